This design comes from an exercise in tuning for small area and a short achievable clock period on the open sky130 flow, not from production work.
At most, simulation tests tie the RTL to the original design; equivalence was not proved.
Order is by start time. A run may have started before the one above it ended, and the first run may already hold edits.
Not every run is shown, and edits may drop behaviour that the tests do not exercise.
Only the layout flow was run in runs 3, 14, 17 and 18; the RTL was not checked for function there.

<file path="flow/design.v">
module assignment6_part1 (
	output reg [15:0] result,
	input wire [7:0] character,
	input wire enable_character,
	input wire clk,
	input wire rst
);
	wire parsed_turn;
	wire signed [15:0] amount;
	parser m_parser (parsed_turn, amount, character, enable_character, clk, rst);
	reg signed [15:0] dial;
	reg signed [15:0] s_dial_signed;
	reg [15:0] s_dial;
	reg [15:0] s_result;
	always @* begin
		s_dial_signed = (dial + amount) % 100;
		s_dial = s_dial_signed < 0 ? s_dial_signed + 100 : s_dial_signed;
		s_result = s_dial == 0 ? result + 1 : result;
	end
	always @(posedge clk) begin
		if (rst) begin
			dial <= 50;
			result <= 0;
		end else if (parsed_turn) begin
			dial <= s_dial;
			result <= s_result;
		end
	end
endmodule
module assignment6_part2 (
	output reg [15:0] result,
	input wire [7:0] character,
	input wire enable_character,
	input wire clk,
	input wire rst
);
	wire parsed_turn;
	wire signed [15:0] amount;
	parser m_parser (parsed_turn, amount, character, enable_character, clk, rst);
	reg signed [15:0] dial;
	reg signed [15:0] s_dial_signed;
	reg [15:0] s_dial;
	reg [15:0] s_result;
	reg [15:0] s_amount_unsigned;
	reg s_zero_hit_after_mod_100;
	always @* begin
		s_dial_signed = (dial + amount) % 100;
		s_dial = s_dial_signed < 0 ? s_dial_signed + 100 : s_dial_signed;
		s_amount_unsigned = amount < 0 ? -amount : amount;
		s_zero_hit_after_mod_100 =
			(amount < 0 && s_amount_unsigned % 100 >= dial && dial != 0) ||
			(amount >= 0 && s_amount_unsigned % 100 + dial >= 100);
		s_result = result + s_amount_unsigned / 100 + s_zero_hit_after_mod_100;
	end
	always @(posedge clk) begin
		if (rst) begin
			dial <= 50;
			result <= 0;
		end else if (parsed_turn) begin
			dial <= s_dial;
			result <= s_result;
		end
	end
endmodule
module parser (
	output wire parsed_turn,
	output wire signed [15:0] amount,
	input wire [7:0] character,
	input wire enable_character,
	input wire clk,
	input wire rst
);
	localparam L = 0;
	localparam R = 1;
	assign parsed_turn = character == "\n" && enable_character;
	assign amount = s_amount;
	reg direction;
	reg [15:0] abs_amount;
	reg s_direction;
	reg [15:0] s_abs_amount;
	reg signed [15:0] s_amount;
	always @* begin
		case (character)
			"L": s_direction = L;
			"R": s_direction = R;
			default: s_direction = direction;
		endcase
		case (character)
			"L",
			"R": s_abs_amount = abs_amount;
			default:
				if (character >= "0" && character <= "9")
					s_abs_amount = abs_amount * 10 + character - "0";
				else
					s_abs_amount = 0;
		endcase
		case (direction)
			L: s_amount = -abs_amount;
			R: s_amount = abs_amount;
		endcase
	end
	always @(posedge clk) begin
		if (rst)
			abs_amount <= 0;
		else if (enable_character) begin
			direction <= s_direction;
			abs_amount <= s_abs_amount;
		end
	end
endmodule
module aoc_dial_top (
	output wire [15:0] result_part1,
	output wire [15:0] result_part2,
	input wire [7:0] character,
	input wire enable_character,
	input wire clk,
	input wire rst
);
	assignment6_part1 m_part1 (result_part1, character, enable_character, clk, rst);
	assignment6_part2 m_part2 (result_part2, character, enable_character, clk, rst);
endmodule
</file>
<file path="flow/constraint.sdc">
create_clock -name core_clock -period 19.0 [get_ports {clk}]
set_input_delay 3.8000 -clock core_clock [delete_from_list [all_inputs] [get_ports {clk}]]
set_output_delay 3.8000 -clock core_clock [all_outputs]
set_load 0.01 [all_outputs]
</file>
<file path="flow/run.sh">
#!/bin/bash
# synth_recipe.tcl (not shown) runs the flow's synth.tcl, then flattens the netlist and writes it again
# the make line also repeats each setting of config.mk as NAME=value (left out here)
make -C /OpenROAD-flow-scripts/flow DESIGN_CONFIG=/design/flow/config.mk WORK_HOME=/design/flow/orfs CLKGATE_MAP_FILE= SYNTH_SCRIPT=/design/flow/synth_recipe.tcl finish
</file>
<file path="flow/config.mk">
export PLATFORM = sky130hd
export DESIGN_NAME = aoc_dial_top
export DESIGN_NICKNAME = aoc_dial_top
export VERILOG_FILES = /design/flow/design.v
export SDC_FILE = /design/flow/constraint.sdc
export NUM_CORES = 4
export LEC_CHECK = 0
export CAP_MARGIN = 20
export CORE_MARGIN = 2
export CORE_UTILIZATION = 40
export SLEW_MARGIN = 20
</file>
==> results of run 1 <==
==> critical path: cells and delay by family, from the launching register on <==
kind	cells	cell delay, ps
and+or+nand+nor	25	4490
xor gates and xnor gates	6	1670
DFF	1	440
AOI/OAI and AO/OA	32	7650
adders and majority gates	7	2300
buffers and inverters	3	400
==> layout make-up <==
class	count	area (sq um)	area share [%]
Inverter	113	424	2.34
Sequential cell	81	1630	9.01
Timing Repair Buffer	57	528	2.92
Multi-Input combinational cell	2059	14500	80.3
Clock inverter	5	36.3	0.200
Clock buffer	11	264	1.46
Tap cell	539	674	3.72
==> cell usage after synthesis (15+ instances only) <==
cell / instances / share of area (%)
nand2_1: 162 / 3.6
clkbuf_1: 64 / 1.4
or3_1: 29 / 1.1
o21ai_0: 109 / 3.2
xor2_1: 70 / 3.6
nand2b_1: 30 / 1.1
and4_1: 16 / 0.83
a21oi_1: 173 / 5.1
nor2_1: 204 / 4.5
nand3_1: 86 / 2.6
a31oi_1: 34 / 1.3
a22oi_1: 24 / 1.1
o22ai_1: 17 / 0.63
o211ai_1: 40 / 1.8
ha_1: 130 / 9.6
o31ai_1: 23 / 1.0
dfxtp_1: 80 / 9.5
nor3_1: 88 / 2.6
o21a_1: 35 / 1.6
and3_1: 23 / 0.85
nor4_1: 26 / 0.96
inv_1: 111 / 2.5
or2_2: 19 / 0.70
a211oi_1: 49 / 2.2
or4_1: 15 / 0.67
a211o_1: 25 / 1.3
nor2b_1: 19 / 0.70
nand4_1: 35 / 1.3
o21bai_1: 23 / 1.0
o211a_1: 15 / 0.89
a21o_1: 49 / 2.2
xnor2_1: 138 / 7.2
mux2i_1: 26 / 1.5
and2_1: 24 / 0.89
==> worst max path at each step <==
stage          slack [ps]  cells past startpoint                           start                  to
2_1_floorplan        4160                     75  m_part1.m_parser.abs_amount[1]  m_part2.result[11]
3_3_place_gp         2700                     73  m_part1.m_parser.abs_amount[0]  m_part2.result[12]
3_5_place_dp         2050                     73  m_part1.m_parser.abs_amount[0]  m_part2.result[14]
4_1_cts              2020                     73  m_part1.m_parser.abs_amount[0]  m_part2.result[14]
5_1_grt               180                     73  m_part1.m_parser.abs_amount[0]  m_part2.result[14]
6_report             1870                     73  m_part1.m_parser.abs_amount[0]  m_part2.result[14]
==> registers in the layout (all words and copies together), names as in the netlist <==
register / cells
m_part1.dial: 16
m_part1.m_parser.abs_amount: 16
m_part1.result: 16
m_part2.dial: 16
m_part2.m_parser.direction: 1
m_part2.result: 16
==> metrics by stage <==
| step | std cells | setup slack (ps) | instance area, sq um |
|---|---|---|---|
| 6_report | 2865 | 1870 | 18100 |
| 5_1_grt | 2865 | 175 | 18100 |
| 4_1_cts | 2865 | 2020 | 18100 |
| 3_5_place_dp | 2849 | 2050 | 17800 |
| 3_3_place_gp | 2849 | 2700 | 17800 |
| 2_1_floorplan | 2328 | 4160 | 16900 |
==> kinds of logic (layout without fill, tap and decap cells) <==
kind of cell	Yosys count	in the layout	synth area share, %
AO/OA/AOI/OAI	843	843	36.4
multiplexers	39	39	2.51
XOR/XNOR	213	213	11.4
buffers and inverters	188	186	4.28
adder cells (fa/ha/maj)	138	138	10.5
AND/OR/NAND/NOR	826	826	25.1
flip-flops	81	81	9.67
==> per-layer routing <==
metal	share of wire [%]	GRT usage, %	wire length, um	vias up
met4	2.2	6.58	1130	0
met1	48	31.2	24000	8499
met3	4.5	1.87	2270	72
met5	0	0	0	-
met2	45	36.4	22800	534
li1	-	-	-	8921
==> results.sh, run 1 <==
export IMPL_cts_repair_timing_setup_buffer_count=0
export IMPL_cpPeakStageDelay_ps=680
export IMPL_worst_setup_path_type="flop to flop"
export IMPL_crit_slowest_cell="a2111oi_1"
export IMPL_fin_util_pct=43.4
export IMPL_final_setup_viol_count=0
export IMPL_grt_overflow=0
export IMPL_fmax_mhz=58.4
export IMPL_floorplan_die_width_um=209
export IMPL_antenna_violating_nets_post_route=0
export IMPL_syn2layout_area_growth_pct=7.34
export IMPL_hold_class="flop to flop"
export IMPL_min_period_ps=17130
export IMPL_synth_nets=2476
export IMPL_antenna_cells=0
export IMPL_cts_made_buffers=9
export IMPL_critical_path_reg2reg_endpoint="m_part2.result[14]"
export IMPL_initial_utilization_pct=40.4
export IMPL_post_cts_resized_instances=0
export IMPL_core_area_sq_um=41800
export IMPL_number_of_global_route_vias_before_repair=16630
export IMPL_synth_seq_cells=81
export IMPL_rsz0062_at_grt="no"
export IMPL_vias=18026
export IMPL_syn_area_per_cell_sq_um=7.25
export IMPL_die_h_um=209
export IMPL_dieArea_sq_um=43800
export IMPL_finalSetupTns_ps=0
export IMPL_final_wtd_congestion=0.972
export IMPL_worst_r2r_cell_count=73
export IMPL_most_common_layout_cells="nor2_1, a21oi_1, nand2_1"
export IMPL_async_flop_share_pct=0
export IMPL_grt_max_degree=78
export IMPL_critPathCaptureType="flop"
export IMPL_worstHoldPathCells=2
export IMPL_r2r_start="m_part1.m_parser.abs_amount[0]"
export IMPL_share_of_cells_above_drive_strength_1_pct=6.10
export IMPL_residual_drc=0
export IMPL_layout_nets=2469
export IMPL_hold_worst_slack_ps=460
export IMPL_io_buffer_count=42
export IMPL_slew_limit_headroom_pct=31.1
export IMPL_timing_final_max_slew_violations=0
export IMPL_cell_type_with_the_highest_occurrence_count_on_the_critical_path="o21ai_0"
export IMPL_clock_tree_htree_level_count=3
export IMPL_totalWireLength_um=50100
export IMPL_cts_tree="built"
export IMPL_cp_startpoint_kind="flop"
export IMPL_critical_path_required_ps=19210
export IMPL_wl_per_cell_um=17.5
export IMPL_clkLatencyLatePin_ps=370
export IMPL_antenna_found_initial=0
export IMPL_postSynth_topFlopCell="dfxtp_1"
export IMPL_post_synth_instance_area_sq_um=16900
export IMPL_hpwlAfterDp_um=39400
export IMPL_cts_sinks=81
export IMPL_clkTransAtPathRegs_ps=70
export IMPL_regToRegSetupSlack_ps=1870
export IMPL_arrival_worst_endpoint_ps=17340
export IMPL_cp_max_fo=11
export IMPL_clock_root_buffer="clkbuf_16"
export IMPL_max_slew_worst_pin_slew_ps=1030
export IMPL_cts_root_to_sink_buffers=2
export IMPL_synth_sequential_area_ratio_pct=9.67
export IMPL_cap_viol_max_count=0
export IMPL_standard_cell_row_count=75
export IMPL_mean_number_of_vias_per_cell=6.29
export IMPL_synth_lib_cells_used_distinct=126
export IMPL_filler_cell_count=4245
export IMPL_initialDrtViolationCount=1278
export IMPL_final_period_utilization_pct=90.2
export IMPL_run_status="finished clean"
export IMPL_timing_hold_violations_final=0
export IMPL_synth_warning_count=3
export IMPL_timing_hold_worst_endpoint="m_part1.dial[7]"
export IMPL_grt_pass1_wl_um=83300
export IMPL_pin_count=43
export IMPL_layout_commonest_cell="nor2_1"
export IMPL_timing_clock_skew_ps=10.6
export IMPL_track_usage_pct=22.3
export IMPL_count_of_hold_fix_buffers_inserted_at_cts=0
export IMPL_min_delay_start="m_part1.dial[7]"
export IMPL_synth_edff_count=1
export IMPL_detailedRoute_firstPassIterationCount=7
export IMPL_syn_inst=2328
Power of run 1 is not shown: the default activity estimate is doubtful for this run.
==> run 2: changes to the inputs <==
==> flow/design.v (replaced) <==
module assignment6 (
	output reg [15:0] result1,
	output reg [15:0] result2,
	input wire [7:0] character,
	input wire enable_character,
	input wire clk,
	input wire rst
);
	reg direction;           
	reg [9:0] q;
	reg [3:0] r1, r0;
	reg [3:0] d1, d0;
	wire is_digit = character[7:4] == 4'h3 && (!character[3] || character[2:1] == 2'b00);
	wire is_lr = character == "L" || character == "R";
	wire is_nl = character == 8'h0a;
	wire [3:0] dg = character[3:0];
	function ge3(input [3:0] a, input [3:0] b, input [3:0] c, input integer k);
		ge3 = a > k / 100 || (a == k / 100 && (b > (k / 10) % 10 || (b == (k / 10) % 10 && c >= k % 10)));
	endfunction
	wire [10:0] gt;
	assign gt[0] = 1'b1;
	assign gt[1] = q > 10'd65;
	assign gt[2] = q > 10'd131;
	assign gt[3] = q > 10'd196;
	assign gt[4] = q > 10'd262;
	assign gt[5] = q > 10'd327;
	assign gt[6] = q > 10'd393;
	assign gt[7] = q > 10'd458;
	assign gt[8] = q > 10'd524;
	assign gt[9] = q > 10'd589;
	assign gt[10] = 1'b0;
	wire e =
		(q == 10'd65  && ge3(r1, r0, dg, 536)) ||
		(q == 10'd131 && ge3(r1, r0, dg, 72)) ||
		(q == 10'd196 && ge3(r1, r0, dg, 608)) ||
		(q == 10'd262 && ge3(r1, r0, dg, 144)) ||
		(q == 10'd327 && ge3(r1, r0, dg, 680)) ||
		(q == 10'd393 && ge3(r1, r0, dg, 216)) ||
		(q == 10'd458 && ge3(r1, r0, dg, 752)) ||
		(q == 10'd524 && ge3(r1, r0, dg, 288)) ||
		(q == 10'd589 && ge3(r1, r0, dg, 824));
	wire [9:0] sel, kk;
	genvar gi;
	generate
		for (gi = 0; gi <= 9; gi = gi + 1) begin : g_sel
			assign sel[gi] = gt[gi] && !gt[gi + 1];
		end
		assign kk[0] = sel[0] && !e;
		for (gi = 1; gi <= 9; gi = gi + 1) begin : g_k
			assign kk[gi] = e ? sel[gi - 1] : sel[gi];
		end
	endgenerate
	wire [9:0] ak =
		({10{kk[1]}} & 10'd655) | ({10{kk[2]}} & 10'd286) | ({10{kk[3]}} & 10'd942) |
		({10{kk[4]}} & 10'd573) | ({10{kk[5]}} & 10'd204) | ({10{kk[6]}} & 10'd860) |
		({10{kk[7]}} & 10'd491) | ({10{kk[8]}} & 10'd122) | ({10{kk[9]}} & 10'd778);
	wire [3:0] bk1 =
		({4{kk[1]}} & 4'd3) | ({4{kk[2]}} & 4'd7) | ({4{kk[4]}} & 4'd4) |
		({4{kk[5]}} & 4'd8) | ({4{kk[6]}} & 4'd1) | ({4{kk[7]}} & 4'd5) |
		({4{kk[8]}} & 4'd8) | ({4{kk[9]}} & 4'd2);
	wire [3:0] bk0 =
		({4{kk[1]}} & 4'd6) | ({4{kk[2]}} & 4'd2) | ({4{kk[3]}} & 4'd8) |
		({4{kk[4]}} & 4'd4) | ({4{kk[6]}} & 4'd6) | ({4{kk[7]}} & 4'd2) |
		({4{kk[8]}} & 4'd8) | ({4{kk[9]}} & 4'd4);
	wire b0 = dg < bk0;
	wire [3:0] t0 = dg - bk0;
	wire [3:0] n_r0 = b0 ? t0 + 4'd10 : t0;
	wire [4:0] t1 = {1'b0, r0} - {1'b0, bk1} - b0;
	wire borrow = t1[4];
	wire [3:0] n_r1 = borrow ? t1[3:0] + 4'd10 : t1[3:0];
	wire [9:0] n_q = {q[6:0], 3'b000} + {q[8:0], 1'b0} + {6'd0, r1} + ~ak + {9'd0, !borrow};
	wire r_ge68 = r1 > 4'd6 || (r1 == 4'd6 && r0 >= 4'd8);
	wire r_gt68 = r1 > 4'd6 || (r1 == 4'd6 && r0 > 4'd8);
	wire r_gt36 = r1 > 4'd3 || (r1 == 4'd3 && r0 > 4'd6);
	wire q327 = q == 10'd327;
	wire ge = gt[5] || (q327 && r_ge68);      
	wire flip = gt[5] || (q327 && r_gt68);    
	wire nz = q != 10'd0 || r1 != 4'd0 || r0 != 4'd0;
	wire neg = direction ? ge : (nz && !flip);
	wire f0b = r0 > 4'd6;
	wire [3:0] f0 = 4'd6 - r0 + (f0b ? 4'd10 : 4'd0);
	wire [3:0] f1t = 4'd3 - r1 - f0b;
	wire [3:0] f1 = r_gt36 ? f1t + 4'd10 : f1t;
	wire [3:0] rm1 = flip ? f1 : r1;
	wire [3:0] rm0 = flip ? f0 : r0;
	wire [9:0] qm = flip ? 10'd655 - q - r_gt36 : q;
	wire [3:0] o1 = neg ? 4'd9 - rm1 : rm1;
	wire [3:0] o0 = neg ? 4'd9 - rm0 : rm0;
	wire [4:0] s0 = d0 + o0 + neg;
	wire c0 = s0 > 5'd9;
	wire [3:0] nd0 = c0 ? s0 - 5'd10 : s0;
	wire [4:0] s1 = d1 + o1 + c0;
	wire c1 = s1 > 5'd9;
	wire [3:0] nd1 = c1 ? s1 - 5'd10 : s1;
	wire nd_zero = nd0 == 4'd0 && nd1 == 4'd0;
	wire d_nz = d0 != 4'd0 || d1 != 4'd0;
	wire hit = neg ? d_nz && (!c1 || nd_zero) : c1;
	wire turn = enable_character && is_nl;
	always @(posedge clk) begin
		if (enable_character && is_lr)
			direction <= character[4];    
	end
	always @(posedge clk) begin
		if (rst) begin
			q <= 0;
			r1 <= 0;
			r0 <= 0;
		end else if (enable_character && !is_lr) begin
			if (is_digit) begin
				q <= n_q;
				r1 <= n_r1;
				r0 <= n_r0;
			end else begin
				q <= 0;
				r1 <= 0;
				r0 <= 0;
			end
		end
	end
	always @(posedge clk) begin
		if (rst) begin
			d1 <= 4'd5;
			d0 <= 4'd0;
			result1 <= 0;
			result2 <= 0;
		end else if (turn) begin
			d1 <= nd1;
			d0 <= nd0;
			result1 <= result1 + nd_zero;
			result2 <= result2 + qm + hit;
		end
	end
endmodule
module aoc_dial_top (
	output wire [15:0] result_part1,
	output wire [15:0] result_part2,
	input wire [7:0] character,
	input wire enable_character,
	input wire clk,
	input wire rst
);
	assignment6 m_dial (result_part1, result_part2, character, enable_character, clk, rst);
endmodule
==> results.sh, run 2 <==
export IMPL_antenna_cells=0
export IMPL_cts_made_buffers=9
export IMPL_cpPeakStageDelay_ps=590
export IMPL_yosys_area_top_type="dfxtp_1"
export IMPL_grt_pass1_wl_um=26300
export IMPL_die_h_um=131
export IMPL_dieArea_sq_um=17200
export IMPL_residual_drc=0
export IMPL_synth_sequential_area_ratio_pct=18.4
export IMPL_timing_clock_skew_ps=7.22
export IMPL_vias=5807
export IMPL_synth_seq_cells=59
export IMPL_synth_top_cells_by_count="ha_1, nand2_1, nor2_1"
export IMPL_fin_util_pct=46.1
export IMPL_clock_root_buffer="clkbuf_16"
export IMPL_hpwlAfterDp_um=11900
export IMPL_rsz0062_at_grt="no"
export IMPL_final_setup_viol_count=0
export IMPL_layout_nets=958
export IMPL_run_status="finished clean"
export IMPL_synth_nets=936
export IMPL_syn_inst=822
export IMPL_critPathTopFamily="compound AO/OA/AOI/OAI gates"
export IMPL_synth_lib_cells_used_distinct=78
export IMPL_slew_limit_headroom_pct=45.5
export IMPL_synth_edff_count=1
export IMPL_antenna_found_initial=0
export IMPL_layoutNonFillerInstCount=1065
export IMPL_crit_slowest_cell="clkdlybuf4s50_1"
export IMPL_number_of_global_route_vias_before_repair=5324
export IMPL_post_cts_resized_instances=0
export IMPL_worst_setup_path_type="primary input to flop"
export IMPL_timing_hold_violations_final=0
export IMPL_cap_viol_max_count=0
export IMPL_timing_final_max_slew_violations=0
export IMPL_arrival_worst_endpoint_ps=10850
export IMPL_min_period_ps=10570
export IMPL_standard_cell_row_count=46
export IMPL_critPathCaptureType="flop"
export IMPL_clkTransAtPathRegs_ps=50
export IMPL_postLayoutCellArea_sq_um=7300
export IMPL_syn_area_per_cell_sq_um=7.86
export IMPL_final_wtd_congestion=0.890
export IMPL_fmax_mhz=94.6
export IMPL_post_synth_instance_area_sq_um=6460
export IMPL_share_of_cells_above_drive_strength_1_pct=5.42
export IMPL_worstPathBufferInverterCount=3
export IMPL_cts_root_to_sink_buffers=2
export IMPL_layout_commonest_cell="ha_1"
export IMPL_synth_warning_count=1
export IMPL_cts_repair_timing_setup_buffer_count=0
export IMPL_core_area_sq_um=15800
export IMPL_initial_utilization_pct=40.8
export IMPL_totalWireLength_um=15900
export IMPL_dp_cells=1049
export IMPL_detailedRoute_firstPassIterationCount=4
export IMPL_cts_tree="built"
export IMPL_io_buffer_count=42
export IMPL_filler_cell_count=1598
export IMPL_most_common_layout_cells="ha_1, nand2_1, nor2_1"
export IMPL_async_flop_share_pct=0
export IMPL_antenna_violating_nets_post_route=0
export IMPL_mean_number_of_vias_per_cell=5.45
export IMPL_cp_startpoint_kind="primary input"
export IMPL_floorplan_die_width_um=131
export IMPL_cts_sinks=59
export IMPL_most_frequent_cell_after_synthesis="ha_1"
export IMPL_count_of_hold_fix_buffers_inserted_at_cts=0
export IMPL_biggestRegsByFlops="m_dial.result1 x16, m_dial.result2 x16, m_dial.q x10"
export IMPL_clkLatencyLatePin_ps=340
export IMPL_syn2layout_area_growth_pct=13.0
export IMPL_grt_max_degree=60
export IMPL_track_usage_pct=19.4
export IMPL_grt_overflow=0
export IMPL_synth_top_area_share_pct=18.0
export IMPL_clock_tree_htree_level_count=3
export IMPL_cp_max_fo=23
export IMPL_initialDrtViolationCount=371
export IMPL_hold_class="flop to flop"
export IMPL_finalSetupTns_ps=0
export IMPL_placed_cell_area_sq_um=7030
export IMPL_postSynth_topFlopCell="dfxtp_1"
export IMPL_wl_per_cell_um=14.9
export IMPL_max_slew_worst_pin_slew_ps=817
export IMPL_final_period_utilization_pct=55.6
export IMPL_synth_area_leaders="dfxtp_1, ha_1, fa_1"
export IMPL_critical_path_required_ps=19280
export IMPL_pin_count=43
## run 2: cell count changes after synthesis, sizes merged, moves of 36 or more
cell / change
nor2: -128
xnor2: -105
nand2: -84
xor2: -50
o21ai: -86
a21oi: -121
a211oi: -50
nor3: -80
nand3: -56
inv: -50
a21o: -38
ha: -49
clkbuf: -37
o211ai: -36
## run 2: worst register-to-register path: cells and delay by family, from the launching register on
kind                     cells  cell delay (ps)
AO/OA/AOI/OAI               16             4730
flip-flops                   1              550
adder cells (fa/ha/maj)      7             2180
AND/OR/NAND/NOR              5              590
XOR/XNOR                     2              660
multiplexers                 1              410
buffers and inverters        3              350
## run 2: logic make-up (layout without fill, tap and decap cells)
| group | count (synthesis) | in the layout | synth area share (%) |
|---|---|---|---|
| AOI/OAI and AO/OA | 187 | 187 | 18.9 |
| adders and majority gates | 103 | 103 | 22.5 |
| buffers and inverters | 100 | 127 | 6.22 |
| and+or+nand+nor | 301 | 301 | 23.6 |
| DFF | 59 | 59 | 18.4 |
| xor gates and xnor gates | 56 | 56 | 7.59 |
| muxes | 16 | 16 | 2.67 |
## run 2: metrics by stage
step                      hold slack [ps]  worst slack [ps]
after floorplan                       462              9150
after detailed placement              470              8090
final                                 477              8430
after global routing                  501              7860
after global placement                463              8150
after CTS                             479              8430
## run 2: final timing paths
path	from	to	slack, ps	depth (start not counted)
max	character[2]	m_dial.q[9]	8430	31
min	m_dial.result1[0]	m_dial.result1[0]	480	2
max reg2reg	m_dial.q[3]	m_dial.result2[9]	9440	34
min reg2reg	m_dial.result1[0]	m_dial.result1[0]	480	2
## run 2: per-layer routing
metal	up-vias	share of wire, %	global-route usage (%)
li1	2951	-	-
met1	2699	49	26.6
met2	135	45	30.9
met3	22	3.9	2.92
met4	0	1.9	7.01
met5	-	0	0
## run 2: final cells by class
type | count | area [sq um] | share of cell area, %
clock inverter | 5 | 38.8 | 0.531
clock buffer | 11 | 233 | 3.19
inverter | 62 | 233 | 3.19
tap | 216 | 270 | 3.70
sequential | 59 | 1190 | 16.3
timing repair buffer | 49 | 468 | 6.41
multi-input combinational | 663 | 4870 | 66.7
Power of run 2 is not shown: the default activity estimate is doubtful for this run.
==> run 3: changes to the inputs <==
==> flow/design.v (replaced) <==
module assignment6 (
	output reg [15:0] result1,
	output reg [15:0] result2,
	input wire [7:0] character,
	input wire enable_character,
	input wire clk,
	input wire rst
);
	reg direction;           
	reg [9:0] q;
	reg [3:0] r1, r0;
	reg [3:0] d1, d0;
	function [3:0] nines(input [3:0] x);
		nines = {~(x[3] | x[2] | x[1]), x[2] ^ x[1], x[1], ~x[0]};
	endfunction
	function [3:0] tab10(input [3:0] x, input [39:0] t);
		integer i;
		begin
			tab10 = 4'd0;
			for (i = 0; i < 10; i = i + 1)
				tab10 = tab10 | ({4{x == i}} & t[4 * i +: 4]);
		end
	endfunction
	function [3:0] bcdsub(input [3:0] x, input [3:0] y);
		reg [4:0] t;
		begin
			t = {1'b0, x} - {1'b0, y};
			bcdsub = t[4] ? t[3:0] + 4'd10 : t[3:0];
		end
	endfunction
	function [4:0] bcdadd(input [3:0] x, input [3:0] y, input ci);
		reg [4:0] t;
		begin
			t = {1'b0, x} + {1'b0, y} + {4'd0, ci};
			bcdadd = t > 5'd9 ? {1'b1, t[3:0] + 4'd6} : t;
		end
	endfunction
	wire is_digit = character[7:4] == 4'h3 && (!character[3] || character[2:1] == 2'b00);
	wire is_lr = character == "L" || character == "R";
	wire is_nl = character == 8'h0a;
	wire [3:0] dg = character[3:0];
	wire [10:0] gt;
	assign gt[0] = 1'b1;
	assign gt[1] = q > 10'd65;
	assign gt[2] = q > 10'd131;
	assign gt[3] = q > 10'd196;
	assign gt[4] = q > 10'd262;
	assign gt[5] = q > 10'd327;
	assign gt[6] = q > 10'd393;
	assign gt[7] = q > 10'd458;
	assign gt[8] = q > 10'd524;
	assign gt[9] = q > 10'd589;
	assign gt[10] = 1'b0;
	wire [9:1] eq;
	assign eq[1] = q == 10'd65;
	assign eq[2] = q == 10'd131;
	assign eq[3] = q == 10'd196;
	assign eq[4] = q == 10'd262;
	assign eq[5] = q == 10'd327;
	assign eq[6] = q == 10'd393;
	assign eq[7] = q == 10'd458;
	assign eq[8] = q == 10'd524;
	assign eq[9] = q == 10'd589;
	wire [9:0] sel;
	genvar gi;
	generate
		for (gi = 0; gi <= 9; gi = gi + 1) begin : g_sel
			assign sel[gi] = gt[gi] && !gt[gi + 1];
		end
	endgenerate
	wire e_hi =
		(eq[1] && {r1, r0} > 8'h53) || (eq[2] && {r1, r0} > 8'h07) ||
		(eq[3] && {r1, r0} > 8'h60) || (eq[4] && {r1, r0} > 8'h14) ||
		(eq[5] && {r1, r0} > 8'h68) || (eq[6] && {r1, r0} > 8'h21) ||
		(eq[7] && {r1, r0} > 8'h75) || (eq[8] && {r1, r0} > 8'h28) ||
		(eq[9] && {r1, r0} > 8'h82);
	wire e_mid =
		(eq[1] && {r1, r0} == 8'h53) || (eq[2] && {r1, r0} == 8'h07) ||
		(eq[3] && {r1, r0} == 8'h60) || (eq[4] && {r1, r0} == 8'h14) ||
		(eq[5] && {r1, r0} == 8'h68) || (eq[6] && {r1, r0} == 8'h21) ||
		(eq[7] && {r1, r0} == 8'h75) || (eq[8] && {r1, r0} == 8'h28) ||
		(eq[9] && {r1, r0} == 8'h82);
	wire [3:0] t0 =
		({4{eq[1]}} & 4'd6) | ({4{eq[2]}} & 4'd2) | ({4{eq[3]}} & 4'd8) |
		({4{eq[4]}} & 4'd4) | ({4{eq[5]}} & 4'd0) | ({4{eq[6]}} & 4'd6) |
		({4{eq[7]}} & 4'd2) | ({4{eq[8]}} & 4'd8) | ({4{eq[9]}} & 4'd4);
	wire e = e_hi || (e_mid && dg >= t0);
	wire [9:0] nak =
		({10{sel[0]}} & ~10'd0)   | ({10{sel[1]}} & ~10'd655) | ({10{sel[2]}} & ~10'd286) |
		({10{sel[3]}} & ~10'd942) | ({10{sel[4]}} & ~10'd573) | ({10{sel[5]}} & ~10'd204) |
		({10{sel[6]}} & ~10'd860) | ({10{sel[7]}} & ~10'd491) | ({10{sel[8]}} & ~10'd122) |
		({10{sel[9]}} & ~10'd778);
	wire [3:0] bk1 =
		({4{sel[1]}} & 4'd3) | ({4{sel[2]}} & 4'd7) | ({4{sel[4]}} & 4'd4) |
		({4{sel[5]}} & 4'd8) | ({4{sel[6]}} & 4'd1) | ({4{sel[7]}} & 4'd5) |
		({4{sel[8]}} & 4'd8) | ({4{sel[9]}} & 4'd2);
	wire [3:0] bk0 =
		({4{sel[1]}} & 4'd6) | ({4{sel[2]}} & 4'd2) | ({4{sel[3]}} & 4'd8) |
		({4{sel[4]}} & 4'd4) | ({4{sel[6]}} & 4'd6) | ({4{sel[7]}} & 4'd2) |
		({4{sel[8]}} & 4'd8) | ({4{sel[9]}} & 4'd4);
	wire [3:0] bj1 =
		({4{eq[1]}} & 4'd3) | ({4{eq[2]}} & 4'd7) | ({4{eq[4]}} & 4'd4) |
		({4{eq[5]}} & 4'd8) | ({4{eq[6]}} & 4'd1) | ({4{eq[7]}} & 4'd5) |
		({4{eq[8]}} & 4'd8) | ({4{eq[9]}} & 4'd2);
	wire [3:0] bj0 =
		({4{eq[1]}} & 4'd6) | ({4{eq[2]}} & 4'd2) | ({4{eq[3]}} & 4'd8) |
		({4{eq[4]}} & 4'd4) | ({4{eq[6]}} & 4'd6) | ({4{eq[7]}} & 4'd2) |
		({4{eq[8]}} & 4'd8) | ({4{eq[9]}} & 4'd4);
	wire [3:0] dj =
		({4{eq[1]}} & 4'd5) | ({4{eq[3]}} & 4'd6) | ({4{eq[4]}} & 4'd1) |
		({4{eq[5]}} & 4'd6) | ({4{eq[6]}} & 4'd2) | ({4{eq[7]}} & 4'd7) |
		({4{eq[8]}} & 4'd2) | ({4{eq[9]}} & 4'd8);
	wire [9:0] y0m1 = {q[6:0], 3'b000} + {q[8:0], 1'b0} + {6'd0, r1} + nak;
	wire [9:0] y0 = y0m1 + 10'd1;
	wire dlt_k = dg < bk0;
	wire borrow_k = r0 < bk1 || (r0 == bk1 && dlt_k);
	wire [9:0] nq_k = borrow_k ? y0m1 : y0;
	wire [3:0] nr0_k = bcdsub(dg, bk0);
	wire [3:0] nr1_k = dlt_k ? bcdsub(r0, bk1 + 4'd1) : bcdsub(r0, bk1);
	wire [3:0] sj = r1 - dj;
	wire dlt_j = dg < bj0;
	wire borrow_j = r0 < bj1 || (r0 == bj1 && dlt_j);
	wire [3:0] nq_j = borrow_j ? sj - 4'd1 : sj;
	wire [3:0] nr0_j = bcdsub(dg, bj0);
	wire [3:0] nr1_j = dlt_j ? bcdsub(r0, bj1 + 4'd1) : bcdsub(r0, bj1);
	wire [9:0] n_q = e ? {6'd0, nq_j} : nq_k;
	wire [3:0] n_r1 = e ? nr1_j : nr1_k;
	wire [3:0] n_r0 = e ? nr0_j : nr0_k;
	wire r_ge68 = {r1, r0} >= 8'h68;
	wire r_gt68 = {r1, r0} > 8'h68;
	wire r_gt36 = {r1, r0} > 8'h36;
	wire ge = gt[5] || (eq[5] && r_ge68);      
	wire flip = gt[5] || (eq[5] && r_gt68);    
	wire nz = q != 10'd0 || r1 != 4'd0 || r0 != 4'd0;
	wire neg = direction ? ge : (nz && !flip);
	wire [3:0] f0 = tab10(r0, {4'd7, 4'd8, 4'd9, 4'd0, 4'd1, 4'd2, 4'd3, 4'd4, 4'd5, 4'd6});
	wire r0_gt6 = r0 > 4'd6;
	wire [3:0] f1 = r0_gt6 ? tab10(r1, {4'd3, 4'd4, 4'd5, 4'd6, 4'd7, 4'd8, 4'd9, 4'd0, 4'd1, 4'd2})
	                       : tab10(r1, {4'd4, 4'd5, 4'd6, 4'd7, 4'd8, 4'd9, 4'd0, 4'd1, 4'd2, 4'd3});
	wire [3:0] rm1 = flip ? f1 : r1;
	wire [3:0] rm0 = flip ? f0 : r0;
	wire [3:0] o1 = neg ? nines(rm1) : rm1;
	wire [3:0] o0 = neg ? nines(rm0) : rm0;
	wire [4:0] u0 = bcdadd(d0, o0, neg);
	wire [4:0] u1 = bcdadd(d1, o1, u0[4]);
	wire [3:0] nd0 = u0[3:0], nd1 = u1[3:0];
	wire nd_zero = nd0 == 4'd0 && nd1 == 4'd0;
	wire d_nz = d0 != 4'd0 || d1 != 4'd0;
	wire hit = neg ? d_nz && (!u1[4] || nd_zero) : u1[4];
	wire turn = enable_character && is_nl;
	wire [15:0] res2_next = result2 + {{6{flip}}, q ^ {10{flip}}} + {6'd0, flip ? 10'd655 : 10'd0}
		+ {15'd0, flip && !r_gt36} + {15'd0, hit};
	always @(posedge clk) begin
		if (enable_character && is_lr)
			direction <= character[4];    
	end
	always @(posedge clk) begin
		if (rst) begin
			q <= 0;
			r1 <= 0;
			r0 <= 0;
		end else if (enable_character && !is_lr) begin
			if (is_digit) begin
				q <= n_q;
				r1 <= n_r1;
				r0 <= n_r0;
			end else begin
				q <= 0;
				r1 <= 0;
				r0 <= 0;
			end
		end
	end
	always @(posedge clk) begin
		if (rst) begin
			d1 <= 4'd5;
			d0 <= 4'd0;
			result1 <= 0;
			result2 <= 0;
		end else begin
			if (turn) begin
				d1 <= nd1;
				d0 <= nd0;
				result2 <= res2_next;
			end
			result1 <= result1 + (turn && nd_zero);
		end
	end
endmodule
module aoc_dial_top (
	output wire [15:0] result_part1,
	output wire [15:0] result_part2,
	input wire [7:0] character,
	input wire enable_character,
	input wire clk,
	input wire rst
);
	assignment6 m_dial (result_part1, result_part2, character, enable_character, clk, rst);
endmodule
==> results.sh, run 3 <==
export IMPL_rsz0062_at_grt="no"
export IMPL_filler_cell_count=1858
export IMPL_synth_lib_cells_used_distinct=74
export IMPL_synth_nets=1119
export IMPL_dieArea_sq_um=20000
export IMPL_clkTransAtPathRegs_ps=60
export IMPL_syn_inst=999
export IMPL_antenna_cells=0
export IMPL_synth_warning_count=1
export IMPL_initialDrtViolationCount=575
export IMPL_finalSetupTns_ps=0
export IMPL_number_of_global_route_vias_before_repair=6650
export IMPL_worst_setup_path_type="flop to flop"
export IMPL_sequential_standard_cell_area_sq_um=1190
export IMPL_layout_nets=1134
export IMPL_track_usage_pct=20.9
export IMPL_synth_edff_count=1
export IMPL_hpwlAfterDp_um=15400
export IMPL_min_delay_start="m_dial.result2[5]"
export IMPL_cpPeakStageDelay_ps=800
export IMPL_min_period_ps=10840
export IMPL_antenna_violating_nets_post_route=0
export IMPL_totalWireLength_um=20300
export IMPL_timing_critical_path_from="m_dial.r1[1]"
export IMPL_async_flop_share_pct=0
export IMPL_critPathTopFamily="compound AO/OA/AOI/OAI gates"
export IMPL_residual_drc=0
export IMPL_timing_final_max_slew_violations=0
export IMPL_critical_path_required_ps=19230
export IMPL_multi_input_logic_area_sq_um=5830
export IMPL_post_cts_resized_instances=0
export IMPL_antenna_found_initial=0
export IMPL_die_h_um=141
export IMPL_final_period_utilization_pct=57.0
export IMPL_arrival_worst_endpoint_ps=11070
export IMPL_detailedRoute_firstPassIterationCount=5
export IMPL_final_setup_viol_count=0
export IMPL_grt_overflow=0
export IMPL_timing_hold_violations_final=0
export IMPL_final_wtd_congestion=0.934
export IMPL_fmax_mhz=92.3
export IMPL_wl_per_cell_um=16.2
export IMPL_dp_cells=1237
export IMPL_count_of_hold_fix_buffers_inserted_at_cts=0
export IMPL_biggestRegsByFlops="m_dial.result1 x16, m_dial.result2 x16, m_dial.q x10"
export IMPL_standard_cell_row_count=50
export IMPL_synth_top_cells_by_count="nor2_1, inv_1, ha_1"
export IMPL_r2r_start="m_dial.r1[1]"
export IMPL_cp_startpoint_kind="flop"
export IMPL_layout_commonest_cell="nor2_1"
export IMPL_postSynth_topFlopCell="dfxtp_1"
export IMPL_syn2layout_area_growth_pct=12.6
export IMPL_max_slew_worst_pin_slew_ps=924
export IMPL_mean_number_of_vias_per_cell=5.65
export IMPL_core_area_sq_um=18600
export IMPL_share_of_cells_above_drive_strength_1_pct=4.71
export IMPL_initial_utilization_pct=40.6
export IMPL_cap_viol_max_count=0
export IMPL_timing_clock_skew_ps=7.06
export IMPL_worstPathBufferInverterCount=4
export IMPL_syn_area_per_cell_sq_um=7.55
export IMPL_cts_tree="built"
export IMPL_cts_root_to_sink_buffers=2
export IMPL_synth_top_area_share_pct=15.4
export IMPL_hold_class="flop to flop"
export IMPL_hold_worst_slack_ps=481
export IMPL_post_synth_instance_area_sq_um=7540
export IMPL_postLayoutCellArea_sq_um=8490
export IMPL_cp_max_fo=25
export IMPL_pin_count=43
export IMPL_most_frequent_cell_after_synthesis="nor2_1"
export IMPL_vias=7074
export IMPL_crit_slowest_cell="o31ai_4"
export IMPL_clock_tree_htree_level_count=3
export IMPL_synth_sequential_area_ratio_pct=15.8
export IMPL_run_status="finished clean"
export IMPL_most_common_layout_cells="nor2_1, inv_1, ha_1"
export IMPL_slew_limit_headroom_pct=38.0
export IMPL_cts_repair_timing_setup_buffer_count=0
export IMPL_grt_pass1_wl_um=34100
export IMPL_critPathCaptureType="flop"
export IMPL_yosys_area_top_type="dfxtp_1"
export IMPL_cts_made_buffers=9
export IMPL_clkLatencyLatePin_ps=350
export IMPL_grt_max_degree=57
export IMPL_cell_type_with_the_highest_occurrence_count_on_the_critical_path="a21oi_1"
export IMPL_layoutNonFillerInstCount=1253
export IMPL_synth_seq_cells=59
export IMPL_clock_root_buffer="clkbuf_16"
export IMPL_cts_sinks=59
export IMPL_io_buffer_count=42
export IMPL_floorplan_die_width_um=141
export IMPL_synth_area_leaders="dfxtp_1, ha_1, fa_1"
export IMPL_placed_cell_area_sq_um=8140
==> run 3: cell count changes in the layout (fill, tap and decap cells not counted), sizes merged, moves of 11 or more <==
cell / before / now
nor2b: 12 / 23
a21oi: 56 / 67
xor2: 20 / 40
o21ai: 41 / 53
nor3: 12 / 27
nor2: 77 / 99
inv: 62 / 90
mux2i: 6 / 18
==> run 3: worst register-to-register path: cells and delay by family, from the launching register on <==
family,cells,cell delay (ps)
AOI/OAI and AO/OA,17,3720
xor gates and xnor gates,3,790
adders and majority gates,7,2530
buffers and inverters,4,680
DFF,1,750
and+or+nand+nor,11,2270
==> run 3: layout make-up <==
class	count	share of cell area (%)
flip-flops and latches	59	14.0
clock inverters	6	1.31
clock buffers	10	2.81
well taps	234	3.45
repair buffers	51	5.69
inverters	92	4.07
multi-input cells	801	68.7
==> run 3: cells by family (layout without fill, tap and decap cells) <==
| kind of cell | count (synthesis) | count (layout) | share of synthesized area [%] |
|---|---|---|---|
| simple gates | 363 | 363 | 24.8 |
| compound gates | 220 | 220 | 18.6 |
| buf+inv | 139 | 159 | 6.93 |
| fa+ha+maj | 109 | 109 | 20.5 |
| xor+xnor | 82 | 82 | 9.70 |
| flops | 59 | 59 | 15.8 |
| mux | 27 | 27 | 3.78 |
==> run 3: final timing paths <==
| kind | endpoint | slack, ps | cells after the start |
|---|---|---|---|
| worst max-delay path | m_dial.result2[10] | 8160 | 42 |
| worst min-delay path | m_dial.result2[5] | 480 | 2 |
| worst max register to register | m_dial.result2[10] | 8160 | 42 |
| worst min register to register | m_dial.result2[5] | 480 | 2 |
==> run 3: per-stage QoR <==
step,worst slack (ps),util (%)
6_report,8160,45.7
5_1_grt,7150,45.7
4_1_cts,8240,45.7
3_3_place_gp,8570,43.8
2_1_floorplan,9870,-
3_5_place_dp,8200,43.8
==> run 3: metal layers <==
layer  share of wire [%]  vias up  track usage (%)
met5                   0        -                0
met4                 1.1        0             4.11
met3                 4.9       21             3.78
met2                  45      177             33.6
met1                  49     3327             29.5
li1                    -     3549                -
Power of run 3 is not shown: the default activity estimate is doubtful for this run.
==> run 4: changes to the inputs <==
==> flow/design.v (replaced) <==
module assignment6 (
	output reg [15:0] result1,
	output reg [15:0] result2,
	input wire [7:0] character,
	input wire enable_character,
	input wire clk,
	input wire rst
);
	reg direction;           
	reg [9:0] q;
	reg [3:0] r1, r0;
	reg [3:0] d1, d0;
	function [3:0] nines(input [3:0] x);
		nines = {~(x[3] | x[2] | x[1]), x[2] ^ x[1], x[1], ~x[0]};
	endfunction
	function [3:0] tab10(input [3:0] x, input [39:0] t);
		integer i;
		begin
			tab10 = 4'd0;
			for (i = 0; i < 10; i = i + 1)
				tab10 = tab10 | ({4{x == i}} & t[4 * i +: 4]);
		end
	endfunction
	function [3:0] bcdsub(input [3:0] x, input [3:0] y);
		reg [4:0] t;
		begin
			t = {1'b0, x} - {1'b0, y};
			bcdsub = t[4] ? t[3:0] + 4'd10 : t[3:0];
		end
	endfunction
	function [4:0] bcdadd(input [3:0] x, input [3:0] y, input ci);
		reg [4:0] t;
		begin
			t = {1'b0, x} + {1'b0, y} + {4'd0, ci};
			bcdadd = t > 5'd9 ? {1'b1, t[3:0] + 4'd6} : t;
		end
	endfunction
	wire is_digit = character[7:4] == 4'h3 && (!character[3] || character[2:1] == 2'b00);
	wire is_lr = character == "L" || character == "R";
	wire is_nl = character == 8'h0a;
	wire [3:0] dg = character[3:0];
	wire [3:0] rlo = r0;
	wire [7:0] r = {r1, r0};
	wire [10:0] gt;     
	wire [9:1] tie;     
	assign gt[0] = 1'b1;
	assign gt[1] = q > 10'd65  || (q == 10'd65  && r > 8'h53);
	assign gt[2] = q > 10'd131 || (q == 10'd131 && r > 8'h07);
	assign gt[3] = q > 10'd196 || (q == 10'd196 && r > 8'h60);
	assign gt[4] = q > 10'd262 || (q == 10'd262 && r > 8'h14);
	assign gt[5] = q > 10'd327 || (q == 10'd327 && r >= 8'h68);    
	assign gt[6] = q > 10'd393 || (q == 10'd393 && r > 8'h21);
	assign gt[7] = q > 10'd458 || (q == 10'd458 && r > 8'h75);
	assign gt[8] = q > 10'd524 || (q == 10'd524 && r > 8'h28);
	assign gt[9] = q > 10'd589 || (q == 10'd589 && r > 8'h82);
	assign gt[10] = 1'b0;
	assign tie[1] = q == 10'd65  && r == 8'h53;
	assign tie[2] = q == 10'd131 && r == 8'h07;
	assign tie[3] = q == 10'd196 && r == 8'h60;
	assign tie[4] = q == 10'd262 && r == 8'h14;
	assign tie[5] = 1'b0;
	assign tie[6] = q == 10'd393 && r == 8'h21;
	assign tie[7] = q == 10'd458 && r == 8'h75;
	assign tie[8] = q == 10'd524 && r == 8'h28;
	assign tie[9] = q == 10'd589 && r == 8'h82;
	wire [3:0] dj =
		({4{tie[1]}} & 4'd6) | ({4{tie[2]}} & 4'd2) | ({4{tie[3]}} & 4'd8) |
		({4{tie[4]}} & 4'd4) | ({4{tie[6]}} & 4'd6) | ({4{tie[7]}} & 4'd2) |
		({4{tie[8]}} & 4'd8) | ({4{tie[9]}} & 4'd4);
	wire e = (|tie) && dg >= dj;
	wire [3:0] nr0_j = dg - dj;
	wire [9:0] sel;
	genvar gi;
	generate
		for (gi = 0; gi <= 9; gi = gi + 1) begin : g_sel
			assign sel[gi] = gt[gi] && !gt[gi + 1];
		end
	endgenerate
	wire [9:0] nak =
		({10{sel[0]}} & ~10'd0)   | ({10{sel[1]}} & ~10'd655) | ({10{sel[2]}} & ~10'd286) |
		({10{sel[3]}} & ~10'd942) | ({10{sel[4]}} & ~10'd573) | ({10{sel[5]}} & ~10'd204) |
		({10{sel[6]}} & ~10'd860) | ({10{sel[7]}} & ~10'd491) | ({10{sel[8]}} & ~10'd122) |
		({10{sel[9]}} & ~10'd778);
	wire [3:0] bk1 =
		({4{sel[1]}} & 4'd3) | ({4{sel[2]}} & 4'd7) | ({4{sel[4]}} & 4'd4) |
		({4{sel[5]}} & 4'd8) | ({4{sel[6]}} & 4'd1) | ({4{sel[7]}} & 4'd5) |
		({4{sel[8]}} & 4'd8) | ({4{sel[9]}} & 4'd2);
	wire [3:0] bk0 =
		({4{sel[1]}} & 4'd6) | ({4{sel[2]}} & 4'd2) | ({4{sel[3]}} & 4'd8) |
		({4{sel[4]}} & 4'd4) | ({4{sel[6]}} & 4'd6) | ({4{sel[7]}} & 4'd2) |
		({4{sel[8]}} & 4'd8) | ({4{sel[9]}} & 4'd4);
	wire [9:0] y0m1 = {q[6:0], 3'b000} + {q[8:0], 1'b0} + {6'd0, r1} + nak;
	wire [9:0] y0 = y0m1 + 10'd1;
	wire b0k = dg < bk0;
	wire borrow_k = rlo < bk1 || (rlo == bk1 && b0k);
	wire [9:0] nq_k = borrow_k ? y0m1 : y0;
	wire [3:0] nr0_k = bcdsub(dg, bk0);
	wire [3:0] nr1_k = b0k ? bcdsub(rlo, bk1 + 4'd1) : bcdsub(rlo, bk1);
	wire [9:0] n_q = e ? 10'd0 : nq_k;
	wire [3:0] n_r1 = e ? 4'd0 : nr1_k;
	wire [3:0] n_r0 = e ? nr0_j : nr0_k;
	wire r_gt68 = r > 8'h68;
	wire r_gt36 = r > 8'h36;
	wire ge = gt[5];                                   
	wire flip = q > 10'd327 || (q == 10'd327 && r_gt68);    
	wire nz = q != 10'd0 || r != 8'h00;
	wire neg = direction ? ge : (nz && !flip);
	wire [3:0] f0 = tab10(r0, {4'd7, 4'd8, 4'd9, 4'd0, 4'd1, 4'd2, 4'd3, 4'd4, 4'd5, 4'd6});
	wire r0_gt6 = r0 > 4'd6;
	wire [3:0] f1 = r0_gt6 ? tab10(r1, {4'd3, 4'd4, 4'd5, 4'd6, 4'd7, 4'd8, 4'd9, 4'd0, 4'd1, 4'd2})
	                       : tab10(r1, {4'd4, 4'd5, 4'd6, 4'd7, 4'd8, 4'd9, 4'd0, 4'd1, 4'd2, 4'd3});
	wire [3:0] rm1 = flip ? f1 : r1;
	wire [3:0] rm0 = flip ? f0 : r0;
	wire d_nz = d0 != 4'd0 || d1 != 4'd0;
	wire d0_nz = d0 != 4'd0;
	wire [3:0] md0 = d0_nz ? 4'd10 - d0 : 4'd0;
	wire [3:0] md1 = d0_nz ? nines(d1) : (d1 != 4'd0 ? 4'd10 - d1 : 4'd0);
	wire [3:0] v1 = neg ? d1 : md1;
	wire [3:0] v0 = neg ? d0 : md0;
	wire rm_ge_v = rm1 > v1 || (rm1 == v1 && rm0 >= v0);
	wire nd_zero = rm1 == v1 && rm0 == v0;
	wire hit = d_nz && rm_ge_v;
	wire [3:0] o1 = neg ? nines(rm1) : rm1;
	wire [3:0] o0 = neg ? nines(rm0) : rm0;
	wire [4:0] u0 = bcdadd(d0, o0, neg);
	wire [4:0] u1 = bcdadd(d1, o1, u0[4]);
	wire turn = enable_character && is_nl;
	wire [15:0] res2_next = result2 + {{6{flip}}, q ^ {10{flip}}} + {6'd0, flip ? 10'd655 : 10'd0}
		+ {15'd0, flip && !r_gt36} + {15'd0, hit};
	wire [15:0] res1_next = result1 + 16'd1;
	wire ld_a = rst || (enable_character && !is_lr);
	wire clr_a = rst || !is_digit;
	wire ld_t = rst || turn;
	wire ld_1 = rst || (turn && nd_zero);
	always @(posedge clk) begin
		if (enable_character && is_lr)
			direction <= character[4];    
		if (ld_a) begin
			q <= clr_a ? 10'd0 : n_q;
			r1 <= clr_a ? 4'd0 : n_r1;
			r0 <= clr_a ? 4'd0 : n_r0;
		end
		if (ld_t) begin
			d1 <= rst ? 4'd5 : u1[3:0];
			d0 <= rst ? 4'd0 : u0[3:0];
			result2 <= rst ? 16'd0 : res2_next;
		end
		if (ld_1)
			result1 <= rst ? 16'd0 : res1_next;
	end
endmodule
module aoc_dial_top (
	output wire [15:0] result_part1,
	output wire [15:0] result_part2,
	input wire [7:0] character,
	input wire enable_character,
	input wire clk,
	input wire rst
);
	assignment6 m_dial (result_part1, result_part2, character, enable_character, clk, rst);
endmodule
--- a/flow/config.mk
+++ b/flow/config.mk
@@ -6,6 +6,8 @@
 export NUM_CORES = 4
 export LEC_CHECK = 0
+export ABC_AREA = 1
 export CAP_MARGIN = 20
 export CORE_MARGIN = 2
-export CORE_UTILIZATION = 40
+export CORE_UTILIZATION = 65
+export PLACE_DENSITY = 0.75
 export SLEW_MARGIN = 20
==> results.sh, run 4 <==
export IMPL_count_of_hold_fix_buffers_inserted_at_cts=0
export IMPL_synth_lib_cells_used_distinct=60
export IMPL_post_synth_instance_area_sq_um=7660
export IMPL_biggestRegsByFlops="m_dial.result1 x16, m_dial.result2 x16, m_dial.q x10"
export IMPL_totalWireLength_um=18800
export IMPL_antenna_cells=0
export IMPL_cts_tree="built"
export IMPL_critPathCaptureType="flop"
export IMPL_arrival_worst_endpoint_ps=6770
export IMPL_cts_repair_timing_setup_buffer_count=0
export IMPL_clkTransAtPathRegs_ps=60
export IMPL_core_area_sq_um=11500
export IMPL_mean_number_of_vias_per_cell=5.77
export IMPL_antenna_found_initial=0
export IMPL_rsz0062_at_grt="no"
export IMPL_worstHoldPathCells=2
export IMPL_share_of_cells_above_drive_strength_1_pct=10.8
export IMPL_pre_cts_setup_slack_ps=11990
export IMPL_worstPathBufferInverterCount=2
export IMPL_timing_final_max_slew_violations=0
export IMPL_track_usage_pct=30.9
export IMPL_vias=7059
export IMPL_clkLatencyLatePin_ps=350
export IMPL_detailedRoute_firstPassIterationCount=7
export IMPL_timing_critical_path_from="character[2]"
export IMPL_clock_tree_htree_level_count=3
export IMPL_pin_count=43
export IMPL_number_of_global_route_vias_before_repair=6798
export IMPL_syn2layout_area_growth_pct=9.93
export IMPL_residual_drc=0
export IMPL_worst_setup_path_type="primary input to flop"
export IMPL_regToRegSetupSlack_ps=12840
export IMPL_most_frequent_cell_after_synthesis="nand2_1"
export IMPL_final_wtd_congestion=1.03
export IMPL_cp_max_fo=7
export IMPL_synth_warning_count=1
export IMPL_synth_top_cells_by_count="nand2_1, inv_1, nor2_1"
export IMPL_most_common_layout_cells="nand2_1, inv_1, nor2_1"
export IMPL_grt_max_degree=33
export IMPL_sequential_standard_cell_area_sq_um=1770
export IMPL_layout_setup_ws_ps=12340
export IMPL_antenna_violating_nets_post_route=0
export IMPL_cpPeakStageDelay_ps=630
export IMPL_worst_r2r_cell_count=32
export IMPL_path_depth=16
export IMPL_dp_cells=1207
export IMPL_post_cts_resized_instances=0
export IMPL_cells_along_the_critical_path="clkdlybuf4s50_1 -> inv_1 -> fa_1 -> fa_1 -> nand4_1 -> nand2_2 -> nor2_2 -> nand2_1 -> nor3_2 -> nand2_1 -> nor2_1 -> nand2_1 -> nand2_1 -> nand2_1 -> nor2_1 -> nor2_2"
export IMPL_yosys_area_top_type="edfxtp_1"
export IMPL_final_setup_viol_count=0
export IMPL_filler_cell_count=974
export IMPL_cts_made_buffers=9
export IMPL_timing_hold_violations_final=0
export IMPL_synth_sequential_area_ratio_pct=23.1
export IMPL_multi_input_logic_area_sq_um=5030
export IMPL_layout_nets=1185
export IMPL_finalSetupTns_ps=0
export IMPL_wl_per_cell_um=15.4
export IMPL_slew_limit_headroom_pct=34.1
export IMPL_cp_startpoint_kind="primary input"
export IMPL_fmax_mhz=150
export IMPL_min_period_ps=6660
export IMPL_cap_viol_max_count=0
export IMPL_timing_clock_skew_ps=8.59
export IMPL_initial_utilization_pct=66.8
export IMPL_syn_inst=1039
export IMPL_grt_overflow=0
export IMPL_r2r_start="m_dial.r0[1]"
export IMPL_cts_root_to_sink_buffers=2
export IMPL_crit_slowest_cell="clkdlybuf4s50_1"
export IMPL_run_status="finished clean"
export IMPL_io_buffer_count=42
export IMPL_dieArea_sq_um=12700
export IMPL_hpwlAfterDp_um=14700
export IMPL_initialDrtViolationCount=629
export IMPL_critical_path_required_ps=19110
export IMPL_async_flop_share_pct=0
export IMPL_final_period_utilization_pct=35.0
export IMPL_floorplan_die_width_um=113
export IMPL_synth_top_area_share_pct=23.1
export IMPL_clock_root_buffer="clkbuf_16"
export IMPL_synth_seq_cells=59
export IMPL_critPathTopFamily="simple AND/OR/NAND/NOR gates"
export IMPL_layout_commonest_cell="nand2_1"
export IMPL_synth_edff_count=59
export IMPL_cts_sinks=59
export IMPL_synth_nets=1149
export IMPL_synth_area_leaders="edfxtp_1, ha_1, nand2_1"
export IMPL_standard_cell_row_count=39
export IMPL_grt_pass1_wl_um=31900
export IMPL_syn_area_per_cell_sq_um=7.37
export IMPL_critical_path_reg2reg_endpoint="m_dial.d1[2]"
export IMPL_die_h_um=113
export IMPL_layoutNonFillerInstCount=1223
export IMPL_postSynth_topFlopCell="edfxtp_1"
export IMPL_max_slew_worst_pin_slew_ps=987
export IMPL_fin_util_pct=73.4
export IMPL_crit_end="m_dial.q[9]"
export IMPL_hold_class="flop to flop"
export IMPL_cell_type_with_the_highest_occurrence_count_on_the_critical_path="nand2_1"
==> run 4: cell count changes after synthesis, sizes merged, moves of 18 or more <==
cell,before,now
a22oi,18,0
a21oi,67,86
nor2b,23,1
xnor2,41,9
nand2,69,199
clkbuf,41,4
inv,89,184
edfxtp,1,59
nor2,99,119
dfxtp,58,0
mux2i,18,0
==> run 4: how the worst min path moves through the flow <==
stage / startpoint / end / slack [ps]
after detailed placement: m_dial.result1[15] / m_dial.result1[15] / 610
after CTS: m_dial.result1[11] / m_dial.result1[11] / 640
after floorplan: m_dial.result1[0] / m_dial.result1[0] / 650
after global routing: m_dial.result1[0] / m_dial.result1[0] / 670
after global placement: m_dial.result1[0] / m_dial.result1[0] / 620
final: m_dial.result1[15] / m_dial.result1[15] / 630
==> run 4: layout make-up <==
cell class                 instances  area share, %
sequential                        59           21.0
inverter                         184           8.35
clock buffer                      11           2.76
multi-input combinational        777           59.8
clock inverter                     5          0.758
tap                              143           2.13
timing repair buffer              44           5.17
==> run 4: logic make-up after synthesis <==
logic type      count (synthesis)  synth area share [%]
compound gates                194                  14.6
xor+xnor                       33                  3.77
fa+ha+maj                      99                  18.1
buf+inv                       203                  11.1
flops                          59                  23.1
mux                             1                 0.147
simple gates                  450                  29.0
==> run 4: worst register-to-register path, delay by kind of cell (launching register included) <==
family,cells,cell delay (ps)
adders and majority gates,5,1590
and+or+nand+nor,13,1470
buffers and inverters,7,810
AOI/OAI and AO/OA,5,780
xor gates and xnor gates,2,630
DFF,1,590
==> run 4: per-stage QoR <==
step,hold slack (ps),area [sq um]
after floorplan,648,7660
after global placement,620,8120
after detailed placement,611,8120
after CTS,642,8420
after global routing,674,8420
final,629,8420
==> run 4: metal layers <==
metal | GRT usage [%] | wire length [um] | up-vias
li1 | - | - | 3556
met2 | 49.3 | 8440 | 244
met4 | 10.2 | 434 | 0
met5 | 0 | 0 | -
met1 | 43.2 | 8760 | 3208
met3 | 4.97 | 1200 | 51
Power of run 4 is not shown: the default activity estimate is doubtful for this run.
==> run 5: changes to the inputs <==
==> flow/flow/run.sh (new file) <==
#!/bin/bash
# Standard layout, with plain buffers on the ports instead of the delay
# buffers buffer_ports picks by default.
set -e
export BUFFER_PORTS_ARGS="-buffer_cell sky130_fd_sc_hd__buf_2"
cat standard.sh > standard_sh_copy.log
bash standard.sh > standard.log 2>&1
==> flow/standard.sh (new file) <==
#!/bin/bash
# synth_recipe.tcl (not shown) runs the flow's synth.tcl, then flattens the netlist and writes it again
# the make line also repeats each setting of config.mk as NAME=value (left out here)
make -C /OpenROAD-flow-scripts/flow DESIGN_CONFIG=/design/flow/config.mk WORK_HOME=/design/flow/orfs CLKGATE_MAP_FILE= SYNTH_SCRIPT=/design/flow/synth_recipe.tcl "${@:-finish}"
--- a/flow/config.mk
+++ b/flow/config.mk
@@ -9,5 +9,4 @@
 export CAP_MARGIN = 20
 export CORE_MARGIN = 2
-export CORE_UTILIZATION = 65
-export PLACE_DENSITY = 0.75
+export CORE_UTILIZATION = 40
 export SLEW_MARGIN = 20
removed: flow/run.sh
==> results.sh, run 5 <==
export IMPL_cts_repair_timing_setup_buffer_count=0
export IMPL_crit_slowest_cell="fa_1"
export IMPL_cpPeakStageDelay_ps=490
export IMPL_filler_cell_count=1934
export IMPL_wl_per_cell_um=14.9
export IMPL_synth_top_area_share_pct=23.1
export IMPL_syn2layout_area_growth_pct=8.91
export IMPL_most_frequent_cell_after_synthesis="nand2_1"
export IMPL_biggestRegsByFlops="m_dial.result1 x16, m_dial.result2 x16, m_dial.q x10"
export IMPL_antenna_violating_nets_post_route=0
export IMPL_timing_final_max_slew_violations=0
export IMPL_finalSetupTns_ps=0
export IMPL_totalWireLength_um=19600
export IMPL_clkLatencyLatePin_ps=350
export IMPL_slew_limit_headroom_pct=42.7
export IMPL_synth_warning_count=1
export IMPL_most_common_layout_cells="nand2_1, inv_1, nor2_1"
export IMPL_run_status="finished clean"
export IMPL_pin_count=43
export IMPL_syn_inst=1039
export IMPL_cts_tree="built"
export IMPL_synth_seq_cells=59
export IMPL_grt_pass1_wl_um=32200
export IMPL_synth_edff_count=59
export IMPL_clock_root_buffer="clkbuf_16"
export IMPL_syn_area_per_cell_sq_um=7.37
export IMPL_arrival_worst_endpoint_ps=6270
export IMPL_async_flop_share_pct=0
export IMPL_clkTransAtPathRegs_ps=60
export IMPL_clock_tree_htree_level_count=3
export IMPL_timing_critical_path_from="character[1]"
export IMPL_final_period_utilization_pct=32.5
export IMPL_critical_path_required_ps=19100
export IMPL_cts_made_buffers=9
export IMPL_hold_class="flop to flop"
export IMPL_cell_type_with_the_highest_occurrence_count_on_the_critical_path="nand2_1"
export IMPL_cells_along_the_critical_path="buf_2 -> inv_1 -> ha_1 -> fa_1 -> fa_1 -> nand4_1 -> nand2_2 -> nor2_2 -> nand2_1 -> nor3_2 -> nand2_1 -> nor2_1 -> nand2_1 -> nand2_1 -> nand2_1 -> nor2_1 -> nor2_2"
export IMPL_antenna_cells=0
export IMPL_count_of_hold_fix_buffers_inserted_at_cts=0
export IMPL_cp_startpoint_kind="primary input"
export IMPL_post_synth_instance_area_sq_um=7660
export IMPL_initial_utilization_pct=40.8
export IMPL_standard_cell_row_count=50
export IMPL_number_of_global_route_vias_before_repair=6504
export IMPL_postSynth_topFlopCell="edfxtp_1"
export IMPL_io_buffer_count=42
export IMPL_cp_max_fo=7
export IMPL_rsz0062_at_grt="no"
export IMPL_synth_area_leaders="edfxtp_1, ha_1, nand2_1"
export IMPL_dieArea_sq_um=20300
export IMPL_cap_viol_max_count=0
export IMPL_pre_cts_setup_slack_ps=12460
export IMPL_residual_drc=0
export IMPL_track_usage_pct=20.0
export IMPL_antenna_found_initial=0
export IMPL_min_delay_start="m_dial.result1[14]"
export IMPL_floorplan_die_width_um=142
export IMPL_fmax_mhz=162
export IMPL_die_h_um=142
export IMPL_core_area_sq_um=18800
export IMPL_min_period_ps=6180
export IMPL_cts_root_to_sink_buffers=2
export IMPL_synth_top_cells_by_count="nand2_1, inv_1, nor2_1"
export IMPL_hpwlAfterDp_um=15600
export IMPL_timing_clock_skew_ps=13.0
export IMPL_initialDrtViolationCount=497
export IMPL_vias=6872
export IMPL_post_cts_resized_instances=0
export IMPL_layout_nets=1186
export IMPL_max_slew_worst_pin_slew_ps=848
export IMPL_layout_commonest_cell="nand2_1"
export IMPL_r2r_start="m_dial.q[2]"
export IMPL_timing_hold_violations_final=0
export IMPL_layout_setup_ws_ps=12820
export IMPL_final_setup_viol_count=0
export IMPL_synth_nets=1149
export IMPL_synth_sequential_area_ratio_pct=23.1
export IMPL_final_wtd_congestion=0.986
export IMPL_mean_number_of_vias_per_cell=5.23
export IMPL_worst_setup_path_type="primary input to flop"
export IMPL_critPathCaptureType="flop"
export IMPL_cts_sinks=59
export IMPL_share_of_cells_above_drive_strength_1_pct=14.8
export IMPL_grt_max_degree=27
export IMPL_yosys_area_top_type="edfxtp_1"
export IMPL_grt_overflow=0
export IMPL_synth_lib_cells_used_distinct=60
export IMPL_detailedRoute_firstPassIterationCount=5
## run 5: cell type report
type                       instances  area [sq um]  share of cell area (%)
multi-input combinational        777          5030                    60.3
clock buffer                       9           225                    2.70
timing repair buffer              45           233                    2.79
inverter                         184           703                    8.43
sequential                        59          1770                    21.2
tap                              234           293                    3.51
clock inverter                     6          81.3                   0.975
## run 5: metal layers
layer	global-route usage [%]	wire (um)	vias to the layer above
li1	-	-	3569
met1	28.7	9860	3138
met2	31.2	8620	139
met3	2.49	734	26
met4	6.51	405	0
met5	0	0	-
## run 5: through the flow
| stage | instance area [sq um] | hold slack [ps] | util [%] | instances |
|---|---|---|---|---|
| 6_report | 8340 | 621 | 44.4 | 1314 |
| 5_1_grt | 8340 | 645 | 44.4 | 1314 |
| 4_1_cts | 8340 | 621 | 44.4 | 1314 |
| 3_5_place_dp | 8030 | 615 | 42.8 | 1299 |
| 3_3_place_gp | 8030 | 608 | 42.8 | 1299 |
| 2_1_floorplan | 7660 | 648 | - | 1039 |
## run 5: worst paths after layout
path,cells after the start,endpoint,slack (ps)
worst max-delay path,17,m_dial.q[9],12820
worst min register to register,1,m_dial.result1[14],620
worst max register to register,31,m_dial.d1[2],12980
worst min-delay path,1,m_dial.result1[14],620
## run 5: critical path, delay by kind of cell
family,cells,cell delay [ps]
fa+ha+maj,3,1100
buf+inv,2,160
simple gates,12,1210
## run 5: cell families (layout without fill, tap and decap cells)
family | after synthesis | count (layout) | share of synthesized area (%)
and+or+nand+nor | 450 | 450 | 29.0
DFF | 59 | 59 | 23.1
xor gates and xnor gates | 33 | 33 | 3.77
buffers and inverters | 203 | 244 | 11.1
muxes | 1 | 1 | 0.147
AOI/OAI and AO/OA | 194 | 194 | 14.6
adders and majority gates | 99 | 99 | 18.1
Power of run 5 is not shown: the default activity estimate is doubtful for this run.
==> run 6: changes to the inputs <==
==> flow/run.sh (new file) <==
#!/bin/bash
# synth_recipe.tcl (not shown) runs the flow's synth.tcl, then flattens the netlist and writes it again
# the make line also repeats each setting of config.mk as NAME=value (left out here)
make -C /OpenROAD-flow-scripts/flow DESIGN_CONFIG=/design/flow/config.mk WORK_HOME=/design/flow/orfs CLKGATE_MAP_FILE= SYNTH_SCRIPT=/design/flow/synth_recipe.tcl finish
removed: flow/flow/run.sh
removed: flow/standard.sh
==> results.sh, run 6 <==
export IMPL_run_status="finished clean"
export IMPL_grt_max_degree=25
export IMPL_initial_utilization_pct=40.8
export IMPL_layout_setup_ws_ps=12370
export IMPL_hold_class="flop to flop"
export IMPL_hpwlAfterDp_um=15400
export IMPL_r2r_start="m_dial.r0[1]"
export IMPL_mean_number_of_vias_per_cell=5.21
export IMPL_final_setup_viol_count=0
export IMPL_cts_root_to_sink_buffers=2
export IMPL_syn_inst=1039
export IMPL_post_cts_resized_instances=0
export IMPL_cts_tree="built"
export IMPL_finalSetupTns_ps=0
export IMPL_antenna_found_initial=0
export IMPL_rsz0062_at_grt="no"
export IMPL_synth_sequential_area_ratio_pct=23.1
export IMPL_timing_clock_skew_ps=7.56
export IMPL_die_h_um=142
export IMPL_dieArea_sq_um=20300
export IMPL_regToRegSetupSlack_ps=13000
export IMPL_timing_final_max_slew_violations=0
export IMPL_grt_pass1_wl_um=32500
export IMPL_cap_viol_max_count=0
export IMPL_critPathCaptureType="flop"
export IMPL_cp_startpoint_kind="primary input"
export IMPL_antenna_violating_nets_post_route=0
export IMPL_synth_top_area_share_pct=23.1
export IMPL_synth_lib_cells_used_distinct=60
export IMPL_synth_warning_count=1
export IMPL_clock_root_buffer="clkbuf_16"
export IMPL_synth_edff_count=59
export IMPL_timing_hold_worst_endpoint="m_dial.result1[14]"
export IMPL_vias=6851
export IMPL_pin_count=43
export IMPL_totalWireLength_um=19400
export IMPL_synth_top_cells_by_count="nand2_1, inv_1, nor2_1"
export IMPL_wl_per_cell_um=14.8
export IMPL_min_delay_start="m_dial.result1[14]"
export IMPL_worst_r2r_cell_count=32
export IMPL_layout_commonest_cell="nand2_1"
export IMPL_cts_sinks=59
export IMPL_clkLatencyLatePin_ps=340
export IMPL_slew_limit_headroom_pct=47.8
export IMPL_fmax_mhz=151
export IMPL_track_usage_pct=19.9
export IMPL_syn_area_per_cell_sq_um=7.37
export IMPL_share_of_cells_above_drive_strength_1_pct=10.8
export IMPL_core_area_sq_um=18800
export IMPL_timing_hold_violations_final=0
export IMPL_syn2layout_area_growth_pct=11.5
export IMPL_floorplan_die_width_um=142
export IMPL_detailedRoute_firstPassIterationCount=6
export IMPL_postSynth_topFlopCell="edfxtp_1"
export IMPL_synth_seq_cells=59
export IMPL_final_wtd_congestion=0.935
export IMPL_critical_path_reg2reg_endpoint="m_dial.d1[2]"
export IMPL_cts_made_buffers=9
export IMPL_layout_nets=1187
export IMPL_standard_cell_row_count=50
export IMPL_residual_drc=0
export IMPL_worstHoldPathCells=1
export IMPL_initialDrtViolationCount=442
export IMPL_pre_cts_setup_slack_ps=12030
export IMPL_synth_area_leaders="edfxtp_1, ha_1, nand2_1"
export IMPL_worst_setup_path_type="primary input to flop"
export IMPL_filler_cell_count=1916
export IMPL_most_common_layout_cells="nand2_1, inv_1, nor2_1"
export IMPL_max_slew_worst_pin_slew_ps=773
export IMPL_clock_tree_htree_level_count=3
export IMPL_arrival_worst_endpoint_ps=6720
export IMPL_io_buffer_count=42
export IMPL_cp_max_fo=7
export IMPL_post_synth_instance_area_sq_um=7660
export IMPL_grt_overflow=0
export IMPL_biggestRegsByFlops="m_dial.result1 x16, m_dial.result2 x16, m_dial.q x10"
export IMPL_critical_path_required_ps=19090
export IMPL_synth_nets=1149
export IMPL_final_period_utilization_pct=34.9
export IMPL_antenna_cells=0
export IMPL_min_period_ps=6630
export IMPL_cts_repair_timing_setup_buffer_count=0
export IMPL_count_of_hold_fix_buffers_inserted_at_cts=0
export IMPL_clkTransAtPathRegs_ps=60
export IMPL_async_flop_share_pct=0
export IMPL_number_of_global_route_vias_before_repair=6532
export IMPL_yosys_area_top_type="edfxtp_1"
export IMPL_most_frequent_cell_after_synthesis="nand2_1"
==> run 6: through the flow <==
stage	area, sq um	std cells	hold slack (ps)	util [%]
after floorplan	7660	1039	648	-
after global placement	8250	1300	622	44.0
after detailed placement	8250	1300	623	44.0
after CTS	8540	1316	632	45.5
after global routing	8540	1316	653	45.5
final	8540	1316	630	45.5
==> run 6: cells by family after synthesis <==
group	share of synthesized area, %
adders and majority gates	18.1
buffers and inverters	11.1
xor gates and xnor gates	3.77
and+or+nand+nor	29.0
muxes	0.147
DFF	23.1
AOI/OAI and AO/OA	14.6
==> run 6: critical path, stage by stage <==
cell and delay, ps:
clkdlybuf4s50_1 650, inv_1 130, fa_1 440, fa_1 500, nand4_1 160, nand2_2 120
nor3_2 180, nand2_1 100, nor2_1 130, inv_1 80, nor3_2 130, nand2_1 80
o21ai_0 150, a21oi_1 50
==> run 6: worst max path at each step <==
stage	end	slack (ps)	start
3_5_place_dp	m_dial.q[9]	12030	character[2]
2_1_floorplan	m_dial.q[9]	12820	character[1]
6_report	m_dial.q[8]	12370	character[2]
5_1_grt	m_dial.q[8]	12100	character[2]
3_3_place_gp	m_dial.q[9]	12050	character[2]
4_1_cts	m_dial.q[9]	12380	character[2]
==> run 6: metal layers <==
layer / share of wire [%] / track usage (%) / vias up
li1: - / - / 3555
met1: 49 / 27.7 / 3108
met2: 45 / 32.4 / 160
met3: 4.5 / 3.26 / 28
met4: 1.5 / 4.59 / 0
met5: 0 / 0 / -
==> run 6: area by class of cell <==
class | count | area (sq um) | share of cell area, %
inverters | 184 | 703 | 8.24
clock inverters | 6 | 56.3 | 0.660
well taps | 234 | 293 | 3.43
repair buffers | 46 | 450 | 5.28
flip-flops and latches | 59 | 1770 | 20.8
multi-input cells | 777 | 5030 | 59.0
clock buffers | 10 | 229 | 2.68
Power of run 6 is not shown: the default activity estimate is doubtful for this run.
==> run 7: changes to the inputs <==
==> flow/flow/run.sh (new file) <==
#!/bin/bash
# Standard layout, with plain buffers on the ports instead of the delay
# buffers buffer_ports picks by default, and timing repair that aims past
# the clock period (the constraints themselves are unchanged).
set -e
export BUFFER_PORTS_ARGS="-buffer_cell sky130_fd_sc_hd__buf_2"
export SETUP_SLACK_MARGIN=13
bash standard.sh > standard.log 2>&1
==> flow/standard.sh (new file) <==
#!/bin/bash
# synth_recipe.tcl (not shown) runs the flow's synth.tcl, then flattens the netlist and writes it again
# the make line also repeats each setting of config.mk as NAME=value (left out here)
make -C /OpenROAD-flow-scripts/flow DESIGN_CONFIG=/design/flow/config.mk WORK_HOME=/design/flow/orfs CLKGATE_MAP_FILE= SYNTH_SCRIPT=/design/flow/synth_recipe.tcl "${@:-finish}"
removed: flow/run.sh
==> results.sh, run 7 <==
export IMPL_run_status="finished clean"
export IMPL_core_area_sq_um=18800
export IMPL_cap_viol_max_count=0
export IMPL_filler_cell_count=1911
export IMPL_biggestRegsByFlops="m_dial.result1 x16, m_dial.result2 x16, m_dial.q x10"
export IMPL_sequential_standard_cell_area_sq_um=1770
export IMPL_antenna_found_initial=0
export IMPL_syn_area_per_cell_sq_um=7.37
export IMPL_clock_root_buffer="clkbuf_16"
export IMPL_timing_clock_skew_ps=11.6
export IMPL_clkTransAtPathRegs_ps=60
export IMPL_syn2layout_area_growth_pct=14.9
export IMPL_wl_per_cell_um=15.0
export IMPL_antenna_cells=0
export IMPL_track_usage_pct=20.2
export IMPL_cts_sinks=59
export IMPL_layoutNonFillerInstCount=1357
export IMPL_final_wtd_congestion=0.963
export IMPL_most_frequent_cell_after_synthesis="nand2_1"
export IMPL_layout_nets=1228
export IMPL_synth_top_area_share_pct=23.1
export IMPL_r2r_start="m_dial.r1[3]"
export IMPL_hpwlAfterDp_um=15600
export IMPL_clkLatencyLatePin_ps=350
export IMPL_cts_root_to_sink_buffers=2
export IMPL_placed_cell_area_sq_um=8060
export IMPL_antenna_violating_nets_post_route=0
export IMPL_async_flop_share_pct=0
export IMPL_number_of_global_route_vias_before_repair=6567
export IMPL_totalWireLength_um=20300
export IMPL_io_buffer_count=42
export IMPL_mean_number_of_vias_per_cell=5.23
export IMPL_synth_top_cells_by_count="nand2_1, inv_1, nor2_1"
export IMPL_critPathCaptureType="flop"
export IMPL_max_slew_worst_pin_slew_ps=710
export IMPL_synth_area_leaders="edfxtp_1, ha_1, nand2_1"
export IMPL_synth_sequential_area_ratio_pct=23.1
export IMPL_clock_tree_htree_level_count=3
export IMPL_yosys_area_top_type="edfxtp_1"
export IMPL_timing_final_max_slew_violations=0
export IMPL_worstHoldPathCells=1
export IMPL_hold_class="flop to flop"
export IMPL_pin_count=43
export IMPL_layout_setup_ws_ps=13100
export IMPL_timing_hold_violations_final=0
export IMPL_synth_lib_cells_used_distinct=60
export IMPL_cts_made_buffers=9
export IMPL_fmax_mhz=170
export IMPL_cp_max_fo=6
export IMPL_min_period_ps=5900
export IMPL_min_delay_start="m_dial.result1[14]"
export IMPL_syn_inst=1039
export IMPL_dp_cells=1299
export IMPL_residual_drc=0
export IMPL_cp_startpoint_kind="primary input"
export IMPL_grt_overflow=0
export IMPL_grt_pass1_wl_um=32800
export IMPL_finalSetupTns_ps=0
export IMPL_post_synth_instance_area_sq_um=7660
export IMPL_synth_seq_cells=59
export IMPL_critical_path_reg2reg_endpoint="m_dial.d1[2]"
export IMPL_floorplan_die_width_um=142
export IMPL_multi_input_logic_area_sq_um=5130
export IMPL_grt_max_degree=33
export IMPL_synth_nets=1149
export IMPL_share_of_cells_above_drive_strength_1_pct=19.1
export IMPL_worst_setup_path_type="primary input to flop"
export IMPL_vias=7099
export IMPL_detailedRoute_firstPassIterationCount=5
export IMPL_worst_r2r_cell_count=33
export IMPL_postSynth_topFlopCell="edfxtp_1"
export IMPL_arrival_worst_endpoint_ps=6000
export IMPL_initial_utilization_pct=40.8
export IMPL_synth_edff_count=59
export IMPL_dieArea_sq_um=20300
export IMPL_count_of_hold_fix_buffers_inserted_at_cts=0
export IMPL_die_h_um=142
export IMPL_critical_path_required_ps=19110
export IMPL_timing_hold_worst_endpoint="m_dial.result1[14]"
export IMPL_most_common_layout_cells="nand2_1, inv_1, nor2_1"
export IMPL_standard_cell_row_count=50
export IMPL_final_setup_viol_count=0
export IMPL_rsz0062_at_grt="no"
export IMPL_final_period_utilization_pct=31.0
export IMPL_regToRegSetupSlack_ps=13470
export IMPL_timing_critical_path_from="character[1]"
export IMPL_layout_commonest_cell="nand2_1"
export IMPL_synth_warning_count=1
export IMPL_cts_tree="built"
export IMPL_pre_cts_setup_slack_ps=12530
export IMPL_slew_limit_headroom_pct=52.0
export IMPL_initialDrtViolationCount=577
export IMPL_postLayoutCellArea_sq_um=8790
[run 7: cell counts after synthesis]
No cell type changed its count.
[run 7: worst max-delay path: stages]
cell	delay, ps
buf_4	130
inv_12	40
ha_4	150
fa_2	360
fa_2	390
nand4_1	130
nand2_4	100
nor2_4	110
nand2_2	90
nor3_4	140
nand2_2	90
nor2_2	100
nand2_1	60
nand2_1	70
nand2_2	60
nor2_2	130
nor2_2	40
[run 7: metal layers]
layer  wire [um]  track usage, %  part of all wire, %
met3         873            2.49                  4.3
met2        9370            33.2                   46
met1        9690            28.1                   48
met5           0               0                    0
met4         376            5.58                  1.9
[run 7: how the worst max path moves through the flow]
stage | to | cells past startpoint | slack (ps)
after CTS | m_dial.d1[2] | 31 | 13010
after floorplan | m_dial.q[9] | 16 | 12920
after global placement | m_dial.q[9] | 17 | 12550
final | m_dial.q[9] | 17 | 13100
after global routing | m_dial.q[9] | 17 | 12970
after detailed placement | m_dial.q[9] | 17 | 12530
[run 7: cells by family (layout without fill, tap and decap cells)]
group / after synthesis / in the layout / share of synthesized area (%)
AO/OA/AOI/OAI: 194 / 194 / 14.6
adder cells (fa/ha/maj): 99 / 99 / 18.1
buffers and inverters: 203 / 286 / 11.1
multiplexers: 1 / 1 / 0.147
AND/OR/NAND/NOR: 450 / 451 / 29.0
flip-flops: 59 / 59 / 23.1
XOR/XNOR: 33 / 33 / 3.77
[run 7: what timing repair did]
item,CTS,global route
cloned,0,1
endpoints found under the setup margin,4,5
resized for setup,1,20
pin swaps,1,11
buffers inserted,4,37
[run 7: stage by stage]
step | hold slack, ps | utilization (%)
floorplan | 648 | -
global placement | 607 | 43.0
detailed placement | 619 | 43.0
CTS | 627 | 44.9
global route | 651 | 46.9
finish | 621 | 46.9
[run 7: cell type report]
type                            count  share of cell area (%)
Sequential cell                    59                    20.1
Multi-Input combinational cell    778                    58.3
Inverter                          184                    8.25
Clock buffer                       10                    2.60
Timing Repair Buffer               86                    6.20
Tap cell                          234                    3.33
Clock inverter                      6                    1.18
Power of run 7 is not shown: the default activity estimate is doubtful for this run.
==> run 8: changes to the inputs <==
--- a/flow/design.v
+++ b/flow/design.v
@@ -34,4 +34,26 @@
 			t = {1'b0, x} + {1'b0, y} + {4'd0, ci};
 			bcdadd = t > 5'd9 ? {1'b1, t[3:0] + 4'd6} : t;
+		end
+	endfunction
+	function [10:0] skadd10(input [9:0] a, input [9:0] b, input ci);
+		reg [9:0] g, p, gg, pp;
+		reg [10:0] c;
+		integer i, l, j;
+		begin
+			g = a & b;
+			p = a ^ b;
+			gg = g;
+			pp = p;
+			for (l = 0; l < 4; l = l + 1)
+				for (i = 0; i < 10; i = i + 1)
+					if ((i >> l) & 1) begin
+						j = ((i >> (l + 1)) << (l + 1)) + (1 << l) - 1;
+						gg[i] = gg[i] | (pp[i] & gg[j]);
+						pp[i] = pp[i] & pp[j];
+					end
+			c[0] = ci;
+			for (i = 1; i <= 10; i = i + 1)
+				c[i] = gg[i - 1] | (pp[i - 1] & ci);
+			skadd10 = {c[10], p ^ c[9:0]};
 		end
 	endfunction
@@ -126,6 +148,13 @@
 	wire [4:0] u1 = bcdadd(d1, o1, u0[4]);
 	wire turn = enable_character && is_nl;
-	wire [15:0] res2_next = result2 + {{6{flip}}, q ^ {10{flip}}} + {6'd0, flip ? 10'd655 : 10'd0}
-		+ {15'd0, flip && !r_gt36} + {15'd0, hit};
+	wire [9:0] xa = result2[9:0];
+	wire [9:0] xb = q ^ {10{flip}};
+	wire [9:0] xc = {10{flip}} & 10'd655;
+	wire [9:0] cs_s = xa ^ xb ^ xc;
+	wire [10:0] cs_c = {(xa & xb) | (xa & xc) | (xb & xc), flip && !r_gt36};
+	wire [10:0] lo = skadd10(cs_s, cs_c[9:0], hit);
+	wire up = lo[10] ^ cs_c[10] ^ flip;
+	wire [5:0] hi_inc = result2[15:10] + 6'd1;
+	wire [15:0] res2_next = {up ? hi_inc : result2[15:10], lo[9:0]};
 	wire [15:0] res1_next = result1 + 16'd1;
 	wire ld_a = rst || (enable_character && !is_lr);
==> flow/flow/run.sh (replaced) <==
#!/bin/bash
# Standard layout, with plain buffers on the ports instead of the delay
# buffers buffer_ports picks by default.
set -e
export BUFFER_PORTS_ARGS="-buffer_cell sky130_fd_sc_hd__buf_2"
bash standard.sh > standard.log 2>&1
==> results.sh, run 8 <==
export IMPL_critical_path_required_ps=19090
export IMPL_pin_count=43
export IMPL_antenna_cells=0
export IMPL_hpwlAfterDp_um=14800
export IMPL_layout_commonest_cell="inv_1"
export IMPL_initialDrtViolationCount=543
export IMPL_multi_input_logic_area_sq_um=4440
export IMPL_globalRouteMet1Util_pct=30.7
export IMPL_cp_startpoint_kind="primary input"
export IMPL_yosys_area_top_type="edfxtp_1"
export IMPL_grt_pass1_wl_um=31100
export IMPL_layout_nets=1115
export IMPL_synth_nets=1074
export IMPL_min_delay_start="m_dial.result2[15]"
export IMPL_mean_number_of_vias_per_cell=5.23
export IMPL_number_of_global_route_vias_before_repair=6218
export IMPL_clkLatencyLatePin_ps=330
export IMPL_synth_seq_cells=59
export IMPL_dieArea_sq_um=18500
export IMPL_timing_hold_worst_endpoint="m_dial.result2[15]"
export IMPL_critical_path_reg2reg_endpoint="m_dial.d1[2]"
export IMPL_synth_top_area_share_pct=25.4
export IMPL_async_flop_share_pct=0
export IMPL_final_period_utilization_pct=32.8
export IMPL_worst_setup_path_type="primary input to flop"
export IMPL_synth_warning_count=1
export IMPL_cts_root_to_sink_buffers=2
export IMPL_most_common_layout_cells="inv_1, nand2_1, nor2_1"
export IMPL_arrival_worst_endpoint_ps=6320
export IMPL_detailedRoute_firstPassIterationCount=7
export IMPL_syn2layout_area_growth_pct=10.4
export IMPL_io_buffer_count=42
export IMPL_initial_utilization_pct=40.6
export IMPL_standard_cell_row_count=48
export IMPL_max_slew_worst_pin_slew_ps=900
export IMPL_hold_class="flop to flop"
export IMPL_critPathCaptureType="flop"
export IMPL_cells_along_the_critical_path="buf_2 -> inv_1 -> ha_1 -> fa_1 -> fa_1 -> nand4_1 -> nand2_1 -> inv_1 -> nand2_1 -> nor2_1 -> nand2_1 -> nor2_1 -> nand2_1 -> xor2_1 -> nand3_1 -> nand2_1 -> nor2_1"
export IMPL_cts_made_buffers=9
export IMPL_post_synth_instance_area_sq_um=6970
export IMPL_crit_slowest_cell="fa_1"
export IMPL_cts_repair_timing_setup_buffer_count=0
export IMPL_share_of_cells_above_drive_strength_1_pct=8.45
export IMPL_timing_final_max_slew_violations=0
export IMPL_grt_max_degree=29
export IMPL_count_of_hold_fix_buffers_inserted_at_cts=0
export IMPL_antenna_found_initial=0
export IMPL_worst_r2r_cell_count=30
export IMPL_grt_overflow=0
export IMPL_wl_per_cell_um=14.8
export IMPL_finalSetupTns_ps=0
export IMPL_gr_usage_met3_pct=2.54
export IMPL_run_status="finished clean"
export IMPL_timing_hold_violations_final=0
export IMPL_critPathTopFamily="adder cells"
export IMPL_worstPathBufferInverterCount=3
export IMPL_fmax_mhz=160
export IMPL_postSynth_topFlopCell="edfxtp_1"
export IMPL_sequential_standard_cell_area_sq_um=1770
export IMPL_antenna_violating_nets_post_route=0
export IMPL_cts_sinks=59
export IMPL_cell_type_with_the_highest_occurrence_count_on_the_critical_path="nand2_1"
export IMPL_regToRegSetupSlack_ps=12870
export IMPL_final_setup_viol_count=0
export IMPL_slew_limit_headroom_pct=39.9
export IMPL_vias=6499
export IMPL_clkTransAtPathRegs_ps=60
export IMPL_track_usage_pct=21.2
export IMPL_synth_lib_cells_used_distinct=55
export IMPL_syn_inst=972
export IMPL_residual_drc=0
export IMPL_cts_tree="built"
export IMPL_die_h_um=136
export IMPL_synth_top_cells_by_count="inv_1, nand2_1, nor2_1"
export IMPL_cpPeakStageDelay_ps=500
export IMPL_min_period_ps=6230
export IMPL_r2r_start="m_dial.q[3]"
export IMPL_clock_root_buffer="clkbuf_16"
export IMPL_cap_viol_max_count=0
export IMPL_synth_sequential_area_ratio_pct=25.4
export IMPL_worstHoldPathCells=2
export IMPL_most_frequent_cell_after_synthesis="inv_1"
export IMPL_synth_edff_count=59
export IMPL_timing_critical_path_from="character[1]"
export IMPL_gr_max_usage_layer="met2"
export IMPL_syn_area_per_cell_sq_um=7.17
export IMPL_floorplan_die_width_um=136
export IMPL_synth_area_leaders="edfxtp_1, ha_1, inv_1"
export IMPL_biggestRegsByFlops="m_dial.result1 x16, m_dial.result2 x16, m_dial.q x10"
export IMPL_final_wtd_congestion=0.991
export IMPL_post_cts_resized_instances=0
export IMPL_cp_max_fo=7
export IMPL_clock_tree_htree_level_count=3
export IMPL_core_area_sq_um=17200
export IMPL_global_route_track_usage_on_met2_pct=33.0
export IMPL_rsz0062_at_grt="no"
export IMPL_totalWireLength_um=18400
export IMPL_timing_clock_skew_ps=9.41
export IMPL_filler_cell_count=1837
==> run 8: worst register-to-register path, delay by kind of cell, from the launching register on <==
family / cells / cell delay, ps
XOR/XNOR: 2 / 460
adder cells (fa/ha/maj): 5 / 1660
buffers and inverters: 8 / 1070
AND/OR/NAND/NOR: 8 / 920
AO/OA/AOI/OAI: 7 / 1200
flip-flops: 1 / 530
==> run 8: through the flow <==
step | cell area [sq um] | utilization (%) | std cells | setup slack (ps) | hold slack (ps)
3_5_place_dp | 7410 | 43.1 | 1227 | 12450 | 609
4_1_cts | 7700 | 44.8 | 1243 | 12770 | 626
3_3_place_gp | 7410 | 43.1 | 1227 | 12500 | 597
2_1_floorplan | 6970 | - | 972 | 12660 | 648
6_report | 7700 | 44.8 | 1243 | 12770 | 622
5_1_grt | 7700 | 44.8 | 1243 | 12150 | 669
==> run 8: logic make-up (layout without fill, tap and decap cells) <==
logic type	Yosys count	in the layout	share of synthesized area, %
XOR/XNOR	37	37	4.76
AO/OA/AOI/OAI	182	182	15.1
multiplexers	1	1	0.162
adder cells (fa/ha/maj)	91	91	18.4
flip-flops	59	59	25.4
AND/OR/NAND/NOR	403	403	25.1
buffers and inverters	199	245	11.0
==> run 8: layer usage <==
metal	vias to the layer above	part of all wire [%]
met5	-	0
met4	0	2.0
met3	27	4.9
met2	166	45
met1	2976	49
li1	3330	-
==> run 8: how the worst max path moves through the flow <==
stage,endpoint,slack [ps],cells after the start
6_report,m_dial.q[9],12770,17
5_1_grt,m_dial.d1[2],12150,32
4_1_cts,m_dial.q[9],12770,17
3_5_place_dp,m_dial.q[9],12450,17
3_3_place_gp,m_dial.q[9],12500,17
2_1_floorplan,m_dial.result1[0],12660,4
==> run 8: final cells by class <==
type,instances,area share (%)
inverters,185,9.02
repair buffers,44,2.93
clock buffers,11,3.02
multi-input cells,714,57.6
flip-flops and latches,59,23.0
well taps,225,3.66
clock inverters,5,0.699
Power of run 8 is not shown: the default activity estimate is doubtful for this run.
==> run 9: changes to the inputs <==
--- a/flow/config.mk
+++ b/flow/config.mk
@@ -10,3 +10,4 @@
 export CORE_MARGIN = 2
 export CORE_UTILIZATION = 40
+export CTS_BUF_LIST = sky130_fd_sc_hd__clkbuf_4
 export SLEW_MARGIN = 20
==> results.sh, run 9 <==
export IMPL_cap_viol_max_count=0
export IMPL_critical_path_required_ps=19160
export IMPL_clkLatencyLatePin_ps=430
export IMPL_detailedRoute_firstPassIterationCount=6
export IMPL_synth_nets=1074
export IMPL_multi_input_logic_area_sq_um=4440
export IMPL_final_period_utilization_pct=32.2
export IMPL_arrival_worst_endpoint_ps=6290
export IMPL_antenna_found_initial=1
export IMPL_cp_max_fo=16
export IMPL_timing_clock_skew_ps=13.2
export IMPL_cpPeakStageDelay_ps=560
export IMPL_synth_warning_count=1
export IMPL_vias=6479
export IMPL_syn_area_per_cell_sq_um=7.17
export IMPL_hold_class="flop to flop"
export IMPL_grt_pass1_wl_um=31100
export IMPL_yosys_area_top_type="edfxtp_1"
export IMPL_synth_edff_count=59
export IMPL_track_usage_pct=21.3
export IMPL_critPathCaptureType="flop"
export IMPL_dieArea_sq_um=18500
export IMPL_sequential_standard_cell_area_sq_um=1770
export IMPL_cell_type_with_the_highest_occurrence_count_on_the_critical_path="inv_1"
export IMPL_clkTransAtPathRegs_ps=110
export IMPL_filler_cell_count=1860
export IMPL_run_status="finished clean"
export IMPL_async_flop_share_pct=0
export IMPL_syn2layout_area_growth_pct=8.33
export IMPL_timing_final_max_slew_violations=0
export IMPL_initialDrtViolationCount=565
export IMPL_crit_slowest_cell="edfxtp_1"
export IMPL_biggestRegsByFlops="m_dial.result1 x16, m_dial.result2 x16, m_dial.q x10"
export IMPL_fin_util_pct=44.0
export IMPL_antenna_violating_nets_post_route=0
export IMPL_number_of_global_route_vias_before_repair=6225
export IMPL_cts_sinks=59
export IMPL_worst_setup_path_type="flop to flop"
export IMPL_final_wtd_congestion=0.991
export IMPL_grt_overflow=0
export IMPL_synth_lib_cells_used_distinct=55
export IMPL_clock_root_buffer="clkbuf_4"
export IMPL_final_setup_viol_count=0
export IMPL_cts_repair_timing_setup_buffer_count=0
export IMPL_core_area_sq_um=17200
export IMPL_post_synth_instance_area_sq_um=6970
export IMPL_synth_seq_cells=59
export IMPL_synth_top_cells_by_count="inv_1, nand2_1, nor2_1"
export IMPL_residual_drc=0
export IMPL_postSynth_topFlopCell="edfxtp_1"
export IMPL_synth_area_leaders="edfxtp_1, ha_1, inv_1"
export IMPL_synth_top_area_share_pct=25.4
export IMPL_totalWireLength_um=18400
export IMPL_cts_tree="built"
export IMPL_most_common_layout_cells="inv_1, nand2_1, nor2_1"
export IMPL_finalSetupTns_ps=0
export IMPL_pin_count=43
export IMPL_min_period_ps=6130
export IMPL_rsz0062_at_grt="no"
export IMPL_io_buffer_count=42
export IMPL_layout_commonest_cell="inv_1"
export IMPL_synth_sequential_area_ratio_pct=25.4
export IMPL_clock_tree_htree_level_count=3
export IMPL_fmax_mhz=163
export IMPL_most_frequent_cell_after_synthesis="inv_1"
export IMPL_post_cts_resized_instances=0
export IMPL_grt_max_degree=29
export IMPL_layout_nets=1115
export IMPL_standard_cell_row_count=48
export IMPL_cts_made_buffers=9
export IMPL_share_of_cells_above_drive_strength_1_pct=8.64
export IMPL_mean_number_of_vias_per_cell=5.20
export IMPL_cts_root_to_sink_buffers=2
export IMPL_count_of_hold_fix_buffers_inserted_at_cts=0
export IMPL_timing_hold_violations_final=0
export IMPL_cp_startpoint_kind="flop"
export IMPL_wl_per_cell_um=14.8
export IMPL_slew_limit_headroom_pct=40.1
export IMPL_floorplan_die_width_um=136
export IMPL_initial_utilization_pct=40.6
export IMPL_syn_inst=972
export IMPL_hpwlAfterDp_um=14800
export IMPL_die_h_um=136
export IMPL_max_slew_worst_pin_slew_ps=889
run 9: cell counts after synthesis:
No cell type changed its count.
run 9: final cells by class:
cell class	count	area share [%]
clock buffers	11	1.09
multi-input cells	714	58.8
well taps	225	3.73
clock inverters	5	0.713
flip-flops and latches	59	23.5
repair buffers	44	2.98
diodes	2	0.0663
inverters	185	9.20
run 9: layer usage:
metal	vias up	global-route usage (%)	part of all wire, %
met4	0	6.31	2.2
met3	31	3.58	5.2
met5	-	0	0
li1	3325	-	-
met1	2935	30.5	48
met2	188	32.8	44
run 9: worst max-delay path: cells and delay by family, from the launching register on:
kind	cells	cell delay (ps)
fa+ha+maj	5	1660
simple gates	11	1240
buf+inv	8	1040
compound gates	5	870
flops	1	560
xor+xnor	2	470
run 9: kinds of logic after synthesis:
logic type / share of synthesized area [%]
AND/OR/NAND/NOR: 25.1
buffers and inverters: 11.0
XOR/XNOR: 4.76
adder cells (fa/ha/maj): 18.4
AO/OA/AOI/OAI: 15.1
flip-flops: 25.4
multiplexers: 0.162
run 9: stage by stage:
stage	setup slack [ps]	hold WS (ps)	instances	area, sq um
detailed placement	12450	609	1227	7410
global placement	12500	597	1227	7410
floorplan	12660	648	972	6970
CTS	12850	640	1243	7550
global route	12150	679	1245	7550
finish	12870	638	1245	7550
run 9: final timing paths:
kind,from,endpoint,slack (ps),depth (start not counted)
setup / recovery,m_dial.r0[1],m_dial.d1[2],12870,31
hold reg to reg,m_dial.result2[15],m_dial.result2[15],640,2
setup reg to reg,m_dial.r0[1],m_dial.d1[2],12870,31
hold / removal,m_dial.result2[15],m_dial.result2[15],640,2
Power of run 9 is not shown: the default activity estimate is doubtful for this run.
==> run 10: changes to the inputs <==
==> flow/flow/run.sh (replaced) <==
#!/bin/bash
# Standard layout, with plain buffers on the ports instead of the delay
# buffers buffer_ports picks by default, and a clock tree of small buffers
# without dummy loads.
set -e
export BUFFER_PORTS_ARGS="-buffer_cell sky130_fd_sc_hd__buf_2"
export CTS_ARGS="-sink_clustering_enable -repair_clock_nets -buf_list sky130_fd_sc_hd__clkbuf_8 -dont_use_dummy_load"
bash standard.sh > standard.log 2>&1
--- a/flow/config.mk
+++ b/flow/config.mk
@@ -10,4 +10,3 @@
 export CORE_MARGIN = 2
 export CORE_UTILIZATION = 40
-export CTS_BUF_LIST = sky130_fd_sc_hd__clkbuf_4
 export SLEW_MARGIN = 20
==> results.sh, run 10 <==
export IMPL_run_status="finished clean"
export IMPL_critical_path_required_ps=19100
export IMPL_rsz0062_at_grt="no"
export IMPL_synth_top_area_share_pct=25.4
export IMPL_cpPeakStageDelay_ps=500
export IMPL_mean_number_of_vias_per_cell=5.26
export IMPL_postSynth_topFlopCell="edfxtp_1"
export IMPL_worst_setup_path_type="primary input to flop"
export IMPL_number_of_global_route_vias_before_repair=6222
export IMPL_vias=6501
export IMPL_cap_viol_max_count=0
export IMPL_synth_lib_cells_used_distinct=55
export IMPL_share_of_cells_above_drive_strength_1_pct=8.01
export IMPL_critPathCaptureType="flop"
export IMPL_track_usage_pct=21.2
export IMPL_final_period_utilization_pct=32.7
export IMPL_synth_edff_count=59
export IMPL_finalSetupTns_ps=0
export IMPL_die_h_um=136
export IMPL_layout_nets=1115
export IMPL_clock_tree_htree_level_count=3
export IMPL_cp_max_fo=7
export IMPL_synth_warning_count=1
export IMPL_cts_root_to_sink_buffers=2
export IMPL_biggestRegsByFlops="m_dial.result1 x16, m_dial.result2 x16, m_dial.q x10"
export IMPL_worstHoldPathCells=2
export IMPL_wl_per_cell_um=14.9
export IMPL_hold_class="flop to flop"
export IMPL_syn_area_per_cell_sq_um=7.17
export IMPL_totalWireLength_um=18400
export IMPL_most_frequent_cell_after_synthesis="inv_1"
export IMPL_antenna_cells=0
export IMPL_synth_nets=1074
export IMPL_io_buffer_count=42
export IMPL_final_wtd_congestion=0.991
export IMPL_dieArea_sq_um=18500
export IMPL_cell_type_with_the_highest_occurrence_count_on_the_critical_path="nand2_1"
export IMPL_layout_commonest_cell="inv_1"
export IMPL_core_area_sq_um=17200
export IMPL_cts_tree="built"
export IMPL_initialDrtViolationCount=526
export IMPL_post_synth_instance_area_sq_um=6970
export IMPL_worst_r2r_cell_count=30
export IMPL_timing_final_max_slew_violations=0
export IMPL_final_setup_viol_count=0
export IMPL_cells_along_the_critical_path="buf_2 -> inv_1 -> ha_1 -> fa_1 -> fa_1 -> nand4_1 -> nand2_1 -> inv_1 -> nand2_1 -> nor2_1 -> nand2_1 -> nor2_1 -> nand2_1 -> xor2_1 -> nand3_1 -> nand2_1 -> nor2_1"
export IMPL_post_cts_resized_instances=0
export IMPL_cts_sinks=59
export IMPL_max_slew_worst_pin_slew_ps=903
export IMPL_timing_hold_violations_final=0
export IMPL_arrival_worst_endpoint_ps=6310
export IMPL_syn2layout_area_growth_pct=8.08
export IMPL_layout_setup_ws_ps=12780
export IMPL_syn_inst=972
export IMPL_fin_util_pct=43.9
export IMPL_antenna_violating_nets_post_route=0
export IMPL_yosys_area_top_type="edfxtp_1"
export IMPL_fmax_mhz=161
export IMPL_cp_startpoint_kind="primary input"
export IMPL_synth_top_cells_by_count="inv_1, nand2_1, nor2_1"
export IMPL_grt_overflow=0
export IMPL_synth_sequential_area_ratio_pct=25.4
export IMPL_cts_made_buffers=9
export IMPL_standard_cell_row_count=48
export IMPL_filler_cell_count=1856
export IMPL_async_flop_share_pct=0
export IMPL_synth_seq_cells=59
export IMPL_most_common_layout_cells="inv_1, nand2_1, nor2_1"
export IMPL_min_period_ps=6220
export IMPL_hpwlAfterDp_um=14800
export IMPL_grt_pass1_wl_um=31100
export IMPL_pin_count=43
export IMPL_synth_area_leaders="edfxtp_1, ha_1, inv_1"
export IMPL_clkTransAtPathRegs_ps=70
export IMPL_detailedRoute_firstPassIterationCount=5
export IMPL_crit_slowest_cell="fa_1"
export IMPL_count_of_hold_fix_buffers_inserted_at_cts=0
export IMPL_cts_repair_timing_setup_buffer_count=0
export IMPL_timing_clock_skew_ps=15.4
export IMPL_initial_utilization_pct=40.6
export IMPL_clock_root_buffer="clkbuf_8"
export IMPL_pre_cts_setup_slack_ps=12450
export IMPL_clkLatencyLatePin_ps=340
export IMPL_antenna_found_initial=0
export IMPL_residual_drc=0
export IMPL_grt_max_degree=29
export IMPL_floorplan_die_width_um=136
export IMPL_slew_limit_headroom_pct=39.7
[run 10: cell counts after synthesis]
Identical to the previous run, type by type.
[run 10: cell type report]
type	count	area (sq um)	share of cell area, %
multi-input combinational	714	4440	58.9
sequential	59	1770	23.5
inverter	185	694	9.22
tap	225	282	3.74
timing repair buffer	44	225	2.99
clock buffer	9	124	1.64
[run 10: final timing paths]
kind                           start                  to  slack (ps)
hold reg to reg   m_dial.result2[15]  m_dial.result2[15]         630
hold / removal    m_dial.result2[15]  m_dial.result2[15]         630
setup / recovery        character[1]         m_dial.q[9]       12780
setup reg to reg         m_dial.q[3]        m_dial.d1[2]       12880
[run 10: kinds of logic (layout without fill, tap and decap cells)]
| group | after synthesis | in the layout | synth area share (%) |
|---|---|---|---|
| multiplexers | 1 | 1 | 0.162 |
| buffers and inverters | 199 | 238 | 11.0 |
| flip-flops | 59 | 59 | 25.4 |
| AO/OA/AOI/OAI | 182 | 182 | 15.1 |
| XOR/XNOR | 37 | 37 | 4.76 |
| adder cells (fa/ha/maj) | 91 | 91 | 18.4 |
| AND/OR/NAND/NOR | 403 | 403 | 25.1 |
[run 10: worst max-delay path, delay by kind of cell]
kind	cells	cell delay (ps)
xor gates and xnor gates	1	180
adders and majority gates	3	1110
and+or+nand+nor	10	970
buffers and inverters	3	260
[run 10: per-layer routing]
metal | vias to the layer above | share of wire, % | global-route usage (%)
met5 | - | 0 | 0
met4 | 0 | 2.3 | 6.25
met3 | 30 | 4.2 | 2.76
met2 | 170 | 44 | 33.1
met1 | 2979 | 49 | 30.6
li1 | 3322 | - | -
[run 10: per-stage QoR]
stage               area (sq um)  cells  hold WS, ps
finish                      7530   1236          629
global route                7530   1236          672
CTS                         7530   1236          631
detailed placement          7410   1227          609
global placement            7410   1227          597
floorplan                   6970    972          648
Power of run 10 is not shown: the default activity estimate is doubtful for this run.
==> run 11: changes to the inputs <==
==> flow/flow/run.sh (replaced) <==
#!/bin/bash
# Standard layout, with plain buffers on the ports instead of the delay
# buffers buffer_ports picks by default, and a clock tree of small buffers
# without dummy loads.
set -e
export BUFFER_PORTS_ARGS="-buffer_cell sky130_fd_sc_hd__buf_2"
export CTS_ARGS="-sink_clustering_enable -repair_clock_nets -buf_list sky130_fd_sc_hd__clkbuf_8 -dont_use_dummy_load -sink_clustering_size 30 -sink_clustering_max_diameter 200"
bash standard.sh > standard.log 2>&1
==> results.sh, run 11 <==
export IMPL_run_status="finished clean"
export IMPL_hold_worst_slack_ps=629
export IMPL_antenna_found_initial=0
export IMPL_count_of_hold_fix_buffers_inserted_at_cts=0
export IMPL_io_buffer_count=42
export IMPL_standard_cell_row_count=48
export IMPL_synth_area_leaders="edfxtp_1, ha_1, inv_1"
export IMPL_clock_tree_htree_level_count=3
export IMPL_worst_setup_path_type="primary input to flop"
export IMPL_syn_area_per_cell_sq_um=7.17
export IMPL_mean_number_of_vias_per_cell=5.26
export IMPL_synthesized_area_fraction_occupied_by_xor_and_xnor_cells_pct=4.76
export IMPL_timing_final_max_slew_violations=0
export IMPL_initial_utilization_pct=40.6
export IMPL_detailedRoute_firstPassIterationCount=5
export IMPL_max_slew_worst_pin_slew_ps=903
export IMPL_track_usage_pct=21.2
export IMPL_cts_tree="built"
export IMPL_synth_nets=1074
export IMPL_wl_per_cell_um=14.9
export IMPL_clkLatencyLatePin_ps=340
export IMPL_cts_repair_timing_setup_buffer_count=0
export IMPL_post_synth_instance_area_sq_um=6970
export IMPL_antenna_cells=0
export IMPL_cp_startpoint_kind="primary input"
export IMPL_cap_viol_max_count=0
export IMPL_most_common_layout_cells="inv_1, nand2_1, nor2_1"
export IMPL_grt_overflow=0
export IMPL_yosys_mux_area_fraction_pct=0.162
export IMPL_min_period_ps=6220
export IMPL_die_h_um=136
export IMPL_most_frequent_cell_after_synthesis="inv_1"
export IMPL_synth_sequential_area_ratio_pct=25.4
export IMPL_finalSetupTns_ps=0
export IMPL_timing_clock_skew_ps=15.4
export IMPL_antenna_violating_nets_post_route=0
export IMPL_number_of_global_route_vias_before_repair=6222
export IMPL_critical_path_required_ps=19100
export IMPL_syn2layout_area_growth_pct=8.08
export IMPL_layout_commonest_cell="inv_1"
export IMPL_arrival_worst_endpoint_ps=6310
export IMPL_fmax_mhz=161
export IMPL_hpwlAfterDp_um=14800
export IMPL_synth_simple_gate_area_share_pct=25.1
export IMPL_grt_max_degree=29
export IMPL_synth_top_area_share_pct=25.4
export IMPL_cts_made_buffers=9
export IMPL_pin_count=43
export IMPL_core_area_sq_um=17200
export IMPL_share_of_cells_above_drive_strength_1_pct=8.01
export IMPL_synth_edff_count=59
export IMPL_grt_pass1_wl_um=31100
export IMPL_post_cts_resized_instances=0
export IMPL_yosys_area_top_type="edfxtp_1"
export IMPL_synth_seq_cells=59
export IMPL_postSynth_topFlopCell="edfxtp_1"
export IMPL_initialDrtViolationCount=526
export IMPL_syn_inst=972
export IMPL_hold_class="flop to flop"
export IMPL_dieArea_sq_um=18500
export IMPL_synth_top_cells_by_count="inv_1, nand2_1, nor2_1"
export IMPL_synth_compound_area_share_pct=15.1
export IMPL_synth_warning_count=1
export IMPL_cp_max_fo=7
export IMPL_biggestRegsByFlops="m_dial.result1 x16, m_dial.result2 x16, m_dial.q x10"
export IMPL_residual_drc=0
export IMPL_final_wtd_congestion=0.991
export IMPL_clock_root_buffer="clkbuf_8"
export IMPL_cts_sinks=59
export IMPL_rsz0062_at_grt="no"
export IMPL_layout_nets=1115
export IMPL_clkTransAtPathRegs_ps=70
export IMPL_async_flop_share_pct=0
export IMPL_floorplan_die_width_um=136
export IMPL_synth_top_family_by_area="simple AND/OR/NAND/NOR gates"
export IMPL_critPathCaptureType="flop"
export IMPL_vias=6501
export IMPL_synth_fa_ha_area_share_pct=18.4
export IMPL_synth_lib_cells_used_distinct=55
export IMPL_timing_hold_violations_final=0
export IMPL_final_setup_viol_count=0
export IMPL_slew_limit_headroom_pct=39.7
export IMPL_final_period_utilization_pct=32.7
export IMPL_cts_root_to_sink_buffers=2
export IMPL_totalWireLength_um=18400
==> run 11: cell counts after synthesis <==
No cell type changed its count.
==> run 11: logic make-up after synthesis <==
| family | after synthesis |
|---|---|
| buffers and inverters | 199 |
| adder cells (fa/ha/maj) | 91 |
| XOR/XNOR | 37 |
| multiplexers | 1 |
| AND/OR/NAND/NOR | 403 |
| flip-flops | 59 |
| AO/OA/AOI/OAI | 182 |
==> run 11: metrics by stage <==
step	setup WS [ps]	util, %	std cells	cell area [sq um]
floorplan	12660	-	972	6970
global placement	12500	43.1	1227	7410
detailed placement	12450	43.1	1227	7410
CTS	12800	43.9	1236	7530
global route	12160	43.9	1236	7530
finish	12780	43.9	1236	7530
==> run 11: final timing paths <==
| kind | startpoint | end | slack (ps) | depth (start not counted) |
|---|---|---|---|---|
| setup reg to reg | m_dial.q[3] | m_dial.d1[2] | 12880 | 30 |
| hold / removal | m_dial.result2[15] | m_dial.result2[15] | 630 | 2 |
| setup / recovery | character[1] | m_dial.q[9] | 12780 | 17 |
| hold reg to reg | m_dial.result2[15] | m_dial.result2[15] | 630 | 2 |
==> run 11: layout make-up <==
class / count / area [sq um]
timing repair buffer: 44 / 225
inverter: 185 / 694
clock buffer: 9 / 124
fill: 1856 / 9640
tap: 225 / 282
sequential: 59 / 1770
multi-input combinational: 714 / 4440
==> run 11: critical path: stages <==
cell     delay [ps]
buf_2            90
inv_1            70
ha_1            230
fa_1            380
fa_1            500
nand4_1         140
nand2_1         140
inv_1           100
nand2_1          80
nor2_1          130
nand2_1          60
nor2_1          120
nand2_1          80
xor2_1          180
nand3_1         100
nand2_1          80
nor2_1           40
==> run 11: metal layers <==
| layer | global-route usage (%) | up-vias | routed length (um) |
|---|---|---|---|
| li1 | - | 3322 | - |
| met1 | 30.6 | 2979 | 9070 |
| met2 | 33.1 | 170 | 8180 |
| met3 | 2.76 | 30 | 770 |
| met4 | 6.25 | 0 | 426 |
| met5 | 0 | - | 0 |
Power of run 11 is not shown: the default activity estimate is doubtful for this run.
==> run 12: changes to the inputs <==
==> flow/flow/run.sh (replaced) <==
#!/bin/bash
# Standard layout, with plain buffers on the ports instead of the delay
# buffers buffer_ports picks by default, and a clock tree of small buffers
# without dummy loads.
set -e
export BUFFER_PORTS_ARGS="-buffer_cell sky130_fd_sc_hd__buf_2"
export CTS_ARGS="-sink_clustering_enable -repair_clock_nets -buf_list sky130_fd_sc_hd__clkbuf_8 -dont_use_dummy_load"
export SETUP_SLACK_MARGIN=13.1
bash standard.sh > standard.log 2>&1
==> results.sh, run 12 <==
export IMPL_run_status="finished clean"
export IMPL_residual_drc=0
export IMPL_critPathCaptureType="flop"
export IMPL_rsz0062_at_grt="no"
export IMPL_gr_max_usage_layer="met2"
export IMPL_antenna_found_initial=0
export IMPL_biggestRegsByFlops="m_dial.result1 x16, m_dial.result2 x16, m_dial.q x10"
export IMPL_postSynth_topFlopCell="edfxtp_1"
export IMPL_synth_warning_count=1
export IMPL_synth_compound_area_share_pct=15.1
export IMPL_most_frequent_cell_after_synthesis="inv_1"
export IMPL_io_buffer_count=42
export IMPL_cp_startpoint_kind="primary input"
export IMPL_arrival_worst_endpoint_ps=5860
export IMPL_global_route_track_usage_on_met2_pct=31.4
export IMPL_synthesized_area_fraction_occupied_by_xor_and_xnor_cells_pct=4.76
export IMPL_clkTransAtPathRegs_ps=80
export IMPL_synth_top_area_share_pct=25.4
export IMPL_totalWireLength_um=18700
export IMPL_vias=6550
export IMPL_pin_count=43
export IMPL_initial_utilization_pct=40.6
export IMPL_synth_seq_cells=59
export IMPL_finalSetupTns_ps=0
export IMPL_hpwlAfterDp_um=14900
export IMPL_antenna_violating_nets_post_route=0
export IMPL_cap_viol_max_count=0
export IMPL_layout_commonest_cell="inv_1"
export IMPL_wl_per_cell_um=14.9
export IMPL_post_synth_instance_area_sq_um=6970
export IMPL_worst_setup_path_type="primary input to flop"
export IMPL_core_area_sq_um=17200
export IMPL_critical_path_required_ps=19110
export IMPL_min_period_ps=5750
export IMPL_cts_sinks=59
export IMPL_synth_area_leaders="edfxtp_1, ha_1, inv_1"
export IMPL_timing_clock_skew_ps=24.2
export IMPL_cts_root_to_sink_buffers=2
export IMPL_syn_inst=972
export IMPL_clock_tree_htree_level_count=3
export IMPL_dieArea_sq_um=18500
export IMPL_hold_class="flop to flop"
export IMPL_cts_tree="built"
export IMPL_grt_pass1_wl_um=30500
export IMPL_synth_nets=1074
export IMPL_final_wtd_congestion=0.978
export IMPL_mean_number_of_vias_per_cell=5.21
export IMPL_max_slew_worst_pin_slew_ps=932
export IMPL_synth_top_family_by_area="simple AND/OR/NAND/NOR gates"
export IMPL_cts_made_buffers=9
export IMPL_yosys_mux_area_fraction_pct=0.162
export IMPL_cp_max_fo=5
export IMPL_number_of_global_route_vias_before_repair=6037
export IMPL_synth_sequential_area_ratio_pct=25.4
export IMPL_track_usage_pct=20.9
export IMPL_fmax_mhz=174
export IMPL_syn2layout_area_growth_pct=12.9
export IMPL_syn_area_per_cell_sq_um=7.17
export IMPL_antenna_cells=0
export IMPL_timing_hold_violations_final=0
export IMPL_globalRouteMet1Util_pct=30.1
export IMPL_synth_edff_count=59
export IMPL_final_setup_viol_count=0
export IMPL_standard_cell_row_count=48
export IMPL_grt_max_degree=29
export IMPL_synth_lib_cells_used_distinct=55
export IMPL_share_of_cells_above_drive_strength_1_pct=12.8
export IMPL_grt_overflow=0
export IMPL_initialDrtViolationCount=567
export IMPL_timing_final_max_slew_violations=0
export IMPL_async_flop_share_pct=0
export IMPL_most_common_layout_cells="inv_1, nand2_1, nor2_1"
export IMPL_synth_fa_ha_area_share_pct=18.4
export IMPL_final_period_utilization_pct=30.3
export IMPL_die_h_um=136
export IMPL_synth_top_cells_by_count="inv_1, nand2_1, nor2_1"
export IMPL_yosys_area_top_type="edfxtp_1"
export IMPL_detailedRoute_firstPassIterationCount=5
export IMPL_clkLatencyLatePin_ps=360
export IMPL_synth_simple_gate_area_share_pct=25.1
export IMPL_floorplan_die_width_um=136
export IMPL_layout_nets=1136
export IMPL_gr_usage_met3_pct=3.24
export IMPL_clock_root_buffer="clkbuf_8"
export IMPL_slew_limit_headroom_pct=37.2
run 12: cell count changes in the layout (fill, tap and decap cells not counted), moves of 4 or more:
cell,delta
inv_1,-9
buf_4,+21
inv_2,+5
nand2_1,-4
nor2_1,-5
run 12: logic make-up (layout without fill, tap and decap cells):
logic type,count (synthesis),after routing
and+or+nand+nor,403,403
buffers and inverters,199,259
AOI/OAI and AO/OA,182,182
adders and majority gates,91,91
DFF,59,59
xor gates and xnor gates,37,37
muxes,1,1
run 12: worst max-delay path, cell delays in order:
cell	delay (ps)
buf_6	100
inv_12	30
ha_4	150
fa_2	340
fa_2	390
nand4_1	100
nand2_2	110
inv_2	90
nand2_4	60
nor2_4	90
nand2_1	70
nor2_2	120
nand2_2	80
xor2_2	150
a21oi_1	130
nor2_1	50
run 12: path summary, 6_finish.rpt:
check | slack [ps] | depth (start not counted) | from | end
worst max-delay path | 13250 | 16 | character[1] | m_dial.q[9]
worst min-delay path | 640 | 1 | m_dial.result2[10] | m_dial.result2[10]
worst max register to register | 13470 | 31 | m_dial.q[9] | m_dial.d1[2]
worst min register to register | 640 | 1 | m_dial.result2[10] | m_dial.result2[10]
run 12: cell type report:
class                      count  area (sq um)
timing repair buffer          65           398
fill                        1792          9310
sequential                    59          1770
inverter                     185           719
multi-input combinational    714          4580
clock buffer                   9           124
tap                          225           282
run 12: stage by stage:
step | area [sq um] | std cells | hold slack (ps) | utilization, % | setup slack (ps)
after global placement | 7460 | 1226 | 610 | 43.4 | 12650
final | 7870 | 1257 | 637 | 45.8 | 13250
after global routing | 7870 | 1257 | 682 | 45.8 | 13090
after floorplan | 7020 | 972 | 648 | - | 13020
after detailed placement | 7460 | 1226 | 622 | 43.4 | 12600
after CTS | 7600 | 1237 | 634 | 44.3 | 13090
run 12: repair_timing:
action                     in CTS  in global routing
setup endpoints to repair      22                 21
pin swaps                       1                 11
resized for setup               2                 35
buffers inserted                2                 19
hold buffers                    0                  0
run 12: per-layer routing:
layer / vias to the layer above / part of all wire (%)
met5: - / 0
met4: 0 / 3.4
met3: 36 / 4.1
met2: 172 / 43
met1: 2997 / 49
li1: 3345 / -
Power of run 12 is not shown: the default activity estimate is doubtful for this run.
==> run 13: changes to the inputs <==
==> flow/flow/run.sh (replaced) <==
#!/bin/bash
# The standard flow's layout (standard.sh) with three changes to how it is made:
# - synthesis is the standard flow's script, with ABC mapping by flow/abc_area.script
#   (registers are untouched: they are mapped before ABC runs);
# - plain buffers on the ports instead of the delay buffers buffer_ports
#   picks by default;
# - a clock tree of clkbuf_8 without dummy loads.
set -e
W=$PWD
export BUFFER_PORTS_ARGS="-buffer_cell sky130_fd_sc_hd__buf_2"
export CTS_ARGS="-sink_clustering_enable -repair_clock_nets -buf_list sky130_fd_sc_hd__clkbuf_8 -dont_use_dummy_load"
{
	echo "proc abc {args} { set i [lsearch \$args -script]; if {\$i >= 0} { lset args [expr {\$i + 1}] $W/flow/abc_area.script }; yosys abc {*}\$args }"
	cat synth_recipe.tcl
} > flow_synth.tcl
sed "s#SYNTH_SCRIPT=[^ ]*#SYNTH_SCRIPT=$W/flow_synth.tcl#" standard.sh > standard_flow_synth.sh
bash standard_flow_synth.sh synth > synth.log 2>&1
bash standard.sh > standard.log 2>&1
==> flow/flow/abc_area.script (new file) <==
strash
ifraig
scorr
dc2
strash
&get -n
&st
&dch -f
&nf -R 1000
&put
topo
stime -c
upsize -c
dnsize -c
==> results.sh, run 13 <==
export IMPL_most_common_layout_cells="nor2_1, ha_1, clkinv_1"
export IMPL_share_of_cells_above_drive_strength_1_pct=7.43
export IMPL_timing_critical_path_from="m_dial.q[5]"
export IMPL_post_cts_resized_instances=0
export IMPL_totalWireLength_um=15800
export IMPL_post_synth_instance_area_sq_um=6340
export IMPL_dieArea_sq_um=16900
export IMPL_cp_max_fo=27
export IMPL_layout_nets=898
export IMPL_initial_utilization_pct=40.5
export IMPL_cap_viol_max_count=0
export IMPL_finalSetupTns_ps=0
export IMPL_cts_sinks=59
export IMPL_antenna_violating_nets_post_route=0
export IMPL_pin_count=43
export IMPL_clock_tree_htree_level_count=3
export IMPL_clkTransAtPathRegs_ps=80
export IMPL_min_delay_start="m_dial.result1[0]"
export IMPL_cts_made_buffers=9
export IMPL_synth_nets=843
export IMPL_number_of_global_route_vias_before_repair=5525
export IMPL_final_period_utilization_pct=35.4
export IMPL_wl_per_cell_um=15.6
export IMPL_initialDrtViolationCount=379
export IMPL_cp_startpoint_kind="flop"
export IMPL_floorplan_die_width_um=130
export IMPL_final_setup_viol_count=0
export IMPL_syn2layout_area_growth_pct=9.77
export IMPL_synth_area_leaders="edfxtp_1, ha_1, fa_1"
export IMPL_grt_overflow=0
export IMPL_hpwlAfterDp_um=12200
export IMPL_vias=5609
export IMPL_crit_slowest_cell="edfxtp_1"
export IMPL_clock_root_buffer="clkbuf_8"
export IMPL_postSynth_topFlopCell="edfxtp_1"
export IMPL_timing_hold_violations_final=0
export IMPL_io_buffer_count=42
export IMPL_run_status="finished clean"
export IMPL_synth_edff_count=59
export IMPL_count_of_hold_fix_buffers_inserted_at_cts=0
export IMPL_synth_lib_cells_used_distinct=53
export IMPL_timing_final_max_slew_violations=0
export IMPL_cpPeakStageDelay_ps=480
export IMPL_cts_tree="built"
export IMPL_clkLatencyLatePin_ps=360
export IMPL_syn_area_per_cell_sq_um=8.55
export IMPL_cts_root_to_sink_buffers=2
export IMPL_arrival_worst_endpoint_ps=6720
export IMPL_final_wtd_congestion=0.898
export IMPL_synth_warning_count=1
export IMPL_standard_cell_row_count=46
export IMPL_yosys_area_top_type="edfxtp_1"
export IMPL_hold_class="flop to flop"
export IMPL_worst_setup_path_type="flop to flop"
export IMPL_synth_sequential_area_ratio_pct=28.0
export IMPL_grt_max_degree=46
export IMPL_fmax_mhz=149
export IMPL_antenna_found_initial=0
export IMPL_async_flop_share_pct=0
export IMPL_mean_number_of_vias_per_cell=5.55
export IMPL_critPathCaptureType="flop"
export IMPL_biggestRegsByFlops="m_dial.result1 x16, m_dial.result2 x16, m_dial.q x10"
export IMPL_layout_commonest_cell="nor2_1"
export IMPL_cts_repair_timing_setup_buffer_count=0
export IMPL_residual_drc=0
export IMPL_max_slew_worst_pin_slew_ps=898
export IMPL_die_h_um=130
export IMPL_min_period_ps=6730
export IMPL_track_usage_pct=19.9
export IMPL_r2r_start="m_dial.q[5]"
export IMPL_synth_seq_cells=59
export IMPL_rsz0062_at_grt="no"
export IMPL_detailedRoute_firstPassIterationCount=6
export IMPL_core_area_sq_um=15700
export IMPL_most_frequent_cell_after_synthesis="nor2_1"
export IMPL_slew_limit_headroom_pct=40.1
export IMPL_timing_clock_skew_ps=24.1
export IMPL_cell_type_with_the_highest_occurrence_count_on_the_critical_path="o21a_1"
export IMPL_grt_pass1_wl_um=26600
export IMPL_syn_inst=741
export IMPL_filler_cell_count=1604
export IMPL_antenna_cells=0
export IMPL_critical_path_required_ps=18990
export IMPL_synth_top_area_share_pct=28.0
export IMPL_synth_top_cells_by_count="nor2_1, ha_1, clkinv_1"
[run 13: changes by cell type in the layout (fill, tap and decap cells not counted), sizes merged, moves of 9 or more]
| cell | before | now |
|---|---|---|
| and3 | 4 | 17 |
| nand3 | 41 | 20 |
| a21o | 2 | 12 |
| a21oi | 74 | 65 |
| nand2 | 169 | 58 |
| buf | 64 | 44 |
| xnor2 | 15 | 29 |
| inv | 183 | 1 |
| clkinv | 0 | 69 |
| nor2 | 122 | 77 |
| o21ai | 64 | 30 |
| o21a | 2 | 12 |
| nor2b | 0 | 17 |
| nor3 | 28 | 58 |
[run 13: final timing paths]
path | end | slack, ps | depth (start not counted)
min reg2reg | m_dial.result1[0] | 650 | 1
max reg2reg | m_dial.result2[14] | 12270 | 29
min | m_dial.result1[0] | 650 | 1
max | m_dial.result2[14] | 12270 | 29
[run 13: area by class of cell]
| cell class | instances | area [sq um] | area share [%] |
|---|---|---|---|
| multi-input cells | 612 | 4300 | 61.8 |
| repair buffers | 44 | 225 | 3.24 |
| flip-flops and latches | 59 | 1770 | 25.5 |
| well taps | 216 | 270 | 3.89 |
| clock buffers | 9 | 124 | 1.78 |
| inverters | 70 | 263 | 3.78 |
[run 13: kinds of logic (layout without fill, tap and decap cells)]
logic type	count (synthesis)	after routing	synth area share (%)
buf+inv	70	123	4.15
mux	6	6	0.968
xor+xnor	48	48	6.64
simple gates	307	307	24.2
fa+ha+maj	91	91	20.2
flops	59	59	28.0
compound gates	160	160	15.9
[run 13: critical path: cells and delay by family, from the launching register on]
kind	cells	cell delay (ps)
fa+ha+maj	1	300
compound gates	17	3330
mux	1	90
flops	1	480
simple gates	10	2150
[run 13: metrics by stage]
stage	std cells	hold slack, ps	instance area (sq um)	setup WS (ps)	utilization, %
6_report	1010	645	6960	12270	44.4
5_1_grt	1010	694	6960	11650	44.4
4_1_cts	1010	652	6960	12280	44.4
3_5_place_dp	1001	639	6830	12080	43.6
3_3_place_gp	1001	636	6830	12120	43.6
2_1_floorplan	741	648	6340	12540	-
[run 13: routing by layer]
metal  global-route usage [%]  share of wire [%]  wire [um]
met5                        0                  0          0
met1                     27.8                 49       7670
met3                     3.69                5.0        787
met4                     5.76                1.6        258
met2                     31.6                 45       7050
Power of run 13 is not shown: the default activity estimate is doubtful for this run.
==> run 14: changes to the inputs <==
--- a/flow/design.v
+++ b/flow/design.v
@@ -86,10 +86,12 @@
 	assign tie[8] = q == 10'd524 && r == 8'h28;
 	assign tie[9] = q == 10'd589 && r == 8'h82;
-	wire [3:0] dj =
-		({4{tie[1]}} & 4'd6) | ({4{tie[2]}} & 4'd2) | ({4{tie[3]}} & 4'd8) |
-		({4{tie[4]}} & 4'd4) | ({4{tie[6]}} & 4'd6) | ({4{tie[7]}} & 4'd2) |
-		({4{tie[8]}} & 4'd8) | ({4{tie[9]}} & 4'd4);
-	wire e = (|tie) && dg >= dj;
-	wire [3:0] nr0_j = dg - dj;
+	wire td2 = tie[2] || tie[7];
+	wire td4 = tie[4] || tie[9];
+	wire td6 = tie[1] || tie[6];
+	wire td8 = tie[3] || tie[8];
+	wire e = (td2 && dg >= 4'd2) || (td4 && dg >= 4'd4) || (td6 && dg >= 4'd6) || (td8 && dg >= 4'd8);
+	wire [3:0] nr0_j =
+		({4{td2}} & tab10(dg, {4'd7, 4'd6, 4'd5, 4'd4, 4'd3, 4'd2, 4'd1, 4'd0, 4'd9, 4'd8})) | ({4{td4}} & tab10(dg, {4'd5, 4'd4, 4'd3, 4'd2, 4'd1, 4'd0, 4'd9, 4'd8, 4'd7, 4'd6})) |
+		({4{td6}} & tab10(dg, {4'd3, 4'd2, 4'd1, 4'd0, 4'd9, 4'd8, 4'd7, 4'd6, 4'd5, 4'd4})) | ({4{td8}} & tab10(dg, {4'd1, 4'd0, 4'd9, 4'd8, 4'd7, 4'd6, 4'd5, 4'd4, 4'd3, 4'd2}));
 	wire [9:0] sel;
 	genvar gi;
@@ -112,10 +114,21 @@
 		({4{sel[4]}} & 4'd4) | ({4{sel[6]}} & 4'd6) | ({4{sel[7]}} & 4'd2) |
 		({4{sel[8]}} & 4'd8) | ({4{sel[9]}} & 4'd4);
-	wire [9:0] y0m1 = {q[6:0], 3'b000} + {q[8:0], 1'b0} + {6'd0, r1} + nak;
-	wire [9:0] y0 = y0m1 + 10'd1;
-	wire b0k = dg < bk0;
+	wire [9:0] ya = {q[6:0], 3'b000}, yb = {q[8:0], 1'b0}, yc = {6'd0, r1};
+	wire [9:0] ys1 = ya ^ yb ^ yc;
+	wire [9:0] yc1 = {(ya[8:0] & yb[8:0]) | (ya[8:0] & yc[8:0]) | (yb[8:0] & yc[8:0]), 1'b0};
+	wire [9:0] ys2 = ys1 ^ yc1 ^ nak;
+	wire [9:0] yc2 = {(ys1[8:0] & yc1[8:0]) | (ys1[8:0] & nak[8:0]) | (yc1[8:0] & nak[8:0]), 1'b0};
+	wire bz0 = sel[0] || sel[5];
+	wire bz2 = sel[2] || sel[7];
+	wire bz4 = sel[4] || sel[9];
+	wire bz6 = sel[1] || sel[6];
+	wire bz8 = sel[3] || sel[8];
+	wire b0k = (bz2 && dg < 4'd2) || (bz4 && dg < 4'd4) || (bz6 && dg < 4'd6) || (bz8 && dg < 4'd8);
+	wire [3:0] nr0_k =
+		({4{bz0}} & dg) | ({4{bz2}} & tab10(dg, {4'd7, 4'd6, 4'd5, 4'd4, 4'd3, 4'd2, 4'd1, 4'd0, 4'd9, 4'd8})) | ({4{bz4}} & tab10(dg, {4'd5, 4'd4, 4'd3, 4'd2, 4'd1, 4'd0, 4'd9, 4'd8, 4'd7, 4'd6})) |
+		({4{bz6}} & tab10(dg, {4'd3, 4'd2, 4'd1, 4'd0, 4'd9, 4'd8, 4'd7, 4'd6, 4'd5, 4'd4})) | ({4{bz8}} & tab10(dg, {4'd1, 4'd0, 4'd9, 4'd8, 4'd7, 4'd6, 4'd5, 4'd4, 4'd3, 4'd2}));
 	wire borrow_k = rlo < bk1 || (rlo == bk1 && b0k);
-	wire [9:0] nq_k = borrow_k ? y0m1 : y0;
-	wire [3:0] nr0_k = bcdsub(dg, bk0);
+	wire [10:0] yk = skadd10(ys2, yc2, !borrow_k);
+	wire [9:0] nq_k = yk[9:0];
 	wire [3:0] nr1_k = b0k ? bcdsub(rlo, bk1 + 4'd1) : bcdsub(rlo, bk1);
 	wire [9:0] n_q = e ? 10'd0 : nq_k;
--- a/flow/flow/run.sh
+++ b/flow/flow/run.sh
@@ -16,3 +16,4 @@
 sed "s#SYNTH_SCRIPT=[^ ]*#SYNTH_SCRIPT=$W/flow_synth.tcl#" standard.sh > standard_flow_synth.sh
 bash standard_flow_synth.sh synth > synth.log 2>&1
+export SETUP_SLACK_MARGIN=13.3
 bash standard.sh > standard.log 2>&1
==> results.sh, run 14 <==
export IMPL_run_status="finished clean"
export IMPL_dieArea_sq_um=16400
export IMPL_antenna_cells=0
export IMPL_pre_cts_setup_slack_ps=11870
export IMPL_worstHoldPathCells=1
export IMPL_totalWireLength_um=18700
export IMPL_count_of_hold_fix_buffers_inserted_at_cts=0
export IMPL_final_setup_viol_count=0
export IMPL_synth_edff_count=59
export IMPL_initialDrtViolationCount=526
export IMPL_synth_area_leaders="edfxtp_1, ha_1, a21oi_1"
export IMPL_clock_root_buffer="clkbuf_8"
export IMPL_path_depth=18
export IMPL_final_period_utilization_pct=33.2
export IMPL_cap_viol_max_count=0
export IMPL_filler_cell_count=1451
export IMPL_cts_made_buffers=9
export IMPL_post_synth_instance_area_sq_um=6140
export IMPL_arrival_worst_endpoint_ps=6400
export IMPL_placed_cell_area_sq_um=6740
export IMPL_cts_sinks=59
export IMPL_async_flop_share_pct=0
export IMPL_biggestRegsByFlops="m_dial.result1 x16, m_dial.result2 x16, m_dial.q x10"
export IMPL_die_h_um=128
export IMPL_hold_class="flop to flop"
export IMPL_synth_warning_count=1
export IMPL_synth_top_cells_by_count="a21oi_1, nor2_1, ha_1"
export IMPL_io_buffer_count=42
export IMPL_standard_cell_row_count=45
export IMPL_clkTransAtPathRegs_ps=80
export IMPL_cp_max_fo=7
export IMPL_clkLatencyLatePin_ps=360
export IMPL_critPathCaptureType="flop"
export IMPL_finalSetupTns_ps=0
export IMPL_worstPathBufferInverterCount=2
export IMPL_antenna_found_initial=0
export IMPL_detailedRoute_firstPassIterationCount=5
export IMPL_syn_area_per_cell_sq_um=8.59
export IMPL_vias=6084
export IMPL_most_common_layout_cells="buf_4, a21oi_1, nor2_1"
export IMPL_antenna_violating_nets_post_route=0
export IMPL_core_area_sq_um=15100
export IMPL_cts_tree="built"
export IMPL_yosys_area_top_type="edfxtp_1"
export IMPL_grt_max_degree=31
export IMPL_mean_number_of_vias_per_cell=5.84
export IMPL_syn_inst=715
export IMPL_cp_startpoint_kind="primary input"
export IMPL_worst_r2r_cell_count=33
export IMPL_layout_nets=947
export IMPL_regToRegSetupSlack_ps=13020
export IMPL_fmax_mhz=159
export IMPL_synth_sequential_area_ratio_pct=28.9
export IMPL_pin_count=43
export IMPL_worst_setup_path_type="primary input to flop"
export IMPL_synth_lib_cells_used_distinct=62
export IMPL_layout_commonest_cell="buf_4"
export IMPL_min_period_ps=6300
export IMPL_cpPeakStageDelay_ps=190
export IMPL_wl_per_cell_um=17.9
export IMPL_synth_seq_cells=59
export IMPL_residual_drc=0
export IMPL_clock_tree_htree_level_count=3
export IMPL_slew_limit_headroom_pct=42.0
export IMPL_postLayoutCellArea_sq_um=7930
export IMPL_crit_slowest_cell="a21o_1"
export IMPL_most_frequent_cell_after_synthesis="a21oi_1"
export IMPL_hpwlAfterDp_um=12800
export IMPL_cells_along_the_critical_path="buf_12 -> buf_12 -> nor3_4 -> and2_4 -> nor3_4 -> nor3b_2 -> a21oi_2 -> and3_4 -> o21ai_4 -> nand2b_1 -> a21o_1 -> a21o_1 -> a21o_1 -> a21o_1 -> a21o_1 -> and2_4 -> nor3_4 -> nor2_1"
export IMPL_rsz0062_at_grt="yes"
export IMPL_share_of_cells_above_drive_strength_1_pct=24.9
export IMPL_layout_setup_ws_ps=12700
export IMPL_syn2layout_area_growth_pct=29.1
export IMPL_critPathTopFamily="simple AND/OR/NAND/NOR gates"
export IMPL_fin_util_pct=52.6
export IMPL_synth_top_area_share_pct=28.9
export IMPL_timing_final_max_slew_violations=0
export IMPL_floorplan_die_width_um=128
export IMPL_grt_pass1_wl_um=30300
export IMPL_cts_root_to_sink_buffers=2
export IMPL_track_usage_pct=23.2
export IMPL_number_of_global_route_vias_before_repair=5901
export IMPL_max_slew_worst_pin_slew_ps=868
export IMPL_timing_clock_skew_ps=33.3
export IMPL_initial_utilization_pct=40.7
export IMPL_final_wtd_congestion=0.892
export IMPL_critical_path_required_ps=19100
export IMPL_grt_overflow=0
export IMPL_cell_type_with_the_highest_occurrence_count_on_the_critical_path="a21o_1"
export IMPL_postSynth_topFlopCell="edfxtp_1"
export IMPL_synth_nets=806
export IMPL_timing_hold_violations_final=0
[run 14: what timing repair did]
item,in CTS,in global routing
resized for setup,48,35
cloned,2,0
setup endpoints to repair,38,22
pin swaps,53,45
buffers inserted,63,21
endpoints found under the hold margin,0,0
[run 14: cell families (layout without fill, tap and decap cells)]
kind of cell	Yosys count	after routing	share of synthesized area (%)
AOI/OAI and AO/OA	200	200	20.3
xor gates and xnor gates	35	35	4.99
adders and majority gates	80	80	18.0
buffers and inverters	38	177	2.32
DFF	59	59	28.9
muxes	5	5	0.835
and+or+nand+nor	298	298	24.7
[run 14: worst register-to-register path, delay by kind of cell, from the launching register on]
family	cells	cell delay (ps)
AO/OA/AOI/OAI	14	2270
AND/OR/NAND/NOR	13	2060
buffers and inverters	4	590
flip-flops	1	460
adder cells (fa/ha/maj)	1	270
XOR/XNOR	1	80
[run 14: path summary, 6_finish.rpt]
kind                      from                 end
max reg2reg        m_dial.q[3]  m_dial.result2[12]
max               character[1]         m_dial.q[9]
min          m_dial.result1[0]   m_dial.result1[0]
min reg2reg  m_dial.result1[0]   m_dial.result1[0]
[run 14: per-layer routing]
metal	vias to the layer above	routed length (um)	GRT usage [%]	share of wire, %
li1	2952	-	-	-
met4	0	331	6.53	1.8
met5	-	0	0	0
met2	177	8920	38.4	48
met3	26	879	3.67	4.7
met1	2929	8530	31.6	46
[run 14: final cells by class]
cell class                 instances  area (sq um)  area share [%]
inverter                          38           146            1.85
multi-input combinational        618          4650            58.7
sequential                        59          1770            22.3
timing repair buffer             130          1000            12.6
tap                              188           235            2.97
clock buffer                       9           124            1.56
[run 14: metrics by stage]
stage / hold WS, ps / cells
floorplan: 648 / 715
global placement: 619 / 947
detailed placement: 640 / 947
CTS: 652 / 1021
global route: 699 / 1042
finish: 648 / 1042
Power of run 14 is not shown: the default activity estimate is doubtful for this run.
==> run 15: changes to the inputs <==
==> flow/design.v: back to that of run 8 <==
==> flow/flow/run.sh (replaced) <==
#!/bin/bash
# Standard layout, with plain buffers on the ports instead of the delay
# buffers buffer_ports picks by default, and a clock tree of small buffers
# without dummy loads.
set -e
export BUFFER_PORTS_ARGS="-buffer_cell sky130_fd_sc_hd__buf_2"
export CTS_ARGS="-sink_clustering_enable -repair_clock_nets -buf_list sky130_fd_sc_hd__clkbuf_8 -dont_use_dummy_load"
export SETUP_SLACK_MARGIN=13.5
bash standard.sh > standard.log 2>&1
removed: flow/flow/abc_area.script
==> results.sh, run 15 <==
export IMPL_synth_area_leaders="edfxtp_1, ha_1, inv_1"
export IMPL_synth_lib_cells_used_distinct=55
export IMPL_grt_pass1_wl_um=32100
export IMPL_most_common_layout_cells="inv_1, nand2_1, nor2_1"
export IMPL_initialDrtViolationCount=464
export IMPL_track_usage_pct=22.0
export IMPL_cells_along_the_critical_path="buf_12 -> inv_12 -> ha_4 -> fa_2 -> fa_2 -> nand4_1 -> nand2_2 -> inv_2 -> nand2_4 -> nor2_4 -> nand2_2 -> nor2_4 -> nand2_2 -> xor2_1 -> nand3_1 -> nand2_1 -> nor2_1"
export IMPL_critical_path_required_ps=19110
export IMPL_cts_made_buffers=9
export IMPL_slew_limit_headroom_pct=52.1
export IMPL_mean_number_of_vias_per_cell=5.30
export IMPL_syn_area_per_cell_sq_um=7.17
export IMPL_count_of_hold_fix_buffers_inserted_at_cts=0
export IMPL_timing_final_max_slew_violations=0
export IMPL_crit_slowest_cell="fa_2"
export IMPL_synth_sequential_area_ratio_pct=25.4
export IMPL_clock_tree_htree_level_count=3
export IMPL_fin_util_pct=47.5
export IMPL_max_slew_worst_pin_slew_ps=713
export IMPL_cp_startpoint_kind="primary input"
export IMPL_final_setup_viol_count=0
export IMPL_clkTransAtPathRegs_ps=70
export IMPL_die_h_um=136
export IMPL_layout_nets=1164
export IMPL_worst_setup_path_type="primary input to flop"
export IMPL_dieArea_sq_um=18500
export IMPL_most_frequent_cell_after_synthesis="inv_1"
export IMPL_cpPeakStageDelay_ps=360
export IMPL_grt_overflow=0
export IMPL_share_of_cells_above_drive_strength_1_pct=16.0
export IMPL_cts_root_to_sink_buffers=2
export IMPL_synth_edff_count=59
export IMPL_cell_type_with_the_highest_occurrence_count_on_the_critical_path="nand2_2"
export IMPL_synth_warning_count=1
export IMPL_totalWireLength_um=19700
export IMPL_timing_clock_skew_ps=17.8
export IMPL_clkLatencyLatePin_ps=360
export IMPL_postSynth_topFlopCell="edfxtp_1"
export IMPL_async_flop_share_pct=0
export IMPL_arrival_worst_endpoint_ps=5810
export IMPL_timing_hold_violations_final=0
export IMPL_synth_nets=1074
export IMPL_wl_per_cell_um=15.3
export IMPL_final_period_utilization_pct=30.0
export IMPL_rsz0062_at_grt="yes"
export IMPL_antenna_violating_nets_post_route=0
export IMPL_critPathCaptureType="flop"
export IMPL_syn_inst=972
export IMPL_run_status="finished clean"
export IMPL_initial_utilization_pct=40.6
export IMPL_biggestRegsByFlops="m_dial.result1 x16, m_dial.result2 x16, m_dial.q x10"
export IMPL_detailedRoute_firstPassIterationCount=6
export IMPL_filler_cell_count=1808
export IMPL_yosys_area_top_type="edfxtp_1"
export IMPL_pin_count=43
export IMPL_clock_root_buffer="clkbuf_8"
export IMPL_cp_max_fo=4
export IMPL_layoutNonFillerInstCount=1285
export IMPL_dp_cells=1225
export IMPL_floorplan_die_width_um=136
export IMPL_synth_top_area_share_pct=25.4
export IMPL_antenna_cells=0
export IMPL_hold_worst_slack_ps=631
export IMPL_post_synth_instance_area_sq_um=6970
export IMPL_grt_max_degree=29
export IMPL_io_buffer_count=42
export IMPL_residual_drc=0
export IMPL_synth_top_cells_by_count="inv_1, nand2_1, nor2_1"
export IMPL_final_wtd_congestion=0.974
export IMPL_fmax_mhz=175
export IMPL_min_period_ps=5700
export IMPL_cts_sinks=59
export IMPL_vias=6806
export IMPL_synth_seq_cells=59
export IMPL_number_of_global_route_vias_before_repair=6472
export IMPL_cts_tree="built"
export IMPL_antenna_found_initial=0
export IMPL_hpwlAfterDp_um=14900
export IMPL_layout_commonest_cell="inv_1"
export IMPL_standard_cell_row_count=48
export IMPL_syn2layout_area_growth_pct=17.1
export IMPL_cap_viol_max_count=0
export IMPL_core_area_sq_um=17200
export IMPL_hold_class="flop to flop"
export IMPL_finalSetupTns_ps=0
## run 15: repair_timing
item,CTS,global route
pin swaps,10,10
hold endpoints to repair,0,0
buffers inserted,31,20
setup endpoints to repair,66,24
resized for setup,23,34
## run 15: cells by family (layout without fill, tap and decap cells)
group | count (synthesis) | count (layout) | synth area share (%)
AND/OR/NAND/NOR | 403 | 403 | 25.1
buffers and inverters | 199 | 287 | 11.0
XOR/XNOR | 37 | 37 | 4.76
multiplexers | 1 | 1 | 0.162
flip-flops | 59 | 59 | 25.4
AO/OA/AOI/OAI | 182 | 182 | 15.1
adder cells (fa/ha/maj) | 91 | 91 | 18.4
## run 15: worst max-delay path, delay by kind of cell
family / cells / cell delay, ps
XOR/XNOR: 1 / 180
adder cells (fa/ha/maj): 3 / 840
buffers and inverters: 3 / 210
AND/OR/NAND/NOR: 10 / 780
## run 15: final cells by class
type	count	area [sq um]	area share (%)
Multi-Input combinational cell	714	4650	56.9
Tap cell	225	282	3.45
Inverter	185	714	8.75
Sequential cell	59	1770	21.7
Clock buffer	9	124	1.52
Timing Repair Buffer	93	623	7.63
## run 15: routing by layer
| metal | GRT usage, % | up-vias | part of all wire [%] |
|---|---|---|---|
| met5 | 0 | - | 0 |
| met2 | 34.5 | 201 | 45 |
| li1 | - | 3414 | - |
| met3 | 3.32 | 35 | 5.0 |
| met4 | 7.70 | 0 | 2.4 |
| met1 | 30.8 | 3156 | 47 |
## run 15: worst paths after layout
check	start	endpoint	slack, ps	cells past startpoint
max	character[1]	m_dial.q[9]	13300	17
min	m_dial.result2[15]	m_dial.result2[15]	630	2
max reg2reg	m_dial.r1[1]	m_dial.q[9]	13630	27
min reg2reg	m_dial.result2[15]	m_dial.result2[15]	630	2
## run 15: stage by stage
| step | instance area, sq um | setup slack, ps |
|---|---|---|
| after global routing | 8160 | 13170 |
| after global placement | 7450 | 12660 |
| final | 8160 | 13300 |
| after detailed placement | 7450 | 12590 |
| after CTS | 7880 | 13320 |
| after floorplan | 7030 | 13020 |
Power of run 15 is not shown: the default activity estimate is doubtful for this run.
==> run 16: changes to the inputs <==
==> flow/flow/run.sh (replaced) <==
#!/bin/bash
# The standard flow's layout (standard.sh) with three changes to how it is made:
# - synthesis is the standard flow's script, with ABC mapping by flow/abc_area.script
#   (registers are untouched: they are mapped before ABC runs);
# - plain buffers on the ports instead of the delay buffers buffer_ports
#   picks by default;
# - a clock tree of clkbuf_8 without dummy loads.
set -e
W=$PWD
export BUFFER_PORTS_ARGS="-buffer_cell sky130_fd_sc_hd__buf_2"
export CTS_ARGS="-sink_clustering_enable -repair_clock_nets -buf_list sky130_fd_sc_hd__clkbuf_8 -dont_use_dummy_load"
{
	echo "proc abc {args} { set i [lsearch \$args -script]; if {\$i >= 0} { lset args [expr {\$i + 1}] $W/flow/abc_area.script }; yosys abc {*}\$args }"
	cat synth_recipe.tcl
} > flow_synth.tcl
sed "s#SYNTH_SCRIPT=[^ ]*#SYNTH_SCRIPT=$W/flow_synth.tcl#" standard.sh > standard_flow_synth.sh
bash standard_flow_synth.sh synth > synth.log 2>&1
export SETUP_SLACK_MARGIN=13.3
bash standard.sh > standard.log 2>&1
==> flow/flow/abc_area.script (new file) <==
strash
ifraig
scorr
dc2
strash
&get -n
&st
&dch -f
&nf -R 1000
&put
topo
stime -c
upsize -c
dnsize -c
==> results.sh, run 16 <==
export IMPL_run_status="finished clean"
export IMPL_detailedRoute_firstPassIterationCount=5
export IMPL_critical_path_required_ps=19060
export IMPL_synth_top_family_by_area="simple AND/OR/NAND/NOR gates"
export IMPL_cts_sinks=59
export IMPL_synth_seq_cells=59
export IMPL_synth_sequential_area_ratio_pct=28.0
export IMPL_synth_fa_ha_area_share_pct=20.2
export IMPL_final_period_utilization_pct=30.1
export IMPL_syn2layout_area_growth_pct=22.2
export IMPL_antenna_cells=0
export IMPL_io_buffer_count=42
export IMPL_timing_hold_worst_endpoint="m_dial.result2[10]"
export IMPL_slew_limit_headroom_pct=35.2
export IMPL_hpwlAfterDp_um=13500
export IMPL_most_common_layout_cells="ha_1, nor2_1, clkinv_1"
export IMPL_pin_count=43
export IMPL_filler_cell_count=1485
export IMPL_rsz0062_at_grt="yes"
export IMPL_async_flop_share_pct=0
export IMPL_mean_number_of_vias_per_cell=5.62
export IMPL_standard_cell_row_count=46
export IMPL_syn_inst=741
export IMPL_worstHoldPathCells=1
export IMPL_timing_hold_violations_final=0
export IMPL_biggestRegsByFlops="m_dial.result1 x16, m_dial.result2 x16, m_dial.q x10"
export IMPL_layout_nets=953
export IMPL_cap_viol_max_count=0
export IMPL_regToRegSetupSlack_ps=13280
export IMPL_max_slew_worst_pin_slew_ps=960
export IMPL_antenna_found_initial=0
export IMPL_synthesized_area_fraction_occupied_by_xor_and_xnor_cells_pct=6.64
export IMPL_grt_pass1_wl_um=29600
export IMPL_arrival_worst_endpoint_ps=5780
export IMPL_finalSetupTns_ps=0
export IMPL_critPathCaptureType="flop"
export IMPL_final_setup_viol_count=0
export IMPL_cp_startpoint_kind="flop"
export IMPL_die_h_um=130
export IMPL_synth_simple_gate_area_share_pct=24.2
export IMPL_synth_top_area_share_pct=28.0
export IMPL_clock_tree_htree_level_count=3
export IMPL_synth_compound_area_share_pct=15.9
export IMPL_core_area_sq_um=15700
export IMPL_r2r_start="m_dial.q[9]"
export IMPL_synth_top_cells_by_count="nor2_1, ha_1, clkinv_1"
export IMPL_post_synth_instance_area_sq_um=6340
export IMPL_count_of_hold_fix_buffers_inserted_at_cts=0
export IMPL_min_delay_start="m_dial.result2[10]"
export IMPL_vias=5982
export IMPL_syn_area_per_cell_sq_um=8.55
export IMPL_postSynth_topFlopCell="edfxtp_1"
export IMPL_hold_class="flop to flop"
export IMPL_clkLatencyLatePin_ps=360
export IMPL_pre_cts_setup_slack_ps=12420
export IMPL_initial_utilization_pct=40.5
export IMPL_min_period_ps=5720
export IMPL_fin_util_pct=49.4
export IMPL_wl_per_cell_um=17.4
export IMPL_cts_tree="built"
export IMPL_cts_root_to_sink_buffers=2
export IMPL_synth_area_leaders="edfxtp_1, ha_1, fa_1"
export IMPL_grt_overflow=0
export IMPL_initialDrtViolationCount=346
export IMPL_layout_setup_ws_ps=13280
export IMPL_fmax_mhz=175
export IMPL_grt_max_degree=46
export IMPL_clkTransAtPathRegs_ps=80
export IMPL_share_of_cells_above_drive_strength_1_pct=20.3
export IMPL_cp_max_fo=6
export IMPL_floorplan_die_width_um=130
export IMPL_yosys_mux_area_fraction_pct=0.968
export IMPL_critical_path_reg2reg_endpoint="m_dial.result2[12]"
export IMPL_timing_final_max_slew_violations=0
export IMPL_residual_drc=0
export IMPL_most_frequent_cell_after_synthesis="nor2_1"
export IMPL_yosys_area_top_type="edfxtp_1"
export IMPL_dieArea_sq_um=16900
export IMPL_clock_root_buffer="clkbuf_8"
export IMPL_synth_warning_count=1
export IMPL_cts_made_buffers=9
export IMPL_totalWireLength_um=18500
export IMPL_number_of_global_route_vias_before_repair=5820
export IMPL_timing_clock_skew_ps=24.4
export IMPL_final_wtd_congestion=0.939
export IMPL_synth_lib_cells_used_distinct=53
export IMPL_synth_nets=843
export IMPL_antenna_violating_nets_post_route=0
export IMPL_layout_commonest_cell="ha_1"
export IMPL_track_usage_pct=22.5
export IMPL_worst_r2r_cell_count=27
export IMPL_synth_edff_count=59
export IMPL_worst_setup_path_type="flop to flop"
==> run 16: routing by layer <==
layer / share of wire, % / GRT usage [%] / vias to the layer above
met2: 46 / 36.3 / 205
met1: 46 / 30.6 / 2813
li1: - / - / 2918
met5: 0 / 0 / -
met3: 5.3 / 3.85 / 46
met4: 2.9 / 7.72 / 0
==> run 16: critical path, cell delays in order (launching register included) <==
cell,delay (ps)
edfxtp_1,470
nand2b_4,210
nor4_4,280
nand3_2,140
o21a_4,270
a21oi_4,210
a21oi_4,70
a211oi_1,300
xor2_1,200
nand2_1,90
ha_1,300
a211oi_2,200
o21ai_1,90
nand2_1,90
a31oi_2,70
a21o_1,200
a21oi_2,150
nor2b_2,70
o21a_1,210
o21a_1,200
o21a_1,210
o21a_1,190
o21a_1,200
o21a_1,210
o21a_1,200
or3_1,330
a21oi_2,180
nor2_4,80
==> run 16: layout make-up <==
type	count	area (sq um)	area share (%)
tap	216	270	3.49
timing repair buffer	98	659	8.52
multi-input combinational	613	4640	59.9
inverter	70	279	3.60
sequential	59	1770	22.9
clock buffer	9	124	1.60
==> run 16: worst max path at each step <==
stage	startpoint	end	slack, ps	depth (start not counted)
after floorplan	character[1]	m_dial.q[9]	12970	13
after global placement	character[1]	m_dial.q[9]	12600	14
after detailed placement	m_dial.q[4]	m_dial.result2[15]	12420	29
after CTS	m_dial.q[3]	m_dial.result2[12]	13300	27
after global routing	m_dial.q[7]	m_dial.result2[12]	13010	29
final	m_dial.q[9]	m_dial.result2[12]	13280	27
==> run 16: logic make-up after synthesis <==
group,after synthesis
xor+xnor,48
simple gates,307
flops,59
compound gates,160
buf+inv,70
mux,6
fa+ha+maj,91
==> run 16: stage by stage <==
stage	cells	hold WS (ps)	instance area, sq um
2_1_floorplan	741	648	6400
3_3_place_gp	1001	621	6900
3_5_place_dp	1001	637	6900
4_1_cts	1045	648	7420
5_1_grt	1065	664	7740
6_report	1065	647	7740
==> run 16: repair_timing <==
item / 4_1_cts / 5_1_grt
setup endpoints to repair: 43 / 13
pin swaps: 15 / 28
gates resized for setup: 29 / 43
gates cloned: 1 / 0
buffers inserted: 34 / 20
Power of run 16 is not shown: the default activity estimate is doubtful for this run.
==> run 17: changes to the inputs <==
--- a/flow/design.v
+++ b/flow/design.v
@@ -112,9 +112,13 @@
 		({4{sel[4]}} & 4'd4) | ({4{sel[6]}} & 4'd6) | ({4{sel[7]}} & 4'd2) |
 		({4{sel[8]}} & 4'd8) | ({4{sel[9]}} & 4'd4);
-	wire [9:0] y0m1 = {q[6:0], 3'b000} + {q[8:0], 1'b0} + {6'd0, r1} + nak;
-	wire [9:0] y0 = y0m1 + 10'd1;
+	wire [9:0] ya = {q[6:0], 3'b000}, yb = {q[8:0], 1'b0}, yc = {6'd0, r1};
+	wire [9:0] ys1 = ya ^ yb ^ yc;
+	wire [9:0] yc1 = {(ya[8:0] & yb[8:0]) | (ya[8:0] & yc[8:0]) | (yb[8:0] & yc[8:0]), 1'b0};
+	wire [9:0] ys2 = ys1 ^ yc1 ^ nak;
+	wire [9:0] yc2 = {(ys1[8:0] & yc1[8:0]) | (ys1[8:0] & nak[8:0]) | (yc1[8:0] & nak[8:0]), 1'b0};
 	wire b0k = dg < bk0;
 	wire borrow_k = rlo < bk1 || (rlo == bk1 && b0k);
-	wire [9:0] nq_k = borrow_k ? y0m1 : y0;
+	wire [10:0] yk = skadd10(ys2, yc2, !borrow_k);
+	wire [9:0] nq_k = yk[9:0];
 	wire [3:0] nr0_k = bcdsub(dg, bk0);
 	wire [3:0] nr1_k = b0k ? bcdsub(rlo, bk1 + 4'd1) : bcdsub(rlo, bk1);
--- a/flow/flow/run.sh
+++ b/flow/flow/run.sh
@@ -16,4 +16,4 @@
 sed "s#SYNTH_SCRIPT=[^ ]*#SYNTH_SCRIPT=$W/flow_synth.tcl#" standard.sh > standard_flow_synth.sh
 bash standard_flow_synth.sh synth > synth.log 2>&1
-export SETUP_SLACK_MARGIN=13.3
+export SETUP_SLACK_MARGIN=13.2
 bash standard.sh > standard.log 2>&1
==> results.sh, run 17 <==
export IMPL_cells_along_the_critical_path="buf_12 -> clkinv_8 -> ha_4 -> fa_2 -> fa_2 -> a31oi_4 -> a31oi_4 -> nor2b_2 -> o21ai_2 -> nand2b_1 -> a21o_1 -> a21o_1 -> a21o_1 -> a21o_1 -> and2_4 -> o21a_1 -> nor3_1"
export IMPL_vias=5988
export IMPL_synth_top_cells_by_count="nor2_1, ha_1, a21oi_1"
export IMPL_count_of_hold_fix_buffers_inserted_at_cts=0
export IMPL_number_of_global_route_vias_before_repair=5845
export IMPL_synth_area_leaders="edfxtp_1, ha_1, fa_1"
export IMPL_finalSetupTns_ps=0
export IMPL_slew_limit_headroom_pct=48.1
export IMPL_r2r_start="m_dial.q[4]"
export IMPL_timing_critical_path_from="character[1]"
export IMPL_synth_warning_count=1
export IMPL_crit_slowest_cell="fa_2"
export IMPL_wl_per_cell_um=17.7
export IMPL_post_synth_instance_area_sq_um=6170
export IMPL_arrival_worst_endpoint_ps=6300
export IMPL_cts_root_to_sink_buffers=2
export IMPL_core_area_sq_um=15100
export IMPL_initialDrtViolationCount=307
export IMPL_layout_commonest_cell="buf_4"
export IMPL_fin_util_pct=52.3
export IMPL_antenna_found_initial=0
export IMPL_initial_utilization_pct=40.8
export IMPL_io_buffer_count=42
export IMPL_synth_lib_cells_used_distinct=61
export IMPL_cp_startpoint_kind="primary input"
export IMPL_final_period_utilization_pct=32.6
export IMPL_cts_sinks=59
export IMPL_rsz0062_at_grt="yes"
export IMPL_hpwlAfterDp_um=12400
export IMPL_layout_nets=960
export IMPL_hold_class="flop to flop"
export IMPL_standard_cell_row_count=45
export IMPL_synth_nets=806
export IMPL_cpPeakStageDelay_ps=380
export IMPL_critPathCaptureType="flop"
export IMPL_detailedRoute_firstPassIterationCount=4
export IMPL_clock_tree_htree_level_count=3
export IMPL_synth_seq_cells=59
export IMPL_fmax_mhz=161
export IMPL_dieArea_sq_um=16400
export IMPL_timing_final_max_slew_violations=0
export IMPL_synth_top_area_share_pct=28.7
export IMPL_pin_count=43
export IMPL_min_period_ps=6190
export IMPL_die_h_um=128
export IMPL_syn_area_per_cell_sq_um=8.75
export IMPL_run_status="finished clean"
export IMPL_totalWireLength_um=18500
export IMPL_most_frequent_cell_after_synthesis="nor2_1"
export IMPL_min_delay_start="m_dial.result1[0]"
export IMPL_cell_type_with_the_highest_occurrence_count_on_the_critical_path="a21o_1"
export IMPL_synth_sequential_area_ratio_pct=28.7
export IMPL_timing_clock_skew_ps=27.7
export IMPL_final_setup_viol_count=0
export IMPL_yosys_area_top_type="edfxtp_1"
export IMPL_postSynth_topFlopCell="edfxtp_1"
export IMPL_placed_cell_area_sq_um=6710
export IMPL_synth_edff_count=59
export IMPL_filler_cell_count=1383
export IMPL_syn_inst=706
export IMPL_cp_max_fo=3
export IMPL_postLayoutCellArea_sq_um=7910
export IMPL_biggestRegsByFlops="m_dial.result1 x16, m_dial.result2 x16, m_dial.q x10"
export IMPL_worst_setup_path_type="primary input to flop"
export IMPL_max_slew_worst_pin_slew_ps=771
export IMPL_floorplan_die_width_um=128
export IMPL_critical_path_required_ps=19110
export IMPL_timing_hold_violations_final=0
export IMPL_grt_overflow=0
export IMPL_antenna_cells=0
export IMPL_most_common_layout_cells="buf_4, ha_1, nor2_1"
export IMPL_async_flop_share_pct=0
export IMPL_residual_drc=0
export IMPL_antenna_violating_nets_post_route=0
export IMPL_cts_tree="built"
export IMPL_syn2layout_area_growth_pct=28.2
export IMPL_cts_made_buffers=9
export IMPL_grt_max_degree=46
export IMPL_track_usage_pct=22.8
export IMPL_clkTransAtPathRegs_ps=80
export IMPL_cap_viol_max_count=0
export IMPL_clock_root_buffer="clkbuf_8"
export IMPL_mean_number_of_vias_per_cell=5.72
export IMPL_share_of_cells_above_drive_strength_1_pct=25.1
export IMPL_grt_pass1_wl_um=29500
export IMPL_clkLatencyLatePin_ps=370
export IMPL_final_wtd_congestion=0.950
==> run 17: cell types whose count changed in the layout (fill, tap and decap cells not counted), sizes merged, moves of 7 or more <==
cell    change
buf        +44
nor3       -17
a211oi      -7
a31oi       +9
clkinv     -21
==> run 17: kinds of logic after synthesis <==
| kind of cell | Yosys count | synth area share (%) |
|---|---|---|
| xor gates and xnor gates | 39 | 5.53 |
| and+or+nand+nor | 294 | 24.4 |
| muxes | 3 | 0.507 |
| DFF | 59 | 28.7 |
| AOI/OAI and AO/OA | 174 | 17.8 |
| adders and majority gates | 89 | 20.1 |
| buffers and inverters | 48 | 2.96 |
==> run 17: repair_timing <==
| item | CTS | global route |
|---|---|---|
| cloned | 1 | 1 |
| hold endpoints to repair | 0 | 0 |
| setup endpoints to repair | 22 | 18 |
| buffers inserted | 80 | 16 |
| pin swaps | 21 | 21 |
| resized for setup | 43 | 36 |
==> run 17: path summary, 6_finish.rpt <==
kind	depth (start not counted)	endpoint	slack (ps)
worst max register to register	31	m_dial.result2[15]	12960
worst max-delay path	17	m_dial.q[9]	12810
worst min-delay path	1	m_dial.result1[0]	650
worst min register to register	1	m_dial.result1[0]	650
==> run 17: through the flow <==
| stage | worst slack [ps] | std cells | hold WS (ps) |
|---|---|---|---|
| 2_1_floorplan | 12470 | 706 | 647 |
| 3_3_place_gp | 12070 | 939 | 634 |
| 3_5_place_dp | 11980 | 939 | 642 |
| 4_1_cts | 12830 | 1029 | 654 |
| 5_1_grt | 12670 | 1046 | 681 |
| 6_report | 12810 | 1046 | 654 |
==> run 17: per-layer routing <==
layer  GRT usage, %  part of all wire [%]
met4           7.56                   2.7
met5              0                     0
met1           30.0                    46
met3           4.34                   4.3
met2           37.6                    47
==> run 17: layout make-up <==
type                            instances  area [sq um]  area share [%]
Sequential cell                        59          1770            22.4
Timing Repair Buffer                  142          1070            13.5
Inverter                               48           203            2.56
Multi-Input combinational cell        600          4510            57.0
Clock buffer                            9           124            1.57
Tap cell                              188           235            2.97
==> run 17: critical path: cells and delay by family <==
family                     cells  cell delay [ps]
AOI/OAI and AO/OA              8             1050
and+or+nand+nor                4              430
adders and majority gates      3              880
buffers and inverters          2              130
Power of run 17 is not shown: the default activity estimate is doubtful for this run.
==> run 18: changes to the inputs <==
--- a/flow/design.v
+++ b/flow/design.v
@@ -117,5 +117,6 @@
 	wire [9:0] ys2 = ys1 ^ yc1 ^ nak;
 	wire [9:0] yc2 = {(ys1[8:0] & yc1[8:0]) | (ys1[8:0] & nak[8:0]) | (yc1[8:0] & nak[8:0]), 1'b0};
-	wire b0k = dg < bk0;
+	wire b0k = ((sel[2] || sel[7]) && dg < 4'd2) || ((sel[4] || sel[9]) && dg < 4'd4) ||
+		((sel[1] || sel[6]) && dg < 4'd6) || ((sel[3] || sel[8]) && dg < 4'd8);
 	wire borrow_k = rlo < bk1 || (rlo == bk1 && b0k);
 	wire [10:0] yk = skadd10(ys2, yc2, !borrow_k);
@@ -159,6 +160,6 @@
 	wire [10:0] lo = skadd10(cs_s, cs_c[9:0], hit);
 	wire up = lo[10] ^ cs_c[10] ^ flip;
-	wire [5:0] hi_inc = result2[15:10] + 6'd1;
-	wire [15:0] res2_next = {up ? hi_inc : result2[15:10], lo[9:0]};
+	wire [5:0] hi_ones = {&result2[14:10], &result2[13:10], &result2[12:10], &result2[11:10], result2[10], 1'b1};
+	wire [15:0] res2_next = {result2[15:10] ^ ({6{up}} & hi_ones), lo[9:0]};
 	wire [15:0] res1_next = result1 + 16'd1;
 	wire ld_a = rst || (enable_character && !is_lr);
==> results.sh, run 18 <==
export IMPL_layout_commonest_cell="buf_4"
export IMPL_postSynth_topFlopCell="edfxtp_1"
export IMPL_most_common_layout_cells="buf_4, ha_1, nor2_1"
export IMPL_async_flop_share_pct=0
export IMPL_arrival_worst_endpoint_ps=6260
export IMPL_clkTransAtPathRegs_ps=70
export IMPL_layout_nets=990
export IMPL_critical_path_required_ps=19100
export IMPL_initial_utilization_pct=40.5
export IMPL_worstPathBufferInverterCount=3
export IMPL_vias=6281
export IMPL_filler_cell_count=1417
export IMPL_pin_count=43
export IMPL_timing_clock_skew_ps=18.2
export IMPL_biggestRegsByFlops="m_dial.result1 x16, m_dial.result2 x16, m_dial.q x10"
export IMPL_synth_sequential_area_ratio_pct=27.9
export IMPL_final_wtd_congestion=0.911
export IMPL_grt_max_degree=45
export IMPL_synth_nets=827
export IMPL_cts_sinks=59
export IMPL_residual_drc=0
export IMPL_hpwlAfterDp_um=12900
export IMPL_synth_seq_cells=59
export IMPL_clock_tree_htree_level_count=3
export IMPL_grt_pass1_wl_um=30100
export IMPL_post_synth_instance_area_sq_um=6360
export IMPL_rsz0062_at_grt="yes"
export IMPL_fin_util_pct=53.6
export IMPL_cpPeakStageDelay_ps=460
export IMPL_initialDrtViolationCount=457
export IMPL_min_period_ps=6150
export IMPL_syn2layout_area_growth_pct=32.4
export IMPL_clock_root_buffer="clkbuf_8"
export IMPL_syn_inst=726
export IMPL_multi_input_logic_area_sq_um=4970
export IMPL_die_h_um=130
export IMPL_io_buffer_count=42
export IMPL_cell_type_with_the_highest_occurrence_count_on_the_critical_path="a21o_1"
export IMPL_max_slew_worst_pin_slew_ps=951
export IMPL_worst_setup_path_type="flop to flop"
export IMPL_final_period_utilization_pct=32.4
export IMPL_clkLatencyLatePin_ps=370
export IMPL_synth_warning_count=1
export IMPL_dieArea_sq_um=16900
export IMPL_number_of_global_route_vias_before_repair=5971
export IMPL_cp_max_fo=6
export IMPL_fmax_mhz=163
export IMPL_detailedRoute_firstPassIterationCount=7
export IMPL_core_area_sq_um=15700
export IMPL_final_setup_viol_count=0
export IMPL_grt_overflow=0
export IMPL_cts_made_buffers=9
export IMPL_antenna_cells=0
export IMPL_wl_per_cell_um=17.9
export IMPL_sequential_standard_cell_area_sq_um=1770
export IMPL_most_frequent_cell_after_synthesis="ha_1"
export IMPL_mean_number_of_vias_per_cell=5.69
export IMPL_critPathCaptureType="flop"
export IMPL_cts_root_to_sink_buffers=2
export IMPL_run_status="finished clean"
export IMPL_synth_edff_count=59
export IMPL_totalWireLength_um=19700
export IMPL_crit_slowest_cell="edfxtp_1"
export IMPL_track_usage_pct=22.9
export IMPL_synth_top_cells_by_count="ha_1, nor2_1, a21oi_1"
export IMPL_timing_final_max_slew_violations=0
export IMPL_hold_class="flop to flop"
export IMPL_floorplan_die_width_um=130
export IMPL_antenna_violating_nets_post_route=0
export IMPL_cts_tree="built"
export IMPL_syn_area_per_cell_sq_um=8.76
export IMPL_slew_limit_headroom_pct=35.8
export IMPL_synth_lib_cells_used_distinct=68
export IMPL_synth_area_leaders="edfxtp_1, ha_1, fa_1"
export IMPL_antenna_found_initial=0
export IMPL_cap_viol_max_count=0
export IMPL_standard_cell_row_count=46
export IMPL_finalSetupTns_ps=0
export IMPL_synth_top_area_share_pct=27.9
export IMPL_timing_hold_violations_final=0
export IMPL_yosys_area_top_type="edfxtp_1"
export IMPL_cp_startpoint_kind="flop"
export IMPL_critPathTopFamily="simple AND/OR/NAND/NOR gates"
export IMPL_share_of_cells_above_drive_strength_1_pct=30.3
-- run 18: changes by cell type after synthesis, moves of 4 or more --
cell      previous run  this run
a211oi_1             2         9
nand3_1             15        24
and3_1              19        15
xnor2_1             24        28
o21a_1              16        12
a31oi_1             14        10
or2_1                5         1
nand4_1             12         6
nor3_1              41        48
-- run 18: routing by layer --
layer	vias to the layer above	part of all wire, %	track usage, %
li1	3023	-	-
met5	-	0	0
met4	0	3.7	9.74
met3	55	4.9	4.31
met1	3001	43	28.7
met2	202	48	38.5
-- run 18: logic make-up (layout without fill, tap and decap cells) --
| logic type | count (synthesis) | after routing | synth area share (%) |
|---|---|---|---|
| and+or+nand+nor | 308 | 309 | 25.7 |
| AOI/OAI and AO/OA | 171 | 171 | 17.2 |
| adders and majority gates | 90 | 90 | 19.6 |
| DFF | 59 | 59 | 27.9 |
| buffers and inverters | 50 | 210 | 2.95 |
| xor gates and xnor gates | 43 | 43 | 5.92 |
| muxes | 5 | 5 | 0.826 |
-- run 18: worst paths after layout --
path                           from                 end  slack (ps)  cells after the start
setup / recovery        m_dial.q[4]  m_dial.result2[15]       12850                     32
hold / removal    m_dial.result1[0]   m_dial.result1[0]         650                      1
setup reg to reg        m_dial.q[4]  m_dial.result2[15]       12850                     32
hold reg to reg   m_dial.result1[0]   m_dial.result1[0]         650                      1
-- run 18: cell type report --
class,instances,area share [%]
Sequential cell,59,21.0
Clock buffer,9,1.47
Tap cell,216,3.21
Timing Repair Buffer,151,13.0
Multi-Input combinational cell,618,59.0
Inverter,50,2.27
-- run 18: timing repair --
item | 4_1_cts | 5_1_grt
gates resized for setup | 68 | 56
endpoints found under the setup margin | 64 | 61
pin swaps | 25 | 33
endpoints found under the hold margin | 0 | 0
buffers inserted | 71 | 37
gates cloned | 1 | 0
hold buffers | 0 | 0
-- run 18: worst register-to-register path, delay by kind of cell, from the launching register on --
kind / cells / cell delay (ps)
simple gates: 16 / 2730
compound gates: 12 / 2140
xor+xnor: 1 / 140
buf+inv: 3 / 420
flops: 1 / 460
-- run 18: stage by stage --
stage          hold WS [ps]  area, sq um  worst slack, ps  cells
2_1_floorplan           647         6440            12710    726
3_3_place_gp            626         6930            12260    985
3_5_place_dp            630         6930            12220    985
4_1_cts                 652         7900            12920   1066
5_1_grt                 714         8420            12540   1103
6_report                650         8420            12850   1103
Power of run 18 is not shown: the default activity estimate is doubtful for this run.
==> run 19: changes to the inputs <==
--- a/flow/design.v
+++ b/flow/design.v
@@ -112,14 +112,10 @@
 		({4{sel[4]}} & 4'd4) | ({4{sel[6]}} & 4'd6) | ({4{sel[7]}} & 4'd2) |
 		({4{sel[8]}} & 4'd8) | ({4{sel[9]}} & 4'd4);
-	wire [9:0] ya = {q[6:0], 3'b000}, yb = {q[8:0], 1'b0}, yc = {6'd0, r1};
-	wire [9:0] ys1 = ya ^ yb ^ yc;
-	wire [9:0] yc1 = {(ya[8:0] & yb[8:0]) | (ya[8:0] & yc[8:0]) | (yb[8:0] & yc[8:0]), 1'b0};
-	wire [9:0] ys2 = ys1 ^ yc1 ^ nak;
-	wire [9:0] yc2 = {(ys1[8:0] & yc1[8:0]) | (ys1[8:0] & nak[8:0]) | (yc1[8:0] & nak[8:0]), 1'b0};
+	wire [9:0] y0m1 = {q[6:0], 3'b000} + {q[8:0], 1'b0} + {6'd0, r1} + nak;
+	wire [9:0] y0 = y0m1 + 10'd1;
 	wire b0k = ((sel[2] || sel[7]) && dg < 4'd2) || ((sel[4] || sel[9]) && dg < 4'd4) ||
 		((sel[1] || sel[6]) && dg < 4'd6) || ((sel[3] || sel[8]) && dg < 4'd8);
 	wire borrow_k = rlo < bk1 || (rlo == bk1 && b0k);
-	wire [10:0] yk = skadd10(ys2, yc2, !borrow_k);
-	wire [9:0] nq_k = yk[9:0];
+	wire [9:0] nq_k = borrow_k ? y0m1 : y0;
 	wire [3:0] nr0_k = bcdsub(dg, bk0);
 	wire [3:0] nr1_k = b0k ? bcdsub(rlo, bk1 + 4'd1) : bcdsub(rlo, bk1);
--- a/flow/flow/run.sh
+++ b/flow/flow/run.sh
@@ -16,4 +16,4 @@
 sed "s#SYNTH_SCRIPT=[^ ]*#SYNTH_SCRIPT=$W/flow_synth.tcl#" standard.sh > standard_flow_synth.sh
 bash standard_flow_synth.sh synth > synth.log 2>&1
-export SETUP_SLACK_MARGIN=13.2
+export SETUP_SLACK_MARGIN=13.3
 bash standard.sh > standard.log 2>&1
==> results.sh, run 19 <==
export IMPL_grt_overflow=0
export IMPL_fmax_mhz=165
export IMPL_grt_pass1_wl_um=28600
export IMPL_cts_tree="built"
export IMPL_track_usage_pct=21.2
export IMPL_synth_warning_count=1
export IMPL_rsz0062_at_grt="yes"
export IMPL_cp_max_fo=6
export IMPL_cts_sinks=59
export IMPL_initial_utilization_pct=40.6
export IMPL_slew_limit_headroom_pct=56.3
export IMPL_worst_setup_path_type="flop to flop"
export IMPL_syn_area_per_cell_sq_um=8.76
export IMPL_count_of_hold_fix_buffers_inserted_at_cts=0
export IMPL_async_flop_share_pct=0
export IMPL_antenna_found_initial=0
export IMPL_cp_startpoint_kind="flop"
export IMPL_timing_clock_skew_ps=23.2
export IMPL_cts_root_to_sink_buffers=2
export IMPL_clkTransAtPathRegs_ps=70
export IMPL_finalSetupTns_ps=0
export IMPL_synth_lib_cells_used_distinct=72
export IMPL_synth_area_leaders="edfxtp_1, ha_1, fa_1"
export IMPL_min_period_ps=6050
export IMPL_hpwlAfterDp_um=12700
export IMPL_layout_commonest_cell="buf_4"
export IMPL_hold_class="flop to flop"
export IMPL_totalWireLength_um=17800
export IMPL_number_of_global_route_vias_before_repair=5954
export IMPL_synth_top_cells_by_count="nor2_1, ha_1, a21oi_1"
export IMPL_timing_hold_violations_final=0
export IMPL_residual_drc=0
export IMPL_clkLatencyLatePin_ps=370
export IMPL_floorplan_die_width_um=131
export IMPL_syn_inst=734
export IMPL_sequential_standard_cell_area_sq_um=1770
export IMPL_synth_edff_count=59
export IMPL_final_wtd_congestion=1.02
export IMPL_mean_number_of_vias_per_cell=5.67
export IMPL_standard_cell_row_count=46
export IMPL_filler_cell_count=1486
export IMPL_initialDrtViolationCount=333
export IMPL_antenna_violating_nets_post_route=0
export IMPL_critPathTopFamily="compound AO/OA/AOI/OAI gates"
export IMPL_postSynth_topFlopCell="edfxtp_1"
export IMPL_wl_per_cell_um=16.5
export IMPL_synth_nets=836
export IMPL_clock_tree_htree_level_count=3
export IMPL_layout_setup_ws_ps=12950
export IMPL_io_buffer_count=42
export IMPL_post_synth_instance_area_sq_um=6430
export IMPL_cts_made_buffers=9
export IMPL_pre_cts_setup_slack_ps=12390
export IMPL_synth_top_area_share_pct=27.5
export IMPL_most_frequent_cell_after_synthesis="nor2_1"
export IMPL_antenna_cells=0
export IMPL_critPathCaptureType="flop"
export IMPL_cap_viol_max_count=0
export IMPL_clock_root_buffer="clkbuf_8"
export IMPL_crit_slowest_cell="edfxtp_1"
export IMPL_syn2layout_area_growth_pct=24.0
export IMPL_arrival_worst_endpoint_ps=6160
export IMPL_core_area_sq_um=15800
export IMPL_biggestRegsByFlops="m_dial.result1 x16, m_dial.result2 x16, m_dial.q x10"
export IMPL_synth_seq_cells=59
export IMPL_most_common_layout_cells="buf_4, nor2_1, ha_1"
export IMPL_run_status="finished clean"
export IMPL_cpPeakStageDelay_ps=480
export IMPL_timing_final_max_slew_violations=0
export IMPL_max_slew_worst_pin_slew_ps=655
export IMPL_detailedRoute_firstPassIterationCount=5
export IMPL_grt_max_degree=45
export IMPL_worstPathBufferInverterCount=1
export IMPL_die_h_um=131
export IMPL_multi_input_logic_area_sq_um=4760
export IMPL_pin_count=43
export IMPL_final_period_utilization_pct=31.9
export IMPL_yosys_area_top_type="edfxtp_1"
export IMPL_critical_path_required_ps=19110
export IMPL_share_of_cells_above_drive_strength_1_pct=25.3
export IMPL_dieArea_sq_um=17100
export IMPL_cell_type_with_the_highest_occurrence_count_on_the_critical_path="o21a_1"
export IMPL_vias=6090
export IMPL_synth_sequential_area_ratio_pct=27.5
export IMPL_final_setup_viol_count=0
export IMPL_layout_nets=963
-- run 19: cell count changes in the layout (fill, tap and decap cells not counted), sizes merged, moves of 8 or more --
cell    before  now
nand2       57   48
xnor2       28   36
buf        151  114
clkinv      46   56
nand3       26   18
nor2        73   87
-- run 19: area by class of cell --
cell class / count / share of cell area, %
multi-input cells: 611 / 59.7
flip-flops and latches: 59 / 22.2
repair buffers: 115 / 9.62
inverters: 65 / 3.56
well taps: 216 / 3.39
clock buffers: 9 / 1.55
-- run 19: final timing paths --
check	from	to	slack, ps	cells past startpoint
max reg2reg	m_dial.r1[3]	m_dial.result2[15]	12950	32
max	m_dial.r1[3]	m_dial.result2[15]	12950	32
min	m_dial.result1[0]	m_dial.result1[0]	660	1
min reg2reg	m_dial.result1[0]	m_dial.result1[0]	660	1
-- run 19: kinds of logic after synthesis --
family	synth area share (%)
muxes	0.953
adders and majority gates	19.8
xor gates and xnor gates	6.81
AOI/OAI and AO/OA	16.1
DFF	27.5
and+or+nand+nor	24.9
buffers and inverters	3.83
-- run 19: stage by stage --
stage / utilization, % / hold slack, ps / std cells / cell area [sq um]
detailed placement: 44.3 / 644 / 993 / 7020
global placement: 44.3 / 628 / 993 / 7020
floorplan: - / 648 / 734 / 6530
CTS: 48.8 / 658 / 1060 / 7720
finish: 50.4 / 658 / 1075 / 7970
global route: 50.4 / 698 / 1075 / 7970
-- run 19: repair_timing --
item                                    4_1_cts  5_1_grt
cloned                                        1        0
endpoints found under the setup margin       40       33
endpoints found under the hold margin         0        0
setup buffers                                57       15
pin swaps                                    14       13
resized for setup                            36       29
-- run 19: metal layers --
layer | track usage (%) | vias to the layer above | wire length (um)
met3 | 3.22 | 44 | 833
li1 | - | 2927 | -
met2 | 35.3 | 203 | 8650
met5 | 0 | - | 0
met1 | 26.9 | 2916 | 7700
met4 | 10.7 | 0 | 584
Power of run 19 is not shown: the default activity estimate is doubtful for this run.
==> run 20: changes to the inputs <==
--- a/flow/design.v
+++ b/flow/design.v
@@ -114,6 +114,5 @@
 	wire [9:0] y0m1 = {q[6:0], 3'b000} + {q[8:0], 1'b0} + {6'd0, r1} + nak;
 	wire [9:0] y0 = y0m1 + 10'd1;
-	wire b0k = ((sel[2] || sel[7]) && dg < 4'd2) || ((sel[4] || sel[9]) && dg < 4'd4) ||
-		((sel[1] || sel[6]) && dg < 4'd6) || ((sel[3] || sel[8]) && dg < 4'd8);
+	wire b0k = dg < bk0;
 	wire borrow_k = rlo < bk1 || (rlo == bk1 && b0k);
 	wire [9:0] nq_k = borrow_k ? y0m1 : y0;
@@ -156,6 +155,6 @@
 	wire [10:0] lo = skadd10(cs_s, cs_c[9:0], hit);
 	wire up = lo[10] ^ cs_c[10] ^ flip;
-	wire [5:0] hi_ones = {&result2[14:10], &result2[13:10], &result2[12:10], &result2[11:10], result2[10], 1'b1};
-	wire [15:0] res2_next = {result2[15:10] ^ ({6{up}} & hi_ones), lo[9:0]};
+	wire [5:0] hi_inc = result2[15:10] + 6'd1;
+	wire [15:0] res2_next = {up ? hi_inc : result2[15:10], lo[9:0]};
 	wire [15:0] res1_next = result1 + 16'd1;
 	wire ld_a = rst || (enable_character && !is_lr);
--- a/flow/flow/run.sh
+++ b/flow/flow/run.sh
@@ -17,3 +17,4 @@
 bash standard_flow_synth.sh synth > synth.log 2>&1
 export SETUP_SLACK_MARGIN=13.3
+export SETUP_MOVE_SEQUENCE="unbuffer,sizeup,swap"
 bash standard.sh > standard.log 2>&1
==> results.sh, run 20 <==
export IMPL_run_status="finished clean"
export IMPL_critical_path_reg2reg_endpoint="m_dial.result2[12]"
export IMPL_wl_per_cell_um=17.1
export IMPL_placed_cell_area_sq_um=6900
export IMPL_timing_hold_violations_final=0
export IMPL_postLayoutCellArea_sq_um=7310
export IMPL_timing_critical_path_from="m_dial.q[9]"
export IMPL_slew_limit_headroom_pct=43.0
export IMPL_cp_startpoint_kind="flop"
export IMPL_crit_slowest_cell="edfxtp_1"
export IMPL_initial_utilization_pct=40.5
export IMPL_synth_top_cells_by_count="nor2_1, ha_1, clkinv_1"
export IMPL_most_common_layout_cells="nor2_1, ha_1, clkinv_1"
export IMPL_die_h_um=130
export IMPL_layoutNonFillerInstCount=1010
export IMPL_synth_sequential_area_ratio_pct=28.0
export IMPL_clock_root_buffer="clkbuf_8"
export IMPL_syn_area_per_cell_sq_um=8.55
export IMPL_final_period_utilization_pct=32.0
export IMPL_floorplan_die_width_um=130
export IMPL_worstHoldPathCells=1
export IMPL_yosys_area_top_type="edfxtp_1"
export IMPL_number_of_global_route_vias_before_repair=5664
export IMPL_synth_top_area_share_pct=28.0
export IMPL_dieArea_sq_um=16900
export IMPL_cap_viol_max_count=0
export IMPL_max_slew_worst_pin_slew_ps=855
export IMPL_hpwlAfterDp_um=13500
export IMPL_count_of_hold_fix_buffers_inserted_at_cts=0
export IMPL_detailedRoute_firstPassIterationCount=5
export IMPL_most_frequent_cell_after_synthesis="nor2_1"
export IMPL_grt_pass1_wl_um=28300
export IMPL_cpPeakStageDelay_ps=640
export IMPL_dp_cells=1001
export IMPL_antenna_found_initial=0
export IMPL_syn2layout_area_growth_pct=15.4
export IMPL_synth_top_family_by_area="simple AND/OR/NAND/NOR gates"
export IMPL_finalSetupTns_ps=0
export IMPL_antenna_cells=0
export IMPL_synth_nets=843
export IMPL_cts_made_buffers=9
export IMPL_synth_seq_cells=59
export IMPL_fmax_mhz=164
export IMPL_synth_simple_gate_area_share_pct=24.2
export IMPL_final_wtd_congestion=0.939
export IMPL_cts_tree="built"
export IMPL_crit_end="m_dial.result2[12]"
export IMPL_synth_area_leaders="edfxtp_1, ha_1, fa_1"
export IMPL_biggestRegsByFlops="m_dial.result1 x16, m_dial.result2 x16, m_dial.q x10"
export IMPL_post_synth_instance_area_sq_um=6340
export IMPL_standard_cell_row_count=46
export IMPL_critical_path_required_ps=19080
export IMPL_postSynth_topFlopCell="edfxtp_1"
export IMPL_antenna_violating_nets_post_route=0
export IMPL_regToRegSetupSlack_ps=12910
export IMPL_min_period_ps=6090
export IMPL_grt_max_degree=46
export IMPL_worst_setup_path_type="flop to flop"
export IMPL_arrival_worst_endpoint_ps=6170
export IMPL_totalWireLength_um=17300
export IMPL_synth_fa_ha_area_share_pct=20.2
export IMPL_async_flop_share_pct=0
export IMPL_layout_nets=898
export IMPL_cts_sinks=59
export IMPL_cp_max_fo=27
export IMPL_core_area_sq_um=15700
export IMPL_initialDrtViolationCount=267
export IMPL_critPathCaptureType="flop"
export IMPL_synth_warning_count=1
export IMPL_yosys_mux_area_fraction_pct=0.968
export IMPL_vias=5663
export IMPL_grt_overflow=0
export IMPL_synth_lib_cells_used_distinct=53
export IMPL_io_buffer_count=42
export IMPL_timing_clock_skew_ps=24.4
export IMPL_timing_final_max_slew_violations=0
export IMPL_clock_tree_htree_level_count=3
export IMPL_syn_inst=741
export IMPL_r2r_start="m_dial.q[9]"
export IMPL_track_usage_pct=21.4
export IMPL_cts_root_to_sink_buffers=2
export IMPL_synth_edff_count=59
export IMPL_worst_r2r_cell_count=28
export IMPL_clkLatencyLatePin_ps=360
export IMPL_hold_class="flop to flop"
export IMPL_residual_drc=0
export IMPL_synthesized_area_fraction_occupied_by_xor_and_xnor_cells_pct=6.64
export IMPL_synth_compound_area_share_pct=15.9
export IMPL_pin_count=43
export IMPL_final_setup_viol_count=0
export IMPL_rsz0062_at_grt="yes"
export IMPL_clkTransAtPathRegs_ps=80
export IMPL_cell_type_with_the_highest_occurrence_count_on_the_critical_path="o21a_1"
export IMPL_share_of_cells_above_drive_strength_1_pct=14.1
export IMPL_mean_number_of_vias_per_cell=5.61
==> run 20: metrics by stage <==
stage | hold slack (ps) | util, % | worst slack (ps)
after floorplan | 648 | - | 12970
after detailed placement | 637 | 44.1 | 12420
after global placement | 621 | 44.1 | 12600
after CTS | 648 | 45.9 | 13000
final | 648 | 46.7 | 12910
after global routing | 664 | 46.7 | 12510
==> run 20: worst min path at each step <==
stage	startpoint	to	slack [ps]
floorplan	m_dial.result2[10]	m_dial.result2[10]	650
global placement	m_dial.result2[10]	m_dial.result2[10]	620
detailed placement	m_dial.result2[10]	m_dial.result2[10]	640
CTS	m_dial.result2[10]	m_dial.result2[10]	650
global route	m_dial.result2[10]	m_dial.result2[10]	660
finish	m_dial.result2[10]	m_dial.result2[10]	650
==> run 20: critical path: cells and delay by family, from the launching register on <==
kind / cells / cell delay (ps)
AOI/OAI and AO/OA: 16 / 3010
and+or+nand+nor: 10 / 1690
DFF: 1 / 640
adders and majority gates: 1 / 300
muxes: 1 / 100
==> run 20: cell type report <==
type                            instances  area, sq um
Clock buffer                            9          124
Fill cell                            1531         8340
Inverter                               70          285
Multi-Input combinational cell        612         4620
Sequential cell                        59         1770
Tap cell                              216          270
Timing Repair Buffer                   44          243
==> run 20: timing repair <==
item	CTS	global route
pin swaps	28	8
resized for setup	39	26
cloned	0	0
setup buffers	0	0
endpoints found under the setup margin	43	33
==> run 20: cell families (layout without fill, tap and decap cells) <==
kind of cell             count (synthesis)  count (layout)
buffers and inverters                   70             123
XOR/XNOR                                48              48
adder cells (fa/ha/maj)                 91              91
AND/OR/NAND/NOR                        307             307
flip-flops                              59              59
multiplexers                             6               6
AO/OA/AOI/OAI                          160             160
==> run 20: routing by layer <==
layer	GRT usage, %	part of all wire (%)	up-vias
li1	-	-	2805
met1	29.5	47	2671
met2	34.7	46	156
met3	3.20	4.1	31
met4	7.08	2.3	0
met5	0	0	-
Power of run 20 is not shown: the default activity estimate is doubtful for this run.
==> run 21: changes to the inputs <==
--- a/flow/flow/run.sh
+++ b/flow/flow/run.sh
@@ -16,5 +16,4 @@
 sed "s#SYNTH_SCRIPT=[^ ]*#SYNTH_SCRIPT=$W/flow_synth.tcl#" standard.sh > standard_flow_synth.sh
 bash standard_flow_synth.sh synth > synth.log 2>&1
-export SETUP_SLACK_MARGIN=13.3
-export SETUP_MOVE_SEQUENCE="unbuffer,sizeup,swap"
+export SETUP_SLACK_MARGIN=13.6
 bash standard.sh > standard.log 2>&1
==> results.sh, run 21 <==
export IMPL_run_status="finished clean"
export IMPL_fmax_mhz=174
export IMPL_biggestRegsByFlops="m_dial.result1 x16, m_dial.result2 x16, m_dial.q x10"
export IMPL_final_period_utilization_pct=30.3
export IMPL_layout_setup_ws_ps=13240
export IMPL_totalWireLength_um=18600
export IMPL_mean_number_of_vias_per_cell=5.59
export IMPL_most_frequent_cell_after_synthesis="nor2_1"
export IMPL_cts_tree="built"
export IMPL_rsz0062_at_grt="yes"
export IMPL_die_h_um=130
export IMPL_detailedRoute_firstPassIterationCount=5
export IMPL_cts_root_to_sink_buffers=2
export IMPL_io_buffer_count=42
export IMPL_wl_per_cell_um=16.7
export IMPL_most_common_layout_cells="buf_4, ha_1, clkinv_1"
export IMPL_timing_clock_skew_ps=18.6
export IMPL_hold_worst_slack_ps=642
export IMPL_postSynth_topFlopCell="edfxtp_1"
export IMPL_antenna_cells=0
export IMPL_initial_utilization_pct=40.5
export IMPL_post_synth_instance_area_sq_um=6340
export IMPL_cap_viol_max_count=0
export IMPL_antenna_violating_nets_post_route=0
export IMPL_cp_startpoint_kind="primary input"
export IMPL_grt_max_degree=46
export IMPL_critical_path_required_ps=19090
export IMPL_hpwlAfterDp_um=12700
export IMPL_cells_along_the_critical_path="buf_12 -> clkinv_8 -> ha_4 -> fa_2 -> fa_2 -> nand3_2 -> o21ai_4 -> nor3_4 -> nand3_2 -> nor2_2 -> nand2_2 -> xor2_2 -> nor2_1 -> a211oi_2"
export IMPL_cts_sinks=59
export IMPL_synth_seq_cells=59
export IMPL_layout_commonest_cell="buf_4"
export IMPL_syn_area_per_cell_sq_um=8.55
export IMPL_clock_tree_htree_level_count=3
export IMPL_grt_overflow=0
export IMPL_timing_hold_violations_final=0
export IMPL_arrival_worst_endpoint_ps=5850
export IMPL_synth_top_cells_by_count="nor2_1, ha_1, clkinv_1"
export IMPL_clkLatencyLatePin_ps=360
export IMPL_synth_nets=843
export IMPL_max_slew_worst_pin_slew_ps=850
export IMPL_core_area_sq_um=15700
export IMPL_critPathTopFamily="adder cells"
export IMPL_floorplan_die_width_um=130
export IMPL_cpPeakStageDelay_ps=390
export IMPL_final_setup_viol_count=0
export IMPL_synth_lib_cells_used_distinct=53
export IMPL_share_of_cells_above_drive_strength_1_pct=28.0
export IMPL_cts_made_buffers=9
export IMPL_syn2layout_area_growth_pct=32.0
export IMPL_synth_area_leaders="edfxtp_1, ha_1, fa_1"
export IMPL_worst_setup_path_type="primary input to flop"
export IMPL_worstPathBufferInverterCount=2
export IMPL_layout_nets=1003
export IMPL_clkTransAtPathRegs_ps=70
export IMPL_synth_sequential_area_ratio_pct=28.0
export IMPL_initialDrtViolationCount=470
export IMPL_clock_root_buffer="clkbuf_8"
export IMPL_standard_cell_row_count=46
export IMPL_finalSetupTns_ps=0
export IMPL_track_usage_pct=21.5
export IMPL_postLayoutCellArea_sq_um=8370
export IMPL_pre_cts_setup_slack_ps=12590
export IMPL_timing_final_max_slew_violations=0
export IMPL_slew_limit_headroom_pct=43.4
export IMPL_final_wtd_congestion=0.965
export IMPL_vias=6232
export IMPL_crit_slowest_cell="fa_2"
export IMPL_yosys_area_top_type="edfxtp_1"
export IMPL_number_of_global_route_vias_before_repair=5795
export IMPL_grt_pass1_wl_um=28800
export IMPL_hold_class="flop to flop"
export IMPL_sequential_standard_cell_area_sq_um=1770
export IMPL_residual_drc=0
export IMPL_synth_top_area_share_pct=28.0
export IMPL_cp_max_fo=2
export IMPL_min_period_ps=5760
export IMPL_syn_inst=741
export IMPL_antenna_found_initial=0
export IMPL_dieArea_sq_um=16900
export IMPL_async_flop_share_pct=0
export IMPL_pin_count=43
export IMPL_placed_cell_area_sq_um=6960
export IMPL_synth_edff_count=59
export IMPL_filler_cell_count=1441
export IMPL_synth_warning_count=1
export IMPL_multi_input_logic_area_sq_um=4830
export IMPL_critPathCaptureType="flop"
==> run 21: cell counts after synthesis <==
No cell type changed its count.
==> run 21: through the flow <==
step / utilization [%] / instances
detailed placement: 44.5 / 1001
global placement: 44.5 / 1001
finish: 53.4 / 1115
CTS: 49.3 / 1075
floorplan: - / 741
global route: 53.4 / 1115
==> run 21: cell type report <==
cell class	instances	share of cell area, %
well taps	216	3.23
repair buffers	147	13.0
flip-flops and latches	59	21.2
inverters	70	3.42
clock buffers	9	1.48
multi-input cells	614	57.7
==> run 21: per-layer routing <==
metal	wire [um]	track usage, %	up-vias
met3	810	2.75	32
li1	-	-	3025
met4	412	7.15	0
met5	0	0	-
met1	8160	28.3	2968
met2	9200	36.7	207
==> run 21: what timing repair did <==
item,in CTS,in global routing
buffers inserted,64,39
endpoints found under the hold margin,0,0
setup endpoints to repair,27,41
gates resized for setup,39,73
gates cloned,1,1
pin swaps,24,48
hold buffers,0,0
==> run 21: kinds of logic after synthesis <==
kind of cell	share of synthesized area [%]
adder cells (fa/ha/maj)	20.2
multiplexers	0.968
AO/OA/AOI/OAI	15.9
AND/OR/NAND/NOR	24.2
XOR/XNOR	6.64
flip-flops	28.0
buffers and inverters	4.15
==> run 21: path summary, 6_finish.rpt <==
check	startpoint	to	slack [ps]	cells after the start
max	character[1]	m_dial.q[9]	13240	14
min reg2reg	m_dial.result1[0]	m_dial.result1[0]	640	1
min	m_dial.result1[0]	m_dial.result1[0]	640	1
max reg2reg	m_dial.q[4]	m_dial.d1[2]	13390	24
Power of run 21 is not shown: the default activity estimate is doubtful for this run.
==> run 22: changes to the inputs <==
--- a/flow/flow/run.sh
+++ b/flow/flow/run.sh
@@ -16,4 +16,4 @@
 sed "s#SYNTH_SCRIPT=[^ ]*#SYNTH_SCRIPT=$W/flow_synth.tcl#" standard.sh > standard_flow_synth.sh
 bash standard_flow_synth.sh synth > synth.log 2>&1
-export SETUP_SLACK_MARGIN=13.6
+export SETUP_SLACK_MARGIN=13.3
 bash standard.sh > standard.log 2>&1
--- a/flow/config.mk
+++ b/flow/config.mk
@@ -9,4 +9,5 @@
 export CAP_MARGIN = 20
 export CORE_MARGIN = 2
-export CORE_UTILIZATION = 40
+export CORE_UTILIZATION = 60
+export PLACE_DENSITY = 0.7
 export SLEW_MARGIN = 20
==> results.sh, run 22 <==
export IMPL_synth_top_cells_by_count="nor2_1, ha_1, clkinv_1"
export IMPL_floorplan_die_width_um=107
export IMPL_grt_max_degree=46
export IMPL_cts_root_to_sink_buffers=2
export IMPL_postSynth_topFlopCell="edfxtp_1"
export IMPL_layout_setup_ws_ps=13090
export IMPL_synth_edff_count=59
export IMPL_final_setup_viol_count=0
export IMPL_grt_overflow=0
export IMPL_layout_commonest_cell="buf_4"
export IMPL_vias=6541
export IMPL_antenna_violating_nets_post_route=0
export IMPL_cts_sinks=59
export IMPL_pre_cts_setup_slack_ps=12420
export IMPL_detailedRoute_firstPassIterationCount=6
export IMPL_timing_clock_skew_ps=23.1
export IMPL_cpPeakStageDelay_ps=580
export IMPL_final_period_utilization_pct=31.1
export IMPL_syn2layout_area_growth_pct=24.9
export IMPL_hpwlAfterDp_um=13500
export IMPL_clkTransAtPathRegs_ps=70
export IMPL_syn_inst=741
export IMPL_synth_lib_cells_used_distinct=53
export IMPL_residual_drc=0
export IMPL_yosys_area_top_type="edfxtp_1"
export IMPL_synth_top_area_share_pct=28.0
export IMPL_core_area_sq_um=10300
export IMPL_track_usage_pct=34.6
export IMPL_cap_viol_max_count=0
export IMPL_dp_cells=920
export IMPL_timing_final_max_slew_violations=0
export IMPL_wl_per_cell_um=20.5
export IMPL_hold_class="flop to flop"
export IMPL_biggestRegsByFlops="m_dial.result1 x16, m_dial.result2 x16, m_dial.q x10"
export IMPL_most_common_layout_cells="buf_4, ha_1, clkinv_1"
export IMPL_min_period_ps=5910
export IMPL_cp_startpoint_kind="flop"
export IMPL_timing_hold_violations_final=0
export IMPL_worst_setup_path_type="flop to flop"
export IMPL_dieArea_sq_um=11400
export IMPL_multi_input_logic_area_sq_um=4720
export IMPL_syn_area_per_cell_sq_um=8.55
export IMPL_max_slew_worst_pin_slew_ps=794
export IMPL_slew_limit_headroom_pct=47.1
export IMPL_critical_path_required_ps=19130
export IMPL_run_status="finished clean"
export IMPL_number_of_global_route_vias_before_repair=6182
export IMPL_mean_number_of_vias_per_cell=6.48
export IMPL_most_frequent_cell_after_synthesis="nor2_1"
export IMPL_initial_utilization_pct=61.7
export IMPL_totalWireLength_um=20700
export IMPL_synth_area_leaders="edfxtp_1, ha_1, fa_1"
export IMPL_layout_nets=977
export IMPL_critPathCaptureType="flop"
export IMPL_cell_type_with_the_highest_occurrence_count_on_the_critical_path="o21a_1"
export IMPL_finalSetupTns_ps=0
export IMPL_standard_cell_row_count=37
export IMPL_initialDrtViolationCount=749
export IMPL_async_flop_share_pct=0
export IMPL_placed_cell_area_sq_um=6790
export IMPL_cts_made_buffers=9
export IMPL_grt_pass1_wl_um=30600
export IMPL_final_wtd_congestion=0.979
export IMPL_synth_sequential_area_ratio_pct=28.0
export IMPL_postLayoutCellArea_sq_um=7920
export IMPL_crit_slowest_cell="edfxtp_1"
export IMPL_die_h_um=107
export IMPL_antenna_found_initial=0
export IMPL_cts_tree="built"
export IMPL_sequential_standard_cell_area_sq_um=1770
export IMPL_io_buffer_count=42
export IMPL_count_of_hold_fix_buffers_inserted_at_cts=0
export IMPL_fmax_mhz=169
export IMPL_share_of_cells_above_drive_strength_1_pct=24.2
export IMPL_synth_nets=843
export IMPL_clock_tree_htree_level_count=3
export IMPL_cp_max_fo=9
export IMPL_layoutNonFillerInstCount=1010
export IMPL_synth_warning_count=1
export IMPL_clock_root_buffer="clkbuf_8"
export IMPL_rsz0062_at_grt="yes"
export IMPL_pin_count=43
export IMPL_synth_seq_cells=59
export IMPL_clkLatencyLatePin_ps=350
export IMPL_post_synth_instance_area_sq_um=6340
export IMPL_arrival_worst_endpoint_ps=6040
export IMPL_filler_cell_count=718
==> run 22: cell count changes in the layout (fill, tap and decap cells not counted), sizes merged <==
cell      change
buf          -25
clkinvlp      +2
diode         +1
inv           -2
or2           -1
==> run 22: final cells by class <==
class	instances	share of cell area, %
sequential	59	22.4
tap	136	2.15
multi-input combinational	613	59.6
timing repair buffer	122	10.7
clock buffer	9	1.56
antenna	1	0.0316
inverter	70	3.59
==> run 22: worst paths after layout <==
check | cells past startpoint | startpoint | slack [ps] | end
max | 27 | m_dial.q[1] | 13090 | m_dial.result2[12]
min | 1 | m_dial.result1[0] | 640 | m_dial.result1[0]
max reg2reg | 27 | m_dial.q[1] | 13090 | m_dial.result2[12]
min reg2reg | 1 | m_dial.result1[0] | 640 | m_dial.result1[0]
==> run 22: through the flow <==
stage	utilization, %	hold slack (ps)
2_1_floorplan	-	648
3_3_place_gp	66.1	620
3_5_place_dp	66.1	627
4_1_cts	72.4	638
5_1_grt	77.0	656
6_report	77.0	639
==> run 22: logic make-up after synthesis <==
| kind of cell | count (synthesis) | share of synthesized area [%] |
|---|---|---|
| buffers and inverters | 70 | 4.15 |
| muxes | 6 | 0.968 |
| DFF | 59 | 28.0 |
| xor gates and xnor gates | 48 | 6.64 |
| and+or+nand+nor | 307 | 24.2 |
| AOI/OAI and AO/OA | 160 | 15.9 |
| adders and majority gates | 91 | 20.2 |
==> run 22: worst max-delay path: cells and delay by family (launching register included) <==
kind	cells	cell delay [ps]
AO/OA/AOI/OAI	15	2960
multiplexers	1	190
AND/OR/NAND/NOR	9	1550
adder cells (fa/ha/maj)	1	270
buffers and inverters	1	150
flip-flops	1	580
==> run 22: timing repair <==
item / CTS / global route
buffers inserted: 48 / 31
pin swaps: 30 / 20
gates cloned: 1 / 0
resized for setup: 38 / 51
endpoints found under the setup margin: 25 / 14
==> run 22: metal layers <==
| layer | vias up | GRT usage [%] | wire, um |
|---|---|---|---|
| li1 | 2959 | - | - |
| met5 | - | 0 | 0 |
| met1 | 3088 | 43.1 | 7940 |
| met3 | 98 | 8.02 | 1880 |
| met2 | 396 | 57.4 | 9940 |
| met4 | 0 | 15.0 | 993 |
Power of run 22 is not shown: the default activity estimate is doubtful for this run.
==> run 23: changes to the inputs <==
--- a/flow/flow/run.sh
+++ b/flow/flow/run.sh
@@ -16,4 +16,4 @@
 sed "s#SYNTH_SCRIPT=[^ ]*#SYNTH_SCRIPT=$W/flow_synth.tcl#" standard.sh > standard_flow_synth.sh
 bash standard_flow_synth.sh synth > synth.log 2>&1
-export SETUP_SLACK_MARGIN=13.3
+export SETUP_SLACK_MARGIN=13.2
 bash standard.sh > standard.log 2>&1
--- a/flow/config.mk
+++ b/flow/config.mk
@@ -9,5 +9,4 @@
 export CAP_MARGIN = 20
 export CORE_MARGIN = 2
-export CORE_UTILIZATION = 60
-export PLACE_DENSITY = 0.7
+export CORE_UTILIZATION = 40
 export SLEW_MARGIN = 20
==> results.sh, run 23 <==
export IMPL_count_of_hold_fix_buffers_inserted_at_cts=0
export IMPL_hpwlAfterDp_um=13500
export IMPL_timing_clock_skew_ps=20.5
export IMPL_worst_setup_path_type="primary input to flop"
export IMPL_placed_cell_area_sq_um=6900
export IMPL_critPathCaptureType="flop"
export IMPL_timing_hold_violations_final=0
export IMPL_postSynth_topFlopCell="edfxtp_1"
export IMPL_slew_limit_headroom_pct=33.4
export IMPL_mean_number_of_vias_per_cell=5.61
export IMPL_finalSetupTns_ps=0
export IMPL_timing_critical_path_from="character[1]"
export IMPL_pre_cts_setup_slack_ps=12360
export IMPL_initialDrtViolationCount=419
export IMPL_standard_cell_row_count=46
export IMPL_most_frequent_cell_after_synthesis="nor2_1"
export IMPL_max_slew_worst_pin_slew_ps=986
export IMPL_share_of_cells_above_drive_strength_1_pct=20.8
export IMPL_grt_overflow=0
export IMPL_residual_drc=0
export IMPL_cts_root_to_sink_buffers=2
export IMPL_routed_top_layer="met4"
export IMPL_antenna_found_initial=0
export IMPL_detailedRoute_firstPassIterationCount=4
export IMPL_synth_area_leaders="edfxtp_1, ha_1, fa_1"
export IMPL_rsz0062_at_grt="yes"
export IMPL_synth_seq_cells=59
export IMPL_cp_max_fo=5
export IMPL_antenna_violating_nets_post_route=0
export IMPL_track_usage_pct=21.8
export IMPL_floorplan_die_width_um=130
export IMPL_filler_cell_count=1503
export IMPL_cts_sinks=59
export IMPL_hold_worst_slack_ps=641
export IMPL_layout_setup_ws_ps=13220
export IMPL_clkTransAtPathRegs_ps=60
export IMPL_biggestRegsByFlops="m_dial.result1 x16, m_dial.result2 x16, m_dial.q x10"
export IMPL_arrival_worst_endpoint_ps=5860
export IMPL_synth_edff_count=59
export IMPL_synth_top_cells_by_count="nor2_1, ha_1, clkinv_1"
export IMPL_syn2layout_area_growth_pct=22.6
export IMPL_wire_length_on_met3_um=846
export IMPL_final_period_utilization_pct=30.4
export IMPL_critical_path_reg2reg_endpoint="m_dial.result2[12]"
export IMPL_grt_max_degree=46
export IMPL_yosys_area_top_type="edfxtp_1"
export IMPL_final_setup_viol_count=0
export IMPL_cts_made_buffers=9
export IMPL_die_h_um=130
export IMPL_number_of_global_route_vias_before_repair=5756
export IMPL_postLayoutCellArea_sq_um=7770
export IMPL_met1Wirelength_um=8510
export IMPL_most_common_layout_cells="ha_1, buf_4, nor2_1"
export IMPL_crit_slowest_cell="fa_2"
export IMPL_syn_area_per_cell_sq_um=8.55
export IMPL_fmax_mhz=173
export IMPL_syn_inst=741
export IMPL_clock_root_buffer="clkbuf_8"
export IMPL_r2r_start="m_dial.q[5]"
export IMPL_clock_tree_htree_level_count=3
export IMPL_crit_end="m_dial.q[9]"
export IMPL_totalWireLength_um=18500
export IMPL_cp_startpoint_kind="primary input"
export IMPL_critical_path_required_ps=19080
export IMPL_wl_per_cell_um=17.2
export IMPL_regToRegSetupSlack_ps=13300
export IMPL_min_period_ps=5780
export IMPL_clkLatencyLatePin_ps=350
export IMPL_synth_top_area_share_pct=28.0
export IMPL_run_status="finished clean"
export IMPL_grt_pass1_wl_um=28800
export IMPL_synth_warning_count=1
export IMPL_timing_final_max_slew_violations=0
export IMPL_dieArea_sq_um=16900
export IMPL_cpPeakStageDelay_ps=360
export IMPL_layout_commonest_cell="ha_1"
export IMPL_antenna_cells=0
export IMPL_post_synth_instance_area_sq_um=6340
export IMPL_core_area_sq_um=15700
export IMPL_cells_along_the_critical_path="buf_6 -> clkinv_8 -> ha_4 -> fa_2 -> fa_2 -> nand3_2 -> o21ai_4 -> nor3_4 -> nand3_2 -> nor2_4 -> nand2_1 -> xor2_2 -> nor2_1 -> a211oi_2"
export IMPL_cts_tree="built"
export IMPL_worst_r2r_cell_count=29
export IMPL_layout_nets=964
export IMPL_cap_viol_max_count=0
export IMPL_vias=6032
export IMPL_hold_class="flop to flop"
export IMPL_pin_count=43
export IMPL_async_flop_share_pct=0
export IMPL_final_wtd_congestion=0.946
export IMPL_io_buffer_count=42
export IMPL_wl_met2_um=8700
export IMPL_synth_nets=843
export IMPL_synth_sequential_area_ratio_pct=28.0
export IMPL_initial_utilization_pct=40.5
export IMPL_synth_lib_cells_used_distinct=53
-- run 23: per-stage QoR --
stage / cells / utilization, %
after floorplan: 741 / -
after global placement: 1001 / 44.1
after detailed placement: 1001 / 44.1
after CTS: 1038 / 46.7
after global routing: 1076 / 49.6
final: 1076 / 49.6
-- run 23: cell families (layout without fill, tap and decap cells) --
group	count (synthesis)	in the layout	share of synthesized area [%]
fa+ha+maj	91	91	20.2
xor+xnor	48	48	6.64
mux	6	6	0.968
simple gates	307	307	24.2
buf+inv	70	188	4.15
flops	59	59	28.0
compound gates	160	161	15.9
-- run 23: what timing repair did --
action                                  in CTS  in global routing
gates cloned                                 1                  0
pin swaps                                   12                 26
endpoints found under the setup margin      20                 29
gates resized for setup                     21                 41
hold endpoints to repair                     0                  0
setup buffers                               27                 38
-- run 23: how the worst min path moves through the flow --
stage,from,to,slack (ps),depth (start not counted)
after floorplan,m_dial.result2[10],m_dial.result2[10],650,1
after global placement,m_dial.result1[0],m_dial.result1[0],620,1
after detailed placement,m_dial.result2[10],m_dial.result2[10],630,1
after CTS,m_dial.result2[10],m_dial.result2[10],640,1
after global routing,m_dial.result1[0],m_dial.result1[0],670,1
final,m_dial.result2[10],m_dial.result2[10],640,1
-- run 23: area by class of cell --
| cell class | instances | area, sq um | area share (%) |
|---|---|---|---|
| clock buffer | 9 | 124 | 1.59 |
| inverter | 70 | 279 | 3.59 |
| multi-input combinational | 613 | 4600 | 59.2 |
| sequential | 59 | 1770 | 22.8 |
| tap | 216 | 270 | 3.48 |
| timing repair buffer | 109 | 722 | 9.29 |
-- run 23: worst max-delay path, delay by kind of cell --
kind            cells  cell delay (ps)
fa+ha+maj           3              850
simple gates        6              740
xor+xnor            1              170
buf+inv             2              160
compound gates      2              130
-- run 23: routing by layer --
layer	up-vias	global-route usage, %
met5	-	0
met4	0	6.58
met3	40	4.02
met2	161	35.4
met1	2902	29.6
li1	2929	-
Power of run 23 is not shown: the default activity estimate is doubtful for this run.
==> run 24: changes to the inputs <==
--- a/flow/flow/run.sh
+++ b/flow/flow/run.sh
@@ -16,4 +16,4 @@
 sed "s#SYNTH_SCRIPT=[^ ]*#SYNTH_SCRIPT=$W/flow_synth.tcl#" standard.sh > standard_flow_synth.sh
 bash standard_flow_synth.sh synth > synth.log 2>&1
-export SETUP_SLACK_MARGIN=13.2
+export SETUP_SLACK_MARGIN=13.3
 bash standard.sh > standard.log 2>&1
==> flow/flow/abc_area.script (replaced) <==
strash
ifraig
scorr
dc2
strash
dch -f
map -B 0.9
topo
stime -c
upsize -c
dnsize -c
==> results.sh, run 24 <==
export IMPL_run_status="finished clean"
export IMPL_cts_made_buffers=9
export IMPL_core_area_sq_um=16500
export IMPL_cpPeakStageDelay_ps=440
export IMPL_count_of_hold_fix_buffers_inserted_at_cts=0
export IMPL_mean_number_of_vias_per_cell=5.11
export IMPL_io_buffer_count=42
export IMPL_hold_class="flop to flop"
export IMPL_synth_lib_cells_used_distinct=50
export IMPL_final_wtd_congestion=0.931
export IMPL_crit_slowest_cell="fa_2"
export IMPL_synth_warning_count=1
export IMPL_clkLatencyLatePin_ps=380
export IMPL_timing_hold_violations_final=0
export IMPL_arrival_worst_endpoint_ps=6040
export IMPL_initial_utilization_pct=40.7
export IMPL_sequential_standard_cell_area_sq_um=1770
export IMPL_detailedRoute_firstPassIterationCount=7
export IMPL_synth_top_cells_by_count="clkinv_1, nand2_1, nor2_1"
export IMPL_worstPathBufferInverterCount=3
export IMPL_synthesized_area_fraction_occupied_by_xor_and_xnor_cells_pct=4.30
export IMPL_grt_max_degree=31
export IMPL_floorplan_die_width_um=134
export IMPL_clkTransAtPathRegs_ps=90
export IMPL_track_usage_pct=20.5
export IMPL_clock_root_buffer="clkbuf_8"
export IMPL_slew_limit_headroom_pct=39.4
export IMPL_syn2layout_area_growth_pct=18.6
export IMPL_hpwlAfterDp_um=13800
export IMPL_synth_seq_cells=59
export IMPL_synth_top_family_by_area="simple AND/OR/NAND/NOR gates"
export IMPL_layout_commonest_cell="clkinv_1"
export IMPL_yosys_mux_area_fraction_pct=0
export IMPL_final_setup_viol_count=0
export IMPL_cts_tree="built"
export IMPL_finalSetupTns_ps=0
export IMPL_antenna_found_initial=0
export IMPL_grt_pass1_wl_um=29100
export IMPL_most_common_layout_cells="clkinv_1, nand2_1, nor2_1"
export IMPL_worst_setup_path_type="primary input to flop"
export IMPL_final_period_utilization_pct=31.1
export IMPL_vias=6316
export IMPL_totalWireLength_um=17800
export IMPL_min_period_ps=5900
export IMPL_antenna_violating_nets_post_route=0
export IMPL_standard_cell_row_count=47
export IMPL_cts_root_to_sink_buffers=2
export IMPL_syn_area_per_cell_sq_um=7.31
export IMPL_async_flop_share_pct=0
export IMPL_grt_overflow=0
export IMPL_cts_sinks=59
export IMPL_fmax_mhz=169
export IMPL_cap_viol_max_count=0
export IMPL_antenna_cells=0
export IMPL_layout_nets=1121
export IMPL_pre_cts_setup_slack_ps=12290
export IMPL_synth_area_leaders="edfxtp_1, ha_1, clkinv_1"
export IMPL_synth_nets=1022
export IMPL_critPathTopFamily="adder cells"
export IMPL_filler_cell_count=1674
export IMPL_timing_clock_skew_ps=35.4
export IMPL_syn_inst=920
export IMPL_synth_top_area_share_pct=26.3
export IMPL_multi_input_logic_area_sq_um=4440
export IMPL_rsz0062_at_grt="yes"
export IMPL_dieArea_sq_um=17900
export IMPL_cp_max_fo=2
export IMPL_layout_setup_ws_ps=13100
export IMPL_synth_sequential_area_ratio_pct=26.3
export IMPL_die_h_um=134
export IMPL_synth_fa_ha_area_share_pct=19.0
export IMPL_cells_along_the_critical_path="buf_12 -> clkinv_16 -> ha_4 -> fa_2 -> fa_2 -> nand4_1 -> nand2_2 -> nor2_4 -> inv_4 -> nor2_4 -> nand3_2 -> nor2_2 -> nand2_2 -> xnor2_2 -> a21oi_1 -> o21a_1"
export IMPL_critPathCaptureType="flop"
export IMPL_share_of_cells_above_drive_strength_1_pct=18.0
export IMPL_wl_per_cell_um=14.4
export IMPL_clock_tree_htree_level_count=3
export IMPL_synth_simple_gate_area_share_pct=24.7
export IMPL_number_of_global_route_vias_before_repair=6034
export IMPL_yosys_area_top_type="edfxtp_1"
export IMPL_cp_startpoint_kind="primary input"
export IMPL_synth_edff_count=59
export IMPL_postSynth_topFlopCell="edfxtp_1"
export IMPL_critical_path_required_ps=19140
export IMPL_initialDrtViolationCount=488
export IMPL_residual_drc=0
export IMPL_max_slew_worst_pin_slew_ps=907
export IMPL_biggestRegsByFlops="m_dial.result1 x16, m_dial.result2 x16, m_dial.q x10"
export IMPL_timing_final_max_slew_violations=0
export IMPL_most_frequent_cell_after_synthesis="clkinv_1"
export IMPL_post_synth_instance_area_sq_um=6730
export IMPL_synth_compound_area_share_pct=14.6
export IMPL_pin_count=43
## run 24: routing by layer
| metal | up-vias | track usage, % | wire length [um] |
|---|---|---|---|
| met2 | 147 | 32.8 | 8040 |
| met3 | 35 | 4.19 | 842 |
| met4 | 0 | 8.16 | 582 |
| met1 | 2877 | 27.1 | 8360 |
| li1 | 3257 | - | - |
| met5 | - | 0 | 0 |
## run 24: kinds of logic (layout without fill, tap and decap cells)
group,after synthesis,after routing
fa+ha+maj,91,91
buf+inv,194,291
compound gates,167,167
xor+xnor,33,33
flops,59,59
simple gates,376,376
## run 24: path summary, 6_finish.rpt
kind	start	end	slack, ps	cells after the start
worst max-delay path	character[1]	m_dial.q[9]	13100	16
worst min-delay path	m_dial.result2[10]	m_dial.result2[10]	640	1
worst max register to register	m_dial.q[5]	m_dial.d1[2]	13630	32
worst min register to register	m_dial.result2[10]	m_dial.result2[10]	640	1
## run 24: timing repair
action                     4_1_cts  5_1_grt
pin swaps                       15       13
hold endpoints to repair         0        0
resized for setup               30       32
setup endpoints to repair       44       38
setup buffers                   25       19
## run 24: cell type report
| cell class | instances | area share, % |
|---|---|---|
| multi-input cells | 667 | 55.6 |
| repair buffers | 88 | 7.39 |
| flip-flops and latches | 59 | 22.2 |
| inverters | 194 | 9.80 |
| well taps | 220 | 3.45 |
| clock buffers | 9 | 1.55 |
## run 24: metrics by stage
stage                     hold WS [ps]  util (%)  cells  cell area (sq um)
after floorplan                    636         -    920               6790
after global placement             603      44.1   1184               7290
after detailed placement           630      44.1   1184               7290
after CTS                          641      46.8   1218               7740
after global routing               664      48.3   1237               7980
final                              636      48.3   1237               7980
Power of run 24 is not shown: the default activity estimate is doubtful for this run.
==> run 25: changes to the inputs <==
--- a/flow/design.v
+++ b/flow/design.v
@@ -114,5 +114,6 @@
 	wire [9:0] y0m1 = {q[6:0], 3'b000} + {q[8:0], 1'b0} + {6'd0, r1} + nak;
 	wire [9:0] y0 = y0m1 + 10'd1;
-	wire b0k = dg < bk0;
+	wire b0k = ((sel[2] || sel[7]) && dg < 4'd2) || ((sel[4] || sel[9]) && dg < 4'd4) ||
+		((sel[1] || sel[6]) && dg < 4'd6) || ((sel[3] || sel[8]) && dg < 4'd8);
 	wire borrow_k = rlo < bk1 || (rlo == bk1 && b0k);
 	wire [9:0] nq_k = borrow_k ? y0m1 : y0;
@@ -155,6 +156,6 @@
 	wire [10:0] lo = skadd10(cs_s, cs_c[9:0], hit);
 	wire up = lo[10] ^ cs_c[10] ^ flip;
-	wire [5:0] hi_inc = result2[15:10] + 6'd1;
-	wire [15:0] res2_next = {up ? hi_inc : result2[15:10], lo[9:0]};
+	wire [5:0] hi_ones = {&result2[14:10], &result2[13:10], &result2[12:10], &result2[11:10], result2[10], 1'b1};
+	wire [15:0] res2_next = {result2[15:10] ^ ({6{up}} & hi_ones), lo[9:0]};
 	wire [15:0] res1_next = result1 + 16'd1;
 	wire ld_a = rst || (enable_character && !is_lr);
==> flow/flow/run.sh (replaced) <==
#!/bin/bash
# Standard layout, with plain buffers on the ports instead of the delay
# buffers buffer_ports picks by default, and a clock tree of small buffers
# without dummy loads.
set -e
export BUFFER_PORTS_ARGS="-buffer_cell sky130_fd_sc_hd__buf_2"
export CTS_ARGS="-sink_clustering_enable -repair_clock_nets -buf_list sky130_fd_sc_hd__clkbuf_8 -dont_use_dummy_load"
export SETUP_SLACK_MARGIN=13.3
bash standard.sh > standard.log 2>&1
removed: flow/flow/abc_area.script
==> results.sh, run 25 <==
export IMPL_cts_root_to_sink_buffers=2
export IMPL_grt_pass1_wl_um=32600
export IMPL_critical_path_required_ps=19160
export IMPL_worstPathBufferInverterCount=3
export IMPL_mean_number_of_vias_per_cell=5.20
export IMPL_core_area_sq_um=18000
export IMPL_synth_top_cells_by_count="nand2_1, inv_1, nor2_1"
export IMPL_die_h_um=140
export IMPL_slew_limit_headroom_pct=55.9
export IMPL_syn2layout_area_growth_pct=11.7
export IMPL_regToRegSetupSlack_ps=13610
export IMPL_post_synth_instance_area_sq_um=7370
export IMPL_syn_inst=1065
export IMPL_pre_cts_setup_slack_ps=12640
export IMPL_residual_drc=0
export IMPL_final_setup_viol_count=0
export IMPL_synth_warning_count=1
export IMPL_async_flop_share_pct=0
export IMPL_totalWireLength_um=19800
export IMPL_most_frequent_cell_after_synthesis="nand2_1"
export IMPL_final_wtd_congestion=0.996
export IMPL_number_of_global_route_vias_before_repair=6696
export IMPL_synth_seq_cells=59
export IMPL_antenna_cells=0
export IMPL_synth_top_area_share_pct=24.0
export IMPL_initial_utilization_pct=40.9
export IMPL_synth_lib_cells_used_distinct=52
export IMPL_finalSetupTns_ps=0
export IMPL_min_period_ps=5440
export IMPL_biggestRegsByFlops="m_dial.result1 x16, m_dial.result2 x16, m_dial.q x10"
export IMPL_floorplan_die_width_um=140
export IMPL_filler_cell_count=1934
export IMPL_syn_area_per_cell_sq_um=6.92
export IMPL_initialDrtViolationCount=476
export IMPL_share_of_cells_above_drive_strength_1_pct=13.7
export IMPL_dieArea_sq_um=19500
export IMPL_cap_viol_max_count=0
export IMPL_postSynth_topFlopCell="edfxtp_1"
export IMPL_antenna_violating_nets_post_route=0
export IMPL_cpPeakStageDelay_ps=360
export IMPL_cts_made_buffers=9
export IMPL_max_slew_worst_pin_slew_ps=657
export IMPL_clock_tree_htree_level_count=3
export IMPL_clock_root_buffer="clkbuf_8"
export IMPL_hold_worst_slack_ps=633
export IMPL_most_common_layout_cells="nand2_1, inv_1, nor2_1"
export IMPL_wl_per_cell_um=14.6
export IMPL_critPathCaptureType="flop"
export IMPL_run_status="finished clean"
export IMPL_detailedRoute_firstPassIterationCount=5
export IMPL_synth_edff_count=59
export IMPL_layout_setup_ws_ps=13560
export IMPL_timing_clock_skew_ps=18.2
export IMPL_crit_slowest_cell="nor2_2"
export IMPL_clkLatencyLatePin_ps=340
export IMPL_track_usage_pct=20.5
export IMPL_io_buffer_count=42
export IMPL_cp_max_fo=8
export IMPL_cp_startpoint_kind="primary input"
export IMPL_cts_tree="built"
export IMPL_hold_class="flop to flop"
export IMPL_rsz0062_at_grt="yes"
export IMPL_synth_area_leaders="edfxtp_1, ha_1, nand2_1"
export IMPL_timing_final_max_slew_violations=0
export IMPL_fmax_mhz=184
export IMPL_critPathTopFamily="simple AND/OR/NAND/NOR gates"
export IMPL_layout_commonest_cell="nand2_1"
export IMPL_cts_sinks=59
export IMPL_timing_hold_violations_final=0
export IMPL_grt_overflow=0
export IMPL_standard_cell_row_count=49
export IMPL_cells_along_the_critical_path="buf_2 -> ha_1 -> a21oi_1 -> nand3_1 -> nand2_1 -> inv_1 -> nor2_2 -> inv_1 -> a21oi_1"
export IMPL_arrival_worst_endpoint_ps=5610
export IMPL_layout_nets=1235
export IMPL_clkTransAtPathRegs_ps=70
export IMPL_grt_max_degree=29
export IMPL_hpwlAfterDp_um=16000
export IMPL_yosys_area_top_type="edfxtp_1"
export IMPL_final_period_utilization_pct=28.7
export IMPL_vias=7071
export IMPL_pin_count=43
export IMPL_count_of_hold_fix_buffers_inserted_at_cts=0
export IMPL_antenna_found_initial=0
export IMPL_synth_sequential_area_ratio_pct=24.0
export IMPL_synth_nets=1167
export IMPL_worst_setup_path_type="primary input to flop"
run 25: area by class of cell:
cell class | instances | area [sq um] | share of cell area [%]
Clock buffer | 9 | 124 | 1.50
Inverter | 188 | 718 | 8.72
Multi-Input combinational cell | 803 | 4900 | 59.5
Sequential cell | 59 | 1770 | 21.5
Tap cell | 229 | 287 | 3.48
Timing Repair Buffer | 72 | 435 | 5.29
run 25: final timing paths:
path | from | endpoint | cells past startpoint
setup reg to reg | m_dial.r0[3] | m_dial.d1[2] | 29
setup / recovery | character[3] | m_dial.q[7] | 9
hold reg to reg | m_dial.result2[15] | m_dial.result2[15] | 2
hold / removal | m_dial.result2[15] | m_dial.result2[15] | 2
run 25: worst min-delay path: stages (launching register included):
cell and delay (ps):
edfxtp_1 370, xor2_1 70, nor2_1 80
run 25: stage by stage:
| step | std cells | utilization (%) | cell area, sq um |
|---|---|---|---|
| 2_1_floorplan | 1065 | - | 7380 |
| 3_3_place_gp | 1321 | 43.3 | 7810 |
| 3_5_place_dp | 1321 | 43.3 | 7810 |
| 4_1_cts | 1339 | 44.5 | 8020 |
| 5_1_grt | 1360 | 45.7 | 8240 |
| 6_report | 1360 | 45.7 | 8240 |
run 25: cell families after synthesis:
kind of cell             count (synthesis)  share of synthesized area [%]
AND/OR/NAND/NOR                        515                           30.7
buffers and inverters                  203                           10.7
AO/OA/AOI/OAI                          147                           11.4
adder cells (fa/ha/maj)                 91                           17.3
flip-flops                              59                           24.0
XOR/XNOR                                48                           5.70
multiplexers                             2                          0.289
run 25: layer usage:
metal	share of wire, %	up-vias	global-route usage (%)
li1	-	3630	-
met1	49	3208	29.4
met2	45	204	32.8
met3	4.9	29	1.89
met4	1.8	0	6.47
met5	0	-	0
run 25: repair_timing:
action,4_1_cts,5_1_grt
setup buffers,9,20
resized for setup,8,19
endpoints found under the setup margin,45,52
pin swaps,0,6
Power of run 25 is not shown: the default activity estimate is doubtful for this run.
==> run 26: changes to the inputs <==
--- a/flow/flow/run.sh
+++ b/flow/flow/run.sh
@@ -6,4 +6,4 @@
 export BUFFER_PORTS_ARGS="-buffer_cell sky130_fd_sc_hd__buf_2"
 export CTS_ARGS="-sink_clustering_enable -repair_clock_nets -buf_list sky130_fd_sc_hd__clkbuf_8 -dont_use_dummy_load"
-export SETUP_SLACK_MARGIN=13.3
+export SETUP_SLACK_MARGIN=13.1
 bash standard.sh > standard.log 2>&1
==> results.sh, run 26 <==
export IMPL_cts_root_to_sink_buffers=2
export IMPL_vias=7018
export IMPL_timing_clock_skew_ps=16.4
export IMPL_pin_count=43
export IMPL_initial_utilization_pct=40.9
export IMPL_postLayoutCellArea_sq_um=8110
export IMPL_postSynth_topFlopCell="edfxtp_1"
export IMPL_cts_tree="built"
export IMPL_cp_startpoint_kind="primary input"
export IMPL_synth_top_cells_by_count="nand2_1, inv_1, nor2_1"
export IMPL_run_status="finished clean"
export IMPL_initialDrtViolationCount=458
export IMPL_async_flop_share_pct=0
export IMPL_clkLatencyLatePin_ps=340
export IMPL_residual_drc=0
export IMPL_number_of_global_route_vias_before_repair=6657
export IMPL_slew_limit_headroom_pct=45.4
export IMPL_clock_tree_htree_level_count=3
export IMPL_yosys_area_top_type="edfxtp_1"
export IMPL_synth_warning_count=1
export IMPL_worst_setup_path_type="primary input to flop"
export IMPL_grt_max_degree=29
export IMPL_synth_lib_cells_used_distinct=52
export IMPL_timing_final_max_slew_violations=0
export IMPL_final_period_utilization_pct=30.0
export IMPL_synth_area_leaders="edfxtp_1, ha_1, nand2_1"
export IMPL_detailedRoute_firstPassIterationCount=5
export IMPL_wl_per_cell_um=14.6
export IMPL_io_buffer_count=42
export IMPL_core_area_sq_um=18000
export IMPL_min_period_ps=5700
export IMPL_standard_cell_row_count=49
export IMPL_dieArea_sq_um=19500
export IMPL_synth_nets=1167
export IMPL_synth_sequential_area_ratio_pct=24.0
export IMPL_max_slew_worst_pin_slew_ps=814
export IMPL_wire_length_on_met3_um=1100
export IMPL_share_of_cells_above_drive_strength_1_pct=11.8
export IMPL_worstHoldPathCells=2
export IMPL_met1Wirelength_um=9470
export IMPL_grt_overflow=0
export IMPL_final_setup_viol_count=0
export IMPL_synth_seq_cells=59
export IMPL_fmax_mhz=175
export IMPL_layout_commonest_cell="nand2_1"
export IMPL_timing_hold_violations_final=0
export IMPL_grt_pass1_wl_um=32400
export IMPL_layout_nets=1223
export IMPL_cts_sinks=59
export IMPL_worst_r2r_cell_count=26
export IMPL_rsz0062_at_grt="yes"
export IMPL_routed_top_layer="met4"
export IMPL_antenna_cells=0
export IMPL_totalWireLength_um=19600
export IMPL_most_frequent_cell_after_synthesis="nand2_1"
export IMPL_regToRegSetupSlack_ps=13470
export IMPL_biggestRegsByFlops="m_dial.result1 x16, m_dial.result2 x16, m_dial.q x10"
export IMPL_antenna_found_initial=0
export IMPL_cp_max_fo=28
export IMPL_syn2layout_area_growth_pct=10.1
export IMPL_syn_inst=1065
export IMPL_finalSetupTns_ps=0
export IMPL_critPathCaptureType="flop"
export IMPL_die_h_um=140
export IMPL_mean_number_of_vias_per_cell=5.21
export IMPL_arrival_worst_endpoint_ps=5670
export IMPL_antenna_violating_nets_post_route=0
export IMPL_cap_viol_max_count=0
export IMPL_most_common_layout_cells="nand2_1, inv_1, nor2_1"
export IMPL_clkTransAtPathRegs_ps=70
export IMPL_cts_made_buffers=9
export IMPL_synth_top_area_share_pct=24.0
export IMPL_clock_root_buffer="clkbuf_8"
export IMPL_floorplan_die_width_um=140
export IMPL_syn_area_per_cell_sq_um=6.92
export IMPL_hold_class="flop to flop"
export IMPL_synth_edff_count=59
export IMPL_placed_cell_area_sq_um=7810
export IMPL_hpwlAfterDp_um=16000
export IMPL_critical_path_required_ps=18970
export IMPL_wl_met2_um=8700
export IMPL_final_wtd_congestion=0.996
export IMPL_track_usage_pct=20.4
export IMPL_post_synth_instance_area_sq_um=7370
[run 26: through the flow]
| stage | instances | setup WS, ps | hold slack, ps | utilization (%) |
|---|---|---|---|---|
| after floorplan | 1065 | 13480 | 645 | - |
| after global placement | 1321 | 12650 | 622 | 43.3 |
| after detailed placement | 1321 | 12640 | 622 | 43.3 |
| after CTS | 1332 | 13020 | 644 | 44.1 |
| after global routing | 1348 | 13020 | 663 | 45.0 |
| final | 1348 | 13300 | 633 | 45.0 |
[run 26: layout make-up]
class / instances / area, sq um
Clock buffer: 9 / 124
Fill cell: 1940 / 9910
Timing Repair Buffer: 60 / 345
Sequential cell: 59 / 1770
Inverter: 188 / 718
Tap cell: 229 / 287
Multi-Input combinational cell: 803 / 4870
[run 26: worst max-delay path, stage by stage]
cell,delay [ps]
buf_2,320
clkinv_1,750
nand2_2,780
[run 26: repair_timing]
action / in CTS / in global routing
gates resized for setup: 2 / 11
pin swaps: 0 / 1
setup endpoints to repair: 27 / 21
endpoints found under the hold margin: 0 / 0
hold buffers: 0 / 0
gates cloned: 0 / 0
buffers inserted: 2 / 15
[run 26: path summary, 6_finish.rpt]
check                            end          startpoint
hold / removal    m_dial.result2[15]  m_dial.result2[15]
hold reg to reg   m_dial.result2[15]  m_dial.result2[15]
setup / recovery        m_dial.d1[2]                 rst
setup reg to reg        m_dial.d1[2]         m_dial.q[4]
[run 26: per-layer routing]
layer | vias to the layer above | global-route usage (%)
li1 | 3609 | -
met1 | 3174 | 29.1
met2 | 209 | 32.5
met3 | 26 | 2.10
met4 | 0 | 6.37
met5 | - | 0
[run 26: kinds of logic (layout without fill, tap and decap cells)]
| family | count (synthesis) | after routing | share of synthesized area (%) |
|---|---|---|---|
| buffers and inverters | 203 | 257 | 10.7 |
| multiplexers | 2 | 2 | 0.289 |
| AND/OR/NAND/NOR | 515 | 515 | 30.7 |
| XOR/XNOR | 48 | 48 | 5.70 |
| flip-flops | 59 | 59 | 24.0 |
| adder cells (fa/ha/maj) | 91 | 91 | 17.3 |
| AO/OA/AOI/OAI | 147 | 147 | 11.4 |
Power of run 26 is not shown: the default activity estimate is doubtful for this run.
==> run 27: changes to the inputs <==
--- a/flow/flow/run.sh
+++ b/flow/flow/run.sh
@@ -6,4 +6,4 @@
 export BUFFER_PORTS_ARGS="-buffer_cell sky130_fd_sc_hd__buf_2"
 export CTS_ARGS="-sink_clustering_enable -repair_clock_nets -buf_list sky130_fd_sc_hd__clkbuf_8 -dont_use_dummy_load"
-export SETUP_SLACK_MARGIN=13.1
+export SETUP_SLACK_MARGIN=12.9
 bash standard.sh > standard.log 2>&1
==> results.sh, run 27 <==
export IMPL_postLayoutCellArea_sq_um=8050
export IMPL_track_usage_pct=20.3
export IMPL_detailedRoute_firstPassIterationCount=5
export IMPL_synth_edff_count=59
export IMPL_arrival_worst_endpoint_ps=5830
export IMPL_run_status="finished clean"
export IMPL_io_buffer_count=42
export IMPL_grt_max_degree=29
export IMPL_synth_nets=1167
export IMPL_final_setup_viol_count=0
export IMPL_vias=7001
export IMPL_cts_tree="built"
export IMPL_count_of_hold_fix_buffers_inserted_at_cts=0
export IMPL_share_of_cells_above_drive_strength_1_pct=11.0
export IMPL_rsz0062_at_grt="yes"
export IMPL_clock_tree_htree_level_count=3
export IMPL_timing_final_max_slew_violations=0
export IMPL_cts_root_to_sink_buffers=2
export IMPL_sequential_standard_cell_area_sq_um=1770
export IMPL_cp_max_fo=28
export IMPL_wl_per_cell_um=14.5
export IMPL_synth_warning_count=1
export IMPL_syn2layout_area_growth_pct=9.17
export IMPL_critPathCaptureType="flop"
export IMPL_grt_overflow=0
export IMPL_synth_lib_cells_used_distinct=52
export IMPL_syn_inst=1065
export IMPL_hpwlAfterDp_um=16000
export IMPL_postSynth_topFlopCell="edfxtp_1"
export IMPL_synth_seq_cells=59
export IMPL_initial_utilization_pct=40.9
export IMPL_slew_limit_headroom_pct=42.7
export IMPL_pin_count=43
export IMPL_grt_pass1_wl_um=32300
export IMPL_synth_area_leaders="edfxtp_1, ha_1, nand2_1"
export IMPL_number_of_global_route_vias_before_repair=6664
export IMPL_cts_made_buffers=9
export IMPL_standard_cell_row_count=49
export IMPL_antenna_cells=0
export IMPL_timing_hold_violations_final=0
export IMPL_pre_cts_setup_slack_ps=12640
export IMPL_clkTransAtPathRegs_ps=70
export IMPL_filler_cell_count=1944
export IMPL_worst_setup_path_type="primary input to flop"
export IMPL_mean_number_of_vias_per_cell=5.22
export IMPL_max_slew_worst_pin_slew_ps=857
export IMPL_clkLatencyLatePin_ps=340
export IMPL_hold_class="flop to flop"
export IMPL_final_wtd_congestion=0.996
export IMPL_residual_drc=0
export IMPL_totalWireLength_um=19500
export IMPL_cap_viol_max_count=0
export IMPL_timing_clock_skew_ps=17.1
export IMPL_yosys_area_top_type="edfxtp_1"
export IMPL_most_common_layout_cells="nand2_1, inv_1, nor2_1"
export IMPL_final_period_utilization_pct=30.9
export IMPL_synth_top_area_share_pct=24.0
export IMPL_antenna_violating_nets_post_route=0
export IMPL_die_h_um=140
export IMPL_critical_path_required_ps=18950
export IMPL_post_synth_instance_area_sq_um=7370
export IMPL_cp_startpoint_kind="primary input"
export IMPL_core_area_sq_um=18000
export IMPL_placed_cell_area_sq_um=7810
export IMPL_cts_sinks=59
export IMPL_synth_top_cells_by_count="nand2_1, inv_1, nor2_1"
export IMPL_initialDrtViolationCount=470
export IMPL_dieArea_sq_um=19500
export IMPL_multi_input_logic_area_sq_um=4850
export IMPL_async_flop_share_pct=0
export IMPL_most_frequent_cell_after_synthesis="nand2_1"
export IMPL_finalSetupTns_ps=0
export IMPL_clock_root_buffer="clkbuf_8"
export IMPL_antenna_found_initial=0
export IMPL_layout_nets=1216
export IMPL_layout_setup_ws_ps=13120
export IMPL_floorplan_die_width_um=140
export IMPL_synth_sequential_area_ratio_pct=24.0
export IMPL_fmax_mhz=170
export IMPL_biggestRegsByFlops="m_dial.result1 x16, m_dial.result2 x16, m_dial.q x10"
export IMPL_min_period_ps=5880
export IMPL_layout_commonest_cell="nand2_1"
export IMPL_syn_area_per_cell_sq_um=6.92
## run 27: final timing paths
check | slack, ps | depth (start not counted) | start | endpoint
setup reg to reg | 13240 | 28 | m_dial.r0[3] | m_dial.d1[2]
hold / removal | 630 | 2 | m_dial.result2[15] | m_dial.result2[15]
hold reg to reg | 630 | 2 | m_dial.result2[15] | m_dial.result2[15]
setup / recovery | 13120 | 3 | rst | m_dial.r1[1]
## run 27: cell type report
type	count	area share, %
Multi-Input combinational cell	803	60.3
Sequential cell	59	22.0
Inverter	188	8.93
Timing Repair Buffer	53	3.64
Tap cell	229	3.56
Clock buffer	9	1.54
## run 27: layer usage
metal / routed length, um / part of all wire [%] / vias up / global-route usage [%]
met1: 9580 / 49 / 3186 / 29.0
met4: 308 / 1.6 / 0 / 6.37
met2: 8650 / 44 / 188 / 32.3
met5: 0 / 0 / - / 0
li1: - / - / 3603 / -
met3: 934 / 4.8 / 24 / 2.10
## run 27: logic make-up after synthesis
kind of cell,Yosys count,synth area share (%)
fa+ha+maj,91,17.3
buf+inv,203,10.7
xor+xnor,48,5.70
compound gates,147,11.4
mux,2,0.289
flops,59,24.0
simple gates,515,30.7
## run 27: repair_timing
item | CTS | global route
endpoints found under the setup margin | 1 | 27
resized for setup | 0 | 9
pin swaps | 0 | 0
setup buffers | 1 | 9
## run 27: worst max-delay path: stages
cell and delay [ps]:
buf_2 320, clkinv_1 740, nand2_1 950
## run 27: stage by stage
stage	hold slack, ps	instances	util (%)
floorplan	645	1065	-
global placement	622	1321	43.3
detailed placement	622	1321	43.3
CTS	644	1331	44.1
global route	663	1341	44.6
finish	633	1341	44.6
Power of run 27 is not shown: the default activity estimate is doubtful for this run.
==> run 28: changes to the inputs <==
--- a/flow/flow/run.sh
+++ b/flow/flow/run.sh
@@ -6,4 +6,4 @@
 export BUFFER_PORTS_ARGS="-buffer_cell sky130_fd_sc_hd__buf_2"
 export CTS_ARGS="-sink_clustering_enable -repair_clock_nets -buf_list sky130_fd_sc_hd__clkbuf_8 -dont_use_dummy_load"
-export SETUP_SLACK_MARGIN=12.9
+export SETUP_SLACK_MARGIN=13.7
 bash standard.sh > standard.log 2>&1
==> results.sh, run 28 <==
export IMPL_clkTransAtPathRegs_ps=60
export IMPL_io_buffer_count=42
export IMPL_layout_commonest_cell="nand2_1"
export IMPL_grt_pass1_wl_um=34200
export IMPL_layout_nets=1276
export IMPL_arrival_worst_endpoint_ps=5320
export IMPL_most_frequent_cell_after_synthesis="nand2_1"
export IMPL_hpwlAfterDp_um=16400
export IMPL_postLayoutCellArea_sq_um=8750
export IMPL_pin_count=43
export IMPL_grt_max_degree=29
export IMPL_core_area_sq_um=18000
export IMPL_synth_seq_cells=59
export IMPL_synth_edff_count=59
export IMPL_synth_sequential_area_ratio_pct=24.0
export IMPL_yosys_mux_area_fraction_pct=0.289
export IMPL_worst_setup_path_type="primary input to flop"
export IMPL_fmax_mhz=192
export IMPL_synth_lib_cells_used_distinct=52
export IMPL_critPathCaptureType="flop"
export IMPL_cts_sinks=59
export IMPL_initial_utilization_pct=40.9
export IMPL_totalWireLength_um=21500
export IMPL_async_flop_share_pct=0
export IMPL_synth_area_leaders="edfxtp_1, ha_1, nand2_1"
export IMPL_hold_class="flop to flop"
export IMPL_track_usage_pct=21.6
export IMPL_fin_util_pct=48.5
export IMPL_number_of_global_route_vias_before_repair=6675
export IMPL_syn_area_per_cell_sq_um=6.92
export IMPL_post_synth_instance_area_sq_um=7370
export IMPL_placed_cell_area_sq_um=7830
export IMPL_antenna_violating_nets_post_route=0
export IMPL_final_period_utilization_pct=27.4
export IMPL_rsz0062_at_grt="no"
export IMPL_standard_cell_row_count=49
export IMPL_initialDrtViolationCount=517
export IMPL_synth_nets=1167
export IMPL_slew_limit_headroom_pct=62.0
export IMPL_timing_hold_violations_final=0
export IMPL_biggestRegsByFlops="m_dial.result1 x16, m_dial.result2 x16, m_dial.q x10"
export IMPL_timing_final_max_slew_violations=0
export IMPL_detailedRoute_firstPassIterationCount=5
export IMPL_residual_drc=0
export IMPL_syn_inst=1065
export IMPL_antenna_cells=0
export IMPL_timing_clock_skew_ps=21.3
export IMPL_synth_warning_count=1
export IMPL_synth_top_area_share_pct=24.0
export IMPL_cp_startpoint_kind="primary input"
export IMPL_final_setup_viol_count=0
export IMPL_cts_root_to_sink_buffers=2
export IMPL_floorplan_die_width_um=140
export IMPL_vias=7287
export IMPL_synth_compound_area_share_pct=11.4
export IMPL_cts_made_buffers=9
export IMPL_synth_top_cells_by_count="nand2_1, inv_1, nor2_1"
export IMPL_syn2layout_area_growth_pct=18.7
export IMPL_count_of_hold_fix_buffers_inserted_at_cts=0
export IMPL_critical_path_required_ps=19110
export IMPL_most_common_layout_cells="nand2_1, inv_1, nor2_1"
export IMPL_share_of_cells_above_drive_strength_1_pct=20.1
export IMPL_max_slew_worst_pin_slew_ps=566
export IMPL_clock_tree_htree_level_count=3
export IMPL_layoutNonFillerInstCount=1401
export IMPL_synth_top_family_by_area="simple AND/OR/NAND/NOR gates"
export IMPL_multi_input_logic_area_sq_um=5070
export IMPL_clkLatencyLatePin_ps=350
export IMPL_min_period_ps=5210
export IMPL_dp_cells=1321
export IMPL_wl_per_cell_um=15.4
export IMPL_cp_max_fo=9
export IMPL_dieArea_sq_um=19500
export IMPL_yosys_area_top_type="edfxtp_1"
export IMPL_sequential_standard_cell_area_sq_um=1770
export IMPL_filler_cell_count=1822
export IMPL_clock_root_buffer="clkbuf_8"
export IMPL_run_status="finished clean"
export IMPL_synthesized_area_fraction_occupied_by_xor_and_xnor_cells_pct=5.70
export IMPL_synth_fa_ha_area_share_pct=17.3
export IMPL_finalSetupTns_ps=0
export IMPL_final_wtd_congestion=0.980
export IMPL_grt_overflow=0
export IMPL_postSynth_topFlopCell="edfxtp_1"
export IMPL_antenna_found_initial=0
export IMPL_die_h_um=140
export IMPL_cap_viol_max_count=0
export IMPL_cts_tree="built"
export IMPL_synth_simple_gate_area_share_pct=30.7
export IMPL_mean_number_of_vias_per_cell=5.20
## run 28: cell count changes in the layout (fill, tap and decap cells not counted), sizes merged
cell,previous run,this run
nand2,226,227
buf,53,112
## run 28: per-stage QoR
step | hold slack [ps] | worst slack (ps)
global route | 662 | 13640
finish | 624 | 13790
CTS | 628 | 13700
global placement | 595 | 12810
detailed placement | 610 | 12780
floorplan | 645 | 13680
## run 28: layer usage
metal / track usage [%] / wire, um / part of all wire (%) / vias to the layer above
met5: 0 / 0 / 0 / -
met4: 7.47 / 630 / 2.9 / 0
met1: 30.6 / 10100 / 47 / 3328
met3: 3.54 / 1070 / 5.0 / 45
met2: 33.5 / 9740 / 45 / 210
li1: - / - / - / 3704
## run 28: logic make-up (layout without fill, tap and decap cells)
logic type | after synthesis | after routing
flops | 59 | 59
fa+ha+maj | 91 | 91
buf+inv | 203 | 309
compound gates | 147 | 147
xor+xnor | 48 | 48
simple gates | 515 | 516
mux | 2 | 2
## run 28: worst max-delay path: stages
cell	delay, ps
buf_2	200
inv_1	90
fa_1	550
inv_1	40
ha_1	260
nand2_1	50
o21ai_1	80
o21ai_1	170
nor2_1	60
## run 28: path summary, 6_finish.rpt
path                                          from            endpoint  slack, ps  cells past startpoint
worst max register to register         m_dial.q[9]        m_dial.d1[2]      13960                     29
worst max-delay path                  character[2]        m_dial.r0[2]      13790                      9
worst min register to register  m_dial.result2[15]  m_dial.result2[15]        620                      2
worst min-delay path            m_dial.result2[15]  m_dial.result2[15]        620                      2
## run 28: timing repair
action / 4_1_cts / 5_1_grt
resized for setup: 18 / 69
cloned: 0 / 1
buffers inserted: 23 / 47
pin swaps: 1 / 22
setup endpoints to repair: 67 / 12
## run 28: area by class of cell
cell class / count / area share (%)
multi-input cells: 804 / 57.9
flip-flops and latches: 59 / 20.2
repair buffers: 112 / 8.66
inverters: 188 / 8.45
well taps: 229 / 3.27
clock buffers: 9 / 1.42
Power of run 28 is not shown: the default activity estimate is doubtful for this run.
==> run 29: changes to the inputs <==
--- a/flow/flow/run.sh
+++ b/flow/flow/run.sh
@@ -6,4 +6,4 @@
 export BUFFER_PORTS_ARGS="-buffer_cell sky130_fd_sc_hd__buf_2"
 export CTS_ARGS="-sink_clustering_enable -repair_clock_nets -buf_list sky130_fd_sc_hd__clkbuf_8 -dont_use_dummy_load"
-export SETUP_SLACK_MARGIN=13.7
+export SETUP_SLACK_MARGIN=13.4
 bash standard.sh > standard.log 2>&1
==> results.sh, run 29 <==
export IMPL_run_status="finished clean"
export IMPL_detailedRoute_firstPassIterationCount=5
export IMPL_synth_edff_count=59
export IMPL_die_h_um=140
export IMPL_worst_r2r_cell_count=29
export IMPL_synth_seq_cells=59
export IMPL_critical_path_required_ps=19080
export IMPL_grt_overflow=0
export IMPL_cap_viol_max_count=0
export IMPL_synth_warning_count=1
export IMPL_layout_nets=1238
export IMPL_final_period_utilization_pct=28.3
export IMPL_synth_area_leaders="edfxtp_1, ha_1, nand2_1"
export IMPL_timing_clock_skew_ps=16.5
export IMPL_grt_max_degree=29
export IMPL_synthesized_area_fraction_occupied_by_xor_and_xnor_cells_pct=5.70
export IMPL_core_area_sq_um=18000
export IMPL_async_flop_share_pct=0
export IMPL_placed_cell_area_sq_um=7810
export IMPL_antenna_violating_nets_post_route=0
export IMPL_critPathCaptureType="flop"
export IMPL_most_frequent_cell_after_synthesis="nand2_1"
export IMPL_cp_startpoint_kind="primary input"
export IMPL_multi_input_logic_area_sq_um=4910
export IMPL_cts_root_to_sink_buffers=2
export IMPL_antenna_found_initial=0
export IMPL_slew_limit_headroom_pct=55.8
export IMPL_dieArea_sq_um=19500
export IMPL_yosys_area_top_type="edfxtp_1"
export IMPL_floorplan_die_width_um=140
export IMPL_track_usage_pct=20.5
export IMPL_synth_simple_gate_area_share_pct=30.7
export IMPL_postSynth_topFlopCell="edfxtp_1"
export IMPL_min_delay_start="m_dial.result2[15]"
export IMPL_count_of_hold_fix_buffers_inserted_at_cts=0
export IMPL_synth_sequential_area_ratio_pct=24.0
export IMPL_arrival_worst_endpoint_ps=5460
export IMPL_cts_tree="built"
export IMPL_layout_commonest_cell="nand2_1"
export IMPL_synth_fa_ha_area_share_pct=17.3
export IMPL_synth_top_family_by_area="simple AND/OR/NAND/NOR gates"
export IMPL_clkLatencyLatePin_ps=340
export IMPL_antenna_cells=0
export IMPL_final_setup_viol_count=0
export IMPL_rsz0062_at_grt="no"
export IMPL_timing_final_max_slew_violations=0
export IMPL_postLayoutCellArea_sq_um=8270
export IMPL_sequential_standard_cell_area_sq_um=1770
export IMPL_share_of_cells_above_drive_strength_1_pct=14.2
export IMPL_fmax_mhz=186
export IMPL_clock_tree_htree_level_count=3
export IMPL_vias=7055
export IMPL_syn_inst=1065
export IMPL_clock_root_buffer="clkbuf_8"
export IMPL_cts_made_buffers=9
export IMPL_residual_drc=0
export IMPL_most_common_layout_cells="nand2_1, inv_1, nor2_1"
export IMPL_initialDrtViolationCount=432
export IMPL_critical_path_reg2reg_endpoint="m_dial.d1[2]"
export IMPL_pin_count=43
export IMPL_io_buffer_count=42
export IMPL_synth_top_cells_by_count="nand2_1, inv_1, nor2_1"
export IMPL_timing_hold_worst_endpoint="m_dial.result2[15]"
export IMPL_r2r_start="m_dial.r0[3]"
export IMPL_syn2layout_area_growth_pct=12.2
export IMPL_standard_cell_row_count=49
export IMPL_yosys_mux_area_fraction_pct=0.289
export IMPL_finalSetupTns_ps=0
export IMPL_worstHoldPathCells=2
export IMPL_initial_utilization_pct=40.9
export IMPL_min_period_ps=5370
export IMPL_synth_lib_cells_used_distinct=52
export IMPL_final_wtd_congestion=0.996
export IMPL_worst_setup_path_type="primary input to flop"
export IMPL_hpwlAfterDp_um=16000
export IMPL_biggestRegsByFlops="m_dial.result1 x16, m_dial.result2 x16, m_dial.q x10"
export IMPL_filler_cell_count=1926
export IMPL_synth_compound_area_share_pct=11.4
export IMPL_grt_pass1_wl_um=32600
export IMPL_wl_per_cell_um=14.5
export IMPL_totalWireLength_um=19800
export IMPL_synth_nets=1167
export IMPL_mean_number_of_vias_per_cell=5.18
export IMPL_cp_max_fo=5
export IMPL_hold_class="flop to flop"
export IMPL_cts_sinks=59
export IMPL_max_slew_worst_pin_slew_ps=658
export IMPL_clkTransAtPathRegs_ps=70
export IMPL_post_synth_instance_area_sq_um=7370
export IMPL_timing_hold_violations_final=0
export IMPL_syn_area_per_cell_sq_um=6.92
export IMPL_regToRegSetupSlack_ps=13750
export IMPL_number_of_global_route_vias_before_repair=6700
export IMPL_synth_top_area_share_pct=24.0
==> run 29: how the worst max path moves through the flow <==
stage	start	end	cells after the start
floorplan	character[1]	m_dial.result1[0]	4
global placement	rst	m_dial.d1[1]	3
detailed placement	rst	m_dial.d1[0]	3
CTS	m_dial.r0[0]	m_dial.d1[2]	29
global route	m_dial.q[0]	m_dial.d1[2]	28
finish	character[1]	m_dial.r0[2]	10
==> run 29: metal layers <==
layer / wire length, um / share of wire [%] / global-route usage (%) / vias up
met5: 0 / 0 / 0 / -
met4: 360 / 1.8 / 6.58 / 0
met3: 1060 / 5.3 / 1.89 / 25
met2: 8860 / 45 / 32.8 / 197
met1: 9540 / 48 / 29.3 / 3190
li1: - / - / - / 3643
==> run 29: layout make-up <==
cell class	instances	share of cell area, %
Clock buffer	9	1.50
Timing Repair Buffer	75	5.58
Tap cell	229	3.46
Sequential cell	59	21.4
Multi-Input combinational cell	803	59.4
Inverter	188	8.65
==> run 29: stage by stage <==
step / hold WS (ps) / utilization (%) / worst slack (ps) / cells
floorplan: 645 / - / 13480 / 1065
global placement: 622 / 43.3 / 12650 / 1321
detailed placement: 622 / 43.3 / 12640 / 1321
CTS: 644 / 44.7 / 13390 / 1341
global route: 663 / 45.9 / 13410 / 1363
finish: 633 / 45.9 / 13630 / 1363
==> run 29: cell families (layout without fill, tap and decap cells) <==
logic type | Yosys count | after routing
buffers and inverters | 203 | 272
AND/OR/NAND/NOR | 515 | 515
XOR/XNOR | 48 | 48
multiplexers | 2 | 2
flip-flops | 59 | 59
adder cells (fa/ha/maj) | 91 | 91
AO/OA/AOI/OAI | 147 | 147
==> run 29: critical path, stage by stage <==
cell     delay (ps)
buf_2           120
inv_1           100
ha_1            250
fa_1            500
inv_1            50
ha_1            270
nand2_1          60
o21ai_0          70
o21ai_0         180
nor2_1           60
==> run 29: timing repair <==
| action | in CTS | in global routing |
|---|---|---|
| setup buffers | 11 | 21 |
| endpoints found under the setup margin | 45 | 14 |
| resized for setup | 12 | 20 |
| pin swaps | 0 | 6 |
Power of run 29 is not shown: the default activity estimate is doubtful for this run.
==> run 30: changes to the inputs <==
==> flow/flow/run.sh (replaced) <==
#!/bin/bash
# The standard flow's layout (standard.sh) with three changes to how it is made:
# - synthesis is the standard flow's script, with ABC mapping by flow/abc_area.script
#   (registers are untouched: they are mapped before ABC runs);
# - plain buffers on the ports instead of the delay buffers buffer_ports
#   picks by default;
# - a clock tree of clkbuf_8 without dummy loads.
set -e
W=$PWD
export BUFFER_PORTS_ARGS="-buffer_cell sky130_fd_sc_hd__buf_2"
export CTS_ARGS="-sink_clustering_enable -repair_clock_nets -buf_list sky130_fd_sc_hd__clkbuf_8 -dont_use_dummy_load"
{
	echo "proc abc {args} { set i [lsearch \$args -script]; if {\$i >= 0} { lset args [expr {\$i + 1}] $W/flow/abc_area.script }; yosys abc {*}\$args }"
	cat synth_recipe.tcl
} > flow_synth.tcl
sed "s#SYNTH_SCRIPT=[^ ]*#SYNTH_SCRIPT=$W/flow_synth.tcl#" standard.sh > standard_flow_synth.sh
bash standard_flow_synth.sh synth > synth.log 2>&1
export SETUP_SLACK_MARGIN=13.3
bash standard.sh > standard.log 2>&1
==> flow/flow/abc_area.script (new file) <==
strash
ifraig
scorr
dc2
strash
&get -n
&st
&dch -f
&nf -R 1000
&put
&get -n
&st
&dch -f
&nf -R 1000
&put
topo
stime -c
upsize -c
dnsize -c
==> results.sh, run 30 <==
export IMPL_cts_root_to_sink_buffers=2
export IMPL_count_of_hold_fix_buffers_inserted_at_cts=0
export IMPL_cts_sinks=59
export IMPL_cell_type_with_the_highest_occurrence_count_on_the_critical_path="o21a_1"
export IMPL_sequential_standard_cell_area_sq_um=1770
export IMPL_grt_max_degree=45
export IMPL_cp_max_fo=8
export IMPL_initial_utilization_pct=40.5
export IMPL_antenna_found_initial=0
export IMPL_min_period_ps=6040
export IMPL_dp_cells=995
export IMPL_synth_warning_count=1
export IMPL_biggestRegsByFlops="m_dial.result1 x16, m_dial.result2 x16, m_dial.q x10"
export IMPL_synth_nets=838
export IMPL_hold_class="flop to flop"
export IMPL_clkTransAtPathRegs_ps=80
export IMPL_syn_area_per_cell_sq_um=8.64
export IMPL_die_h_um=130
export IMPL_share_of_cells_above_drive_strength_1_pct=25.1
export IMPL_layout_nets=973
export IMPL_clock_root_buffer="clkbuf_8"
export IMPL_floorplan_die_width_um=130
export IMPL_clkLatencyLatePin_ps=370
export IMPL_yosys_area_top_type="edfxtp_1"
export IMPL_grt_overflow=0
export IMPL_postSynth_topFlopCell="edfxtp_1"
export IMPL_worst_setup_path_type="flop to flop"
export IMPL_wl_per_cell_um=16.5
export IMPL_run_status="finished clean"
export IMPL_final_period_utilization_pct=31.8
export IMPL_grt_pass1_wl_um=28700
export IMPL_synth_seq_cells=59
export IMPL_cpPeakStageDelay_ps=510
export IMPL_antenna_cells=0
export IMPL_standard_cell_row_count=46
export IMPL_rsz0062_at_grt="yes"
export IMPL_wl_met2_um=8690
export IMPL_met1Wirelength_um=7900
export IMPL_pin_count=43
export IMPL_max_slew_worst_pin_slew_ps=897
export IMPL_core_area_sq_um=15700
export IMPL_vias=6010
export IMPL_synth_sequential_area_ratio_pct=27.8
export IMPL_final_setup_viol_count=0
export IMPL_fmax_mhz=166
export IMPL_hpwlAfterDp_um=13100
export IMPL_cap_viol_max_count=0
export IMPL_syn2layout_area_growth_pct=25.3
export IMPL_number_of_global_route_vias_before_repair=5812
export IMPL_synth_area_leaders="edfxtp_1, ha_1, fa_1"
export IMPL_antenna_violating_nets_post_route=0
export IMPL_slew_limit_headroom_pct=40.2
export IMPL_async_flop_share_pct=0
export IMPL_layoutNonFillerInstCount=1085
export IMPL_cts_tree="built"
export IMPL_multi_input_logic_area_sq_um=4690
export IMPL_totalWireLength_um=17900
export IMPL_cts_made_buffers=9
export IMPL_detailedRoute_firstPassIterationCount=5
export IMPL_mean_number_of_vias_per_cell=5.54
export IMPL_synth_lib_cells_used_distinct=58
export IMPL_track_usage_pct=21.7
export IMPL_timing_clock_skew_ps=31.3
export IMPL_wire_length_on_met3_um=653
export IMPL_timing_hold_violations_final=0
export IMPL_crit_slowest_cell="edfxtp_1"
export IMPL_most_common_layout_cells="buf_4, ha_1, nor2_1"
export IMPL_final_wtd_congestion=0.933
export IMPL_synth_edff_count=59
export IMPL_post_synth_instance_area_sq_um=6360
export IMPL_most_frequent_cell_after_synthesis="ha_1"
export IMPL_initialDrtViolationCount=323
export IMPL_finalSetupTns_ps=0
export IMPL_timing_final_max_slew_violations=0
export IMPL_clock_tree_htree_level_count=3
export IMPL_routed_top_layer="met4"
export IMPL_synth_top_area_share_pct=27.8
export IMPL_dieArea_sq_um=16900
export IMPL_io_buffer_count=42
export IMPL_synth_top_cells_by_count="ha_1, nor2_1, clkinv_1"
export IMPL_cp_startpoint_kind="flop"
export IMPL_filler_cell_count=1501
export IMPL_critical_path_required_ps=19100
export IMPL_critPathCaptureType="flop"
export IMPL_syn_inst=736
export IMPL_arrival_worst_endpoint_ps=6140
export IMPL_residual_drc=0
export IMPL_layout_commonest_cell="buf_4"
==> run 30: routing by layer <==
layer | track usage [%] | vias up
li1 | - | 2963
met1 | 27.5 | 2841
met2 | 35.8 | 160
met3 | 3.12 | 46
met4 | 11.5 | 0
met5 | 0 | -
==> run 30: stage by stage <==
step                      hold WS (ps)  util [%]  area, sq um  worst slack, ps
after floorplan                    648         -         6480            12940
after global placement             614      44.4         6970            12230
after detailed placement           620      44.4         6970            12050
after CTS                          635      49.3         7750            12860
after global routing               656      50.7         7970            12640
final                              637      50.7         7970            12960
==> run 30: kinds of logic (layout without fill, tap and decap cells) <==
family / after synthesis / after routing / share of synthesized area, %
compound gates: 172 / 173 / 17.5
xor+xnor: 50 / 50 / 6.88
fa+ha+maj: 91 / 91 / 20.0
buf+inv: 68 / 200 / 4.01
flops: 59 / 59 / 27.8
mux: 5 / 5 / 0.806
simple gates: 291 / 291 / 23.0
==> run 30: cell type report <==
class / instances / share of cell area (%)
clock buffer: 9 / 1.55
inverter: 68 / 3.55
multi-input combinational: 610 / 58.9
sequential: 59 / 22.2
tap: 216 / 3.39
timing repair buffer: 123 / 10.4
==> run 30: worst max-delay path, delay by kind of cell (launching register included) <==
kind            cells  cell delay, ps
buf+inv             1             200
simple gates       14            2070
fa+ha+maj           1             310
flops               1             510
xor+xnor            1             160
compound gates     15            2540
==> run 30: worst paths after layout <==
path	slack [ps]	endpoint	cells after the start	startpoint
max reg2reg	12960	m_dial.result2[15]	32	m_dial.r1[3]
max	12960	m_dial.result2[15]	32	m_dial.r1[3]
min reg2reg	640	m_dial.result1[15]	1	m_dial.result1[15]
min	640	m_dial.result1[15]	1	m_dial.result1[15]
==> run 30: repair_timing <==
action / 4_1_cts / 5_1_grt
endpoints found under the setup margin: 41 / 40
gates resized for setup: 36 / 23
pin swaps: 33 / 29
setup buffers: 64 / 16
cloned: 1 / 0
Power of run 30 is not shown: the default activity estimate is doubtful for this run.
==> run 31: changes to the inputs <==
==> flow/flow/run.sh (replaced) <==
#!/bin/bash
# Standard layout, with plain buffers on the ports instead of the delay
# buffers buffer_ports picks by default, and a clock tree of small buffers
# without dummy loads.
set -e
export BUFFER_PORTS_ARGS="-buffer_cell sky130_fd_sc_hd__buf_2"
export CTS_ARGS="-sink_clustering_enable -repair_clock_nets -buf_list sky130_fd_sc_hd__clkbuf_4 -dont_use_dummy_load"
export SETUP_SLACK_MARGIN=13.4
bash standard.sh > standard.log 2>&1
removed: flow/flow/abc_area.script
==> results.sh, run 31 <==
export IMPL_run_status="finished clean"
export IMPL_syn_inst=1065
export IMPL_grt_max_degree=29
export IMPL_worst_setup_path_type="primary input to flop"
export IMPL_layout_commonest_cell="nand2_1"
export IMPL_grt_overflow=0
export IMPL_track_usage_pct=20.5
export IMPL_max_slew_worst_pin_slew_ps=654
export IMPL_post_synth_instance_area_sq_um=7370
export IMPL_die_h_um=140
export IMPL_totalWireLength_um=19800
export IMPL_cts_made_buffers=9
export IMPL_timing_hold_violations_final=0
export IMPL_cap_viol_max_count=0
export IMPL_timing_final_max_slew_violations=0
export IMPL_synth_edff_count=59
export IMPL_io_buffer_count=42
export IMPL_cp_startpoint_kind="primary input"
export IMPL_synth_seq_cells=59
export IMPL_core_area_sq_um=18000
export IMPL_wl_per_cell_um=14.6
export IMPL_grt_pass1_wl_um=32600
export IMPL_mean_number_of_vias_per_cell=5.20
export IMPL_most_common_layout_cells="nand2_1, inv_1, nor2_1"
export IMPL_clock_root_buffer="clkbuf_4"
export IMPL_synth_top_area_share_pct=24.0
export IMPL_syn2layout_area_growth_pct=11.1
export IMPL_standard_cell_row_count=49
export IMPL_count_of_hold_fix_buffers_inserted_at_cts=0
export IMPL_antenna_violating_nets_post_route=0
export IMPL_final_setup_viol_count=0
export IMPL_cts_sinks=59
export IMPL_postSynth_topFlopCell="edfxtp_1"
export IMPL_filler_cell_count=1941
export IMPL_fmax_mhz=186
export IMPL_critical_path_required_ps=19250
export IMPL_synth_area_leaders="edfxtp_1, ha_1, nand2_1"
export IMPL_hpwlAfterDp_um=16000
export IMPL_dieArea_sq_um=19500
export IMPL_syn_area_per_cell_sq_um=6.92
export IMPL_most_frequent_cell_after_synthesis="nand2_1"
export IMPL_rsz0062_at_grt="yes"
export IMPL_pin_count=43
export IMPL_critPathCaptureType="flop"
export IMPL_cp_max_fo=8
export IMPL_floorplan_die_width_um=140
export IMPL_synth_top_cells_by_count="nand2_1, inv_1, nor2_1"
export IMPL_vias=7087
export IMPL_cts_tree="built"
export IMPL_detailedRoute_firstPassIterationCount=5
export IMPL_synth_warning_count=1
export IMPL_number_of_global_route_vias_before_repair=6714
export IMPL_slew_limit_headroom_pct=56.1
export IMPL_residual_drc=0
export IMPL_antenna_found_initial=1
export IMPL_cts_root_to_sink_buffers=2
export IMPL_share_of_cells_above_drive_strength_1_pct=13.9
export IMPL_synth_sequential_area_ratio_pct=24.0
export IMPL_layout_nets=1236
export IMPL_biggestRegsByFlops="m_dial.result1 x16, m_dial.result2 x16, m_dial.q x10"
export IMPL_synth_nets=1167
export IMPL_yosys_area_top_type="edfxtp_1"
export IMPL_hold_class="flop to flop"
export IMPL_initialDrtViolationCount=461
export IMPL_arrival_worst_endpoint_ps=5610
export IMPL_final_wtd_congestion=0.996
export IMPL_clock_tree_htree_level_count=3
export IMPL_initial_utilization_pct=40.9
export IMPL_clkLatencyLatePin_ps=420
export IMPL_async_flop_share_pct=0
export IMPL_clkTransAtPathRegs_ps=110
export IMPL_finalSetupTns_ps=0
export IMPL_final_period_utilization_pct=28.2
export IMPL_min_period_ps=5360
export IMPL_synth_lib_cells_used_distinct=52
export IMPL_timing_clock_skew_ps=30.3
[run 31: changes by cell type in the layout (fill, tap and decap cells not counted), sizes merged, moves of 14 or more]
cell / delta
a31oi: -14
and3: -16
buf: -49
clkinv: -62
inv: +181
nand2: +174
nand3: +46
nand4: +20
nor2: +77
nor3: -32
o21ai: +31
xnor2: -20
xor2: +18
[run 31: final timing paths]
kind / from / to / slack (ps) / cells after the start
worst min register to register: m_dial.result2[15] / m_dial.result2[15] / 640 / 2
worst max register to register: m_dial.r0[3] / m_dial.d1[2] / 13670 / 29
worst max-delay path: character[3] / m_dial.q[7] / 13640 / 9
worst min-delay path: m_dial.result2[15] / m_dial.result2[15] / 640 / 2
[run 31: cells by family (layout without fill, tap and decap cells)]
| family | count (synthesis) | in the layout | synth area share, % |
|---|---|---|---|
| and+or+nand+nor | 515 | 515 | 30.7 |
| buffers and inverters | 203 | 270 | 10.7 |
| AOI/OAI and AO/OA | 147 | 147 | 11.4 |
| xor gates and xnor gates | 48 | 48 | 5.70 |
| adders and majority gates | 91 | 91 | 17.3 |
| DFF | 59 | 59 | 24.0 |
| other | 0 | 1 | 0 |
| muxes | 2 | 2 | 0.289 |
[run 31: through the flow]
step / instance area (sq um) / utilization [%] / instances / hold slack [ps] / setup WS (ps)
2_1_floorplan: 7380 / - / 1065 / 645 / 13480
3_3_place_gp: 7810 / 43.3 / 1321 / 622 / 12650
3_5_place_dp: 7810 / 43.3 / 1321 / 622 / 12640
4_1_cts: 8000 / 44.4 / 1341 / 653 / 13390
5_1_grt: 8190 / 45.4 / 1362 / 673 / 13320
6_report: 8190 / 45.4 / 1362 / 642 / 13640
[run 31: worst max-delay path, stage by stage]
cell and delay, ps:
buf_2 140, ha_1 350, a21oi_1 160, nand3_1 90, nand2_1 130, inv_1 100, nor2_2 360, inv_1 250
a21oi_1 230
[run 31: layout make-up]
class	instances	area, sq um	area share (%)
diodes	1	2.50	0.0306
clock buffers	9	67.6	0.825
inverters	188	716	8.74
multi-input cells	803	4900	59.9
flip-flops and latches	59	1770	21.6
well taps	229	287	3.50
repair buffers	73	443	5.41
[run 31: timing repair]
item                                    in CTS  in global routing
resized for setup                           12                 16
pin swaps                                    0                  6
buffers inserted                            11                 19
endpoints found under the setup margin      45                 11
[run 31: routing by layer]
metal	track usage (%)	routed length, um	up-vias	share of wire (%)
met1	29.3	9790	3234	49
met3	2.17	860	24	4.3
met5	0	0	-	0
li1	-	-	3641	-
met2	32.8	8850	188	45
met4	6.32	344	0	1.7
Power of run 31 is not shown: the default activity estimate is doubtful for this run.
==> run 32: changes to the inputs <==
--- a/flow/flow/run.sh
+++ b/flow/flow/run.sh
@@ -4,5 +4,5 @@
 # without dummy loads.
 set -e
-export BUFFER_PORTS_ARGS="-buffer_cell sky130_fd_sc_hd__buf_2"
+export BUFFER_PORTS_ARGS="-buffer_cell sky130_fd_sc_hd__buf_1"
 export CTS_ARGS="-sink_clustering_enable -repair_clock_nets -buf_list sky130_fd_sc_hd__clkbuf_4 -dont_use_dummy_load"
 export SETUP_SLACK_MARGIN=13.4
==> results.sh, run 32 <==
export IMPL_run_status="finished clean"
export IMPL_io_buffer_count=42
export IMPL_syn2layout_area_growth_pct=10.3
export IMPL_cts_made_buffers=9
export IMPL_final_wtd_congestion=0.989
export IMPL_timing_final_max_slew_violations=0
export IMPL_cts_sinks=59
export IMPL_initial_utilization_pct=40.9
export IMPL_antenna_found_initial=1
export IMPL_postSynth_topFlopCell="edfxtp_1"
export IMPL_worst_r2r_cell_count=26
export IMPL_syn_area_per_cell_sq_um=6.92
export IMPL_core_area_sq_um=18000
export IMPL_wl_per_cell_um=14.4
export IMPL_share_of_cells_above_drive_strength_1_pct=9.99
export IMPL_max_slew_worst_pin_slew_ps=910
export IMPL_timing_critical_path_from="rst"
export IMPL_clkLatencyLatePin_ps=400
export IMPL_fmax_mhz=183
export IMPL_cts_tree="built"
export IMPL_grt_max_degree=29
export IMPL_layout_setup_ws_ps=13530
export IMPL_synth_top_area_share_pct=24.0
export IMPL_initialDrtViolationCount=545
export IMPL_synth_top_cells_by_count="nand2_1, inv_1, nor2_1"
export IMPL_critPathCaptureType="flop"
export IMPL_layout_nets=1235
export IMPL_synth_warning_count=1
export IMPL_mean_number_of_vias_per_cell=5.16
export IMPL_grt_pass1_wl_um=31600
export IMPL_crit_slowest_cell="clkinv_1"
export IMPL_most_frequent_cell_after_synthesis="nand2_1"
export IMPL_timing_clock_skew_ps=35.4
export IMPL_floorplan_die_width_um=140
export IMPL_die_h_um=140
export IMPL_yosys_area_top_type="edfxtp_1"
export IMPL_cp_startpoint_kind="primary input"
export IMPL_number_of_global_route_vias_before_repair=6494
export IMPL_final_period_utilization_pct=28.8
export IMPL_antenna_violating_nets_post_route=0
export IMPL_most_common_layout_cells="nand2_1, inv_1, nor2_1"
export IMPL_synth_nets=1167
export IMPL_crit_end="m_dial.d0[1]"
export IMPL_clock_tree_htree_level_count=3
export IMPL_track_usage_pct=19.9
export IMPL_dieArea_sq_um=19500
export IMPL_rsz0062_at_grt="no"
export IMPL_detailedRoute_firstPassIterationCount=5
export IMPL_synth_edff_count=59
export IMPL_pin_count=43
export IMPL_cts_root_to_sink_buffers=2
export IMPL_regToRegSetupSlack_ps=13780
export IMPL_worst_setup_path_type="primary input to flop"
export IMPL_hpwlAfterDp_um=15700
export IMPL_post_synth_instance_area_sq_um=7370
export IMPL_cpPeakStageDelay_ps=760
export IMPL_async_flop_share_pct=0
export IMPL_totalWireLength_um=19600
export IMPL_path_depth=4
export IMPL_min_period_ps=5470
export IMPL_synth_seq_cells=59
export IMPL_layout_commonest_cell="nand2_1"
export IMPL_hold_class="flop to flop"
export IMPL_synth_lib_cells_used_distinct=52
export IMPL_grt_overflow=0
export IMPL_cells_along_the_critical_path="buf_1 -> buf_4 -> clkinv_1 -> nand2_4"
export IMPL_residual_drc=0
export IMPL_cp_max_fo=28
export IMPL_slew_limit_headroom_pct=38.9
export IMPL_syn_inst=1065
export IMPL_critPathTopFamily="buffers and inverters"
export IMPL_vias=7022
export IMPL_standard_cell_row_count=49
export IMPL_biggestRegsByFlops="m_dial.result1 x16, m_dial.result2 x16, m_dial.q x10"
export IMPL_arrival_worst_endpoint_ps=5510
export IMPL_pre_cts_setup_slack_ps=12710
export IMPL_critical_path_reg2reg_endpoint="m_dial.d1[1]"
export IMPL_r2r_start="m_dial.q[3]"
export IMPL_cap_viol_max_count=0
export IMPL_critical_path_required_ps=19040
export IMPL_final_setup_viol_count=0
export IMPL_clkTransAtPathRegs_ps=80
export IMPL_filler_cell_count=1911
export IMPL_timing_hold_violations_final=0
export IMPL_clock_root_buffer="clkbuf_4"
export IMPL_hold_worst_slack_ps=631
export IMPL_synth_sequential_area_ratio_pct=24.0
export IMPL_finalSetupTns_ps=0
export IMPL_synth_area_leaders="edfxtp_1, ha_1, nand2_1"
export IMPL_worstPathBufferInverterCount=3
run 32: changes by cell type in the layout (fill, tap and decap cells not counted), moves of 2 or more:
cell | before | now
nor2_1 | 138 | 136
nor2_2 | 9 | 13
buf_4 | 31 | 29
inv_2 | 20 | 18
buf_1 | 0 | 42
nand2_2 | 17 | 15
buf_2 | 42 | 0
inv_4 | 2 | 4
nor2_4 | 4 | 2
run 32: through the flow:
stage | cells | util (%) | instance area [sq um]
finish | 1361 | 45.1 | 8130
global route | 1361 | 45.1 | 8130
CTS | 1336 | 43.7 | 7880
detailed placement | 1322 | 43.1 | 7760
global placement | 1322 | 43.1 | 7760
floorplan | 1065 | - | 7380
run 32: worst min-delay path by stage:
stage / depth (start not counted) / end / from
floorplan: 2 / m_dial.result2[15] / m_dial.result2[15]
global placement: 2 / m_dial.result1[2] / m_dial.result1[2]
detailed placement: 2 / m_dial.result2[15] / m_dial.result2[15]
CTS: 1 / m_dial.result1[0] / m_dial.result1[0]
global route: 1 / m_dial.result1[0] / m_dial.result1[0]
finish: 1 / m_dial.result1[0] / m_dial.result1[0]
run 32: final cells by class:
type	count	area, sq um	share of cell area (%)
Antenna cell	1	2.50	0.0308
Clock buffer	9	67.6	0.832
Inverter	188	719	8.85
Multi-Input combinational cell	803	4900	60.3
Sequential cell	59	1770	21.8
Tap cell	229	287	3.53
Timing Repair Buffer	72	380	4.68
run 32: metal layers:
metal | track usage (%) | wire, um | vias to the layer above
met5 | 0 | 0 | -
met4 | 5.42 | 322 | 0
met3 | 2.65 | 1090 | 23
met2 | 31.6 | 8680 | 207
met1 | 28.6 | 9500 | 3166
li1 | - | - | 3626
run 32: cells by family after synthesis:
| logic type | synth area share (%) |
|---|---|
| AO/OA/AOI/OAI | 11.4 |
| flip-flops | 24.0 |
| AND/OR/NAND/NOR | 30.7 |
| multiplexers | 0.289 |
| adder cells (fa/ha/maj) | 17.3 |
| buffers and inverters | 10.7 |
| XOR/XNOR | 5.70 |
run 32: timing repair:
action | in CTS | in global routing
pin swaps | 0 | 6
endpoints found under the hold margin | 0 | 0
cloned | 0 | 0
setup buffers | 5 | 23
endpoints found under the setup margin | 45 | 50
resized for setup | 7 | 22
hold buffers | 0 | 0
Power of run 32 is not shown: the default activity estimate is doubtful for this run.
==> run 33: changes to the inputs <==
==> flow/flow/run.sh (replaced) <==
#!/bin/bash
# Standard layout, with plain buffers on the ports instead of the delay
# buffers buffer_ports picks by default, and a clock tree of small buffers
# without dummy loads.
set -e
export BUFFER_PORTS_ARGS="-buffer_cell sky130_fd_sc_hd__buf_1"
export CTS_ARGS="-sink_clustering_enable -repair_clock_nets -buf_list sky130_fd_sc_hd__clkbuf_8 -dont_use_dummy_load"
export SETUP_SLACK_MARGIN=13.4
bash standard.sh > standard.log 2>&1
==> results.sh, run 33 <==
export IMPL_most_common_layout_cells="nand2_1, inv_1, nor2_1"
export IMPL_min_period_ps=5390
export IMPL_async_flop_share_pct=0
export IMPL_gr_usage_met3_pct=2.65
export IMPL_layout_commonest_cell="nand2_1"
export IMPL_grt_overflow=0
export IMPL_layout_nets=1237
export IMPL_globalRouteMet1Util_pct=28.6
export IMPL_clkLatencyLatePin_ps=340
export IMPL_wl_per_cell_um=14.3
export IMPL_floorplan_die_width_um=140
export IMPL_fmax_mhz=186
export IMPL_syn2layout_area_growth_pct=11.3
export IMPL_filler_cell_count=1901
export IMPL_cts_sinks=59
export IMPL_worst_setup_path_type="primary input to flop"
export IMPL_run_status="finished clean"
export IMPL_synth_top_area_share_pct=24.0
export IMPL_cp_startpoint_kind="primary input"
export IMPL_grt_max_degree=29
export IMPL_clkTransAtPathRegs_ps=60
export IMPL_clock_tree_htree_level_count=3
export IMPL_most_frequent_cell_after_synthesis="nand2_1"
export IMPL_share_of_cells_above_drive_strength_1_pct=10.2
export IMPL_layout_setup_ws_ps=13610
export IMPL_synth_nets=1167
export IMPL_mean_number_of_vias_per_cell=5.15
export IMPL_gr_max_usage_layer="met2"
export IMPL_hpwlAfterDp_um=15700
export IMPL_dieArea_sq_um=19500
export IMPL_cts_tree="built"
export IMPL_pre_cts_setup_slack_ps=12710
export IMPL_hold_class="flop to flop"
export IMPL_grt_pass1_wl_um=31600
export IMPL_max_slew_worst_pin_slew_ps=671
export IMPL_final_wtd_congestion=0.989
export IMPL_synth_area_leaders="edfxtp_1, ha_1, nand2_1"
export IMPL_initialDrtViolationCount=550
export IMPL_yosys_area_top_type="edfxtp_1"
export IMPL_critPathCaptureType="flop"
export IMPL_antenna_found_initial=0
export IMPL_cts_made_buffers=9
export IMPL_pin_count=43
export IMPL_totalWireLength_um=19500
export IMPL_final_period_utilization_pct=28.4
export IMPL_core_area_sq_um=18000
export IMPL_synth_sequential_area_ratio_pct=24.0
export IMPL_synth_top_cells_by_count="nand2_1, inv_1, nor2_1"
export IMPL_synth_seq_cells=59
export IMPL_vias=7011
export IMPL_arrival_worst_endpoint_ps=5470
export IMPL_rsz0062_at_grt="yes"
export IMPL_track_usage_pct=19.9
export IMPL_number_of_global_route_vias_before_repair=6498
export IMPL_synth_warning_count=1
export IMPL_detailedRoute_firstPassIterationCount=5
export IMPL_cap_viol_max_count=0
export IMPL_global_route_track_usage_on_met2_pct=31.6
export IMPL_cp_max_fo=9
export IMPL_synth_edff_count=59
export IMPL_die_h_um=140
export IMPL_syn_inst=1065
export IMPL_slew_limit_headroom_pct=55.0
export IMPL_standard_cell_row_count=49
export IMPL_postSynth_topFlopCell="edfxtp_1"
export IMPL_syn_area_per_cell_sq_um=6.92
export IMPL_hold_worst_slack_ps=627
export IMPL_initial_utilization_pct=40.9
export IMPL_clock_root_buffer="clkbuf_8"
export IMPL_io_buffer_count=42
export IMPL_post_synth_instance_area_sq_um=7370
export IMPL_antenna_violating_nets_post_route=0
export IMPL_finalSetupTns_ps=0
export IMPL_timing_clock_skew_ps=24.0
export IMPL_residual_drc=0
export IMPL_antenna_cells=0
export IMPL_synth_lib_cells_used_distinct=52
export IMPL_biggestRegsByFlops="m_dial.result1 x16, m_dial.result2 x16, m_dial.q x10"
export IMPL_final_setup_viol_count=0
export IMPL_cts_root_to_sink_buffers=2
export IMPL_critical_path_required_ps=19080
export IMPL_timing_final_max_slew_violations=0
export IMPL_timing_hold_violations_final=0
-- run 33: layout make-up --
cell class	instances	area, sq um	area share (%)
Clock buffer	9	124	1.51
Inverter	188	721	8.79
Multi-Input combinational cell	803	4900	59.8
Sequential cell	59	1770	21.6
Tap cell	229	287	3.49
Timing Repair Buffer	74	397	4.84
-- run 33: worst paths after layout --
kind	start	end	slack, ps	cells after the start
setup / recovery	character[2]	m_dial.r0[2]	13610	9
hold / removal	m_dial.result1[0]	m_dial.result1[0]	630	1
setup reg to reg	m_dial.q[3]	m_dial.d1[2]	13750	26
hold reg to reg	m_dial.result1[0]	m_dial.result1[0]	630	1
-- run 33: logic make-up (layout without fill, tap and decap cells) --
kind of cell,after synthesis,after routing,share of synthesized area [%]
compound gates,147,147,11.4
xor+xnor,48,48,5.70
fa+ha+maj,91,91,17.3
buf+inv,203,271,10.7
flops,59,59,24.0
mux,2,2,0.289
simple gates,515,515,30.7
-- run 33: worst max-delay path: stages --
cell and delay [ps]:
buf_1 300, inv_1 120, fa_1 560, inv_1 50, ha_1 280, nand2_1 60, o21ai_0 90, o21ai_1 160
nor2_1 50
-- run 33: timing repair --
| item | 4_1_cts | 5_1_grt |
|---|---|---|
| cloned | 0 | 0 |
| buffers inserted | 5 | 25 |
| setup endpoints to repair | 45 | 61 |
| resized for setup | 7 | 24 |
| pin swaps | 0 | 4 |
| hold buffers | 0 | 0 |
-- run 33: per-stage QoR --
step                instance area, sq um  cells  utilization, %
floorplan                           7380   1065               -
global placement                    7760   1322            43.1
detailed placement                  7760   1322            43.1
CTS                                 7940   1336            44.1
global route                        8200   1362            45.5
finish                              8200   1362            45.5
-- run 33: per-layer routing --
layer | vias to the layer above | part of all wire, %
li1 | 3627 | -
met1 | 3151 | 48
met2 | 205 | 44
met3 | 28 | 5.8
met4 | 0 | 1.9
met5 | - | 0
Power of run 33 is not shown: the default activity estimate is doubtful for this run.
==> run 34: changes to the inputs <==
--- a/flow/flow/run.sh
+++ b/flow/flow/run.sh
@@ -6,4 +6,4 @@
 export BUFFER_PORTS_ARGS="-buffer_cell sky130_fd_sc_hd__buf_1"
 export CTS_ARGS="-sink_clustering_enable -repair_clock_nets -buf_list sky130_fd_sc_hd__clkbuf_8 -dont_use_dummy_load"
-export SETUP_SLACK_MARGIN=13.4
+export SETUP_SLACK_MARGIN=13.5
 bash standard.sh > standard.log 2>&1
==> results.sh, run 34 <==
export IMPL_fmax_mhz=186
export IMPL_rsz0062_at_grt="no"
export IMPL_worstPathBufferInverterCount=3
export IMPL_critical_path_required_ps=19090
export IMPL_yosys_area_top_type="edfxtp_1"
export IMPL_grt_max_degree=29
export IMPL_crit_slowest_cell="fa_1"
export IMPL_slew_limit_headroom_pct=58.7
export IMPL_share_of_cells_above_drive_strength_1_pct=12.5
export IMPL_finalSetupTns_ps=0
export IMPL_cpPeakStageDelay_ps=510
export IMPL_mean_number_of_vias_per_cell=5.26
export IMPL_clock_tree_htree_level_count=3
export IMPL_initialDrtViolationCount=567
export IMPL_synth_top_cells_by_count="nand2_1, inv_1, nor2_1"
export IMPL_hold_worst_slack_ps=632
export IMPL_track_usage_pct=20.0
export IMPL_antenna_violating_nets_post_route=0
export IMPL_worst_r2r_cell_count=26
export IMPL_synth_sequential_area_ratio_pct=24.0
export IMPL_initial_utilization_pct=40.9
export IMPL_most_frequent_cell_after_synthesis="nand2_1"
export IMPL_wl_per_cell_um=14.5
export IMPL_async_flop_share_pct=0
export IMPL_grt_pass1_wl_um=31500
export IMPL_synth_seq_cells=59
export IMPL_synth_nets=1167
export IMPL_die_h_um=140
export IMPL_cts_sinks=59
export IMPL_number_of_global_route_vias_before_repair=6475
export IMPL_path_depth=10
export IMPL_io_buffer_count=42
export IMPL_synth_top_area_share_pct=24.0
export IMPL_arrival_worst_endpoint_ps=5450
export IMPL_critPathCaptureType="flop"
export IMPL_synth_lib_cells_used_distinct=52
export IMPL_cp_startpoint_kind="primary input"
export IMPL_biggestRegsByFlops="m_dial.result1 x16, m_dial.result2 x16, m_dial.q x10"
export IMPL_residual_drc=0
export IMPL_worstHoldPathCells=2
export IMPL_cells_along_the_critical_path="clkbuf_2 -> inv_2 -> ha_1 -> fa_1 -> inv_1 -> ha_1 -> nand2_1 -> o21ai_0 -> o21ai_0 -> nor2_1"
export IMPL_layout_nets=1255
export IMPL_min_period_ps=5370
export IMPL_antenna_found_initial=0
export IMPL_worst_setup_path_type="primary input to flop"
export IMPL_timing_hold_violations_final=0
export IMPL_final_setup_viol_count=0
export IMPL_layoutNonFillerInstCount=1380
export IMPL_run_status="finished clean"
export IMPL_critPathTopFamily="adder cells"
export IMPL_standard_cell_row_count=49
export IMPL_cap_viol_max_count=0
export IMPL_pin_count=43
export IMPL_layout_commonest_cell="nand2_1"
export IMPL_cts_root_to_sink_buffers=2
export IMPL_clkTransAtPathRegs_ps=80
export IMPL_dp_cells=1322
export IMPL_cts_made_buffers=9
export IMPL_core_area_sq_um=18000
export IMPL_synth_edff_count=59
export IMPL_hpwlAfterDp_um=15600
export IMPL_timing_clock_skew_ps=26.5
export IMPL_post_synth_instance_area_sq_um=7370
export IMPL_detailedRoute_firstPassIterationCount=5
export IMPL_syn_area_per_cell_sq_um=6.92
export IMPL_most_common_layout_cells="nand2_1, inv_1, nor2_1"
export IMPL_synth_area_leaders="edfxtp_1, ha_1, nand2_1"
export IMPL_postSynth_topFlopCell="edfxtp_1"
export IMPL_final_period_utilization_pct=28.2
export IMPL_cts_tree="built"
export IMPL_cp_max_fo=5
export IMPL_timing_final_max_slew_violations=0
export IMPL_grt_overflow=0
export IMPL_clock_root_buffer="clkbuf_8"
export IMPL_synth_warning_count=1
export IMPL_max_slew_worst_pin_slew_ps=615
export IMPL_totalWireLength_um=20100
export IMPL_clkLatencyLatePin_ps=360
export IMPL_dieArea_sq_um=19500
export IMPL_syn2layout_area_growth_pct=13.8
export IMPL_vias=7260
export IMPL_hold_class="flop to flop"
export IMPL_final_wtd_congestion=0.981
export IMPL_syn_inst=1065
export IMPL_floorplan_die_width_um=140
export IMPL_antenna_cells=0
==> run 34: logic make-up (layout without fill, tap and decap cells) <==
logic type | count (synthesis) | after routing | synth area share [%]
compound gates | 147 | 147 | 11.4
xor+xnor | 48 | 48 | 5.70
fa+ha+maj | 91 | 91 | 17.3
buf+inv | 203 | 289 | 10.7
flops | 59 | 59 | 24.0
mux | 2 | 2 | 0.289
simple gates | 515 | 515 | 30.7
==> run 34: repair_timing <==
action                                 4_1_cts  5_1_grt
buffers inserted                            10       39
endpoints found under the hold margin        0        0
hold buffers                                 0        0
setup endpoints to repair                   46       14
resized for setup                           14       31
pin swaps                                    1        9
==> run 34: final cells by class <==
type | count | area, sq um
Fill cell | 1853 | 9640
Multi-Input combinational cell | 803 | 4920
Sequential cell | 59 | 1770
Inverter | 188 | 727
Timing Repair Buffer | 92 | 556
Tap cell | 229 | 287
Clock buffer | 9 | 124
==> run 34: path summary, 6_finish.rpt <==
path	start	endpoint	slack, ps
worst max-delay path	character[1]	m_dial.r0[2]	13630
worst min-delay path	m_dial.result2[15]	m_dial.result2[15]	630
worst max register to register	m_dial.q[5]	m_dial.d1[2]	13780
worst min register to register	m_dial.result2[15]	m_dial.result2[15]	630
==> run 34: per-stage QoR <==
step | instance area (sq um) | setup WS (ps) | utilization [%]
6_report | 8390 | 13630 | 46.5
5_1_grt | 8390 | 13450 | 46.5
4_1_cts | 8010 | 13490 | 44.4
3_5_place_dp | 7760 | 12600 | 43.1
3_3_place_gp | 7760 | 12640 | 43.1
2_1_floorplan | 7390 | 13560 | -
==> run 34: routing by layer <==
| metal | global-route usage, % | part of all wire [%] |
|---|---|---|
| met5 | 0 | 0 |
| met4 | 6.47 | 2.4 |
| met3 | 2.68 | 6.4 |
| met2 | 31.9 | 44 |
| met1 | 28.1 | 47 |
==> run 34: worst reg2reg max path, stage by stage (launching register included) <==
cell and delay [ps]:
edfxtp_1 450, nor2_4 250, nand2_1 170, a21oi_4 260, o21a_2 250, nor2_2 60
nor2_4 180, clkinvlp_4 180, nand3_1 120, o21ai_0 90, ha_1 360, xor2_2 250
ha_1 180, nand2_1 60, a21oi_2 170, a21oi_1 110, fa_2 380, fa_2 380
xnor2_2 220, inv_1 70, ha_1 200, inv_1 80, o311ai_0 130, nand2_1 160
inv_1 70, nand2_1 60, o211ai_1 80
Power of run 34 is not shown: the default activity estimate is doubtful for this run.
==> run 35: changes to the inputs <==
--- a/flow/flow/run.sh
+++ b/flow/flow/run.sh
@@ -6,4 +6,4 @@
 export BUFFER_PORTS_ARGS="-buffer_cell sky130_fd_sc_hd__buf_1"
 export CTS_ARGS="-sink_clustering_enable -repair_clock_nets -buf_list sky130_fd_sc_hd__clkbuf_8 -dont_use_dummy_load"
-export SETUP_SLACK_MARGIN=13.5
+export SETUP_SLACK_MARGIN=13.4
 bash standard.sh > standard.log 2>&1
--- a/flow/config.mk
+++ b/flow/config.mk
@@ -6,5 +6,5 @@
 export NUM_CORES = 4
 export LEC_CHECK = 0
-export ABC_AREA = 1
+export ABC_AREA = 0
 export CAP_MARGIN = 20
 export CORE_MARGIN = 2
==> results.sh, run 35 <==
export IMPL_hold_class="flop to flop"
export IMPL_die_h_um=139
export IMPL_worst_r2r_cell_count=21
export IMPL_pin_count=43
export IMPL_synth_lib_cells_used_distinct=80
export IMPL_max_slew_worst_pin_slew_ps=942
export IMPL_final_period_utilization_pct=29.8
export IMPL_core_area_sq_um=17900
export IMPL_cts_made_buffers=9
export IMPL_cts_sinks=59
export IMPL_finalSetupTns_ps=0
export IMPL_synth_sequential_area_ratio_pct=24.3
export IMPL_worst_setup_path_type="flop to flop"
export IMPL_rsz0062_at_grt="yes"
export IMPL_dp_cells=1102
export IMPL_slew_limit_headroom_pct=37.2
export IMPL_layoutNonFillerInstCount=1182
export IMPL_mean_number_of_vias_per_cell=5.92
export IMPL_track_usage_pct=21.8
export IMPL_synth_edff_count=59
export IMPL_antenna_cells=0
export IMPL_timing_hold_worst_endpoint="m_dial.result1[0]"
export IMPL_cp_startpoint_kind="flop"
export IMPL_synth_area_leaders="edfxtp_1, ha_1, fa_1"
export IMPL_worstHoldPathCells=1
export IMPL_synth_top_area_share_pct=24.3
export IMPL_residual_drc=0
export IMPL_synth_top_cells_by_count="nor2_1, ha_1, inv_1"
export IMPL_arrival_worst_endpoint_ps=5890
export IMPL_clkTransAtPathRegs_ps=70
export IMPL_wl_per_cell_um=18.0
export IMPL_min_period_ps=5670
export IMPL_grt_overflow=0
export IMPL_run_status="finished clean"
export IMPL_syn_inst=865
export IMPL_grt_pass1_wl_um=34100
export IMPL_cap_viol_max_count=0
export IMPL_r2r_start="m_dial.q[3]"
export IMPL_final_setup_viol_count=0
export IMPL_filler_cell_count=1731
export IMPL_synth_seq_cells=59
export IMPL_hpwlAfterDp_um=14700
export IMPL_syn_area_per_cell_sq_um=8.42
export IMPL_clkLatencyLatePin_ps=370
export IMPL_initialDrtViolationCount=651
export IMPL_cts_tree="built"
export IMPL_layout_nets=1057
export IMPL_critical_path_reg2reg_endpoint="m_dial.d1[3]"
export IMPL_number_of_global_route_vias_before_repair=6542
export IMPL_postSynth_topFlopCell="edfxtp_1"
export IMPL_biggestRegsByFlops="m_dial.result1 x16, m_dial.result2 x16, m_dial.q x10"
export IMPL_most_frequent_cell_after_synthesis="nor2_1"
export IMPL_timing_clock_skew_ps=14.0
export IMPL_critPathCaptureType="flop"
export IMPL_async_flop_share_pct=0
export IMPL_clock_root_buffer="clkbuf_8"
export IMPL_floorplan_die_width_um=139
export IMPL_share_of_cells_above_drive_strength_1_pct=19.3
export IMPL_hold_worst_slack_ps=620
export IMPL_initial_utilization_pct=40.7
export IMPL_cp_max_fo=7
export IMPL_most_common_layout_cells="nor2_1, buf_4, ha_1"
export IMPL_layout_commonest_cell="nor2_1"
export IMPL_antenna_found_initial=0
export IMPL_detailedRoute_firstPassIterationCount=5
export IMPL_fmax_mhz=176
export IMPL_io_buffer_count=42
export IMPL_grt_max_degree=45
export IMPL_clock_tree_htree_level_count=3
export IMPL_critical_path_required_ps=19220
export IMPL_final_wtd_congestion=0.938
export IMPL_yosys_area_top_type="edfxtp_1"
export IMPL_antenna_violating_nets_post_route=0
export IMPL_dieArea_sq_um=19300
export IMPL_syn2layout_area_growth_pct=19.9
export IMPL_cts_root_to_sink_buffers=2
export IMPL_synth_warning_count=1
export IMPL_synth_nets=967
export IMPL_vias=6994
export IMPL_standard_cell_row_count=49
export IMPL_min_delay_start="m_dial.result1[0]"
export IMPL_post_synth_instance_area_sq_um=7280
export IMPL_timing_hold_violations_final=0
export IMPL_timing_final_max_slew_violations=0
export IMPL_regToRegSetupSlack_ps=13330
export IMPL_totalWireLength_um=21300
## run 35: cell types whose count changed in the layout (fill, tap and decap cells not counted), moves of 15 or more
cell | before | now
xnor2_1 | 13 | 33
a21oi_1 | 56 | 34
inv_2 | 20 | 1
nor2_1 | 135 | 81
nand2_1 | 206 | 57
inv_1 | 160 | 66
or3_1 | 0 | 15
buf_4 | 47 | 71
nand2b_1 | 0 | 15
nand3_1 | 68 | 36
nor2b_1 | 0 | 17
## run 35: how the worst max path moves through the flow
stage                      start           end  slack, ps  cells after the start
finish               m_dial.q[3]  m_dial.d1[3]      13330                     21
floorplan           m_dial.r0[2]  m_dial.d1[3]      13410                     24
detailed placement  m_dial.r0[3]  m_dial.d1[3]      12220                     22
CTS                 m_dial.r0[3]  m_dial.d1[3]      13350                     19
global route         m_dial.q[3]  m_dial.d1[3]      13170                     21
global placement    m_dial.r0[3]  m_dial.d1[3]      12440                     22
## run 35: layout make-up
class                           instances  area, sq um  area share [%]
Timing Repair Buffer                  115          726            8.31
Multi-Input combinational cell        702         5560            63.7
Inverter                               68          259            2.97
Clock buffer                            9          124            1.42
Sequential cell                        59         1770            20.3
Tap cell                              229          287            3.28
## run 35: kinds of logic after synthesis
group,count (synthesis),synth area share (%)
xor+xnor,58,7.16
compound gates,183,17.1
mux,19,2.78
flops,59,24.3
fa+ha+maj,91,17.5
simple gates,351,25.6
buf+inv,104,5.55
## run 35: per-layer routing
metal	vias up	GRT usage, %	wire [um]
met4	0	6.70	490
met5	-	0	0
met3	50	4.90	1670
met2	337	32.8	9470
met1	3252	31.2	9640
li1	3355	-	-
## run 35: worst max-delay path, stage by stage (launching register included)
cell	delay [ps]
edfxtp_1	550
buf_4	220
nor4_1	250
and2_1	320
o21a_2	210
buf_4	120
o211ai_4	130
nand2_4	130
mux2_2	330
a31oi_1	150
o21ai_0	100
ha_1	300
or4_4	560
a41oi_4	300
fa_2	290
fa_2	490
ha_4	200
a31oi_2	140
a221oi_2	70
buf_4	160
or3_1	340
a21oi_2	160
## run 35: metrics by stage
stage               area, sq um  worst slack, ps  utilization, %
finish                     8730            13330            48.8
global route               8730            13170            48.8
CTS                        8270            13350            46.2
detailed placement         7610            12220            42.5
global placement           7610            12440            42.5
floorplan                  7300            13410               -
## run 35: timing repair
| item | in CTS | in global routing |
|---|---|---|
| buffers inserted | 45 | 26 |
| hold buffers | 0 | 0 |
| setup endpoints to repair | 47 | 40 |
| pin swaps | 13 | 26 |
| gates resized for setup | 45 | 54 |
Power of run 35 is not shown: the default activity estimate is doubtful for this run.

separate check: timing with driven ports:
In the flow no input, the clock included, has a driving cell. The finished layouts below were timed again as built, in two steps.
Step 1: set_driving_cell puts a clkbuf_16 on clk and a buf_2 on each other input, an assumption about the parent block.
Step 2 also shifts input and output timing later by t, the mid clock arrival at the registers, as if the neighbouring blocks saw the same clock.
a / b / c = ideal ports / drivers / drivers and shift; a / b = the first two.
| run | t, ns | slack for setup (ns) | worst slew at a driven data input, ns |
|---|---|---|---|
| run 1 | 0.402 | 1.870 / 1.870 / 1.870 | 0.03 |
| run 2 | 0.381 | 8.431 / 8.451 / 8.070 | 0.03 |
| run 3 | 0.380 | 8.163 / 8.163 / 8.163 | 0.04 |
| run 4 | 0.386 | 12.343 / 12.359 / 11.973 | 0.03 |
| run 5 | 0.389 | 12.821 / 12.845 / 12.456 | 0.03 |
| run 6 | 0.382 | 12.375 / 12.393 / 12.011 | 0.03 |
| run 7 | 0.388 | 13.102 / 13.119 / 12.731 | 0.03 |
| run 8 | 0.367 | 12.769 / 12.783 / 12.415 | 0.03 |
| run 9 | 0.460 | 12.873 / 12.873 / 12.433 | 0.03 |
| run 10 | 0.368 | 12.783 / 12.796 / 12.428 | 0.03 |
| run 11 | 0.368 | 12.783 / 12.796 / 12.428 | 0.03 |
| run 12 | 0.386 | 13.251 / 13.256 / 12.870 | 0.04 |
| run 13 | 0.385 | 12.273 / 12.273 / 12.039 | 0.03 |
| run 14 | 0.387 | 12.701 / 12.692 / 12.305 | 0.06 |
| run 15 | 0.391 | 13.298 / 13.279 / 12.888 | 0.06 |
| run 16 | 0.389 | 13.280 / 13.280 / 12.919 | 0.05 |
| run 17 | 0.395 | 12.806 / 12.783 / 12.388 | 0.06 |
| run 18 | 0.394 | 12.847 / 12.847 / 12.511 | 0.07 |
| run 19 | 0.402 | 12.948 / 12.948 / 12.948 | 0.05 |
| run 20 | 0.391 | 12.914 / 12.914 / 12.742 | 0.06 |
| run 21 | 0.386 | 13.238 / 13.212 / 12.826 | 0.06 |
| run 22 | 0.378 | 13.085 / 13.082 / 12.704 | 0.06 |
| run 23 | 0.380 | 13.220 / 13.215 / 12.835 | 0.04 |
| run 24 | 0.402 | 13.095 / 13.071 / 12.669 | 0.06 |
| run 25 | 0.368 | 13.557 / 13.575 / 13.206 | 0.03 |
| run 26 | 0.368 | 13.300 / 13.316 / 12.947 | 0.03 |
| run 27 | 0.365 | 13.120 / 13.136 / 12.770 | 0.03 |
| run 28 | 0.381 | 13.790 / 13.793 / 13.412 | 0.05 |
| run 29 | 0.370 | 13.628 / 13.638 / 13.268 | 0.03 |
| run 30 | 0.395 | 12.960 / 12.960 / 12.937 | 0.04 |
| run 31 | 0.441 | 13.638 / 13.656 / 13.215 | 0.03 |
| run 32 | 0.423 | 13.526 / 13.540 / 13.117 | 0.03 |
| run 33 | 0.368 | 13.610 / 13.624 / 13.256 | 0.03 |
| run 34 | 0.383 | 13.635 / 13.651 / 13.268 | 0.03 |
| run 35 | 0.401 | 13.330 / 13.330 / 13.114 | 0.03 |
After both steps every run listed still meets setup and hold. For run 9, which loses most, drivers alone change the setup slack by 0.000 ns; drivers and shift together by -0.440 ns.
